This is an optimization exercise on Yosys and OpenROAD, whose aim is small area and a short achievable clock period, not a production implementation. At most, simulation tests tie the RTL to the original design; equivalence was not proved. Runs are listed by start time; runs that overlapped did not see each other's results, and the first one shown may already differ from the original design. Some runs may be left out. An edit can pass the tests and still lose a function that they never use. No functional check of the RTL was part of runs 3 to 6, 9, 11 and 13.

==> flow/design.v <==
module mult32(input clk,
	      input rst,
	      input en,
	      input [31:0] a,
	      input [31:0] b,
	      output [31:0] z,
				output output_ready);
reg [49:0] temp_out ;
reg s_a, s_b, s_z;
reg [9:0] e_a, e_b, e_z;
reg [23:0] m_a, m_b, m_z;
reg guard, round, lonz;
reg [31:0] Z, temp2;
reg out_ready;
reg [31:0] z_q;
reg out_ready_q;
reg [5:0] diff2;
reg [15:0] val16;
reg [7:0] val8;
reg [3:0] val4;
always@(posedge clk)
begin
	if(rst == 1)
	begin
		Z = 32'd0;
		out_ready = 0;
	end
	else if(en == 0)
	begin
		out_ready = 0;
	end
	else if(en == 1)
	begin 
		s_a = a[31];
		s_b = b[31];
		e_a = a[30:23] - 127;
		e_b = b[30:23] - 127;
		m_a[22:0] = a[22:0];
		m_b[22:0] = b[22:0];
		m_a[23] = 1;
		m_b[23] = 1;
		if((e_a == 128 && m_a[22:0] != 0) || (e_b == 128 && m_b[22:0] != 0))
		begin
			Z[31] = 1;
			Z[30:23] = 8'hff;
			Z[22] = 1;
			Z[21:0] = 0;
			out_ready = 1;
		end
		else if(e_a == 128)
		begin
			if(($signed(e_b) == -127) && (m_b[22:0] == 0))
			begin
				Z[31] = 1;
				Z[30:23] = 8'hff;
				Z[22] = 1;
				Z[21:0] = 0;
				out_ready = 1;
			end
			else
			begin
				Z[31] = s_a ^ s_b;
				Z[30:23] = 8'hff;
				Z[22:0] = 0;
				out_ready = 1;
			end
		end
		else if(e_b == 128)
		begin
			if(($signed(e_a) == -127) && (m_a[22:0] == 0))
			begin
				Z[31] = 1;
				Z[30:23] = 8'hff;
				Z[22] = 1;
				Z[21:0] = 0;
				out_ready = 1;
			end
			else
			begin
				Z[31] = s_a ^ s_b;
				Z[30:23] = 8'hff;
				Z[22:0] = 0;
				out_ready = 1;
			end
		end
		else if($signed(e_a) == -127 && m_a[22:0] == 23'd0)  	
		begin	   
			Z[31] = s_a ^ s_b;
			Z[30:23] = 0;
			Z[22:0] = 0;
			out_ready = 1;
		end
		else if($signed(e_b) == -127 && m_b[22:0] == 23'd0)	
		begin	   
			Z[31] = s_a ^ s_b;
			Z[30:23] = 0;
			Z[22:0] = 0;
			out_ready = 1;
		end
		else
		begin
			s_z = s_a ^ s_b;
			e_z = e_a + e_b + 1;
			temp_out = m_a * m_b * 4;
			m_z = temp_out [49:26];
			guard = temp_out [25];
			round = temp_out [24];
			lonz = (temp_out[23:0] != 0);
			if(m_z[23] == 0)
			begin
				temp2 [23:0] = m_z[23:0];
				temp2 [31:24] = 0;
				if (temp2 == 0)
				begin 
					diff2 = 32;
				end
				else
				begin
    			diff2[5] = 1'b0;
  		  	diff2[4] = (temp2[31:16] == 16'b0);
    			val16 = diff2[4] ? temp2[15:0] : temp2[31:16];
    			diff2[3] = (val16[15:8] == 8'b0);
    			val8 = diff2[3] ? val16[7:0] : val16 [15:8];
    			diff2[2] = (val8[7:4] == 4'b0);
    			val4 = diff2[2] ? val8[3:0] : val8[7:4];
    			diff2[1] = (val4[3:2] == 2'b0);
    			diff2[0] = diff2[1] ? ~val4[1] : ~val4[3];
				end
				m_z = m_z << (diff2 - 8);
				e_z = e_z - (diff2 - 8);
			end
			if (guard && (round | lonz | m_z[0]))
			begin
				m_z = m_z + 1;
				if(m_z == 24'hffffff)
				begin
					e_z = e_z + 1;
				end
			end
			Z[22:0] = m_z [22:0];
			Z[31:23] = e_z [7:0] + 127;	
			Z[31] = s_z;
			if($signed(e_z) < -126)
			begin
				Z[31:0] = 0; 
			end
			if($signed(e_z) == -126 && m_z[23] == 0)
			begin
				Z[30:23] = 0;
			end	
			if($signed(e_z) > 127)
			begin
				Z[22:0] = 0;
				Z[30:23] = 8'hff;
				Z[31] = s_z;
			end
			out_ready = 1;		
		end
	end
	z_q <= Z;
	out_ready_q <= out_ready;
end
assign z = z_q;
assign output_ready = out_ready_q;
endmodule	
module adder32(input clk,
						 input rst,
						 input en,
						 input [31:0] a,
						 input [31:0] b,
						 output [31:0] z,
						 output output_ready);
reg s_a, s_b, s_z;
reg [9:0] e_a, e_b, e_z, e_min, diff;
reg [26:0] m_a, m_b;
reg [23:0] m_z;
reg [27:0] temp;
reg guard, round, lonz;
reg [31:0] Z, temp2;
reg out_ready;
reg [31:0] z_q;
reg out_ready_q;
reg [5:0] diff2;
reg [15:0] val16;
reg [7:0] val8;
reg [3:0] val4;
always@(posedge clk)
begin		
	if(rst == 1)
	begin
		diff = 0;
		diff2 = 0;
		Z = 32'd0;
		out_ready = 0;
		temp = 0;
	end
	else if (en == 0)
	begin
		out_ready = 0;
	end
	else if (en == 1)
	begin
		s_a = a[31];
		s_b = b[31];
		e_a = a[30:23] - 127;
		e_b = b[30:23] - 127;
		m_a[26] = 1;
		m_b[26] = 1;
		m_a [25:3]= a[22:0];
		m_b [25:3]= b[22:0];
		m_a [2:0] = 3'd0;
		m_b [2:0] = 3'd0;
		if((e_a == 128 && m_a[25:0] != 0) || (e_b == 128 && m_b[25:0] != 0))
		begin
			Z[31] = 1;
			Z[30:23] = 8'hff;
			Z[22] = 1;
			Z[21:0] = 0;
			out_ready = 1;
		end
		else if(e_a == 128)
		begin
			Z[31] = s_a;
			Z[30:23] = 8'hff;
			Z[22:0] = 0;
			out_ready = 1;
		end
		else if(e_b == 128)
		begin
			Z[31] = s_b;
			Z[30:23] = 8'hff;
			Z[22:0] = 0;
			out_ready = 1;
		end
		else if(($signed(e_a) == -127 && m_a[25:0] == 0) && ($signed(e_b) == -127 && m_b[25:0] == 0))
		begin	   
			Z[31] = s_a & s_b;
			Z[30:23] = 0;
			Z[22:0] = 0;
			out_ready = 1;
		end
		else if($signed(e_a) == -127 && m_a[25:0] == 0) 	
		begin	   
			Z[31] = s_b;
			Z[30:23] = e_b[7:0] + 127;
			Z[22:0] = m_b[25:3];
			out_ready = 1;
		end
		else if($signed(e_b) == -127 && m_b[25:0] == 0)  	
		begin	   
			Z[31] = s_a;
			Z[30:23] = e_a[7:0] + 127;
			Z[22:0] = m_a[25:3];
			out_ready = 1;
		end
		else if(($signed(e_a) == $signed(e_b)) && (m_a == m_b) && (s_a != s_b))			
		begin
			Z[31] = 0;
			Z[30:23] = 0;
			Z[22:0] = 0;
			out_ready = 1;
		end
		else
		begin
			if($signed(e_a) > $signed(e_b))
			begin
				diff = e_a - e_b;
				e_b = e_b + diff;
				m_b = m_b >> diff;
				m_b[0] = m_b[0] | m_b[1];
			end
			else if ($signed(e_a) < $signed(e_b))
			begin
				diff = e_b - e_a;
				e_a = e_a + diff;
				m_a = m_a >> diff;
				m_a[0] = m_a[0] | m_a[1];
			end
			e_z = e_a;
			if(s_a == s_b)
			begin
				temp = m_a + m_b;
				s_z = s_a;
			end
			else
			begin
				if(m_a >= m_b)
				begin
					temp = m_a - m_b;
					s_z = s_a;
				end
				else
				begin
					temp = m_b - m_a;
					s_z = s_b;
				end
			end
			if(temp[27] == 1)
			begin
				m_z = temp[27:4];
				e_z = e_z + 1;
				guard = temp[3];
				round = temp[2];
				lonz = temp[1] | temp[0];
			end
			else
			begin
				m_z = temp[26:3];
				guard = temp[2];
				round = temp[1];
				lonz = temp[0];
				m_z[0] = guard;
			end
			if(m_z [23] == 0)
			begin
				temp2 [23:0] = m_z;
				temp2 [31:24] = 0;
				if (temp2 == 0)
				begin 
					diff2 = 32;
				end
				else
				begin
    			diff2[5] = 1'b0;
  		  	diff2[4] = (temp2[31:16] == 16'b0);
    			val16 = diff2[4] ? temp2[15:0] : temp2[31:16];
    			diff2[3] = (val16[15:8] == 8'b0);
    			val8 = diff2[3] ? val16[7:0] : val16 [15:8];
    			diff2[2] = (val8[7:4] == 4'b0);
    			val4 = diff2[2] ? val8[3:0] : val8[7:4];
    			diff2[1] = (val4[3:2] == 2'b0);
    			diff2[0] = diff2[1] ? ~val4[1] : ~val4[3];
				end
				m_z = m_z << (diff2 - 8);
				e_z = e_z - (diff2 - 8);
			end
			if(guard && (round | lonz | m_z[0]))
			begin
				m_z = m_z + 1;
				if(m_z == 24'hffffff)
				begin
					e_z = e_z + 1;
				end
			end
			Z[22:0] = m_z [22:0];
			Z[30:23] = e_z[7:0] + 127;	
			Z[31] = s_z;
			if($signed(e_z) < -126)
			begin
				Z[31:0] = 0; 
			end
			if($signed(e_z) == -127 && m_z[23] == 0)
				Z[30:23] = 0;
			if ($signed(e_z) == -127 && m_z[23:0] == 24'h0)
			          Z[31] = 0;  
			if($signed(e_z) > 127)
			begin
				Z[22:0] = 0;
				Z[30:23] = 8'hff;
				Z[31] = s_z;
			end
			out_ready = 1;	
		end
	end
	z_q <= Z;
	out_ready_q <= out_ready;
end
assign z = z_q;
assign output_ready = out_ready_q;
endmodule
module PE (input [31:0] x, input [31:0] w, input [31:0] acc, output reg [31:0] res, input clk, output reg [31:0] wout);
  reg [31:0] S1;
  wire [31:0] addout,multout;
  always @(posedge clk) begin
    res <= addout;
    wout <= w;
  end
mult32 m1(.clk(clk),.en(1'b1),.rst(1'b0),.a(x),.b(w),.z(multout),.output_ready());
adder32 a1(.clk(clk),.en(1'b1),.rst(1'b0),.a(multout),.b(acc),.z(addout),.output_ready());
endmodule
==> flow/run.sh <==
#!/bin/bash
# synth_recipe.tcl (not shown) runs the flow's synth.tcl, then flattens the netlist and writes it again
# the make line also repeats each setting of config.mk as NAME=value (left out here)
make -C /OpenROAD-flow-scripts/flow DESIGN_CONFIG=/design/flow/config.mk WORK_HOME=/design/flow/orfs CLKGATE_MAP_FILE= SYNTH_SCRIPT=/design/flow/synth_recipe.tcl finish
==> flow/config.mk <==
export PLATFORM = sky130hd
export DESIGN_NAME = PE
export DESIGN_NICKNAME = PE
export VERILOG_FILES = /design/flow/design.v
export SDC_FILE = /design/flow/constraint.sdc
export NUM_CORES = 4
export LEC_CHECK = 0
export CAP_MARGIN = 20
export CORE_MARGIN = 2
export CORE_UTILIZATION = 40
export SLEW_MARGIN = 20
==> flow/constraint.sdc <==
create_clock -name core_clock -period 18.0 [get_ports {clk}]
set_input_delay 3.6000 -clock core_clock [delete_from_list [all_inputs] [get_ports {clk}]]
set_output_delay 3.6000 -clock core_clock [all_outputs]
set_load 0.01 [all_outputs]
==> flow_summary.json, run 1 <==
{
  "cp-end-kind": "flip-flop",
  "clkTransAtPathRegs_ps": 120,
  "cpMaxStageDelayCell": "clkdlybuf4s50_1",
  "grt.overflow.total": 0,
  "syn_inst": 5594,
  "wl_per_cell_um": 23.1,
  "dieArea_um2": 111000,
  "cts_max_path_buffers": 2,
  "period_needed_ps": 17310,
  "ios": 161,
  "grt_pass1_wl_mm": 263,
  "vias": 43700,
  "fin_setup_tns_ps": 0,
  "cts-htree-levels": 4,
  "post-place-cells": 7302,
  "cts_tree": "done",
  "grt_pass1_vias": 44000,
  "grt_max_degree": 53,
  "yosys_warnings": 3,
  "ant_nets": 0,
  "slew_headroom_pct": 27.8,
  "whs_endpoint": "res[15]",
  "place_area_um2": 48700,
  "fin_crit_sh_pct": 96.2,
  "clock-sinks": 128,
  "clock-root-buffer": "clkbuf_16",
  "die_width_um": 333,
  "cts_made_buffers": 17,
  "rr_endpoint": "a1.z_q[25]",
  "hold_viol": 0,
  "die_y_um": 333,
  "hpwl_mm": 140,
  "hp-class": "reg -> reg",
  "cp_common_cell": "buf_4",
  "portBuffers": 160,
  "drc": 0,
  "muxShareOfSynthArea_pct": 5.86,
  "worst_pin_slew_ps": 1080,
  "dominantRegCellSynth": "dfxtp_1",
  "yosys.area_share.simple_pct": 22.7,
  "fill_cells": 10900,
  "nNetsFinal": 6819,
  "layout-drive-gt1-share_pct": 11.0,
  "worst_setup_path_start_kind": "input pin",
  "first_pass_iters": 9,
  "cts_setup_buffers": 0,
  "rows": 120,
  "critPathMaxFanout": 13,
  "synth_top_family_by_area": "adder cells",
  "finalMaxSlewViolations": 0,
  "max_stage_delay_ps": 680,
  "viasPerCell": 5.95,
  "async_flop_share_pct": 0,
  "r2r_start": "m1.z_q[23]",
  "synth_top_area_share_pct": 22.6,
  "yosys.cell_count.top_type": "nand2_1",
  "place_congestion": 1.02,
  "diodes": 0,
  "yosysSeqAreaShare_pct": 5.93,
  "outcome": "timing/DRC/antenna clean",
  "insertion_delay_ps": 520,
  "synth_top_cell_by_area": "fa_1",
  "critPathArrivalTime_ps": 17660,
  "initial_core_util_pct": 40.3,
  "synthAdderAreaFrac_pct": 32.0,
  "cap_violations": 0,
  "worst-r2r-cell-count": 54,
  "holdCritStartpoint": "a1.z_q[15]",
  "layoutNonFillerInstCount": 7334,
  "core_um2": 107000,
  "synth_compound_area_share_pct": 20.0,
  "antenna_found_initial": 3,
  "skew_ps": 57.1,
  "hold_depth": 0,
  "worst_ep_required_time_ps": 18350,
  "avgSynthCellArea_um2": 7.72,
  "synth.cells.most_frequent": "nand2_1 (713), inv_1 (650), fa_1 (488)",
  "area_growth_pct": 14.2,
  "synth_edf_count": 0,
  "synth_xor_area_share_pct": 4.78,
  "r2r_slack_ps": 3720,
  "drtIter0Drc": 4084,
  "synth-seq-cells": 128,
  "synth.cell_area_um2": 43200,
  "crit_type": "in -> reg",
  "stdcell_area_um2": 49300,
  "ys_types": 137,
  "rsz0062_at_grt": "no",
  "netlist_top_cells_area": "fa_1 (23%), ha_1 (9.2%), nand2_1 (6.2%), dfxtp_1 (5.9%), inv_1 (5.6%)",
  "cts_hold_buf": 0,
  "grt_usage_pct": 30.4,
  "fmax_mhz": 57.8,
  "setup_viol": 0,
  "wirelength_mm": 170
}
[registers in the layout, indices dropped and copies added (netlist names)]
| name | cells |
|---|---|
| a1.z_q | 32 |
| m1.z_q | 32 |
| res | 32 |
| wout | 32 |
[worst max-delay path: cells and delay by family]
family | cells | cell delay (ps)
XOR/XNOR | 2 | 440
buffers and inverters | 9 | 2060
AO/OA/AOI/OAI | 18 | 4830
adder cells (fa/ha/maj) | 3 | 920
multiplexers | 2 | 630
AND/OR/NAND/NOR | 21 | 5160
[per-stage QoR]
stage | worst slack, ps | utilization (%) | hold WS [ps]
floorplan | 2210 | - | 310
global placement | 354 | 45.5 | 312
detailed placement | 304 | 45.5 | 312
CTS | 772 | 46.0 | 295
global route | 0.149 | 46.1 | 313
finish | 689 | 46.1 | 290
[repair_timing]
| action | in CTS | in global routing |
|---|---|---|
| endpoints found under the setup margin | 0 | 51 |
| resized for setup | 0 | 7 |
| hold endpoints to repair | 0 | 0 |
[worst max path at each step]
stage | startpoint | to | slack, ps | depth (start not counted)
after floorplan | acc[25] | a1.z_q[28] | 2210 | 59
after global placement | acc[25] | a1.z_q[30] | 350 | 52
after detailed placement | acc[25] | a1.z_q[28] | 300 | 54
after CTS | acc[25] | a1.z_q[28] | 770 | 55
after global routing | w[14] | m1.z_q[30] | 0.1 | 46
final | acc[25] | a1.z_q[25] | 690 | 55
[routing by layer]
layer  track usage [%]  routed length (um)
met5                 0                   0
met4              13.9                8630
met3              3.54               11000
met2              50.4               79100
met1              39.6               70900
[layout make-up]
type	count	area, um^2	area share (%)
Multi-Input combinational cell	4506	36900	74.9
Timing Repair Buffer	598	4950	10.0
Sequential cell	128	2560	5.20
Inverter	667	2510	5.08
Tap cell	1403	1760	3.56
Clock buffer	17	425	0.863
Clock inverter	15	164	0.332
[cells by family (layout without fill, tap and decap cells)]
logic type,Yosys count,after routing
AND/OR/NAND/NOR,1999,1999
AO/OA/AOI/OAI,1230,1230
buffers and inverters,966,1297
adder cells (fa/ha/maj),812,812
XOR/XNOR,235,235
multiplexers,223,223
flip-flops,128,128
other,1,7
[placed cells by master (no fill, tap or decap), types with 158 or more instances in the layout]
cell	Yosys	routed
a21oi_1	278	278
nand2_1	713	713
xnor2_1	162	158
mux2i_1	167	167
fa_1	488	488
and2_1	273	273
ha_1	316	314
o21ai_0	197	194
buf_4	13	433
inv_1	650	650
nor2_1	343	343
clkdlybuf4s50_1	0	160
Power of run 1 is left out: the tool's default activity adds up to more than one toggle a clock period on the data nets, which glitch-free logic cannot reach.
==> run 2: changes to the inputs <==
==> flow/design.v (replaced) <==
module mult32 (input [31:0] a, input [31:0] b, output reg [31:0] z);
  wire       s  = a[31] ^ b[31];
  wire [7:0] ea = a[30:23];
  wire [7:0] eb = b[30:23];
  wire       fa_nz = |a[22:0];
  wire       fb_nz = |b[22:0];
  wire       a_max = &ea;
  wire       b_max = &eb;
  wire       a_nan = a_max & fa_nz;
  wire       b_nan = b_max & fb_nz;
  wire       a_zero = ~|ea & ~fa_nz;
  wire       b_zero = ~|eb & ~fb_nz;
  wire [47:0] ps, pc;
  mul24 u_mul (.a({1'b1, a[22:0]}), .b({1'b1, b[22:0]}), .s(ps), .c(pc));
  wire [47:0] p = ps + pc;
  wire        hi = p[47];
  wire        g  = p[23];
  wire        r  = p[22];
  reg  [4:0]  tza, tzb;
  integer i;
  always @* begin
    tza = 5'd23;
    tzb = 5'd23;
    for (i = 22; i >= 0; i = i - 1) begin
      if (a[i]) tza = i[4:0];
      if (b[i]) tzb = i[4:0];
    end
  end
  wire [5:0]  tz = {1'b0, tza} + {1'b0, tzb};
  wire        st = tz < 6'd22;
  wire        inc_hi = g & (r | st | p[24]);
  wire        inc_lo = g & (r | st);
  wire [22:0] f_hi = p[46:24] + {22'd0, inc_hi};
  wire [22:0] f_lo = {p[45:24], inc_lo};
  wire        ec_hi = inc_hi & (p[46:24] == 23'h7ffffe);
  wire        ec_lo = inc_lo & (p[46:24] == 23'h7fffff);
  wire [22:0] f  = hi ? f_hi : f_lo;
  wire        ec = hi ? ec_hi : ec_lo;
  wire [9:0]  t = {2'b0, ea} + {2'b0, eb} + {9'b0, ec} - {9'b0, ~hi};
  wire        uf = t[9] | (t < 10'd127);
  wire        of = ~t[9] & (t > 10'd380);
  wire [7:0]  fe = t[7:0] + 8'd130;
  always @* begin
    if (a_nan | b_nan | (a_max & b_zero) | (b_max & a_zero))
      z = 32'hffc00000;
    else if (a_max | b_max)
      z = {s, 8'hff, 23'd0};
    else if (a_zero | b_zero)
      z = {s, 31'd0};
    else if (uf)
      z = 32'd0;
    else if (of)
      z = {s, 8'hff, 23'd0};
    else
      z = {s, fe, f};
  end
endmodule
module mul24 (input [23:0] a, input [23:0] b, output [47:0] s, output [47:0] c);
  wire pp1 = a[0] & b[0];
  wire pp2 = a[1] & b[0];
  wire pp3 = a[2] & b[0];
  wire pp4 = a[3] & b[0];
  wire pp5 = a[4] & b[0];
  wire pp6 = a[5] & b[0];
  wire pp7 = a[6] & b[0];
  wire pp8 = a[7] & b[0];
  wire pp9 = a[8] & b[0];
  wire pp10 = a[9] & b[0];
  wire pp11 = a[10] & b[0];
  wire pp12 = a[11] & b[0];
  wire pp13 = a[12] & b[0];
  wire pp14 = a[13] & b[0];
  wire pp15 = a[14] & b[0];
  wire pp16 = a[15] & b[0];
  wire pp17 = a[16] & b[0];
  wire pp18 = a[17] & b[0];
  wire pp19 = a[18] & b[0];
  wire pp20 = a[19] & b[0];
  wire pp21 = a[20] & b[0];
  wire pp22 = a[21] & b[0];
  wire pp23 = a[22] & b[0];
  wire pp24 = a[0] & b[1];
  wire pp25 = a[1] & b[1];
  wire pp26 = a[2] & b[1];
  wire pp27 = a[3] & b[1];
  wire pp28 = a[4] & b[1];
  wire pp29 = a[5] & b[1];
  wire pp30 = a[6] & b[1];
  wire pp31 = a[7] & b[1];
  wire pp32 = a[8] & b[1];
  wire pp33 = a[9] & b[1];
  wire pp34 = a[10] & b[1];
  wire pp35 = a[11] & b[1];
  wire pp36 = a[12] & b[1];
  wire pp37 = a[13] & b[1];
  wire pp38 = a[14] & b[1];
  wire pp39 = a[15] & b[1];
  wire pp40 = a[16] & b[1];
  wire pp41 = a[17] & b[1];
  wire pp42 = a[18] & b[1];
  wire pp43 = a[19] & b[1];
  wire pp44 = a[20] & b[1];
  wire pp45 = a[21] & b[1];
  wire pp46 = a[22] & b[1];
  wire pp47 = a[0] & b[2];
  wire pp48 = a[1] & b[2];
  wire pp49 = a[2] & b[2];
  wire pp50 = a[3] & b[2];
  wire pp51 = a[4] & b[2];
  wire pp52 = a[5] & b[2];
  wire pp53 = a[6] & b[2];
  wire pp54 = a[7] & b[2];
  wire pp55 = a[8] & b[2];
  wire pp56 = a[9] & b[2];
  wire pp57 = a[10] & b[2];
  wire pp58 = a[11] & b[2];
  wire pp59 = a[12] & b[2];
  wire pp60 = a[13] & b[2];
  wire pp61 = a[14] & b[2];
  wire pp62 = a[15] & b[2];
  wire pp63 = a[16] & b[2];
  wire pp64 = a[17] & b[2];
  wire pp65 = a[18] & b[2];
  wire pp66 = a[19] & b[2];
  wire pp67 = a[20] & b[2];
  wire pp68 = a[21] & b[2];
  wire pp69 = a[22] & b[2];
  wire pp70 = a[0] & b[3];
  wire pp71 = a[1] & b[3];
  wire pp72 = a[2] & b[3];
  wire pp73 = a[3] & b[3];
  wire pp74 = a[4] & b[3];
  wire pp75 = a[5] & b[3];
  wire pp76 = a[6] & b[3];
  wire pp77 = a[7] & b[3];
  wire pp78 = a[8] & b[3];
  wire pp79 = a[9] & b[3];
  wire pp80 = a[10] & b[3];
  wire pp81 = a[11] & b[3];
  wire pp82 = a[12] & b[3];
  wire pp83 = a[13] & b[3];
  wire pp84 = a[14] & b[3];
  wire pp85 = a[15] & b[3];
  wire pp86 = a[16] & b[3];
  wire pp87 = a[17] & b[3];
  wire pp88 = a[18] & b[3];
  wire pp89 = a[19] & b[3];
  wire pp90 = a[20] & b[3];
  wire pp91 = a[21] & b[3];
  wire pp92 = a[22] & b[3];
  wire pp93 = a[0] & b[4];
  wire pp94 = a[1] & b[4];
  wire pp95 = a[2] & b[4];
  wire pp96 = a[3] & b[4];
  wire pp97 = a[4] & b[4];
  wire pp98 = a[5] & b[4];
  wire pp99 = a[6] & b[4];
  wire pp100 = a[7] & b[4];
  wire pp101 = a[8] & b[4];
  wire pp102 = a[9] & b[4];
  wire pp103 = a[10] & b[4];
  wire pp104 = a[11] & b[4];
  wire pp105 = a[12] & b[4];
  wire pp106 = a[13] & b[4];
  wire pp107 = a[14] & b[4];
  wire pp108 = a[15] & b[4];
  wire pp109 = a[16] & b[4];
  wire pp110 = a[17] & b[4];
  wire pp111 = a[18] & b[4];
  wire pp112 = a[19] & b[4];
  wire pp113 = a[20] & b[4];
  wire pp114 = a[21] & b[4];
  wire pp115 = a[22] & b[4];
  wire pp116 = a[0] & b[5];
  wire pp117 = a[1] & b[5];
  wire pp118 = a[2] & b[5];
  wire pp119 = a[3] & b[5];
  wire pp120 = a[4] & b[5];
  wire pp121 = a[5] & b[5];
  wire pp122 = a[6] & b[5];
  wire pp123 = a[7] & b[5];
  wire pp124 = a[8] & b[5];
  wire pp125 = a[9] & b[5];
  wire pp126 = a[10] & b[5];
  wire pp127 = a[11] & b[5];
  wire pp128 = a[12] & b[5];
  wire pp129 = a[13] & b[5];
  wire pp130 = a[14] & b[5];
  wire pp131 = a[15] & b[5];
  wire pp132 = a[16] & b[5];
  wire pp133 = a[17] & b[5];
  wire pp134 = a[18] & b[5];
  wire pp135 = a[19] & b[5];
  wire pp136 = a[20] & b[5];
  wire pp137 = a[21] & b[5];
  wire pp138 = a[22] & b[5];
  wire pp139 = a[0] & b[6];
  wire pp140 = a[1] & b[6];
  wire pp141 = a[2] & b[6];
  wire pp142 = a[3] & b[6];
  wire pp143 = a[4] & b[6];
  wire pp144 = a[5] & b[6];
  wire pp145 = a[6] & b[6];
  wire pp146 = a[7] & b[6];
  wire pp147 = a[8] & b[6];
  wire pp148 = a[9] & b[6];
  wire pp149 = a[10] & b[6];
  wire pp150 = a[11] & b[6];
  wire pp151 = a[12] & b[6];
  wire pp152 = a[13] & b[6];
  wire pp153 = a[14] & b[6];
  wire pp154 = a[15] & b[6];
  wire pp155 = a[16] & b[6];
  wire pp156 = a[17] & b[6];
  wire pp157 = a[18] & b[6];
  wire pp158 = a[19] & b[6];
  wire pp159 = a[20] & b[6];
  wire pp160 = a[21] & b[6];
  wire pp161 = a[22] & b[6];
  wire pp162 = a[0] & b[7];
  wire pp163 = a[1] & b[7];
  wire pp164 = a[2] & b[7];
  wire pp165 = a[3] & b[7];
  wire pp166 = a[4] & b[7];
  wire pp167 = a[5] & b[7];
  wire pp168 = a[6] & b[7];
  wire pp169 = a[7] & b[7];
  wire pp170 = a[8] & b[7];
  wire pp171 = a[9] & b[7];
  wire pp172 = a[10] & b[7];
  wire pp173 = a[11] & b[7];
  wire pp174 = a[12] & b[7];
  wire pp175 = a[13] & b[7];
  wire pp176 = a[14] & b[7];
  wire pp177 = a[15] & b[7];
  wire pp178 = a[16] & b[7];
  wire pp179 = a[17] & b[7];
  wire pp180 = a[18] & b[7];
  wire pp181 = a[19] & b[7];
  wire pp182 = a[20] & b[7];
  wire pp183 = a[21] & b[7];
  wire pp184 = a[22] & b[7];
  wire pp185 = a[0] & b[8];
  wire pp186 = a[1] & b[8];
  wire pp187 = a[2] & b[8];
  wire pp188 = a[3] & b[8];
  wire pp189 = a[4] & b[8];
  wire pp190 = a[5] & b[8];
  wire pp191 = a[6] & b[8];
  wire pp192 = a[7] & b[8];
  wire pp193 = a[8] & b[8];
  wire pp194 = a[9] & b[8];
  wire pp195 = a[10] & b[8];
  wire pp196 = a[11] & b[8];
  wire pp197 = a[12] & b[8];
  wire pp198 = a[13] & b[8];
  wire pp199 = a[14] & b[8];
  wire pp200 = a[15] & b[8];
  wire pp201 = a[16] & b[8];
  wire pp202 = a[17] & b[8];
  wire pp203 = a[18] & b[8];
  wire pp204 = a[19] & b[8];
  wire pp205 = a[20] & b[8];
  wire pp206 = a[21] & b[8];
  wire pp207 = a[22] & b[8];
  wire pp208 = a[0] & b[9];
  wire pp209 = a[1] & b[9];
  wire pp210 = a[2] & b[9];
  wire pp211 = a[3] & b[9];
  wire pp212 = a[4] & b[9];
  wire pp213 = a[5] & b[9];
  wire pp214 = a[6] & b[9];
  wire pp215 = a[7] & b[9];
  wire pp216 = a[8] & b[9];
  wire pp217 = a[9] & b[9];
  wire pp218 = a[10] & b[9];
  wire pp219 = a[11] & b[9];
  wire pp220 = a[12] & b[9];
  wire pp221 = a[13] & b[9];
  wire pp222 = a[14] & b[9];
  wire pp223 = a[15] & b[9];
  wire pp224 = a[16] & b[9];
  wire pp225 = a[17] & b[9];
  wire pp226 = a[18] & b[9];
  wire pp227 = a[19] & b[9];
  wire pp228 = a[20] & b[9];
  wire pp229 = a[21] & b[9];
  wire pp230 = a[22] & b[9];
  wire pp231 = a[0] & b[10];
  wire pp232 = a[1] & b[10];
  wire pp233 = a[2] & b[10];
  wire pp234 = a[3] & b[10];
  wire pp235 = a[4] & b[10];
  wire pp236 = a[5] & b[10];
  wire pp237 = a[6] & b[10];
  wire pp238 = a[7] & b[10];
  wire pp239 = a[8] & b[10];
  wire pp240 = a[9] & b[10];
  wire pp241 = a[10] & b[10];
  wire pp242 = a[11] & b[10];
  wire pp243 = a[12] & b[10];
  wire pp244 = a[13] & b[10];
  wire pp245 = a[14] & b[10];
  wire pp246 = a[15] & b[10];
  wire pp247 = a[16] & b[10];
  wire pp248 = a[17] & b[10];
  wire pp249 = a[18] & b[10];
  wire pp250 = a[19] & b[10];
  wire pp251 = a[20] & b[10];
  wire pp252 = a[21] & b[10];
  wire pp253 = a[22] & b[10];
  wire pp254 = a[0] & b[11];
  wire pp255 = a[1] & b[11];
  wire pp256 = a[2] & b[11];
  wire pp257 = a[3] & b[11];
  wire pp258 = a[4] & b[11];
  wire pp259 = a[5] & b[11];
  wire pp260 = a[6] & b[11];
  wire pp261 = a[7] & b[11];
  wire pp262 = a[8] & b[11];
  wire pp263 = a[9] & b[11];
  wire pp264 = a[10] & b[11];
  wire pp265 = a[11] & b[11];
  wire pp266 = a[12] & b[11];
  wire pp267 = a[13] & b[11];
  wire pp268 = a[14] & b[11];
  wire pp269 = a[15] & b[11];
  wire pp270 = a[16] & b[11];
  wire pp271 = a[17] & b[11];
  wire pp272 = a[18] & b[11];
  wire pp273 = a[19] & b[11];
  wire pp274 = a[20] & b[11];
  wire pp275 = a[21] & b[11];
  wire pp276 = a[22] & b[11];
  wire pp277 = a[0] & b[12];
  wire pp278 = a[1] & b[12];
  wire pp279 = a[2] & b[12];
  wire pp280 = a[3] & b[12];
  wire pp281 = a[4] & b[12];
  wire pp282 = a[5] & b[12];
  wire pp283 = a[6] & b[12];
  wire pp284 = a[7] & b[12];
  wire pp285 = a[8] & b[12];
  wire pp286 = a[9] & b[12];
  wire pp287 = a[10] & b[12];
  wire pp288 = a[11] & b[12];
  wire pp289 = a[12] & b[12];
  wire pp290 = a[13] & b[12];
  wire pp291 = a[14] & b[12];
  wire pp292 = a[15] & b[12];
  wire pp293 = a[16] & b[12];
  wire pp294 = a[17] & b[12];
  wire pp295 = a[18] & b[12];
  wire pp296 = a[19] & b[12];
  wire pp297 = a[20] & b[12];
  wire pp298 = a[21] & b[12];
  wire pp299 = a[22] & b[12];
  wire pp300 = a[0] & b[13];
  wire pp301 = a[1] & b[13];
  wire pp302 = a[2] & b[13];
  wire pp303 = a[3] & b[13];
  wire pp304 = a[4] & b[13];
  wire pp305 = a[5] & b[13];
  wire pp306 = a[6] & b[13];
  wire pp307 = a[7] & b[13];
  wire pp308 = a[8] & b[13];
  wire pp309 = a[9] & b[13];
  wire pp310 = a[10] & b[13];
  wire pp311 = a[11] & b[13];
  wire pp312 = a[12] & b[13];
  wire pp313 = a[13] & b[13];
  wire pp314 = a[14] & b[13];
  wire pp315 = a[15] & b[13];
  wire pp316 = a[16] & b[13];
  wire pp317 = a[17] & b[13];
  wire pp318 = a[18] & b[13];
  wire pp319 = a[19] & b[13];
  wire pp320 = a[20] & b[13];
  wire pp321 = a[21] & b[13];
  wire pp322 = a[22] & b[13];
  wire pp323 = a[0] & b[14];
  wire pp324 = a[1] & b[14];
  wire pp325 = a[2] & b[14];
  wire pp326 = a[3] & b[14];
  wire pp327 = a[4] & b[14];
  wire pp328 = a[5] & b[14];
  wire pp329 = a[6] & b[14];
  wire pp330 = a[7] & b[14];
  wire pp331 = a[8] & b[14];
  wire pp332 = a[9] & b[14];
  wire pp333 = a[10] & b[14];
  wire pp334 = a[11] & b[14];
  wire pp335 = a[12] & b[14];
  wire pp336 = a[13] & b[14];
  wire pp337 = a[14] & b[14];
  wire pp338 = a[15] & b[14];
  wire pp339 = a[16] & b[14];
  wire pp340 = a[17] & b[14];
  wire pp341 = a[18] & b[14];
  wire pp342 = a[19] & b[14];
  wire pp343 = a[20] & b[14];
  wire pp344 = a[21] & b[14];
  wire pp345 = a[22] & b[14];
  wire pp346 = a[0] & b[15];
  wire pp347 = a[1] & b[15];
  wire pp348 = a[2] & b[15];
  wire pp349 = a[3] & b[15];
  wire pp350 = a[4] & b[15];
  wire pp351 = a[5] & b[15];
  wire pp352 = a[6] & b[15];
  wire pp353 = a[7] & b[15];
  wire pp354 = a[8] & b[15];
  wire pp355 = a[9] & b[15];
  wire pp356 = a[10] & b[15];
  wire pp357 = a[11] & b[15];
  wire pp358 = a[12] & b[15];
  wire pp359 = a[13] & b[15];
  wire pp360 = a[14] & b[15];
  wire pp361 = a[15] & b[15];
  wire pp362 = a[16] & b[15];
  wire pp363 = a[17] & b[15];
  wire pp364 = a[18] & b[15];
  wire pp365 = a[19] & b[15];
  wire pp366 = a[20] & b[15];
  wire pp367 = a[21] & b[15];
  wire pp368 = a[22] & b[15];
  wire pp369 = a[0] & b[16];
  wire pp370 = a[1] & b[16];
  wire pp371 = a[2] & b[16];
  wire pp372 = a[3] & b[16];
  wire pp373 = a[4] & b[16];
  wire pp374 = a[5] & b[16];
  wire pp375 = a[6] & b[16];
  wire pp376 = a[7] & b[16];
  wire pp377 = a[8] & b[16];
  wire pp378 = a[9] & b[16];
  wire pp379 = a[10] & b[16];
  wire pp380 = a[11] & b[16];
  wire pp381 = a[12] & b[16];
  wire pp382 = a[13] & b[16];
  wire pp383 = a[14] & b[16];
  wire pp384 = a[15] & b[16];
  wire pp385 = a[16] & b[16];
  wire pp386 = a[17] & b[16];
  wire pp387 = a[18] & b[16];
  wire pp388 = a[19] & b[16];
  wire pp389 = a[20] & b[16];
  wire pp390 = a[21] & b[16];
  wire pp391 = a[22] & b[16];
  wire pp392 = a[0] & b[17];
  wire pp393 = a[1] & b[17];
  wire pp394 = a[2] & b[17];
  wire pp395 = a[3] & b[17];
  wire pp396 = a[4] & b[17];
  wire pp397 = a[5] & b[17];
  wire pp398 = a[6] & b[17];
  wire pp399 = a[7] & b[17];
  wire pp400 = a[8] & b[17];
  wire pp401 = a[9] & b[17];
  wire pp402 = a[10] & b[17];
  wire pp403 = a[11] & b[17];
  wire pp404 = a[12] & b[17];
  wire pp405 = a[13] & b[17];
  wire pp406 = a[14] & b[17];
  wire pp407 = a[15] & b[17];
  wire pp408 = a[16] & b[17];
  wire pp409 = a[17] & b[17];
  wire pp410 = a[18] & b[17];
  wire pp411 = a[19] & b[17];
  wire pp412 = a[20] & b[17];
  wire pp413 = a[21] & b[17];
  wire pp414 = a[22] & b[17];
  wire pp415 = a[0] & b[18];
  wire pp416 = a[1] & b[18];
  wire pp417 = a[2] & b[18];
  wire pp418 = a[3] & b[18];
  wire pp419 = a[4] & b[18];
  wire pp420 = a[5] & b[18];
  wire pp421 = a[6] & b[18];
  wire pp422 = a[7] & b[18];
  wire pp423 = a[8] & b[18];
  wire pp424 = a[9] & b[18];
  wire pp425 = a[10] & b[18];
  wire pp426 = a[11] & b[18];
  wire pp427 = a[12] & b[18];
  wire pp428 = a[13] & b[18];
  wire pp429 = a[14] & b[18];
  wire pp430 = a[15] & b[18];
  wire pp431 = a[16] & b[18];
  wire pp432 = a[17] & b[18];
  wire pp433 = a[18] & b[18];
  wire pp434 = a[19] & b[18];
  wire pp435 = a[20] & b[18];
  wire pp436 = a[21] & b[18];
  wire pp437 = a[22] & b[18];
  wire pp438 = a[0] & b[19];
  wire pp439 = a[1] & b[19];
  wire pp440 = a[2] & b[19];
  wire pp441 = a[3] & b[19];
  wire pp442 = a[4] & b[19];
  wire pp443 = a[5] & b[19];
  wire pp444 = a[6] & b[19];
  wire pp445 = a[7] & b[19];
  wire pp446 = a[8] & b[19];
  wire pp447 = a[9] & b[19];
  wire pp448 = a[10] & b[19];
  wire pp449 = a[11] & b[19];
  wire pp450 = a[12] & b[19];
  wire pp451 = a[13] & b[19];
  wire pp452 = a[14] & b[19];
  wire pp453 = a[15] & b[19];
  wire pp454 = a[16] & b[19];
  wire pp455 = a[17] & b[19];
  wire pp456 = a[18] & b[19];
  wire pp457 = a[19] & b[19];
  wire pp458 = a[20] & b[19];
  wire pp459 = a[21] & b[19];
  wire pp460 = a[22] & b[19];
  wire pp461 = a[0] & b[20];
  wire pp462 = a[1] & b[20];
  wire pp463 = a[2] & b[20];
  wire pp464 = a[3] & b[20];
  wire pp465 = a[4] & b[20];
  wire pp466 = a[5] & b[20];
  wire pp467 = a[6] & b[20];
  wire pp468 = a[7] & b[20];
  wire pp469 = a[8] & b[20];
  wire pp470 = a[9] & b[20];
  wire pp471 = a[10] & b[20];
  wire pp472 = a[11] & b[20];
  wire pp473 = a[12] & b[20];
  wire pp474 = a[13] & b[20];
  wire pp475 = a[14] & b[20];
  wire pp476 = a[15] & b[20];
  wire pp477 = a[16] & b[20];
  wire pp478 = a[17] & b[20];
  wire pp479 = a[18] & b[20];
  wire pp480 = a[19] & b[20];
  wire pp481 = a[20] & b[20];
  wire pp482 = a[21] & b[20];
  wire pp483 = a[22] & b[20];
  wire pp484 = a[0] & b[21];
  wire pp485 = a[1] & b[21];
  wire pp486 = a[2] & b[21];
  wire pp487 = a[3] & b[21];
  wire pp488 = a[4] & b[21];
  wire pp489 = a[5] & b[21];
  wire pp490 = a[6] & b[21];
  wire pp491 = a[7] & b[21];
  wire pp492 = a[8] & b[21];
  wire pp493 = a[9] & b[21];
  wire pp494 = a[10] & b[21];
  wire pp495 = a[11] & b[21];
  wire pp496 = a[12] & b[21];
  wire pp497 = a[13] & b[21];
  wire pp498 = a[14] & b[21];
  wire pp499 = a[15] & b[21];
  wire pp500 = a[16] & b[21];
  wire pp501 = a[17] & b[21];
  wire pp502 = a[18] & b[21];
  wire pp503 = a[19] & b[21];
  wire pp504 = a[20] & b[21];
  wire pp505 = a[21] & b[21];
  wire pp506 = a[22] & b[21];
  wire pp507 = a[0] & b[22];
  wire pp508 = a[1] & b[22];
  wire pp509 = a[2] & b[22];
  wire pp510 = a[3] & b[22];
  wire pp511 = a[4] & b[22];
  wire pp512 = a[5] & b[22];
  wire pp513 = a[6] & b[22];
  wire pp514 = a[7] & b[22];
  wire pp515 = a[8] & b[22];
  wire pp516 = a[9] & b[22];
  wire pp517 = a[10] & b[22];
  wire pp518 = a[11] & b[22];
  wire pp519 = a[12] & b[22];
  wire pp520 = a[13] & b[22];
  wire pp521 = a[14] & b[22];
  wire pp522 = a[15] & b[22];
  wire pp523 = a[16] & b[22];
  wire pp524 = a[17] & b[22];
  wire pp525 = a[18] & b[22];
  wire pp526 = a[19] & b[22];
  wire pp527 = a[20] & b[22];
  wire pp528 = a[21] & b[22];
  wire pp529 = a[22] & b[22];
  wire s530, c531;
  ha_cell us530 (.a(pp20), .b(pp42), .s(s530), .co(c531));
  wire s532, c533;
  fa_cell us532 (.a(pp21), .b(pp43), .ci(pp65), .s(s532), .co(c533));
  wire s534, c535;
  ha_cell us534 (.a(pp87), .b(pp109), .s(s534), .co(c535));
  wire s536, c537;
  fa_cell us536 (.a(pp22), .b(pp44), .ci(pp66), .s(s536), .co(c537));
  wire s538, c539;
  fa_cell us538 (.a(pp88), .b(pp110), .ci(pp132), .s(s538), .co(c539));
  wire s540, c541;
  ha_cell us540 (.a(pp154), .b(pp176), .s(s540), .co(c541));
  wire s542, c543;
  fa_cell us542 (.a(pp23), .b(pp45), .ci(pp67), .s(s542), .co(c543));
  wire s544, c545;
  fa_cell us544 (.a(pp89), .b(pp111), .ci(pp133), .s(s544), .co(c545));
  wire s546, c547;
  fa_cell us546 (.a(pp155), .b(pp177), .ci(pp199), .s(s546), .co(c547));
  wire s548, c549;
  ha_cell us548 (.a(pp221), .b(pp243), .s(s548), .co(c549));
  wire s550, c551;
  fa_cell us550 (.a(b[0]), .b(a[0]), .ci(pp46), .s(s550), .co(c551));
  wire s552, c553;
  fa_cell us552 (.a(pp68), .b(pp90), .ci(pp112), .s(s552), .co(c553));
  wire s554, c555;
  fa_cell us554 (.a(pp134), .b(pp156), .ci(pp178), .s(s554), .co(c555));
  wire s556, c557;
  fa_cell us556 (.a(pp200), .b(pp222), .ci(pp244), .s(s556), .co(c557));
  wire s558, c559;
  ha_cell us558 (.a(pp266), .b(pp288), .s(s558), .co(c559));
  wire s560, c561;
  fa_cell us560 (.a(b[1]), .b(a[1]), .ci(pp69), .s(s560), .co(c561));
  wire s562, c563;
  fa_cell us562 (.a(pp91), .b(pp113), .ci(pp135), .s(s562), .co(c563));
  wire s564, c565;
  fa_cell us564 (.a(pp157), .b(pp179), .ci(pp201), .s(s564), .co(c565));
  wire s566, c567;
  fa_cell us566 (.a(pp223), .b(pp245), .ci(pp267), .s(s566), .co(c567));
  wire s568, c569;
  ha_cell us568 (.a(pp289), .b(pp311), .s(s568), .co(c569));
  wire s570, c571;
  fa_cell us570 (.a(b[2]), .b(a[2]), .ci(pp92), .s(s570), .co(c571));
  wire s572, c573;
  fa_cell us572 (.a(pp114), .b(pp136), .ci(pp158), .s(s572), .co(c573));
  wire s574, c575;
  fa_cell us574 (.a(pp180), .b(pp202), .ci(pp224), .s(s574), .co(c575));
  wire s576, c577;
  fa_cell us576 (.a(pp246), .b(pp268), .ci(pp290), .s(s576), .co(c577));
  wire s578, c579;
  fa_cell us578 (.a(b[3]), .b(a[3]), .ci(pp115), .s(s578), .co(c579));
  wire s580, c581;
  fa_cell us580 (.a(pp137), .b(pp159), .ci(pp181), .s(s580), .co(c581));
  wire s582, c583;
  fa_cell us582 (.a(pp203), .b(pp225), .ci(pp247), .s(s582), .co(c583));
  wire s584, c585;
  fa_cell us584 (.a(b[4]), .b(a[4]), .ci(pp138), .s(s584), .co(c585));
  wire s586, c587;
  fa_cell us586 (.a(pp160), .b(pp182), .ci(pp204), .s(s586), .co(c587));
  wire s588, c589;
  fa_cell us588 (.a(b[5]), .b(a[5]), .ci(pp161), .s(s588), .co(c589));
  wire s590, c591;
  ha_cell us590 (.a(pp14), .b(pp36), .s(s590), .co(c591));
  wire s592, c593;
  fa_cell us592 (.a(pp15), .b(pp37), .ci(pp59), .s(s592), .co(c593));
  wire s594, c595;
  ha_cell us594 (.a(pp81), .b(pp103), .s(s594), .co(c595));
  wire s596, c597;
  fa_cell us596 (.a(pp16), .b(pp38), .ci(pp60), .s(s596), .co(c597));
  wire s598, c599;
  fa_cell us598 (.a(pp82), .b(pp104), .ci(pp126), .s(s598), .co(c599));
  wire s600, c601;
  ha_cell us600 (.a(pp148), .b(pp170), .s(s600), .co(c601));
  wire s602, c603;
  fa_cell us602 (.a(pp17), .b(pp39), .ci(pp61), .s(s602), .co(c603));
  wire s604, c605;
  fa_cell us604 (.a(pp83), .b(pp105), .ci(pp127), .s(s604), .co(c605));
  wire s606, c607;
  fa_cell us606 (.a(pp149), .b(pp171), .ci(pp193), .s(s606), .co(c607));
  wire s608, c609;
  ha_cell us608 (.a(pp215), .b(pp237), .s(s608), .co(c609));
  wire s610, c611;
  fa_cell us610 (.a(pp18), .b(pp40), .ci(pp62), .s(s610), .co(c611));
  wire s612, c613;
  fa_cell us612 (.a(pp84), .b(pp106), .ci(pp128), .s(s612), .co(c613));
  wire s614, c615;
  fa_cell us614 (.a(pp150), .b(pp172), .ci(pp194), .s(s614), .co(c615));
  wire s616, c617;
  fa_cell us616 (.a(pp216), .b(pp238), .ci(pp260), .s(s616), .co(c617));
  wire s618, c619;
  ha_cell us618 (.a(pp282), .b(pp304), .s(s618), .co(c619));
  wire s620, c621;
  fa_cell us620 (.a(pp19), .b(pp41), .ci(pp63), .s(s620), .co(c621));
  wire s622, c623;
  fa_cell us622 (.a(pp85), .b(pp107), .ci(pp129), .s(s622), .co(c623));
  wire s624, c625;
  fa_cell us624 (.a(pp151), .b(pp173), .ci(pp195), .s(s624), .co(c625));
  wire s626, c627;
  fa_cell us626 (.a(pp217), .b(pp239), .ci(pp261), .s(s626), .co(c627));
  wire s628, c629;
  fa_cell us628 (.a(pp283), .b(pp305), .ci(pp327), .s(s628), .co(c629));
  wire s630, c631;
  ha_cell us630 (.a(pp349), .b(pp371), .s(s630), .co(c631));
  wire s632, c633;
  fa_cell us632 (.a(pp64), .b(pp86), .ci(pp108), .s(s632), .co(c633));
  wire s634, c635;
  fa_cell us634 (.a(pp130), .b(pp152), .ci(pp174), .s(s634), .co(c635));
  wire s636, c637;
  fa_cell us636 (.a(pp196), .b(pp218), .ci(pp240), .s(s636), .co(c637));
  wire s638, c639;
  fa_cell us638 (.a(pp262), .b(pp284), .ci(pp306), .s(s638), .co(c639));
  wire s640, c641;
  fa_cell us640 (.a(pp328), .b(pp350), .ci(pp372), .s(s640), .co(c641));
  wire s642, c643;
  fa_cell us642 (.a(pp394), .b(pp416), .ci(pp438), .s(s642), .co(c643));
  wire s644, c645;
  fa_cell us644 (.a(pp131), .b(pp153), .ci(pp175), .s(s644), .co(c645));
  wire s646, c647;
  fa_cell us646 (.a(pp197), .b(pp219), .ci(pp241), .s(s646), .co(c647));
  wire s648, c649;
  fa_cell us648 (.a(pp263), .b(pp285), .ci(pp307), .s(s648), .co(c649));
  wire s650, c651;
  fa_cell us650 (.a(pp329), .b(pp351), .ci(pp373), .s(s650), .co(c651));
  wire s652, c653;
  fa_cell us652 (.a(pp395), .b(pp417), .ci(pp439), .s(s652), .co(c653));
  wire s654, c655;
  fa_cell us654 (.a(pp461), .b(c531), .ci(s534), .s(s654), .co(c655));
  wire s656, c657;
  fa_cell us656 (.a(pp198), .b(pp220), .ci(pp242), .s(s656), .co(c657));
  wire s658, c659;
  fa_cell us658 (.a(pp264), .b(pp286), .ci(pp308), .s(s658), .co(c659));
  wire s660, c661;
  fa_cell us660 (.a(pp330), .b(pp352), .ci(pp374), .s(s660), .co(c661));
  wire s662, c663;
  fa_cell us662 (.a(pp396), .b(pp418), .ci(pp440), .s(s662), .co(c663));
  wire s664, c665;
  fa_cell us664 (.a(pp462), .b(pp484), .ci(c535), .s(s664), .co(c665));
  wire s666, c667;
  fa_cell us666 (.a(s540), .b(c533), .ci(s536), .s(s666), .co(c667));
  wire s668, c669;
  fa_cell us668 (.a(pp265), .b(pp287), .ci(pp309), .s(s668), .co(c669));
  wire s670, c671;
  fa_cell us670 (.a(pp331), .b(pp353), .ci(pp375), .s(s670), .co(c671));
  wire s672, c673;
  fa_cell us672 (.a(pp397), .b(pp419), .ci(pp441), .s(s672), .co(c673));
  wire s674, c675;
  fa_cell us674 (.a(pp463), .b(pp485), .ci(pp507), .s(s674), .co(c675));
  wire s676, c677;
  fa_cell us676 (.a(c541), .b(s548), .ci(c537), .s(s676), .co(c677));
  wire s678, c679;
  fa_cell us678 (.a(c539), .b(s542), .ci(s544), .s(s678), .co(c679));
  wire s680, c681;
  fa_cell us680 (.a(pp310), .b(pp332), .ci(pp354), .s(s680), .co(c681));
  wire s682, c683;
  fa_cell us682 (.a(pp376), .b(pp398), .ci(pp420), .s(s682), .co(c683));
  wire s684, c685;
  fa_cell us684 (.a(pp442), .b(pp464), .ci(pp486), .s(s684), .co(c685));
  wire s686, c687;
  fa_cell us686 (.a(pp508), .b(c549), .ci(s558), .s(s686), .co(c687));
  wire s688, c689;
  fa_cell us688 (.a(c543), .b(c545), .ci(c547), .s(s688), .co(c689));
  wire s690, c691;
  fa_cell us690 (.a(s550), .b(s552), .ci(s554), .s(s690), .co(c691));
  wire s692, c693;
  fa_cell us692 (.a(pp333), .b(pp355), .ci(pp377), .s(s692), .co(c693));
  wire s694, c695;
  fa_cell us694 (.a(pp399), .b(pp421), .ci(pp443), .s(s694), .co(c695));
  wire s696, c697;
  fa_cell us696 (.a(pp465), .b(pp487), .ci(pp509), .s(s696), .co(c697));
  wire s698, c699;
  fa_cell us698 (.a(c559), .b(s568), .ci(c551), .s(s698), .co(c699));
  wire s700, c701;
  fa_cell us700 (.a(c553), .b(c555), .ci(c557), .s(s700), .co(c701));
  wire s702, c703;
  fa_cell us702 (.a(s560), .b(s562), .ci(s564), .s(s702), .co(c703));
  wire s704, c705;
  fa_cell us704 (.a(pp312), .b(pp334), .ci(pp356), .s(s704), .co(c705));
  wire s706, c707;
  fa_cell us706 (.a(pp378), .b(pp400), .ci(pp422), .s(s706), .co(c707));
  wire s708, c709;
  fa_cell us708 (.a(pp444), .b(pp466), .ci(pp488), .s(s708), .co(c709));
  wire s710, c711;
  fa_cell us710 (.a(pp510), .b(c569), .ci(c561), .s(s710), .co(c711));
  wire s712, c713;
  fa_cell us712 (.a(c563), .b(c565), .ci(c567), .s(s712), .co(c713));
  wire s714, c715;
  fa_cell us714 (.a(s570), .b(s572), .ci(s574), .s(s714), .co(c715));
  wire s716, c717;
  fa_cell us716 (.a(pp269), .b(pp291), .ci(pp313), .s(s716), .co(c717));
  wire s718, c719;
  fa_cell us718 (.a(pp335), .b(pp357), .ci(pp379), .s(s718), .co(c719));
  wire s720, c721;
  fa_cell us720 (.a(pp401), .b(pp423), .ci(pp445), .s(s720), .co(c721));
  wire s722, c723;
  fa_cell us722 (.a(pp467), .b(pp489), .ci(pp511), .s(s722), .co(c723));
  wire s724, c725;
  fa_cell us724 (.a(c571), .b(c573), .ci(c575), .s(s724), .co(c725));
  wire s726, c727;
  fa_cell us726 (.a(c577), .b(s578), .ci(s580), .s(s726), .co(c727));
  wire s728, c729;
  fa_cell us728 (.a(pp226), .b(pp248), .ci(pp270), .s(s728), .co(c729));
  wire s730, c731;
  fa_cell us730 (.a(pp292), .b(pp314), .ci(pp336), .s(s730), .co(c731));
  wire s732, c733;
  fa_cell us732 (.a(pp358), .b(pp380), .ci(pp402), .s(s732), .co(c733));
  wire s734, c735;
  fa_cell us734 (.a(pp424), .b(pp446), .ci(pp468), .s(s734), .co(c735));
  wire s736, c737;
  fa_cell us736 (.a(pp490), .b(pp512), .ci(c579), .s(s736), .co(c737));
  wire s738, c739;
  fa_cell us738 (.a(c581), .b(c583), .ci(s584), .s(s738), .co(c739));
  wire s740, c741;
  fa_cell us740 (.a(pp183), .b(pp205), .ci(pp227), .s(s740), .co(c741));
  wire s742, c743;
  fa_cell us742 (.a(pp249), .b(pp271), .ci(pp293), .s(s742), .co(c743));
  wire s744, c745;
  fa_cell us744 (.a(pp315), .b(pp337), .ci(pp359), .s(s744), .co(c745));
  wire s746, c747;
  fa_cell us746 (.a(pp381), .b(pp403), .ci(pp425), .s(s746), .co(c747));
  wire s748, c749;
  fa_cell us748 (.a(pp447), .b(pp469), .ci(pp491), .s(s748), .co(c749));
  wire s750, c751;
  fa_cell us750 (.a(pp513), .b(c585), .ci(c587), .s(s750), .co(c751));
  wire s752, c753;
  fa_cell us752 (.a(b[6]), .b(a[6]), .ci(pp184), .s(s752), .co(c753));
  wire s754, c755;
  fa_cell us754 (.a(pp206), .b(pp228), .ci(pp250), .s(s754), .co(c755));
  wire s756, c757;
  fa_cell us756 (.a(pp272), .b(pp294), .ci(pp316), .s(s756), .co(c757));
  wire s758, c759;
  fa_cell us758 (.a(pp338), .b(pp360), .ci(pp382), .s(s758), .co(c759));
  wire s760, c761;
  fa_cell us760 (.a(pp404), .b(pp426), .ci(pp448), .s(s760), .co(c761));
  wire s762, c763;
  fa_cell us762 (.a(pp470), .b(pp492), .ci(pp514), .s(s762), .co(c763));
  wire s764, c765;
  fa_cell us764 (.a(b[7]), .b(a[7]), .ci(pp207), .s(s764), .co(c765));
  wire s766, c767;
  fa_cell us766 (.a(pp229), .b(pp251), .ci(pp273), .s(s766), .co(c767));
  wire s768, c769;
  fa_cell us768 (.a(pp295), .b(pp317), .ci(pp339), .s(s768), .co(c769));
  wire s770, c771;
  fa_cell us770 (.a(pp361), .b(pp383), .ci(pp405), .s(s770), .co(c771));
  wire s772, c773;
  fa_cell us772 (.a(pp427), .b(pp449), .ci(pp471), .s(s772), .co(c773));
  wire s774, c775;
  fa_cell us774 (.a(b[8]), .b(a[8]), .ci(pp230), .s(s774), .co(c775));
  wire s776, c777;
  fa_cell us776 (.a(pp252), .b(pp274), .ci(pp296), .s(s776), .co(c777));
  wire s778, c779;
  fa_cell us778 (.a(pp318), .b(pp340), .ci(pp362), .s(s778), .co(c779));
  wire s780, c781;
  fa_cell us780 (.a(pp384), .b(pp406), .ci(pp428), .s(s780), .co(c781));
  wire s782, c783;
  fa_cell us782 (.a(b[9]), .b(a[9]), .ci(pp253), .s(s782), .co(c783));
  wire s784, c785;
  fa_cell us784 (.a(pp275), .b(pp297), .ci(pp319), .s(s784), .co(c785));
  wire s786, c787;
  fa_cell us786 (.a(pp341), .b(pp363), .ci(pp385), .s(s786), .co(c787));
  wire s788, c789;
  fa_cell us788 (.a(b[10]), .b(a[10]), .ci(pp276), .s(s788), .co(c789));
  wire s790, c791;
  fa_cell us790 (.a(pp298), .b(pp320), .ci(pp342), .s(s790), .co(c791));
  wire s792, c793;
  fa_cell us792 (.a(b[11]), .b(a[11]), .ci(pp299), .s(s792), .co(c793));
  wire s794, c795;
  ha_cell us794 (.a(pp10), .b(pp32), .s(s794), .co(c795));
  wire s796, c797;
  fa_cell us796 (.a(pp11), .b(pp33), .ci(pp55), .s(s796), .co(c797));
  wire s798, c799;
  ha_cell us798 (.a(pp77), .b(pp99), .s(s798), .co(c799));
  wire s800, c801;
  fa_cell us800 (.a(pp12), .b(pp34), .ci(pp56), .s(s800), .co(c801));
  wire s802, c803;
  fa_cell us802 (.a(pp78), .b(pp100), .ci(pp122), .s(s802), .co(c803));
  wire s804, c805;
  ha_cell us804 (.a(pp144), .b(pp166), .s(s804), .co(c805));
  wire s806, c807;
  fa_cell us806 (.a(pp13), .b(pp35), .ci(pp57), .s(s806), .co(c807));
  wire s808, c809;
  fa_cell us808 (.a(pp79), .b(pp101), .ci(pp123), .s(s808), .co(c809));
  wire s810, c811;
  fa_cell us810 (.a(pp145), .b(pp167), .ci(pp189), .s(s810), .co(c811));
  wire s812, c813;
  ha_cell us812 (.a(pp211), .b(pp233), .s(s812), .co(c813));
  wire s814, c815;
  fa_cell us814 (.a(pp58), .b(pp80), .ci(pp102), .s(s814), .co(c815));
  wire s816, c817;
  fa_cell us816 (.a(pp124), .b(pp146), .ci(pp168), .s(s816), .co(c817));
  wire s818, c819;
  fa_cell us818 (.a(pp190), .b(pp212), .ci(pp234), .s(s818), .co(c819));
  wire s820, c821;
  fa_cell us820 (.a(pp256), .b(pp278), .ci(pp300), .s(s820), .co(c821));
  wire s822, c823;
  fa_cell us822 (.a(pp125), .b(pp147), .ci(pp169), .s(s822), .co(c823));
  wire s824, c825;
  fa_cell us824 (.a(pp191), .b(pp213), .ci(pp235), .s(s824), .co(c825));
  wire s826, c827;
  fa_cell us826 (.a(pp257), .b(pp279), .ci(pp301), .s(s826), .co(c827));
  wire s828, c829;
  fa_cell us828 (.a(pp323), .b(c591), .ci(s594), .s(s828), .co(c829));
  wire s830, c831;
  fa_cell us830 (.a(pp192), .b(pp214), .ci(pp236), .s(s830), .co(c831));
  wire s832, c833;
  fa_cell us832 (.a(pp258), .b(pp280), .ci(pp302), .s(s832), .co(c833));
  wire s834, c835;
  fa_cell us834 (.a(pp324), .b(pp346), .ci(c595), .s(s834), .co(c835));
  wire s836, c837;
  fa_cell us836 (.a(s600), .b(c593), .ci(s596), .s(s836), .co(c837));
  wire s838, c839;
  fa_cell us838 (.a(pp259), .b(pp281), .ci(pp303), .s(s838), .co(c839));
  wire s840, c841;
  fa_cell us840 (.a(pp325), .b(pp347), .ci(pp369), .s(s840), .co(c841));
  wire s842, c843;
  fa_cell us842 (.a(c601), .b(s608), .ci(c597), .s(s842), .co(c843));
  wire s844, c845;
  fa_cell us844 (.a(c599), .b(s602), .ci(s604), .s(s844), .co(c845));
  wire s846, c847;
  fa_cell us846 (.a(pp326), .b(pp348), .ci(pp370), .s(s846), .co(c847));
  wire s848, c849;
  fa_cell us848 (.a(pp392), .b(c609), .ci(s618), .s(s848), .co(c849));
  wire s850, c851;
  fa_cell us850 (.a(c603), .b(c605), .ci(c607), .s(s850), .co(c851));
  wire s852, c853;
  fa_cell us852 (.a(s610), .b(s612), .ci(s614), .s(s852), .co(c853));
  wire s854, c855;
  fa_cell us854 (.a(pp393), .b(pp415), .ci(c619), .s(s854), .co(c855));
  wire s856, c857;
  fa_cell us856 (.a(s630), .b(c611), .ci(c613), .s(s856), .co(c857));
  wire s858, c859;
  fa_cell us858 (.a(c615), .b(c617), .ci(s620), .s(s858), .co(c859));
  wire s860, c861;
  fa_cell us860 (.a(s622), .b(s624), .ci(s626), .s(s860), .co(c861));
  wire s862, c863;
  fa_cell us862 (.a(c631), .b(s530), .ci(c621), .s(s862), .co(c863));
  wire s864, c865;
  fa_cell us864 (.a(c623), .b(c625), .ci(c627), .s(s864), .co(c865));
  wire s866, c867;
  fa_cell us866 (.a(c629), .b(s632), .ci(s634), .s(s866), .co(c867));
  wire s868, c869;
  fa_cell us868 (.a(s636), .b(s638), .ci(s640), .s(s868), .co(c869));
  wire s870, c871;
  fa_cell us870 (.a(c633), .b(c635), .ci(c637), .s(s870), .co(c871));
  wire s872, c873;
  fa_cell us872 (.a(c639), .b(c641), .ci(c643), .s(s872), .co(c873));
  wire s874, c875;
  fa_cell us874 (.a(s644), .b(s646), .ci(s648), .s(s874), .co(c875));
  wire s876, c877;
  fa_cell us876 (.a(s650), .b(s652), .ci(s532), .s(s876), .co(c877));
  wire s878, c879;
  fa_cell us878 (.a(c645), .b(c647), .ci(c649), .s(s878), .co(c879));
  wire s880, c881;
  fa_cell us880 (.a(c651), .b(c653), .ci(s656), .s(s880), .co(c881));
  wire s882, c883;
  fa_cell us882 (.a(s658), .b(s660), .ci(s662), .s(s882), .co(c883));
  wire s884, c885;
  fa_cell us884 (.a(s538), .b(c655), .ci(s664), .s(s884), .co(c885));
  wire s886, c887;
  fa_cell us886 (.a(c657), .b(c659), .ci(c661), .s(s886), .co(c887));
  wire s888, c889;
  fa_cell us888 (.a(c663), .b(s668), .ci(s670), .s(s888), .co(c889));
  wire s890, c891;
  fa_cell us890 (.a(s672), .b(s674), .ci(s546), .s(s890), .co(c891));
  wire s892, c893;
  fa_cell us892 (.a(c665), .b(c667), .ci(s676), .s(s892), .co(c893));
  wire s894, c895;
  fa_cell us894 (.a(c669), .b(c671), .ci(c673), .s(s894), .co(c895));
  wire s896, c897;
  fa_cell us896 (.a(c675), .b(s680), .ci(s682), .s(s896), .co(c897));
  wire s898, c899;
  fa_cell us898 (.a(s684), .b(s556), .ci(s686), .s(s898), .co(c899));
  wire s900, c901;
  fa_cell us900 (.a(c677), .b(c679), .ci(s688), .s(s900), .co(c901));
  wire s902, c903;
  fa_cell us902 (.a(c681), .b(c683), .ci(c685), .s(s902), .co(c903));
  wire s904, c905;
  fa_cell us904 (.a(s692), .b(s694), .ci(s696), .s(s904), .co(c905));
  wire s906, c907;
  fa_cell us906 (.a(s566), .b(c687), .ci(c689), .s(s906), .co(c907));
  wire s908, c909;
  fa_cell us908 (.a(c691), .b(s698), .ci(s700), .s(s908), .co(c909));
  wire s910, c911;
  fa_cell us910 (.a(c693), .b(c695), .ci(c697), .s(s910), .co(c911));
  wire s912, c913;
  fa_cell us912 (.a(s704), .b(s706), .ci(s708), .s(s912), .co(c913));
  wire s914, c915;
  fa_cell us914 (.a(s576), .b(c699), .ci(c701), .s(s914), .co(c915));
  wire s916, c917;
  fa_cell us916 (.a(c703), .b(s710), .ci(s712), .s(s916), .co(c917));
  wire s918, c919;
  fa_cell us918 (.a(c705), .b(c707), .ci(c709), .s(s918), .co(c919));
  wire s920, c921;
  fa_cell us920 (.a(s716), .b(s718), .ci(s720), .s(s920), .co(c921));
  wire s922, c923;
  fa_cell us922 (.a(s722), .b(s582), .ci(c711), .s(s922), .co(c923));
  wire s924, c925;
  fa_cell us924 (.a(c713), .b(c715), .ci(s724), .s(s924), .co(c925));
  wire s926, c927;
  fa_cell us926 (.a(c717), .b(c719), .ci(c721), .s(s926), .co(c927));
  wire s928, c929;
  fa_cell us928 (.a(c723), .b(s728), .ci(s730), .s(s928), .co(c929));
  wire s930, c931;
  fa_cell us930 (.a(s732), .b(s734), .ci(s586), .s(s930), .co(c931));
  wire s932, c933;
  fa_cell us932 (.a(c725), .b(c727), .ci(s736), .s(s932), .co(c933));
  wire s934, c935;
  fa_cell us934 (.a(c729), .b(c731), .ci(c733), .s(s934), .co(c935));
  wire s936, c937;
  fa_cell us936 (.a(c735), .b(s740), .ci(s742), .s(s936), .co(c937));
  wire s938, c939;
  fa_cell us938 (.a(s744), .b(s746), .ci(s748), .s(s938), .co(c939));
  wire s940, c941;
  fa_cell us940 (.a(s588), .b(c737), .ci(c739), .s(s940), .co(c941));
  wire s942, c943;
  fa_cell us942 (.a(c741), .b(c743), .ci(c745), .s(s942), .co(c943));
  wire s944, c945;
  fa_cell us944 (.a(c747), .b(c749), .ci(s752), .s(s944), .co(c945));
  wire s946, c947;
  fa_cell us946 (.a(s754), .b(s756), .ci(s758), .s(s946), .co(c947));
  wire s948, c949;
  fa_cell us948 (.a(s760), .b(s762), .ci(c589), .s(s948), .co(c949));
  wire s950, c951;
  fa_cell us950 (.a(pp493), .b(pp515), .ci(c753), .s(s950), .co(c951));
  wire s952, c953;
  fa_cell us952 (.a(c755), .b(c757), .ci(c759), .s(s952), .co(c953));
  wire s954, c955;
  fa_cell us954 (.a(c761), .b(c763), .ci(s764), .s(s954), .co(c955));
  wire s956, c957;
  fa_cell us956 (.a(s766), .b(s768), .ci(s770), .s(s956), .co(c957));
  wire s958, c959;
  fa_cell us958 (.a(pp450), .b(pp472), .ci(pp494), .s(s958), .co(c959));
  wire s960, c961;
  fa_cell us960 (.a(pp516), .b(c765), .ci(c767), .s(s960), .co(c961));
  wire s962, c963;
  fa_cell us962 (.a(c769), .b(c771), .ci(c773), .s(s962), .co(c963));
  wire s964, c965;
  fa_cell us964 (.a(s774), .b(s776), .ci(s778), .s(s964), .co(c965));
  wire s966, c967;
  fa_cell us966 (.a(pp407), .b(pp429), .ci(pp451), .s(s966), .co(c967));
  wire s968, c969;
  fa_cell us968 (.a(pp473), .b(pp495), .ci(pp517), .s(s968), .co(c969));
  wire s970, c971;
  fa_cell us970 (.a(c775), .b(c777), .ci(c779), .s(s970), .co(c971));
  wire s972, c973;
  fa_cell us972 (.a(c781), .b(s782), .ci(s784), .s(s972), .co(c973));
  wire s974, c975;
  fa_cell us974 (.a(pp364), .b(pp386), .ci(pp408), .s(s974), .co(c975));
  wire s976, c977;
  fa_cell us976 (.a(pp430), .b(pp452), .ci(pp474), .s(s976), .co(c977));
  wire s978, c979;
  fa_cell us978 (.a(pp496), .b(pp518), .ci(c783), .s(s978), .co(c979));
  wire s980, c981;
  fa_cell us980 (.a(c785), .b(c787), .ci(s788), .s(s980), .co(c981));
  wire s982, c983;
  fa_cell us982 (.a(pp321), .b(pp343), .ci(pp365), .s(s982), .co(c983));
  wire s984, c985;
  fa_cell us984 (.a(pp387), .b(pp409), .ci(pp431), .s(s984), .co(c985));
  wire s986, c987;
  fa_cell us986 (.a(pp453), .b(pp475), .ci(pp497), .s(s986), .co(c987));
  wire s988, c989;
  fa_cell us988 (.a(pp519), .b(c789), .ci(c791), .s(s988), .co(c989));
  wire s990, c991;
  fa_cell us990 (.a(b[12]), .b(a[12]), .ci(pp322), .s(s990), .co(c991));
  wire s992, c993;
  fa_cell us992 (.a(pp344), .b(pp366), .ci(pp388), .s(s992), .co(c993));
  wire s994, c995;
  fa_cell us994 (.a(pp410), .b(pp432), .ci(pp454), .s(s994), .co(c995));
  wire s996, c997;
  fa_cell us996 (.a(pp476), .b(pp498), .ci(pp520), .s(s996), .co(c997));
  wire s998, c999;
  fa_cell us998 (.a(b[13]), .b(a[13]), .ci(pp345), .s(s998), .co(c999));
  wire s1000, c1001;
  fa_cell us1000 (.a(pp367), .b(pp389), .ci(pp411), .s(s1000), .co(c1001));
  wire s1002, c1003;
  fa_cell us1002 (.a(pp433), .b(pp455), .ci(pp477), .s(s1002), .co(c1003));
  wire s1004, c1005;
  fa_cell us1004 (.a(b[14]), .b(a[14]), .ci(pp368), .s(s1004), .co(c1005));
  wire s1006, c1007;
  fa_cell us1006 (.a(pp390), .b(pp412), .ci(pp434), .s(s1006), .co(c1007));
  wire s1008, c1009;
  fa_cell us1008 (.a(b[15]), .b(a[15]), .ci(pp391), .s(s1008), .co(c1009));
  wire s1010, c1011;
  ha_cell us1010 (.a(pp7), .b(pp29), .s(s1010), .co(c1011));
  wire s1012, c1013;
  fa_cell us1012 (.a(pp8), .b(pp30), .ci(pp52), .s(s1012), .co(c1013));
  wire s1014, c1015;
  ha_cell us1014 (.a(pp74), .b(pp96), .s(s1014), .co(c1015));
  wire s1016, c1017;
  fa_cell us1016 (.a(pp9), .b(pp31), .ci(pp53), .s(s1016), .co(c1017));
  wire s1018, c1019;
  fa_cell us1018 (.a(pp75), .b(pp97), .ci(pp119), .s(s1018), .co(c1019));
  wire s1020, c1021;
  ha_cell us1020 (.a(pp141), .b(pp163), .s(s1020), .co(c1021));
  wire s1022, c1023;
  fa_cell us1022 (.a(pp54), .b(pp76), .ci(pp98), .s(s1022), .co(c1023));
  wire s1024, c1025;
  fa_cell us1024 (.a(pp120), .b(pp142), .ci(pp164), .s(s1024), .co(c1025));
  wire s1026, c1027;
  fa_cell us1026 (.a(pp186), .b(pp208), .ci(s794), .s(s1026), .co(c1027));
  wire s1028, c1029;
  fa_cell us1028 (.a(pp121), .b(pp143), .ci(pp165), .s(s1028), .co(c1029));
  wire s1030, c1031;
  fa_cell us1030 (.a(pp187), .b(pp209), .ci(pp231), .s(s1030), .co(c1031));
  wire s1032, c1033;
  fa_cell us1032 (.a(c795), .b(s798), .ci(s796), .s(s1032), .co(c1033));
  wire s1034, c1035;
  fa_cell us1034 (.a(pp188), .b(pp210), .ci(pp232), .s(s1034), .co(c1035));
  wire s1036, c1037;
  fa_cell us1036 (.a(pp254), .b(c799), .ci(s804), .s(s1036), .co(c1037));
  wire s1038, c1039;
  fa_cell us1038 (.a(c797), .b(s800), .ci(s802), .s(s1038), .co(c1039));
  wire s1040, c1041;
  fa_cell us1040 (.a(pp255), .b(pp277), .ci(c805), .s(s1040), .co(c1041));
  wire s1042, c1043;
  fa_cell us1042 (.a(s812), .b(c801), .ci(c803), .s(s1042), .co(c1043));
  wire s1044, c1045;
  fa_cell us1044 (.a(s806), .b(s808), .ci(s810), .s(s1044), .co(c1045));
  wire s1046, c1047;
  fa_cell us1046 (.a(c813), .b(s590), .ci(c807), .s(s1046), .co(c1047));
  wire s1048, c1049;
  fa_cell us1048 (.a(c809), .b(c811), .ci(s814), .s(s1048), .co(c1049));
  wire s1050, c1051;
  fa_cell us1050 (.a(s816), .b(s818), .ci(s820), .s(s1050), .co(c1051));
  wire s1052, c1053;
  fa_cell us1052 (.a(c815), .b(c817), .ci(c819), .s(s1052), .co(c1053));
  wire s1054, c1055;
  fa_cell us1054 (.a(c821), .b(s822), .ci(s824), .s(s1054), .co(c1055));
  wire s1056, c1057;
  fa_cell us1056 (.a(s826), .b(s592), .ci(s828), .s(s1056), .co(c1057));
  wire s1058, c1059;
  fa_cell us1058 (.a(c823), .b(c825), .ci(c827), .s(s1058), .co(c1059));
  wire s1060, c1061;
  fa_cell us1060 (.a(s830), .b(s832), .ci(s598), .s(s1060), .co(c1061));
  wire s1062, c1063;
  fa_cell us1062 (.a(c829), .b(s834), .ci(s836), .s(s1062), .co(c1063));
  wire s1064, c1065;
  fa_cell us1064 (.a(c831), .b(c833), .ci(s838), .s(s1064), .co(c1065));
  wire s1066, c1067;
  fa_cell us1066 (.a(s840), .b(s606), .ci(c835), .s(s1066), .co(c1067));
  wire s1068, c1069;
  fa_cell us1068 (.a(c837), .b(s842), .ci(s844), .s(s1068), .co(c1069));
  wire s1070, c1071;
  fa_cell us1070 (.a(c839), .b(c841), .ci(s846), .s(s1070), .co(c1071));
  wire s1072, c1073;
  fa_cell us1072 (.a(s616), .b(s848), .ci(c843), .s(s1072), .co(c1073));
  wire s1074, c1075;
  fa_cell us1074 (.a(c845), .b(s850), .ci(s852), .s(s1074), .co(c1075));
  wire s1076, c1077;
  fa_cell us1076 (.a(c847), .b(s628), .ci(c849), .s(s1076), .co(c1077));
  wire s1078, c1079;
  fa_cell us1078 (.a(s854), .b(c851), .ci(c853), .s(s1078), .co(c1079));
  wire s1080, c1081;
  fa_cell us1080 (.a(s856), .b(s858), .ci(s860), .s(s1080), .co(c1081));
  wire s1082, c1083;
  fa_cell us1082 (.a(s642), .b(c855), .ci(c857), .s(s1082), .co(c1083));
  wire s1084, c1085;
  fa_cell us1084 (.a(c859), .b(c861), .ci(s862), .s(s1084), .co(c1085));
  wire s1086, c1087;
  fa_cell us1086 (.a(s864), .b(s866), .ci(s868), .s(s1086), .co(c1087));
  wire s1088, c1089;
  fa_cell us1088 (.a(s654), .b(c863), .ci(c865), .s(s1088), .co(c1089));
  wire s1090, c1091;
  fa_cell us1090 (.a(c867), .b(c869), .ci(s870), .s(s1090), .co(c1091));
  wire s1092, c1093;
  fa_cell us1092 (.a(s872), .b(s874), .ci(s876), .s(s1092), .co(c1093));
  wire s1094, c1095;
  fa_cell us1094 (.a(c871), .b(c873), .ci(c875), .s(s1094), .co(c1095));
  wire s1096, c1097;
  fa_cell us1096 (.a(c877), .b(s878), .ci(s880), .s(s1096), .co(c1097));
  wire s1098, c1099;
  fa_cell us1098 (.a(s882), .b(s666), .ci(s884), .s(s1098), .co(c1099));
  wire s1100, c1101;
  fa_cell us1100 (.a(c879), .b(c881), .ci(c883), .s(s1100), .co(c1101));
  wire s1102, c1103;
  fa_cell us1102 (.a(s886), .b(s888), .ci(s890), .s(s1102), .co(c1103));
  wire s1104, c1105;
  fa_cell us1104 (.a(s678), .b(c885), .ci(s892), .s(s1104), .co(c1105));
  wire s1106, c1107;
  fa_cell us1106 (.a(c887), .b(c889), .ci(c891), .s(s1106), .co(c1107));
  wire s1108, c1109;
  fa_cell us1108 (.a(s894), .b(s896), .ci(s690), .s(s1108), .co(c1109));
  wire s1110, c1111;
  fa_cell us1110 (.a(s898), .b(c893), .ci(s900), .s(s1110), .co(c1111));
  wire s1112, c1113;
  fa_cell us1112 (.a(c895), .b(c897), .ci(s902), .s(s1112), .co(c1113));
  wire s1114, c1115;
  fa_cell us1114 (.a(s904), .b(s702), .ci(c899), .s(s1114), .co(c1115));
  wire s1116, c1117;
  fa_cell us1116 (.a(c901), .b(s906), .ci(s908), .s(s1116), .co(c1117));
  wire s1118, c1119;
  fa_cell us1118 (.a(c903), .b(c905), .ci(s910), .s(s1118), .co(c1119));
  wire s1120, c1121;
  fa_cell us1120 (.a(s912), .b(s714), .ci(c907), .s(s1120), .co(c1121));
  wire s1122, c1123;
  fa_cell us1122 (.a(c909), .b(s914), .ci(s916), .s(s1122), .co(c1123));
  wire s1124, c1125;
  fa_cell us1124 (.a(c911), .b(c913), .ci(s918), .s(s1124), .co(c1125));
  wire s1126, c1127;
  fa_cell us1126 (.a(s920), .b(s726), .ci(c915), .s(s1126), .co(c1127));
  wire s1128, c1129;
  fa_cell us1128 (.a(c917), .b(s922), .ci(s924), .s(s1128), .co(c1129));
  wire s1130, c1131;
  fa_cell us1130 (.a(c919), .b(c921), .ci(s926), .s(s1130), .co(c1131));
  wire s1132, c1133;
  fa_cell us1132 (.a(s928), .b(s930), .ci(s738), .s(s1132), .co(c1133));
  wire s1134, c1135;
  fa_cell us1134 (.a(c923), .b(c925), .ci(s932), .s(s1134), .co(c1135));
  wire s1136, c1137;
  fa_cell us1136 (.a(c927), .b(c929), .ci(c931), .s(s1136), .co(c1137));
  wire s1138, c1139;
  fa_cell us1138 (.a(s934), .b(s936), .ci(s938), .s(s1138), .co(c1139));
  wire s1140, c1141;
  fa_cell us1140 (.a(s750), .b(c933), .ci(s940), .s(s1140), .co(c1141));
  wire s1142, c1143;
  fa_cell us1142 (.a(c935), .b(c937), .ci(c939), .s(s1142), .co(c1143));
  wire s1144, c1145;
  fa_cell us1144 (.a(s942), .b(s944), .ci(s946), .s(s1144), .co(c1145));
  wire s1146, c1147;
  fa_cell us1146 (.a(s948), .b(c751), .ci(c941), .s(s1146), .co(c1147));
  wire s1148, c1149;
  fa_cell us1148 (.a(s772), .b(c943), .ci(c945), .s(s1148), .co(c1149));
  wire s1150, c1151;
  fa_cell us1150 (.a(c947), .b(c949), .ci(s950), .s(s1150), .co(c1151));
  wire s1152, c1153;
  fa_cell us1152 (.a(s952), .b(s954), .ci(s956), .s(s1152), .co(c1153));
  wire s1154, c1155;
  fa_cell us1154 (.a(s958), .b(s780), .ci(c951), .s(s1154), .co(c1155));
  wire s1156, c1157;
  fa_cell us1156 (.a(c953), .b(c955), .ci(c957), .s(s1156), .co(c1157));
  wire s1158, c1159;
  fa_cell us1158 (.a(s960), .b(s962), .ci(s964), .s(s1158), .co(c1159));
  wire s1160, c1161;
  fa_cell us1160 (.a(c959), .b(s966), .ci(s968), .s(s1160), .co(c1161));
  wire s1162, c1163;
  fa_cell us1162 (.a(s786), .b(c961), .ci(c963), .s(s1162), .co(c1163));
  wire s1164, c1165;
  fa_cell us1164 (.a(c965), .b(s970), .ci(s972), .s(s1164), .co(c1165));
  wire s1166, c1167;
  fa_cell us1166 (.a(c967), .b(c969), .ci(s974), .s(s1166), .co(c1167));
  wire s1168, c1169;
  fa_cell us1168 (.a(s976), .b(s790), .ci(c971), .s(s1168), .co(c1169));
  wire s1170, c1171;
  fa_cell us1170 (.a(c973), .b(s978), .ci(s980), .s(s1170), .co(c1171));
  wire s1172, c1173;
  fa_cell us1172 (.a(c975), .b(c977), .ci(s982), .s(s1172), .co(c1173));
  wire s1174, c1175;
  fa_cell us1174 (.a(s984), .b(s986), .ci(s792), .s(s1174), .co(c1175));
  wire s1176, c1177;
  fa_cell us1176 (.a(c979), .b(c981), .ci(s988), .s(s1176), .co(c1177));
  wire s1178, c1179;
  fa_cell us1178 (.a(c983), .b(c985), .ci(c987), .s(s1178), .co(c1179));
  wire s1180, c1181;
  fa_cell us1180 (.a(s990), .b(s992), .ci(s994), .s(s1180), .co(c1181));
  wire s1182, c1183;
  fa_cell us1182 (.a(s996), .b(c793), .ci(c989), .s(s1182), .co(c1183));
  wire s1184, c1185;
  fa_cell us1184 (.a(pp499), .b(pp521), .ci(c991), .s(s1184), .co(c1185));
  wire s1186, c1187;
  fa_cell us1186 (.a(c993), .b(c995), .ci(c997), .s(s1186), .co(c1187));
  wire s1188, c1189;
  fa_cell us1188 (.a(s998), .b(s1000), .ci(s1002), .s(s1188), .co(c1189));
  wire s1190, c1191;
  fa_cell us1190 (.a(pp456), .b(pp478), .ci(pp500), .s(s1190), .co(c1191));
  wire s1192, c1193;
  fa_cell us1192 (.a(pp522), .b(c999), .ci(c1001), .s(s1192), .co(c1193));
  wire s1194, c1195;
  fa_cell us1194 (.a(c1003), .b(s1004), .ci(s1006), .s(s1194), .co(c1195));
  wire s1196, c1197;
  fa_cell us1196 (.a(pp413), .b(pp435), .ci(pp457), .s(s1196), .co(c1197));
  wire s1198, c1199;
  fa_cell us1198 (.a(pp479), .b(pp501), .ci(pp523), .s(s1198), .co(c1199));
  wire s1200, c1201;
  fa_cell us1200 (.a(c1005), .b(c1007), .ci(s1008), .s(s1200), .co(c1201));
  wire s1202, c1203;
  fa_cell us1202 (.a(b[16]), .b(a[16]), .ci(pp414), .s(s1202), .co(c1203));
  wire s1204, c1205;
  fa_cell us1204 (.a(pp436), .b(pp458), .ci(pp480), .s(s1204), .co(c1205));
  wire s1206, c1207;
  fa_cell us1206 (.a(pp502), .b(pp524), .ci(c1009), .s(s1206), .co(c1207));
  wire s1208, c1209;
  fa_cell us1208 (.a(b[17]), .b(a[17]), .ci(pp437), .s(s1208), .co(c1209));
  wire s1210, c1211;
  fa_cell us1210 (.a(pp459), .b(pp481), .ci(pp503), .s(s1210), .co(c1211));
  wire s1212, c1213;
  fa_cell us1212 (.a(b[18]), .b(a[18]), .ci(pp460), .s(s1212), .co(c1213));
  wire s1214, c1215;
  ha_cell us1214 (.a(pp5), .b(pp27), .s(s1214), .co(c1215));
  wire s1216, c1217;
  fa_cell us1216 (.a(pp6), .b(pp28), .ci(pp50), .s(s1216), .co(c1217));
  wire s1218, c1219;
  ha_cell us1218 (.a(pp72), .b(pp94), .s(s1218), .co(c1219));
  wire s1220, c1221;
  fa_cell us1220 (.a(pp51), .b(pp73), .ci(pp95), .s(s1220), .co(c1221));
  wire s1222, c1223;
  fa_cell us1222 (.a(pp117), .b(pp139), .ci(s1010), .s(s1222), .co(c1223));
  wire s1224, c1225;
  fa_cell us1224 (.a(pp118), .b(pp140), .ci(pp162), .s(s1224), .co(c1225));
  wire s1226, c1227;
  fa_cell us1226 (.a(c1011), .b(s1014), .ci(s1012), .s(s1226), .co(c1227));
  wire s1228, c1229;
  fa_cell us1228 (.a(pp185), .b(c1015), .ci(s1020), .s(s1228), .co(c1229));
  wire s1230, c1231;
  fa_cell us1230 (.a(c1013), .b(s1016), .ci(s1018), .s(s1230), .co(c1231));
  wire s1232, c1233;
  fa_cell us1232 (.a(c1021), .b(c1017), .ci(c1019), .s(s1232), .co(c1233));
  wire s1234, c1235;
  fa_cell us1234 (.a(s1022), .b(s1024), .ci(s1026), .s(s1234), .co(c1235));
  wire s1236, c1237;
  fa_cell us1236 (.a(c1023), .b(c1025), .ci(s1028), .s(s1236), .co(c1237));
  wire s1238, c1239;
  fa_cell us1238 (.a(s1030), .b(c1027), .ci(s1032), .s(s1238), .co(c1239));
  wire s1240, c1241;
  fa_cell us1240 (.a(c1029), .b(c1031), .ci(s1034), .s(s1240), .co(c1241));
  wire s1242, c1243;
  fa_cell us1242 (.a(s1036), .b(c1033), .ci(s1038), .s(s1242), .co(c1243));
  wire s1244, c1245;
  fa_cell us1244 (.a(c1035), .b(c1037), .ci(s1040), .s(s1244), .co(c1245));
  wire s1246, c1247;
  fa_cell us1246 (.a(c1039), .b(s1042), .ci(s1044), .s(s1246), .co(c1247));
  wire s1248, c1249;
  fa_cell us1248 (.a(c1041), .b(c1043), .ci(c1045), .s(s1248), .co(c1249));
  wire s1250, c1251;
  fa_cell us1250 (.a(s1046), .b(s1048), .ci(s1050), .s(s1250), .co(c1251));
  wire s1252, c1253;
  fa_cell us1252 (.a(c1047), .b(c1049), .ci(c1051), .s(s1252), .co(c1253));
  wire s1254, c1255;
  fa_cell us1254 (.a(s1052), .b(s1054), .ci(s1056), .s(s1254), .co(c1255));
  wire s1256, c1257;
  fa_cell us1256 (.a(c1053), .b(c1055), .ci(s1058), .s(s1256), .co(c1257));
  wire s1258, c1259;
  fa_cell us1258 (.a(s1060), .b(c1057), .ci(s1062), .s(s1258), .co(c1259));
  wire s1260, c1261;
  fa_cell us1260 (.a(c1059), .b(c1061), .ci(s1064), .s(s1260), .co(c1261));
  wire s1262, c1263;
  fa_cell us1262 (.a(s1066), .b(c1063), .ci(s1068), .s(s1262), .co(c1263));
  wire s1264, c1265;
  fa_cell us1264 (.a(c1065), .b(s1070), .ci(c1067), .s(s1264), .co(c1265));
  wire s1266, c1267;
  fa_cell us1266 (.a(c1069), .b(s1072), .ci(s1074), .s(s1266), .co(c1267));
  wire s1268, c1269;
  fa_cell us1268 (.a(c1071), .b(s1076), .ci(c1073), .s(s1268), .co(c1269));
  wire s1270, c1271;
  fa_cell us1270 (.a(c1075), .b(s1078), .ci(s1080), .s(s1270), .co(c1271));
  wire s1272, c1273;
  fa_cell us1272 (.a(c1077), .b(c1079), .ci(c1081), .s(s1272), .co(c1273));
  wire s1274, c1275;
  fa_cell us1274 (.a(s1082), .b(s1084), .ci(s1086), .s(s1274), .co(c1275));
  wire s1276, c1277;
  fa_cell us1276 (.a(c1083), .b(c1085), .ci(c1087), .s(s1276), .co(c1277));
  wire s1278, c1279;
  fa_cell us1278 (.a(s1088), .b(s1090), .ci(s1092), .s(s1278), .co(c1279));
  wire s1280, c1281;
  fa_cell us1280 (.a(c1089), .b(c1091), .ci(c1093), .s(s1280), .co(c1281));
  wire s1282, c1283;
  fa_cell us1282 (.a(s1094), .b(s1096), .ci(s1098), .s(s1282), .co(c1283));
  wire s1284, c1285;
  fa_cell us1284 (.a(c1095), .b(c1097), .ci(s1100), .s(s1284), .co(c1285));
  wire s1286, c1287;
  fa_cell us1286 (.a(s1102), .b(c1099), .ci(s1104), .s(s1286), .co(c1287));
  wire s1288, c1289;
  fa_cell us1288 (.a(c1101), .b(c1103), .ci(s1106), .s(s1288), .co(c1289));
  wire s1290, c1291;
  fa_cell us1290 (.a(s1108), .b(c1105), .ci(s1110), .s(s1290), .co(c1291));
  wire s1292, c1293;
  fa_cell us1292 (.a(c1107), .b(c1109), .ci(s1112), .s(s1292), .co(c1293));
  wire s1294, c1295;
  fa_cell us1294 (.a(s1114), .b(c1111), .ci(s1116), .s(s1294), .co(c1295));
  wire s1296, c1297;
  fa_cell us1296 (.a(c1113), .b(s1118), .ci(c1115), .s(s1296), .co(c1297));
  wire s1298, c1299;
  fa_cell us1298 (.a(c1117), .b(s1120), .ci(s1122), .s(s1298), .co(c1299));
  wire s1300, c1301;
  fa_cell us1300 (.a(c1119), .b(s1124), .ci(c1121), .s(s1300), .co(c1301));
  wire s1302, c1303;
  fa_cell us1302 (.a(c1123), .b(s1126), .ci(s1128), .s(s1302), .co(c1303));
  wire s1304, c1305;
  fa_cell us1304 (.a(c1125), .b(s1130), .ci(s1132), .s(s1304), .co(c1305));
  wire s1306, c1307;
  fa_cell us1306 (.a(c1127), .b(c1129), .ci(s1134), .s(s1306), .co(c1307));
  wire s1308, c1309;
  fa_cell us1308 (.a(c1131), .b(c1133), .ci(s1136), .s(s1308), .co(c1309));
  wire s1310, c1311;
  fa_cell us1310 (.a(s1138), .b(c1135), .ci(s1140), .s(s1310), .co(c1311));
  wire s1312, c1313;
  fa_cell us1312 (.a(c1137), .b(c1139), .ci(s1142), .s(s1312), .co(c1313));
  wire s1314, c1315;
  fa_cell us1314 (.a(s1144), .b(c1141), .ci(s1146), .s(s1314), .co(c1315));
  wire s1316, c1317;
  fa_cell us1316 (.a(c1143), .b(c1145), .ci(s1148), .s(s1316), .co(c1317));
  wire s1318, c1319;
  fa_cell us1318 (.a(s1150), .b(s1152), .ci(c1147), .s(s1318), .co(c1319));
  wire s1320, c1321;
  fa_cell us1320 (.a(c1149), .b(c1151), .ci(c1153), .s(s1320), .co(c1321));
  wire s1322, c1323;
  fa_cell us1322 (.a(s1154), .b(s1156), .ci(s1158), .s(s1322), .co(c1323));
  wire s1324, c1325;
  fa_cell us1324 (.a(s1160), .b(c1155), .ci(c1157), .s(s1324), .co(c1325));
  wire s1326, c1327;
  fa_cell us1326 (.a(c1159), .b(s1162), .ci(s1164), .s(s1326), .co(c1327));
  wire s1328, c1329;
  fa_cell us1328 (.a(c1161), .b(s1166), .ci(c1163), .s(s1328), .co(c1329));
  wire s1330, c1331;
  fa_cell us1330 (.a(c1165), .b(s1168), .ci(s1170), .s(s1330), .co(c1331));
  wire s1332, c1333;
  fa_cell us1332 (.a(c1167), .b(s1172), .ci(s1174), .s(s1332), .co(c1333));
  wire s1334, c1335;
  fa_cell us1334 (.a(c1169), .b(c1171), .ci(s1176), .s(s1334), .co(c1335));
  wire s1336, c1337;
  fa_cell us1336 (.a(c1173), .b(c1175), .ci(s1178), .s(s1336), .co(c1337));
  wire s1338, c1339;
  fa_cell us1338 (.a(s1180), .b(c1177), .ci(s1182), .s(s1338), .co(c1339));
  wire s1340, c1341;
  fa_cell us1340 (.a(c1179), .b(c1181), .ci(s1184), .s(s1340), .co(c1341));
  wire s1342, c1343;
  fa_cell us1342 (.a(s1186), .b(s1188), .ci(c1183), .s(s1342), .co(c1343));
  wire s1344, c1345;
  fa_cell us1344 (.a(s1190), .b(c1185), .ci(c1187), .s(s1344), .co(c1345));
  wire s1346, c1347;
  fa_cell us1346 (.a(c1189), .b(s1192), .ci(s1194), .s(s1346), .co(c1347));
  wire s1348, c1349;
  fa_cell us1348 (.a(c1191), .b(s1196), .ci(s1198), .s(s1348), .co(c1349));
  wire s1350, c1351;
  fa_cell us1350 (.a(c1193), .b(c1195), .ci(s1200), .s(s1350), .co(c1351));
  wire s1352, c1353;
  fa_cell us1352 (.a(c1197), .b(c1199), .ci(s1202), .s(s1352), .co(c1353));
  wire s1354, c1355;
  fa_cell us1354 (.a(s1204), .b(c1201), .ci(s1206), .s(s1354), .co(c1355));
  wire s1356, c1357;
  fa_cell us1356 (.a(pp525), .b(c1203), .ci(c1205), .s(s1356), .co(c1357));
  wire s1358, c1359;
  fa_cell us1358 (.a(s1208), .b(s1210), .ci(c1207), .s(s1358), .co(c1359));
  wire s1360, c1361;
  fa_cell us1360 (.a(pp482), .b(pp504), .ci(pp526), .s(s1360), .co(c1361));
  wire s1362, c1363;
  fa_cell us1362 (.a(c1209), .b(c1211), .ci(s1212), .s(s1362), .co(c1363));
  wire s1364, c1365;
  fa_cell us1364 (.a(b[19]), .b(a[19]), .ci(pp483), .s(s1364), .co(c1365));
  wire s1366, c1367;
  fa_cell us1366 (.a(pp505), .b(pp527), .ci(c1213), .s(s1366), .co(c1367));
  wire s1368, c1369;
  fa_cell us1368 (.a(b[20]), .b(a[20]), .ci(pp506), .s(s1368), .co(c1369));
  wire s1370, c1371;
  ha_cell us1370 (.a(pp4), .b(pp26), .s(s1370), .co(c1371));
  wire s1372, c1373;
  fa_cell us1372 (.a(pp49), .b(pp71), .ci(pp93), .s(s1372), .co(c1373));
  wire s1374, c1375;
  fa_cell us1374 (.a(pp116), .b(c1215), .ci(s1218), .s(s1374), .co(c1375));
  wire s1376, c1377;
  fa_cell us1376 (.a(c1219), .b(c1217), .ci(s1220), .s(s1376), .co(c1377));
  wire s1378, c1379;
  fa_cell us1378 (.a(c1221), .b(s1224), .ci(c1223), .s(s1378), .co(c1379));
  wire s1380, c1381;
  fa_cell us1380 (.a(c1225), .b(s1228), .ci(c1227), .s(s1380), .co(c1381));
  wire s1382, c1383;
  fa_cell us1382 (.a(c1229), .b(c1231), .ci(s1232), .s(s1382), .co(c1383));
  wire s1384, c1385;
  fa_cell us1384 (.a(c1233), .b(s1236), .ci(c1235), .s(s1384), .co(c1385));
  wire s1386, c1387;
  fa_cell us1386 (.a(c1237), .b(s1240), .ci(c1239), .s(s1386), .co(c1387));
  wire s1388, c1389;
  fa_cell us1388 (.a(c1241), .b(s1244), .ci(c1243), .s(s1388), .co(c1389));
  wire s1390, c1391;
  fa_cell us1390 (.a(c1245), .b(c1247), .ci(s1248), .s(s1390), .co(c1391));
  wire s1392, c1393;
  fa_cell us1392 (.a(c1249), .b(c1251), .ci(s1252), .s(s1392), .co(c1393));
  wire s1394, c1395;
  fa_cell us1394 (.a(c1253), .b(s1256), .ci(c1255), .s(s1394), .co(c1395));
  wire s1396, c1397;
  fa_cell us1396 (.a(c1257), .b(s1260), .ci(c1259), .s(s1396), .co(c1397));
  wire s1398, c1399;
  fa_cell us1398 (.a(c1261), .b(s1264), .ci(c1263), .s(s1398), .co(c1399));
  wire s1400, c1401;
  fa_cell us1400 (.a(c1265), .b(c1267), .ci(s1268), .s(s1400), .co(c1401));
  wire s1402, c1403;
  fa_cell us1402 (.a(c1269), .b(c1271), .ci(s1272), .s(s1402), .co(c1403));
  wire s1404, c1405;
  fa_cell us1404 (.a(c1273), .b(c1275), .ci(s1276), .s(s1404), .co(c1405));
  wire s1406, c1407;
  fa_cell us1406 (.a(c1277), .b(c1279), .ci(s1280), .s(s1406), .co(c1407));
  wire s1408, c1409;
  fa_cell us1408 (.a(c1281), .b(s1284), .ci(c1283), .s(s1408), .co(c1409));
  wire s1410, c1411;
  fa_cell us1410 (.a(c1285), .b(s1288), .ci(c1287), .s(s1410), .co(c1411));
  wire s1412, c1413;
  fa_cell us1412 (.a(c1289), .b(s1292), .ci(c1291), .s(s1412), .co(c1413));
  wire s1414, c1415;
  fa_cell us1414 (.a(c1293), .b(s1296), .ci(c1295), .s(s1414), .co(c1415));
  wire s1416, c1417;
  fa_cell us1416 (.a(c1297), .b(c1299), .ci(s1300), .s(s1416), .co(c1417));
  wire s1418, c1419;
  fa_cell us1418 (.a(s1304), .b(c1301), .ci(c1303), .s(s1418), .co(c1419));
  wire s1420, c1421;
  fa_cell us1420 (.a(c1305), .b(s1308), .ci(c1307), .s(s1420), .co(c1421));
  wire s1422, c1423;
  fa_cell us1422 (.a(c1309), .b(s1312), .ci(c1311), .s(s1422), .co(c1423));
  wire s1424, c1425;
  fa_cell us1424 (.a(c1313), .b(s1316), .ci(c1315), .s(s1424), .co(c1425));
  wire s1426, c1427;
  fa_cell us1426 (.a(c1317), .b(s1320), .ci(s1322), .s(s1426), .co(c1427));
  wire s1428, c1429;
  fa_cell us1428 (.a(c1321), .b(c1323), .ci(s1324), .s(s1428), .co(c1429));
  wire s1430, c1431;
  fa_cell us1430 (.a(c1325), .b(c1327), .ci(s1328), .s(s1430), .co(c1431));
  wire s1432, c1433;
  fa_cell us1432 (.a(s1332), .b(c1329), .ci(c1331), .s(s1432), .co(c1433));
  wire s1434, c1435;
  fa_cell us1434 (.a(c1333), .b(s1336), .ci(c1335), .s(s1434), .co(c1435));
  wire s1436, c1437;
  fa_cell us1436 (.a(c1337), .b(s1340), .ci(c1339), .s(s1436), .co(c1437));
  wire s1438, c1439;
  fa_cell us1438 (.a(c1341), .b(s1344), .ci(s1346), .s(s1438), .co(c1439));
  wire s1440, c1441;
  fa_cell us1440 (.a(s1348), .b(c1345), .ci(c1347), .s(s1440), .co(c1441));
  wire s1442, c1443;
  fa_cell us1442 (.a(c1349), .b(s1352), .ci(c1351), .s(s1442), .co(c1443));
  wire s1444, c1445;
  fa_cell us1444 (.a(c1353), .b(s1356), .ci(c1355), .s(s1444), .co(c1445));
  wire s1446, c1447;
  fa_cell us1446 (.a(s1360), .b(c1357), .ci(s1362), .s(s1446), .co(c1447));
  wire s1448, c1449;
  fa_cell us1448 (.a(c1361), .b(s1364), .ci(c1363), .s(s1448), .co(c1449));
  wire s1450, c1451;
  fa_cell us1450 (.a(pp528), .b(c1365), .ci(s1368), .s(s1450), .co(c1451));
  wire s1452, c1453;
  fa_cell us1452 (.a(b[21]), .b(a[21]), .ci(pp529), .s(s1452), .co(c1453));
  wire s1454, c1455;
  ha_cell us1454 (.a(pp3), .b(pp25), .s(s1454), .co(c1455));
  wire s1456, c1457;
  fa_cell us1456 (.a(pp48), .b(pp70), .ci(s1370), .s(s1456), .co(c1457));
  wire s1458, c1459;
  fa_cell us1458 (.a(c1371), .b(s1214), .ci(s1372), .s(s1458), .co(c1459));
  wire s1460, c1461;
  fa_cell us1460 (.a(c1373), .b(s1216), .ci(s1374), .s(s1460), .co(c1461));
  wire s1462, c1463;
  fa_cell us1462 (.a(c1375), .b(s1222), .ci(s1376), .s(s1462), .co(c1463));
  wire s1464, c1465;
  fa_cell us1464 (.a(c1377), .b(s1226), .ci(s1378), .s(s1464), .co(c1465));
  wire s1466, c1467;
  fa_cell us1466 (.a(s1230), .b(c1379), .ci(s1380), .s(s1466), .co(c1467));
  wire s1468, c1469;
  fa_cell us1468 (.a(s1234), .b(c1381), .ci(s1382), .s(s1468), .co(c1469));
  wire s1470, c1471;
  fa_cell us1470 (.a(c1383), .b(s1238), .ci(s1384), .s(s1470), .co(c1471));
  wire s1472, c1473;
  fa_cell us1472 (.a(s1242), .b(c1385), .ci(s1386), .s(s1472), .co(c1473));
  wire s1474, c1475;
  fa_cell us1474 (.a(s1246), .b(c1387), .ci(s1388), .s(s1474), .co(c1475));
  wire s1476, c1477;
  fa_cell us1476 (.a(s1250), .b(c1389), .ci(s1390), .s(s1476), .co(c1477));
  wire s1478, c1479;
  fa_cell us1478 (.a(s1254), .b(c1391), .ci(s1392), .s(s1478), .co(c1479));
  wire s1480, c1481;
  fa_cell us1480 (.a(c1393), .b(s1258), .ci(s1394), .s(s1480), .co(c1481));
  wire s1482, c1483;
  fa_cell us1482 (.a(s1262), .b(c1395), .ci(s1396), .s(s1482), .co(c1483));
  wire s1484, c1485;
  fa_cell us1484 (.a(s1266), .b(c1397), .ci(s1398), .s(s1484), .co(c1485));
  wire s1486, c1487;
  fa_cell us1486 (.a(s1270), .b(c1399), .ci(s1400), .s(s1486), .co(c1487));
  wire s1488, c1489;
  fa_cell us1488 (.a(s1274), .b(c1401), .ci(s1402), .s(s1488), .co(c1489));
  wire s1490, c1491;
  fa_cell us1490 (.a(s1278), .b(c1403), .ci(s1404), .s(s1490), .co(c1491));
  wire s1492, c1493;
  fa_cell us1492 (.a(s1282), .b(c1405), .ci(s1406), .s(s1492), .co(c1493));
  wire s1494, c1495;
  fa_cell us1494 (.a(c1407), .b(s1286), .ci(s1408), .s(s1494), .co(c1495));
  wire s1496, c1497;
  fa_cell us1496 (.a(s1290), .b(c1409), .ci(s1410), .s(s1496), .co(c1497));
  wire s1498, c1499;
  fa_cell us1498 (.a(s1294), .b(c1411), .ci(s1412), .s(s1498), .co(c1499));
  wire s1500, c1501;
  fa_cell us1500 (.a(s1298), .b(c1413), .ci(s1414), .s(s1500), .co(c1501));
  wire s1502, c1503;
  fa_cell us1502 (.a(s1302), .b(c1415), .ci(s1416), .s(s1502), .co(c1503));
  wire s1504, c1505;
  fa_cell us1504 (.a(s1306), .b(c1417), .ci(s1418), .s(s1504), .co(c1505));
  wire s1506, c1507;
  fa_cell us1506 (.a(s1310), .b(c1419), .ci(s1420), .s(s1506), .co(c1507));
  wire s1508, c1509;
  fa_cell us1508 (.a(s1314), .b(c1421), .ci(s1422), .s(s1508), .co(c1509));
  wire s1510, c1511;
  fa_cell us1510 (.a(s1318), .b(c1423), .ci(s1424), .s(s1510), .co(c1511));
  wire s1512, c1513;
  fa_cell us1512 (.a(s1426), .b(c1319), .ci(c1425), .s(s1512), .co(c1513));
  wire s1514, c1515;
  fa_cell us1514 (.a(s1326), .b(c1427), .ci(s1428), .s(s1514), .co(c1515));
  wire s1516, c1517;
  fa_cell us1516 (.a(s1330), .b(c1429), .ci(s1430), .s(s1516), .co(c1517));
  wire s1518, c1519;
  fa_cell us1518 (.a(s1334), .b(c1431), .ci(s1432), .s(s1518), .co(c1519));
  wire s1520, c1521;
  fa_cell us1520 (.a(s1338), .b(c1433), .ci(s1434), .s(s1520), .co(c1521));
  wire s1522, c1523;
  fa_cell us1522 (.a(s1342), .b(c1435), .ci(s1436), .s(s1522), .co(c1523));
  wire s1524, c1525;
  fa_cell us1524 (.a(s1438), .b(c1343), .ci(c1437), .s(s1524), .co(c1525));
  wire s1526, c1527;
  fa_cell us1526 (.a(s1350), .b(c1439), .ci(s1440), .s(s1526), .co(c1527));
  wire s1528, c1529;
  fa_cell us1528 (.a(s1354), .b(c1441), .ci(s1442), .s(s1528), .co(c1529));
  wire s1530, c1531;
  fa_cell us1530 (.a(s1358), .b(c1443), .ci(s1444), .s(s1530), .co(c1531));
  wire s1532, c1533;
  fa_cell us1532 (.a(s1446), .b(c1359), .ci(c1445), .s(s1532), .co(c1533));
  wire s1534, c1535;
  fa_cell us1534 (.a(s1366), .b(c1447), .ci(s1448), .s(s1534), .co(c1535));
  wire s1536, c1537;
  fa_cell us1536 (.a(s1450), .b(c1367), .ci(c1449), .s(s1536), .co(c1537));
  wire s1538, c1539;
  fa_cell us1538 (.a(s1452), .b(c1369), .ci(c1451), .s(s1538), .co(c1539));
  wire s1540, c1541;
  fa_cell us1540 (.a(b[22]), .b(a[22]), .ci(c1453), .s(s1540), .co(c1541));
  assign s = {1'b0, c1541, c1539, c1537, c1535, c1533, c1531, c1529, c1527, c1525, c1523, c1521, c1519, c1517, c1515, c1513, c1511, c1509, c1507, c1505, c1503, c1501, c1499, c1497, c1495, c1493, c1491, c1489, c1487, c1485, c1483, c1481, c1479, c1477, c1475, c1473, c1471, c1469, c1467, c1465, c1463, c1461, c1459, c1457, c1455, s1454, pp2, pp1};
  assign c = {1'b0, 1'b1, s1540, s1538, s1536, s1534, s1532, s1530, s1528, s1526, s1524, s1522, s1520, s1518, s1516, s1514, s1512, s1510, s1508, s1506, s1504, s1502, s1500, s1498, s1496, s1494, s1492, s1490, s1488, s1486, s1484, s1482, s1480, s1478, s1476, s1474, s1472, s1470, s1468, s1466, s1464, s1462, s1460, s1458, s1456, pp47, pp24, 1'b0};
endmodule
module fa_cell (input a, input b, input ci, output s, output co);
  assign s  = a ^ b ^ ci;
  assign co = (a & b) | (a & ci) | (b & ci);
endmodule
module ha_cell (input a, input b, output s, output co);
  assign s  = a ^ b;
  assign co = a & b;
endmodule
module adder32 (input [31:0] a, input [31:0] b, output reg [31:0] z);
  wire       sa = a[31];
  wire       sb = b[31];
  wire [7:0] ea = a[30:23];
  wire [7:0] eb = b[30:23];
  wire       fa_nz = |a[22:0];
  wire       fb_nz = |b[22:0];
  wire       a_max = &ea;
  wire       b_max = &eb;
  wire       a_zero = ~|ea & ~fa_nz;
  wire       b_zero = ~|eb & ~fb_nz;
  wire       sub = sa ^ sb;
  wire       a_eq = a[30:0] == b[30:0];
  wire [8:0]  dab = {1'b0, ea} - {1'b0, eb};
  wire [8:0]  dba = {1'b0, eb} - {1'b0, ea};
  wire        xa = ~dab[8];
  wire [7:0]  d  = xa ? dab[7:0] : dba[7:0];
  wire [7:0]  ex = xa ? ea : eb;
  wire [22:0] fx = xa ? a[22:0] : b[22:0];
  wire [22:0] fy = xa ? b[22:0] : a[22:0];
  wire        sx = xa ? sa : sb;
  wire        sy = xa ? sb : sa;
  wire [26:0] mx  = {1'b1, fx, 3'b000};
  wire [26:0] my  = {1'b1, fy, 3'b000};
  wire [26:0] sh0 = ((|d[7:5]) | (d[4:0] > 5'd26)) ? 27'd0 : (my >> d[4:0]);
  wire [26:0] sh  = {sh0[26:1], sh0[0] | sh0[1]};
  wire [27:0] t   = sub ? ({1'b0, mx} - {1'b0, sh}) : ({1'b0, mx} + {1'b0, sh});
  wire        c   = t[27];
  wire        n1  = ~t[27] & ~t[26];
  wire [23:0] mf  = c ? t[27:4] : (n1 ? {t[25:4], t[2], 1'b0} : {t[26:4], t[2]});
  wire        gf  = c ? t[3] : t[2];
  wire        rf  = c ? t[2] : t[1];
  wire        stf = c ? (t[1] | t[0]) : t[0];
  wire        incf = gf & (rf | stf | mf[0]);
  wire [23:0] mrf = mf + {23'd0, incf};
  wire        ecf = incf & (mf == 24'hfffffe);
  wire [9:0]  ef  = {2'b0, ex} + {9'd0, c} + {9'd0, ecf} - {9'd0, n1};
  wire [24:0] xn  = {1'b1, fx, 1'b0};
  wire [24:0] yn  = d[0] ? {2'b01, fy} : {1'b1, fy, 1'b0};
  wire [25:0] t1  = {1'b0, xn} - {1'b0, yn};
  wire [25:0] t2  = {1'b0, yn} - {1'b0, xn};
  wire        neg = t1[25];
  wire [24:0] tn  = neg ? t2[24:0] : t1[24:0];
  wire        sn  = neg ? sy : sx;
  wire [23:0] mn  = {tn[24:2], tn[0]};
  reg  [4:0]  lz;
  integer i;
  always @* begin
    lz = 5'd24;
    for (i = 0; i < 24; i = i + 1)
      if (mn[i]) lz = 5'd23 - i[4:0];
  end
  wire [23:0] mnn  = mn << lz;
  wire        incn = (lz == 5'd0) & tn[0];
  wire [23:0] mrn  = mnn + {23'd0, incn};
  wire        ecn  = incn & (mnn == 24'hfffffe);
  wire [9:0]  en   = {2'b0, ex} + {9'd0, ecn} - {5'd0, lz};
  wire        near = sub & ~|d[7:1];
  wire        sr = near ? sn : sx;
  wire [23:0] mr = near ? mrn : mrf;
  wire [9:0]  er = near ? en : ef;
  wire        uf = $signed(er) < 10'sd1;
  wire        of = $signed(er) > 10'sd254;
  always @* begin
    if ((a_max & fa_nz) | (b_max & fb_nz))
      z = 32'hffc00000;
    else if (a_max)
      z = {sa, 8'hff, 23'd0};
    else if (b_max)
      z = {sb, 8'hff, 23'd0};
    else if (a_zero & b_zero)
      z = {sa & sb, 31'd0};
    else if (a_zero)
      z = b;
    else if (b_zero)
      z = a;
    else if (a_eq & sub)
      z = 32'd0;
    else if (uf)
      z = 32'd0;
    else if (of)
      z = {sr, 8'hff, 23'd0};
    else
      z = {sr, er[7:0], mr[22:0]};
  end
endmodule
module PE (input [31:0] x, input [31:0] w, input [31:0] acc, output reg [31:0] res, input clk, output reg [31:0] wout);
  reg  [31:0] x_q;
  reg  [31:0] acc_q;
  reg  [31:0] prod_q;
  wire [31:0] prod;
  wire [31:0] sum;
  mult32 m1 (.a(x_q), .b(wout), .z(prod));
  adder32 a1 (.a(prod_q), .b(acc_q), .z(sum));
  always @(posedge clk) begin
    x_q    <= x;
    wout   <= w;
    prod_q <= prod;
    acc_q  <= acc;
    res    <= sum;
  end
endmodule
==> run 2 against run 1 <==
Effect of this change: setup slack improved by 2500 ps; core utilization fell by 2.3 points; register-to-register slack got worse by 560 ps; via count fell by 17%; die area fell by 11%; critical path type is now reg -> reg; critical endpoint is now res[11]; largest cell class unchanged.
==> flow_summary.json, run 2 <==
{
  "yosysSeqAreaShare_pct": 8.30,
  "max_stage_delay_ps": 900,
  "hpwl_mm": 117,
  "clock-sinks": 160,
  "cts_setup_buffers": 0,
  "period_needed_ps": 14840,
  "cts_resized": 0,
  "rows": 113,
  "fmax_mhz": 67.4,
  "antenna_found_initial": 4,
  "ant_nets": 0,
  "initial_core_util_pct": 40.5,
  "syn_inst": 4866,
  "synth_edf_count": 0,
  "yosys.cell_count.top_type": "inv_1",
  "area_growth_pct": 8.01,
  "ios": 161,
  "yosys_warnings": 3,
  "synth_top_area_share_pct": 25.5,
  "critPathArrivalTime_ps": 15270,
  "fill_cells": 9745,
  "grt_usage_pct": 30.5,
  "worst-r2r-cell-count": 55,
  "synth.cells.most_frequent": "inv_1 (710), fa_1 (492), nand2_1 (482)",
  "die_y_um": 315,
  "skew_ps": 35.8,
  "insertion_delay_ps": 520,
  "wirelength_mm": 151,
  "synthAdderAreaFrac_pct": 33.5,
  "synth_compound_area_share_pct": 18.9,
  "fin_setup_tns_ps": 0,
  "portBuffers": 160,
  "first_pass_iters": 8,
  "diodes": 0,
  "drtIter0Drc": 3698,
  "worst_ep_required_time_ps": 18430,
  "worst_pin_slew_ps": 1250,
  "rr_endpoint": "res[11]",
  "r2r_slack_ps": 3160,
  "cts_hold_buf": 0,
  "r2r_start": "acc_q[23]",
  "hp-class": "reg -> reg",
  "cap_violations": 0,
  "dieArea_um2": 99000,
  "setup_viol": 0,
  "nNetsFinal": 5670,
  "final_common_cell": "inv_1",
  "clock-root-buffer": "clkbuf_16",
  "critPathMaxFanout": 41,
  "fin_crit_sh_pct": 82.4,
  "grt_max_degree": 56,
  "cts_tree": "done",
  "final_cell_mix": "inv_1 (710), fa_1 (492), nand2_1 (482)",
  "synth_top_family_by_area": "adder cells",
  "hold_viol": 0,
  "core_um2": 95300,
  "grt.overflow.total": 0,
  "muxShareOfSynthArea_pct": 3.71,
  "clkTransAtPathRegs_ps": 80,
  "synth_xor_area_share_pct": 4.36,
  "layout-drive-gt1-share_pct": 5.53,
  "cts-htree-levels": 4,
  "crit_type": "reg -> reg",
  "cp-end-kind": "flip-flop",
  "slew_headroom_pct": 16.3,
  "dominantRegCellSynth": "dfxtp_1",
  "cts_max_path_buffers": 2,
  "setup.worst_path.end": "res[11]",
  "viasPerCell": 5.92,
  "place_congestion": 1.01,
  "cts_made_buffers": 17,
  "synth-seq-cells": 160,
  "outcome": "timing/DRC/antenna clean",
  "critPathLaunch": "acc_q[23]",
  "finalMaxSlewViolations": 0,
  "cpMaxStageDelayCell": "a21boi_2",
  "worst_setup_path_start_kind": "flip-flop",
  "async_flop_share_pct": 0,
  "rsz0062_at_grt": "no",
  "holdCritStartpoint": "x_q[31]",
  "vias": 36200,
  "netlist_top_cells_area": "fa_1 (26%), dfxtp_1 (8.3%), ha_1 (8.0%), inv_1 (6.9%), and2_1 (4.8%)",
  "synth.cell_area_um2": 38600,
  "wl_per_cell_um": 24.8,
  "avgSynthCellArea_um2": 7.93,
  "synth_top_cell_by_area": "fa_1",
  "drc": 0,
  "yosys.area_share.simple_pct": 20.8,
  "grt_pass1_vias": 36100,
  "ys_types": 129,
  "grt_pass1_wl_mm": 229,
  "die_width_um": 315
}
==> run 2: cells by family (layout without fill, tap and decap cells) <==
kind of cell | Yosys count | count (layout)
AND/OR/NAND/NOR | 1592 | 1592
flip-flops | 160 | 160
buffers and inverters | 1003 | 983
other | 1 | 1
multiplexers | 120 | 120
XOR/XNOR | 188 | 188
adder cells (fa/ha/maj) | 739 | 739
AO/OA/AOI/OAI | 1063 | 1063
==> run 2: per-stage QoR <==
step / setup WS (ps) / cells / hold slack, ps / cell area (um^2) / utilization (%)
floorplan: 7200 / 4866 / 467 / 38600 / -
global placement: 3960 / 6080 / 546 / 41100 / 43.1
detailed placement: 3560 / 6080 / 552 / 41100 / 43.1
CTS: 3540 / 6111 / 570 / 41700 / 43.7
global route: 1960 / 6111 / 629 / 41700 / 43.7
finish: 3160 / 6111 / 552 / 41700 / 43.7
==> run 2: cell type report <==
cell class	instances	area, um^2	share of cell area, %
clock buffers	17	425	1.02
clock inverters	14	171	0.411
inverters	715	2680	6.44
multi-input cells	3703	31400	75.4
flip-flops and latches	160	3210	7.70
well taps	1265	1580	3.80
repair buffers	237	2180	5.23
==> run 2: worst max-delay path: cells and delay by family, from the launching register on <==
| family | cells | cell delay, ps |
|---|---|---|
| compound gates | 23 | 6150 |
| xor+xnor | 1 | 140 |
| fa+ha+maj | 6 | 1870 |
| buf+inv | 7 | 1620 |
| flops | 1 | 430 |
| simple gates | 18 | 4460 |
==> run 2: layer usage <==
metal	global-route usage, %	vias up	wire (um)
li1	-	16200	-
met2	48.5	1890	67900
met3	5.20	364	13100
met4	12.7	2	7100
met5	0	-	13
met1	40.9	17700	63200
==> run 2: how the worst min path moves through the flow <==
| stage | to | slack, ps | cells after the start |
|---|---|---|---|
| 2_1_floorplan | res[31] | 470 | 2 |
| 4_1_cts | prod_q[31] | 570 | 2 |
| 3_5_place_dp | prod_q[31] | 550 | 2 |
| 3_3_place_gp | prod_q[31] | 550 | 2 |
| 5_1_grt | prod_q[31] | 630 | 2 |
| 6_report | prod_q[31] | 550 | 2 |
Power of run 2 is left out for the same reason.
==> run 3: changes to the inputs <==
--- a/flow/design.v
+++ b/flow/design.v
@@ -1,3 +1,13 @@
-module mult32 (input [31:0] a, input [31:0] b, output reg [31:0] z);
+module mult32 (input [31:0] a, input [31:0] b,
+               output        zs,      
+               output [7:0]  ze,      
+               output [22:0] zf,      
+               output        zzero,   
+               output        zinf,    
+               output        znan,    
+               output [7:0]  ec0,     
+               output [7:0]  ec1,     
+               output [7:0]  ec2,     
+               output [1:0]  k);
   wire       s  = a[31] ^ b[31];
   wire [7:0] ea = a[30:23];
@@ -35,24 +45,30 @@
   wire        ec_hi = inc_hi & (p[46:24] == 23'h7ffffe);
   wire        ec_lo = inc_lo & (p[46:24] == 23'h7fffff);
-  wire [22:0] f  = hi ? f_hi : f_lo;
   wire        ec = hi ? ec_hi : ec_lo;
-  wire [9:0]  t = {2'b0, ea} + {2'b0, eb} + {9'b0, ec} - {9'b0, ~hi};
-  wire        uf = t[9] | (t < 10'd127);
-  wire        of = ~t[9] & (t > 10'd380);
-  wire [7:0]  fe = t[7:0] + 8'd130;
-  always @* begin
-    if (a_nan | b_nan | (a_max & b_zero) | (b_max & a_zero))
-      z = 32'hffc00000;
-    else if (a_max | b_max)
-      z = {s, 8'hff, 23'd0};
-    else if (a_zero | b_zero)
-      z = {s, 31'd0};
-    else if (uf)
-      z = 32'd0;
-    else if (of)
-      z = {s, 8'hff, 23'd0};
-    else
-      z = {s, fe, f};
-  end
+  wire [8:0]  e2 = {1'b0, ea} + {1'b0, eb};
+  wire [9:0]  tm = {1'b0, e2} - 10'd1;
+  wire [9:0]  t0 = {1'b0, e2};
+  wire [9:0]  tp = {1'b0, e2} + 10'd1;
+  wire        uf_m = tm[9] | (tm < 10'd127);
+  wire        uf_0 = t0 < 10'd127;
+  wire        uf_p = tp < 10'd127;
+  wire        of_m = ~tm[9] & (tm > 10'd380);
+  wire        of_0 = t0 > 10'd380;
+  wire        of_p = tp > 10'd380;
+  assign k   = {1'b0, hi} + {1'b0, ec};
+  wire        uf = (k == 2'd0) ? uf_m : (k == 2'd1) ? uf_0 : uf_p;
+  wire        of = (k == 2'd0) ? of_m : (k == 2'd1) ? of_0 : of_p;
+  assign ec0 = tm[7:0] + 8'd130;
+  assign ec1 = t0[7:0] + 8'd130;
+  assign ec2 = tp[7:0] + 8'd130;
+  wire        in_nan = a_nan | b_nan | (a_max & b_zero) | (b_max & a_zero);
+  wire        in_inf = a_max | b_max;
+  wire        in_zero = a_zero | b_zero;
+  assign znan  = in_nan;
+  assign zinf  = ~in_nan & (in_inf | (~in_zero & ~uf & of));
+  assign zzero = ~in_nan & ~in_inf & (in_zero | uf);
+  assign zs = in_nan | (s & ~(~in_inf & ~in_zero & uf));
+  assign ze = (k == 2'd0) ? ec0 : (k == 2'd1) ? ec1 : ec2;
+  assign zf = hi ? f_hi : f_lo;
 endmodule
 module mul24 (input [23:0] a, input [23:0] b, output [47:0] s, output [47:0] c);
@@ -1609,26 +1625,34 @@
   assign co = a & b;
 endmodule
-module adder32 (input [31:0] a, input [31:0] b, output reg [31:0] z);
-  wire       sa = a[31];
-  wire       sb = b[31];
-  wire [7:0] ea = a[30:23];
-  wire [7:0] eb = b[30:23];
-  wire       fa_nz = |a[22:0];
-  wire       fb_nz = |b[22:0];
-  wire       a_max = &ea;
-  wire       b_max = &eb;
-  wire       a_zero = ~|ea & ~fa_nz;
-  wire       b_zero = ~|eb & ~fb_nz;
-  wire       sub = sa ^ sb;
-  wire       a_eq = a[30:0] == b[30:0];
-  wire [8:0]  dab = {1'b0, ea} - {1'b0, eb};
-  wire [8:0]  dba = {1'b0, eb} - {1'b0, ea};
-  wire        xa = ~dab[8];
-  wire [7:0]  d  = xa ? dab[7:0] : dba[7:0];
-  wire [7:0]  ex = xa ? ea : eb;
-  wire [22:0] fx = xa ? a[22:0] : b[22:0];
-  wire [22:0] fy = xa ? b[22:0] : a[22:0];
-  wire        sx = xa ? sa : sb;
-  wire        sy = xa ? sb : sa;
+module add_pre (input [7:0] ec0, input [7:0] ec1, input [7:0] ec2, input [1:0] k,
+                input [7:0] eb, output xa, output [7:0] d);
+  wire [8:0] ab0 = {1'b0, ec0} - {1'b0, eb};
+  wire [8:0] ab1 = {1'b0, ec1} - {1'b0, eb};
+  wire [8:0] ab2 = {1'b0, ec2} - {1'b0, eb};
+  wire [8:0] ba0 = {1'b0, eb} - {1'b0, ec0};
+  wire [8:0] ba1 = {1'b0, eb} - {1'b0, ec1};
+  wire [8:0] ba2 = {1'b0, eb} - {1'b0, ec2};
+  wire [7:0] d0 = ab0[8] ? ba0[7:0] : ab0[7:0];
+  wire [7:0] d1 = ab1[8] ? ba1[7:0] : ab1[7:0];
+  wire [7:0] d2 = ab2[8] ? ba2[7:0] : ab2[7:0];
+  assign xa = (k == 2'd0) ? ~ab0[8] : (k == 2'd1) ? ~ab1[8] : ~ab2[8];
+  assign d  = (k == 2'd0) ? d0 : (k == 2'd1) ? d1 : d2;
+endmodule
+module adder32 (input as, input [7:0] ae, input [22:0] af,
+                input a_zero, input a_inf, input a_nan,
+                input [31:0] b, input xa, input [7:0] d,
+                output reg [31:0] z);
+  wire        sb = b[31];
+  wire [7:0]  eb = b[30:23];
+  wire [22:0] bf = b[22:0];
+  wire        fb_nz = |bf;
+  wire        b_max = &eb;
+  wire        b_zero = ~|eb & ~fb_nz;
+  wire        sub = as ^ sb;
+  wire        a_eq = {ae, af} == b[30:0];
+  wire [7:0]  ex = xa ? ae : eb;
+  wire [22:0] fx = xa ? af : bf;
+  wire [22:0] fy = xa ? bf : af;
+  wire        sx = xa ? as : sb;
   wire [26:0] mx  = {1'b1, fx, 3'b000};
   wire [26:0] my  = {1'b1, fy, 3'b000};
@@ -1645,12 +1669,18 @@
   wire [23:0] mrf = mf + {23'd0, incf};
   wire        ecf = incf & (mf == 24'hfffffe);
-  wire [9:0]  ef  = {2'b0, ex} + {9'd0, c} + {9'd0, ecf} - {9'd0, n1};
-  wire [24:0] xn  = {1'b1, fx, 1'b0};
-  wire [24:0] yn  = d[0] ? {2'b01, fy} : {1'b1, fy, 1'b0};
-  wire [25:0] t1  = {1'b0, xn} - {1'b0, yn};
-  wire [25:0] t2  = {1'b0, yn} - {1'b0, xn};
-  wire        neg = t1[25];
-  wire [24:0] tn  = neg ? t2[24:0] : t1[24:0];
-  wire        sn  = neg ? sy : sx;
+  wire [8:0]  exm = {1'b0, ex} - 9'd1;
+  wire [8:0]  ex1 = {1'b0, ex} + 9'd1;
+  wire [8:0]  ex2 = {1'b0, ex} + 9'd2;
+  wire [1:0]  kf  = {1'b0, ~n1} + {1'b0, c} + {1'b0, ecf};
+  wire [7:0]  ef  = (kf == 2'd0) ? exm[7:0] : (kf == 2'd1) ? ex : (kf == 2'd2) ? ex1[7:0] : ex2[7:0];
+  wire        uff = (kf == 2'd0) ? (ex < 8'd2) : (kf == 2'd1) ? (ex == 8'd0) : 1'b0;
+  wire        off = (kf == 2'd2) ? (ex == 8'd254) : (kf == 2'd3) ? (ex >= 8'd253) : 1'b0;
+  wire [25:0] nab0 = {2'b01, af, 1'b0} - {2'b01, bf, 1'b0};
+  wire [25:0] nba0 = {2'b01, bf, 1'b0} - {2'b01, af, 1'b0};
+  wire [25:0] nab1 = {2'b01, af, 1'b0} - {3'b001, bf};
+  wire [25:0] nba1 = {2'b01, bf, 1'b0} - {3'b001, af};
+  wire        neg = nab0[25];
+  wire [24:0] tn  = d[0] ? (xa ? nab1[24:0] : nba1[24:0]) : (neg ? nba0[24:0] : nab0[24:0]);
+  wire        sn  = d[0] ? sx : (neg ? sb : as);
   wire [23:0] mn  = {tn[24:2], tn[0]};
   reg  [4:0]  lz;
@@ -1662,27 +1692,31 @@
   end
   wire [23:0] mnn  = mn << lz;
-  wire        incn = (lz == 5'd0) & tn[0];
-  wire [23:0] mrn  = mnn + {23'd0, incn};
-  wire        ecn  = incn & (mnn == 24'hfffffe);
-  wire [9:0]  en   = {2'b0, ex} + {9'd0, ecn} - {5'd0, lz};
+  wire        lz0  = mn[23];
+  wire [23:0] mn1  = mn + {23'd0, tn[0]};
+  wire        ecn  = tn[0] & (mn == 24'hfffffe);
+  wire [23:0] mrn  = lz0 ? mn1 : mnn;
+  wire [8:0]  exl  = {1'b0, ex} - {4'd0, lz};
+  wire [7:0]  en   = lz0 ? (ecn ? ex1[7:0] : ex) : exl[7:0];
+  wire        ufn  = lz0 ? (ex == 8'd0) & ~ecn : exl[8] | (exl[7:0] == 8'd0);
+  wire        ofn  = lz0 & ecn & (ex == 8'd254);
   wire        near = sub & ~|d[7:1];
   wire        sr = near ? sn : sx;
   wire [23:0] mr = near ? mrn : mrf;
-  wire [9:0]  er = near ? en : ef;
-  wire        uf = $signed(er) < 10'sd1;
-  wire        of = $signed(er) > 10'sd254;
+  wire [7:0]  er = near ? en : ef;
+  wire        uf = near ? ufn : uff;
+  wire        of = near ? ofn : off;
   always @* begin
-    if ((a_max & fa_nz) | (b_max & fb_nz))
+    if (a_nan | (b_max & fb_nz))
       z = 32'hffc00000;
-    else if (a_max)
-      z = {sa, 8'hff, 23'd0};
+    else if (a_inf)
+      z = {as, 8'hff, 23'd0};
     else if (b_max)
       z = {sb, 8'hff, 23'd0};
     else if (a_zero & b_zero)
-      z = {sa & sb, 31'd0};
+      z = {as & sb, 31'd0};
     else if (a_zero)
       z = b;
     else if (b_zero)
-      z = a;
+      z = {as, ae, af};
     else if (a_eq & sub)
       z = 32'd0;
@@ -1692,5 +1726,5 @@
       z = {sr, 8'hff, 23'd0};
     else
-      z = {sr, er[7:0], mr[22:0]};
+      z = {sr, er, mr[22:0]};
   end
 endmodule
@@ -1698,15 +1732,30 @@
   reg  [31:0] x_q;
   reg  [31:0] acc_q;
-  reg  [31:0] prod_q;
-  wire [31:0] prod;
+  reg         ps_q, pzero_q, pinf_q, pnan_q, xa_q;
+  reg  [7:0]  pe_q, d_q;
+  reg  [22:0] pf_q;
+  wire        ps, pzero, pinf, pnan, xa;
+  wire [7:0]  pe, d, ec0, ec1, ec2;
+  wire [22:0] pf;
+  wire [1:0]  k;
   wire [31:0] sum;
-  mult32 m1 (.a(x_q), .b(wout), .z(prod));
-  adder32 a1 (.a(prod_q), .b(acc_q), .z(sum));
+  mult32 m1 (.a(x_q), .b(wout), .zs(ps), .ze(pe), .zf(pf), .zzero(pzero), .zinf(pinf),
+             .znan(pnan), .ec0(ec0), .ec1(ec1), .ec2(ec2), .k(k));
+  add_pre p1 (.ec0(ec0), .ec1(ec1), .ec2(ec2), .k(k), .eb(acc[30:23]), .xa(xa), .d(d));
+  adder32 a1 (.as(ps_q), .ae(pe_q), .af(pf_q), .a_zero(pzero_q), .a_inf(pinf_q), .a_nan(pnan_q),
+              .b(acc_q), .xa(xa_q), .d(d_q), .z(sum));
   always @(posedge clk) begin
-    x_q    <= x;
-    wout   <= w;
-    prod_q <= prod;
-    acc_q  <= acc;
-    res    <= sum;
+    x_q     <= x;
+    wout    <= w;
+    acc_q   <= acc;
+    ps_q    <= ps;
+    pe_q    <= pe;
+    pf_q    <= pf;
+    pzero_q <= pzero;
+    pinf_q  <= pinf;
+    pnan_q  <= pnan;
+    xa_q    <= xa;
+    d_q     <= d;
+    res     <= sum;
   end
 endmodule
==> run 3 against run 2 <==
Effect of this change: via count up 12%; die area is 8.4% higher; largest cell class unchanged; wire length up 7.3%; highest routed layer is now met4; clock skew rose by 1.9 ps; cell area increased by 8.5%; global-route usage fell by 0.46 points; critical endpoint is now res[16]; cell count increased by 9.3%; core utilization shrank 0.11 points; critical path depth down 22; non-clock buffer count increased by 4; setup slack improved by 3500 ps; flip-flop and latch count is 12 higher.
==> flow_summary.json, run 3 <==
{
  "core_um2": 104000,
  "first_pass_iters": 6,
  "cts_setup_buffers": 0,
  "cts-htree-levels": 4,
  "layout-drive-gt1-share_pct": 4.64,
  "fmax_mhz": 88.6,
  "portBuffers": 160,
  "dominantRegCellSynth": "dfxtp_1",
  "netlist_top_cells_area": "fa_1 (24%), ha_1 (9.3%), dfxtp_1 (8.2%), inv_1 (6.7%), nand2_1 (4.9%)",
  "clock-sinks": 172,
  "viasPerCell": 6.04,
  "cp_common_cell": "nand2_1",
  "crit_type": "reg -> reg",
  "final-seq-area_um2": 3460,
  "die_y_um": 328,
  "place_congestion": 1.05,
  "vias": 40400,
  "synth_top_cell_by_area": "fa_1",
  "setup_viol": 0,
  "multi_input_area_um2": 34400,
  "grt.overflow.total": 0,
  "synth_top_area_share_pct": 23.7,
  "final_cell_mix": "inv_1 (745), nand2_1 (548), fa_1 (496)",
  "cts_tree": "done",
  "rsz0062_at_grt": "no",
  "hold_viol": 0,
  "final_common_cell": "inv_1",
  "period_needed_ps": 11290,
  "cts_max_path_buffers": 2,
  "outcome": "timing/DRC/antenna clean",
  "avgSynthCellArea_um2": 7.86,
  "worst_setup_path_start_kind": "flip-flop",
  "critPathMaxFanout": 76,
  "cp-end-kind": "flip-flop",
  "r2r_start": "xa_q",
  "fin_setup_tns_ps": 0,
  "dieArea_um2": 107000,
  "die_width_um": 328,
  "drc": 0,
  "fin_crit_sh_pct": 62.7,
  "area_growth_pct": 8.00,
  "worst_pin_slew_ps": 1160,
  "skew_ps": 37.8,
  "cpMaxStageDelayCell": "dfxtp_4",
  "critPathArrivalTime_ps": 11770,
  "clock-root-buffer": "clkbuf_16",
  "fill_cells": 10600,
  "syn_inst": 5326,
  "rows": 118,
  "max_stage_delay_ps": 830,
  "ys_types": 98,
  "cts_made_buffers": 17,
  "hp-class": "reg -> reg",
  "slew_headroom_pct": 20.8,
  "grt_pass1_wl_mm": 246,
  "wl_per_cell_um": 24.3,
  "synth.cell_area_um2": 41900,
  "wirelength_mm": 162,
  "place_area_um2": 44600,
  "stdcell_area_um2": 45200,
  "cts_hold_buf": 0,
  "finalMaxSlewViolations": 0,
  "cap_violations": 0,
  "clkTransAtPathRegs_ps": 90,
  "synth-seq-cells": 172,
  "nNetsFinal": 6192,
  "synth.cells.most_frequent": "inv_1 (745), nand2_1 (548), fa_1 (496)",
  "ant_nets": 0,
  "critPathLaunch": "xa_q",
  "yosys.cell_count.top_type": "inv_1",
  "async_flop_share_pct": 0,
  "holdCritStartpoint": "acc_q[30]",
  "grt_pass1_vias": 39600,
  "hpwl_mm": 124,
  "drtIter0Drc": 4536,
  "yosysSeqAreaShare_pct": 8.22,
  "insertion_delay_ps": 550,
  "antenna_found_initial": 3,
  "grt_usage_pct": 30.0,
  "initial_core_util_pct": 40.4,
  "ios": 161,
  "grt_max_degree": 77,
  "worst_ep_required_time_ps": 18480,
  "yosys_warnings": 3,
  "cts_resized": 0,
  "synth_edf_count": 0
}
[run 3: kinds of logic (layout without fill, tap and decap cells)]
| group | after synthesis | in the layout | synth area share (%) |
|---|---|---|---|
| simple gates | 1688 | 1688 | 19.9 |
| fa+ha+maj | 807 | 807 | 33.0 |
| other cells | 0 | 1 | 0 |
| buf+inv | 1049 | 1024 | 9.76 |
| compound gates | 1277 | 1277 | 20.6 |
| xor+xnor | 177 | 177 | 3.70 |
| mux | 156 | 156 | 4.78 |
| flops | 172 | 172 | 8.22 |
[run 3: final timing paths]
path	to	slack [ps]	cells past startpoint
setup reg to reg	res[16]	6710	33
hold reg to reg	res[30]	570	2
setup / recovery	res[16]	6710	33
hold / removal	res[30]	570	2
[run 3: metrics by stage]
stage	utilization (%)	hold slack (ps)	setup slack, ps	instances
finish	43.6	571	6710	6682
global route	43.6	593	6000	6681
CTS	43.6	578	7190	6681
detailed placement	43.0	561	7210	6649
global placement	43.0	567	7340	6649
floorplan	-	440	8010	5326
[run 3: layer usage]
layer  track usage [%]  vias up  routed length, um
met3              5.04      448              14300
met1              39.4    19700              66300
met4              13.7        0               8560
met2              48.3     2195              73200
met5                 0        -                  0
li1                  -    18000                  -
[run 3: critical path, delay by kind of cell, from the launching register on]
kind,cells,cell delay (ps)
compound gates,14,3900
simple gates,12,3290
buf+inv,4,1610
fa+ha+maj,2,1090
flops,1,830
mux,1,400
[run 3: layout make-up]
class                      count  share of cell area [%]
clock inverter                15                   0.451
tap                         1380                    3.82
inverter                     751                    6.23
timing repair buffer         241                    4.89
antenna                        1                 0.00553
multi-input combinational   4105                    76.0
clock buffer                  17                   0.941
sequential                   172                    7.64
Power of run 3 is left out for the same reason.
==> run 4: changes to the inputs <==
--- a/flow/config.mk
+++ b/flow/config.mk
@@ -6,6 +6,7 @@
 export NUM_CORES = 4
 export LEC_CHECK = 0
-export CAP_MARGIN = 20
+export CAP_MARGIN = 50
 export CORE_MARGIN = 2
 export CORE_UTILIZATION = 40
-export SLEW_MARGIN = 20
+export SETUP_SLACK_MARGIN = 5
+export SLEW_MARGIN = 80
==> run 4 against run 3 <==
Effect of this change: core utilization grew 7.0 points; die area is the same; cell count grew 3.8%; first-iteration DRC count shrank 4.7%; highest routed layer is now met5; register-to-register slack got worse by 1100 ps; flip-flop and latch count did not move; largest cell class unchanged; clock skew decreased by 8.7 ps; synthesized cell count is the same; sequential share of layout area is 0.71 points lower.
==> flow_summary.json, run 4 <==
{
  "area_growth_pct": 25.4,
  "grt_pass1_vias": 41700,
  "dominantRegCellSynth": "dfxtp_1",
  "synth_edf_count": 0,
  "fmax_mhz": 80.6,
  "crit_type": "reg -> reg",
  "critPathArrivalTime_ps": 12820,
  "syn_inst": 5326,
  "die_width_um": 328,
  "period_needed_ps": 12410,
  "cts-htree-levels": 4,
  "ant_nets": 0,
  "grt_util_met2_pct": 49.4,
  "vias": 41800,
  "cap_violations": 0,
  "use_met1_pct": 40.4,
  "hold_viol": 0,
  "r2r_start": "xa_q",
  "hp-class": "reg -> reg",
  "critPathMaxFanout": 25,
  "cts_max_path_buffers": 2,
  "netlist_top_cells_area": "fa_1 (24%), ha_1 (9.3%), dfxtp_1 (8.2%), inv_1 (6.7%), nand2_1 (4.9%)",
  "fill_cells": 9794,
  "clock-sinks": 172,
  "drc": 0,
  "worst_setup_path_start_kind": "flip-flop",
  "synth-seq-cells": 172,
  "busiest_layer": "met2",
  "grt.overflow.total": 0,
  "die_y_um": 328,
  "rr_endpoint": "res[29]",
  "drtIter0Drc": 4323,
  "viasPerCell": 6.02,
  "rows": 118,
  "first_pass_iters": 6,
  "ys_types": 98,
  "grt_pass1_wl_mm": 255,
  "worst_pin_slew_ps": 334,
  "cts_tree": "done",
  "layout-drive-gt1-share_pct": 19.8,
  "yosys.cell_count.top_type": "inv_1",
  "outcome": "timing/DRC/antenna clean",
  "worst_ep_required_time_ps": 18410,
  "setup.worst_path.end": "res[29]",
  "async_flop_share_pct": 0,
  "yosys_warnings": 3,
  "dieArea_um2": 107000,
  "skew_ps": 29.1,
  "synth_top_area_share_pct": 23.7,
  "fin_setup_tns_ps": 0,
  "setup_viol": 0,
  "insertion_delay_ps": 550,
  "hold_depth": 2,
  "ios": 161,
  "synth_top_cell_by_area": "fa_1",
  "initial_core_util_pct": 40.4,
  "cts_setup_buffers": 0,
  "finalMaxSlewViolations": 0,
  "antenna_found_initial": 1,
  "grt_usage_pct": 31.0,
  "cts_made_buffers": 17,
  "final_cell_mix": "inv_1 (711), nand2_1 (541), fa_1 (493)",
  "cts_hold_buf": 0,
  "yosysSeqAreaShare_pct": 8.22,
  "clock-root-buffer": "clkbuf_16",
  "max_stage_delay_ps": 570,
  "r2r_slack_ps": 5590,
  "nNetsFinal": 6448,
  "clkTransAtPathRegs_ps": 90,
  "cpMaxStageDelayCell": "clkdlybuf4s50_1",
  "synth.cell_area_um2": 41900,
  "portBuffers": 160,
  "wirelength_mm": 168,
  "grt_max_degree": 38,
  "cp_common_cell": "clkdlybuf4s50_1",
  "synth.cells.most_frequent": "inv_1 (745), nand2_1 (548), fa_1 (496)",
  "wl_per_cell_um": 24.2,
  "final_common_cell": "inv_1",
  "critPathLaunch": "xa_q",
  "worst-r2r-cell-count": 44,
  "rsz0062_at_grt": "no",
  "cp-end-kind": "flip-flop",
  "hpwl_mm": 129,
  "cts_resized": 0,
  "fin_crit_sh_pct": 68.9,
  "use_met3_pct": 5.18,
  "core_um2": 104000,
  "place_congestion": 1.05,
  "slew_headroom_pct": 77.6,
  "avgSynthCellArea_um2": 7.86
}
==> run 4: cell count changes in the layout (fill, tap and decap cells not counted), sizes merged, moves of 2 or more <==
| cell | before | now |
|---|---|---|
| buf | 81 | 248 |
| clkdlybuf4s50 | 160 | 207 |
| clkbuf | 17 | 35 |
| clkdlybuf4s25 | 0 | 15 |
| clkdlybuf4s15 | 0 | 7 |
| clkdlybuf4s18 | 0 | 2 |
| clkinv | 7 | 9 |
==> run 4: final cells by class <==
type / count / area (um^2) / share of cell area, %
clock inverter: 15 / 206 / 0.393
clock buffer: 17 / 425 / 0.811
multi-input combinational: 4105 / 39100 / 74.5
antenna: 1 / 2.50 / 0.00477
timing repair buffer: 497 / 4520 / 8.61
tap: 1380 / 1730 / 3.29
inverter: 751 / 2850 / 5.42
sequential: 172 / 3640 / 6.94
==> run 4: how the worst min path moves through the flow <==
stage                     endpoint  slack, ps  startpoint
after floorplan            res[31]        440      pnan_q
after global placement     res[31]        570      pinf_q
after detailed placement   res[31]        550      pnan_q
after CTS                  res[31]        590      pnan_q
after global routing       res[28]        610   acc_q[28]
final                      res[28]        570   acc_q[28]
==> run 4: kinds of logic (layout without fill, tap and decap cells) <==
logic type,after synthesis,count (layout),synth area share [%]
simple gates,1688,1688,19.9
buf+inv,1049,1280,9.76
compound gates,1277,1277,20.6
mux,156,156,4.78
flops,172,172,8.22
xor+xnor,177,177,3.70
fa+ha+maj,807,807,33.0
other cells,0,1,0
==> run 4: metal layers <==
layer	wire (um)	part of all wire (%)
met5	13	0.0077
met4	9420	5.6
met3	14400	8.6
met2	76100	45
met1	68100	41
==> run 4: per-stage QoR <==
stage	util, %	instance area (um^2)	hold slack [ps]	instances	setup WS (ps)
global placement	43.0	44600	567	6649	7340
floorplan	-	41900	440	5326	8010
finish	50.6	52500	574	6938	5590
detailed placement	48.6	50400	549	6883	5840
CTS	49.3	51100	590	6915	5740
global route	50.6	52500	610	6937	5010
==> run 4: worst max-delay path: cells and delay by family, from the launching register on <==
kind / cells / cell delay, ps
buf+inv: 16 / 5990
compound gates: 15 / 2840
simple gates: 7 / 1340
fa+ha+maj: 2 / 920
mux: 2 / 400
flops: 1 / 390
xor+xnor: 2 / 350
Power of run 4 is left out for the same reason.
==> run 5: changes to the inputs <==
==> flow/flow/run.sh (new file) <==
#!/bin/bash
# The standard layout, with repair_timing asked to keep a setup margin, so that
# the timing repair also works on paths that already meet the 18 ns clock.
set -euo pipefail
MARGIN=$(cat flow/margin.txt)
bash standard.sh SETUP_SLACK_MARGIN=$MARGIN finish > flow_make.log 2>&1
==> flow/flow/margin.txt (new file) <==
9
==> flow/standard.sh (new file) <==
#!/bin/bash
# synth_recipe.tcl (not shown) runs the flow's synth.tcl, then flattens the netlist and writes it again
# the make line also repeats each setting of config.mk as NAME=value (left out here)
make -C /OpenROAD-flow-scripts/flow DESIGN_CONFIG=/design/flow/config.mk WORK_HOME=/design/flow/orfs CLKGATE_MAP_FILE= SYNTH_SCRIPT=/design/flow/synth_recipe.tcl "${@:-finish}"
--- a/flow/config.mk
+++ b/flow/config.mk
@@ -6,7 +6,6 @@
 export NUM_CORES = 4
 export LEC_CHECK = 0
-export CAP_MARGIN = 50
+export CAP_MARGIN = 20
 export CORE_MARGIN = 2
 export CORE_UTILIZATION = 40
-export SETUP_SLACK_MARGIN = 5
-export SLEW_MARGIN = 80
+export SLEW_MARGIN = 20
removed: flow/run.sh
==> run 5 against run 4 <==
Effect of this change: non-clock buffer count is 212 lower; register-to-register slack better by 3600 ps; clock skew grew 0.57 ps; flip-flop and latch count is the same; sequential share of layout area up 0.62 points; critical path type unchanged.
==> flow_summary.json, run 5 <==
{
  "synth-seq-cells": 172,
  "cts_made_buffers": 17,
  "holdCritStartpoint": "acc_q[30]",
  "final_common_cell": "inv_1",
  "grt_pass1_wl_mm": 250,
  "wl_met2_mm": 73.2,
  "clock-sinks": 172,
  "first_pass_iters": 8,
  "core_um2": 104000,
  "yosys.cell_count.top_type": "inv_1",
  "skew_ps": 29.7,
  "worst_setup_path_start_kind": "flip-flop",
  "hold_depth": 2,
  "initial_core_util_pct": 40.4,
  "grt_usage_pct": 30.6,
  "cts_max_path_buffers": 2,
  "hpwl_mm": 126,
  "cap_violations": 0,
  "nNetsFinal": 6242,
  "r2r_slack_ps": 9150,
  "area_growth_pct": 10.5,
  "layout-drive-gt1-share_pct": 7.31,
  "place_congestion": 1.04,
  "clkTransAtPathRegs_ps": 100,
  "portBuffers": 160,
  "drtIter0Drc": 4928,
  "crit_type": "reg -> reg",
  "wirelength_mm": 166,
  "vias": 40700,
  "die_width_um": 328,
  "grt_max_degree": 67,
  "dieArea_um2": 107000,
  "worst-r2r-cell-count": 28,
  "hold_viol": 0,
  "clock-root-buffer": "clkbuf_16",
  "synth_edf_count": 0,
  "synth_top_area_share_pct": 23.7,
  "critPathArrivalTime_ps": 9230,
  "synth.cells.most_frequent": "inv_1 (745), nand2_1 (548), fa_1 (496)",
  "met3_length_mm": 16.6,
  "fin_setup_tns_ps": 0,
  "setup_viol": 0,
  "cts-htree-levels": 4,
  "cts_hold_buf": 0,
  "die_y_um": 328,
  "slew_headroom_pct": 26.4,
  "ys_types": 98,
  "netlist_top_cells_area": "fa_1 (24%), ha_1 (9.3%), dfxtp_1 (8.2%), inv_1 (6.7%), nand2_1 (4.9%)",
  "avgSynthCellArea_um2": 7.86,
  "dominantRegCellSynth": "dfxtp_1",
  "highest_layer": "met5",
  "outcome": "timing/DRC/antenna clean",
  "max_stage_delay_ps": 780,
  "rows": 118,
  "ios": 161,
  "antenna_found_initial": 6,
  "ant_nets": 0,
  "rsz0062_at_grt": "no",
  "critPathMaxFanout": 8,
  "yosysSeqAreaShare_pct": 8.22,
  "cp-end-kind": "flip-flop",
  "syn_inst": 5326,
  "cts_tree": "done",
  "rr_endpoint": "res[27]",
  "cpMaxStageDelayCell": "dfxtp_1",
  "finalMaxSlewViolations": 0,
  "worst_pin_slew_ps": 1100,
  "yosys_warnings": 3,
  "synth_top_cell_by_area": "fa_1",
  "wl_per_cell_um": 24.7,
  "final_cell_mix": "inv_1 (740), nand2_1 (547), fa_1 (495)",
  "grt.overflow.total": 0,
  "worst_ep_required_time_ps": 18380,
  "whs_endpoint": "res[30]",
  "fin_crit_sh_pct": 49.2,
  "drt-met1-wl_mm": 66.1,
  "insertion_delay_ps": 540,
  "grt_pass1_vias": 40200,
  "r2r_start": "pf_q[3]",
  "fmax_mhz": 113,
  "viasPerCell": 6.04,
  "synth.cell_area_um2": 41900,
  "drc": 0,
  "hp-class": "reg -> reg",
  "period_needed_ps": 8850,
  "async_flop_share_pct": 0
}
[run 5: routing by layer]
| layer | up-vias | GRT usage [%] |
|---|---|---|
| met4 | 4 | 16.0 |
| met5 | - | 0 |
| met1 | 19800 | 39.9 |
| met3 | 498 | 5.73 |
| li1 | 18100 | - |
| met2 | 2268 | 48.1 |
[run 5: area by class of cell]
| class | instances | area (um^2) |
|---|---|---|
| Clock inverter | 15 | 201 |
| Antenna cell | 2 | 5.00 |
| Timing Repair Buffer | 285 | 2680 |
| Multi-Input combinational cell | 4109 | 34900 |
| Sequential cell | 172 | 3500 |
| Clock buffer | 17 | 425 |
| Tap cell | 1380 | 1730 |
| Timing Repair inverter | 2 | 10.0 |
| Fill cell | 10500 | 57400 |
| Inverter | 751 | 2840 |
[run 5: critical path, delay by kind of cell (launching register included)]
| kind | cells | cell delay (ps) |
|---|---|---|
| compound gates | 15 | 4110 |
| simple gates | 6 | 1420 |
| mux | 4 | 1200 |
| fa+ha+maj | 2 | 960 |
| flops | 1 | 780 |
| buf+inv | 1 | 210 |
[run 5: timing repair]
action | CTS | global route
resized for setup | 52 | 101
buffers inserted | 9 | 25
gates cloned | 5 | 3
pin swaps | 3 | 6
endpoints found under the setup margin | 59 | 56
[run 5: cells by family (layout without fill, tap and decap cells)]
logic type	after synthesis	count (layout)	synth area share, %
mux	156	156	4.78
simple gates	1688	1690	19.9
fa+ha+maj	807	807	33.0
compound gates	1277	1279	20.6
other cells	0	2	0
flops	172	172	8.22
buf+inv	1049	1070	9.76
xor+xnor	177	177	3.70
[run 5: stage by stage]
step	utilization [%]	hold slack [ps]	instance area, um^2	cells	setup slack [ps]
floorplan	-	440	41900	5326	9050
global placement	43.1	552	44700	6657	6900
detailed placement	43.1	559	44700	6657	6820
CTS	44.0	570	45600	6703	9000
global route	44.6	597	46300	6731	8890
finish	44.6	566	46300	6733	9150
[run 5: worst max-delay path by stage]
stage	from	end	slack, ps
CTS	wout[4]	pinf_q	9000
global route	xa_q	res[27]	8890
global placement	x_q[22]	d_q[2]	6900
finish	pf_q[3]	res[27]	9150
floorplan	xa_q	res[22]	9050
detailed placement	x_q[22]	d_q[2]	6820
Power of run 5 is left out for the same reason.
==> run 6: changes to the inputs <==
--- a/flow/design.v
+++ b/flow/design.v
@@ -73,539 +73,541 @@
 endmodule
 module mul24 (input [23:0] a, input [23:0] b, output [47:0] s, output [47:0] c);
-  wire pp1 = a[0] & b[0];
-  wire pp2 = a[1] & b[0];
-  wire pp3 = a[2] & b[0];
-  wire pp4 = a[3] & b[0];
-  wire pp5 = a[4] & b[0];
-  wire pp6 = a[5] & b[0];
-  wire pp7 = a[6] & b[0];
-  wire pp8 = a[7] & b[0];
-  wire pp9 = a[8] & b[0];
-  wire pp10 = a[9] & b[0];
-  wire pp11 = a[10] & b[0];
-  wire pp12 = a[11] & b[0];
-  wire pp13 = a[12] & b[0];
-  wire pp14 = a[13] & b[0];
-  wire pp15 = a[14] & b[0];
-  wire pp16 = a[15] & b[0];
-  wire pp17 = a[16] & b[0];
-  wire pp18 = a[17] & b[0];
-  wire pp19 = a[18] & b[0];
-  wire pp20 = a[19] & b[0];
-  wire pp21 = a[20] & b[0];
-  wire pp22 = a[21] & b[0];
-  wire pp23 = a[22] & b[0];
-  wire pp24 = a[0] & b[1];
-  wire pp25 = a[1] & b[1];
-  wire pp26 = a[2] & b[1];
-  wire pp27 = a[3] & b[1];
-  wire pp28 = a[4] & b[1];
-  wire pp29 = a[5] & b[1];
-  wire pp30 = a[6] & b[1];
-  wire pp31 = a[7] & b[1];
-  wire pp32 = a[8] & b[1];
-  wire pp33 = a[9] & b[1];
-  wire pp34 = a[10] & b[1];
-  wire pp35 = a[11] & b[1];
-  wire pp36 = a[12] & b[1];
-  wire pp37 = a[13] & b[1];
-  wire pp38 = a[14] & b[1];
-  wire pp39 = a[15] & b[1];
-  wire pp40 = a[16] & b[1];
-  wire pp41 = a[17] & b[1];
-  wire pp42 = a[18] & b[1];
-  wire pp43 = a[19] & b[1];
-  wire pp44 = a[20] & b[1];
-  wire pp45 = a[21] & b[1];
-  wire pp46 = a[22] & b[1];
-  wire pp47 = a[0] & b[2];
-  wire pp48 = a[1] & b[2];
-  wire pp49 = a[2] & b[2];
-  wire pp50 = a[3] & b[2];
-  wire pp51 = a[4] & b[2];
-  wire pp52 = a[5] & b[2];
-  wire pp53 = a[6] & b[2];
-  wire pp54 = a[7] & b[2];
-  wire pp55 = a[8] & b[2];
-  wire pp56 = a[9] & b[2];
-  wire pp57 = a[10] & b[2];
-  wire pp58 = a[11] & b[2];
-  wire pp59 = a[12] & b[2];
-  wire pp60 = a[13] & b[2];
-  wire pp61 = a[14] & b[2];
-  wire pp62 = a[15] & b[2];
-  wire pp63 = a[16] & b[2];
-  wire pp64 = a[17] & b[2];
-  wire pp65 = a[18] & b[2];
-  wire pp66 = a[19] & b[2];
-  wire pp67 = a[20] & b[2];
-  wire pp68 = a[21] & b[2];
-  wire pp69 = a[22] & b[2];
-  wire pp70 = a[0] & b[3];
-  wire pp71 = a[1] & b[3];
-  wire pp72 = a[2] & b[3];
-  wire pp73 = a[3] & b[3];
-  wire pp74 = a[4] & b[3];
-  wire pp75 = a[5] & b[3];
-  wire pp76 = a[6] & b[3];
-  wire pp77 = a[7] & b[3];
-  wire pp78 = a[8] & b[3];
-  wire pp79 = a[9] & b[3];
-  wire pp80 = a[10] & b[3];
-  wire pp81 = a[11] & b[3];
-  wire pp82 = a[12] & b[3];
-  wire pp83 = a[13] & b[3];
-  wire pp84 = a[14] & b[3];
-  wire pp85 = a[15] & b[3];
-  wire pp86 = a[16] & b[3];
-  wire pp87 = a[17] & b[3];
-  wire pp88 = a[18] & b[3];
-  wire pp89 = a[19] & b[3];
-  wire pp90 = a[20] & b[3];
-  wire pp91 = a[21] & b[3];
-  wire pp92 = a[22] & b[3];
-  wire pp93 = a[0] & b[4];
-  wire pp94 = a[1] & b[4];
-  wire pp95 = a[2] & b[4];
-  wire pp96 = a[3] & b[4];
-  wire pp97 = a[4] & b[4];
-  wire pp98 = a[5] & b[4];
-  wire pp99 = a[6] & b[4];
-  wire pp100 = a[7] & b[4];
-  wire pp101 = a[8] & b[4];
-  wire pp102 = a[9] & b[4];
-  wire pp103 = a[10] & b[4];
-  wire pp104 = a[11] & b[4];
-  wire pp105 = a[12] & b[4];
-  wire pp106 = a[13] & b[4];
-  wire pp107 = a[14] & b[4];
-  wire pp108 = a[15] & b[4];
-  wire pp109 = a[16] & b[4];
-  wire pp110 = a[17] & b[4];
-  wire pp111 = a[18] & b[4];
-  wire pp112 = a[19] & b[4];
-  wire pp113 = a[20] & b[4];
-  wire pp114 = a[21] & b[4];
-  wire pp115 = a[22] & b[4];
-  wire pp116 = a[0] & b[5];
-  wire pp117 = a[1] & b[5];
-  wire pp118 = a[2] & b[5];
-  wire pp119 = a[3] & b[5];
-  wire pp120 = a[4] & b[5];
-  wire pp121 = a[5] & b[5];
-  wire pp122 = a[6] & b[5];
-  wire pp123 = a[7] & b[5];
-  wire pp124 = a[8] & b[5];
-  wire pp125 = a[9] & b[5];
-  wire pp126 = a[10] & b[5];
-  wire pp127 = a[11] & b[5];
-  wire pp128 = a[12] & b[5];
-  wire pp129 = a[13] & b[5];
-  wire pp130 = a[14] & b[5];
-  wire pp131 = a[15] & b[5];
-  wire pp132 = a[16] & b[5];
-  wire pp133 = a[17] & b[5];
-  wire pp134 = a[18] & b[5];
-  wire pp135 = a[19] & b[5];
-  wire pp136 = a[20] & b[5];
-  wire pp137 = a[21] & b[5];
-  wire pp138 = a[22] & b[5];
-  wire pp139 = a[0] & b[6];
-  wire pp140 = a[1] & b[6];
-  wire pp141 = a[2] & b[6];
-  wire pp142 = a[3] & b[6];
-  wire pp143 = a[4] & b[6];
-  wire pp144 = a[5] & b[6];
-  wire pp145 = a[6] & b[6];
-  wire pp146 = a[7] & b[6];
-  wire pp147 = a[8] & b[6];
-  wire pp148 = a[9] & b[6];
-  wire pp149 = a[10] & b[6];
-  wire pp150 = a[11] & b[6];
-  wire pp151 = a[12] & b[6];
-  wire pp152 = a[13] & b[6];
-  wire pp153 = a[14] & b[6];
-  wire pp154 = a[15] & b[6];
-  wire pp155 = a[16] & b[6];
-  wire pp156 = a[17] & b[6];
-  wire pp157 = a[18] & b[6];
-  wire pp158 = a[19] & b[6];
-  wire pp159 = a[20] & b[6];
-  wire pp160 = a[21] & b[6];
-  wire pp161 = a[22] & b[6];
-  wire pp162 = a[0] & b[7];
-  wire pp163 = a[1] & b[7];
-  wire pp164 = a[2] & b[7];
-  wire pp165 = a[3] & b[7];
-  wire pp166 = a[4] & b[7];
-  wire pp167 = a[5] & b[7];
-  wire pp168 = a[6] & b[7];
-  wire pp169 = a[7] & b[7];
-  wire pp170 = a[8] & b[7];
-  wire pp171 = a[9] & b[7];
-  wire pp172 = a[10] & b[7];
-  wire pp173 = a[11] & b[7];
-  wire pp174 = a[12] & b[7];
-  wire pp175 = a[13] & b[7];
-  wire pp176 = a[14] & b[7];
-  wire pp177 = a[15] & b[7];
-  wire pp178 = a[16] & b[7];
-  wire pp179 = a[17] & b[7];
-  wire pp180 = a[18] & b[7];
-  wire pp181 = a[19] & b[7];
-  wire pp182 = a[20] & b[7];
-  wire pp183 = a[21] & b[7];
-  wire pp184 = a[22] & b[7];
-  wire pp185 = a[0] & b[8];
-  wire pp186 = a[1] & b[8];
-  wire pp187 = a[2] & b[8];
-  wire pp188 = a[3] & b[8];
-  wire pp189 = a[4] & b[8];
-  wire pp190 = a[5] & b[8];
-  wire pp191 = a[6] & b[8];
-  wire pp192 = a[7] & b[8];
-  wire pp193 = a[8] & b[8];
-  wire pp194 = a[9] & b[8];
-  wire pp195 = a[10] & b[8];
-  wire pp196 = a[11] & b[8];
-  wire pp197 = a[12] & b[8];
-  wire pp198 = a[13] & b[8];
-  wire pp199 = a[14] & b[8];
-  wire pp200 = a[15] & b[8];
-  wire pp201 = a[16] & b[8];
-  wire pp202 = a[17] & b[8];
-  wire pp203 = a[18] & b[8];
-  wire pp204 = a[19] & b[8];
-  wire pp205 = a[20] & b[8];
-  wire pp206 = a[21] & b[8];
-  wire pp207 = a[22] & b[8];
-  wire pp208 = a[0] & b[9];
-  wire pp209 = a[1] & b[9];
-  wire pp210 = a[2] & b[9];
-  wire pp211 = a[3] & b[9];
-  wire pp212 = a[4] & b[9];
-  wire pp213 = a[5] & b[9];
-  wire pp214 = a[6] & b[9];
-  wire pp215 = a[7] & b[9];
-  wire pp216 = a[8] & b[9];
-  wire pp217 = a[9] & b[9];
-  wire pp218 = a[10] & b[9];
-  wire pp219 = a[11] & b[9];
-  wire pp220 = a[12] & b[9];
-  wire pp221 = a[13] & b[9];
-  wire pp222 = a[14] & b[9];
-  wire pp223 = a[15] & b[9];
-  wire pp224 = a[16] & b[9];
-  wire pp225 = a[17] & b[9];
-  wire pp226 = a[18] & b[9];
-  wire pp227 = a[19] & b[9];
-  wire pp228 = a[20] & b[9];
-  wire pp229 = a[21] & b[9];
-  wire pp230 = a[22] & b[9];
-  wire pp231 = a[0] & b[10];
-  wire pp232 = a[1] & b[10];
-  wire pp233 = a[2] & b[10];
-  wire pp234 = a[3] & b[10];
-  wire pp235 = a[4] & b[10];
-  wire pp236 = a[5] & b[10];
-  wire pp237 = a[6] & b[10];
-  wire pp238 = a[7] & b[10];
-  wire pp239 = a[8] & b[10];
-  wire pp240 = a[9] & b[10];
-  wire pp241 = a[10] & b[10];
-  wire pp242 = a[11] & b[10];
-  wire pp243 = a[12] & b[10];
-  wire pp244 = a[13] & b[10];
-  wire pp245 = a[14] & b[10];
-  wire pp246 = a[15] & b[10];
-  wire pp247 = a[16] & b[10];
-  wire pp248 = a[17] & b[10];
-  wire pp249 = a[18] & b[10];
-  wire pp250 = a[19] & b[10];
-  wire pp251 = a[20] & b[10];
-  wire pp252 = a[21] & b[10];
-  wire pp253 = a[22] & b[10];
-  wire pp254 = a[0] & b[11];
-  wire pp255 = a[1] & b[11];
-  wire pp256 = a[2] & b[11];
-  wire pp257 = a[3] & b[11];
-  wire pp258 = a[4] & b[11];
-  wire pp259 = a[5] & b[11];
-  wire pp260 = a[6] & b[11];
-  wire pp261 = a[7] & b[11];
-  wire pp262 = a[8] & b[11];
-  wire pp263 = a[9] & b[11];
-  wire pp264 = a[10] & b[11];
-  wire pp265 = a[11] & b[11];
-  wire pp266 = a[12] & b[11];
-  wire pp267 = a[13] & b[11];
-  wire pp268 = a[14] & b[11];
-  wire pp269 = a[15] & b[11];
-  wire pp270 = a[16] & b[11];
-  wire pp271 = a[17] & b[11];
-  wire pp272 = a[18] & b[11];
-  wire pp273 = a[19] & b[11];
-  wire pp274 = a[20] & b[11];
-  wire pp275 = a[21] & b[11];
-  wire pp276 = a[22] & b[11];
-  wire pp277 = a[0] & b[12];
-  wire pp278 = a[1] & b[12];
-  wire pp279 = a[2] & b[12];
-  wire pp280 = a[3] & b[12];
-  wire pp281 = a[4] & b[12];
-  wire pp282 = a[5] & b[12];
-  wire pp283 = a[6] & b[12];
-  wire pp284 = a[7] & b[12];
-  wire pp285 = a[8] & b[12];
-  wire pp286 = a[9] & b[12];
-  wire pp287 = a[10] & b[12];
-  wire pp288 = a[11] & b[12];
-  wire pp289 = a[12] & b[12];
-  wire pp290 = a[13] & b[12];
-  wire pp291 = a[14] & b[12];
-  wire pp292 = a[15] & b[12];
-  wire pp293 = a[16] & b[12];
-  wire pp294 = a[17] & b[12];
-  wire pp295 = a[18] & b[12];
-  wire pp296 = a[19] & b[12];
-  wire pp297 = a[20] & b[12];
-  wire pp298 = a[21] & b[12];
-  wire pp299 = a[22] & b[12];
-  wire pp300 = a[0] & b[13];
-  wire pp301 = a[1] & b[13];
-  wire pp302 = a[2] & b[13];
-  wire pp303 = a[3] & b[13];
-  wire pp304 = a[4] & b[13];
-  wire pp305 = a[5] & b[13];
-  wire pp306 = a[6] & b[13];
-  wire pp307 = a[7] & b[13];
-  wire pp308 = a[8] & b[13];
-  wire pp309 = a[9] & b[13];
-  wire pp310 = a[10] & b[13];
-  wire pp311 = a[11] & b[13];
-  wire pp312 = a[12] & b[13];
-  wire pp313 = a[13] & b[13];
-  wire pp314 = a[14] & b[13];
-  wire pp315 = a[15] & b[13];
-  wire pp316 = a[16] & b[13];
-  wire pp317 = a[17] & b[13];
-  wire pp318 = a[18] & b[13];
-  wire pp319 = a[19] & b[13];
-  wire pp320 = a[20] & b[13];
-  wire pp321 = a[21] & b[13];
-  wire pp322 = a[22] & b[13];
-  wire pp323 = a[0] & b[14];
-  wire pp324 = a[1] & b[14];
-  wire pp325 = a[2] & b[14];
-  wire pp326 = a[3] & b[14];
-  wire pp327 = a[4] & b[14];
-  wire pp328 = a[5] & b[14];
-  wire pp329 = a[6] & b[14];
-  wire pp330 = a[7] & b[14];
-  wire pp331 = a[8] & b[14];
-  wire pp332 = a[9] & b[14];
-  wire pp333 = a[10] & b[14];
-  wire pp334 = a[11] & b[14];
-  wire pp335 = a[12] & b[14];
-  wire pp336 = a[13] & b[14];
-  wire pp337 = a[14] & b[14];
-  wire pp338 = a[15] & b[14];
-  wire pp339 = a[16] & b[14];
-  wire pp340 = a[17] & b[14];
-  wire pp341 = a[18] & b[14];
-  wire pp342 = a[19] & b[14];
-  wire pp343 = a[20] & b[14];
-  wire pp344 = a[21] & b[14];
-  wire pp345 = a[22] & b[14];
-  wire pp346 = a[0] & b[15];
-  wire pp347 = a[1] & b[15];
-  wire pp348 = a[2] & b[15];
-  wire pp349 = a[3] & b[15];
-  wire pp350 = a[4] & b[15];
-  wire pp351 = a[5] & b[15];
-  wire pp352 = a[6] & b[15];
-  wire pp353 = a[7] & b[15];
-  wire pp354 = a[8] & b[15];
-  wire pp355 = a[9] & b[15];
-  wire pp356 = a[10] & b[15];
-  wire pp357 = a[11] & b[15];
-  wire pp358 = a[12] & b[15];
-  wire pp359 = a[13] & b[15];
-  wire pp360 = a[14] & b[15];
-  wire pp361 = a[15] & b[15];
-  wire pp362 = a[16] & b[15];
-  wire pp363 = a[17] & b[15];
-  wire pp364 = a[18] & b[15];
-  wire pp365 = a[19] & b[15];
-  wire pp366 = a[20] & b[15];
-  wire pp367 = a[21] & b[15];
-  wire pp368 = a[22] & b[15];
-  wire pp369 = a[0] & b[16];
-  wire pp370 = a[1] & b[16];
-  wire pp371 = a[2] & b[16];
-  wire pp372 = a[3] & b[16];
-  wire pp373 = a[4] & b[16];
-  wire pp374 = a[5] & b[16];
-  wire pp375 = a[6] & b[16];
-  wire pp376 = a[7] & b[16];
-  wire pp377 = a[8] & b[16];
-  wire pp378 = a[9] & b[16];
-  wire pp379 = a[10] & b[16];
-  wire pp380 = a[11] & b[16];
-  wire pp381 = a[12] & b[16];
-  wire pp382 = a[13] & b[16];
-  wire pp383 = a[14] & b[16];
-  wire pp384 = a[15] & b[16];
-  wire pp385 = a[16] & b[16];
-  wire pp386 = a[17] & b[16];
-  wire pp387 = a[18] & b[16];
-  wire pp388 = a[19] & b[16];
-  wire pp389 = a[20] & b[16];
-  wire pp390 = a[21] & b[16];
-  wire pp391 = a[22] & b[16];
-  wire pp392 = a[0] & b[17];
-  wire pp393 = a[1] & b[17];
-  wire pp394 = a[2] & b[17];
-  wire pp395 = a[3] & b[17];
-  wire pp396 = a[4] & b[17];
-  wire pp397 = a[5] & b[17];
-  wire pp398 = a[6] & b[17];
-  wire pp399 = a[7] & b[17];
-  wire pp400 = a[8] & b[17];
-  wire pp401 = a[9] & b[17];
-  wire pp402 = a[10] & b[17];
-  wire pp403 = a[11] & b[17];
-  wire pp404 = a[12] & b[17];
-  wire pp405 = a[13] & b[17];
-  wire pp406 = a[14] & b[17];
-  wire pp407 = a[15] & b[17];
-  wire pp408 = a[16] & b[17];
-  wire pp409 = a[17] & b[17];
-  wire pp410 = a[18] & b[17];
-  wire pp411 = a[19] & b[17];
-  wire pp412 = a[20] & b[17];
-  wire pp413 = a[21] & b[17];
-  wire pp414 = a[22] & b[17];
-  wire pp415 = a[0] & b[18];
-  wire pp416 = a[1] & b[18];
-  wire pp417 = a[2] & b[18];
-  wire pp418 = a[3] & b[18];
-  wire pp419 = a[4] & b[18];
-  wire pp420 = a[5] & b[18];
-  wire pp421 = a[6] & b[18];
-  wire pp422 = a[7] & b[18];
-  wire pp423 = a[8] & b[18];
-  wire pp424 = a[9] & b[18];
-  wire pp425 = a[10] & b[18];
-  wire pp426 = a[11] & b[18];
-  wire pp427 = a[12] & b[18];
-  wire pp428 = a[13] & b[18];
-  wire pp429 = a[14] & b[18];
-  wire pp430 = a[15] & b[18];
-  wire pp431 = a[16] & b[18];
-  wire pp432 = a[17] & b[18];
-  wire pp433 = a[18] & b[18];
-  wire pp434 = a[19] & b[18];
-  wire pp435 = a[20] & b[18];
-  wire pp436 = a[21] & b[18];
-  wire pp437 = a[22] & b[18];
-  wire pp438 = a[0] & b[19];
-  wire pp439 = a[1] & b[19];
-  wire pp440 = a[2] & b[19];
-  wire pp441 = a[3] & b[19];
-  wire pp442 = a[4] & b[19];
-  wire pp443 = a[5] & b[19];
-  wire pp444 = a[6] & b[19];
-  wire pp445 = a[7] & b[19];
-  wire pp446 = a[8] & b[19];
-  wire pp447 = a[9] & b[19];
-  wire pp448 = a[10] & b[19];
-  wire pp449 = a[11] & b[19];
-  wire pp450 = a[12] & b[19];
-  wire pp451 = a[13] & b[19];
-  wire pp452 = a[14] & b[19];
-  wire pp453 = a[15] & b[19];
-  wire pp454 = a[16] & b[19];
-  wire pp455 = a[17] & b[19];
-  wire pp456 = a[18] & b[19];
-  wire pp457 = a[19] & b[19];
-  wire pp458 = a[20] & b[19];
-  wire pp459 = a[21] & b[19];
-  wire pp460 = a[22] & b[19];
-  wire pp461 = a[0] & b[20];
-  wire pp462 = a[1] & b[20];
-  wire pp463 = a[2] & b[20];
-  wire pp464 = a[3] & b[20];
-  wire pp465 = a[4] & b[20];
-  wire pp466 = a[5] & b[20];
-  wire pp467 = a[6] & b[20];
-  wire pp468 = a[7] & b[20];
-  wire pp469 = a[8] & b[20];
-  wire pp470 = a[9] & b[20];
-  wire pp471 = a[10] & b[20];
-  wire pp472 = a[11] & b[20];
-  wire pp473 = a[12] & b[20];
-  wire pp474 = a[13] & b[20];
-  wire pp475 = a[14] & b[20];
-  wire pp476 = a[15] & b[20];
-  wire pp477 = a[16] & b[20];
-  wire pp478 = a[17] & b[20];
-  wire pp479 = a[18] & b[20];
-  wire pp480 = a[19] & b[20];
-  wire pp481 = a[20] & b[20];
-  wire pp482 = a[21] & b[20];
-  wire pp483 = a[22] & b[20];
-  wire pp484 = a[0] & b[21];
-  wire pp485 = a[1] & b[21];
-  wire pp486 = a[2] & b[21];
-  wire pp487 = a[3] & b[21];
-  wire pp488 = a[4] & b[21];
-  wire pp489 = a[5] & b[21];
-  wire pp490 = a[6] & b[21];
-  wire pp491 = a[7] & b[21];
-  wire pp492 = a[8] & b[21];
-  wire pp493 = a[9] & b[21];
-  wire pp494 = a[10] & b[21];
-  wire pp495 = a[11] & b[21];
-  wire pp496 = a[12] & b[21];
-  wire pp497 = a[13] & b[21];
-  wire pp498 = a[14] & b[21];
-  wire pp499 = a[15] & b[21];
-  wire pp500 = a[16] & b[21];
-  wire pp501 = a[17] & b[21];
-  wire pp502 = a[18] & b[21];
-  wire pp503 = a[19] & b[21];
-  wire pp504 = a[20] & b[21];
-  wire pp505 = a[21] & b[21];
-  wire pp506 = a[22] & b[21];
-  wire pp507 = a[0] & b[22];
-  wire pp508 = a[1] & b[22];
-  wire pp509 = a[2] & b[22];
-  wire pp510 = a[3] & b[22];
-  wire pp511 = a[4] & b[22];
-  wire pp512 = a[5] & b[22];
-  wire pp513 = a[6] & b[22];
-  wire pp514 = a[7] & b[22];
-  wire pp515 = a[8] & b[22];
-  wire pp516 = a[9] & b[22];
-  wire pp517 = a[10] & b[22];
-  wire pp518 = a[11] & b[22];
-  wire pp519 = a[12] & b[22];
-  wire pp520 = a[13] & b[22];
-  wire pp521 = a[14] & b[22];
-  wire pp522 = a[15] & b[22];
-  wire pp523 = a[16] & b[22];
-  wire pp524 = a[17] & b[22];
-  wire pp525 = a[18] & b[22];
-  wire pp526 = a[19] & b[22];
-  wire pp527 = a[20] & b[22];
-  wire pp528 = a[21] & b[22];
-  wire pp529 = a[22] & b[22];
+  wire [23:0] an = ~a;
+  wire [23:0] bn = ~b;
+  wire pp1 = ~(a[0] & b[0]);
+  wire pp2 = ~(a[1] & b[0]);
+  wire pp3 = ~(a[2] & b[0]);
+  wire pp4 = ~(a[3] & b[0]);
+  wire pp5 = ~(a[4] & b[0]);
+  wire pp6 = ~(a[5] & b[0]);
+  wire pp7 = ~(a[6] & b[0]);
+  wire pp8 = ~(a[7] & b[0]);
+  wire pp9 = ~(a[8] & b[0]);
+  wire pp10 = ~(a[9] & b[0]);
+  wire pp11 = ~(a[10] & b[0]);
+  wire pp12 = ~(a[11] & b[0]);
+  wire pp13 = ~(a[12] & b[0]);
+  wire pp14 = ~(a[13] & b[0]);
+  wire pp15 = ~(a[14] & b[0]);
+  wire pp16 = ~(a[15] & b[0]);
+  wire pp17 = ~(a[16] & b[0]);
+  wire pp18 = ~(a[17] & b[0]);
+  wire pp19 = ~(a[18] & b[0]);
+  wire pp20 = ~(a[19] & b[0]);
+  wire pp21 = ~(a[20] & b[0]);
+  wire pp22 = ~(a[21] & b[0]);
+  wire pp23 = ~(a[22] & b[0]);
+  wire pp24 = ~(a[0] & b[1]);
+  wire pp25 = ~(a[1] & b[1]);
+  wire pp26 = ~(a[2] & b[1]);
+  wire pp27 = ~(a[3] & b[1]);
+  wire pp28 = ~(a[4] & b[1]);
+  wire pp29 = ~(a[5] & b[1]);
+  wire pp30 = ~(a[6] & b[1]);
+  wire pp31 = ~(a[7] & b[1]);
+  wire pp32 = ~(a[8] & b[1]);
+  wire pp33 = ~(a[9] & b[1]);
+  wire pp34 = ~(a[10] & b[1]);
+  wire pp35 = ~(a[11] & b[1]);
+  wire pp36 = ~(a[12] & b[1]);
+  wire pp37 = ~(a[13] & b[1]);
+  wire pp38 = ~(a[14] & b[1]);
+  wire pp39 = ~(a[15] & b[1]);
+  wire pp40 = ~(a[16] & b[1]);
+  wire pp41 = ~(a[17] & b[1]);
+  wire pp42 = ~(a[18] & b[1]);
+  wire pp43 = ~(a[19] & b[1]);
+  wire pp44 = ~(a[20] & b[1]);
+  wire pp45 = ~(a[21] & b[1]);
+  wire pp46 = ~(a[22] & b[1]);
+  wire pp47 = ~(a[0] & b[2]);
+  wire pp48 = ~(a[1] & b[2]);
+  wire pp49 = ~(a[2] & b[2]);
+  wire pp50 = ~(a[3] & b[2]);
+  wire pp51 = ~(a[4] & b[2]);
+  wire pp52 = ~(a[5] & b[2]);
+  wire pp53 = ~(a[6] & b[2]);
+  wire pp54 = ~(a[7] & b[2]);
+  wire pp55 = ~(a[8] & b[2]);
+  wire pp56 = ~(a[9] & b[2]);
+  wire pp57 = ~(a[10] & b[2]);
+  wire pp58 = ~(a[11] & b[2]);
+  wire pp59 = ~(a[12] & b[2]);
+  wire pp60 = ~(a[13] & b[2]);
+  wire pp61 = ~(a[14] & b[2]);
+  wire pp62 = ~(a[15] & b[2]);
+  wire pp63 = ~(a[16] & b[2]);
+  wire pp64 = ~(a[17] & b[2]);
+  wire pp65 = ~(a[18] & b[2]);
+  wire pp66 = ~(a[19] & b[2]);
+  wire pp67 = ~(a[20] & b[2]);
+  wire pp68 = ~(a[21] & b[2]);
+  wire pp69 = ~(a[22] & b[2]);
+  wire pp70 = ~(a[0] & b[3]);
+  wire pp71 = ~(a[1] & b[3]);
+  wire pp72 = ~(a[2] & b[3]);
+  wire pp73 = ~(a[3] & b[3]);
+  wire pp74 = ~(a[4] & b[3]);
+  wire pp75 = ~(a[5] & b[3]);
+  wire pp76 = ~(a[6] & b[3]);
+  wire pp77 = ~(a[7] & b[3]);
+  wire pp78 = ~(a[8] & b[3]);
+  wire pp79 = ~(a[9] & b[3]);
+  wire pp80 = ~(a[10] & b[3]);
+  wire pp81 = ~(a[11] & b[3]);
+  wire pp82 = ~(a[12] & b[3]);
+  wire pp83 = ~(a[13] & b[3]);
+  wire pp84 = ~(a[14] & b[3]);
+  wire pp85 = ~(a[15] & b[3]);
+  wire pp86 = ~(a[16] & b[3]);
+  wire pp87 = ~(a[17] & b[3]);
+  wire pp88 = ~(a[18] & b[3]);
+  wire pp89 = ~(a[19] & b[3]);
+  wire pp90 = ~(a[20] & b[3]);
+  wire pp91 = ~(a[21] & b[3]);
+  wire pp92 = ~(a[22] & b[3]);
+  wire pp93 = ~(a[0] & b[4]);
+  wire pp94 = ~(a[1] & b[4]);
+  wire pp95 = ~(a[2] & b[4]);
+  wire pp96 = ~(a[3] & b[4]);
+  wire pp97 = ~(a[4] & b[4]);
+  wire pp98 = ~(a[5] & b[4]);
+  wire pp99 = ~(a[6] & b[4]);
+  wire pp100 = ~(a[7] & b[4]);
+  wire pp101 = ~(a[8] & b[4]);
+  wire pp102 = ~(a[9] & b[4]);
+  wire pp103 = ~(a[10] & b[4]);
+  wire pp104 = ~(a[11] & b[4]);
+  wire pp105 = ~(a[12] & b[4]);
+  wire pp106 = ~(a[13] & b[4]);
+  wire pp107 = ~(a[14] & b[4]);
+  wire pp108 = ~(a[15] & b[4]);
+  wire pp109 = ~(a[16] & b[4]);
+  wire pp110 = ~(a[17] & b[4]);
+  wire pp111 = ~(a[18] & b[4]);
+  wire pp112 = ~(a[19] & b[4]);
+  wire pp113 = ~(a[20] & b[4]);
+  wire pp114 = ~(a[21] & b[4]);
+  wire pp115 = ~(a[22] & b[4]);
+  wire pp116 = ~(a[0] & b[5]);
+  wire pp117 = ~(a[1] & b[5]);
+  wire pp118 = ~(a[2] & b[5]);
+  wire pp119 = ~(a[3] & b[5]);
+  wire pp120 = ~(a[4] & b[5]);
+  wire pp121 = ~(a[5] & b[5]);
+  wire pp122 = ~(a[6] & b[5]);
+  wire pp123 = ~(a[7] & b[5]);
+  wire pp124 = ~(a[8] & b[5]);
+  wire pp125 = ~(a[9] & b[5]);
+  wire pp126 = ~(a[10] & b[5]);
+  wire pp127 = ~(a[11] & b[5]);
+  wire pp128 = ~(a[12] & b[5]);
+  wire pp129 = ~(a[13] & b[5]);
+  wire pp130 = ~(a[14] & b[5]);
+  wire pp131 = ~(a[15] & b[5]);
+  wire pp132 = ~(a[16] & b[5]);
+  wire pp133 = ~(a[17] & b[5]);
+  wire pp134 = ~(a[18] & b[5]);
+  wire pp135 = ~(a[19] & b[5]);
+  wire pp136 = ~(a[20] & b[5]);
+  wire pp137 = ~(a[21] & b[5]);
+  wire pp138 = ~(a[22] & b[5]);
+  wire pp139 = ~(a[0] & b[6]);
+  wire pp140 = ~(a[1] & b[6]);
+  wire pp141 = ~(a[2] & b[6]);
+  wire pp142 = ~(a[3] & b[6]);
+  wire pp143 = ~(a[4] & b[6]);
+  wire pp144 = ~(a[5] & b[6]);
+  wire pp145 = ~(a[6] & b[6]);
+  wire pp146 = ~(a[7] & b[6]);
+  wire pp147 = ~(a[8] & b[6]);
+  wire pp148 = ~(a[9] & b[6]);
+  wire pp149 = ~(a[10] & b[6]);
+  wire pp150 = ~(a[11] & b[6]);
+  wire pp151 = ~(a[12] & b[6]);
+  wire pp152 = ~(a[13] & b[6]);
+  wire pp153 = ~(a[14] & b[6]);
+  wire pp154 = ~(a[15] & b[6]);
+  wire pp155 = ~(a[16] & b[6]);
+  wire pp156 = ~(a[17] & b[6]);
+  wire pp157 = ~(a[18] & b[6]);
+  wire pp158 = ~(a[19] & b[6]);
+  wire pp159 = ~(a[20] & b[6]);
+  wire pp160 = ~(a[21] & b[6]);
+  wire pp161 = ~(a[22] & b[6]);
+  wire pp162 = ~(a[0] & b[7]);
+  wire pp163 = ~(a[1] & b[7]);
+  wire pp164 = ~(a[2] & b[7]);
+  wire pp165 = ~(a[3] & b[7]);
+  wire pp166 = ~(a[4] & b[7]);
+  wire pp167 = ~(a[5] & b[7]);
+  wire pp168 = ~(a[6] & b[7]);
+  wire pp169 = ~(a[7] & b[7]);
+  wire pp170 = ~(a[8] & b[7]);
+  wire pp171 = ~(a[9] & b[7]);
+  wire pp172 = ~(a[10] & b[7]);
+  wire pp173 = ~(a[11] & b[7]);
+  wire pp174 = ~(a[12] & b[7]);
+  wire pp175 = ~(a[13] & b[7]);
+  wire pp176 = ~(a[14] & b[7]);
+  wire pp177 = ~(a[15] & b[7]);
+  wire pp178 = ~(a[16] & b[7]);
+  wire pp179 = ~(a[17] & b[7]);
+  wire pp180 = ~(a[18] & b[7]);
+  wire pp181 = ~(a[19] & b[7]);
+  wire pp182 = ~(a[20] & b[7]);
+  wire pp183 = ~(a[21] & b[7]);
+  wire pp184 = ~(a[22] & b[7]);
+  wire pp185 = ~(a[0] & b[8]);
+  wire pp186 = ~(a[1] & b[8]);
+  wire pp187 = ~(a[2] & b[8]);
+  wire pp188 = ~(a[3] & b[8]);
+  wire pp189 = ~(a[4] & b[8]);
+  wire pp190 = ~(a[5] & b[8]);
+  wire pp191 = ~(a[6] & b[8]);
+  wire pp192 = ~(a[7] & b[8]);
+  wire pp193 = ~(a[8] & b[8]);
+  wire pp194 = ~(a[9] & b[8]);
+  wire pp195 = ~(a[10] & b[8]);
+  wire pp196 = ~(a[11] & b[8]);
+  wire pp197 = ~(a[12] & b[8]);
+  wire pp198 = ~(a[13] & b[8]);
+  wire pp199 = ~(a[14] & b[8]);
+  wire pp200 = ~(a[15] & b[8]);
+  wire pp201 = ~(a[16] & b[8]);
+  wire pp202 = ~(a[17] & b[8]);
+  wire pp203 = ~(a[18] & b[8]);
+  wire pp204 = ~(a[19] & b[8]);
+  wire pp205 = ~(a[20] & b[8]);
+  wire pp206 = ~(a[21] & b[8]);
+  wire pp207 = ~(a[22] & b[8]);
+  wire pp208 = ~(a[0] & b[9]);
+  wire pp209 = ~(a[1] & b[9]);
+  wire pp210 = ~(a[2] & b[9]);
+  wire pp211 = ~(a[3] & b[9]);
+  wire pp212 = ~(a[4] & b[9]);
+  wire pp213 = ~(a[5] & b[9]);
+  wire pp214 = ~(a[6] & b[9]);
+  wire pp215 = ~(a[7] & b[9]);
+  wire pp216 = ~(a[8] & b[9]);
+  wire pp217 = ~(a[9] & b[9]);
+  wire pp218 = ~(a[10] & b[9]);
+  wire pp219 = ~(a[11] & b[9]);
+  wire pp220 = ~(a[12] & b[9]);
+  wire pp221 = ~(a[13] & b[9]);
+  wire pp222 = ~(a[14] & b[9]);
+  wire pp223 = ~(a[15] & b[9]);
+  wire pp224 = ~(a[16] & b[9]);
+  wire pp225 = ~(a[17] & b[9]);
+  wire pp226 = ~(a[18] & b[9]);
+  wire pp227 = ~(a[19] & b[9]);
+  wire pp228 = ~(a[20] & b[9]);
+  wire pp229 = ~(a[21] & b[9]);
+  wire pp230 = ~(a[22] & b[9]);
+  wire pp231 = ~(a[0] & b[10]);
+  wire pp232 = ~(a[1] & b[10]);
+  wire pp233 = ~(a[2] & b[10]);
+  wire pp234 = ~(a[3] & b[10]);
+  wire pp235 = ~(a[4] & b[10]);
+  wire pp236 = ~(a[5] & b[10]);
+  wire pp237 = ~(a[6] & b[10]);
+  wire pp238 = ~(a[7] & b[10]);
+  wire pp239 = ~(a[8] & b[10]);
+  wire pp240 = ~(a[9] & b[10]);
+  wire pp241 = ~(a[10] & b[10]);
+  wire pp242 = ~(a[11] & b[10]);
+  wire pp243 = ~(a[12] & b[10]);
+  wire pp244 = ~(a[13] & b[10]);
+  wire pp245 = ~(a[14] & b[10]);
+  wire pp246 = ~(a[15] & b[10]);
+  wire pp247 = ~(a[16] & b[10]);
+  wire pp248 = ~(a[17] & b[10]);
+  wire pp249 = ~(a[18] & b[10]);
+  wire pp250 = ~(a[19] & b[10]);
+  wire pp251 = ~(a[20] & b[10]);
+  wire pp252 = ~(a[21] & b[10]);
+  wire pp253 = ~(a[22] & b[10]);
+  wire pp254 = ~(a[0] & b[11]);
+  wire pp255 = ~(a[1] & b[11]);
+  wire pp256 = ~(a[2] & b[11]);
+  wire pp257 = ~(a[3] & b[11]);
+  wire pp258 = ~(a[4] & b[11]);
+  wire pp259 = ~(a[5] & b[11]);
+  wire pp260 = ~(a[6] & b[11]);
+  wire pp261 = ~(a[7] & b[11]);
+  wire pp262 = ~(a[8] & b[11]);
+  wire pp263 = ~(a[9] & b[11]);
+  wire pp264 = ~(a[10] & b[11]);
+  wire pp265 = ~(a[11] & b[11]);
+  wire pp266 = ~(a[12] & b[11]);
+  wire pp267 = ~(a[13] & b[11]);
+  wire pp268 = ~(a[14] & b[11]);
+  wire pp269 = ~(a[15] & b[11]);
+  wire pp270 = ~(a[16] & b[11]);
+  wire pp271 = ~(a[17] & b[11]);
+  wire pp272 = ~(a[18] & b[11]);
+  wire pp273 = ~(a[19] & b[11]);
+  wire pp274 = ~(a[20] & b[11]);
+  wire pp275 = ~(a[21] & b[11]);
+  wire pp276 = ~(a[22] & b[11]);
+  wire pp277 = ~(a[0] & b[12]);
+  wire pp278 = ~(a[1] & b[12]);
+  wire pp279 = ~(a[2] & b[12]);
+  wire pp280 = ~(a[3] & b[12]);
+  wire pp281 = ~(a[4] & b[12]);
+  wire pp282 = ~(a[5] & b[12]);
+  wire pp283 = ~(a[6] & b[12]);
+  wire pp284 = ~(a[7] & b[12]);
+  wire pp285 = ~(a[8] & b[12]);
+  wire pp286 = ~(a[9] & b[12]);
+  wire pp287 = ~(a[10] & b[12]);
+  wire pp288 = ~(a[11] & b[12]);
+  wire pp289 = ~(a[12] & b[12]);
+  wire pp290 = ~(a[13] & b[12]);
+  wire pp291 = ~(a[14] & b[12]);
+  wire pp292 = ~(a[15] & b[12]);
+  wire pp293 = ~(a[16] & b[12]);
+  wire pp294 = ~(a[17] & b[12]);
+  wire pp295 = ~(a[18] & b[12]);
+  wire pp296 = ~(a[19] & b[12]);
+  wire pp297 = ~(a[20] & b[12]);
+  wire pp298 = ~(a[21] & b[12]);
+  wire pp299 = ~(a[22] & b[12]);
+  wire pp300 = ~(a[0] & b[13]);
+  wire pp301 = ~(a[1] & b[13]);
+  wire pp302 = ~(a[2] & b[13]);
+  wire pp303 = ~(a[3] & b[13]);
+  wire pp304 = ~(a[4] & b[13]);
+  wire pp305 = ~(a[5] & b[13]);
+  wire pp306 = ~(a[6] & b[13]);
+  wire pp307 = ~(a[7] & b[13]);
+  wire pp308 = ~(a[8] & b[13]);
+  wire pp309 = ~(a[9] & b[13]);
+  wire pp310 = ~(a[10] & b[13]);
+  wire pp311 = ~(a[11] & b[13]);
+  wire pp312 = ~(a[12] & b[13]);
+  wire pp313 = ~(a[13] & b[13]);
+  wire pp314 = ~(a[14] & b[13]);
+  wire pp315 = ~(a[15] & b[13]);
+  wire pp316 = ~(a[16] & b[13]);
+  wire pp317 = ~(a[17] & b[13]);
+  wire pp318 = ~(a[18] & b[13]);
+  wire pp319 = ~(a[19] & b[13]);
+  wire pp320 = ~(a[20] & b[13]);
+  wire pp321 = ~(a[21] & b[13]);
+  wire pp322 = ~(a[22] & b[13]);
+  wire pp323 = ~(a[0] & b[14]);
+  wire pp324 = ~(a[1] & b[14]);
+  wire pp325 = ~(a[2] & b[14]);
+  wire pp326 = ~(a[3] & b[14]);
+  wire pp327 = ~(a[4] & b[14]);
+  wire pp328 = ~(a[5] & b[14]);
+  wire pp329 = ~(a[6] & b[14]);
+  wire pp330 = ~(a[7] & b[14]);
+  wire pp331 = ~(a[8] & b[14]);
+  wire pp332 = ~(a[9] & b[14]);
+  wire pp333 = ~(a[10] & b[14]);
+  wire pp334 = ~(a[11] & b[14]);
+  wire pp335 = ~(a[12] & b[14]);
+  wire pp336 = ~(a[13] & b[14]);
+  wire pp337 = ~(a[14] & b[14]);
+  wire pp338 = ~(a[15] & b[14]);
+  wire pp339 = ~(a[16] & b[14]);
+  wire pp340 = ~(a[17] & b[14]);
+  wire pp341 = ~(a[18] & b[14]);
+  wire pp342 = ~(a[19] & b[14]);
+  wire pp343 = ~(a[20] & b[14]);
+  wire pp344 = ~(a[21] & b[14]);
+  wire pp345 = ~(a[22] & b[14]);
+  wire pp346 = ~(a[0] & b[15]);
+  wire pp347 = ~(a[1] & b[15]);
+  wire pp348 = ~(a[2] & b[15]);
+  wire pp349 = ~(a[3] & b[15]);
+  wire pp350 = ~(a[4] & b[15]);
+  wire pp351 = ~(a[5] & b[15]);
+  wire pp352 = ~(a[6] & b[15]);
+  wire pp353 = ~(a[7] & b[15]);
+  wire pp354 = ~(a[8] & b[15]);
+  wire pp355 = ~(a[9] & b[15]);
+  wire pp356 = ~(a[10] & b[15]);
+  wire pp357 = ~(a[11] & b[15]);
+  wire pp358 = ~(a[12] & b[15]);
+  wire pp359 = ~(a[13] & b[15]);
+  wire pp360 = ~(a[14] & b[15]);
+  wire pp361 = ~(a[15] & b[15]);
+  wire pp362 = ~(a[16] & b[15]);
+  wire pp363 = ~(a[17] & b[15]);
+  wire pp364 = ~(a[18] & b[15]);
+  wire pp365 = ~(a[19] & b[15]);
+  wire pp366 = ~(a[20] & b[15]);
+  wire pp367 = ~(a[21] & b[15]);
+  wire pp368 = ~(a[22] & b[15]);
+  wire pp369 = ~(a[0] & b[16]);
+  wire pp370 = ~(a[1] & b[16]);
+  wire pp371 = ~(a[2] & b[16]);
+  wire pp372 = ~(a[3] & b[16]);
+  wire pp373 = ~(a[4] & b[16]);
+  wire pp374 = ~(a[5] & b[16]);
+  wire pp375 = ~(a[6] & b[16]);
+  wire pp376 = ~(a[7] & b[16]);
+  wire pp377 = ~(a[8] & b[16]);
+  wire pp378 = ~(a[9] & b[16]);
+  wire pp379 = ~(a[10] & b[16]);
+  wire pp380 = ~(a[11] & b[16]);
+  wire pp381 = ~(a[12] & b[16]);
+  wire pp382 = ~(a[13] & b[16]);
+  wire pp383 = ~(a[14] & b[16]);
+  wire pp384 = ~(a[15] & b[16]);
+  wire pp385 = ~(a[16] & b[16]);
+  wire pp386 = ~(a[17] & b[16]);
+  wire pp387 = ~(a[18] & b[16]);
+  wire pp388 = ~(a[19] & b[16]);
+  wire pp389 = ~(a[20] & b[16]);
+  wire pp390 = ~(a[21] & b[16]);
+  wire pp391 = ~(a[22] & b[16]);
+  wire pp392 = ~(a[0] & b[17]);
+  wire pp393 = ~(a[1] & b[17]);
+  wire pp394 = ~(a[2] & b[17]);
+  wire pp395 = ~(a[3] & b[17]);
+  wire pp396 = ~(a[4] & b[17]);
+  wire pp397 = ~(a[5] & b[17]);
+  wire pp398 = ~(a[6] & b[17]);
+  wire pp399 = ~(a[7] & b[17]);
+  wire pp400 = ~(a[8] & b[17]);
+  wire pp401 = ~(a[9] & b[17]);
+  wire pp402 = ~(a[10] & b[17]);
+  wire pp403 = ~(a[11] & b[17]);
+  wire pp404 = ~(a[12] & b[17]);
+  wire pp405 = ~(a[13] & b[17]);
+  wire pp406 = ~(a[14] & b[17]);
+  wire pp407 = ~(a[15] & b[17]);
+  wire pp408 = ~(a[16] & b[17]);
+  wire pp409 = ~(a[17] & b[17]);
+  wire pp410 = ~(a[18] & b[17]);
+  wire pp411 = ~(a[19] & b[17]);
+  wire pp412 = ~(a[20] & b[17]);
+  wire pp413 = ~(a[21] & b[17]);
+  wire pp414 = ~(a[22] & b[17]);
+  wire pp415 = ~(a[0] & b[18]);
+  wire pp416 = ~(a[1] & b[18]);
+  wire pp417 = ~(a[2] & b[18]);
+  wire pp418 = ~(a[3] & b[18]);
+  wire pp419 = ~(a[4] & b[18]);
+  wire pp420 = ~(a[5] & b[18]);
+  wire pp421 = ~(a[6] & b[18]);
+  wire pp422 = ~(a[7] & b[18]);
+  wire pp423 = ~(a[8] & b[18]);
+  wire pp424 = ~(a[9] & b[18]);
+  wire pp425 = ~(a[10] & b[18]);
+  wire pp426 = ~(a[11] & b[18]);
+  wire pp427 = ~(a[12] & b[18]);
+  wire pp428 = ~(a[13] & b[18]);
+  wire pp429 = ~(a[14] & b[18]);
+  wire pp430 = ~(a[15] & b[18]);
+  wire pp431 = ~(a[16] & b[18]);
+  wire pp432 = ~(a[17] & b[18]);
+  wire pp433 = ~(a[18] & b[18]);
+  wire pp434 = ~(a[19] & b[18]);
+  wire pp435 = ~(a[20] & b[18]);
+  wire pp436 = ~(a[21] & b[18]);
+  wire pp437 = ~(a[22] & b[18]);
+  wire pp438 = ~(a[0] & b[19]);
+  wire pp439 = ~(a[1] & b[19]);
+  wire pp440 = ~(a[2] & b[19]);
+  wire pp441 = ~(a[3] & b[19]);
+  wire pp442 = ~(a[4] & b[19]);
+  wire pp443 = ~(a[5] & b[19]);
+  wire pp444 = ~(a[6] & b[19]);
+  wire pp445 = ~(a[7] & b[19]);
+  wire pp446 = ~(a[8] & b[19]);
+  wire pp447 = ~(a[9] & b[19]);
+  wire pp448 = ~(a[10] & b[19]);
+  wire pp449 = ~(a[11] & b[19]);
+  wire pp450 = ~(a[12] & b[19]);
+  wire pp451 = ~(a[13] & b[19]);
+  wire pp452 = ~(a[14] & b[19]);
+  wire pp453 = ~(a[15] & b[19]);
+  wire pp454 = ~(a[16] & b[19]);
+  wire pp455 = ~(a[17] & b[19]);
+  wire pp456 = ~(a[18] & b[19]);
+  wire pp457 = ~(a[19] & b[19]);
+  wire pp458 = ~(a[20] & b[19]);
+  wire pp459 = ~(a[21] & b[19]);
+  wire pp460 = ~(a[22] & b[19]);
+  wire pp461 = ~(a[0] & b[20]);
+  wire pp462 = ~(a[1] & b[20]);
+  wire pp463 = ~(a[2] & b[20]);
+  wire pp464 = ~(a[3] & b[20]);
+  wire pp465 = ~(a[4] & b[20]);
+  wire pp466 = ~(a[5] & b[20]);
+  wire pp467 = ~(a[6] & b[20]);
+  wire pp468 = ~(a[7] & b[20]);
+  wire pp469 = ~(a[8] & b[20]);
+  wire pp470 = ~(a[9] & b[20]);
+  wire pp471 = ~(a[10] & b[20]);
+  wire pp472 = ~(a[11] & b[20]);
+  wire pp473 = ~(a[12] & b[20]);
+  wire pp474 = ~(a[13] & b[20]);
+  wire pp475 = ~(a[14] & b[20]);
+  wire pp476 = ~(a[15] & b[20]);
+  wire pp477 = ~(a[16] & b[20]);
+  wire pp478 = ~(a[17] & b[20]);
+  wire pp479 = ~(a[18] & b[20]);
+  wire pp480 = ~(a[19] & b[20]);
+  wire pp481 = ~(a[20] & b[20]);
+  wire pp482 = ~(a[21] & b[20]);
+  wire pp483 = ~(a[22] & b[20]);
+  wire pp484 = ~(a[0] & b[21]);
+  wire pp485 = ~(a[1] & b[21]);
+  wire pp486 = ~(a[2] & b[21]);
+  wire pp487 = ~(a[3] & b[21]);
+  wire pp488 = ~(a[4] & b[21]);
+  wire pp489 = ~(a[5] & b[21]);
+  wire pp490 = ~(a[6] & b[21]);
+  wire pp491 = ~(a[7] & b[21]);
+  wire pp492 = ~(a[8] & b[21]);
+  wire pp493 = ~(a[9] & b[21]);
+  wire pp494 = ~(a[10] & b[21]);
+  wire pp495 = ~(a[11] & b[21]);
+  wire pp496 = ~(a[12] & b[21]);
+  wire pp497 = ~(a[13] & b[21]);
+  wire pp498 = ~(a[14] & b[21]);
+  wire pp499 = ~(a[15] & b[21]);
+  wire pp500 = ~(a[16] & b[21]);
+  wire pp501 = ~(a[17] & b[21]);
+  wire pp502 = ~(a[18] & b[21]);
+  wire pp503 = ~(a[19] & b[21]);
+  wire pp504 = ~(a[20] & b[21]);
+  wire pp505 = ~(a[21] & b[21]);
+  wire pp506 = ~(a[22] & b[21]);
+  wire pp507 = ~(a[0] & b[22]);
+  wire pp508 = ~(a[1] & b[22]);
+  wire pp509 = ~(a[2] & b[22]);
+  wire pp510 = ~(a[3] & b[22]);
+  wire pp511 = ~(a[4] & b[22]);
+  wire pp512 = ~(a[5] & b[22]);
+  wire pp513 = ~(a[6] & b[22]);
+  wire pp514 = ~(a[7] & b[22]);
+  wire pp515 = ~(a[8] & b[22]);
+  wire pp516 = ~(a[9] & b[22]);
+  wire pp517 = ~(a[10] & b[22]);
+  wire pp518 = ~(a[11] & b[22]);
+  wire pp519 = ~(a[12] & b[22]);
+  wire pp520 = ~(a[13] & b[22]);
+  wire pp521 = ~(a[14] & b[22]);
+  wire pp522 = ~(a[15] & b[22]);
+  wire pp523 = ~(a[16] & b[22]);
+  wire pp524 = ~(a[17] & b[22]);
+  wire pp525 = ~(a[18] & b[22]);
+  wire pp526 = ~(a[19] & b[22]);
+  wire pp527 = ~(a[20] & b[22]);
+  wire pp528 = ~(a[21] & b[22]);
+  wire pp529 = ~(a[22] & b[22]);
   wire s530, c531;
-  ha_cell us530 (.a(pp20), .b(pp42), .s(s530), .co(c531));
+  han_cell us530 (.a(pp20), .b(pp42), .s(s530), .co(c531));
   wire s532, c533;
   fa_cell us532 (.a(pp21), .b(pp43), .ci(pp65), .s(s532), .co(c533));
   wire s534, c535;
-  ha_cell us534 (.a(pp87), .b(pp109), .s(s534), .co(c535));
+  han_cell us534 (.a(pp87), .b(pp109), .s(s534), .co(c535));
   wire s536, c537;
   fa_cell us536 (.a(pp22), .b(pp44), .ci(pp66), .s(s536), .co(c537));
@@ -613,5 +615,5 @@
   fa_cell us538 (.a(pp88), .b(pp110), .ci(pp132), .s(s538), .co(c539));
   wire s540, c541;
-  ha_cell us540 (.a(pp154), .b(pp176), .s(s540), .co(c541));
+  han_cell us540 (.a(pp154), .b(pp176), .s(s540), .co(c541));
   wire s542, c543;
   fa_cell us542 (.a(pp23), .b(pp45), .ci(pp67), .s(s542), .co(c543));
@@ -621,7 +623,7 @@
   fa_cell us546 (.a(pp155), .b(pp177), .ci(pp199), .s(s546), .co(c547));
   wire s548, c549;
-  ha_cell us548 (.a(pp221), .b(pp243), .s(s548), .co(c549));
+  han_cell us548 (.a(pp221), .b(pp243), .s(s548), .co(c549));
   wire s550, c551;
-  fa_cell us550 (.a(b[0]), .b(a[0]), .ci(pp46), .s(s550), .co(c551));
+  fa_cell us550 (.a(bn[0]), .b(an[0]), .ci(pp46), .s(s550), .co(c551));
   wire s552, c553;
   fa_cell us552 (.a(pp68), .b(pp90), .ci(pp112), .s(s552), .co(c553));
@@ -631,7 +633,7 @@
   fa_cell us556 (.a(pp200), .b(pp222), .ci(pp244), .s(s556), .co(c557));
   wire s558, c559;
-  ha_cell us558 (.a(pp266), .b(pp288), .s(s558), .co(c559));
+  han_cell us558 (.a(pp266), .b(pp288), .s(s558), .co(c559));
   wire s560, c561;
-  fa_cell us560 (.a(b[1]), .b(a[1]), .ci(pp69), .s(s560), .co(c561));
+  fa_cell us560 (.a(bn[1]), .b(an[1]), .ci(pp69), .s(s560), .co(c561));
   wire s562, c563;
   fa_cell us562 (.a(pp91), .b(pp113), .ci(pp135), .s(s562), .co(c563));
@@ -641,7 +643,7 @@
   fa_cell us566 (.a(pp223), .b(pp245), .ci(pp267), .s(s566), .co(c567));
   wire s568, c569;
-  ha_cell us568 (.a(pp289), .b(pp311), .s(s568), .co(c569));
+  han_cell us568 (.a(pp289), .b(pp311), .s(s568), .co(c569));
   wire s570, c571;
-  fa_cell us570 (.a(b[2]), .b(a[2]), .ci(pp92), .s(s570), .co(c571));
+  fa_cell us570 (.a(bn[2]), .b(an[2]), .ci(pp92), .s(s570), .co(c571));
   wire s572, c573;
   fa_cell us572 (.a(pp114), .b(pp136), .ci(pp158), .s(s572), .co(c573));
@@ -651,5 +653,5 @@
   fa_cell us576 (.a(pp246), .b(pp268), .ci(pp290), .s(s576), .co(c577));
   wire s578, c579;
-  fa_cell us578 (.a(b[3]), .b(a[3]), .ci(pp115), .s(s578), .co(c579));
+  fa_cell us578 (.a(bn[3]), .b(an[3]), .ci(pp115), .s(s578), .co(c579));
   wire s580, c581;
   fa_cell us580 (.a(pp137), .b(pp159), .ci(pp181), .s(s580), .co(c581));
@@ -657,15 +659,15 @@
   fa_cell us582 (.a(pp203), .b(pp225), .ci(pp247), .s(s582), .co(c583));
   wire s584, c585;
-  fa_cell us584 (.a(b[4]), .b(a[4]), .ci(pp138), .s(s584), .co(c585));
+  fa_cell us584 (.a(bn[4]), .b(an[4]), .ci(pp138), .s(s584), .co(c585));
   wire s586, c587;
   fa_cell us586 (.a(pp160), .b(pp182), .ci(pp204), .s(s586), .co(c587));
   wire s588, c589;
-  fa_cell us588 (.a(b[5]), .b(a[5]), .ci(pp161), .s(s588), .co(c589));
+  fa_cell us588 (.a(bn[5]), .b(an[5]), .ci(pp161), .s(s588), .co(c589));
   wire s590, c591;
-  ha_cell us590 (.a(pp14), .b(pp36), .s(s590), .co(c591));
+  han_cell us590 (.a(pp14), .b(pp36), .s(s590), .co(c591));
   wire s592, c593;
   fa_cell us592 (.a(pp15), .b(pp37), .ci(pp59), .s(s592), .co(c593));
   wire s594, c595;
-  ha_cell us594 (.a(pp81), .b(pp103), .s(s594), .co(c595));
+  han_cell us594 (.a(pp81), .b(pp103), .s(s594), .co(c595));
   wire s596, c597;
   fa_cell us596 (.a(pp16), .b(pp38), .ci(pp60), .s(s596), .co(c597));
@@ -673,5 +675,5 @@
   fa_cell us598 (.a(pp82), .b(pp104), .ci(pp126), .s(s598), .co(c599));
   wire s600, c601;
-  ha_cell us600 (.a(pp148), .b(pp170), .s(s600), .co(c601));
+  han_cell us600 (.a(pp148), .b(pp170), .s(s600), .co(c601));
   wire s602, c603;
   fa_cell us602 (.a(pp17), .b(pp39), .ci(pp61), .s(s602), .co(c603));
@@ -681,5 +683,5 @@
   fa_cell us606 (.a(pp149), .b(pp171), .ci(pp193), .s(s606), .co(c607));
   wire s608, c609;
-  ha_cell us608 (.a(pp215), .b(pp237), .s(s608), .co(c609));
+  han_cell us608 (.a(pp215), .b(pp237), .s(s608), .co(c609));
   wire s610, c611;
   fa_cell us610 (.a(pp18), .b(pp40), .ci(pp62), .s(s610), .co(c611));
@@ -691,5 +693,5 @@
   fa_cell us616 (.a(pp216), .b(pp238), .ci(pp260), .s(s616), .co(c617));
   wire s618, c619;
-  ha_cell us618 (.a(pp282), .b(pp304), .s(s618), .co(c619));
+  han_cell us618 (.a(pp282), .b(pp304), .s(s618), .co(c619));
   wire s620, c621;
   fa_cell us620 (.a(pp19), .b(pp41), .ci(pp63), .s(s620), .co(c621));
@@ -703,5 +705,5 @@
   fa_cell us628 (.a(pp283), .b(pp305), .ci(pp327), .s(s628), .co(c629));
   wire s630, c631;
-  ha_cell us630 (.a(pp349), .b(pp371), .s(s630), .co(c631));
+  han_cell us630 (.a(pp349), .b(pp371), .s(s630), .co(c631));
   wire s632, c633;
   fa_cell us632 (.a(pp64), .b(pp86), .ci(pp108), .s(s632), .co(c633));
@@ -825,5 +827,5 @@
   fa_cell us750 (.a(pp513), .b(c585), .ci(c587), .s(s750), .co(c751));
   wire s752, c753;
-  fa_cell us752 (.a(b[6]), .b(a[6]), .ci(pp184), .s(s752), .co(c753));
+  fa_cell us752 (.a(bn[6]), .b(an[6]), .ci(pp184), .s(s752), .co(c753));
   wire s754, c755;
   fa_cell us754 (.a(pp206), .b(pp228), .ci(pp250), .s(s754), .co(c755));
@@ -837,5 +839,5 @@
   fa_cell us762 (.a(pp470), .b(pp492), .ci(pp514), .s(s762), .co(c763));
   wire s764, c765;
-  fa_cell us764 (.a(b[7]), .b(a[7]), .ci(pp207), .s(s764), .co(c765));
+  fa_cell us764 (.a(bn[7]), .b(an[7]), .ci(pp207), .s(s764), .co(c765));
   wire s766, c767;
   fa_cell us766 (.a(pp229), .b(pp251), .ci(pp273), .s(s766), .co(c767));
@@ -847,5 +849,5 @@
   fa_cell us772 (.a(pp427), .b(pp449), .ci(pp471), .s(s772), .co(c773));
   wire s774, c775;
-  fa_cell us774 (.a(b[8]), .b(a[8]), .ci(pp230), .s(s774), .co(c775));
+  fa_cell us774 (.a(bn[8]), .b(an[8]), .ci(pp230), .s(s774), .co(c775));
   wire s776, c777;
   fa_cell us776 (.a(pp252), .b(pp274), .ci(pp296), .s(s776), .co(c777));
@@ -855,5 +857,5 @@
   fa_cell us780 (.a(pp384), .b(pp406), .ci(pp428), .s(s780), .co(c781));
   wire s782, c783;
-  fa_cell us782 (.a(b[9]), .b(a[9]), .ci(pp253), .s(s782), .co(c783));
+  fa_cell us782 (.a(bn[9]), .b(an[9]), .ci(pp253), .s(s782), .co(c783));
   wire s784, c785;
   fa_cell us784 (.a(pp275), .b(pp297), .ci(pp319), .s(s784), .co(c785));
@@ -861,15 +863,15 @@
   fa_cell us786 (.a(pp341), .b(pp363), .ci(pp385), .s(s786), .co(c787));
   wire s788, c789;
-  fa_cell us788 (.a(b[10]), .b(a[10]), .ci(pp276), .s(s788), .co(c789));
+  fa_cell us788 (.a(bn[10]), .b(an[10]), .ci(pp276), .s(s788), .co(c789));
   wire s790, c791;
   fa_cell us790 (.a(pp298), .b(pp320), .ci(pp342), .s(s790), .co(c791));
   wire s792, c793;
-  fa_cell us792 (.a(b[11]), .b(a[11]), .ci(pp299), .s(s792), .co(c793));
+  fa_cell us792 (.a(bn[11]), .b(an[11]), .ci(pp299), .s(s792), .co(c793));
   wire s794, c795;
-  ha_cell us794 (.a(pp10), .b(pp32), .s(s794), .co(c795));
+  han_cell us794 (.a(pp10), .b(pp32), .s(s794), .co(c795));
   wire s796, c797;
   fa_cell us796 (.a(pp11), .b(pp33), .ci(pp55), .s(s796), .co(c797));
   wire s798, c799;
-  ha_cell us798 (.a(pp77), .b(pp99), .s(s798), .co(c799));
+  han_cell us798 (.a(pp77), .b(pp99), .s(s798), .co(c799));
   wire s800, c801;
   fa_cell us800 (.a(pp12), .b(pp34), .ci(pp56), .s(s800), .co(c801));
@@ -877,5 +879,5 @@
   fa_cell us802 (.a(pp78), .b(pp100), .ci(pp122), .s(s802), .co(c803));
   wire s804, c805;
-  ha_cell us804 (.a(pp144), .b(pp166), .s(s804), .co(c805));
+  han_cell us804 (.a(pp144), .b(pp166), .s(s804), .co(c805));
   wire s806, c807;
   fa_cell us806 (.a(pp13), .b(pp35), .ci(pp57), .s(s806), .co(c807));
@@ -885,5 +887,5 @@
   fa_cell us810 (.a(pp145), .b(pp167), .ci(pp189), .s(s810), .co(c811));
   wire s812, c813;
-  ha_cell us812 (.a(pp211), .b(pp233), .s(s812), .co(c813));
+  han_cell us812 (.a(pp211), .b(pp233), .s(s812), .co(c813));
   wire s814, c815;
   fa_cell us814 (.a(pp58), .b(pp80), .ci(pp102), .s(s814), .co(c815));
@@ -1063,5 +1065,5 @@
   fa_cell us988 (.a(pp519), .b(c789), .ci(c791), .s(s988), .co(c989));
   wire s990, c991;
-  fa_cell us990 (.a(b[12]), .b(a[12]), .ci(pp322), .s(s990), .co(c991));
+  fa_cell us990 (.a(bn[12]), .b(an[12]), .ci(pp322), .s(s990), .co(c991));
   wire s992, c993;
   fa_cell us992 (.a(pp344), .b(pp366), .ci(pp388), .s(s992), .co(c993));
@@ -1071,5 +1073,5 @@
   fa_cell us996 (.a(pp476), .b(pp498), .ci(pp520), .s(s996), .co(c997));
   wire s998, c999;
-  fa_cell us998 (.a(b[13]), .b(a[13]), .ci(pp345), .s(s998), .co(c999));
+  fa_cell us998 (.a(bn[13]), .b(an[13]), .ci(pp345), .s(s998), .co(c999));
   wire s1000, c1001;
   fa_cell us1000 (.a(pp367), .b(pp389), .ci(pp411), .s(s1000), .co(c1001));
@@ -1077,15 +1079,15 @@
   fa_cell us1002 (.a(pp433), .b(pp455), .ci(pp477), .s(s1002), .co(c1003));
   wire s1004, c1005;
-  fa_cell us1004 (.a(b[14]), .b(a[14]), .ci(pp368), .s(s1004), .co(c1005));
+  fa_cell us1004 (.a(bn[14]), .b(an[14]), .ci(pp368), .s(s1004), .co(c1005));
   wire s1006, c1007;
   fa_cell us1006 (.a(pp390), .b(pp412), .ci(pp434), .s(s1006), .co(c1007));
   wire s1008, c1009;
-  fa_cell us1008 (.a(b[15]), .b(a[15]), .ci(pp391), .s(s1008), .co(c1009));
+  fa_cell us1008 (.a(bn[15]), .b(an[15]), .ci(pp391), .s(s1008), .co(c1009));
   wire s1010, c1011;
-  ha_cell us1010 (.a(pp7), .b(pp29), .s(s1010), .co(c1011));
+  han_cell us1010 (.a(pp7), .b(pp29), .s(s1010), .co(c1011));
   wire s1012, c1013;
   fa_cell us1012 (.a(pp8), .b(pp30), .ci(pp52), .s(s1012), .co(c1013));
   wire s1014, c1015;
-  ha_cell us1014 (.a(pp74), .b(pp96), .s(s1014), .co(c1015));
+  han_cell us1014 (.a(pp74), .b(pp96), .s(s1014), .co(c1015));
   wire s1016, c1017;
   fa_cell us1016 (.a(pp9), .b(pp31), .ci(pp53), .s(s1016), .co(c1017));
@@ -1093,5 +1095,5 @@
   fa_cell us1018 (.a(pp75), .b(pp97), .ci(pp119), .s(s1018), .co(c1019));
   wire s1020, c1021;
-  ha_cell us1020 (.a(pp141), .b(pp163), .s(s1020), .co(c1021));
+  han_cell us1020 (.a(pp141), .b(pp163), .s(s1020), .co(c1021));
   wire s1022, c1023;
   fa_cell us1022 (.a(pp54), .b(pp76), .ci(pp98), .s(s1022), .co(c1023));
@@ -1275,5 +1277,5 @@
   fa_cell us1200 (.a(c1005), .b(c1007), .ci(s1008), .s(s1200), .co(c1201));
   wire s1202, c1203;
-  fa_cell us1202 (.a(b[16]), .b(a[16]), .ci(pp414), .s(s1202), .co(c1203));
+  fa_cell us1202 (.a(bn[16]), .b(an[16]), .ci(pp414), .s(s1202), .co(c1203));
   wire s1204, c1205;
   fa_cell us1204 (.a(pp436), .b(pp458), .ci(pp480), .s(s1204), .co(c1205));
@@ -1281,15 +1283,15 @@
   fa_cell us1206 (.a(pp502), .b(pp524), .ci(c1009), .s(s1206), .co(c1207));
   wire s1208, c1209;
-  fa_cell us1208 (.a(b[17]), .b(a[17]), .ci(pp437), .s(s1208), .co(c1209));
+  fa_cell us1208 (.a(bn[17]), .b(an[17]), .ci(pp437), .s(s1208), .co(c1209));
   wire s1210, c1211;
   fa_cell us1210 (.a(pp459), .b(pp481), .ci(pp503), .s(s1210), .co(c1211));
   wire s1212, c1213;
-  fa_cell us1212 (.a(b[18]), .b(a[18]), .ci(pp460), .s(s1212), .co(c1213));
+  fa_cell us1212 (.a(bn[18]), .b(an[18]), .ci(pp460), .s(s1212), .co(c1213));
   wire s1214, c1215;
-  ha_cell us1214 (.a(pp5), .b(pp27), .s(s1214), .co(c1215));
+  han_cell us1214 (.a(pp5), .b(pp27), .s(s1214), .co(c1215));
   wire s1216, c1217;
   fa_cell us1216 (.a(pp6), .b(pp28), .ci(pp50), .s(s1216), .co(c1217));
   wire s1218, c1219;
-  ha_cell us1218 (.a(pp72), .b(pp94), .s(s1218), .co(c1219));
+  han_cell us1218 (.a(pp72), .b(pp94), .s(s1218), .co(c1219));
   wire s1220, c1221;
   fa_cell us1220 (.a(pp51), .b(pp73), .ci(pp95), .s(s1220), .co(c1221));
@@ -1437,11 +1439,11 @@
   fa_cell us1362 (.a(c1209), .b(c1211), .ci(s1212), .s(s1362), .co(c1363));
   wire s1364, c1365;
-  fa_cell us1364 (.a(b[19]), .b(a[19]), .ci(pp483), .s(s1364), .co(c1365));
+  fa_cell us1364 (.a(bn[19]), .b(an[19]), .ci(pp483), .s(s1364), .co(c1365));
   wire s1366, c1367;
   fa_cell us1366 (.a(pp505), .b(pp527), .ci(c1213), .s(s1366), .co(c1367));
   wire s1368, c1369;
-  fa_cell us1368 (.a(b[20]), .b(a[20]), .ci(pp506), .s(s1368), .co(c1369));
+  fa_cell us1368 (.a(bn[20]), .b(an[20]), .ci(pp506), .s(s1368), .co(c1369));
   wire s1370, c1371;
-  ha_cell us1370 (.a(pp4), .b(pp26), .s(s1370), .co(c1371));
+  han_cell us1370 (.a(pp4), .b(pp26), .s(s1370), .co(c1371));
   wire s1372, c1373;
   fa_cell us1372 (.a(pp49), .b(pp71), .ci(pp93), .s(s1372), .co(c1373));
@@ -1525,7 +1527,7 @@
   fa_cell us1450 (.a(pp528), .b(c1365), .ci(s1368), .s(s1450), .co(c1451));
   wire s1452, c1453;
-  fa_cell us1452 (.a(b[21]), .b(a[21]), .ci(pp529), .s(s1452), .co(c1453));
+  fa_cell us1452 (.a(bn[21]), .b(an[21]), .ci(pp529), .s(s1452), .co(c1453));
   wire s1454, c1455;
-  ha_cell us1454 (.a(pp3), .b(pp25), .s(s1454), .co(c1455));
+  han_cell us1454 (.a(pp3), .b(pp25), .s(s1454), .co(c1455));
   wire s1456, c1457;
   fa_cell us1456 (.a(pp48), .b(pp70), .ci(s1370), .s(s1456), .co(c1457));
@@ -1613,7 +1615,7 @@
   fa_cell us1538 (.a(s1452), .b(c1369), .ci(c1451), .s(s1538), .co(c1539));
   wire s1540, c1541;
-  fa_cell us1540 (.a(b[22]), .b(a[22]), .ci(c1453), .s(s1540), .co(c1541));
-  assign s = {1'b0, c1541, c1539, c1537, c1535, c1533, c1531, c1529, c1527, c1525, c1523, c1521, c1519, c1517, c1515, c1513, c1511, c1509, c1507, c1505, c1503, c1501, c1499, c1497, c1495, c1493, c1491, c1489, c1487, c1485, c1483, c1481, c1479, c1477, c1475, c1473, c1471, c1469, c1467, c1465, c1463, c1461, c1459, c1457, c1455, s1454, pp2, pp1};
-  assign c = {1'b0, 1'b1, s1540, s1538, s1536, s1534, s1532, s1530, s1528, s1526, s1524, s1522, s1520, s1518, s1516, s1514, s1512, s1510, s1508, s1506, s1504, s1502, s1500, s1498, s1496, s1494, s1492, s1490, s1488, s1486, s1484, s1482, s1480, s1478, s1476, s1474, s1472, s1470, s1468, s1466, s1464, s1462, s1460, s1458, s1456, pp47, pp24, 1'b0};
+  fa_cell us1540 (.a(bn[22]), .b(an[22]), .ci(c1453), .s(s1540), .co(c1541));
+  assign s = ~{1'b1, c1541, c1539, c1537, c1535, c1533, c1531, c1529, c1527, c1525, c1523, c1521, c1519, c1517, c1515, c1513, c1511, c1509, c1507, c1505, c1503, c1501, c1499, c1497, c1495, c1493, c1491, c1489, c1487, c1485, c1483, c1481, c1479, c1477, c1475, c1473, c1471, c1469, c1467, c1465, c1463, c1461, c1459, c1457, c1455, s1454, pp2, pp1};
+  assign c = ~{1'b1, 1'b0, s1540, s1538, s1536, s1534, s1532, s1530, s1528, s1526, s1524, s1522, s1520, s1518, s1516, s1514, s1512, s1510, s1508, s1506, s1504, s1502, s1500, s1498, s1496, s1494, s1492, s1490, s1488, s1486, s1484, s1482, s1480, s1478, s1476, s1474, s1472, s1470, s1468, s1466, s1464, s1462, s1460, s1458, s1456, pp47, pp24, 1'b1};
 endmodule
 module fa_cell (input a, input b, input ci, output s, output co);
@@ -1621,7 +1623,7 @@
   assign co = (a & b) | (a & ci) | (b & ci);
 endmodule
-module ha_cell (input a, input b, output s, output co);
-  assign s  = a ^ b;
-  assign co = a & b;
+module han_cell (input a, input b, output s, output co);
+  assign s  = ~(a ^ b);
+  assign co = a | b;
 endmodule
 module add_pre (input [7:0] ec0, input [7:0] ec1, input [7:0] ec2, input [1:0] k,
@@ -1676,11 +1678,11 @@
   wire        uff = (kf == 2'd0) ? (ex < 8'd2) : (kf == 2'd1) ? (ex == 8'd0) : 1'b0;
   wire        off = (kf == 2'd2) ? (ex == 8'd254) : (kf == 2'd3) ? (ex >= 8'd253) : 1'b0;
-  wire [25:0] nab0 = {2'b01, af, 1'b0} - {2'b01, bf, 1'b0};
-  wire [25:0] nba0 = {2'b01, bf, 1'b0} - {2'b01, af, 1'b0};
-  wire [25:0] nab1 = {2'b01, af, 1'b0} - {3'b001, bf};
-  wire [25:0] nba1 = {2'b01, bf, 1'b0} - {3'b001, af};
-  wire        neg = nab0[25];
-  wire [24:0] tn  = d[0] ? (xa ? nab1[24:0] : nba1[24:0]) : (neg ? nba0[24:0] : nab0[24:0]);
-  wire        sn  = d[0] ? sx : (neg ? sb : as);
+  wire [24:0] xn  = {1'b1, fx, 1'b0};
+  wire [24:0] yn  = d[0] ? {2'b01, fy} : {1'b1, fy, 1'b0};
+  wire [25:0] t1  = {1'b0, xn} - {1'b0, yn};
+  wire [25:0] t2  = {1'b0, yn} - {1'b0, xn};
+  wire        neg = t1[25];
+  wire [24:0] tn  = neg ? t2[24:0] : t1[24:0];
+  wire        sn  = neg ? (xa ? sb : as) : sx;
   wire [23:0] mn  = {tn[24:2], tn[0]};
   reg  [4:0]  lz;
==> flow/run.sh (new file) <==
#!/bin/bash
# synth_recipe.tcl (not shown) runs the flow's synth.tcl, then flattens the netlist and writes it again
# the make line also repeats each setting of config.mk as NAME=value (left out here)
make -C /OpenROAD-flow-scripts/flow DESIGN_CONFIG=/design/flow/config.mk WORK_HOME=/design/flow/orfs CLKGATE_MAP_FILE= SYNTH_SCRIPT=/design/flow/synth_recipe.tcl finish
--- a/flow/config.mk
+++ b/flow/config.mk
@@ -10,2 +10,4 @@
 export CORE_UTILIZATION = 40
 export SLEW_MARGIN = 20
+export SYNTH_HIERARCHICAL = 1
+export SYNTH_MINIMUM_KEEP_SIZE = 0
removed: flow/flow/run.sh
removed: flow/flow/margin.txt
removed: flow/standard.sh
==> run 6 against run 5 <==
Effect of this change: die area shrank 5.7%; via count shrank 9.1%; core utilization shrank 1.9 points; synthesized area shrank 5.8%; cell count shrank 9.7%; flip-flop and latch count is the same; maximum frequency shrank 19%.
==> flow_summary.json, run 6 <==
{
  "final_cell_mix": "nand2_1 (833), fa_1 (495), inv_1 (421)",
  "grt_max_degree": 72,
  "antenna_found_initial": 3,
  "avgSynthCellArea_um2": 8.23,
  "fin_crit_sh_pct": 60.8,
  "cts_made_buffers": 17,
  "period_needed_ps": 10940,
  "place_congestion": 0.988,
  "syn_inst": 4795,
  "clock-root-buffer": "clkbuf_16",
  "max_stage_delay_ps": 940,
  "synth.cell_area_um2": 39500,
  "worst_ep_required_time_ps": 18390,
  "yosys_warnings": 9,
  "finalMaxSlewViolations": 0,
  "cts-htree-levels": 4,
  "portBuffers": 160,
  "die_y_um": 318,
  "cts_resized": 0,
  "final-seq-area_um2": 3460,
  "wirelength_mm": 144,
  "initial_core_util_pct": 40.2,
  "fill_cells": 9896,
  "cts_max_path_buffers": 2,
  "dieArea_um2": 101000,
  "insertion_delay_ps": 500,
  "final_common_cell": "nand2_1",
  "cap_violations": 0,
  "vias": 37000,
  "cp_common_cell": "a21oi_1",
  "grt_pass1_vias": 36900,
  "fin_setup_tns_ps": 0,
  "critPathLaunch": "xa_q",
  "cts_hold_buf": 0,
  "rsz0062_at_grt": "no",
  "hp-class": "reg -> reg",
  "cts_setup_buffers": 0,
  "die_width_um": 318,
  "clock-sinks": 172,
  "hpwl_mm": 112,
  "layout-drive-gt1-share_pct": 6.24,
  "wl_per_cell_um": 23.7,
  "r2r_start": "xa_q",
  "cp-end-kind": "flip-flop",
  "fmax_mhz": 91.4,
  "rows": 115,
  "grt.overflow.total": 0,
  "slew_headroom_pct": 24.8,
  "skew_ps": 24.7,
  "nNetsFinal": 5627,
  "cpMaxStageDelayCell": "dfxtp_4",
  "drtIter0Drc": 3917,
  "grt_usage_pct": 28.3,
  "holdCritStartpoint": "pe_q[6]",
  "critPathArrivalTime_ps": 11330,
  "ios": 161,
  "critPathMaxFanout": 71,
  "ant_nets": 0,
  "grt_pass1_wl_mm": 224,
  "area_growth_pct": 6.32,
  "multi_input_area_um2": 32500,
  "cts_tree": "done",
  "hold_viol": 0,
  "setup_viol": 0,
  "viasPerCell": 6.08,
  "clkTransAtPathRegs_ps": 80,
  "core_um2": 98100,
  "crit_type": "reg -> reg",
  "worst_setup_path_start_kind": "flip-flop",
  "outcome": "timing/DRC/antenna clean",
  "drc": 0,
  "first_pass_iters": 8,
  "worst_pin_slew_ps": 1120
}
==> run 6: final cells by class <==
class	instances	area share [%]
diodes	1	0.00597
clock buffers	18	1.05
clock inverters	14	0.358
inverters	425	3.80
multi-input cells	3930	77.5
flip-flops and latches	172	8.24
well taps	1287	3.84
repair buffers	235	5.16
==> run 6: worst paths after layout <==
path	end	slack (ps)	cells past startpoint
max	res[17]	7060	39
max reg2reg	res[17]	7060	39
min reg2reg	res[29]	580	2
min	res[29]	580	2
==> run 6: worst max-delay path: cells and delay by family (launching register included) <==
| kind | cells | cell delay (ps) |
|---|---|---|
| flops | 1 | 940 |
| compound gates | 16 | 3260 |
| buf+inv | 5 | 1040 |
| simple gates | 12 | 2820 |
| fa+ha+maj | 3 | 1490 |
| mux | 3 | 1170 |
==> run 6: per-stage QoR <==
step | worst slack, ps | cell area, um^2 | hold slack, ps | utilization (%) | cells
4_1_cts | 7360 | 41900 | 584 | 42.7 | 6081
5_1_grt | 6250 | 41900 | 625 | 42.7 | 6081
6_report | 7060 | 41900 | 578 | 42.7 | 6082
2_1_floorplan | 9540 | 39500 | 469 | - | 4797
3_5_place_dp | 7380 | 41400 | 569 | 42.1 | 6049
3_3_place_gp | 7600 | 41400 | 564 | 42.1 | 6049
==> run 6: layer usage <==
layer	vias up	global-route usage, %	wire length [um]
met4	0	11.4	6330
li1	16600	-	-
met2	1803	45.1	64900
met5	-	0	0
met1	18300	39.1	61800
met3	343	3.43	11400
Power of run 6 is left out for the same reason.
==> run 7: changes to the inputs <==
--- a/flow/design.v
+++ b/flow/design.v
@@ -6,7 +6,5 @@
                output        zinf,    
                output        znan,    
-               output [7:0]  ec0,     
-               output [7:0]  ec1,     
-               output [7:0]  ec2,     
+               output [9:0]  f0,      
                output [1:0]  k);
   wire       s  = a[31] ^ b[31];
@@ -59,7 +57,8 @@
   wire        uf = (k == 2'd0) ? uf_m : (k == 2'd1) ? uf_0 : uf_p;
   wire        of = (k == 2'd0) ? of_m : (k == 2'd1) ? of_0 : of_p;
-  assign ec0 = tm[7:0] + 8'd130;
-  assign ec1 = t0[7:0] + 8'd130;
-  assign ec2 = tp[7:0] + 8'd130;
+  wire [7:0]  ec0 = tm[7:0] + 8'd130;
+  wire [7:0]  ec1 = t0[7:0] + 8'd130;
+  wire [7:0]  ec2 = tp[7:0] + 8'd130;
+  assign f0  = tm - 10'd126;
   wire        in_nan = a_nan | b_nan | (a_max & b_zero) | (b_max & a_zero);
   wire        in_inf = a_max | b_max;
@@ -1627,16 +1626,16 @@
   assign co = a | b;
 endmodule
-module add_pre (input [7:0] ec0, input [7:0] ec1, input [7:0] ec2, input [1:0] k,
-                input [7:0] eb, output xa, output [7:0] d);
-  wire [8:0] ab0 = {1'b0, ec0} - {1'b0, eb};
-  wire [8:0] ab1 = {1'b0, ec1} - {1'b0, eb};
-  wire [8:0] ab2 = {1'b0, ec2} - {1'b0, eb};
-  wire [8:0] ba0 = {1'b0, eb} - {1'b0, ec0};
-  wire [8:0] ba1 = {1'b0, eb} - {1'b0, ec1};
-  wire [8:0] ba2 = {1'b0, eb} - {1'b0, ec2};
-  wire [7:0] d0 = ab0[8] ? ba0[7:0] : ab0[7:0];
-  wire [7:0] d1 = ab1[8] ? ba1[7:0] : ab1[7:0];
-  wire [7:0] d2 = ab2[8] ? ba2[7:0] : ab2[7:0];
-  assign xa = (k == 2'd0) ? ~ab0[8] : (k == 2'd1) ? ~ab1[8] : ~ab2[8];
+module add_pre (input [9:0] f0, input [1:0] k, input [7:0] eb,
+                output xa, output [7:0] d);
+  wire [9:0] p0 = f0 - {2'b0, eb};
+  wire [9:0] n0 = {2'b0, eb} - f0;
+  wire [9:0] p1 = p0 + 10'd1;
+  wire [9:0] p2 = p0 + 10'd2;
+  wire [9:0] n1 = n0 - 10'd1;
+  wire [9:0] n2 = n0 - 10'd2;
+  wire [7:0] d0 = p0[9] ? n0[7:0] : p0[7:0];
+  wire [7:0] d1 = p1[9] ? n1[7:0] : p1[7:0];
+  wire [7:0] d2 = p2[9] ? n2[7:0] : p2[7:0];
+  assign xa = (k == 2'd0) ? ~p0[9] : (k == 2'd1) ? ~p1[9] : ~p2[9];
   assign d  = (k == 2'd0) ? d0 : (k == 2'd1) ? d1 : d2;
 endmodule
@@ -1738,11 +1737,12 @@
   reg  [22:0] pf_q;
   wire        ps, pzero, pinf, pnan, xa;
-  wire [7:0]  pe, d, ec0, ec1, ec2;
+  wire [7:0]  pe, d;
+  wire [9:0]  f0;
   wire [22:0] pf;
   wire [1:0]  k;
   wire [31:0] sum;
   mult32 m1 (.a(x_q), .b(wout), .zs(ps), .ze(pe), .zf(pf), .zzero(pzero), .zinf(pinf),
-             .znan(pnan), .ec0(ec0), .ec1(ec1), .ec2(ec2), .k(k));
-  add_pre p1 (.ec0(ec0), .ec1(ec1), .ec2(ec2), .k(k), .eb(acc[30:23]), .xa(xa), .d(d));
+             .znan(pnan), .f0(f0), .k(k));
+  add_pre p1 (.f0(f0), .k(k), .eb(acc[30:23]), .xa(xa), .d(d));
   adder32 a1 (.as(ps_q), .ae(pe_q), .af(pf_q), .a_zero(pzero_q), .a_inf(pinf_q), .a_nan(pnan_q),
               .b(acc_q), .xa(xa_q), .d(d_q), .z(sum));
==> flow/flow/run.sh (new file) <==
#!/bin/bash
# The standard layout, with repair_timing asked to keep a setup margin, so that
# the timing repair also works on paths that already meet the 18 ns clock.
set -euo pipefail
MARGIN=$(cat flow/margin.txt)
bash standard.sh SETUP_SLACK_MARGIN=$MARGIN finish > flow_make.log 2>&1
==> flow/flow/margin.txt (new file) <==
13
==> flow/standard.sh (new file) <==
#!/bin/bash
# synth_recipe.tcl (not shown) runs the flow's synth.tcl, then flattens the netlist and writes it again
# the make line also repeats each setting of config.mk as NAME=value (left out here)
make -C /OpenROAD-flow-scripts/flow DESIGN_CONFIG=/design/flow/config.mk WORK_HOME=/design/flow/orfs CLKGATE_MAP_FILE= SYNTH_SCRIPT=/design/flow/synth_recipe.tcl "${@:-finish}"
removed: flow/run.sh
==> run 7 against run 6 <==
Effect of this change: maximum frequency is 36% higher; wire length increased by 13%; hold slack improved by 6.0 ps; first-iteration DRC count grew 9.3%; synthesized area down 1.9%; core utilization up 9.5 points; sequential share of layout area is 1.0 points lower; global-route usage rose by 3.8 points; setup slack better by 2900 ps; count of clock-buffer cells in the layout is 2 higher; cell count grew 7.3%.
==> flow_summary.json, run 7 <==
{
  "nNetsFinal": 6046,
  "yosys_warnings": 9,
  "crit_type": "reg -> reg",
  "viasPerCell": 6.18,
  "syn_inst": 4733,
  "setup_viol": 0,
  "finalMaxSlewViolations": 0,
  "slew_headroom_pct": 30.1,
  "core_um2": 96300,
  "rows": 114,
  "rr_endpoint": "d_q[1]",
  "clkTransAtPathRegs_ps": 110,
  "clock-sinks": 172,
  "skew_ps": 35.3,
  "cp-end-kind": "flip-flop",
  "cts_hold_buf": 0,
  "worst_setup_path_start_kind": "flip-flop",
  "antenna_found_initial": 8,
  "fin_crit_sh_pct": 44.8,
  "whs_endpoint": "res[29]",
  "holdCritStartpoint": "pe_q[6]",
  "dieArea_um2": 99300,
  "hold_viol": 0,
  "cap_violations": 0,
  "synth.cell_area_um2": 38700,
  "r2r_start": "wout[7]",
  "final_common_cell": "nand2_1",
  "insertion_delay_ps": 510,
  "diodes": 0,
  "period_needed_ps": 8060,
  "grt_pass1_vias": 40000,
  "cts_made_buffers": 17,
  "clock-root-buffer": "clkbuf_16",
  "drtIter0Drc": 4281,
  "vias": 40300,
  "hold_depth": 2,
  "avgSynthCellArea_um2": 8.18,
  "rsz0062_at_grt": "yes",
  "ios": 161,
  "grt.overflow.total": 0,
  "wirelength_mm": 164,
  "die_y_um": 315,
  "worst-r2r-cell-count": 25,
  "outcome": "timing/DRC/antenna clean",
  "critPathArrivalTime_ps": 8430,
  "portBuffers": 160,
  "grt_pass1_wl_mm": 243,
  "fin_setup_tns_ps": 0,
  "grt_max_degree": 58,
  "first_pass_iters": 6,
  "r2r_slack_ps": 9940,
  "cts-htree-levels": 4,
  "fmax_mhz": 124,
  "worst_ep_required_time_ps": 18370,
  "worst_pin_slew_ps": 1040,
  "final_cell_mix": "nand2_1 (801), fa_1 (453), buf_4 (397)",
  "critPathMaxFanout": 10,
  "cts_tree": "done",
  "die_width_um": 315,
  "hp-class": "reg -> reg",
  "wl_per_cell_um": 25.1,
  "place_congestion": 1.01,
  "ant_nets": 0,
  "cts_max_path_buffers": 2,
  "initial_core_util_pct": 40.2,
  "drc": 0,
  "grt_usage_pct": 32.1,
  "hpwl_mm": 108,
  "area_growth_pct": 30.0,
  "layout-drive-gt1-share_pct": 26.1
}
run 7: cell types whose count changed in the layout (fill, tap and decap cells not counted), moves of 42 or more:
cell	before	now
fa_1	495	453
o21ai_0	219	151
a21oi_2	6	48
inv_1	421	376
ha_4	0	47
clkdlybuf4s50_1	160	109
ha_1	254	159
dfxtp_1	162	104
buf_6	0	63
a21oi_1	286	221
dfxtp_4	1	44
buf_4	75	397
buf_12	0	68
run 7: how the worst max path moves through the flow:
stage          startpoint  endpoint  slack (ps)  cells after the start
2_1_floorplan        xa_q   res[21]       10350                     43
3_3_place_gp         xa_q   res[21]        7930                     37
3_5_place_dp         xa_q   res[21]        7740                     37
4_1_cts          wout[11]    d_q[1]       10030                     23
5_1_grt           wout[7]    d_q[1]        9770                     24
6_report          wout[7]    d_q[1]        9940                     25
run 7: metrics by stage:
| step | setup slack (ps) | cell area (um^2) | instances | hold WS (ps) | util (%) |
|---|---|---|---|---|---|
| after floorplan | 10350 | 39400 | 4735 | 472 | - |
| after global placement | 7930 | 40900 | 5943 | 585 | 42.4 |
| after detailed placement | 7740 | 40900 | 5943 | 568 | 42.4 |
| after CTS | 10030 | 48000 | 6374 | 571 | 49.9 |
| after global routing | 9770 | 50300 | 6523 | 606 | 52.3 |
| final | 9940 | 50300 | 6523 | 584 | 52.3 |
run 7: final cells by class:
type | count | area, um^2
Multi-Input combinational cell | 3895 | 35300
Fill cell | 8736 | 45900
Inverter | 409 | 1580
Timing Repair inverter | 4 | 26.3
Timing Repair Buffer | 736 | 7650
Clock buffer | 20 | 447
Clock inverter | 11 | 119
Sequential cell | 172 | 3640
Tap cell | 1276 | 1600
run 7: timing repair:
item	in CTS	in global routing
gates cloned	27	5
endpoints found under the setup margin	125	90
gates resized for setup	689	267
pin swaps	174	131
buffers inserted	373	144
run 7: per-layer routing:
layer  global-route usage, %  routed length [um]
met3                    7.83               18000
met2                    49.9               72300
met4                    15.9                9490
met1                    41.5               63800
met5                       0                 147
run 7: critical path: stages, from the launching register on:
cell and delay (ps):
dfxtp_4 400, buf_12 130, nand2_1 80, fa_2 400, fa_1 510, fa_2 610
fa_2 450, fa_2 380, fa_2 540, fa_1 440, inv_2 90, ha_4 240
o21ai_1 150, a21oi_1 90, o21a_1 110, a2111o_1 480, buf_4 200, a2111oi_4 360
o21ai_1 200, a21oi_4 200, nand4_1 190, or4_4 620, mux2i_4 290, inv_4 90
or3_4 390, a32o_2 290
Power of run 7 is left out for the same reason.
==> run 8: changes to the inputs <==
==> flow/flow/margin.txt (replaced) <==
11
==> run 8 against run 7 <==
Effect of this change: register-to-register slack gained 40 ps; synthesized cell count is the same; die area is the same; critical path depth grew 3; clock skew shrank 2.9 ps; maximum frequency grew 0.46%; hold slack is essentially flat; global-route usage shrank 0.77 points; via count shrank 2.4%; critical path type unchanged.
==> flow_summary.json, run 8 <==
{
  "cts-htree-levels": 4,
  "worst_pin_slew_ps": 1040,
  "fin_crit_sh_pct": 44.6,
  "insertion_delay_ps": 500,
  "grt_pass1_wl_mm": 238,
  "die_y_um": 315,
  "viasPerCell": 6.16,
  "fmax_mhz": 125,
  "cp-end-kind": "flip-flop",
  "worst_ep_required_time_ps": 18370,
  "antenna_found_initial": 4,
  "nNetsFinal": 5917,
  "portBuffers": 160,
  "max_stage_delay_ps": 550,
  "whs_endpoint": "res[22]",
  "period_needed_ps": 8020,
  "worst_hold_slack_ps": 584,
  "critical-path-top-delay-family": "adder cells",
  "final_common_cell": "nand2_1",
  "clkTransAtPathRegs_ps": 90,
  "critPathArrivalTime_ps": 8390,
  "holdCritStartpoint": "pnan_q",
  "drc": 0,
  "worst_setup_path_start_kind": "flip-flop",
  "layout-drive-gt1-share_pct": 22.6,
  "use_met3_pct": 8.00,
  "r2r_slack_ps": 9980,
  "drtIter0Drc": 4306,
  "final_cell_mix": "nand2_1 (800), fa_1 (458), inv_1 (378)",
  "rows": 114,
  "cts_max_path_buffers": 2,
  "area_growth_pct": 24.9,
  "grt_util_met2_pct": 48.3,
  "skew_ps": 32.3,
  "grt.overflow.total": 0,
  "ant_nets": 0,
  "grt_usage_pct": 31.3,
  "multi_input_area_um2": 34700,
  "syn_inst": 4733,
  "cts_made_buffers": 17,
  "first_pass_iters": 8,
  "hold_viol": 0,
  "dieArea_um2": 99300,
  "busiest_layer": "met2",
  "vias": 39400,
  "hpwl_mm": 107,
  "finalMaxSlewViolations": 0,
  "grt_pass1_vias": 39100,
  "wl_per_cell_um": 24.7,
  "clock-sinks": 172,
  "ios": 161,
  "crit_buf_inv": 5,
  "core_um2": 96300,
  "avgSynthCellArea_um2": 8.18,
  "r2r_start": "x_q[19]",
  "rsz0062_at_grt": "yes",
  "setup_viol": 0,
  "crit_type": "reg -> reg",
  "cpMaxStageDelayCell": "fa_2",
  "initial_core_util_pct": 40.2,
  "cts_tree": "done",
  "hp-class": "reg -> reg",
  "fill_cells": 9057,
  "wirelength_mm": 158,
  "slew_headroom_pct": 30.5,
  "grt_max_degree": 58,
  "place_congestion": 1.00,
  "hold_depth": 2,
  "die_width_um": 315,
  "clock-root-buffer": "clkbuf_16",
  "cap_violations": 0,
  "worst-r2r-cell-count": 28,
  "cts_hold_buf": 0,
  "final-seq-area_um2": 3610,
  "yosys_warnings": 9,
  "rr_endpoint": "pe_q[7]",
  "critPathMaxFanout": 6,
  "synth.cell_area_um2": 38700,
  "use_met1_pct": 41.1,
  "outcome": "timing/DRC/antenna clean",
  "fin_setup_tns_ps": 0
}
-- run 8: timing repair --
item / in CTS / in global routing
pin swaps: 128 / 137
resized for setup: 452 / 228
buffers inserted: 302 / 98
endpoints found under the setup margin: 75 / 75
gates cloned: 17 / 3
-- run 8: final cells by class --
class                      count  share of cell area (%)
sequential                   172                    7.47
clock inverter                15                   0.414
timing repair buffer         609                    12.8
multi-input combinational   3892                    71.8
clock buffer                  17                   0.880
inverter                     409                    3.26
timing repair inverter         5                  0.0621
antenna                        1                 0.00518
tap                         1276                    3.30
-- run 8: worst max-delay path by stage --
stage / start / end / cells after the start
2_1_floorplan: xa_q / res[21] / 43
3_3_place_gp: xa_q / res[21] / 37
3_5_place_dp: xa_q / res[21] / 37
4_1_cts: wout[5] / pinf_q / 25
5_1_grt: wout[9] / pe_q[7] / 29
6_report: x_q[19] / pe_q[7] / 28
-- run 8: metal layers --
metal  share of wire, %  wire, um
met3                 11     16900
met5              0.027        43
met2                 44     70200
met4                5.1      7990
met1                 40     62900
-- run 8: through the flow --
stage / instance area (um^2) / setup slack, ps / cells / util, %
CTS: 46500 / 10140 / 6294 / 48.3
finish: 48300 / 9980 / 6396 / 50.2
global route: 48300 / 9710 / 6395 / 50.2
detailed placement: 40800 / 7730 / 5943 / 42.4
floorplan: 39400 / 10350 / 4735 / -
global placement: 40800 / 7970 / 5943 / 42.4
-- run 8: worst min-delay path, delay by kind of cell, from the launching register on --
family	cells	cell delay [ps]
compound gates	2	190
flops	1	380
Power of run 8 is left out for the same reason.
==> run 9: changes to the inputs <==
--- a/flow/design.v
+++ b/flow/design.v
@@ -37,10 +37,22 @@
   wire [5:0]  tz = {1'b0, tza} + {1'b0, tzb};
   wire        st = tz < 6'd22;
+  wire [47:0] h = ps ^ pc;
+  wire [47:0] gg = ps & pc;
+  wire [47:0] q = h ^ {gg[46:0], 1'b0};
+  reg  [22:0] q_run;    
+  integer j;
+  always @* begin
+    q_run[0] = 1'b1;
+    for (j = 1; j < 23; j = j + 1)
+      q_run[j] = &(q[46:25] | ~({22{1'b1}} >> (22 - j)));
+  end
   wire        inc_hi = g & (r | st | p[24]);
   wire        inc_lo = g & (r | st);
-  wire [22:0] f_hi = p[46:24] + {22'd0, inc_hi};
+  wire [22:0] carry_hi = {23{inc_hi}} & ({q_run[21:0], 1'b1} & {{22{p[24]}}, 1'b1});
+  wire [22:0] f_hi = p[46:24] ^ carry_hi;
   wire [22:0] f_lo = {p[45:24], inc_lo};
-  wire        ec_hi = inc_hi & (p[46:24] == 23'h7ffffe);
-  wire        ec_lo = inc_lo & (p[46:24] == 23'h7fffff);
+  wire        ones_46_26 = &q[46:26];
+  wire        ec_hi = 1'b0;
+  wire        ec_lo = inc_lo & p[24] & q[25] & ones_46_26;
   wire        ec = hi ? ec_hi : ec_lo;
   wire [8:0]  e2 = {1'b0, ea} + {1'b0, eb};
@@ -1668,6 +1680,5 @@
   wire        stf = c ? (t[1] | t[0]) : t[0];
   wire        incf = gf & (rf | stf | mf[0]);
-  wire [23:0] mrf = mf + {23'd0, incf};
-  wire        ecf = incf & (mf == 24'hfffffe);
+  wire        ecf;
   wire [8:0]  exm = {1'b0, ex} - 9'd1;
   wire [8:0]  ex1 = {1'b0, ex} + 9'd1;
@@ -1694,14 +1705,16 @@
   wire [23:0] mnn  = mn << lz;
   wire        lz0  = mn[23];
-  wire [23:0] mn1  = mn + {23'd0, tn[0]};
-  wire        ecn  = tn[0] & (mn == 24'hfffffe);
-  wire [23:0] mrn  = lz0 ? mn1 : mnn;
   wire [8:0]  exl  = {1'b0, ex} - {4'd0, lz};
-  wire [7:0]  en   = lz0 ? (ecn ? ex1[7:0] : ex) : exl[7:0];
-  wire        ufn  = lz0 ? (ex == 8'd0) & ~ecn : exl[8] | (exl[7:0] == 8'd0);
-  wire        ofn  = lz0 & ecn & (ex == 8'd254);
+  wire [7:0]  en   = lz0 ? ex : exl[7:0];
+  wire        ufn  = lz0 ? (ex == 8'd0) : exl[8] | (exl[7:0] == 8'd0);
+  wire        ofn  = 1'b0;
   wire        near = sub & ~|d[7:1];
+  wire [23:0] mi  = near ? mn : mf;
+  wire        ii  = near ? tn[0] : incf;
+  wire [23:0] mi1 = mi + {23'd0, ii};
+  wire        eci = ii & (mi == 24'hfffffe);
+  assign ecf = eci;
   wire        sr = near ? sn : sx;
-  wire [23:0] mr = near ? mrn : mrf;
+  wire [23:0] mr = (near & ~lz0) ? mnn : mi1;
   wire [7:0]  er = near ? en : ef;
   wire        uf = near ? ufn : uff;
==> flow/flow/margin.txt (replaced) <==
10
==> run 9 against run 8 <==
Effect of this change: critical endpoint is now res[7]; flip-flop and latch count unchanged; cell area down 5.3%; highest routed layer unchanged; still clean on timing, DRC and antenna; hold slack worse by 38 ps; die area down 1.9%; register-to-register slack worse by 140 ps; setup slack worse by 140 ps; wire length down 2.0%; maximum frequency down 1.7%; core utilization down 1.8 points; clock skew down 3.4 ps.
==> flow_summary.json, run 9 <==
{
  "cts-htree-levels": 4,
  "area_growth_pct": 20.6,
  "critPathArrivalTime_ps": 8580,
  "period_needed_ps": 8160,
  "rsz0062_at_grt": "yes",
  "post-place-cells": 5803,
  "ant_nets": 0,
  "worst_pin_slew_ps": 1320,
  "fin_setup_tns_ps": 0,
  "cts_max_path_buffers": 2,
  "critPathMaxFanout": 7,
  "clkTransAtPathRegs_ps": 90,
  "grt_max_degree": 51,
  "portBuffers": 160,
  "initial_core_util_pct": 40.2,
  "die_y_um": 312,
  "final_cell_mix": "nand2_1 (813), fa_1 (487), inv_1 (405)",
  "grt_usage_pct": 30.6,
  "fill_cells": 8975,
  "fin_crit_sh_pct": 45.3,
  "place_congestion": 1.05,
  "crit_buf_inv": 5,
  "hpwl_mm": 107,
  "grt_pass1_vias": 36800,
  "max_stage_delay_ps": 850,
  "cts_tree": "done",
  "hold_viol": 0,
  "diodes": 0,
  "core_um2": 94600,
  "grt.overflow.total": 0,
  "clock-sinks": 172,
  "drc": 0,
  "slew_headroom_pct": 11.3,
  "cts_made_buffers": 17,
  "layoutNonFillerInstCount": 6149,
  "outcome": "timing/DRC/antenna clean",
  "wl_per_cell_um": 25.2,
  "layout-drive-gt1-share_pct": 18.2,
  "hp-class": "reg -> reg",
  "final_common_cell": "nand2_1",
  "setup_viol": 0,
  "nNetsFinal": 5697,
  "ios": 161,
  "wirelength_mm": 155,
  "dieArea_um2": 97400,
  "antenna_found_initial": 1,
  "cts_hold_buf": 0,
  "grt_pass1_wl_mm": 228,
  "clock-root-buffer": "clkbuf_16",
  "drtIter0Drc": 4476,
  "crit_type": "reg -> reg",
  "cpMaxStageDelayCell": "o211ai_1",
  "rows": 113,
  "die_width_um": 312,
  "viasPerCell": 6.19,
  "synth.cell_area_um2": 38000,
  "avgSynthCellArea_um2": 8.31,
  "worst_ep_required_time_ps": 18420,
  "vias": 38000,
  "fmax_mhz": 123,
  "skew_ps": 28.9,
  "critical-path-top-delay-family": "compound AO/OA/AOI/OAI gates",
  "first_pass_iters": 9,
  "syn_inst": 4569,
  "cap_violations": 0,
  "yosys_warnings": 9,
  "cp-end-kind": "flip-flop",
  "finalMaxSlewViolations": 0,
  "worst_setup_path_start_kind": "flip-flop",
  "worst_hold_slack_ps": 545,
  "insertion_delay_ps": 510
}
[run 9: changes by cell type in the layout (fill, tap and decap cells not counted), sizes merged, moves of 11 or more]
cell	change
a21o	-16
a21oi	-51
a31oi	+16
buf	-89
fa	+22
inv	+11
mux2i	-20
nor2	-35
o21ai	-30
o21bai	-17
xnor2	-59
xor2	+38
[run 9: what timing repair did]
action,in CTS,in global routing
gates resized for setup,326,238
hold endpoints to repair,0,0
endpoints found under the setup margin,66,64
gates cloned,13,7
setup buffers,227,67
pin swaps,74,90
[run 9: cell type report]
cell class / count / area (um^2) / share of cell area [%]
Multi-Input combinational cell: 3723 / 33000 / 72.0
Timing Repair Buffer: 528 / 5390 / 11.8
Sequential cell: 172 / 3570 / 7.80
Inverter: 429 / 1690 / 3.68
Tap cell: 1265 / 1580 / 3.46
Clock buffer: 17 / 425 / 0.929
Clock inverter: 15 / 154 / 0.336
[run 9: per-layer routing]
layer	track usage [%]	wire, um
met1	40.2	60100
met2	46.5	67000
met3	7.96	18000
met4	15.4	9850
met5	0	14
[run 9: worst register-to-register path, delay by kind of cell (launching register included)]
family / cells / cell delay [ps]
compound gates: 12 / 2980
simple gates: 12 / 2000
fa+ha+maj: 3 / 1150
mux: 3 / 1010
buf+inv: 5 / 580
flops: 1 / 400
[run 9: worst paths after layout]
path | end | slack [ps] | start | depth (start not counted)
setup / recovery | res[7] | 9840 | xa_q | 35
hold reg to reg | res[31] | 550 | ps_q | 2
setup reg to reg | res[7] | 9840 | xa_q | 35
hold / removal | res[31] | 550 | ps_q | 2
[run 9: per-stage QoR]
stage	util (%)	area, um^2	setup slack, ps
final	48.4	45800	9840
after global routing	48.4	45800	9660
after CTS	46.6	44100	9980
after detailed placement	42.2	39900	7320
after global placement	42.2	39900	7520
after floorplan	-	38100	9990
Power of run 9 is left out for the same reason.
==> run 10: changes to the inputs <==
--- a/flow/design.v
+++ b/flow/design.v
@@ -1638,6 +1638,16 @@
   assign co = a | b;
 endmodule
-module add_pre (input [9:0] f0, input [1:0] k, input [7:0] eb,
-                output xa, output [7:0] d);
+module add_pre (input as, input [7:0] ae, input [22:0] af,
+                input a_zero, input a_inf, input a_nan,
+                input [9:0] f0, input [1:0] k, input [31:0] b,
+                output sx, output sy, output [7:0] ex, output [22:0] fx,
+                output [22:0] fy, output [7:0] d,
+                output r_nan, output r_inf, output r_zz, output r_pass);
+  wire        sb = b[31];
+  wire [7:0]  eb = b[30:23];
+  wire [22:0] bf = b[22:0];
+  wire        fb_nz = |bf;
+  wire        b_max = &eb;
+  wire        b_zero = ~|eb & ~fb_nz;
   wire [9:0] p0 = f0 - {2'b0, eb};
   wire [9:0] n0 = {2'b0, eb} - f0;
@@ -1649,23 +1659,23 @@
   wire [7:0] d1 = p1[9] ? n1[7:0] : p1[7:0];
   wire [7:0] d2 = p2[9] ? n2[7:0] : p2[7:0];
-  assign xa = (k == 2'd0) ? ~p0[9] : (k == 2'd1) ? ~p1[9] : ~p2[9];
+  wire       xa = (k == 2'd0) ? ~p0[9] : (k == 2'd1) ? ~p1[9] : ~p2[9];
   assign d  = (k == 2'd0) ? d0 : (k == 2'd1) ? d1 : d2;
+  assign r_nan  = a_nan | (b_max & fb_nz);
+  assign r_inf  = ~r_nan & (a_inf | b_max);
+  assign r_zz   = ~r_nan & ~r_inf & a_zero & b_zero;
+  assign r_pass = ~r_nan & ~r_inf & (a_zero ^ b_zero);
+  wire       xs = a_inf | (~b_max & (b_zero | (~a_zero & xa)));
+  assign sx = xs ? as : sb;
+  assign sy = xs ? sb : as;
+  assign ex = xs ? ae : eb;
+  assign fx = xs ? af : bf;
+  assign fy = xs ? bf : af;
 endmodule
-module adder32 (input as, input [7:0] ae, input [22:0] af,
-                input a_zero, input a_inf, input a_nan,
-                input [31:0] b, input xa, input [7:0] d,
+module adder32 (input sx, input sy, input [7:0] ex, input [22:0] fx,
+                input [22:0] fy, input [7:0] d,
+                input r_nan, input r_inf, input r_zz, input r_pass,
                 output reg [31:0] z);
-  wire        sb = b[31];
-  wire [7:0]  eb = b[30:23];
-  wire [22:0] bf = b[22:0];
-  wire        fb_nz = |bf;
-  wire        b_max = &eb;
-  wire        b_zero = ~|eb & ~fb_nz;
-  wire        sub = as ^ sb;
-  wire        a_eq = {ae, af} == b[30:0];
-  wire [7:0]  ex = xa ? ae : eb;
-  wire [22:0] fx = xa ? af : bf;
-  wire [22:0] fy = xa ? bf : af;
-  wire        sx = xa ? as : sb;
+  wire        sub = sx ^ sy;
+  wire        a_eq = ~|d & (fx == fy);
   wire [26:0] mx  = {1'b1, fx, 3'b000};
   wire [26:0] my  = {1'b1, fy, 3'b000};
@@ -1684,8 +1694,13 @@
   wire [8:0]  ex1 = {1'b0, ex} + 9'd1;
   wire [8:0]  ex2 = {1'b0, ex} + 9'd2;
-  wire [1:0]  kf  = {1'b0, ~n1} + {1'b0, c} + {1'b0, ecf};
-  wire [7:0]  ef  = (kf == 2'd0) ? exm[7:0] : (kf == 2'd1) ? ex : (kf == 2'd2) ? ex1[7:0] : ex2[7:0];
-  wire        uff = (kf == 2'd0) ? (ex < 8'd2) : (kf == 2'd1) ? (ex == 8'd0) : 1'b0;
-  wire        off = (kf == 2'd2) ? (ex == 8'd254) : (kf == 2'd3) ? (ex >= 8'd253) : 1'b0;
+  wire [7:0]  ef0 = c ? ex1[7:0] : (n1 ? exm[7:0] : ex);
+  wire [7:0]  ef1 = c ? ex2[7:0] : (n1 ? ex : ex1[7:0]);
+  wire        uf0 = ~c & (n1 ? (ex < 8'd2) : (ex == 8'd0));
+  wire        uf1 = ~c & n1 & (ex == 8'd0);
+  wire        of0 = c & (ex == 8'd254);
+  wire        of1 = c ? (ex >= 8'd253) : (~n1 & (ex == 8'd254));
+  wire [7:0]  ef  = ecf ? ef1 : ef0;
+  wire        uff = ecf ? uf1 : uf0;
+  wire        off = ecf ? of1 : of0;
   wire [24:0] xn  = {1'b1, fx, 1'b0};
   wire [24:0] yn  = d[0] ? {2'b01, fy} : {1'b1, fy, 1'b0};
@@ -1694,18 +1709,30 @@
   wire        neg = t1[25];
   wire [24:0] tn  = neg ? t2[24:0] : t1[24:0];
-  wire        sn  = neg ? (xa ? sb : as) : sx;
+  wire        sn  = neg ? sy : sx;
   wire [23:0] mn  = {tn[24:2], tn[0]};
-  reg  [4:0]  lz;
+  wire [23:0] m1  = {t1[24:2], t1[0]};
+  wire [23:0] m2  = {t2[24:2], t2[0]};
+  reg  [4:0]  lz1, lz2;
   integer i;
   always @* begin
-    lz = 5'd24;
-    for (i = 0; i < 24; i = i + 1)
-      if (mn[i]) lz = 5'd23 - i[4:0];
+    lz1 = 5'd24;
+    lz2 = 5'd24;
+    for (i = 0; i < 24; i = i + 1) begin
+      if (m1[i]) lz1 = 5'd23 - i[4:0];
+      if (m2[i]) lz2 = 5'd23 - i[4:0];
+    end
   end
+  wire [4:0]  lz   = neg ? lz2 : lz1;
   wire [23:0] mnn  = mn << lz;
   wire        lz0  = mn[23];
   wire [8:0]  exl  = {1'b0, ex} - {4'd0, lz};
   wire [7:0]  en   = lz0 ? ex : exl[7:0];
-  wire        ufn  = lz0 ? (ex == 8'd0) : exl[8] | (exl[7:0] == 8'd0);
+  reg  [23:0] topmask;
+  integer n;
+  always @* begin
+    for (n = 0; n < 24; n = n + 1)
+      topmask[n] = ({1'b0, ex} > (9'd23 - n));
+  end
+  wire        ufn  = ~|(mn & topmask) & ((|mn) | (ex < 8'd25));
   wire        ofn  = 1'b0;
   wire        near = sub & ~|d[7:1];
@@ -1713,6 +1740,5 @@
   wire        ii  = near ? tn[0] : incf;
   wire [23:0] mi1 = mi + {23'd0, ii};
-  wire        eci = ii & (mi == 24'hfffffe);
-  assign ecf = eci;
+  assign ecf = incf & (mf == 24'hfffffe);
   wire        sr = near ? sn : sx;
   wire [23:0] mr = (near & ~lz0) ? mnn : mi1;
@@ -1721,16 +1747,12 @@
   wire        of = near ? ofn : off;
   always @* begin
-    if (a_nan | (b_max & fb_nz))
+    if (r_nan)
       z = 32'hffc00000;
-    else if (a_inf)
-      z = {as, 8'hff, 23'd0};
-    else if (b_max)
-      z = {sb, 8'hff, 23'd0};
-    else if (a_zero & b_zero)
-      z = {as & sb, 31'd0};
-    else if (a_zero)
-      z = b;
-    else if (b_zero)
-      z = {as, ae, af};
+    else if (r_inf)
+      z = {sx, 8'hff, 23'd0};
+    else if (r_zz)
+      z = {sx & sy, 31'd0};
+    else if (r_pass)
+      z = {sx, ex, fx};
     else if (a_eq & sub)
       z = 32'd0;
@@ -1745,31 +1767,36 @@
 module PE (input [31:0] x, input [31:0] w, input [31:0] acc, output reg [31:0] res, input clk, output reg [31:0] wout);
   reg  [31:0] x_q;
-  reg  [31:0] acc_q;
-  reg         ps_q, pzero_q, pinf_q, pnan_q, xa_q;
-  reg  [7:0]  pe_q, d_q;
-  reg  [22:0] pf_q;
-  wire        ps, pzero, pinf, pnan, xa;
-  wire [7:0]  pe, d;
-  wire [9:0]  f0;
+  reg         sx_q, sy_q, rnan_q, rinf_q, rzz_q, rpass_q;
+  reg  [7:0]  ex_q, d_q;
+  reg  [22:0] fx_q, fy_q;
+  wire        ps, pzero, pinf, pnan;
+  wire [7:0]  pe;
   wire [22:0] pf;
+  wire [9:0]  f0;
   wire [1:0]  k;
+  wire        sx, sy, rnan, rinf, rzz, rpass;
+  wire [7:0]  ex, d;
+  wire [22:0] fx, fy;
   wire [31:0] sum;
   mult32 m1 (.a(x_q), .b(wout), .zs(ps), .ze(pe), .zf(pf), .zzero(pzero), .zinf(pinf),
              .znan(pnan), .f0(f0), .k(k));
-  add_pre p1 (.f0(f0), .k(k), .eb(acc[30:23]), .xa(xa), .d(d));
-  adder32 a1 (.as(ps_q), .ae(pe_q), .af(pf_q), .a_zero(pzero_q), .a_inf(pinf_q), .a_nan(pnan_q),
-              .b(acc_q), .xa(xa_q), .d(d_q), .z(sum));
+  add_pre p1 (.as(ps), .ae(pe), .af(pf), .a_zero(pzero), .a_inf(pinf), .a_nan(pnan),
+              .f0(f0), .k(k), .b(acc), .sx(sx), .sy(sy), .ex(ex), .fx(fx), .fy(fy), .d(d),
+              .r_nan(rnan), .r_inf(rinf), .r_zz(rzz), .r_pass(rpass));
+  adder32 a1 (.sx(sx_q), .sy(sy_q), .ex(ex_q), .fx(fx_q), .fy(fy_q), .d(d_q),
+              .r_nan(rnan_q), .r_inf(rinf_q), .r_zz(rzz_q), .r_pass(rpass_q), .z(sum));
   always @(posedge clk) begin
     x_q     <= x;
     wout    <= w;
-    acc_q   <= acc;
-    ps_q    <= ps;
-    pe_q    <= pe;
-    pf_q    <= pf;
-    pzero_q <= pzero;
-    pinf_q  <= pinf;
-    pnan_q  <= pnan;
-    xa_q    <= xa;
+    sx_q    <= sx;
+    sy_q    <= sy;
+    ex_q    <= ex;
+    fx_q    <= fx;
+    fy_q    <= fy;
     d_q     <= d;
+    rnan_q  <= rnan;
+    rinf_q  <= rinf;
+    rzz_q   <= rzz;
+    rpass_q <= rpass;
     res     <= sum;
   end
==> flow/flow/margin.txt (replaced) <==
11
--- a/flow/config.mk
+++ b/flow/config.mk
@@ -8,5 +8,5 @@
 export CAP_MARGIN = 20
 export CORE_MARGIN = 2
-export CORE_UTILIZATION = 40
+export CORE_UTILIZATION = 60
 export SLEW_MARGIN = 20
 export SYNTH_HIERARCHICAL = 1
==> run 10 against run 9 <==
Effect of this change: wire length decreased by 3.1%; die area fell by 33%; setup slack gained 110 ps; via count fell by 0.93%; global-route usage grew 14 points; still clean; core utilization grew 22 points; highest routed layer unchanged; clock skew decreased by 4.7 ps; flip-flop and latch count shrank 8; hold slack better by 110 ps; sequential share of layout area about the same.
==> flow_summary.json, run 10 <==
{
  "outcome": "timing/DRC/antenna clean",
  "wirelength_mm": 150,
  "layout-drive-gt1-share_pct": 15.3,
  "cts_made_buffers": 17,
  "fmax_mhz": 124,
  "portBuffers": 160,
  "crit_buf_inv": 5,
  "nNetsFinal": 5640,
  "drc": 0,
  "cts-htree-levels": 4,
  "cp-end-kind": "flip-flop",
  "hp-class": "reg -> reg",
  "dieArea_um2": 65100,
  "clkTransAtPathRegs_ps": 90,
  "rows": 92,
  "grt.overflow.total": 0,
  "place_area_um2": 39700,
  "vias": 37700,
  "critPathArrivalTime_ps": 8450,
  "worst_pin_slew_ps": 1030,
  "period_needed_ps": 8050,
  "viasPerCell": 6.63,
  "clock-root-buffer": "clkbuf_16",
  "skew_ps": 24.3,
  "cts_tree": "done",
  "yosys_warnings": 9,
  "core_um2": 62700,
  "drtIter0Drc": 4800,
  "r2r_start": "wout[11]",
  "area_growth_pct": 16.9,
  "critPathLaunch": "wout[11]",
  "antenna_found_initial": 9,
  "layoutNonFillerInstCount": 5683,
  "syn_inst": 4578,
  "cts_hold_buf": 0,
  "grt_pass1_vias": 36600,
  "grt_max_degree": 47,
  "cpMaxStageDelayCell": "fa_1",
  "place_congestion": 1.06,
  "insertion_delay_ps": 530,
  "grt_usage_pct": 44.5,
  "ant_nets": 0,
  "grt_pass1_wl_mm": 218,
  "worst_ep_required_time_ps": 18400,
  "hold_viol": 0,
  "finalMaxSlewViolations": 0,
  "fin_crit_sh_pct": 44.7,
  "initial_core_util_pct": 60.3,
  "synth.cell_area_um2": 37800,
  "setup_viol": 0,
  "crit_type": "reg -> reg",
  "reg_top3": "res x32, wout x32, x_q x32",
  "holdCritStartpoint": "ex_q[7]",
  "utilization_pct": 70.5,
  "clock-sinks": 164,
  "stdcell_area_um2": 44200,
  "fill_cells": 4895,
  "worst_setup_path_start_kind": "flip-flop",
  "cts_max_path_buffers": 2,
  "hpwl_mm": 102,
  "die_y_um": 255,
  "fin_setup_tns_ps": 0,
  "post-place-cells": 5392,
  "critical-path-top-delay-family": "adder cells",
  "cap_violations": 0,
  "slew_headroom_pct": 30.8,
  "max_stage_delay_ps": 610,
  "critPathMaxFanout": 15,
  "wl_per_cell_um": 26.4,
  "rsz0062_at_grt": "yes",
  "avgSynthCellArea_um2": 8.27,
  "ios": 161,
  "final_cell_mix": "nand2_1 (804), fa_1 (458), inv_1 (379)",
  "die_width_um": 255,
  "first_pass_iters": 8,
  "final_common_cell": "nand2_1",
  "cp_common_cell": "fa_1"
}
run 10: layout make-up:
class	instances	area, um^2	area share, %
multi-input cells	3775	32500	73.3
repair buffers	455	5120	11.6
flip-flops and latches	164	3430	7.76
inverters	400	1520	3.44
well taps	846	1060	2.39
clock buffers	17	425	0.961
clock inverters	15	204	0.461
diodes	11	27.5	0.0622
run 10: final timing paths:
kind,endpoint,cells after the start,slack (ps)
worst min-delay path,res[30],2,660
worst min register to register,res[30],2,660
worst max-delay path,fx_q[8],28,9950
worst max register to register,fx_q[8],28,9950
run 10: worst reg2reg max path: cells and delay by family, from the launching register on:
family / cells / cell delay, ps
AO/OA/AOI/OAI: 3 / 550
adder cells (fa/ha/maj): 8 / 3930
buffers and inverters: 5 / 650
flip-flops: 1 / 580
multiplexers: 2 / 620
AND/OR/NAND/NOR: 10 / 1600
run 10: per-stage QoR:
stage,hold slack [ps],setup slack (ps)
2_1_floorplan,447,10620
6_report,657,9950
5_1_grt,667,9780
3_3_place_gp,653,7850
3_5_place_dp,646,7960
4_1_cts,640,10220
run 10: repair_timing:
item / CTS / global route
gates resized for setup: 172 / 145
gates cloned: 12 / 15
buffers inserted: 153 / 67
setup endpoints to repair: 99 / 99
pin swaps: 43 / 47
run 10: per-layer routing:
metal  part of all wire (%)  global-route usage [%]  routed length [um]  up-vias
li1                       -                       -                   -    16200
met1                     36                    56.0               54300    18000
met2                     43                    67.0               64500     2801
met3                     13                    13.5               20200      675
met4                    7.3                    27.7               11000        4
met5                  0.067                    1.20                 101        -
Power of run 10 is left out for the same reason.
==> run 11: changes to the inputs <==
--- a/flow/design.v
+++ b/flow/design.v
@@ -1,12 +1,11 @@
-module mult32 (input [31:0] a, input [31:0] b,
-               output        zs,      
-               output [7:0]  ze,      
-               output [22:0] zf,      
-               output        zzero,   
-               output        zinf,    
-               output        znan,    
-               output [9:0]  f0,      
-               output [1:0]  k);
-  wire       s  = a[31] ^ b[31];
+module mul_a (input [31:0] a, input [31:0] b,
+              output [47:0] sn,      
+              output [47:0] cn,
+              output [8:0]  e2,      
+              output        s,       
+              output        in_nan,  
+              output        in_inf,  
+              output        in_zero, 
+              output        st);     
   wire [7:0] ea = a[30:23];
   wire [7:0] eb = b[30:23];
@@ -15,14 +14,12 @@
   wire       a_max = &ea;
   wire       b_max = &eb;
-  wire       a_nan = a_max & fa_nz;
-  wire       b_nan = b_max & fb_nz;
   wire       a_zero = ~|ea & ~fa_nz;
   wire       b_zero = ~|eb & ~fb_nz;
-  wire [47:0] ps, pc;
-  mul24 u_mul (.a({1'b1, a[22:0]}), .b({1'b1, b[22:0]}), .s(ps), .c(pc));
-  wire [47:0] p = ps + pc;
-  wire        hi = p[47];
-  wire        g  = p[23];
-  wire        r  = p[22];
+  mul24 u_mul (.a({1'b1, a[22:0]}), .b({1'b1, b[22:0]}), .sn(sn), .cn(cn));
+  assign s       = a[31] ^ b[31];
+  assign e2      = {1'b0, ea} + {1'b0, eb};
+  assign in_nan  = (a_max & fa_nz) | (b_max & fb_nz) | (a_max & b_zero) | (b_max & a_zero);
+  assign in_inf  = a_max | b_max;
+  assign in_zero = a_zero | b_zero;
   reg  [4:0]  tza, tzb;
   integer i;
@@ -36,5 +33,22 @@
   end
   wire [5:0]  tz = {1'b0, tza} + {1'b0, tzb};
-  wire        st = tz < 6'd22;
+  assign st = tz < 6'd22;
+endmodule
+module mul_b (input [47:0] sn, input [47:0] cn, input [8:0] e2, input s,
+              input in_nan, input in_inf, input in_zero, input st,
+              output        zs,      
+              output [7:0]  ze,      
+              output [22:0] zf,      
+              output        zzero,   
+              output        zinf,    
+              output        znan,    
+              output [9:0]  f0,      
+              output [1:0]  k);
+  wire [47:0] ps = ~sn;
+  wire [47:0] pc = ~cn;
+  wire [47:0] p = ps + pc;
+  wire        hi = p[47];
+  wire        g  = p[23];
+  wire        r  = p[22];
   wire [47:0] h = ps ^ pc;
   wire [47:0] gg = ps & pc;
@@ -53,8 +67,6 @@
   wire [22:0] f_lo = {p[45:24], inc_lo};
   wire        ones_46_26 = &q[46:26];
-  wire        ec_hi = 1'b0;
   wire        ec_lo = inc_lo & p[24] & q[25] & ones_46_26;
-  wire        ec = hi ? ec_hi : ec_lo;
-  wire [8:0]  e2 = {1'b0, ea} + {1'b0, eb};
+  wire        ec = ~hi & ec_lo;
   wire [9:0]  tm = {1'b0, e2} - 10'd1;
   wire [9:0]  t0 = {1'b0, e2};
@@ -73,7 +85,4 @@
   wire [7:0]  ec2 = tp[7:0] + 8'd130;
   assign f0  = tm - 10'd126;
-  wire        in_nan = a_nan | b_nan | (a_max & b_zero) | (b_max & a_zero);
-  wire        in_inf = a_max | b_max;
-  wire        in_zero = a_zero | b_zero;
   assign znan  = in_nan;
   assign zinf  = ~in_nan & (in_inf | (~in_zero & ~uf & of));
@@ -83,5 +92,5 @@
   assign zf = hi ? f_hi : f_lo;
 endmodule
-module mul24 (input [23:0] a, input [23:0] b, output [47:0] s, output [47:0] c);
+module mul24 (input [23:0] a, input [23:0] b, output [47:0] sn, output [47:0] cn);
   wire [23:0] an = ~a;
   wire [23:0] bn = ~b;
@@ -1627,6 +1636,6 @@
   wire s1540, c1541;
   fa_cell us1540 (.a(bn[22]), .b(an[22]), .ci(c1453), .s(s1540), .co(c1541));
-  assign s = ~{1'b1, c1541, c1539, c1537, c1535, c1533, c1531, c1529, c1527, c1525, c1523, c1521, c1519, c1517, c1515, c1513, c1511, c1509, c1507, c1505, c1503, c1501, c1499, c1497, c1495, c1493, c1491, c1489, c1487, c1485, c1483, c1481, c1479, c1477, c1475, c1473, c1471, c1469, c1467, c1465, c1463, c1461, c1459, c1457, c1455, s1454, pp2, pp1};
-  assign c = ~{1'b1, 1'b0, s1540, s1538, s1536, s1534, s1532, s1530, s1528, s1526, s1524, s1522, s1520, s1518, s1516, s1514, s1512, s1510, s1508, s1506, s1504, s1502, s1500, s1498, s1496, s1494, s1492, s1490, s1488, s1486, s1484, s1482, s1480, s1478, s1476, s1474, s1472, s1470, s1468, s1466, s1464, s1462, s1460, s1458, s1456, pp47, pp24, 1'b1};
+  assign sn = {1'b1, c1541, c1539, c1537, c1535, c1533, c1531, c1529, c1527, c1525, c1523, c1521, c1519, c1517, c1515, c1513, c1511, c1509, c1507, c1505, c1503, c1501, c1499, c1497, c1495, c1493, c1491, c1489, c1487, c1485, c1483, c1481, c1479, c1477, c1475, c1473, c1471, c1469, c1467, c1465, c1463, c1461, c1459, c1457, c1455, s1454, pp2, pp1};
+  assign cn = {1'b1, 1'b0, s1540, s1538, s1536, s1534, s1532, s1530, s1528, s1526, s1524, s1522, s1520, s1518, s1516, s1514, s1512, s1510, s1508, s1506, s1504, s1502, s1500, s1498, s1496, s1494, s1492, s1490, s1488, s1486, s1484, s1482, s1480, s1478, s1476, s1474, s1472, s1470, s1468, s1466, s1464, s1462, s1460, s1458, s1456, pp47, pp24, 1'b1};
 endmodule
 module fa_cell (input a, input b, input ci, output s, output co);
@@ -1642,5 +1651,5 @@
                 input [9:0] f0, input [1:0] k, input [31:0] b,
                 output sx, output sy, output [7:0] ex, output [22:0] fx,
-                output [22:0] fy, output [7:0] d,
+                output [26:0] sh, output [7:0] d,
                 output r_nan, output r_inf, output r_zz, output r_pass);
   wire        sb = b[31];
@@ -1670,17 +1679,18 @@
   assign ex = xs ? ae : eb;
   assign fx = xs ? af : bf;
-  assign fy = xs ? bf : af;
+  wire [22:0] fy = xs ? bf : af;
+  wire [26:0] my  = {1'b1, fy, 3'b000};
+  assign sh = (|d[7:5]) ? 27'd0 : (my >> {d[4:3], 3'b000});
 endmodule
 module adder32 (input sx, input sy, input [7:0] ex, input [22:0] fx,
-                input [22:0] fy, input [7:0] d,
+                input [26:0] sh, input [7:0] d,
                 input r_nan, input r_inf, input r_zz, input r_pass,
                 output reg [31:0] z);
   wire        sub = sx ^ sy;
-  wire        a_eq = ~|d & (fx == fy);
+  wire        a_eq = ~|d & (fx == sh[25:3]);
+  wire [26:0] sh1 = sh >> d[2:0];
+  wire [26:0] sha = {sh1[26:1], sh1[0] | sh1[1]};
   wire [26:0] mx  = {1'b1, fx, 3'b000};
-  wire [26:0] my  = {1'b1, fy, 3'b000};
-  wire [26:0] sh0 = ((|d[7:5]) | (d[4:0] > 5'd26)) ? 27'd0 : (my >> d[4:0]);
-  wire [26:0] sh  = {sh0[26:1], sh0[0] | sh0[1]};
-  wire [27:0] t   = sub ? ({1'b0, mx} - {1'b0, sh}) : ({1'b0, mx} + {1'b0, sh});
+  wire [27:0] t   = sub ? ({1'b0, mx} - {1'b0, sha}) : ({1'b0, mx} + {1'b0, sha});
   wire        c   = t[27];
   wire        n1  = ~t[27] & ~t[26];
@@ -1704,5 +1714,5 @@
   wire        off = ecf ? of1 : of0;
   wire [24:0] xn  = {1'b1, fx, 1'b0};
-  wire [24:0] yn  = d[0] ? {2'b01, fy} : {1'b1, fy, 1'b0};
+  wire [24:0] yn  = d[0] ? {1'b0, sh[26:3]} : sh[26:2];
   wire [25:0] t1  = {1'b0, xn} - {1'b0, yn};
   wire [25:0] t2  = {1'b0, yn} - {1'b0, xn};
@@ -1766,8 +1776,12 @@
 endmodule
 module PE (input [31:0] x, input [31:0] w, input [31:0] acc, output reg [31:0] res, input clk, output reg [31:0] wout);
-  reg  [31:0] x_q;
-  reg         sx_q, sy_q, rnan_q, rinf_q, rzz_q, rpass_q;
-  reg  [7:0]  ex_q, d_q;
-  reg  [22:0] fx_q, fy_q;
+  wire [47:0] sn, cn;
+  wire [8:0]  e2;
+  wire        ms, mnan, minf, mzero, mst;
+  reg  [47:0] sn_q, cn_q;
+  reg  [8:0]  e2_q;
+  reg         ms_q, mnan_q, minf_q, mzero_q, mst_q;
+  mul_a ma (.a(x), .b(w), .sn(sn), .cn(cn), .e2(e2), .s(ms), .in_nan(mnan), .in_inf(minf),
+            .in_zero(mzero), .st(mst));
   wire        ps, pzero, pinf, pnan;
   wire [7:0]  pe;
@@ -1777,21 +1791,34 @@
   wire        sx, sy, rnan, rinf, rzz, rpass;
   wire [7:0]  ex, d;
-  wire [22:0] fx, fy;
-  wire [31:0] sum;
-  mult32 m1 (.a(x_q), .b(wout), .zs(ps), .ze(pe), .zf(pf), .zzero(pzero), .zinf(pinf),
-             .znan(pnan), .f0(f0), .k(k));
+  wire [22:0] fx;
+  wire [26:0] sh;
+  reg         sx_q, sy_q, rnan_q, rinf_q, rzz_q, rpass_q;
+  reg  [7:0]  ex_q, d_q;
+  reg  [22:0] fx_q;
+  reg  [26:0] sh_q;
+  mul_b mb (.sn(sn_q), .cn(cn_q), .e2(e2_q), .s(ms_q), .in_nan(mnan_q), .in_inf(minf_q),
+            .in_zero(mzero_q), .st(mst_q), .zs(ps), .ze(pe), .zf(pf), .zzero(pzero), .zinf(pinf),
+            .znan(pnan), .f0(f0), .k(k));
   add_pre p1 (.as(ps), .ae(pe), .af(pf), .a_zero(pzero), .a_inf(pinf), .a_nan(pnan),
-              .f0(f0), .k(k), .b(acc), .sx(sx), .sy(sy), .ex(ex), .fx(fx), .fy(fy), .d(d),
+              .f0(f0), .k(k), .b(acc), .sx(sx), .sy(sy), .ex(ex), .fx(fx), .sh(sh), .d(d),
               .r_nan(rnan), .r_inf(rinf), .r_zz(rzz), .r_pass(rpass));
-  adder32 a1 (.sx(sx_q), .sy(sy_q), .ex(ex_q), .fx(fx_q), .fy(fy_q), .d(d_q),
+  wire [31:0] sum;
+  adder32 a1 (.sx(sx_q), .sy(sy_q), .ex(ex_q), .fx(fx_q), .sh(sh_q), .d(d_q),
               .r_nan(rnan_q), .r_inf(rinf_q), .r_zz(rzz_q), .r_pass(rpass_q), .z(sum));
   always @(posedge clk) begin
-    x_q     <= x;
     wout    <= w;
+    sn_q    <= sn;
+    cn_q    <= cn;
+    e2_q    <= e2;
+    ms_q    <= ms;
+    mnan_q  <= mnan;
+    minf_q  <= minf;
+    mzero_q <= mzero;
+    mst_q   <= mst;
     sx_q    <= sx;
     sy_q    <= sy;
     ex_q    <= ex;
     fx_q    <= fx;
-    fy_q    <= fy;
+    sh_q    <= sh;
     d_q     <= d;
     rnan_q  <= rnan;
==> run 11 against run 10 <==
Effect of this change: cell count rose by 4.2%; non-clock buffer count fell by 118; critical path type is now in -> reg; via count rose by 6.6%; critical path depth fell by 18; core utilization fell by 2.3 points; largest cell class unchanged.
==> flow_summary.json, run 11 <==
{
  "worst-r2r-cell-count": 22,
  "synth.cell_area_um2": 41800,
  "fin_setup_tns_ps": 0,
  "portBuffers": 160,
  "initial_core_util_pct": 60.7,
  "reg_top3": "cn_q x48, sn_q x48",
  "fmax_mhz": 143,
  "hold_depth": 2,
  "area_growth_pct": 12.3,
  "fin_crit_sh_pct": 38.8,
  "yosys_warnings": 10,
  "skew_ps": 28.7,
  "drtIter0Drc": 5082,
  "r2r_slack_ps": 11110,
  "ios": 161,
  "wl_per_cell_um": 28.2,
  "final_common_cell": "nand2_1",
  "grt_usage_pct": 45.7,
  "setup_viol": 0,
  "insertion_delay_ps": 610,
  "hpwl_mm": 114,
  "cts_tree": "done",
  "critPathMaxFanout": 14,
  "finalMaxSlewViolations": 0,
  "die_y_um": 268,
  "wirelength_mm": 167,
  "outcome": "timing/DRC/antenna clean",
  "cts_max_path_buffers": 3,
  "worst_ep_required_time_ps": 18470,
  "grt_max_degree": 52,
  "cts_made_buffers": 37,
  "avgSynthCellArea_um2": 8.46,
  "worst_pin_slew_ps": 1120,
  "hold_viol": 0,
  "place_congestion": 1.09,
  "die_width_um": 268,
  "antenna_found_initial": 15,
  "cp-end-kind": "flip-flop",
  "final_cell_mix": "nand2_1 (808), fa_1 (473), inv_1 (408)",
  "viasPerCell": 6.79,
  "crit_chain": "dlygate4sd2_1, buf_12, inv_1, fa_2, fa_2, fa_1, fa_2, fa_2, fa_1, fa_1",
  "r2r_start": "d_q[0]",
  "nNetsFinal": 5780,
  "grt_pass1_vias": 39400,
  "worst_setup_path_start_kind": "input pin",
  "clock-sinks": 246,
  "layout-drive-gt1-share_pct": 12.6,
  "cap_violations": 0,
  "max_stage_delay_ps": 550,
  "critPathLaunch": "x[2]",
  "syn_inst": 4943,
  "grt_pass1_wl_mm": 245,
  "core_um2": 68800,
  "clock-root-buffer": "clkbuf_16",
  "first_pass_iters": 9,
  "cts-htree-levels": 2,
  "drc": 0,
  "hp-class": "reg -> reg",
  "cpMaxStageDelayCell": "fa_1",
  "grt.overflow.total": 0,
  "holdCritStartpoint": "ex_q[7]",
  "clkTransAtPathRegs_ps": 60,
  "critPathArrivalTime_ps": 7450,
  "rows": 96,
  "slew_headroom_pct": 25.3,
  "rr_endpoint": "res[4]",
  "rsz0062_at_grt": "yes",
  "dieArea_um2": 71800,
  "whs_endpoint": "res[30]",
  "cp_common_cell": "fa_2",
  "vias": 40200,
  "crit_type": "in -> reg",
  "ant_nets": 0,
  "period_needed_ps": 6980
}
run 11: changes by cell type in the layout (fill, tap and decap cells not counted), moves of 28 or more:
cell / change
buf_4: -69
buf_6: -47
bufbuf_16: +29
clkdlybuf4s50_1: -51
dfxtp_1: +122
dfxtp_4: -39
inv_1: +29
mux2_2: +42
mux2_4: -57
nand4_1: +38
nor2_1: -28
o211ai_1: +35
run 11: worst max path at each step:
stage,to,slack (ps)
after floorplan,cn_q[26],10840
after global placement,sh_q[10],9280
after detailed placement,sh_q[10],9240
after CTS,res[22],10960
after global routing,res[30],10930
final,cn_q[27],11020
run 11: worst max-delay path: cells and delay by family:
family,cells,cell delay (ps)
adders and majority gates,7,3140
buffers and inverters,3,700
run 11: per-layer routing:
| layer | up-vias | global-route usage [%] | share of wire (%) |
|---|---|---|---|
| met5 | - | 0 | 0.065 |
| met2 | 2943 | 68.7 | 43 |
| met3 | 908 | 18.1 | 14 |
| li1 | 17100 | - | - |
| met1 | 19200 | 52.6 | 34 |
| met4 | 16 | 34.7 | 9.8 |
run 11: cell type report:
class | instances | area (um^2)
clock buffer | 46 | 1030
multi-input combinational | 3912 | 33600
antenna | 8 | 20.0
timing repair buffer | 337 | 4380
sequential | 246 | 4930
tap | 931 | 1160
fill | 5611 | 21900
inverter | 420 | 1600
clock inverter | 20 | 216
run 11: repair_timing:
| item | in CTS | in global routing |
|---|---|---|
| resized for setup | 223 | 204 |
| gates cloned | 30 | 11 |
| pin swaps | 12 | 29 |
| endpoints found under the setup margin | 135 | 98 |
| endpoints found under the hold margin | 0 | 0 |
| buffers inserted | 17 | 39 |
| hold buffers | 0 | 0 |
run 11: per-stage QoR:
stage | setup slack (ps) | std cells | util [%] | hold slack, ps | instance area, um^2
floorplan | 10840 | 4945 | - | 460 | 41900
detailed placement | 9240 | 5749 | 62.0 | 598 | 42700
finish | 11020 | 5920 | 68.2 | 617 | 46900
global placement | 9280 | 5749 | 62.0 | 602 | 42700
global route | 10930 | 5913 | 68.2 | 643 | 46900
CTS | 10960 | 5862 | 66.5 | 610 | 45800
Power of run 11 is not shown: the default activity estimate is doubtful for this run.
==> run 12: changes to the inputs <==
--- a/flow/design.v
+++ b/flow/design.v
@@ -1681,5 +1681,6 @@
   wire [22:0] fy = xs ? bf : af;
   wire [26:0] my  = {1'b1, fy, 3'b000};
-  assign sh = (|d[7:5]) ? 27'd0 : (my >> {d[4:3], 3'b000});
+  wire [26:0] sh0 = ((|d[7:5]) | (d[4:0] > 5'd26)) ? 27'd0 : (my >> d[4:0]);
+  assign sh = {sh0[26:1], sh0[0] | sh0[1]};
 endmodule
 module adder32 (input sx, input sy, input [7:0] ex, input [22:0] fx,
@@ -1689,8 +1690,6 @@
   wire        sub = sx ^ sy;
   wire        a_eq = ~|d & (fx == sh[25:3]);
-  wire [26:0] sh1 = sh >> d[2:0];
-  wire [26:0] sha = {sh1[26:1], sh1[0] | sh1[1]};
   wire [26:0] mx  = {1'b1, fx, 3'b000};
-  wire [27:0] t   = sub ? ({1'b0, mx} - {1'b0, sha}) : ({1'b0, mx} + {1'b0, sha});
+  wire [27:0] t   = sub ? ({1'b0, mx} - {1'b0, sh}) : ({1'b0, mx} + {1'b0, sh});
   wire        c   = t[27];
   wire        n1  = ~t[27] & ~t[26];
@@ -1714,5 +1713,5 @@
   wire        off = ecf ? of1 : of0;
   wire [24:0] xn  = {1'b1, fx, 1'b0};
-  wire [24:0] yn  = d[0] ? {1'b0, sh[26:3]} : sh[26:2];
+  wire [24:0] yn  = sh[26:2];
   wire [25:0] t1  = {1'b0, xn} - {1'b0, yn};
   wire [25:0] t2  = {1'b0, yn} - {1'b0, xn};
==> run 12 against run 11 <==
Effect of this change: global-route usage fell by 1.2 points; setup slack got worse by 160 ps; clock skew fell by 5.9 ps; synthesized area fell by 5.1%; critical path depth fell by 1; wire length fell by 4.0%; via count fell by 6.6%; first-iteration DRC count fell by 1.0%; non-clock buffer count rose by 11; hold slack improved by 29 ps; largest cell class unchanged; highest routed layer unchanged.
==> flow_summary.json, run 12 <==
{
  "cts-htree-levels": 1,
  "rows": 94,
  "cts_tree": "done",
  "outcome": "timing/DRC/antenna clean",
  "finalMaxSlewViolations": 0,
  "synth.cell_area_um2": 39700,
  "hold_depth": 1,
  "yosys_warnings": 10,
  "cts_max_path_buffers": 3,
  "rsz0062_at_grt": "yes",
  "first_pass_iters": 9,
  "hold_viol": 0,
  "whs_endpoint": "rnan_q",
  "fill_cells": 5287,
  "slew_headroom_pct": 17.5,
  "grt_usage_pct": 44.5,
  "cap_violations": 0,
  "nNetsFinal": 5447,
  "final_common_cell": "nand2_1",
  "worst-r2r-cell-count": 22,
  "clkTransAtPathRegs_ps": 60,
  "grt_pass1_vias": 36100,
  "rr_endpoint": "res[30]",
  "worst_pin_slew_ps": 1220,
  "critPathMaxFanout": 14,
  "crit_chain": "dlymetal6s2s_1, buf_12, nand2_1, fa_1, fa_1, fa_1, fa_2, fa_1, fa_1",
  "max_stage_delay_ps": 640,
  "critical-path-top-delay-family": "adder cells",
  "drtIter0Drc": 5030,
  "clock-root-buffer": "clkbuf_16",
  "dieArea_um2": 68200,
  "vias": 37600,
  "clock-sinks": 246,
  "syn_inst": 4607,
  "core_um2": 65600,
  "worst_ep_required_time_ps": 18460,
  "critPathArrivalTime_ps": 7590,
  "cp_common_cell": "fa_1",
  "cts_made_buffers": 30,
  "r2r_slack_ps": 11040,
  "reg_top3": "cn_q x48, sn_q x48",
  "hpwl_mm": 106,
  "insertion_delay_ps": 600,
  "wirelength_mm": 160,
  "antenna_found_initial": 4,
  "r2r_start": "fx_q[5]",
  "hp-class": "reg -> reg",
  "final_cell_mix": "nand2_1 (815), fa_1 (468), inv_1 (367)",
  "die_y_um": 261,
  "ant_nets": 0,
  "setup_viol": 0,
  "crit_type": "in -> reg",
  "layout-drive-gt1-share_pct": 13.0,
  "drc": 0,
  "area_growth_pct": 12.6,
  "die_width_um": 261,
  "fin_setup_tns_ps": 0,
  "cp-end-kind": "flip-flop",
  "grt_pass1_wl_mm": 227,
  "crit_buf_inv": 2,
  "place_congestion": 1.07,
  "skew_ps": 22.8,
  "cpMaxStageDelayCell": "fa_1",
  "viasPerCell": 6.79,
  "wl_per_cell_um": 29.0,
  "utilization_pct": 68.0,
  "final-seq-area_um2": 4920,
  "fmax_mhz": 140,
  "grt.overflow.total": 0,
  "fin_crit_sh_pct": 39.6,
  "initial_core_util_pct": 60.4,
  "portBuffers": 160,
  "avgSynthCellArea_um2": 8.61,
  "period_needed_ps": 7130,
  "multi_input_area_um2": 31500,
  "holdCritStartpoint": "mnan_q",
  "worst_setup_path_start_kind": "input pin",
  "grt_max_degree": 57,
  "ios": 161
}
==> run 12: changes by cell type in the layout (fill, tap and decap cells not counted), moves of 14 or more <==
| cell | previous run | this run |
|---|---|---|
| o211ai_1 | 59 | 34 |
| nand4_1 | 76 | 51 |
| inv_1 | 408 | 367 |
| o21ai_0 | 180 | 163 |
| o21a_1 | 36 | 17 |
| a21o_1 | 46 | 25 |
| nor3_1 | 110 | 91 |
| nor2_1 | 230 | 252 |
| o31a_1 | 23 | 5 |
| mux4_2 | 3 | 24 |
| or3_1 | 35 | 21 |
==> run 12: layout make-up <==
cell class | count | share of cell area [%]
timing repair buffer | 348 | 10.4
antenna | 1 | 0.00560
clock buffer | 32 | 1.72
clock inverter | 22 | 0.658
multi-input combinational | 3628 | 70.5
tap | 864 | 2.42
inverter | 389 | 3.29
sequential | 246 | 11.0
==> run 12: repair_timing <==
action | 4_1_cts | 5_1_grt
gates cloned | 31 | 18
pin swaps | 20 | 33
gates resized for setup | 259 | 149
hold buffers | 0 | 0
setup buffers | 32 | 40
setup endpoints to repair | 96 | 71
==> run 12: metal layers <==
layer,global-route usage [%],wire length (um)
met2,67.0,66900
met1,55.5,55500
met3,12.0,20800
met4,32.0,17000
met5,0.278,24
==> run 12: per-stage QoR <==
step	area (um^2)	setup WS, ps	hold WS [ps]	instances
2_1_floorplan	39900	10770	452	4609
3_3_place_gp	40500	8870	608	5353
3_5_place_dp	40500	9280	631	5354
4_1_cts	43600	10980	641	5471
5_1_grt	44700	10860	662	5529
6_report	44700	10870	646	5530
==> run 12: worst max-delay path by stage <==
stage / from / to / slack (ps) / cells after the start
finish: x[6] / cn_q[28] / 10870 / 9
global route: acc[25] / sh_q[0] / 10860 / 19
CTS: acc[23] / sh_q[0] / 10980 / 18
detailed placement: acc[24] / sh_q[0] / 9280 / 17
global placement: acc[24] / sh_q[26] / 8870 / 15
floorplan: acc[26] / sh_q[0] / 10770 / 20
Power of run 12 is not shown: the default activity estimate is doubtful for this run.
==> run 13: changes to the inputs <==
--- a/flow/design.v
+++ b/flow/design.v
@@ -1,5 +1,6 @@
 module mul_a (input [31:0] a, input [31:0] b,
-              output [47:0] sn,      
-              output [47:0] cn,
+              output [47:15] sn,     
+              output [47:15] cn,     
+              output        c15,     
               output [8:0]  e2,      
               output        s,       
@@ -16,5 +17,10 @@
   wire       a_zero = ~|ea & ~fa_nz;
   wire       b_zero = ~|eb & ~fb_nz;
-  mul24 u_mul (.a({1'b1, a[22:0]}), .b({1'b1, b[22:0]}), .sn(sn), .cn(cn));
+  wire [47:0] sn_all, cn_all;
+  mul24 u_mul (.a({1'b1, a[22:0]}), .b({1'b1, b[22:0]}), .sn(sn_all), .cn(cn_all));
+  assign sn = sn_all[47:15];
+  assign cn = cn_all[47:15];
+  wire [15:0] low = {1'b0, ~sn_all[14:0]} + {1'b0, ~cn_all[14:0]};
+  assign c15 = low[15];
   assign s       = a[31] ^ b[31];
   assign e2      = {1'b0, ea} + {1'b0, eb};
@@ -35,5 +41,5 @@
   assign st = tz < 6'd22;
 endmodule
-module mul_b (input [47:0] sn, input [47:0] cn, input [8:0] e2, input s,
+module mul_b (input [47:15] sn, input [47:15] cn, input c15, input [8:0] e2, input s,
               input in_nan, input in_inf, input in_zero, input st,
               output        zs,      
@@ -45,13 +51,13 @@
               output [9:0]  f0,      
               output [1:0]  k);
-  wire [47:0] ps = ~sn;
-  wire [47:0] pc = ~cn;
-  wire [47:0] p = ps + pc;
+  wire [47:15] ps = ~sn;
+  wire [47:15] pc = ~cn;
+  wire [47:15] p = ps + pc + {32'd0, c15};
   wire        hi = p[47];
   wire        g  = p[23];
   wire        r  = p[22];
-  wire [47:0] h = ps ^ pc;
-  wire [47:0] gg = ps & pc;
-  wire [47:0] q = h ^ {gg[46:0], 1'b0};
+  wire [47:15] h = ps ^ pc;
+  wire [47:15] gg = ps & pc;
+  wire [47:16] q = h[47:16] ^ gg[46:15];
   reg  [22:0] q_run;    
   integer j;
@@ -1775,11 +1781,13 @@
 endmodule
 module PE (input [31:0] x, input [31:0] w, input [31:0] acc, output reg [31:0] res, input clk, output reg [31:0] wout);
-  wire [47:0] sn, cn;
+  wire [47:15] sn, cn;
+  wire        c15;
   wire [8:0]  e2;
   wire        ms, mnan, minf, mzero, mst;
-  reg  [47:0] sn_q, cn_q;
+  reg  [47:15] sn_q, cn_q;
+  reg         c15_q;
   reg  [8:0]  e2_q;
   reg         ms_q, mnan_q, minf_q, mzero_q, mst_q;
-  mul_a ma (.a(x), .b(w), .sn(sn), .cn(cn), .e2(e2), .s(ms), .in_nan(mnan), .in_inf(minf),
+  mul_a ma (.a(x), .b(w), .sn(sn), .cn(cn), .c15(c15), .e2(e2), .s(ms), .in_nan(mnan), .in_inf(minf),
             .in_zero(mzero), .st(mst));
   wire        ps, pzero, pinf, pnan;
@@ -1796,5 +1804,5 @@
   reg  [22:0] fx_q;
   reg  [26:0] sh_q;
-  mul_b mb (.sn(sn_q), .cn(cn_q), .e2(e2_q), .s(ms_q), .in_nan(mnan_q), .in_inf(minf_q),
+  mul_b mb (.sn(sn_q), .cn(cn_q), .c15(c15_q), .e2(e2_q), .s(ms_q), .in_nan(mnan_q), .in_inf(minf_q),
             .in_zero(mzero_q), .st(mst_q), .zs(ps), .ze(pe), .zf(pf), .zzero(pzero), .zinf(pinf),
             .znan(pnan), .f0(f0), .k(k));
@@ -1809,4 +1817,5 @@
     sn_q    <= sn;
     cn_q    <= cn;
+    c15_q   <= c15;
     e2_q    <= e2;
     ms_q    <= ms;
==> run 13 against run 12 <==
Effect of this change: critical path type unchanged; register-to-register slack gained 60 ps; flip-flop and latch count down 29; critical endpoint is now cn_q[25]; cell count is 1.2% higher; still clean; sequential share of layout area is 1.3 points lower; non-clock buffer count up 65; setup slack lost 39 ps; via count up 1.6%.
==> flow_summary.json, run 13 <==
{
  "clock-root-buffer": "clkbuf_16",
  "ant_nets": 0,
  "drt-met1-wl_mm": 55.2,
  "critPathArrivalTime_ps": 7640,
  "die_width_um": 260,
  "critPathLaunch": "x[22]",
  "max_stage_delay_ps": 610,
  "grt.overflow.total": 0,
  "worst-r2r-cell-count": 19,
  "insertion_delay_ps": 620,
  "clock-sinks": 217,
  "die_y_um": 260,
  "skew_ps": 37.6,
  "r2r_start": "fx_q[2]",
  "final_cell_mix": "nand2_1 (807), fa_1 (465), inv_1 (381)",
  "critical-path-top-delay-family": "adder cells",
  "clkTransAtPathRegs_ps": 60,
  "synth.cell_area_um2": 39300,
  "cp-end-kind": "flip-flop",
  "crit_chain": "clkbuf_2, buf_12, buf_4, nand2_1, fa_2, fa_1, fa_1, fa_1, fa_2, fa_1, fa_2",
  "r2r_slack_ps": 11100,
  "fin_setup_tns_ps": 0,
  "wl_met2_mm": 68.5,
  "avgSynthCellArea_um2": 8.50,
  "post-place-cells": 5350,
  "cts-htree-levels": 1,
  "layout-drive-gt1-share_pct": 14.0,
  "setup_viol": 0,
  "rsz0062_at_grt": "yes",
  "crit_buf_inv": 3,
  "grt_usage_pct": 46.0,
  "area_growth_pct": 13.7,
  "vias": 38200,
  "worst_pin_slew_ps": 1210,
  "cp_common_cell": "fa_1",
  "grt_max_degree": 56,
  "cts_made_buffers": 29,
  "initial_core_util_pct": 60.8,
  "fmax_mhz": 139,
  "path_depth": 11,
  "period_needed_ps": 7170,
  "hp-class": "reg -> reg",
  "viasPerCell": 6.82,
  "syn_inst": 4618,
  "cpMaxStageDelayCell": "fa_1",
  "nNetsFinal": 5520,
  "cts_hold_buf": 0,
  "first_pass_iters": 8,
  "drtIter0Drc": 5053,
  "cts_tree": "done",
  "hold_viol": 0,
  "layoutNonFillerInstCount": 5597,
  "outcome": "timing/DRC/antenna clean",
  "setup.worst_path.end": "cn_q[25]",
  "drc": 0,
  "wl_per_cell_um": 29.1,
  "utilization_pct": 69.2,
  "ios": 161,
  "critPathMaxFanout": 9,
  "hpwl_mm": 105,
  "fin_crit_sh_pct": 39.8,
  "place_congestion": 1.06,
  "reg_top3": "cn_q x33, sn_q x33",
  "cap_violations": 0,
  "core_um2": 64600,
  "grt_pass1_wl_mm": 232,
  "finalMaxSlewViolations": 0,
  "cts_max_path_buffers": 3,
  "yosys_warnings": 10,
  "highest_layer": "met5",
  "antenna_found_initial": 9,
  "rr_endpoint": "res[14]",
  "worst_ep_required_time_ps": 18460,
  "crit_type": "in -> reg",
  "fill_cells": 5033,
  "worst_setup_path_start_kind": "input pin",
  "met3_length_mm": 20.9,
  "final_common_cell": "nand2_1",
  "slew_headroom_pct": 18.5,
  "grt_pass1_vias": 37200,
  "dieArea_um2": 67500,
  "portBuffers": 160,
  "rows": 93,
  "wirelength_mm": 163
}
-- run 13: timing repair --
item / CTS / global route
gates resized for setup: 269 / 177
pin swaps: 19 / 39
endpoints found under the setup margin: 99 / 65
cloned: 39 / 12
buffers inserted: 36 / 103
-- run 13: stage by stage --
stage                     hold WS, ps  area [um^2]  setup WS (ps)
after CTS                         524        43200          10930
after floorplan                   452        39400          10850
after global placement            517        40000           8970
after global routing              556        44600          10830
after detailed placement          523        40000           8910
final                             541        44700          10830
-- run 13: area by class of cell --
class	instances	area, um^2	share of cell area, %
Multi-Input combinational cell	3657	31600	70.7
Timing Repair Buffer	413	5190	11.6
Antenna cell	8	20.0	0.0448
Tap cell	855	1070	2.40
Inverter	398	1500	3.37
Clock buffer	38	800	1.79
Clock inverter	11	158	0.353
Sequential cell	217	4350	9.73
-- run 13: per-layer routing --
metal | global-route usage [%] | vias to the layer above
li1 | - | 16000
met4 | 37.5 | 8
met1 | 54.4 | 18000
met5 | 0.142 | -
met2 | 69.9 | 3069
met3 | 12.8 | 1067
-- run 13: worst min-delay path by stage --
stage | from | to | slack, ps | depth (start not counted)
2_1_floorplan | rnan_q | res[22] | 450 | 2
3_3_place_gp | fx_q[6] | res[6] | 520 | 2
3_5_place_dp | fx_q[6] | res[6] | 520 | 2
4_1_cts | fx_q[6] | res[6] | 520 | 2
5_1_grt | fx_q[6] | res[6] | 560 | 2
6_report | fx_q[6] | res[6] | 540 | 2
-- run 13: tightest hold or removal path, stage by stage (launching register included) --
cell,delay [ps]
dfxtp_1,330
nand2_1,70
o21ai_0,80
Power of run 13 is not shown: the default activity estimate is doubtful for this run.
==> run 14: changes to the inputs <==
==> flow/design.v: back to that of run 12 <==
==> flow/flow/run.sh (replaced) <==
#!/bin/bash
# The standard layout, with two changes to how it is made:
# - repair_timing is asked to keep a setup margin (flow/margin.txt, in ns), so
#   that the timing repair also works on paths that already meet the clock;
# - the port buffers that buffer_ports inserts on every input and output are
#   sky130_fd_sc_hd__buf_2 cells instead of its default delay-buffer cell.
# make's full output goes to flow_make.log; each ORFS step keeps its own log
# under orfs/logs.
set -euo pipefail
MARGIN=$(cat flow/margin.txt)
bash standard.sh SETUP_SLACK_MARGIN=$MARGIN \
  "BUFFER_PORTS_ARGS=-buffer_cell sky130_fd_sc_hd__buf_2" finish > flow_make.log 2>&1
==> run 14 against run 13 <==
Effect of this change: highest routed layer unchanged; critical path depth increased by 6; clock skew increased by 17 ps; still clean; cell area decreased by 7.2%; first-iteration DRC count decreased by 11%; setup slack improved by 140 ps.
==> flow_summary.json, run 14 <==
{
  "clkTransAtPathRegs_ps": 60,
  "fin_crit_sh_pct": 39.1,
  "grt_pass1_wl_mm": 216,
  "wirelength_mm": 144,
  "final_cell_mix": "nand2_1 (815), fa_1 (468), inv_1 (369)",
  "cpMaxStageDelayCell": "a2111oi_4",
  "worst_ep_required_time_ps": 18470,
  "syn_inst": 4607,
  "cp-end-kind": "flip-flop",
  "diodes": 0,
  "outcome": "timing/DRC/antenna clean",
  "ios": 161,
  "critical-path-top-delay-family": "compound AO/OA/AOI/OAI gates",
  "antenna_found_initial": 2,
  "grt_usage_pct": 41.9,
  "clock-root-buffer": "clkbuf_16",
  "cts_max_path_buffers": 3,
  "critPathMaxFanout": 8,
  "skew_ps": 54.6,
  "hpwl_mm": 108,
  "cts_tree": "done",
  "reg_top3": "cn_q x48, sn_q x48",
  "die_y_um": 261,
  "cts_made_buffers": 30,
  "crit_buf_inv": 3,
  "ant_nets": 0,
  "die_width_um": 261,
  "utilization_pct": 63.1,
  "hold_viol": 0,
  "yosys_warnings": 10,
  "grt.overflow.total": 0,
  "nNetsFinal": 5324,
  "finalMaxSlewViolations": 0,
  "rows": 94,
  "area_growth_pct": 4.43,
  "worst_setup_path_start_kind": "input pin",
  "vias": 35800,
  "cap_violations": 0,
  "insertion_delay_ps": 640,
  "avgSynthCellArea_um2": 8.61,
  "drtIter0Drc": 4479,
  "wl_per_cell_um": 26.6,
  "viasPerCell": 6.62,
  "worst_pin_slew_ps": 1190,
  "portBuffers": 160,
  "period_needed_ps": 7030,
  "first_pass_iters": 8,
  "dieArea_um2": 68200,
  "max_stage_delay_ps": 460,
  "cts-htree-levels": 1,
  "core_um2": 65600,
  "layout-drive-gt1-share_pct": 13.2,
  "postLayoutSetupSlackWorst_ps": 10970,
  "synth.cell_area_um2": 39700,
  "fin_setup_tns_ps": 0,
  "final_common_cell": "nand2_1",
  "critPathArrivalTime_ps": 7500,
  "place_congestion": 1.06,
  "grt_max_degree": 57,
  "clock-sinks": 246,
  "initial_core_util_pct": 60.4,
  "hp-class": "reg -> reg",
  "crit_type": "in -> reg",
  "grt_pass1_vias": 35300,
  "setup_viol": 0,
  "fmax_mhz": 142,
  "slew_headroom_pct": 20.1,
  "worst-r2r-cell-count": 16,
  "path_depth": 17,
  "crit_chain": "buf_8, ha_4, fa_2, nand2b_4, a2111oi_4, a211o_1, nand3_2, o311a_1, nor4_4, buf_6, buf_12, mux4_2, mux2i_2, mux2i_1, nor2_1, o221ai_2, or3_1",
  "rsz0062_at_grt": "yes",
  "fill_cells": 5775,
  "dp_slack_ps": 9690,
  "hold_depth": 1,
  "drc": 0
}
-- run 14: path summary, 6_finish.rpt --
path / from / to / slack (ps)
setup reg to reg: fx_q[4] / res[19] / 11100
setup / recovery: acc[23] / sh_q[0] / 10970
hold / removal: mnan_q / rnan_q / 590
hold reg to reg: mnan_q / rnan_q / 590
-- run 14: cell type report --
| class | instances | area [um^2] | area share [%] |
|---|---|---|---|
| multi-input combinational | 3629 | 31400 | 75.8 |
| clock buffer | 39 | 845 | 2.04 |
| tap | 864 | 1080 | 2.61 |
| inverter | 389 | 1470 | 3.55 |
| sequential | 246 | 4920 | 11.9 |
| timing repair buffer | 224 | 1520 | 3.68 |
| clock inverter | 17 | 170 | 0.411 |
-- run 14: what timing repair did --
action                     CTS  global route
resized for setup           61            86
pin swaps                   10            21
cloned                       2             4
hold buffers                 0             0
setup buffers               13            19
setup endpoints to repair   44            56
-- run 14: layer usage --
layer	vias up	track usage [%]	wire length [um]
li1	15500	-	-
met1	17400	54.7	55100
met2	2316	65.1	63500
met3	515	8.69	15500
met4	2	24.0	9970
met5	-	0	10
-- run 14: metrics by stage --
step	cells	hold slack, ps	instance area (um^2)
after global placement	5312	590	39400
after global routing	5408	627	41400
after floorplan	4609	452	39900
after detailed placement	5313	579	39400
final	5408	589	41400
after CTS	5384	583	40800
Power of run 14 is not shown: the default activity estimate is doubtful for this run.
==> run 15: changes to the inputs <==
--- a/flow/design.v
+++ b/flow/design.v
@@ -1,5 +1,6 @@
 module mul_a (input [31:0] a, input [31:0] b,
-              output [47:0] sn,      
-              output [47:0] cn,
+              output [47:15] sn,     
+              output [47:15] cn,     
+              output        c15,     
               output [8:0]  e2,      
               output        s,       
@@ -16,5 +17,10 @@
   wire       a_zero = ~|ea & ~fa_nz;
   wire       b_zero = ~|eb & ~fb_nz;
-  mul24 u_mul (.a({1'b1, a[22:0]}), .b({1'b1, b[22:0]}), .sn(sn), .cn(cn));
+  wire [47:0] sn_all, cn_all;
+  mul24 u_mul (.a({1'b1, a[22:0]}), .b({1'b1, b[22:0]}), .sn(sn_all), .cn(cn_all));
+  assign sn = sn_all[47:15];
+  assign cn = cn_all[47:15];
+  wire [15:0] low = {1'b0, ~sn_all[14:0]} + {1'b0, ~cn_all[14:0]};
+  assign c15 = low[15];
   assign s       = a[31] ^ b[31];
   assign e2      = {1'b0, ea} + {1'b0, eb};
@@ -35,5 +41,5 @@
   assign st = tz < 6'd22;
 endmodule
-module mul_b (input [47:0] sn, input [47:0] cn, input [8:0] e2, input s,
+module mul_b (input [47:15] sn, input [47:15] cn, input c15, input [8:0] e2, input s,
               input in_nan, input in_inf, input in_zero, input st,
               output        zs,      
@@ -45,13 +51,13 @@
               output [9:0]  f0,      
               output [1:0]  k);
-  wire [47:0] ps = ~sn;
-  wire [47:0] pc = ~cn;
-  wire [47:0] p = ps + pc;
+  wire [47:15] ps = ~sn;
+  wire [47:15] pc = ~cn;
+  wire [47:15] p = ps + pc + {32'd0, c15};
   wire        hi = p[47];
   wire        g  = p[23];
   wire        r  = p[22];
-  wire [47:0] h = ps ^ pc;
-  wire [47:0] gg = ps & pc;
-  wire [47:0] q = h ^ {gg[46:0], 1'b0};
+  wire [47:15] h = ps ^ pc;
+  wire [47:15] gg = ps & pc;
+  wire [47:16] q = h[47:16] ^ gg[46:15];
   reg  [22:0] q_run;    
   integer j;
@@ -1651,5 +1657,5 @@
                 input [9:0] f0, input [1:0] k, input [31:0] b,
                 output sx, output sy, output [7:0] ex, output [22:0] fx,
-                output [26:0] sh, output [7:0] d,
+                output [26:0] sh, output d_0, output d_le1,
                 output r_nan, output r_inf, output r_zz, output r_pass);
   wire        sb = b[31];
@@ -1669,5 +1675,7 @@
   wire [7:0] d2 = p2[9] ? n2[7:0] : p2[7:0];
   wire       xa = (k == 2'd0) ? ~p0[9] : (k == 2'd1) ? ~p1[9] : ~p2[9];
-  assign d  = (k == 2'd0) ? d0 : (k == 2'd1) ? d1 : d2;
+  wire [7:0] d = (k == 2'd0) ? d0 : (k == 2'd1) ? d1 : d2;
+  assign d_0   = ~|d;
+  assign d_le1 = ~|d[7:1];
   assign r_nan  = a_nan | (b_max & fb_nz);
   assign r_inf  = ~r_nan & (a_inf | b_max);
@@ -1685,9 +1693,9 @@
 endmodule
 module adder32 (input sx, input sy, input [7:0] ex, input [22:0] fx,
-                input [26:0] sh, input [7:0] d,
+                input [26:0] sh, input d_0, input d_le1,
                 input r_nan, input r_inf, input r_zz, input r_pass,
                 output reg [31:0] z);
   wire        sub = sx ^ sy;
-  wire        a_eq = ~|d & (fx == sh[25:3]);
+  wire        a_eq = d_0 & (fx == sh[25:3]);
   wire [26:0] mx  = {1'b1, fx, 3'b000};
   wire [27:0] t   = sub ? ({1'b0, mx} - {1'b0, sh}) : ({1'b0, mx} + {1'b0, sh});
@@ -1745,5 +1753,5 @@
   wire        ufn  = ~|(mn & topmask) & ((|mn) | (ex < 8'd25));
   wire        ofn  = 1'b0;
-  wire        near = sub & ~|d[7:1];
+  wire        near = sub & d_le1;
   wire [23:0] mi  = near ? mn : mf;
   wire        ii  = near ? tn[0] : incf;
@@ -1775,11 +1783,13 @@
 endmodule
 module PE (input [31:0] x, input [31:0] w, input [31:0] acc, output reg [31:0] res, input clk, output reg [31:0] wout);
-  wire [47:0] sn, cn;
+  wire [47:15] sn, cn;
+  wire        c15;
   wire [8:0]  e2;
   wire        ms, mnan, minf, mzero, mst;
-  reg  [47:0] sn_q, cn_q;
+  reg  [47:15] sn_q, cn_q;
+  reg         c15_q;
   reg  [8:0]  e2_q;
   reg         ms_q, mnan_q, minf_q, mzero_q, mst_q;
-  mul_a ma (.a(x), .b(w), .sn(sn), .cn(cn), .e2(e2), .s(ms), .in_nan(mnan), .in_inf(minf),
+  mul_a ma (.a(x), .b(w), .sn(sn), .cn(cn), .c15(c15), .e2(e2), .s(ms), .in_nan(mnan), .in_inf(minf),
             .in_zero(mzero), .st(mst));
   wire        ps, pzero, pinf, pnan;
@@ -1789,19 +1799,21 @@
   wire [1:0]  k;
   wire        sx, sy, rnan, rinf, rzz, rpass;
-  wire [7:0]  ex, d;
+  wire [7:0]  ex;
+  wire        d_0, d_le1;
   wire [22:0] fx;
   wire [26:0] sh;
   reg         sx_q, sy_q, rnan_q, rinf_q, rzz_q, rpass_q;
-  reg  [7:0]  ex_q, d_q;
+  reg  [7:0]  ex_q;
+  reg         d0_q, dle1_q;
   reg  [22:0] fx_q;
   reg  [26:0] sh_q;
-  mul_b mb (.sn(sn_q), .cn(cn_q), .e2(e2_q), .s(ms_q), .in_nan(mnan_q), .in_inf(minf_q),
+  mul_b mb (.sn(sn_q), .cn(cn_q), .c15(c15_q), .e2(e2_q), .s(ms_q), .in_nan(mnan_q), .in_inf(minf_q),
             .in_zero(mzero_q), .st(mst_q), .zs(ps), .ze(pe), .zf(pf), .zzero(pzero), .zinf(pinf),
             .znan(pnan), .f0(f0), .k(k));
   add_pre p1 (.as(ps), .ae(pe), .af(pf), .a_zero(pzero), .a_inf(pinf), .a_nan(pnan),
-              .f0(f0), .k(k), .b(acc), .sx(sx), .sy(sy), .ex(ex), .fx(fx), .sh(sh), .d(d),
+              .f0(f0), .k(k), .b(acc), .sx(sx), .sy(sy), .ex(ex), .fx(fx), .sh(sh), .d_0(d_0), .d_le1(d_le1),
               .r_nan(rnan), .r_inf(rinf), .r_zz(rzz), .r_pass(rpass));
   wire [31:0] sum;
-  adder32 a1 (.sx(sx_q), .sy(sy_q), .ex(ex_q), .fx(fx_q), .sh(sh_q), .d(d_q),
+  adder32 a1 (.sx(sx_q), .sy(sy_q), .ex(ex_q), .fx(fx_q), .sh(sh_q), .d_0(d0_q), .d_le1(dle1_q),
               .r_nan(rnan_q), .r_inf(rinf_q), .r_zz(rzz_q), .r_pass(rpass_q), .z(sum));
   always @(posedge clk) begin
@@ -1809,4 +1821,5 @@
     sn_q    <= sn;
     cn_q    <= cn;
+    c15_q   <= c15;
     e2_q    <= e2;
     ms_q    <= ms;
@@ -1820,5 +1833,6 @@
     fx_q    <= fx;
     sh_q    <= sh;
-    d_q     <= d;
+    d0_q    <= d_0;
+    dle1_q  <= d_le1;
     rnan_q  <= rnan;
     rinf_q  <= rinf;
==> run 15 against run 14 <==
Effect of this change: flip-flop and latch count is 35 lower; first-iteration DRC count is 5.4% higher; maximum frequency is 0.20% lower; still clean on timing, DRC and antenna; die area is 1.8% lower; count of clock-buffer cells in the layout is 9 lower; highest routed layer unchanged; clock skew is 26 ps lower; non-clock buffer count is 31 higher; critical endpoint is now sh_q[4]; setup slack worse by 14 ps.
==> flow_summary.json, run 15 <==
{
  "skew_ps": 28.3,
  "cts-htree-levels": 1,
  "grt.overflow.total": 0,
  "grt_usage_pct": 42.4,
  "cp-end-kind": "flip-flop",
  "fin_crit_sh_pct": 39.1,
  "initial_core_util_pct": 60.5,
  "worst_setup_path_start_kind": "input pin",
  "critPathMaxFanout": 7,
  "cts_hold_buf": 0,
  "grt_pass1_vias": 36100,
  "finalMaxSlewViolations": 0,
  "rsz0062_at_grt": "yes",
  "die_y_um": 259,
  "fin_setup_tns_ps": 0,
  "yosys_warnings": 10,
  "grt_pass1_wl_mm": 217,
  "antenna_found_initial": 1,
  "wl_per_cell_um": 26.7,
  "cts_tree": "done",
  "layout-drive-gt1-share_pct": 13.1,
  "slew_headroom_pct": 18.8,
  "fmax_mhz": 142,
  "crit_type": "in -> reg",
  "reg_top3": "cn_q x33, sn_q x33",
  "avgSynthCellArea_um2": 8.38,
  "clock-sinks": 211,
  "grt_max_degree": 53,
  "critPathArrivalTime_ps": 7490,
  "period_needed_ps": 7040,
  "rows": 93,
  "clkTransAtPathRegs_ps": 60,
  "critical-path-top-delay-family": "compound AO/OA/AOI/OAI gates",
  "crit_chain": "buf_2, inv_1, ha_4, nor2_1, a21oi_1, xnor2_2, or4_4, o311a_4, a211oi_4, buf_6, buf_12, mux4_2, mux2i_4, mux2i_2, a22oi_1, o21ai_1",
  "ant_nets": 0,
  "vias": 36500,
  "worst_pin_slew_ps": 1210,
  "hold_viol": 0,
  "dieArea_um2": 66900,
  "fill_cells": 5518,
  "hp-class": "reg -> reg",
  "insertion_delay_ps": 590,
  "place_congestion": 1.05,
  "diodes": 0,
  "max_stage_delay_ps": 610,
  "worst_ep_required_time_ps": 18440,
  "viasPerCell": 6.70,
  "area_growth_pct": 6.27,
  "drc": 0,
  "portBuffers": 160,
  "drtIter0Drc": 4720,
  "cts_max_path_buffers": 3,
  "ios": 161,
  "final_common_cell": "nand2_1",
  "core_um2": 64300,
  "crit_buf_inv": 4,
  "wirelength_mm": 145,
  "cpMaxStageDelayCell": "or4_4",
  "cts_made_buffers": 26,
  "synth.cell_area_um2": 38900,
  "die_width_um": 259,
  "syn_inst": 4644,
  "nNetsFinal": 5377,
  "cap_violations": 0,
  "final_cell_mix": "nand2_1 (789), fa_1 (462), inv_1 (387)",
  "outcome": "timing/DRC/antenna clean",
  "clock-root-buffer": "clkbuf_16",
  "setup_viol": 0,
  "first_pass_iters": 7,
  "hpwl_mm": 107
}
-- run 15: path summary, 6_finish.rpt --
kind / startpoint / endpoint / slack (ps) / depth (start not counted)
worst max register to register: fx_q[4] / res[22] / 11120 / 23
worst min-delay path: fx_q[19] / res[19] / 610 / 2
worst min register to register: fx_q[19] / res[19] / 610 / 2
worst max-delay path: acc[25] / sh_q[4] / 10960 / 16
-- run 15: area by class of cell --
type,count,area (um^2),area share (%)
Inverter,393,1480,3.58
Timing Repair inverter,1,5.00,0.0121
Clock buffer,30,697,1.68
Timing Repair Buffer,255,2190,5.30
Sequential cell,211,4240,10.2
Clock inverter,18,259,0.626
Tap cell,855,1070,2.59
Multi-Input combinational cell,3685,31400,76.0
-- run 15: routing by layer --
layer | vias to the layer above | wire length [um] | track usage, %
met5 | - | 64 | 0.214
met4 | 4 | 11400 | 27.7
met3 | 525 | 15500 | 8.11
met2 | 2418 | 65000 | 66.7
met1 | 17800 | 53200 | 53.4
li1 | 15800 | - | -
-- run 15: repair_timing --
item | 4_1_cts | 5_1_grt
endpoints found under the setup margin | 98 | 74
setup buffers | 9 | 31
resized for setup | 96 | 150
pin swaps | 5 | 39
gates cloned | 2 | 11
-- run 15: worst reg2reg max path: cells and delay by family (launching register included) --
kind | cells | cell delay, ps
compound gates | 10 | 2830
simple gates | 6 | 1590
fa+ha+maj | 3 | 790
flops | 1 | 720
buf+inv | 3 | 650
xor+xnor | 1 | 170
-- run 15: through the flow --
stage	hold slack (ps)	cells	setup WS [ps]	instance area, um^2	utilization, %
final	606	5448	10960	41400	64.3
after global routing	612	5448	10810	41400	64.3
after CTS	616	5406	10970	40300	62.6
after detailed placement	612	5347	9360	38800	60.3
after global placement	620	5347	9440	38800	60.3
after floorplan	460	4646	10800	39100	-
Power of run 15 is not shown: the default activity estimate is doubtful for this run.
==> run 16: changes to the inputs <==
--- a/flow/design.v
+++ b/flow/design.v
@@ -1728,17 +1728,11 @@
   wire        sn  = neg ? sy : sx;
   wire [23:0] mn  = {tn[24:2], tn[0]};
-  wire [23:0] m1  = {t1[24:2], t1[0]};
-  wire [23:0] m2  = {t2[24:2], t2[0]};
-  reg  [4:0]  lz1, lz2;
+  reg  [4:0]  lz;
   integer i;
   always @* begin
-    lz1 = 5'd24;
-    lz2 = 5'd24;
-    for (i = 0; i < 24; i = i + 1) begin
-      if (m1[i]) lz1 = 5'd23 - i[4:0];
-      if (m2[i]) lz2 = 5'd23 - i[4:0];
-    end
+    lz = 5'd24;
+    for (i = 0; i < 24; i = i + 1)
+      if (mn[i]) lz = 5'd23 - i[4:0];
   end
-  wire [4:0]  lz   = neg ? lz2 : lz1;
   wire [23:0] mnn  = mn << lz;
   wire        lz0  = mn[23];
==> run 16 against run 15 <==
Effect of this change: wire length shrank 7.9%; flip-flop and latch count stayed put; critical endpoint is now sh_q[0]; cell count shrank 3.9%; hold slack worse by 36 ps; non-clock buffer count shrank 18; synthesized cell count decreased by 4.5%; die area shrank 2.7%; critical path type unchanged; count of clock-buffer cells in the layout rose by 6; maximum frequency increased by 0.13%; core utilization decreased by 0.73 points.
==> flow_summary.json, run 16 <==
{
  "layoutNonFillerInstCount": 5237,
  "fin_crit_sh_pct": 39.1,
  "ios": 161,
  "clock-root-buffer": "clkbuf_16",
  "portBuffers": 160,
  "hpwl_mm": 99.2,
  "worst_pin_slew_ps": 978,
  "post-place-cells": 5142,
  "hold_viol": 0,
  "worst_ep_required_time_ps": 18440,
  "ant_nets": 0,
  "slew_headroom_pct": 34.2,
  "first_pass_iters": 8,
  "worst_setup_path_start_kind": "input pin",
  "hp-class": "reg -> reg",
  "cp_common_cell": "buf_12",
  "antenna_found_initial": 7,
  "die_y_um": 255,
  "fmax_mhz": 142,
  "grt_pass1_vias": 33500,
  "synth.cell_area_um2": 37900,
  "cts_made_buffers": 27,
  "cts-htree-levels": 1,
  "cp-end-kind": "flip-flop",
  "clkTransAtPathRegs_ps": 60,
  "cts_max_path_buffers": 3,
  "final_cell_mix": "nand2_1 (781), fa_1 (467), inv_1 (390)",
  "wirelength_mm": 134,
  "skew_ps": 30.7,
  "cts_tree": "done",
  "place_congestion": 1.03,
  "reg_top3": "cn_q x33, sn_q x33",
  "wl_per_cell_um": 25.5,
  "fin_setup_tns_ps": 0,
  "syn_inst": 4436,
  "cap_violations": 0,
  "finalMaxSlewViolations": 0,
  "area_growth_pct": 5.34,
  "outcome": "timing/DRC/antenna clean",
  "layout-drive-gt1-share_pct": 13.6,
  "grt.overflow.total": 0,
  "initial_core_util_pct": 60.3,
  "period_needed_ps": 7030,
  "crit_type": "in -> reg",
  "grt_max_degree": 45,
  "max_stage_delay_ps": 580,
  "drtIter0Drc": 3920,
  "viasPerCell": 6.53,
  "vias": 34200,
  "setup_viol": 0,
  "grt_usage_pct": 41.0,
  "yosys_warnings": 10,
  "dieArea_um2": 65100,
  "cpMaxStageDelayCell": "or4_4",
  "nNetsFinal": 5175,
  "crit_chain": "buf_8, ha_4, inv_2, fa_2, a211oi_4, o211ai_2, or4_4, o311a_4, a211oi_4, buf_12, buf_12, buf_12, buf_12, mux4_2, mux2i_4, o22ai_1, a32oi_1, o311ai_1",
  "die_width_um": 255,
  "grt_pass1_wl_mm": 202,
  "final_common_cell": "nand2_1",
  "critPathMaxFanout": 5,
  "avgSynthCellArea_um2": 8.53,
  "insertion_delay_ps": 600,
  "core_um2": 62700,
  "rsz0062_at_grt": "yes",
  "critPathArrivalTime_ps": 7470,
  "drc": 0,
  "fill_cells": 5528,
  "clock-sinks": 211,
  "cts_hold_buf": 0,
  "rows": 92,
  "diodes": 0
}
-- run 16: cell count changes in the layout (fill, tap and decap cells not counted), moves of 12 or more --
cell / previous run / this run
and2_1: 28 / 16
buf_12: 21 / 8
a21o_1: 43 / 31
xnor2_1: 101 / 114
nor3_1: 104 / 87
a211oi_1: 51 / 29
a21oi_1: 220 / 208
mux2_2: 44 / 58
buf_6: 11 / 27
nand3_1: 97 / 78
nor2_1: 260 / 240
-- run 16: stage by stage --
stage / hold WS (ps) / setup WS, ps / utilization, % / cell area [um^2]
3_5_place_dp: 562 / 9760 / 60.0 / 37700
6_report: 570 / 10970 / 63.6 / 39900
3_3_place_gp: 548 / 9800 / 60.0 / 37700
4_1_cts: 572 / 10840 / 62.4 / 39200
5_1_grt: 621 / 10890 / 63.6 / 39900
2_1_floorplan: 461 / 10800 / - / 38100
-- run 16: final cells by class --
cell class              count  area (um^2)  share of cell area (%)
repair inverters            1         5.00                  0.0126
clock inverters            13          221                   0.555
inverters                 402         1520                    3.81
clock buffers              36          739                    1.85
flip-flops and latches    211         4230                    10.6
well taps                 846         1060                    2.65
repair buffers            237         1780                    4.47
multi-input cells        3491        30300                    76.0
-- run 16: worst max-delay path, delay by kind of cell --
kind / cells / cell delay (ps)
adder cells (fa/ha/maj): 2 / 510
AO/OA/AOI/OAI: 7 / 1660
multiplexers: 2 / 530
buffers and inverters: 6 / 580
AND/OR/NAND/NOR: 1 / 580
-- run 16: metal layers --
metal / share of wire [%] / routed length [um] / vias to the layer above / GRT usage (%)
met1: 38 / 50500 / 16700 / 51.9
met4: 7.2 / 9590 / 10 / 24.9
met5: 0.051 / 68 / - / 0
met3: 9.6 / 12900 / 517 / 7.53
li1: - / - / 14900 / -
met2: 45 / 60700 / 2105 / 65.4
-- run 16: what timing repair did --
item	4_1_cts	5_1_grt
gates resized for setup	79	121
setup endpoints to repair	65	58
pin swaps	9	20
cloned	3	1
buffers inserted	20	22
-- run 16: worst paths after layout --
| kind | depth (start not counted) | to | slack, ps | from |
|---|---|---|---|---|
| max | 18 | sh_q[0] | 10970 | acc[23] |
| min | 1 | rnan_q | 570 | mnan_q |
| max reg2reg | 20 | res[22] | 11070 | fx_q[18] |
| min reg2reg | 1 | rnan_q | 570 | mnan_q |
Power of run 16 is not shown: the default activity estimate is doubtful for this run.
==> run 17: changes to the inputs <==
--- a/flow/design.v
+++ b/flow/design.v
@@ -53,5 +53,7 @@
   wire [47:15] ps = ~sn;
   wire [47:15] pc = ~cn;
-  wire [47:15] p = ps + pc + {32'd0, c15};
+  wire [47:15] p;
+  wire        p_co;
+  skl_add #(33) u_cpa (.a(ps), .b(pc), .ci(c15), .s(p), .co(p_co));
   wire        hi = p[47];
   wire        g  = p[23];
@@ -98,4 +100,31 @@
   assign zf = hi ? f_hi : f_lo;
 endmodule
+module skl_add #(parameter W = 8) (input [W-1:0] a, input [W-1:0] b, input ci,
+                                  output [W-1:0] s, output co);
+  localparam L = (W >= 64) ? 7 : (W >= 32) ? 6 : (W >= 16) ? 5 : (W >= 8) ? 4 : (W >= 4) ? 3 : (W >= 2) ? 2 : 1;
+  wire [W:0] g0 = {a & b, ci};
+  wire [W:0] p0 = {a ^ b, 1'b0};
+  wire [W:0] g [0:L];
+  wire [W:0] p [0:L];
+  assign g[0] = g0;
+  assign p[0] = p0;
+  genvar l, i;
+  generate
+    for (l = 0; l < L; l = l + 1) begin : lvl
+      for (i = 0; i <= W; i = i + 1) begin : node
+        if ((i >> l) & 1) begin : comb
+          localparam integer J = ((i >> l) << l) - 1;
+          assign g[l + 1][i] = g[l][i] | (p[l][i] & g[l][J]);
+          assign p[l + 1][i] = p[l][i] & p[l][J];
+        end else begin : pass
+          assign g[l + 1][i] = g[l][i];
+          assign p[l + 1][i] = p[l][i];
+        end
+      end
+    end
+  endgenerate
+  assign s  = p0[W:1] ^ g[L][W-1:0];
+  assign co = g[L][W];
+endmodule
 module mul24 (input [23:0] a, input [23:0] b, output [47:0] sn, output [47:0] cn);
   wire [23:0] an = ~a;
@@ -1699,5 +1728,7 @@
   wire        a_eq = d_0 & (fx == sh[25:3]);
   wire [26:0] mx  = {1'b1, fx, 3'b000};
-  wire [27:0] t   = sub ? ({1'b0, mx} - {1'b0, sh}) : ({1'b0, mx} + {1'b0, sh});
+  wire [27:0] t;
+  wire        t_co;
+  skl_add #(28) u_far (.a({1'b0, mx}), .b({1'b0, sh} ^ {28{sub}}), .ci(sub), .s(t), .co(t_co));
   wire        c   = t[27];
   wire        n1  = ~t[27] & ~t[26];
@@ -1722,6 +1753,8 @@
   wire [24:0] xn  = {1'b1, fx, 1'b0};
   wire [24:0] yn  = sh[26:2];
-  wire [25:0] t1  = {1'b0, xn} - {1'b0, yn};
-  wire [25:0] t2  = {1'b0, yn} - {1'b0, xn};
+  wire [25:0] t1, t2;
+  wire        t1_co, t2_co;
+  skl_add #(26) u_n1 (.a({1'b0, xn}), .b(~{1'b0, yn}), .ci(1'b1), .s(t1), .co(t1_co));
+  skl_add #(26) u_n2 (.a({1'b0, yn}), .b(~{1'b0, xn}), .ci(1'b1), .s(t2), .co(t2_co));
   wire        neg = t1[25];
   wire [24:0] tn  = neg ? t2[24:0] : t1[24:0];
==> run 17 against run 16 <==
Effect of this change: wire length down 12%; cell count down 4.2%; non-clock buffer count up 25; synthesized cell count down 5.2%; global-route usage down 4.1 points; register-to-register slack better by 90 ps; cell area down 0.71%; core utilization up 1.8 points; die area down 2.5%; critical path depth up 1; largest cell class unchanged.
==> flow_summary.json, run 17 <==
{
  "ant_nets": 0,
  "worst-r2r-cell-count": 27,
  "vias": 31200,
  "critPathMaxFanout": 7,
  "fmax_mhz": 141,
  "dieArea_um2": 63500,
  "die_width_um": 252,
  "layout-drive-gt1-share_pct": 13.8,
  "drc": 0,
  "synth.cell_area_um2": 36900,
  "area_growth_pct": 7.33,
  "initial_core_util_pct": 60.9,
  "grt_pass1_wl_mm": 181,
  "clock-sinks": 211,
  "hpwl_mm": 85.9,
  "r2r_slack_ps": 11160,
  "cpMaxStageDelayCell": "a221o_2",
  "cp-end-kind": "flip-flop",
  "worst_pin_slew_ps": 1030,
  "insertion_delay_ps": 610,
  "cts-htree-levels": 1,
  "hp-class": "reg -> reg",
  "post-place-cells": 4893,
  "wl_per_cell_um": 23.5,
  "crit_chain": "buf_8, ha_4, inv_2, fa_2, a211o_1, a2111oi_2, nand3b_4, and4_4, nand4_4, xnor2_4, mux2i_4, a221o_2, buf_6, buf_8, buf_16, mux2i_2, mux2_4, mux2_2, nor2_2",
  "die_y_um": 252,
  "final_common_cell": "nand2_1",
  "hold_viol": 0,
  "core_um2": 60600,
  "grt_max_degree": 47,
  "clkTransAtPathRegs_ps": 60,
  "hold_depth": 1,
  "viasPerCell": 6.21,
  "reg_top3": "cn_q x33, sn_q x33",
  "period_needed_ps": 7070,
  "outcome": "timing/DRC/antenna clean",
  "antenna_found_initial": 10,
  "nNetsFinal": 5032,
  "grt_usage_pct": 36.8,
  "syn_inst": 4205,
  "portBuffers": 160,
  "cts_made_buffers": 28,
  "skew_ps": 58.7,
  "r2r_start": "sn_q[19]",
  "ios": 161,
  "crit_type": "in -> reg",
  "critPathArrivalTime_ps": 7610,
  "slew_headroom_pct": 31.1,
  "layoutNonFillerInstCount": 5018,
  "fill_cells": 5200,
  "clock-root-buffer": "clkbuf_16",
  "max_stage_delay_ps": 440,
  "worst_ep_required_time_ps": 18530,
  "avgSynthCellArea_um2": 8.77,
  "cts_max_path_buffers": 3,
  "wirelength_mm": 118,
  "holdCritStartpoint": "mnan_q",
  "rr_endpoint": "sh_q[0]",
  "worst_setup_path_start_kind": "input pin",
  "setup_viol": 0,
  "final_cell_mix": "nand2_1 (731), fa_1 (471), inv_1 (391)",
  "grt.overflow.total": 0,
  "cp_common_cell": "buf_8",
  "fin_setup_tns_ps": 0,
  "first_pass_iters": 8,
  "rsz0062_at_grt": "yes",
  "cts_hold_buf": 0,
  "whs_endpoint": "rpass_q",
  "place_congestion": 1.03,
  "grt_pass1_vias": 31000,
  "finalMaxSlewViolations": 0,
  "fin_crit_sh_pct": 39.3,
  "drtIter0Drc": 2581,
  "cap_violations": 0,
  "rows": 90,
  "yosys_warnings": 13,
  "cts_tree": "done"
}
[run 17: cell types whose count changed in the layout (fill, tap and decap cells not counted), moves of 17 or more]
cell,delta
a21oi_1,-53
ha_1,+42
mux2i_1,+49
mux4_2,-18
nand2_1,-50
nor2_1,-44
nor2b_1,+17
nor3_1,-23
o21ai_0,-31
xor2_1,+51
[run 17: metal layers]
layer / global-route usage [%] / share of wire, %
met4: 16.0 / 4.9
met2: 61.4 / 47
met1: 47.8 / 39
met3: 5.31 / 8.6
met5: 0 / 0.057
[run 17: final cells by class]
class	instances	area [um^2]	area share [%]
multi-input cells	3312	29600	74.8
flip-flops and latches	211	4220	10.7
repair buffers	262	2310	5.83
inverters	396	1500	3.78
well taps	782	978	2.47
clock buffers	37	774	1.96
clock inverters	15	185	0.468
diodes	3	7.51	0.0190
[run 17: through the flow]
stage / utilization (%) / hold WS [ps] / instance area, um^2 / setup WS, ps
CTS: 63.2 / 560 / 38300 / 10980
global placement: 60.8 / 554 / 36800 / 9750
floorplan: - / 446 / 37100 / 10850
finish: 65.3 / 599 / 39600 / 10930
detailed placement: 60.8 / 557 / 36800 / 9690
global route: 65.3 / 631 / 39600 / 10770
[run 17: worst max-delay path by stage]
stage	startpoint	slack, ps	cells past startpoint	to
after global routing	acc[26]	10770	16	sh_q[0]
final	acc[23]	10930	19	sh_q[11]
after CTS	acc[23]	10980	17	sh_q[0]
after global placement	acc[25]	9750	14	sh_q[0]
after detailed placement	acc[25]	9690	14	sh_q[0]
after floorplan	acc[23]	10850	16	sh_q[0]
[run 17: what timing repair did]
action | CTS | global route
gates cloned | 3 | 8
gates resized for setup | 87 | 181
pin swaps | 5 | 27
buffers inserted | 13 | 46
endpoints found under the setup margin | 77 | 70
[run 17: worst max-delay path: cells and delay by family]
kind,cells,cell delay (ps)
fa+ha+maj,2,530
buf+inv,5,550
simple gates,4,710
compound gates,3,1070
mux,4,900
xor+xnor,1,230
Power of run 17 is not shown: default switching activity piles up to over one toggle a cycle in this logic, so the estimate is an artifact.
==> run 18: changes to the inputs <==
--- a/flow/design.v
+++ b/flow/design.v
@@ -1718,6 +1718,5 @@
   wire [22:0] fy = xs ? bf : af;
   wire [26:0] my  = {1'b1, fy, 3'b000};
-  wire [26:0] sh0 = ((|d[7:5]) | (d[4:0] > 5'd26)) ? 27'd0 : (my >> d[4:0]);
-  assign sh = {sh0[26:1], sh0[0] | sh0[1]};
+  assign sh = (|d[7:5]) ? 27'd0 : (my >> d[4:0]);
 endmodule
 module adder32 (input sx, input sy, input [7:0] ex, input [22:0] fx,
@@ -1727,8 +1726,9 @@
   wire        sub = sx ^ sy;
   wire        a_eq = d_0 & (fx == sh[25:3]);
+  wire [26:0] sha = {sh[26:1], sh[0] | sh[1]};
   wire [26:0] mx  = {1'b1, fx, 3'b000};
   wire [27:0] t;
   wire        t_co;
-  skl_add #(28) u_far (.a({1'b0, mx}), .b({1'b0, sh} ^ {28{sub}}), .ci(sub), .s(t), .co(t_co));
+  skl_add #(28) u_far (.a({1'b0, mx}), .b({1'b0, sha} ^ {28{sub}}), .ci(sub), .s(t), .co(t_co));
   wire        c   = t[27];
   wire        n1  = ~t[27] & ~t[26];
==> run 18 against run 17 <==
Effect of this change: the layout now fails its checks (slew limit); synthesized cell count barely moved; die area is 0.83% higher; maximum frequency down 1.7%; non-clock buffer count is 57 higher; count of clock-buffer cells in the layout fell by 5; first-iteration DRC count is 18% higher; clock skew shrank 28 ps; global-route usage rose by 1.5 points; critical path depth fell by 3; register-to-register slack better by 30 ps; largest cell class unchanged.
==> flow_summary.json, run 18 <==
{
  "drtIter0Drc": 3042,
  "dp_slack_ps": 9060,
  "reg_top3": "cn_q x33, sn_q x33",
  "crit_type": "in -> reg",
  "ios": 161,
  "initial_core_util_pct": 60.5,
  "hold_viol": 0,
  "first_pass_iters": 6,
  "grt_util_met2_pct": 62.7,
  "layoutNonFillerInstCount": 5078,
  "grt_usage_pct": 38.3,
  "violations": "slew limit",
  "layout-drive-gt1-share_pct": 16.5,
  "avgSynthCellArea_um2": 8.84,
  "grt_pass1_wl_mm": 187,
  "busiest_layer": "met2",
  "utilization_pct": 66.2,
  "nNetsFinal": 5085,
  "clkTransAtPathRegs_ps": 70,
  "area_growth_pct": 9.38,
  "setup_viol": 0,
  "use_met3_pct": 7.51,
  "postLayoutSetupSlackWorst_ps": 10800,
  "syn_inst": 4207,
  "wirelength_mm": 125,
  "hp-class": "reg -> reg",
  "fin_setup_tns_ps": 0,
  "cts_tree": "done",
  "cap_violations": 0,
  "clock-root-buffer": "clkbuf_16",
  "synth.cell_area_um2": 37200,
  "dieArea_um2": 64000,
  "clock-sinks": 211,
  "grt_pass1_vias": 31600,
  "skew_ps": 31.2,
  "viasPerCell": 6.33,
  "cts_max_path_buffers": 3,
  "rows": 91,
  "outcome": "failed layout checks",
  "worst_pin_slew_ps": 1990,
  "cp-end-kind": "flip-flop",
  "die_y_um": 253,
  "rsz0062_at_grt": "yes",
  "grt_max_degree": 67,
  "critPathArrivalTime_ps": 7670,
  "place_congestion": 1.02,
  "worst_setup_path_start_kind": "input pin",
  "hpwl_mm": 88.9,
  "core_um2": 61500,
  "worst_ep_required_time_ps": 18480,
  "antenna_found_initial": 9,
  "portBuffers": 160,
  "period_needed_ps": 7200,
  "final_common_cell": "nand2_1",
  "critPathMaxFanout": 7,
  "cts_made_buffers": 28,
  "yosys_warnings": 13,
  "vias": 32200,
  "insertion_delay_ps": 610,
  "ant_nets": 0,
  "cts_hold_buf": 0,
  "use_met1_pct": 48.9,
  "fin_crit_sh_pct": 40.0,
  "slew_headroom_pct": -36.4,
  "finalMaxSlewViolations": 13,
  "drc": 0,
  "grt.overflow.total": 0,
  "wl_per_cell_um": 24.7,
  "post-place-cells": 4910,
  "cts-htree-levels": 1,
  "final_cell_mix": "nand2_1 (712), fa_1 (456), inv_1 (386)",
  "fmax_mhz": 139,
  "die_width_um": 253
}
==> run 18: path summary, 6_finish.rpt <==
check                           slack, ps  depth (start not counted)  endpoint  startpoint
worst max-delay path                10800                         16   sh_q[2]     acc[23]
worst min-delay path                  570                          2   res[31]        sx_q
worst max register to register      11190                         26   res[29]     sh_q[5]
worst min register to register        570                          2   res[31]        sx_q
==> run 18: worst max-delay path, cell delays in order <==
cell and delay (ps):
buf_8 80, ha_4 120, inv_2 30, fa_2 340
a21o_1 230, a221oi_4 300, xnor2_2 180, or3b_4 420
or4_4 540, a31oi_4 280, buf_12 180, buf_8 130
mux4_2 360, mux4_2 530, a32oi_1 210, o211ai_1 120
==> run 18: metal layers <==
metal	vias up	share of wire, %
met5	-	0.075
met1	15500	38
li1	14200	-
met2	1943	45
met4	14	6.2
met3	467	11
==> run 18: through the flow <==
stage / cell area (um^2) / hold slack (ps)
detailed placement: 37200 / 553
CTS: 39100 / 570
floorplan: 37400 / 469
global route: 40700 / 625
finish: 40700 / 570
global placement: 37200 / 553
==> run 18: repair_timing <==
action / 4_1_cts / 5_1_grt
gates cloned: 5 / 12
endpoints found under the setup margin: 98 / 55
pin swaps: 18 / 49
resized for setup: 145 / 168
setup buffers: 19 / 79
==> run 18: area by class of cell <==
type	count	area, um^2
multi-input combinational	3308	30000
fill	5221	20800
sequential	211	4230
timing repair buffer	319	2880
inverter	397	1510
tap	790	988
clock buffer	32	726
clock inverter	20	308
antenna	1	2.50
Power of run 18 is left out for the same reason.
==> run 19: changes to the inputs <==
--- a/flow/design.v
+++ b/flow/design.v
@@ -1686,5 +1686,6 @@
                 input [9:0] f0, input [1:0] k, input [31:0] b,
                 output sx, output sy, output [7:0] ex, output [22:0] fx,
-                output [26:0] sh, output d_0, output d_le1,
+                output [22:0] fy, output [4:0] dsh, output dz,
+                output d_0, output d_le1,
                 output r_nan, output r_inf, output r_zz, output r_pass);
   wire        sb = b[31];
@@ -1716,19 +1717,21 @@
   assign ex = xs ? ae : eb;
   assign fx = xs ? af : bf;
-  wire [22:0] fy = xs ? bf : af;
-  wire [26:0] my  = {1'b1, fy, 3'b000};
-  assign sh = (|d[7:5]) ? 27'd0 : (my >> d[4:0]);
+  assign fy = xs ? bf : af;
+  assign dsh = d[4:0];
+  assign dz  = |d[7:5];
 endmodule
 module adder32 (input sx, input sy, input [7:0] ex, input [22:0] fx,
-                input [26:0] sh, input d_0, input d_le1,
+                input [22:0] fy, input [4:0] dsh, input dz, input d_0, input d_le1,
                 input r_nan, input r_inf, input r_zz, input r_pass,
-                output reg [31:0] z);
+                output reg [31:0] z, output zinc, output [4:0] zlz);
   wire        sub = sx ^ sy;
-  wire        a_eq = d_0 & (fx == sh[25:3]);
-  wire [26:0] sha = {sh[26:1], sh[0] | sh[1]};
+  wire        a_eq = d_0 & (fx == fy);
+  wire [26:0] my  = {1'b1, fy, 3'b000};
+  wire [26:0] sh0 = dz ? 27'd0 : (my >> dsh);
+  wire [26:0] sh  = {sh0[26:1], sh0[0] | sh0[1]};
   wire [26:0] mx  = {1'b1, fx, 3'b000};
   wire [27:0] t;
   wire        t_co;
-  skl_add #(28) u_far (.a({1'b0, mx}), .b({1'b0, sha} ^ {28{sub}}), .ci(sub), .s(t), .co(t_co));
+  skl_add #(28) u_far (.a({1'b0, mx}), .b({1'b0, sh} ^ {28{sub}}), .ci(sub), .s(t), .co(t_co));
   wire        c   = t[27];
   wire        n1  = ~t[27] & ~t[26];
@@ -1752,5 +1755,5 @@
   wire        off = ecf ? of1 : of0;
   wire [24:0] xn  = {1'b1, fx, 1'b0};
-  wire [24:0] yn  = sh[26:2];
+  wire [24:0] yn  = dsh[0] ? {2'b01, fy} : {1'b1, fy, 1'b0};
   wire [25:0] t1, t2;
   wire        t1_co, t2_co;
@@ -1768,8 +1771,6 @@
       if (mn[i]) lz = 5'd23 - i[4:0];
   end
-  wire [23:0] mnn  = mn << lz;
   wire        lz0  = mn[23];
-  wire [8:0]  exl  = {1'b0, ex} - {4'd0, lz};
-  wire [7:0]  en   = lz0 ? ex : exl[7:0];
+  wire [7:0]  en   = ex;
   reg  [23:0] topmask;
   integer n;
@@ -1783,11 +1784,14 @@
   wire [23:0] mi  = near ? mn : mf;
   wire        ii  = near ? tn[0] : incf;
-  wire [23:0] mi1 = mi + {23'd0, ii};
   assign ecf = incf & (mf == 24'hfffffe);
   wire        sr = near ? sn : sx;
-  wire [23:0] mr = (near & ~lz0) ? mnn : mi1;
+  wire [23:0] mr = mi;
+  wire        mr_inc = ~(near & ~lz0) & ii;
   wire [7:0]  er = near ? en : ef;
   wire        uf = near ? ufn : uff;
   wire        of = near ? ofn : off;
+  wire normal = ~r_nan & ~r_inf & ~r_zz & ~r_pass & ~(a_eq & sub) & ~uf & ~of;
+  assign zinc = normal & mr_inc;
+  assign zlz  = (normal & near & ~lz0) ? lz : 5'd0;
   always @* begin
     if (r_nan)
@@ -1809,5 +1813,5 @@
   end
 endmodule
-module PE (input [31:0] x, input [31:0] w, input [31:0] acc, output reg [31:0] res, input clk, output reg [31:0] wout);
+module PE (input [31:0] x, input [31:0] w, input [31:0] acc, output [31:0] res, input clk, output reg [31:0] wout);
   wire [47:15] sn, cn;
   wire        c15;
@@ -1829,19 +1833,31 @@
   wire        d_0, d_le1;
   wire [22:0] fx;
-  wire [26:0] sh;
+  wire [22:0] fy;
+  wire [4:0]  dsh;
+  wire        dz;
   reg         sx_q, sy_q, rnan_q, rinf_q, rzz_q, rpass_q;
   reg  [7:0]  ex_q;
   reg         d0_q, dle1_q;
   reg  [22:0] fx_q;
-  reg  [26:0] sh_q;
+  reg  [22:0] fy_q;
+  reg  [4:0]  dsh_q;
+  reg         dz_q;
   mul_b mb (.sn(sn_q), .cn(cn_q), .c15(c15_q), .e2(e2_q), .s(ms_q), .in_nan(mnan_q), .in_inf(minf_q),
             .in_zero(mzero_q), .st(mst_q), .zs(ps), .ze(pe), .zf(pf), .zzero(pzero), .zinf(pinf),
             .znan(pnan), .f0(f0), .k(k));
   add_pre p1 (.as(ps), .ae(pe), .af(pf), .a_zero(pzero), .a_inf(pinf), .a_nan(pnan),
-              .f0(f0), .k(k), .b(acc), .sx(sx), .sy(sy), .ex(ex), .fx(fx), .sh(sh), .d_0(d_0), .d_le1(d_le1),
+              .f0(f0), .k(k), .b(acc), .sx(sx), .sy(sy), .ex(ex), .fx(fx), .fy(fy), .dsh(dsh), .dz(dz), .d_0(d_0), .d_le1(d_le1),
               .r_nan(rnan), .r_inf(rinf), .r_zz(rzz), .r_pass(rpass));
   wire [31:0] sum;
-  adder32 a1 (.sx(sx_q), .sy(sy_q), .ex(ex_q), .fx(fx_q), .sh(sh_q), .d_0(d0_q), .d_le1(dle1_q),
-              .r_nan(rnan_q), .r_inf(rinf_q), .r_zz(rzz_q), .r_pass(rpass_q), .z(sum));
+  wire        suminc;
+  wire [4:0]  sumlz;
+  reg  [31:0] res_q;
+  reg         resinc_q;
+  reg  [4:0]  reslz_q;
+  wire [22:0] res_f = res_q[22:0] << reslz_q;
+  assign res = {res_q[31], res_q[30:23] - {3'd0, reslz_q}, res_f + {22'd0, resinc_q}};
+  adder32 a1 (.sx(sx_q), .sy(sy_q), .ex(ex_q), .fx(fx_q), .fy(fy_q), .dsh(dsh_q), .dz(dz_q), .d_0(d0_q), .d_le1(dle1_q),
+              .r_nan(rnan_q), .r_inf(rinf_q), .r_zz(rzz_q), .r_pass(rpass_q), .z(sum),
+              .zinc(suminc), .zlz(sumlz));
   always @(posedge clk) begin
     wout    <= w;
@@ -1859,5 +1875,7 @@
     ex_q    <= ex;
     fx_q    <= fx;
-    sh_q    <= sh;
+    fy_q    <= fy;
+    dsh_q   <= dsh;
+    dz_q    <= dz;
     d0_q    <= d_0;
     dle1_q  <= d_le1;
@@ -1866,5 +1884,7 @@
     rzz_q   <= rzz;
     rpass_q <= rpass;
-    res     <= sum;
+    res_q    <= sum;
+    resinc_q <= suminc;
+    reslz_q  <= sumlz;
   end
 endmodule
==> run 19 against run 18 <==
Effect of this change: now clean on timing, DRC and antenna; count of clock-buffer cells in the layout increased by 8; cell area decreased by 4.6%; first-iteration DRC count decreased by 4.8%.
==> flow_summary.json, run 19 <==
{
  "outcome": "timing/DRC/antenna clean",
  "grt_pass1_wl_mm": 184,
  "cp-end-kind": "flip-flop",
  "drc": 0,
  "antenna_found_initial": 0,
  "grt.overflow.total": 0,
  "insertion_delay_ps": 620,
  "fmax_mhz": 143,
  "cts-htree-levels": 1,
  "layout-drive-gt1-share_pct": 13.9,
  "cap_violations": 0,
  "first_pass_iters": 6,
  "final_cell_mix": "nand2_1 (706), fa_1 (462), inv_1 (393)",
  "worst_setup_path_start_kind": "input pin",
  "hpwl_mm": 87.9,
  "viasPerCell": 6.33,
  "wl_per_cell_um": 24.7,
  "ant_nets": 0,
  "syn_inst": 4095,
  "crit_type": "in -> reg",
  "vias": 30900,
  "die_y_um": 251,
  "critPathMaxFanout": 26,
  "yosys_warnings": 13,
  "worst_pin_slew_ps": 1210,
  "cts_made_buffers": 30,
  "fin_crit_sh_pct": 38.8,
  "hp-class": "reg -> reg",
  "rsz0062_at_grt": "yes",
  "die_width_um": 251,
  "synth.cell_area_um2": 36700,
  "initial_core_util_pct": 60.7,
  "reg_top3": "cn_q x33, sn_q x33",
  "portBuffers": 160,
  "fin_setup_tns_ps": 0,
  "grt_usage_pct": 37.8,
  "hold_viol": 0,
  "setup_viol": 0,
  "dieArea_um2": 63200,
  "final_common_cell": "nand2_1",
  "clock-root-buffer": "clkbuf_16",
  "clkTransAtPathRegs_ps": 70,
  "dp_slack_ps": 8260,
  "area_growth_pct": 5.71,
  "place_congestion": 0.987,
  "grt_pass1_vias": 32000,
  "core_um2": 60500,
  "rows": 90,
  "nNetsFinal": 4892,
  "worst_ep_required_time_ps": 18530,
  "cts_max_path_buffers": 3,
  "grt_max_degree": 62,
  "drtIter0Drc": 2896,
  "cts_tree": "done",
  "skew_ps": 48.4,
  "period_needed_ps": 6980,
  "cts_hold_buf": 0,
  "wirelength_mm": 120,
  "postLayoutSetupSlackWorst_ps": 11020,
  "finalMaxSlewViolations": 0,
  "clock-sinks": 219,
  "slew_headroom_pct": 19.3,
  "ios": 161,
  "avgSynthCellArea_um2": 8.97,
  "diodes": 0,
  "critPathArrivalTime_ps": 7500
}
## run 19: through the flow
| step | util (%) | cell area [um^2] | cells | hold WS (ps) |
|---|---|---|---|---|
| 2_1_floorplan | - | 36900 | 4109 | 456 |
| 3_3_place_gp | 60.3 | 36500 | 4773 | 542 |
| 3_5_place_dp | 60.3 | 36500 | 4773 | 552 |
| 4_1_cts | 63.3 | 38300 | 4858 | 590 |
| 5_1_grt | 64.2 | 38800 | 4876 | 644 |
| 6_report | 64.2 | 38800 | 4876 | 590 |
## run 19: worst paths after layout
| check | end | slack (ps) | depth (start not counted) | start |
|---|---|---|---|---|
| hold reg to reg | res_q[31] | 590 | 2 | sx_q |
| setup / recovery | cn_q[26] | 11020 | 9 | x[20] |
| setup reg to reg | res_q[24] | 11220 | 28 | dsh_q[0] |
| hold / removal | res_q[31] | 590 | 2 | sx_q |
## run 19: final cells by class
cell class | count | area, um^2
clock buffer | 40 | 858
clock inverter | 16 | 235
fill | 5023 | 21600
inverter | 402 | 1530
multi-input combinational | 3191 | 29000
sequential | 219 | 4390
tap | 782 | 978
timing repair buffer | 226 | 1860
## run 19: metal layers
layer  vias up  global-route usage (%)  part of all wire [%]  wire [um]
met5         -                       0                     0          0
li1      13500                       -                     -          -
met4         0                    18.9                   5.6       6730
met3       497                    7.67                   9.5      11400
met1     15100                    46.1                    37      44500
met2      1745                    63.8                    48      57700
## run 19: critical path, cell delays in order
cell,delay [ps]
buf_4,370
nand2_1,160
fa_2,390
fa_1,510
fa_1,620
fa_2,470
fa_2,350
fa_1,450
fa_2,550
## run 19: what timing repair did
item                                    4_1_cts  5_1_grt
endpoints found under the setup margin       70       89
cloned                                        7        3
gates resized for setup                     109       92
pin swaps                                     7       20
buffers inserted                             22       15
Power of run 19 is left out for the same reason.
==> run 20: changes to the inputs <==
--- a/flow/design.v
+++ b/flow/design.v
@@ -1686,5 +1686,5 @@
                 input [9:0] f0, input [1:0] k, input [31:0] b,
                 output sx, output sy, output [7:0] ex, output [22:0] fx,
-                output [22:0] fy, output [4:0] dsh, output dz,
+                output [26:0] shc, output [2:0] dsh,
                 output d_0, output d_le1,
                 output r_nan, output r_inf, output r_zz, output r_pass);
@@ -1717,16 +1717,16 @@
   assign ex = xs ? ae : eb;
   assign fx = xs ? af : bf;
-  assign fy = xs ? bf : af;
-  assign dsh = d[4:0];
-  assign dz  = |d[7:5];
+  wire [22:0] fy = xs ? bf : af;
+  wire [26:0] my = {1'b1, fy, 3'b000};
+  assign shc = (|d[7:5]) ? 27'd0 : (my >> {d[4:3], 3'b000});
+  assign dsh = d[2:0];
 endmodule
 module adder32 (input sx, input sy, input [7:0] ex, input [22:0] fx,
-                input [22:0] fy, input [4:0] dsh, input dz, input d_0, input d_le1,
+                input [26:0] shc, input [2:0] dsh, input d_0, input d_le1,
                 input r_nan, input r_inf, input r_zz, input r_pass,
                 output reg [31:0] z, output zinc, output [4:0] zlz);
   wire        sub = sx ^ sy;
-  wire        a_eq = d_0 & (fx == fy);
-  wire [26:0] my  = {1'b1, fy, 3'b000};
-  wire [26:0] sh0 = dz ? 27'd0 : (my >> dsh);
+  wire        a_eq = d_0 & (fx == shc[25:3]);
+  wire [26:0] sh0 = shc >> dsh;
   wire [26:0] sh  = {sh0[26:1], sh0[0] | sh0[1]};
   wire [26:0] mx  = {1'b1, fx, 3'b000};
@@ -1755,5 +1755,5 @@
   wire        off = ecf ? of1 : of0;
   wire [24:0] xn  = {1'b1, fx, 1'b0};
-  wire [24:0] yn  = dsh[0] ? {2'b01, fy} : {1'b1, fy, 1'b0};
+  wire [24:0] yn  = dsh[0] ? {1'b0, shc[26:3]} : shc[26:2];
   wire [25:0] t1, t2;
   wire        t1_co, t2_co;
@@ -1784,5 +1784,8 @@
   wire [23:0] mi  = near ? mn : mf;
   wire        ii  = near ? tn[0] : incf;
-  assign ecf = incf & (mf == 24'hfffffe);
+  wire        fe_c  = (&t[27:5]) & ~t[4];
+  wire        fe_n1 = (&t[25:4]) & t[2];
+  wire        fe_0  = (&t[26:4]) & ~t[2];
+  assign ecf = incf & (c ? fe_c : (n1 ? fe_n1 : fe_0));
   wire        sr = near ? sn : sx;
   wire [23:0] mr = mi;
@@ -1833,19 +1836,17 @@
   wire        d_0, d_le1;
   wire [22:0] fx;
-  wire [22:0] fy;
-  wire [4:0]  dsh;
-  wire        dz;
+  wire [26:0] shc;
+  wire [2:0]  dsh;
   reg         sx_q, sy_q, rnan_q, rinf_q, rzz_q, rpass_q;
   reg  [7:0]  ex_q;
   reg         d0_q, dle1_q;
   reg  [22:0] fx_q;
-  reg  [22:0] fy_q;
-  reg  [4:0]  dsh_q;
-  reg         dz_q;
+  reg  [26:0] shc_q;
+  reg  [2:0]  dsh_q;
   mul_b mb (.sn(sn_q), .cn(cn_q), .c15(c15_q), .e2(e2_q), .s(ms_q), .in_nan(mnan_q), .in_inf(minf_q),
             .in_zero(mzero_q), .st(mst_q), .zs(ps), .ze(pe), .zf(pf), .zzero(pzero), .zinf(pinf),
             .znan(pnan), .f0(f0), .k(k));
   add_pre p1 (.as(ps), .ae(pe), .af(pf), .a_zero(pzero), .a_inf(pinf), .a_nan(pnan),
-              .f0(f0), .k(k), .b(acc), .sx(sx), .sy(sy), .ex(ex), .fx(fx), .fy(fy), .dsh(dsh), .dz(dz), .d_0(d_0), .d_le1(d_le1),
+              .f0(f0), .k(k), .b(acc), .sx(sx), .sy(sy), .ex(ex), .fx(fx), .shc(shc), .dsh(dsh), .d_0(d_0), .d_le1(d_le1),
               .r_nan(rnan), .r_inf(rinf), .r_zz(rzz), .r_pass(rpass));
   wire [31:0] sum;
@@ -1857,5 +1858,5 @@
   wire [22:0] res_f = res_q[22:0] << reslz_q;
   assign res = {res_q[31], res_q[30:23] - {3'd0, reslz_q}, res_f + {22'd0, resinc_q}};
-  adder32 a1 (.sx(sx_q), .sy(sy_q), .ex(ex_q), .fx(fx_q), .fy(fy_q), .dsh(dsh_q), .dz(dz_q), .d_0(d0_q), .d_le1(dle1_q),
+  adder32 a1 (.sx(sx_q), .sy(sy_q), .ex(ex_q), .fx(fx_q), .shc(shc_q), .dsh(dsh_q), .d_0(d0_q), .d_le1(dle1_q),
               .r_nan(rnan_q), .r_inf(rinf_q), .r_zz(rzz_q), .r_pass(rpass_q), .z(sum),
               .zinc(suminc), .zlz(sumlz));
@@ -1875,7 +1876,6 @@
     ex_q    <= ex;
     fx_q    <= fx;
-    fy_q    <= fy;
+    shc_q   <= shc;
     dsh_q   <= dsh;
-    dz_q    <= dz;
     d0_q    <= d_0;
     dle1_q  <= d_le1;
==> run 20 against run 19 <==
Effect of this change: hold slack got worse by 1.1 ps; synthesized area barely moved; critical path type is now reg -> out; highest routed layer unchanged; largest cell class unchanged; die area barely moved; maximum frequency fell by 0.64%.
==> flow_summary.json, run 20 <==
{
  "worst_pin_slew_ps": 1020,
  "avgSynthCellArea_um2": 8.93,
  "cts_made_buffers": 28,
  "critical-path-top-delay-family": "compound AO/OA/AOI/OAI gates",
  "core_um2": 60500,
  "worst-r2r-cell-count": 25,
  "wirelength_mm": 113,
  "period_needed_ps": 7020,
  "clkTransAtPathRegs_ps": 70,
  "fin_setup_tns_ps": 0,
  "worst_ep_required_time_ps": 14400,
  "clock-root-buffer": "clkbuf_16",
  "slew_headroom_pct": 32.0,
  "hpwl_mm": 84.2,
  "die_y_um": 251,
  "portBuffers": 160,
  "synth.cell_area_um2": 36700,
  "hp-class": "reg -> reg",
  "crit_type": "reg -> out",
  "grt_pass1_vias": 31600,
  "finalMaxSlewViolations": 0,
  "fin_crit_sh_pct": 39.0,
  "initial_core_util_pct": 60.7,
  "drc": 0,
  "path_depth": 10,
  "die_width_um": 251,
  "viasPerCell": 6.30,
  "syn_inst": 4113,
  "ios": 161,
  "drtIter0Drc": 2702,
  "reg_top3": "cn_q x33, sn_q x33",
  "fmax_mhz": 142,
  "layout-drive-gt1-share_pct": 12.1,
  "rows": 90,
  "worst_setup_path_start_kind": "flip-flop",
  "outcome": "timing/DRC/antenna clean",
  "insertion_delay_ps": 590,
  "skew_ps": 11.8,
  "first_pass_iters": 6,
  "cts_hold_buf": 0,
  "critPathMaxFanout": 7,
  "critPathArrivalTime_ps": 3420,
  "ant_nets": 0,
  "area_growth_pct": 4.55,
  "setup_viol": 0,
  "stdcell_area_um2": 38400,
  "place_congestion": 1.00,
  "grt.overflow.total": 0,
  "hold_viol": 0,
  "clock-sinks": 220,
  "yosys_warnings": 13,
  "grt_pass1_wl_mm": 176,
  "final_cell_mix": "nand2_1 (723), fa_1 (465), inv_1 (400)",
  "wl_per_cell_um": 23.2,
  "cpMaxStageDelayCell": "mux4_1",
  "place_area_um2": 36500,
  "rsz0062_at_grt": "yes",
  "crit_buf_inv": 3,
  "cp-end-kind": "output pin",
  "crit_chain": "buf_12, buf_8, mux4_1, a22oi_1, or2_4, nor3b_4, o211a_4, and4b_1, xor2_1, buf_2",
  "cts-htree-levels": 1,
  "grt_usage_pct": 35.5,
  "rr_endpoint": "res_q[0]",
  "setup.worst_path.end": "res[22]",
  "dieArea_um2": 63200,
  "r2r_slack_ps": 11440,
  "grt_max_degree": 57,
  "vias": 30700,
  "max_stage_delay_ps": 580,
  "cap_violations": 0,
  "critPathLaunch": "reslz_q[0]",
  "antenna_found_initial": 2,
  "r2r_start": "dsh_q[0]",
  "final_common_cell": "nand2_1",
  "worst_hold_slack_ps": 589,
  "nNetsFinal": 4888,
  "cts_max_path_buffers": 3,
  "cts_tree": "done"
}
run 20: cell types whose count changed in the layout (fill, tap and decap cells not counted), moves of 12 or more:
cell	change
mux2_4	-26
xnor2_1	-35
a22o_1	+12
mux2_1	-23
mux2i_1	+45
o211ai_1	+33
a21oi_1	-14
nand2_1	+17
o21ai_0	+21
nor2_1	-51
xor2_1	+32
run 20: stage by stage:
stage               cells  utilization, %  worst slack [ps]
floorplan            4127               -             10840
global placement     4786            60.4              9990
CTS                  4845            62.5             10980
finish               4872            63.5             10980
detailed placement   4786            60.4              9990
global route         4871            63.5             10840
run 20: worst min-delay path: stages (launching register included):
cell and delay (ps):
dfxtp_1 350, o21ai_0 90, nand3_1 100
run 20: layout make-up:
cell class	instances	area, um^2
multi-input combinational	3200	28900
fill	5136	22100
timing repair inverter	1	5.00
sequential	220	4410
clock inverter	14	183
timing repair buffer	210	1570
inverter	405	1530
clock buffer	37	805
tap	782	978
antenna	3	7.51
run 20: repair_timing:
item / CTS / global route
resized for setup: 72 / 89
pin swaps: 6 / 15
setup endpoints to repair: 102 / 108
setup buffers: 6 / 22
cloned: 2 / 2
run 20: worst min path at each step:
stage / startpoint / to / slack [ps] / cells after the start
after floorplan: rnan_q / res_q[22] / 450 / 2
final: sx_q / res_q[31] / 590 / 2
after CTS: sx_q / res_q[31] / 620 / 2
after global routing: sx_q / res_q[31] / 650 / 2
after detailed placement: sx_q / res_q[31] / 620 / 2
after global placement: sx_q / res_q[31] / 620 / 2
run 20: metal layers:
layer  vias to the layer above  part of all wire, %  global-route usage (%)
met5                         -                    0                       0
met1                     15100                   39                    45.7
met4                         0                  4.4                    14.8
met2                      1639                   47                    59.3
li1                      13600                    -                       -
met3                       355                  9.1                    6.26
Power of run 20 is not shown: the default activity estimate is doubtful for this run.

-- port drivers added, routing unchanged --
The results above use ideal ports. As a check the final layouts listed here were re-extracted and re-timed, cells and wires unchanged.
Step 1: set_driving_cell puts a clkbuf_16 on clk and a buf_2 on each other input, an assumption about the parent block.
Step 2, shift: input delay + t, output delay - t, t = (earliest + latest rising clock arrival at the registers) / 2. This alone moves slack from input paths to output paths.
Slacks: no drivers / after step 1 / after step 2; pairs: no drivers / after step 1.
run	t, ns	setup slack, ns	clock arrival spread, ns	pins driven straight from the clock port
run 1	0.560	0.689 / 0.728 / 0.168	0.058 / 0.057	1
run 2	0.561	3.162 / 3.162 / 3.162	0.042 / 0.042	1
run 3	0.602	6.707 / 6.707 / 6.707	0.038 / 0.038	1
run 4	0.607	5.592 / 5.592 / 5.592	0.029 / 0.029	1
run 5	0.591	9.150 / 9.150 / 9.150	0.031 / 0.031	1
run 6	0.554	7.065 / 7.065 / 7.065	0.025 / 0.025	1
run 7	0.560	9.938 / 9.938 / 9.938	0.035 / 0.036	1
run 8	0.548	9.976 / 9.976 / 9.976	0.033 / 0.032	1
run 9	0.555	9.839 / 9.839 / 9.839	0.029 / 0.029	1
run 10	0.583	9.948 / 9.948 / 9.948	0.025 / 0.025	1
run 11	0.661	11.023 / 11.058 / 10.397	0.030 / 0.030	1
run 12	0.661	10.867 / 10.912 / 10.251	0.023 / 0.023	1
run 13	0.655	10.828 / 10.845 / 10.190	0.041 / 0.041	1
run 14	0.682	10.970 / 11.002 / 10.320	0.058 / 0.057	1
run 15	0.639	10.956 / 10.978 / 10.339	0.029 / 0.029	1
run 16	0.659	10.965 / 10.983 / 10.325	0.031 / 0.031	1
run 17	0.636	10.928 / 10.929 / 10.293	0.061 / 0.062	1
run 18	0.657	10.804 / 10.820 / 10.163	0.031 / 0.032	1
run 19	0.659	11.023 / 11.012 / 10.396	0.048 / 0.048	1
run 20	0.651	10.978 / 10.916 / 10.425	0.014 / 0.015	1
The setup slack of run 14, which loses most, moves by +0.032 ns with the drivers and by -0.650 ns with both steps.
